Background: an optimization exercise with open tools, aiming at small area. Do not read the settings as production practice.
At most, simulation tests tie the RTL to the original design; equivalence was not proved.
Order is by start time. A run may have started before the one above it ended, and the first run may already hold edits.
Not every run is shown, and edits may drop behaviour that the tests do not exercise.
The RTL of runs 2, 6, 7, 15, 17, 18 and 21 was laid out without a check of its function.
No activity file was given, so power comes from the tool's default toggle rates.

===== flow/design.v =====
`timescale 1ns / 1ps
module uart(
    input clk,  
    input rst,  
    input rx,  
    output tx,  
    input transmit,  
    input [7:0] tx_byte,  
    output received,  
    output [7:0] rx_byte,  
    output is_receiving,  
    output is_transmitting,  
    output recv_error  
    );
parameter CLOCK_DIVIDE = 2604;  
parameter RX_IDLE = 0;
parameter RX_CHECK_START = 1;
parameter RX_READ_BITS = 2;
parameter RX_CHECK_STOP = 3;
parameter RX_DELAY_RESTART = 4;
parameter RX_ERROR = 5;
parameter RX_RECEIVED = 6;
parameter TX_IDLE = 0;
parameter TX_SENDING = 1;
parameter TX_DELAY_RESTART = 2;
reg [12:0] rx_clk_divider;
reg [12:0] tx_clk_divider;
reg [2:0] recv_state;
reg [5:0] rx_countdown;
reg [3:0] rx_bits_remaining;
reg [7:0] rx_data;
reg tx_out;
reg [1:0] tx_state;
reg [5:0] tx_countdown;
reg [3:0] tx_bits_remaining;
reg [7:0] tx_data;
assign received = recv_state == RX_RECEIVED;
assign recv_error = recv_state == RX_ERROR;
assign is_receiving = recv_state != RX_IDLE;
assign rx_byte = rx_data;
assign tx = tx_out;
assign is_transmitting = tx_state != TX_IDLE;
reg [12:0] rx_clk_divider_n;
reg [12:0] tx_clk_divider_n;
reg [2:0] recv_state_n;
reg [5:0] rx_countdown_n;
reg [3:0] rx_bits_remaining_n;
reg [7:0] rx_data_n;
reg tx_out_n;
reg [1:0] tx_state_n;
reg [5:0] tx_countdown_n;
reg [3:0] tx_bits_remaining_n;
reg [7:0] tx_data_n;
always @(*) begin
	rx_clk_divider_n = rx_clk_divider;
	tx_clk_divider_n = tx_clk_divider;
	recv_state_n = recv_state;
	rx_countdown_n = rx_countdown;
	rx_bits_remaining_n = rx_bits_remaining;
	rx_data_n = rx_data;
	tx_out_n = tx_out;
	tx_state_n = tx_state;
	tx_countdown_n = tx_countdown;
	tx_bits_remaining_n = tx_bits_remaining;
	tx_data_n = tx_data;
	if (rst) begin
		recv_state_n = RX_IDLE;
		tx_state_n = TX_IDLE;
		tx_out_n = 1'b1;
		rx_clk_divider_n = CLOCK_DIVIDE;
		tx_clk_divider_n = CLOCK_DIVIDE;
	end else begin
	rx_clk_divider_n = rx_clk_divider_n - 1'b1;
	if (!rx_clk_divider_n) begin
		rx_clk_divider_n = CLOCK_DIVIDE;
		rx_countdown_n = rx_countdown_n - 1'b1;
	end
	tx_clk_divider_n = tx_clk_divider_n - 1'b1;
	if (!tx_clk_divider_n) begin
		tx_clk_divider_n = CLOCK_DIVIDE;
		tx_countdown_n = tx_countdown_n - 1'b1;
	end
	case (recv_state_n)
		RX_IDLE: begin
			if (!rx) begin
				rx_clk_divider_n = CLOCK_DIVIDE;
				rx_countdown_n = 2;
				recv_state_n = RX_CHECK_START;
			end
		end
		RX_CHECK_START: begin
			if (rx_countdown_n > 2) begin
				rx_countdown_n = 1;
			end
			if (!rx_countdown_n) begin
				if (!rx) begin
					rx_countdown_n = 4;
					rx_bits_remaining_n = 8;
					recv_state_n = RX_READ_BITS;
				end else begin
					recv_state_n = RX_ERROR;
				end
			end
		end
		RX_READ_BITS: begin
			if (!rx_countdown_n) begin
				rx_data_n = {rx, rx_data_n[7:1]};
				rx_countdown_n = 4;
				rx_bits_remaining_n = rx_bits_remaining_n - 1'b1;
				recv_state_n = rx_bits_remaining_n ? RX_READ_BITS : RX_CHECK_STOP;
			end
		end
		RX_CHECK_STOP: begin
			if (!rx_countdown_n) begin
				recv_state_n = rx ? RX_RECEIVED : RX_ERROR;
			end
		end
		RX_DELAY_RESTART: begin
			recv_state_n = rx_countdown_n ? RX_DELAY_RESTART : RX_IDLE;
		end
		RX_ERROR: begin
			rx_countdown_n = 8;
			recv_state_n = RX_DELAY_RESTART;
		end
		RX_RECEIVED: begin
			recv_state_n = RX_IDLE;
		end
		default: begin
			rx_countdown_n = 2;
			recv_state_n = RX_IDLE;
		end
	endcase
	case (tx_state_n)
		TX_IDLE: begin
			if (transmit) begin
				tx_data_n = tx_byte;
				tx_clk_divider_n = CLOCK_DIVIDE;
				tx_countdown_n = 4;
				tx_out_n = 0;
				tx_bits_remaining_n = 8;
				tx_state_n = TX_SENDING;
			end
		end
		TX_SENDING: begin
			if (!tx_countdown_n) begin
				if (tx_bits_remaining_n) begin
					tx_bits_remaining_n = tx_bits_remaining_n - 1;
					tx_out_n = tx_data_n[0];
					tx_data_n = {1'b0, tx_data_n[7:1]};
					tx_countdown_n = 4;
					tx_state_n = TX_SENDING;
				end else begin
					tx_out_n = 1;
					tx_countdown_n = 8;
					tx_state_n = TX_DELAY_RESTART;
				end
			end
		end
		TX_DELAY_RESTART: begin
			tx_state_n = tx_countdown_n ? TX_DELAY_RESTART : TX_IDLE;
		end
		default: begin
			tx_state_n = TX_IDLE;
		end
	endcase
	end
end
always @(posedge clk) begin
	rx_clk_divider <= rx_clk_divider_n;
	tx_clk_divider <= tx_clk_divider_n;
	recv_state <= recv_state_n;
	rx_countdown <= rx_countdown_n;
	rx_bits_remaining <= rx_bits_remaining_n;
	rx_data <= rx_data_n;
	tx_out <= tx_out_n;
	tx_state <= tx_state_n;
	tx_countdown <= tx_countdown_n;
	tx_bits_remaining <= tx_bits_remaining_n;
	tx_data <= tx_data_n;
end
endmodule
`timescale 1ns / 1ps
module packet_gen#(
	parameter DATAP = 8,
	parameter ADDRP = 16,
	parameter EXPIRE_AFTER = 31'h6000
)
(	
	input  Clk,
	input  Rst,
	input  [DATAP-1:0] RX_byte,
	input  REceived,
	input  IS_receiving,
	input  IS_transmitting,
	input  REcv_error,
	input  [DATAP-1:0] Ram_dout,
	input  [7:0] Status,
	output reg [DATAP-1:0] TX_byte,
	output wire Transmit,
	output wire [ADDRP-1:0] Ram_addr,
	output reg Ram_we,
	output reg [DATAP-1:0] Ram_din,
	output reg [DATAP-1:0] Command,
	output [31:0] Module_status
);
	parameter [7:0]
	IDLE 		    = 8'h01,
	CHK_HEAD 	 = 8'h02,
	WR_COMMAND 	 = 8'h03,
	SND_PKT  	 = 8'h04,
	SND_HEAD  	 = 8'h05,
	TRANS 	 	 = 8'h06,
	CALC_LnA 	 = 8'h07,
	WR_MEMORY 	 = 8'h08,
	RD_MEMORY	 = 8'h09,
	SNT_LnA		 = 8'h0a,
	DEFAULT 		 = 8'hf0;
	reg  [7:0] module_status1;
	reg  [7:0]  pg_state;
	reg  [7:0]  head;
	reg  [15:0] pkt_len;
	reg  [15:0] pkt_addr;
	reg  [7:0]  len1;
	reg  [7:0]  addr1;
	reg  [ADDRP-1:0]  addr2;
	reg  [1:0]  lna_count;
	reg  [ADDRP-1:0] data_count;
	reg  [31:0] waTCHDOG;
	reg  [ADDRP-1:0] Ram_addr_i;	
	reg  Transmit1;
	assign Transmit = Transmit1 & !IS_transmitting;
	assign Module_status = {pkt_len,head,module_status1};
	assign Ram_addr = Ram_we ? (Ram_addr_i - 1) : Ram_addr_i;	
	always@(posedge Clk)
	begin : PKT_FSM
		if(Rst)	begin 
			pg_state <= IDLE;
			Ram_we 		<= 1'b0;
			Ram_addr_i 	<= 16'h0000;
			Transmit1 	<= 1'b0;
			TX_byte 		<= 8'h00;
			head			<= 8'h00;
			lna_count	<= 2'b00;
			module_status1 <= 0;
			Ram_din		<= 8'h00;
			Command		<= 8'h00;
		end
		else	begin
			case (pg_state)
				IDLE: begin	
					module_status1 <= IDLE;					
					Ram_we <= 1'b0;
					Ram_addr_i <= 16'h0000;					
					if (!IS_transmitting) begin
						if (!Transmit1)
							TX_byte <= 8'h00;
					end
					else begin
						Transmit1 <= 1'b0;
					end
					head <= 8'h00;
					if(REceived && (RX_byte == 8'h70))	begin
						waTCHDOG <= EXPIRE_AFTER;
						pg_state <= CHK_HEAD;
					end
				end
				CHK_HEAD: begin	
					module_status1 <= CHK_HEAD;
					if(REceived) begin
						head <= RX_byte;
						case (RX_byte)
							8'h63:	begin
								pg_state <= WR_COMMAND;
								waTCHDOG <= EXPIRE_AFTER;
							end
							8'h73: begin
								pg_state <= SND_PKT;	
								waTCHDOG <= EXPIRE_AFTER;
							end
							8'h77: begin
								lna_count <= 2'b00;
								waTCHDOG <= EXPIRE_AFTER;
								pg_state <= CALC_LnA; 	
							end
							8'h72: begin
								lna_count <= 2'b00;
								waTCHDOG <= EXPIRE_AFTER;
								pg_state <= CALC_LnA; 	
							end
							default:	pg_state <= IDLE;
						endcase
					end
				end
				WR_COMMAND: begin
					module_status1 <= WR_COMMAND;
					if(REceived) begin
						Command <= RX_byte;
						waTCHDOG <= EXPIRE_AFTER;
						pg_state <= SND_PKT; 
					end
				end
				SND_PKT: begin
					module_status1 <= SND_PKT;
					if (!IS_transmitting)
					begin		
						if (Transmit1 == 1'b0) begin
							Transmit1 <= 1'b1;	
							TX_byte <= 8'h70;
							waTCHDOG <= EXPIRE_AFTER;
							pg_state <= SND_HEAD;
						end
					end
					else begin
						Transmit1 <= 1'b0;
					end
				end
				SND_HEAD: begin
					module_status1 <= SND_HEAD;
					if (!IS_transmitting)
					begin
						if (Transmit1 == 1'b0 ) begin
							Transmit1 <= 1'b1;	
							TX_byte <= head;
							waTCHDOG <= EXPIRE_AFTER;
							pg_state <= TRANS;
						end
					end
					else begin
						Transmit1 <= 1'b0;
					end
				end
				TRANS: begin		
					module_status1 <= TRANS;
					if (!IS_transmitting)
					begin		
						case (head)
							8'h73: begin
								if (Transmit1 == 1'b0) begin
									TX_byte <= Status;
									Transmit1 <= 1'b1;
									waTCHDOG <= EXPIRE_AFTER;
									pg_state <= IDLE;
								end
							end
							8'h63: begin		
								if (Transmit1 == 1'b0) begin						
									TX_byte <= Command;
									Transmit1 <= 1'b1;
									waTCHDOG <= EXPIRE_AFTER;
									pg_state <= IDLE;
								end
							end
							8'h72: begin								
								pg_state <= SNT_LnA;
								lna_count <= 2'b00;
								waTCHDOG <= EXPIRE_AFTER;
								Transmit1 <= 1'b0;
							end
							8'h77: begin								
								pg_state <= SNT_LnA;
								lna_count <= 2'b00;
								waTCHDOG <= EXPIRE_AFTER;
								Transmit1 <= 1'b0;
							end
							default: pg_state <= IDLE;
						endcase
					end
					else begin
						Transmit1 <= 1'b0;
					end
				end
				CALC_LnA: begin
					module_status1 <= CALC_LnA;
					if(REceived) begin					
						waTCHDOG <= EXPIRE_AFTER;
						case (lna_count)
							2'b00: begin
								len1 <= RX_byte;
								lna_count <= 2'b01;
							end
							2'b01: begin
								pkt_len <= {len1,RX_byte};
								lna_count <= 2'b10;
							end
							2'b10: begin
								addr1 <= RX_byte;
								data_count <= pkt_len + 1;
								lna_count <= 2'b11;
							end
							2'b11: begin
								Ram_addr_i <= {addr1,RX_byte};
								addr2 <= {addr1,RX_byte};
								case (head)
									8'h72: pg_state <= SND_PKT;
									8'h77: pg_state <= WR_MEMORY;
									default: pg_state <= IDLE;
								endcase
							end
						endcase
					end
				end
				SNT_LnA: begin
					module_status1 <= SNT_LnA;
					if (!IS_transmitting)
					begin				
						if (!Transmit1) begin
							waTCHDOG <= EXPIRE_AFTER;
							Transmit1 <= 1'b1;				
							case (lna_count)
								2'b00: begin
									TX_byte <= pkt_len[15:8];
									lna_count <= 2'b01;
								end
								2'b01: begin
									TX_byte <= pkt_len[7:0];
									lna_count <= 2'b10;
								end
								2'b10: begin
									TX_byte <= addr2[15:8];
									lna_count <= 2'b11;
								end
								2'b11: begin
									TX_byte <= addr2[7:0];
									if(head == 8'h72)			begin
										data_count <= pkt_len  + 1;			
										pg_state <= RD_MEMORY;	end
									else
										pg_state <= IDLE;
								end
							endcase
						end
					end
					else begin
						Transmit1 <= 1'b0;
					end
				end
				RD_MEMORY: begin
					module_status1 <= RD_MEMORY;
					if (!IS_transmitting)
					begin				
						if (!Transmit1) begin	
							waTCHDOG <= EXPIRE_AFTER;				
							if(data_count != 0) begin	
								Transmit1 <= 1'b1;				
								Ram_we <= 1'b0;	
								TX_byte <= Ram_dout;
								Ram_addr_i <= Ram_addr_i + 1'b1;
								data_count <= data_count - 1'b1;	
							end
							else if(data_count == 0) begin						
								Ram_we <= 1'b0;						
								Ram_addr_i <= 16'h0000;
								TX_byte <= 8'h00;
								Transmit1 <= 1'b0;
								pg_state <= IDLE;	
							end
						end
					end
					else begin
						Transmit1 <= 1'b0;
					end
				end
				WR_MEMORY: begin
					module_status1 <= WR_MEMORY;
					if(data_count != 0) begin
						if(REceived) begin
							waTCHDOG <= EXPIRE_AFTER;
							Ram_din <= RX_byte;
							Ram_we <= 1'b1;
							Ram_addr_i <= Ram_addr_i + 1'b1;
							data_count <= data_count - 1'b1;
						end
						else begin
							Ram_we <= 1'b0;
						end
					end
					else if(data_count == 0) begin
						Ram_we <= 1'b0;
						Ram_din <= 8'h00;
						pg_state <= SND_PKT;
					end
				end
				default: begin
					pg_state <= IDLE;
					module_status1 <= DEFAULT;
				end
			endcase	
		end
	end	
endmodule 
`timescale 1ns / 1ps
module top_UART (					
	input  clk,
	input  rst,
    input  [8-1:0] status, 
    input  [8-1:0] ram_dout,
    input  rx,
    output tx, 
    output ram_we,
    output [8-1:0] ram_din, 
    output [16-1:0] ram_addr,	
    output [8-1:0] command    				
);
wire transmit,received,is_receiving,is_transmitting,recv_error;
wire [8-1:0]  rx_byte;
wire [8-1:0]  tx_byte;
packet_gen #(
	 .DATAP			(8),
	 .ADDRP			(16),
	 .EXPIRE_AFTER	(31'h6000)
	 ) pkt_gen (
	 .Clk					(clk), 
	 .Rst					(rst), 
	 .RX_byte				(rx_byte), 
	 .REceived				(received), 
	 .IS_receiving			(is_receiving), 
	 .IS_transmitting		(is_transmitting), 
	 .REcv_error			(recv_error), 
	 .Ram_dout				(ram_dout), 
	 .Status				(status), 
	 .TX_byte				(tx_byte), 
	 .Transmit				(transmit), 
	 .Ram_addr				(ram_addr), 
	 .Ram_we				(ram_we), 
	 .Ram_din				(ram_din), 
	 .Command				(command), 
	 .Module_status		    ()
	 );		 
uart #(
	 .CLOCK_DIVIDE			(213)
	 ) uartUUT (
	 .clk					(clk), 
	 .rst					(rst), 
	 .rx					(rx), 
	 .tx					(tx), 
	 .transmit				(transmit), 
	 .tx_byte				(tx_byte), 
	 .received				(received), 
	 .rx_byte				(rx_byte), 
	 .is_receiving			(is_receiving), 
	 .is_transmitting		(is_transmitting), 
	 .recv_error			(recv_error)
	 );
endmodule

===== flow/run.sh =====
#!/bin/bash
# synth_recipe.tcl (not shown) runs the flow's synth.tcl, then flattens the netlist and writes it again
# the make line also repeats each setting of config.mk as NAME=value (left out here)
make -C /OpenROAD-flow-scripts/flow DESIGN_CONFIG=/design/flow/config.mk WORK_HOME=/design/flow/orfs CLKGATE_MAP_FILE= SYNTH_SCRIPT=/design/flow/synth_recipe.tcl finish

===== flow/config.mk =====
export PLATFORM = sky130hd
export DESIGN_NAME = top_UART
export DESIGN_NICKNAME = top_UART
export VERILOG_FILES = /design/flow/design.v
export SDC_FILE = /design/flow/constraint.sdc
export NUM_CORES = 4
export LEC_CHECK = 0
export CAP_MARGIN = 20
export CORE_MARGIN = 2
export CORE_UTILIZATION = 40
export SLEW_MARGIN = 20

===== flow/constraint.sdc =====
create_clock -name core_clock -period 5.0 [get_ports {clk}]
set_input_delay 1.0000 -clock core_clock [delete_from_list [all_inputs] [get_ports {clk}]]
set_output_delay 1.0000 -clock core_clock [all_outputs]
set_load 0.01 [all_outputs]

==> PnR_summary.wiki, run 1 <==
{| class="wikitable"
! Metric !! Value
|-
| Max transition margin || 0.381
|-
| Number of global-route vias before repair || approximately 7700
|-
| Avg Inst Size Synth || a little over 9 sq um
|-
| Antenna violations before repair || 0
|-
| WL final || ~25000 microns
|-
| Yosys warning count || 2
|-
| DRC viols || 0
|-
| Placed Area || 0.0109 sq mm
|-
| Post-detailed-route count of antenna-violating nets || 0
|-
| Synthesis-to-finish area growth || 14.0%
|-
| Global-route usage over all layers || 0.190
|-
| Sequential cell area fraction in the yosys report || 0.474
|-
| Number of flip-flops and latches in the synthesized netlist || 188
|-
| Number of distinct library cells after synthesis || 85
|-
| I/O pins || 53
|-
| Final Cycle Share || 0.826
|-
| Post-synthesis net count || 1112
|-
| Number of enable flip-flop cells after synthesis || 100
|-
| Type of the setup path with the least slack || reg2out
|-
| Kind of end point of the critical path || output port
|-
| Max Cap Violations || 0
|-
| Total number of vias || 7981
|-
| Setup tns final || 0 ns
|-
| Effective utilization at floorplan || 0.404
|-
| Post-CTS setup buffer count || 0
|-
| Cell breakdown of the critical path || nand2b_1 -> nor4_1 -> and3_1 -> nand2_1 -> or4_1 -> nor4_1 -> xnor2_1 -> clkdlybuf4s50_1
|-
| Drt pass-1 iters || 5
|-
| Worst path arrival time || between 3 and 4 ns
|-
| Worst VDD drop || 224 uV
|-
| Final Cell Area || 0.0115 sq mm
|-
| Hold-fix buffer count after cts || 0
|-
| Multi-input logic area || 0.00495 sq mm
|-
| Power density of the placed cells || approximately 310 mW/mm^2
|-
| Most used DFF post-synth || sky130_fd_sc_hd__edfxtp_1
|-
| Net total in the final layout || 1137
|-
| Status || timing/DRC/antenna clean
|-
| Area of the mapped netlist || just over 0.01 sq mm
|-
| Number of endpoints failing setup at the final stage || 0
|-
| Vias/cell || 5.53
|-
| X dimension of the die || 163 microns
|-
| Hold Violations, Final || 0
|-
| Number of cell rows || 58
|-
| Max Fclk || 0.242 GHz
|-
| HPWL Detailed || between 15000 and 20000 microns
|-
| Cell count after synthesis || 1076
|-
| Standby leakage power || ~3.8 nW
|-
| Placer congestion estimate || between 0.9 and 1
|-
| Storage cell area || ~0.0048 sq mm
|-
| Hold Crit Class || reg2reg
|-
| Worst-Skew Late Latency || 0.44 ns
|-
| Clock Skews || 0.0143 ns
|-
| Delay of the slowest cell on the worst path || about 0.55 ns
|-
| Routed length per placed instance || 17.0 microns
|-
| Worst hold slack || ~0.42 ns
|-
| Reg2Reg Setup Slack || approximately 1.4 ns
|-
| Chip height || ~160 microns
|-
| Antenna Cells || 0
|-
| Deepest clock path buffer count || 2
|-
| Type of element launching the critical path || register
|-
| Min Clock Period, post-route || between 4 and 5 ns
|-
| Pin count of the biggest net entering global routing || ~50
|-
| Dominant cells by area after synthesis || sky130_fd_sc_hd__edfxtp_1 30%, sky130_fd_sc_hd__dfxtp_1 18%, sky130_fd_sc_hd__xnor2_1 5.1%
|-
| CP max-delay cell || sky130_fd_sc_hd__clkdlybuf4s50_1
|-
| Number of sinks driven by the clock tree || 188
|-
| Data required time of the critical path || 4.00 ns
|-
| Die footprint || 0.0264 sq mm
|-
| Portion of synthesized cell area occupied by the leading cell type || 0.299
|-
| Buffers on Ports || 52
|-
| Worst-path maximum fanout || 8
|-
| Most common cell type on the critical path || sky130_fd_sc_hd__nor4_1
|-
| # resized after CTS || 0
|-
| Core area || 0.0249 sq mm
|-
| Wire length of the first global-routing pass || between 40000 and 50000 microns
|-
| Share of layout cells above drive strength 1 || 0.0610
|-
| Transition time at the pin with the least slew margin || 0.923 ns
|-
| Clock-pin transition on the worst setup and hold timing paths || 0.08 ns
|-
| Initial DRC count || between 600 and 700
|-
| Clock Root Buffer || sky130_fd_sc_hd__clkbuf_16
|-
| Fill cell count || about 2400
|-
| Synth area leader || sky130_fd_sc_hd__edfxtp_1
|-
| Clock tree from TritonCTS || built
|-
| Number of buffers created by CTS || 17
|-
| RSZ-0062 raised after global routing || false
|-
| Maximum level of the CTS H-tree || 4
|-
| Max Slew Vio Count || 0
|-
| Overflow left after global routing || 0
|-
| Fraction of registers with async set or reset after synthesis || 0
|}
==> routing by layer <==
| layer | vias up | track usage | part of all wire |
|---|---|---|---|
| li1 | 3986 | - | - |
| met1 | 3752 | 0.255 | 0.46 |
| met2 | 198 | 0.308 | 0.47 |
| met3 | 45 | 0.0367 | 0.043 |
| met4 | 0 | 0.0676 | 0.026 |
| met5 | - | 0 | 0 |
==> final timing paths <==
kind / start / to / cells after the start
max: pkt_gen.Ram_we / ram_addr[14] / 8
min: pkt_gen.len1[0] / pkt_gen.pkt_len[8] / 0
max reg2reg: pkt_gen.data_count[4] / pkt_gen.Ram_addr_i[4] / 6
min reg2reg: pkt_gen.len1[0] / pkt_gen.pkt_len[8] / 0
==> stage by stage <==
stage                     cells  power (mW)  setup WS [ns]  utilization
after floorplan            1076        2.13           1.07            -
after global placement     1412        2.26           1.36        0.436
after detailed placement   1412        2.27           1.32        0.437
after CTS                  1444        3.62          0.842        0.460
after global routing       1444        3.74          0.680        0.460
final                      1444        3.59          0.871        0.460
==> kinds of logic after synthesis <==
| logic type | share of synthesized area |
|---|---|
| flip-flops | 0.474 |
| AND/OR/NAND/NOR | 0.222 |
| AO/OA/AOI/OAI | 0.154 |
| XOR/XNOR | 0.0680 |
| buffers and inverters | 0.0363 |
| multiplexers | 0.0240 |
| adder cells (fa/ha/maj) | 0.0212 |
==> power breakdown <==
group,switching (mW),internal (mW)
Clock,0.677,0.673
Sequential,0.0725,1.68
Combinational,0.297,0.187
==> sequential cells by signal, indices dropped and copies added (netlist names), 8 cells and up <==
name and flops:
uartUUT.rx_data 8, uartUUT.tx_data 8, pkt_gen.addr2 16, pkt_gen.pkt_len 16, pkt_gen.Command 8, pkt_gen.len1 8, pkt_gen.head 8, pkt_gen.TX_byte 8
pkt_gen.Ram_din 8, pkt_gen.data_count 16, pkt_gen.Ram_addr_i 16, uartUUT.rx_clk_divider 13, pkt_gen.addr1 8, uartUUT.tx_clk_divider 13
==> synth_stat cells, types with 7 or more instances <==
cell type	instances
sky130_fd_sc_hd__nand2_1	112
sky130_fd_sc_hd__nor2_1	111
sky130_fd_sc_hd__edfxtp_1	100
sky130_fd_sc_hd__dfxtp_1	88
sky130_fd_sc_hd__a21oi_1	58
sky130_fd_sc_hd__xnor2_1	58
sky130_fd_sc_hd__o21ai_0	54
sky130_fd_sc_hd__clkbuf_1	50
sky130_fd_sc_hd__nor3_1	40
sky130_fd_sc_hd__inv_1	36
sky130_fd_sc_hd__nand3_1	32
sky130_fd_sc_hd__mux2i_1	23
sky130_fd_sc_hd__a22oi_1	20
sky130_fd_sc_hd__nor4_1	20
sky130_fd_sc_hd__xor2_1	20
sky130_fd_sc_hd__nand2b_1	18
sky130_fd_sc_hd__ha_1	17
sky130_fd_sc_hd__nand4_1	14
sky130_fd_sc_hd__and2_1	13
sky130_fd_sc_hd__nor2b_1	12
sky130_fd_sc_hd__and3_1	11
sky130_fd_sc_hd__a31oi_1	9
sky130_fd_sc_hd__o21ai_1	9
sky130_fd_sc_hd__a222oi_1	8
sky130_fd_sc_hd__o22ai_1	8
sky130_fd_sc_hd__or3_1	8
sky130_fd_sc_hd__or4_1	8
sky130_fd_sc_hd__o31ai_1	7
==> worst max-delay path, delay by kind of cell, from the launching register on <==
family        cells  cell delay (ns)
xor+xnor          1             0.16
flops             1             0.47
buf+inv           1             0.55
simple gates      6             1.52
==> layout make-up <==
type,count,area share
clock buffers,17,0.0371
clock inverters,15,0.0146
repair buffers,63,0.0522
multi-input cells,792,0.432
well taps,330,0.0360
inverters,39,0.0128
flip-flops and latches,188,0.416
==> cell usage in the layout (no fill, tap or decap), types with 23 or more instances in the layout <==
cell type / n
sky130_fd_sc_hd__inv_1: 36
sky130_fd_sc_hd__nand3_1: 32
sky130_fd_sc_hd__nor3_1: 39
sky130_fd_sc_hd__edfxtp_1: 100
sky130_fd_sc_hd__xnor2_1: 58
sky130_fd_sc_hd__mux2i_1: 23
sky130_fd_sc_hd__nand2_1: 112
sky130_fd_sc_hd__dfxtp_1: 88
sky130_fd_sc_hd__clkdlybuf4s50_1: 51
sky130_fd_sc_hd__nor2_1: 111
sky130_fd_sc_hd__a21oi_1: 58
sky130_fd_sc_hd__o21ai_0: 54
==> run 2: changes to the inputs <==
==> flow/design.v (replaced) <==
`timescale 1ns / 1ps
module top_UART (
	input  clk,
	input  rst,
	input  [8-1:0] status,
	input  [8-1:0] ram_dout,
	input  rx,
	output tx,
	output reg ram_we,
	output reg [8-1:0] ram_din,
	output reg [16-1:0] ram_addr,
	output reg [8-1:0] command
);
localparam [2:0] R_IDLE = 3'd0, R_START = 3'd1, R_READ = 3'd2, R_STOP = 3'd3,
                 R_RECV = 3'd4, R_ERR = 3'd5, R_DELAY = 3'd6;
reg [2:0]  rs;       
reg [10:0] rc;       
reg [8:0]  rsr;      
wire r_ev_half = rc == 11'b11100100101;    
wire r_ev_bit  = rc == 11'b00010101000;    
wire r_ev_rest = rc == 11'b10010111111;    
wire received = rs == R_RECV;
wire [7:0] rx_byte = rsr[8:1];
always @(posedge clk) begin
	if (rst)
		rs <= R_IDLE;
	else case (rs)
		R_IDLE:  if (!rx) rs <= R_START;
		R_START: if (r_ev_half) rs <= rx ? R_ERR : R_READ;
		R_READ:  if (r_ev_bit && rsr[1]) rs <= R_STOP;
		R_STOP:  if (r_ev_bit) rs <= rx ? R_RECV : R_ERR;
		R_RECV:  rs <= R_IDLE;
		R_ERR:   rs <= R_DELAY;
		R_DELAY: if (r_ev_rest) rs <= R_IDLE;
		default: rs <= R_IDLE;
	endcase
end
always @(posedge clk) begin
	if (rs == R_IDLE || rs == R_ERR ||
	    (rs == R_START && r_ev_half) || ((rs == R_READ || rs == R_STOP) && r_ev_bit))
		rc <= 11'd0;
	else
		rc <= {rc[9:0], ~(rc[10] ^ rc[8])};
	if (rs == R_START)
		rsr <= 9'h100;
	else if (rs == R_READ && r_ev_bit)
		rsr <= {rx, rsr[8:1]};
end
reg [3:0] tp;        
reg [9:0] tc;        
reg [7:0] tb;        
reg       t1;        
wire is_tx  = tp != 4'd0;
wire t_ev   = tc == 10'b1100011010;       
wire t_data = tp >= 4'd2 && tp <= 4'd9;
assign tx = (tp == 4'd1) ? 1'b0 : t_data ? tb[0] : 1'b1;
always @(posedge clk) begin
	if (rst)
		tp <= 4'd0;
	else if (!is_tx) begin
		if (t1) tp <= 4'd1;
	end else if (t_ev)
		tp <= (tp == 4'd11) ? 4'd0 : tp + 1'b1;
	if (!is_tx || t_ev)
		tc <= 10'd0;
	else
		tc <= {tc[8:0], ~(tc[9] ^ tc[6])};
end
localparam [3:0] IDLE = 4'd0, CHK_HEAD = 4'd1, WR_COMMAND = 4'd2, SND_PKT = 4'd3,
                 SND_HEAD = 4'd4, TRANS = 4'd5, WR_MEMORY = 4'd6, RD_MEMORY = 4'd7,
                 CALC_LNA = 4'd8,    
                 SNT_LNA = 4'd12;    
localparam [1:0] H_C = 2'd0, H_S = 2'd1, H_W = 2'd3, H_R = 2'd2;
reg [3:0]  st;
reg [1:0]  hd;       
reg [31:0] la;       
wire [15:0] len  = la[31:16];
wire [15:0] addr = la[15:0];
wire        wr = st == WR_MEMORY;
reg  [15:0] diff, addr_inc;
reg         cy, c8;
integer     i;
always @(*) begin
	cy = wr;
	for (i = 0; i < 8; i = i + 1) begin
		diff[i] = ram_addr[i] ^ ~addr[i] ^ cy;
		cy = (ram_addr[i] & ~addr[i]) | (cy & (ram_addr[i] ^ ~addr[i]));
	end
	c8 = cy;
	cy = c8_r;
	for (i = 8; i < 16; i = i + 1) begin
		diff[i] = ram_addr[i] ^ ~addr[i] ^ cy;
		cy = (ram_addr[i] & ~addr[i]) | (cy & (ram_addr[i] ^ ~addr[i]));
	end
	cy = 1'b1;
	for (i = 0; i < 16; i = i + 1) begin
		addr_inc[i] = ram_addr[i] ^ cy;
		cy = cy & ram_addr[i];
	end
end
reg c8_r;
always @(posedge clk) c8_r <= c8;
wire len_max = &len;
wire last = !wr ? (diff == len) : ram_we ? (diff == len) : len_max;
wire [7:0] head_byte = {3'b011, hd != H_C, 1'b0, hd == H_W, 1'b1, hd != H_R};
always @(posedge clk) begin
	if (rst) begin
		st <= IDLE;
		ram_we <= 1'b0;
		ram_addr <= 16'h0000;
		t1 <= 1'b0;
		ram_din <= 8'h00;
		command <= 8'h00;
	end else begin
		if (is_tx && t_ev && t_data)
			tb <= {tb[0], tb[7:1]};
		casez (st)
		IDLE: begin
			ram_we <= 1'b0;
			ram_addr <= 16'h0000;
			if (is_tx) t1 <= 1'b0;
			if (received && rx_byte == 8'h70) st <= CHK_HEAD;
		end
		CHK_HEAD: if (received) begin
			case (rx_byte)
			8'h63: begin hd <= H_C; st <= WR_COMMAND; end
			8'h73: begin hd <= H_S; st <= SND_PKT; end
			8'h77:  begin hd <= H_W; st <= CALC_LNA; end
			8'h72:  begin hd <= H_R; st <= CALC_LNA; end
			default:  st <= IDLE;
			endcase
		end
		WR_COMMAND: if (received) begin
			command <= rx_byte;
			st <= SND_PKT;
		end
		SND_PKT: begin
			if (is_tx) t1 <= 1'b0;
			else if (!t1) begin
				t1 <= 1'b1;
				tb <= 8'h70;
				st <= SND_HEAD;
			end
		end
		SND_HEAD: begin
			if (is_tx) t1 <= 1'b0;
			else if (!t1) begin
				t1 <= 1'b1;
				tb <= head_byte;
				st <= TRANS;
			end
		end
		TRANS: begin
			if (is_tx) t1 <= 1'b0;
			else if (hd[1]) begin
				st <= SNT_LNA;
				t1 <= 1'b0;
			end else if (!t1) begin
				tb <= hd[0] ? status : command;
				t1 <= 1'b1;
				st <= IDLE;
			end
		end
		4'b10??: if (received) begin     
			la <= {la[23:0], rx_byte};
			if (st[1:0] == 2'd3) begin
				ram_addr <= {la[7:0], rx_byte};
				st <= hd[0] ? WR_MEMORY : SND_PKT;
			end else
				st <= st + 1'b1;
		end
		4'b11??: begin                   
			if (is_tx) t1 <= 1'b0;
			else if (!t1) begin
				t1 <= 1'b1;
				tb <= la[31:24];
				la <= {la[23:0], la[31:24]};
				if (st[1:0] == 2'd3)
					st <= hd[0] ? IDLE : RD_MEMORY;
				else
					st <= st + 1'b1;
			end
		end
		RD_MEMORY: begin
			if (is_tx) t1 <= 1'b0;
			else if (!t1) begin
				if (!last) begin
					t1 <= 1'b1;
					tb <= ram_dout;
					ram_addr <= addr_inc;
				end else begin
					ram_addr <= 16'h0000;
					st <= IDLE;
				end
			end
		end
		WR_MEMORY: begin
			if (ram_we) ram_addr <= addr_inc;
			if (!last) begin
				if (received) begin
					ram_din <= rx_byte;
					ram_we <= 1'b1;
				end else
					ram_we <= 1'b0;
			end else begin
				ram_we <= 1'b0;
				ram_din <= 8'h00;
				st <= SND_PKT;
			end
		end
		endcase
	end
end
endmodule
==> PnR_summary.wiki, run 2 <==
{| class="wikitable"
! Metric !! Value
|-
| Number of buffers created by CTS || 17 (unchanged)
|-
| Synth area leader || sky130_fd_sc_hd__dfxtp_1
|-
| Critical register-to-register path startpoint || st[0]
|-
| Global-route usage over all layers || 0.205 (+0.0144)
|-
| Worst path arrival time || 5.37 ns (+2.24 ns)
|-
| Most used DFF post-synth || sky130_fd_sc_hd__dfxtp_1
|-
| Most frequent cell after synthesis || sky130_fd_sc_hd__dfxtp_1
|-
| Transition time at the pin with the least slew margin || 1.09 ns (+0.170 ns)
|-
| CP max-delay cell || sky130_fd_sc_hd__fa_1
|-
| Vias/cell || 5.62 (+1.7%)
|-
| Kind of end point of the critical path || register
|-
| Avg Inst Size Synth || 9.76 sq um (+4.5%)
|-
| Pin count of the biggest net entering global routing || 36 (-27%)
|-
| Post-route setup slack || -0.0593 ns (-0.930 ns)
|-
| Number of endpoints failing setup at the final stage || 22 (+22)
|-
| Layout violations || setup timing
|-
| Antenna Cells || 0 (unchanged)
|-
| RSZ-0062 raised after global routing || true
|-
| Relative contribution of the clock network to total power || 0.510 (+0.134)
|-
| Yosys warning count || 1 (-1)
|-
| Clock tree from TritonCTS || built
|-
| Worst VDD drop || 224 uV (-0.11%)
|-
| Max Cap Violations || 0 (unchanged)
|-
| Initial DRC count || 466 (-26%)
|-
| X dimension of the die || 131 microns (-19%)
|-
| Register name with the most flops || la
|-
| Critical Path Stages || 20 (+12)
|-
| Post-place setup slack || -0.225 ns (-1.55 ns)
|-
| Core area || 0.0158 sq mm (-36%)
|-
| Path depth of the worst reg2reg path || 20 (+14)
|-
| Final Cycle Share || 1.01 (+0.186)
|-
| Reg2Reg Setup Slack || -0.06 ns (-1.41 ns)
|-
| WL final || 17300 microns (-30%)
|-
| Delay of the slowest cell on the worst path || 0.41 ns (-0.14 ns)
|-
| Power density of the placed cells || 303 mW/mm^2 (-3.2%)
|-
| Data required time of the critical path || 5.31 ns (+1.31 ns)
|-
| Area of the mapped netlist || 0.00647 sq mm (-36%)
|-
| Synthesis-to-finish area growth || 26.0%
|-
| Number of cell rows || 46 (-21%)
|-
| Deepest clock path buffer count || 2 (unchanged)
|-
| I/O pins || 53 (unchanged)
|-
| Max transition margin || 0.269 (-0.112)
|-
| Largest family of logic cells by synthesized area || simple AND/OR/NAND/NOR gates
|-
| Hold-fix buffer count after cts || 0 (unchanged)
|-
| Timing startpoint of the critical path || st[0]
|-
| Chip height || 131 microns (-19%)
|-
| Commonest non-fill, non-tap cell in the layout || sky130_fd_sc_hd__dfxtp_1
|-
| Fraction of power spent switching nets || 0.241 (-0.0509)
|-
| Maximum level of the CTS H-tree || 4 (unchanged)
|-
| Type of the setup path with the least slack || reg2reg
|-
| Portion of synthesized cell area occupied by the leading cell type || 0.232 (-0.0668)
|-
| Synth Area in Simple Gates || 0.177 (-0.0448)
|-
| Leading cell types by count after synthesis || 75 x sky130_fd_sc_hd__dfxtp_1, 63 x sky130_fd_sc_hd__nand2_1, 56 x sky130_fd_sc_hd__inv_1, 42 x sky130_fd_sc_hd__edfxtp_1, 41 x sky130_fd_sc_hd__nor2_1
|-
| Number of buffers and inverters on the critical path || 5 (+4)
|-
| RR Endpoint || ram_addr[13]
|-
| Standby leakage power || 3.28 nW (-14%)
|-
| Capture point of the critical path || ram_addr[13]
|-
| Post-detailed-route count of antenna-violating nets || 0 (unchanged)
|-
| Total number of vias || 5352 (-33%)
|-
| Routed length per placed instance || 18.2 microns (+6.8%)
|-
| Worst-Skew Late Latency || 0.42 ns (-0.02 ns)
|-
| Min Clock Period, post-route || 5.06 ns (+0.930 ns)
|-
| DRC viols || 0 (unchanged)
|-
| Hold Crit Class || reg2reg
|-
| Largest registers ranked by flip-flop count || la x32, ram_addr x16, rc x11
|-
| Total net switching power || 0.595 mW (-43%)
|-
| Clock-pin transition on the worst setup and hold timing paths || 0.06 ns (-0.02 ns)
|-
| Flip-flop count of the largest register after layout || 32
|-
| Worst-path maximum fanout || 5 (-3)
|-
| Max Slew Vio Count || 0 (unchanged)
|-
| Drt pass-1 iters || 5 (unchanged)
|-
| Number of enable flip-flop cells after synthesis || 42 (-58%)
|-
| Status || finished with violations
|-
| Cell breakdown of the critical path || inv_2 -> ha_4 -> nand3b_4 -> fa_2 -> fa_2 -> fa_2 -> fa_2 -> fa_2 -> fa_2 -> fa_2 -> inv_2 -> fa_1 -> xnor2_1 -> nand4_1 -> buf_4 -> nor3_4 -> a31oi_4 -> buf_6 -> a222oi_1 -> inv_1
|-
| Dominant cells by area after synthesis || sky130_fd_sc_hd__dfxtp_1 23%, sky130_fd_sc_hd__edfxtp_1 19%, sky130_fd_sc_hd__fa_1 4.6%
|-
| Most common cell type on the critical path || sky130_fd_sc_hd__fa_2
|-
| Design internal power || 1.87 mW (-26%)
|-
| HPWL Detailed || 12300 microns (-28%)
|-
| Mux share of post-synthesis cell area || 0.0537 (+0.0297)
|-
| Synthesized-area fraction occupied by xor and xnor cells || 0.0298 (-0.0382)
|-
| Number of distinct library cells after synthesis || 81 (-4.7%)
|-
| Number of global-route vias before repair || 5260 (-32%)
|-
| Share of the synthesized area in compound gates (AO/OA/AOI/OAI) || 0.163 (+0.00830)
|-
| Cell count after synthesis || 663 (-38%)
|-
| Die footprint || 0.0172 sq mm (-35%)
|-
| Placed Area || 0.00729 sq mm (-33%)
|-
| Most frequent cells in the layout || 73 x sky130_fd_sc_hd__dfxtp_1, 63 x sky130_fd_sc_hd__nand2_1, 54 x sky130_fd_sc_hd__inv_1, 52 x sky130_fd_sc_hd__clkdlybuf4s50_1, 42 x sky130_fd_sc_hd__edfxtp_1
|-
| Effective utilization at floorplan || 0.409 (+0.00522)
|-
| Number of sinks driven by the clock tree || 117 (-38%)
|-
| Hold Violations, Final || 0 (unchanged)
|-
| Clock Root Buffer || sky130_fd_sc_hd__clkbuf_16
|-
| Share of synthesized cell area in full adder, half adder and majority cells || 0.0908 (+0.0697)
|-
| Wire length of the first global-routing pass || 28000 microns (-30%)
|-
| Antenna violations before repair || 0 (unchanged)
|-
| Net total in the final layout || 780 (-31%)
|-
| Part of the power in registers || 0.422 (-0.067)
|-
| Buffers on Ports || 52 (unchanged)
|-
| Final Cell Area || 0.00815 sq mm (-29%)
|-
| Clock Skews || 0.00998 ns (-0.00429 ns)
|-
| Number of flip-flops and latches in the synthesized netlist || 117 (-38%)
|-
| Max Fclk || 0.198 GHz (-18%)
|-
| Placer congestion estimate || 0.919 (+0.79%)
|-
| Fraction of registers with async set or reset after synthesis || 0 (unchanged)
|-
| Logic gate share of total power || 0.068 (-0.067)
|-
| Sequential cell area fraction in the yosys report || 0.427 (-0.0473)
|-
| Share of layout cells above drive strength 1 || 0.156 (+0.0952)
|-
| Overflow left after global routing || 0 (unchanged)
|-
| Post-synthesis net count || 720 (-35%)
|-
| CP delay by family, top || adder cells
|-
| Type of element launching the critical path || register
|}
==> run 2: timing repair <==
item,4_1_cts,5_1_grt
endpoints found under the hold margin,0,0
gates resized for setup,17,20
pin swaps,11,22
setup buffers,4,2
setup endpoints to repair,34,37
gates cloned,1,1
==> run 2: kinds of logic after synthesis <==
family	after synthesis
adders and majority gates	38
buffers and inverters	93
and+or+nand+nor	212
muxes	34
xor gates and xnor gates	22
AOI/OAI and AO/OA	147
DFF	117
==> run 2: how the worst min path moves through the flow <==
stage,cells past startpoint,slack (ns),to,startpoint
after floorplan,1,0.42,tc[2],tc[1]
after global routing,0,0.47,la[21],la[13]
final,1,0.45,tc[5],tc[4]
after detailed placement,1,0.44,tc[5],tc[4]
after CTS,1,0.45,tc[5],tc[4]
after global placement,1,0.43,tc[2],tc[1]
==> run 2: final cells by class <==
type                       instances  area (sq um)
inverter                          56           210
sequential                       117          2770
multi-input combinational        454          3540
fill                            1436          7670
clock inverter                    11           139
clock buffer                      21           482
timing repair buffer              77           744
tap                              216           270
==> run 2: power by group through the flow <==
stage	Sequential [mW]	Clock, mW	Combinational [mW]
6_report	1.04	1.26	0.169
3_3_place_gp	1.06	0	0.161
5_1_grt	1.05	1.32	0.189
3_5_place_dp	1.06	0	0.162
2_1_floorplan	1.04	0	0.138
4_1_cts	1.04	1.28	0.167
==> run 2: metal layers <==
metal	vias up	wire, microns	track usage
met3	30	787	0.0436
met5	-	0	0
met2	164	8270	0.326
li1	2537	-	-
met1	2621	7870	0.275
met4	0	400	0.0755
==> run 2: through the flow <==
| stage | hold WS (ns) | util | setup TNS [ns] | total power, mW | instances |
|---|---|---|---|---|---|
| 6_report | 0.447 | 0.515 | -0.392 | 2.47 | 952 |
| 5_1_grt | 0.468 | 0.515 | -7.06 | 2.56 | 952 |
| 4_1_cts | 0.449 | 0.507 | -0.608 | 2.48 | 949 |
| 3_5_place_dp | 0.436 | 0.460 | -4.93 | 1.22 | 912 |
| 3_3_place_gp | 0.432 | 0.460 | -0.591 | 1.22 | 912 |
| 2_1_floorplan | 0.421 | - | -0.136 | 1.17 | 663 |
==> run 3: changes to the inputs <==
--- a/flow/design.v
+++ b/flow/design.v
@@ -78,7 +78,7 @@
 wire [15:0] addr = la[15:0];
 wire        wr = st == WR_MEMORY;
 reg  [15:0] diff, addr_inc;
-reg         cy, c8;
+reg         cy, c8, c8_r, zero_r;
 integer     i;
 always @(*) begin
 	cy = wr;
@@ -98,10 +98,12 @@
 		cy = cy & ram_addr[i];
 	end
 end
-reg c8_r;
-always @(posedge clk) c8_r <= c8;
+always @(posedge clk) begin
+	c8_r <= c8;
+	zero_r <= diff == len;
+end
 wire len_max = &len;
-wire last = !wr ? (diff == len) : ram_we ? (diff == len) : len_max;
+wire last = (!wr || ram_we) ? zero_r : len_max;
 wire [7:0] head_byte = {3'b011, hd != H_C, 1'b0, hd == H_W, 1'b1, hd != H_R};
 always @(posedge clk) begin
 	if (rst) begin
==> PnR_summary.wiki, run 3 <==
{| class="wikitable"
! Metric !! Value
|-
| Area of the mapped netlist || 0.00644 sq mm (-0.44%)
|-
| Flip-flop count of the largest register after layout || 32 (unchanged)
|-
| Placer congestion estimate || 0.902 (-1.9%)
|-
| Fraction of registers with async set or reset after synthesis || 0 (unchanged)
|-
| Initial DRC count || 375 (-20%)
|-
| Antenna Cells || 0 (unchanged)
|-
| Vias/cell || 5.80 (+3.1%)
|-
| Most frequent cell after synthesis || sky130_fd_sc_hd__dfxtp_1
|-
| Standby leakage power || 2.87 nW (-12%)
|-
| Clock Skews || 0.0127 ns (+0.00271 ns)
|-
| Number of endpoints failing setup at the final stage || 0 (-100%)
|-
| Number of flip-flops and latches in the synthesized netlist || 118 (+0.85%)
|-
| Max Slew Vio Count || 0 (unchanged)
|-
| X dimension of the die || 131 microns (-0.21%)
|-
| Fill cell count || 1481 (+3.1%)
|-
| Pin count of the biggest net entering global routing || 33 (-8.3%)
|-
| Data required time of the critical path || 5.32 ns (about the same)
|-
| Share of layout cells above drive strength 1 || 0.0909 (-0.0653)
|-
| Max transition margin || 0.368 (+0.0996)
|-
| Clock-pin transition on the worst setup and hold timing paths || 0.05 ns (about the same)
|-
| Worst VDD drop || 250 uV (+12%)
|-
| Transition time at the pin with the least slew margin || 0.944 ns (-0.149 ns)
|-
| Final Cycle Share || 0.960 (-0.0514)
|-
| Core Util, Final || 0.489 (-0.0262)
|-
| Worst-path maximum fanout || 5 (unchanged)
|-
| Overflow left after global routing || 0 (unchanged)
|-
| Antenna violations before repair || 0 (unchanged)
|-
| Maximum level of the CTS H-tree || 4 (unchanged)
|-
| Die footprint || 0.0171 sq mm (-0.43%)
|-
| Kind of end point of the critical path || register
|-
| Type of element launching the critical path || register
|-
| Drt pass-1 iters || 7 (+2)
|-
| Global-route usage over all layers || 0.224 (+0.0198)
|-
| Clock tree from TritonCTS || built
|-
| I/O pins || 53 (unchanged)
|-
| Total number of vias || 5207 (-2.7%)
|-
| Wire length of the first global-routing pass || 29000 microns (+3.4%)
|-
| Min Clock Period, post-route || 4.80 ns (-0.257 ns)
|-
| Power density of the placed cells || 351 mW/mm^2 (+16%)
|-
| Type of the setup path with the least slack || reg2reg
|-
| Hold Violations, Final || 0 (unchanged)
|-
| Chip height || 131 microns (-0.21%)
|-
| Routed length per placed instance || 20.5 microns (+12%)
|-
| Sequential cell area fraction in the yosys report || 0.432 (+0.00501)
|-
| Number of sinks driven by the clock tree || 118 (+0.85%)
|-
| Effective utilization at floorplan || 0.407 (-0.00182)
|-
| Number of buffers created by CTS || 17 (unchanged)
|-
| Most used DFF post-synth || sky130_fd_sc_hd__dfxtp_1
|-
| Post-synthesis net count || 684 (-5.0%)
|-
| Dominant cells by area after synthesis || sky130_fd_sc_hd__dfxtp_1 24%, sky130_fd_sc_hd__edfxtp_1 20%, sky130_fd_sc_hd__fa_1 4.7%
|-
| DRC viols || 0 (unchanged)
|-
| Most common cell type on the critical path || sky130_fd_sc_hd__fa_1
|-
| Hold-fix buffer count after cts || 0 (unchanged)
|-
| Clock Root Buffer || sky130_fd_sc_hd__clkbuf_16
|-
| Avg Inst Size Synth || 10.3 sq um (+5.3%)
|-
| Max Fclk || 0.208 GHz (+5.3%)
|-
| Deepest clock path buffer count || 2 (unchanged)
|-
| Max Cap Violations || 0 (unchanged)
|-
| Yosys warning count || 1 (unchanged)
|-
| Number of enable flip-flop cells after synthesis || 42 (unchanged)
|-
| Leading cell types by count after synthesis || 76 x sky130_fd_sc_hd__dfxtp_1, 42 x sky130_fd_sc_hd__edfxtp_1, 36 x sky130_fd_sc_hd__nor2_1, 32 x sky130_fd_sc_hd__inv_1
|-
| Worst hold slack || 0.455 ns (+0.00793 ns)
|-
| Worst path arrival time || 5.12 ns (-0.25 ns)
|-
| Worst-Skew Late Latency || 0.42 ns (about the same)
|-
| Net total in the final layout || 728 (-6.7%)
|-
| Synth area leader || sky130_fd_sc_hd__dfxtp_1
|-
| Register name with the most flops || la
|-
| WL final || 18400 microns (+6.1%)
|-
| Final instance count without filler cells || 898 (-5.7%)
|-
| Status || timing/DRC/antenna clean
|-
| Most frequent cells in the layout || 76 x sky130_fd_sc_hd__dfxtp_1, 52 x sky130_fd_sc_hd__clkdlybuf4s50_1, 42 x sky130_fd_sc_hd__edfxtp_1, 35 x sky130_fd_sc_hd__nor2_1, 32 x sky130_fd_sc_hd__inv_1
|-
| Hold Crit Class || reg2reg
|-
| Post-detailed-route count of antenna-violating nets || 0 (unchanged)
|-
| Total instance count after detailed placement || 868 (-4.8%)
|-
| Buffers on Ports || 52 (unchanged)
|-
| Number of global-route vias before repair || 5141 (-2.3%)
|-
| Cell count after synthesis || 627 (-5.4%)
|-
| Delay of the slowest cell on the worst path || 0.43 ns (+0.02 ns)
|-
| Commonest non-fill, non-tap cell in the layout || sky130_fd_sc_hd__dfxtp_1
|-
| Number of cell rows || 46 (unchanged)
|-
| Portion of synthesized cell area occupied by the leading cell type || 0.236 (+0.00414)
|-
| HPWL Detailed || 12900 microns (+5.1%)
|-
| Largest registers ranked by flip-flop count || la x32, ram_addr x16, rc x11
|-
| Cell breakdown of the critical path || inv_1 -> ha_1 -> nand2_2 -> fa_1 -> fa_1 -> fa_1 -> fa_1 -> fa_1 -> fa_1 -> fa_1 -> inv_1 -> fa_1 -> xnor2_1 -> nand4_1 -> nor4_2
|-
| Setup tns final || 0 ns (+0.392 ns)
|-
| Synthesis-to-finish area growth || 20.1%
|-
| Core area || 0.0158 sq mm (unchanged)
|-
| CP max-delay cell || sky130_fd_sc_hd__fa_1
|-
| Number of distinct library cells after synthesis || 78 (-3.7%)
|}
-- run 3: logic make-up (layout without fill, tap and decap cells) --
kind of cell / count (synthesis) / in the layout / share of synthesized area
simple gates: 181 / 181 / 0.165
compound gates: 163 / 163 / 0.182
flops: 118 / 118 / 0.432
buf+inv: 68 / 123 / 0.0406
fa+ha+maj: 38 / 38 / 0.0912
mux: 36 / 36 / 0.0575
xor+xnor: 23 / 23 / 0.0313
-- run 3: worst max-delay path, delay by kind of cell, from the launching register on --
kind	cells	cell delay (ns)
adder cells (fa/ha/maj)	9	3.47
AND/OR/NAND/NOR	3	0.52
flip-flops	1	0.34
buffers and inverters	2	0.20
XOR/XNOR	1	0.16
-- run 3: timing repair --
item,in CTS,in global routing
endpoints found under the setup margin,0,1
resized for setup,0,2
buffers inserted,0,0
-- run 3: final timing paths --
check | start | end | slack (ns) | cells past startpoint
max | st[0] | zero_r | 0.20 | 15
min | la[12] | la[20] | 0.45 | 0
max reg2reg | st[0] | zero_r | 0.20 | 15
min reg2reg | la[12] | la[20] | 0.45 | 0
-- run 3: cell type report --
cell class	count	area (sq um)	area share
Inverter	32	120	0.0155
Tap cell	216	270	0.0349
Clock buffer	27	524	0.0677
Sequential cell	118	2780	0.360
Timing Repair Buffer	61	588	0.0760
Multi-Input combinational cell	441	3410	0.441
Clock inverter	3	42.5	0.00550
-- run 3: power breakdown --
group	leakage [nW]	total (mW)	internal (mW)	switching, mW
Sequential	0.983	1.08	1.04	0.0419
Clock	0.275	1.19	0.760	0.430
Combinational	1.61	0.451	0.177	0.274
-- run 3: per-stage QoR --
stage / setup slack, ns / total power [mW] / cell area, sq um
2_1_floorplan: 0.282 / 1.41 / 6440
3_3_place_gp: 0.373 / 1.53 / 7160
3_5_place_dp: 0.248 / 1.53 / 7160
4_1_cts: 0.222 / 2.72 / 7730
5_1_grt: -0.0411 / 2.83 / 7740
6_report: 0.198 / 2.72 / 7740
-- run 3: routing by layer --
layer,global-route usage,vias to the layer above,part of all wire
met5,0,-,0
met2,0.332,183,0.44
li1,-,2437,-
met1,0.329,2566,0.49
met3,0.0480,21,0.061
met4,0.0695,0,0.013
==> run 4: changes to the inputs <==
--- a/flow/config.mk
+++ b/flow/config.mk
@@ -7,5 +7,6 @@
 export LEC_CHECK = 0
 export CAP_MARGIN = 20
 export CORE_MARGIN = 2
-export CORE_UTILIZATION = 40
+export CORE_UTILIZATION = 55
+export CTS_BUF_LIST = sky130_fd_sc_hd__clkbuf_2 sky130_fd_sc_hd__clkbuf_4
 export SLEW_MARGIN = 20
==> PnR_summary.wiki, run 4 <==
{| class="wikitable"
! Metric !! Value
|-
| Status || timing/DRC/antenna clean
|-
| Total instance count after detailed placement || 796 (-8.3%)
|-
| Deepest clock path buffer count || 2 (unchanged)
|-
| Antenna Cells || 0 (unchanged)
|-
| Register name with the most flops || la
|-
| Total net switching power || 0.692 mW (-7.2%)
|-
| Standby leakage power || 2.75 nW (-4.2%)
|-
| Post-CTS setup buffer count || 0 (unchanged)
|-
| Power density of the placed cells || 299 mW/mm^2 (-15%)
|-
| Timing startpoint of the critical path || st[0]
|-
| Most frequent cell after synthesis || sky130_fd_sc_hd__dfxtp_1
|-
| RR Endpoint || zero_r
|-
| Part of the power in registers || 0.491 (+0.094)
|-
| Max Cap Violations || 0 (unchanged)
|-
| DRC viols || 0 (unchanged)
|-
| Initial DRC count || 470 (+25%)
|-
| Clock Root Buffer || sky130_fd_sc_hd__clkbuf_4
|-
| Net total in the final layout || 729 (+0.14%)
|-
| Relative contribution of the clock network to total power || 0.306 (-0.132)
|-
| Dominant cells by area after synthesis || sky130_fd_sc_hd__dfxtp_1 24%, sky130_fd_sc_hd__edfxtp_1 20%, sky130_fd_sc_hd__fa_1 4.7%
|-
| Die footprint || 0.0126 sq mm (-27%)
|-
| HPWL Detailed || 12200 microns (-5.6%)
|-
| Final instance count without filler cells || 828 (-7.8%)
|-
| Buffers on Ports || 52 (unchanged)
|-
| Worst-path maximum fanout || 5 (unchanged)
|-
| Fraction of power spent switching nets || 0.315 (+0.0413)
|-
| Data required time of the critical path || 5.45 ns (+0.13 ns)
|-
| Max transition margin || 0.407 (+0.0389)
|-
| Hold Violations, Final || 0 (unchanged)
|-
| Design internal power || 1.50 mW (-24%)
|-
| Final Cell Area || 0.00734 sq mm (-5.1%)
|-
| Post-detailed-route count of antenna-violating nets || 0 (unchanged)
|-
| Overflow left after global routing || 0 (unchanged)
|-
| I/O pins || 53 (unchanged)
|-
| Fraction of registers with async set or reset after synthesis || 0 (unchanged)
|-
| Final Cycle Share || 0.948 (-0.0126)
|-
| Avg Inst Size Synth || 10.3 sq um (unchanged)
|-
| Flip-flop count of the largest register after layout || 32 (unchanged)
|-
| Pin count of the biggest net entering global routing || 33 (unchanged)
|-
| Min Clock Period, post-route || 4.74 ns (-0.0631 ns)
|-
| Hold-fix buffer count after cts || 0 (unchanged)
|-
| Yosys warning count || 1 (unchanged)
|-
| Cell count after synthesis || 627 (unchanged)
|-
| Number of endpoints failing setup at the final stage || 0 (unchanged)
|-
| Met1 track utilization from global routing || 0.409 (+0.0802)
|-
| Routed length per placed instance || 20.5 microns (+0.32%)
|-
| Type of element launching the critical path || register
|-
| Largest registers ranked by flip-flop count || la x32, ram_addr x16, rc x11
|-
| Drt pass-1 iters || 5 (-2)
|-
| X dimension of the die || 112 microns (-14%)
|-
| Portion of synthesized cell area occupied by the leading cell type || 0.236 (unchanged)
|-
| Logic gate share of total power || 0.203 (+0.037)
|-
| Leading cell types by count after synthesis || 76 x sky130_fd_sc_hd__dfxtp_1, 42 x sky130_fd_sc_hd__edfxtp_1, 36 x sky130_fd_sc_hd__nor2_1, 32 x sky130_fd_sc_hd__inv_1
|-
| Maximum level of the CTS H-tree || 4 (unchanged)
|-
| Hold Crit Class || reg2reg
|-
| Met3 usage || 0.0745 (+0.0265)
|-
| Number of enable flip-flop cells after synthesis || 42 (unchanged)
|-
| Placer congestion estimate || 0.913 (+1.3%)
|-
| WL final || 17000 microns (-7.5%)
|-
| Effective utilization at floorplan || 0.564 (+0.157)
|-
| Synthesis-to-finish area growth || 13.9%
|-
| Capture point of the critical path || zero_r
|-
| Clock-pin transition on the worst setup and hold timing paths || 0.11 ns (+0.06 ns)
|-
| Max Slew Vio Count || 0 (unchanged)
|-
| Area of the mapped netlist || 0.00644 sq mm (unchanged)
|-
| Most frequent cells in the layout || 76 x sky130_fd_sc_hd__dfxtp_1, 52 x sky130_fd_sc_hd__clkdlybuf4s50_1, 42 x sky130_fd_sc_hd__edfxtp_1, 35 x sky130_fd_sc_hd__nor2_1, 32 x sky130_fd_sc_hd__inv_1
|-
| Number of flip-flops and latches in the synthesized netlist || 118 (unchanged)
|-
| Path depth of the worst reg2reg path || 15 (unchanged)
|-
| Wire length of the first global-routing pass || 27600 microns (-4.6%)
|-
| Share of layout cells above drive strength 1 || 0.0964 (+0.00544)
|-
| Worst path arrival time || 5.19 ns (+0.07 ns)
|-
| Chip height || 112 microns (-14%)
|-
| Clock Skews || 0.0165 ns (+0.00379 ns)
|-
| Number of buffers created by CTS || 17 (unchanged)
|-
| Number of sinks driven by the clock tree || 118 (unchanged)
|-
| Synth area leader || sky130_fd_sc_hd__dfxtp_1
|-
| Number of global-route vias before repair || 5094 (-0.91%)
|-
| Worst VDD drop || 284 uV (+14%)
|-
| RSZ-0062 raised after global routing || false
|-
| Met2 Resource Use GR || 0.407 (+0.0750)
|-
| Worst-Skew Late Latency || 0.55 ns (+0.13 ns)
|-
| Setup tns final || 0 ns (unchanged)
|-
| Number of distinct library cells after synthesis || 78 (unchanged)
|-
| Vias/cell || 6.33 (+9.2%)
|-
| Transition time at the pin with the least slew margin || 0.886 ns (-0.0581 ns)
|-
| # resized after CTS || 0 (unchanged)
|-
| Global-route usage over all layers || 0.282 (+0.0573)
|-
| Critical register-to-register path startpoint || st[0]
|-
| Routing layer with the top usage in global route || met1
|-
| Antenna violations before repair || 0 (unchanged)
|-
| Kind of end point of the critical path || register
|-
| Post-synthesis net count || 684 (unchanged)
|-
| Most used DFF post-synth || sky130_fd_sc_hd__dfxtp_1
|-
| Core area || 0.0114 sq mm (-28%)
|-
| Sequential cell area fraction in the yosys report || 0.432 (unchanged)
|-
| Type of the setup path with the least slack || reg2reg
|-
| Placed Area || 0.00708 sq mm (-1.2%)
|-
| Clock tree from TritonCTS || built
|-
| Number of cell rows || 39 (-15%)
|-
| Total number of vias || 5242 (+0.67%)
|-
| Max Fclk || 0.211 GHz (+1.3%)
|-
| Commonest non-fill, non-tap cell in the layout || sky130_fd_sc_hd__dfxtp_1
|-
| Reg2Reg Setup Slack || 0.26 ns (+0.06 ns)
|}
-- run 4: changes by cell type in the layout (fill, tap and decap cells not counted), sizes merged --
cell / previous run / this run
clkinv: 1 / 6
buf: 9 / 10
clkbuf: 27 / 17
inv: 32 / 38
bufinv: 1 / 2
-- run 4: layout make-up --
class,instances,area [sq um]
Clock inverter,15,134
Clock buffer,17,128
Multi-Input combinational cell,441,3400
Fill cell,965,4080
Timing Repair Buffer,62,596
Inverter,32,120
Sequential cell,118,2780
Tap cell,143,179
-- run 4: how the worst min path moves through the flow --
stage | start | end | slack (ns) | cells past startpoint
2_1_floorplan | rc[6] | rc[7] | 0.42 | 1
3_3_place_gp | la[13] | la[21] | 0.43 | 0
3_5_place_dp | la[13] | la[21] | 0.43 | 0
4_1_cts | la[13] | la[21] | 0.46 | 0
5_1_grt | la[13] | la[21] | 0.47 | 0
6_report | la[13] | la[21] | 0.46 | 0
-- run 4: cells by family after synthesis --
logic type	Yosys count	share of synthesized area
compound gates	163	0.182
xor+xnor	23	0.0313
fa+ha+maj	38	0.0912
buf+inv	68	0.0406
flops	118	0.432
mux	36	0.0575
simple gates	181	0.165
-- run 4: stage by stage --
stage               hold WS, ns  utilization  setup slack, ns  total power [mW]
floorplan                 0.420            -            0.282              1.41
global placement          0.432        0.620            0.433              1.52
detailed placement        0.435        0.620            0.348              1.53
CTS                       0.461        0.643            0.277              2.19
global route              0.470        0.643           0.0751              2.31
finish                    0.460        0.643            0.261              2.19
-- run 4: critical path: stages (launching register included) --
cell                      delay [ns]
sky130_fd_sc_hd__dfxtp_1        0.37
sky130_fd_sc_hd__inv_1          0.13
sky130_fd_sc_hd__ha_1           0.21
sky130_fd_sc_hd__nand2_1        0.11
sky130_fd_sc_hd__fa_1           0.40
sky130_fd_sc_hd__fa_1           0.41
sky130_fd_sc_hd__fa_1           0.41
sky130_fd_sc_hd__fa_1           0.40
sky130_fd_sc_hd__fa_1           0.41
sky130_fd_sc_hd__fa_1           0.39
sky130_fd_sc_hd__fa_1           0.36
sky130_fd_sc_hd__inv_1          0.08
sky130_fd_sc_hd__fa_1           0.42
sky130_fd_sc_hd__xnor2_1        0.15
sky130_fd_sc_hd__nand4_1        0.11
sky130_fd_sc_hd__nor4_1         0.29
-- run 4: layer usage --
layer  part of all wire  vias to the layer above
met5                  0                        -
met4              0.023                        0
met3              0.087                       33
met2               0.44                      234
met1               0.45                     2535
li1                   -                     2440
-- run 4: power groups by stage --
stage | clock [mW] | sequential [mW] | combinational [mW]
after floorplan | 0 | 1.07 | 0.341
after global placement | 0 | 1.09 | 0.427
after detailed placement | 0 | 1.10 | 0.433
after CTS | 0.683 | 1.07 | 0.436
after global routing | 0.732 | 1.08 | 0.493
final | 0.671 | 1.08 | 0.445
==> run 5: changes to the inputs <==
--- a/flow/config.mk
+++ b/flow/config.mk
@@ -7,6 +7,8 @@
 export LEC_CHECK = 0
 export CAP_MARGIN = 20
 export CORE_MARGIN = 2
-export CORE_UTILIZATION = 55
-export CTS_BUF_LIST = sky130_fd_sc_hd__clkbuf_2 sky130_fd_sc_hd__clkbuf_4
+export CORE_UTILIZATION = 40
+export CTS_BUF_LIST = sky130_fd_sc_hd__clkbuf_4
+export CTS_CLUSTER_DIAMETER = 60
+export CTS_CLUSTER_SIZE = 20
 export SLEW_MARGIN = 20
==> PnR_summary.wiki, run 5 <==
{| class="wikitable"
! Metric !! Value
|-
| Synth area leader || sky130_fd_sc_hd__dfxtp_1
|-
| Yosys warning count || 1 (unchanged)
|-
| CP delay by family, top || adder cells
|-
| Number of distinct library cells after synthesis || 78 (unchanged)
|-
| Cell breakdown of the critical path || inv_1 -> ha_1 -> nand2_2 -> fa_1 -> fa_1 -> fa_1 -> fa_1 -> fa_1 -> fa_1 -> fa_1 -> inv_1 -> fa_1 -> xnor2_1 -> nand4_1 -> nor4_2
|-
| Synthesis-to-finish area growth || 15.3%
|-
| Uppermost signal routing layer after detailed routing || met4
|-
| Total instance count after detailed placement || 868 (+9.0%)
|-
| Deepest clock path buffer count || 2 (unchanged)
|-
| Effective utilization at floorplan || 0.407 (-0.157)
|-
| Delay of the slowest cell on the worst path || 0.43 ns (about the same)
|-
| Antenna violations before repair || 1 (+1)
|-
| Synthesized-area fraction occupied by xor and xnor cells || 0.0313 (unchanged)
|-
| Wire length of the first global-routing pass || 28800 microns (+4.5%)
|-
| Min Clock Period, post-route || 4.82 ns (+0.0812 ns)
|-
| Worst-Skew Late Latency || 0.54 ns (about the same)
|-
| Post-route setup slack || 0.179 ns (-0.0812 ns)
|-
| Vias/cell || 5.79 (-8.5%)
|-
| Most frequent cells in the layout || 76 x sky130_fd_sc_hd__dfxtp_1, 52 x sky130_fd_sc_hd__clkdlybuf4s50_1, 42 x sky130_fd_sc_hd__edfxtp_1, 35 x sky130_fd_sc_hd__nor2_1, 32 x sky130_fd_sc_hd__inv_1
|-
| Post-layout total power || 2.19 mW (about the same)
|-
| Share of the synthesized area in compound gates (AO/OA/AOI/OAI) || 0.182 (unchanged)
|-
| Commonest non-fill, non-tap cell in the layout || sky130_fd_sc_hd__dfxtp_1
|-
| Number of flip-flops and latches in the synthesized netlist || 118 (unchanged)
|-
| Most frequent cell after synthesis || sky130_fd_sc_hd__dfxtp_1
|-
| Maximum level of the CTS H-tree || 4 (unchanged)
|-
| Most common cell type on the critical path || sky130_fd_sc_hd__fa_1
|-
| Worst hold slack || 0.463 ns (+0.00261 ns)
|-
| Most used DFF post-synth || sky130_fd_sc_hd__dfxtp_1
|-
| Flip-flop count of the largest register after layout || 32 (unchanged)
|-
| Avg Inst Size Synth || 10.3 sq um (unchanged)
|-
| Final Cycle Share || 0.964 (+0.0162)
|-
| Max Fclk || 0.207 GHz (-1.7%)
|-
| Cell count after synthesis || 627 (unchanged)
|-
| Max Cap Violations || 0 (unchanged)
|-
| Status || timing/DRC/antenna clean
|-
| HPWL Detailed || 12900 microns (+5.9%)
|-
| Standby leakage power || 2.74 nW (-0.56%)
|-
| Post-detailed-route count of antenna-violating nets || 0 (unchanged)
|-
| Post-CTS setup buffer count || 0 (unchanged)
|-
| Net total in the final layout || 728 (-0.14%)
|-
| Hold Violations, Final || 0 (unchanged)
|-
| Overflow left after global routing || 0 (unchanged)
|-
| Register name with the most flops || la
|-
| Die footprint || 0.0171 sq mm (+36%)
|-
| Share of layout cells above drive strength 1 || 0.0924 (-0.00397)
|-
| Initial DRC count || 364 (-23%)
|-
| Data required time of the critical path || 5.44 ns (about the same)
|-
| X dimension of the die || 131 microns (+17%)
|-
| Leading cell types by count after synthesis || 76 x sky130_fd_sc_hd__dfxtp_1, 42 x sky130_fd_sc_hd__edfxtp_1, 36 x sky130_fd_sc_hd__nor2_1, 32 x sky130_fd_sc_hd__inv_1
|-
| Number of cell rows || 46 (+18%)
|-
| Max Slew Vio Count || 0 (unchanged)
|-
| Number of global-route vias before repair || 5172 (+1.5%)
|-
| Transition time at the pin with the least slew margin || 0.895 ns (+0.00910 ns)
|-
| Type of element launching the critical path || register
|-
| Met2 Routed Length || 7910 microns (+6.7%)
|-
| Buffers on Ports || 52 (unchanged)
|-
| Area of the mapped netlist || 0.00644 sq mm (unchanged)
|-
| Routed length per placed instance || 20.2 microns (-1.6%)
|-
| Share of synthesized cell area in full adder, half adder and majority cells || 0.0912 (unchanged)
|-
| Clock Root Buffer || sky130_fd_sc_hd__clkbuf_4
|-
| Worst VDD drop || 123 uV (-57%)
|-
| Number of sinks driven by the clock tree || 118 (unchanged)
|-
| DRC viols || 0 (unchanged)
|-
| Post-synthesis net count || 684 (unchanged)
|-
| Max transition margin || 0.401 (-0.00609)
|-
| Synth Area in Simple Gates || 0.165 (unchanged)
|-
| Dominant cells by area after synthesis || sky130_fd_sc_hd__dfxtp_1 24%, sky130_fd_sc_hd__edfxtp_1 20%, sky130_fd_sc_hd__fa_1 4.7%
|-
| Largest registers ranked by flip-flop count || la x32, ram_addr x16, rc x11
|-
| Number of endpoints failing setup at the final stage || 0 (unchanged)
|-
| Global-route usage over all layers || 0.224 (-0.0582)
|-
| Clock Skews || 0.0233 ns (+0.00682 ns)
|-
| Final instance count without filler cells || 899 (+8.6%)
|-
| WL final || 18200 microns (+6.8%)
|-
| Placer congestion estimate || 0.902 (-1.3%)
|-
| Drt pass-1 iters || 5 (unchanged)
|-
| Number of buffers and inverters on the critical path || 2 (unchanged)
|-
| Hold Crit Class || reg2reg
|-
| Number of enable flip-flop cells after synthesis || 42 (unchanged)
|-
| Power density of the placed cells || 295 mW/mm^2 (-1.1%)
|-
| Portion of synthesized cell area occupied by the leading cell type || 0.236 (unchanged)
|-
| Fraction of registers with async set or reset after synthesis || 0 (unchanged)
|-
| Mux share of post-synthesis cell area || 0.0575 (unchanged)
|-
| Number of buffers created by CTS || 17 (unchanged)
|-
| Type of the setup path with the least slack || reg2reg
|-
| Clock-pin transition on the worst setup and hold timing paths || 0.10 ns (about the same)
|-
| Chip height || 131 microns (+17%)
|-
| Kind of end point of the critical path || register
|-
| CP max-delay cell || sky130_fd_sc_hd__fa_1
|-
| WL met3 || 1210 microns (-18%)
|-
| Clock tree from TritonCTS || built
|-
| Largest family of logic cells by synthesized area || compound AO/OA/AOI/OAI gates
|-
| Total number of vias || 5209 (-0.63%)
|-
| Pin count of the biggest net entering global routing || 33 (unchanged)
|-
| M1 wire length || 8760 microns (+14%)
|-
| Core area || 0.0158 sq mm (+39%)
|-
| Post-place setup slack || 0.248 ns (-0.0995 ns)
|-
| I/O pins || 53 (unchanged)
|-
| Sequential cell area fraction in the yosys report || 0.432 (unchanged)
|-
| Worst path arrival time || 5.26 ns (+0.07 ns)
|-
| Worst-path maximum fanout || 5 (unchanged)
|}
==> run 5: what timing repair did <==
action / CTS / global route
setup endpoints to repair: 0 / 1
hold buffers: 0 / 0
resized for setup: 0 / 2
==> run 5: final cells by class <==
cell class	count	area (sq um)
Tap cell	216	270
Clock buffer	22	165
Clock inverter	8	87.6
Timing Repair Buffer	61	588
Fill cell	1497	8400
Multi-Input combinational cell	441	3410
Antenna cell	1	2.50
Inverter	32	120
Sequential cell	118	2780
==> run 5: through the flow <==
step,utilization,area [sq um],setup TNS [ns]
2_1_floorplan,-,6440,0
3_3_place_gp,0.453,7160,0
3_5_place_dp,0.453,7160,0
4_1_cts,0.469,7420,0
5_1_grt,0.469,7430,-0.0478
6_report,0.469,7430,0
==> run 5: logic make-up after synthesis <==
family | after synthesis
adder cells (fa/ha/maj) | 38
AND/OR/NAND/NOR | 181
XOR/XNOR | 23
flip-flops | 118
multiplexers | 36
AO/OA/AOI/OAI | 163
buffers and inverters | 68
==> run 5: power by group <==
part	switching [mW]	internal (mW)	total, mW
combinational	0.271	0.177	0.448
sequential	0.0418	1.03	1.08
clock	0.357	0.312	0.669
==> run 5: per-layer routing <==
layer,track usage,vias to the layer above
li1,-,2443
met3,0.0505,23
met2,0.327,191
met5,0,-
met4,0.0726,0
met1,0.328,2552
==> run 5: path summary, 6_finish.rpt <==
path                            start  endpoint  slack (ns)  depth (start not counted)
worst min-delay path            rc[6]     rc[7]        0.46                          1
worst min register to register  rc[6]     rc[7]        0.46                          1
worst max-delay path            st[0]    zero_r        0.18                         15
worst max register to register  st[0]    zero_r        0.18                         15
==> run 6: changes to the inputs <==
--- a/flow/design.v
+++ b/flow/design.v
@@ -46,21 +46,21 @@
 	else if (rs == R_READ && r_ev_bit)
 		rsr <= {rx, rsr[8:1]};
 end
-reg [3:0] tp;        
+localparam [3:0] T_IDLE = 4'd2, T_START = 4'd7;
+reg [3:0] tp;
 reg [9:0] tc;        
 reg [7:0] tb;        
 reg       t1;        
-wire is_tx  = tp != 4'd0;
+wire is_tx  = tp != T_IDLE;
 wire t_ev   = tc == 10'b1100011010;       
-wire t_data = tp >= 4'd2 && tp <= 4'd9;
-assign tx = (tp == 4'd1) ? 1'b0 : t_data ? tb[0] : 1'b1;
+assign tx = tp[3] ? tb[tp[2:0]] : tp != T_START;
 always @(posedge clk) begin
 	if (rst)
-		tp <= 4'd0;
+		tp <= T_IDLE;
 	else if (!is_tx) begin
-		if (t1) tp <= 4'd1;
+		if (t1) tp <= T_START;
 	end else if (t_ev)
-		tp <= (tp == 4'd11) ? 4'd0 : tp + 1'b1;
+		tp <= tp + 1'b1;
 	if (!is_tx || t_ev)
 		tc <= 10'd0;
 	else
@@ -114,8 +114,6 @@
 		ram_din <= 8'h00;
 		command <= 8'h00;
 	end else begin
-		if (is_tx && t_ev && t_data)
-			tb <= {tb[0], tb[7:1]};
 		casez (st)
 		IDLE: begin
 			ram_we <= 1'b0;
--- a/flow/config.mk
+++ b/flow/config.mk
@@ -8,7 +8,4 @@
 export CAP_MARGIN = 20
 export CORE_MARGIN = 2
 export CORE_UTILIZATION = 40
-export CTS_BUF_LIST = sky130_fd_sc_hd__clkbuf_4
-export CTS_CLUSTER_DIAMETER = 60
-export CTS_CLUSTER_SIZE = 20
 export SLEW_MARGIN = 20
==> PnR_summary.wiki, run 6 <==
{| class="wikitable"
! Metric !! Value
|-
| Delay of the slowest cell on the worst path || 0.42 ns (about the same)
|-
| Min Clock Period, post-route || 4.75 ns (-0.0664 ns)
|-
| Clock Root Buffer || sky130_fd_sc_hd__clkbuf_16
|-
| HPWL Detailed || 10900 microns (-15%)
|-
| Storage cell area || 0.00278 sq mm (unchanged)
|-
| Number of endpoints failing setup at the final stage || 0 (unchanged)
|-
| WL final || 15700 microns (-13%)
|-
| Data required time of the critical path || 5.32 ns (-0.12 ns)
|-
| Max transition margin || 0.299 (-0.102)
|-
| Post-synthesis net count || 645 (-5.7%)
|-
| Type of element launching the critical path || register
|-
| Kind of end point of the critical path || register
|-
| Number of global-route vias before repair || 4805 (-7.1%)
|-
| Fraction of registers with async set or reset after synthesis || 0 (unchanged)
|-
| Hold Violations, Final || 0 (unchanged)
|-
| Register name with the most flops || la
|-
| I/O pins || 53 (unchanged)
|-
| Buffers on Ports || 52 (unchanged)
|-
| Setup tns final || 0 ns (unchanged)
|-
| Deepest clock path buffer count || 2 (unchanged)
|-
| Vias/cell || 5.64 (-2.7%)
|-
| RSZ-0062 raised after global routing || false
|-
| Max Cap Violations || 0 (unchanged)
|-
| X dimension of the die || 129 microns (-1.7%)
|-
| Post-place setup slack || 0.174 ns (-0.0740 ns)
|-
| Flip-flop count of the largest register after layout || 32 (unchanged)
|-
| Area of the mapped netlist || 0.00622 sq mm (-3.5%)
|-
| Number of buffers and inverters on the critical path || 3 (+1)
|-
| Max Slew Vio Count || 0 (unchanged)
|-
| Sequential cell area fraction in the yosys report || 0.448 (+0.0158)
|-
| CP delay by family, top || adder cells
|-
| Status || timing/DRC/antenna clean
|-
| Max Fclk || 0.210 GHz (+1.4%)
|-
| Synth area leader || sky130_fd_sc_hd__dfxtp_1
|-
| Worst-Skew Late Latency || 0.43 ns (-0.11 ns)
|-
| Total number of vias || 4730 (-9.2%)
|-
| Pin count of the biggest net entering global routing || 47 (+42%)
|-
| Post-layout total power || 2.64 mW (+20%)
|-
| Antenna violations before repair || 0 (-1)
|-
| Maximum level of the CTS H-tree || 4 (unchanged)
|-
| Worst hold slack || 0.441 ns (-0.0223 ns)
|-
| Wire length of the first global-routing pass || 25700 microns (-11%)
|-
| Multi-input logic area || 0.00318 sq mm (-6.9%)
|-
| Type of the setup path with the least slack || reg2reg
|-
| Final Cell Area || 0.00743 sq mm (about the same)
|-
| Yosys warning count || 1 (unchanged)
|-
| Drt pass-1 iters || 7 (+2)
|-
| Cell count after synthesis || 590 (-5.9%)
|-
| Most common cell type on the critical path || sky130_fd_sc_hd__fa_1
|-
| Most frequent cell after synthesis || sky130_fd_sc_hd__dfxtp_1
|-
| Core area || 0.0152 sq mm (-4.0%)
|-
| Overflow left after global routing || 0 (unchanged)
|-
| Synthesis-to-finish area growth || 19.5%
|-
| Placed Area || 0.00688 sq mm (-3.9%)
|-
| Core Util, Final || 0.489 (+0.0194)
|-
| Hold-fix buffer count after cts || 0 (unchanged)
|-
| Effective utilization at floorplan || 0.409 (+0.00178)
|-
| Most frequent cells in the layout || 76 x sky130_fd_sc_hd__dfxtp_1, 62 x sky130_fd_sc_hd__nor2_1, 51 x sky130_fd_sc_hd__clkdlybuf4s50_1, 46 x sky130_fd_sc_hd__nand2_1, 42 x sky130_fd_sc_hd__edfxtp_1
|-
| Final Cycle Share || 0.951 (-0.0133)
|-
| Global-route usage over all layers || 0.202 (-0.0213)
|-
| Placer congestion estimate || 0.883 (-2.2%)
|-
| Worst path arrival time || 5.08 ns (-0.18 ns)
|-
| Chip height || 129 microns (-1.7%)
|-
| Die footprint || 0.0166 sq mm (-3.4%)
|-
| CP max-delay cell || sky130_fd_sc_hd__fa_1
|-
| Clock Skews || 0.00789 ns (-0.0154 ns)
|-
| Number of cell rows || 45 (-2.2%)
|-
| Transition time at the pin with the least slew margin || 1.05 ns (+0.154 ns)
|-
| Number of enable flip-flop cells after synthesis || 42 (unchanged)
|-
| Routed length per placed instance || 18.7 microns (-7.3%)
|-
| Post-detailed-route count of antenna-violating nets || 0 (unchanged)
|-
| Number of sinks driven by the clock tree || 118 (unchanged)
|-
| Total instance count after detailed placement || 807 (-7.0%)
|-
| Number of distinct library cells after synthesis || 78 (unchanged)
|-
| Avg Inst Size Synth || 10.5 sq um (+2.5%)
|-
| Portion of synthesized cell area occupied by the leading cell type || 0.245 (+0.00865)
|-
| Clock tree from TritonCTS || built
|-
| Power density of the placed cells || 355 mW/mm^2 (+20%)
|-
| Most used DFF post-synth || sky130_fd_sc_hd__dfxtp_1
|-
| Commonest non-fill, non-tap cell in the layout || sky130_fd_sc_hd__dfxtp_1
|-
| DRC viols || 0 (unchanged)
|-
| Initial DRC count || 323 (-11%)
|-
| Number of flip-flops and latches in the synthesized netlist || 118 (unchanged)
|-
| Largest registers ranked by flip-flop count || la x32, ram_addr x16, rc x11
|-
| Cell breakdown of the critical path || inv_2 -> ha_1 -> and3b_2 -> inv_1 -> fa_1 -> fa_1 -> fa_1 -> fa_1 -> fa_1 -> fa_1 -> fa_1 -> inv_1 -> fa_1 -> xnor2_1 -> nand4_1 -> nor4_1
|-
| Standby leakage power || 2.74 nW (about the same)
|-
| Number of buffers created by CTS || 17 (unchanged)
|-
| Share of layout cells above drive strength 1 || 0.114 (+0.0213)
|-
| Worst VDD drop || 227 uV (+85%)
|-
| Antenna Cells || 0 (-1)
|-
| Final instance count without filler cells || 839 (-6.7%)
|-
| Leading cell types by count after synthesis || 76 x sky130_fd_sc_hd__dfxtp_1, 62 x sky130_fd_sc_hd__nor2_1, 46 x sky130_fd_sc_hd__nand2_1, 42 x sky130_fd_sc_hd__edfxtp_1, 32 x sky130_fd_sc_hd__inv_1
|-
| Hold Crit Class || reg2reg
|-
| Dominant cells by area after synthesis || sky130_fd_sc_hd__dfxtp_1 24%, sky130_fd_sc_hd__edfxtp_1 20%, sky130_fd_sc_hd__fa_1 4.8%
|-
| Post-route setup slack || 0.246 ns (+0.0664 ns)
|-
| Worst-path maximum fanout || 6 (+1)
|-
| Net total in the final layout || 693 (-4.8%)
|-
| Fill cell count || 1394 (-6.9%)
|-
| Clock-pin transition on the worst setup and hold timing paths || 0.06 ns (-0.04 ns)
|}
## run 6: changes by cell type after synthesis, moves of 9 or more
cell	change
sky130_fd_sc_hd__a22o_1	+16
sky130_fd_sc_hd__a22oi_2	+9
sky130_fd_sc_hd__and2_1	-13
sky130_fd_sc_hd__nand2_1	+19
sky130_fd_sc_hd__nor2_1	+26
sky130_fd_sc_hd__o21ai_0	-12
sky130_fd_sc_hd__o32ai_1	-9
## run 6: power breakdown
| group | switching [mW] | internal (mW) | leakage, nW | total, mW |
|---|---|---|---|---|
| Combinational | 0.290 | 0.178 | 1.48 | 0.468 |
| Clock | 0.447 | 0.675 | 0.266 | 1.12 |
| Sequential | 0.0359 | 1.02 | 0.989 | 1.05 |
| Total | 0.772 | 1.87 | 2.74 | 2.64 |
## run 6: logic make-up after synthesis
kind of cell / count (synthesis) / synth area share
DFF: 118 / 0.448
buffers and inverters: 62 / 0.0423
adders and majority gates: 36 / 0.0906
xor gates and xnor gates: 23 / 0.0324
AOI/OAI and AO/OA: 124 / 0.168
and+or+nand+nor: 205 / 0.179
muxes: 22 / 0.0407
## run 6: final timing paths
kind | startpoint | end | slack (ns) | cells after the start
max | st[0] | zero_r | 0.25 | 16
min | la[13] | la[21] | 0.44 | 0
max reg2reg | st[0] | zero_r | 0.25 | 16
min reg2reg | la[13] | la[21] | 0.44 | 0
## run 6: layout make-up
type | count | share of cell area
Multi-Input combinational cell | 410 | 0.428
Tap cell | 188 | 0.0317
Clock inverter | 10 | 0.00943
Clock buffer | 22 | 0.0640
Inverter | 32 | 0.0162
Timing Repair Buffer | 59 | 0.0765
Sequential cell | 118 | 0.375
## run 6: routing by layer
layer	share of wire	vias up	GRT usage
li1	-	2254	-
met1	0.48	2298	0.286
met5	0	-	0
met3	0.065	20	0.0607
met4	0.014	0	0.0588
met2	0.44	158	0.301
## run 6: repair_timing
item	in CTS	in global routing
setup buffers	0	0
setup endpoints to repair	0	1
resized for setup	0	2
==> run 7: changes to the inputs <==
==> flow/flow/run.sh (new file) <==
#!/bin/bash
# Layout flow: the standard ORFS flow (standard.sh) with two changes:
#  - each port gets a sky130_fd_sc_hd__buf_1 as its port buffer;
#  - the clock tree is built from small clock buffers, without dummy loads.
# Each tool's output goes to standard.log in the work folder.
set -euo pipefail
export BUFFER_PORTS_ARGS="-buffer_cell sky130_fd_sc_hd__buf_1"
export CTS_ARGS="-sink_clustering_enable -repair_clock_nets -buf_list sky130_fd_sc_hd__clkbuf_4 -root_buf sky130_fd_sc_hd__clkbuf_8 -dont_use_dummy_load"
bash standard.sh > standard.log 2>&1
==> flow/standard.sh (new file) <==
#!/bin/bash
# synth_recipe.tcl (not shown) runs the flow's synth.tcl, then flattens the netlist and writes it again
# the make line also repeats each setting of config.mk as NAME=value (left out here)
make -C /OpenROAD-flow-scripts/flow DESIGN_CONFIG=/design/flow/config.mk WORK_HOME=/design/flow/orfs CLKGATE_MAP_FILE= SYNTH_SCRIPT=/design/flow/synth_recipe.tcl "${@:-finish}"
removed: flow/run.sh
==> PnR_summary.wiki, run 7 <==
{| class="wikitable"
! Metric !! Value
|-
| Buffers on Ports || 52 (unchanged)
|-
| Most frequent cell after synthesis || sky130_fd_sc_hd__dfxtp_1
|-
| Antenna violations before repair || 0 (unchanged)
|-
| Type of element launching the critical path || register
|-
| Net total in the final layout || 693 (unchanged)
|-
| WL final || 15200 microns (-2.9%)
|-
| Clock Root Buffer || sky130_fd_sc_hd__clkbuf_8
|-
| Max Slew Vio Count || 0 (unchanged)
|-
| Worst Hold End || tc[4]
|-
| Clock Skews || 0.0371 ns (+0.0292 ns)
|-
| Post-CTS setup buffer count || 0 (unchanged)
|-
| Hold Violations, Final || 0 (unchanged)
|-
| Worst VDD drop || 191 uV (-16%)
|-
| Path depth of the worst reg2reg path || 16 (unchanged)
|-
| Die footprint || 0.0166 sq mm (unchanged)
|-
| Chip height || 129 microns (unchanged)
|-
| HPWL Detailed || 10900 microns (+0.12%)
|-
| Effective utilization at floorplan || 0.409 (unchanged)
|-
| Post-layout total power || 1.97 mW (-26%)
|-
| Synthesis-to-finish area growth || 7.75%
|-
| Antenna Cells || 0 (unchanged)
|-
| Number of sinks driven by the clock tree || 118 (unchanged)
|-
| Vias/cell || 5.69 (+0.98%)
|-
| Placed Area || 0.00656 sq mm (-4.6%)
|-
| Avg Inst Size Synth || 10.5 sq um (unchanged)
|-
| Flip-flop count of the largest register after layout || 32 (unchanged)
|-
| Reg2Reg Setup Slack || 0.26 ns (about the same)
|-
| Largest registers ranked by flip-flop count || la x32, ram_addr x16, rc x11
|-
| Worst path arrival time || 5.06 ns (-0.02 ns)
|-
| Initial DRC count || 382 (+18%)
|-
| Final instance count without filler cells || 824 (-1.8%)
|-
| Number of enable flip-flop cells after synthesis || 42 (unchanged)
|-
| Type of the setup path with the least slack || reg2reg
|-
| Sequential cell area fraction in the yosys report || 0.448 (unchanged)
|-
| Share of layout cells above drive strength 1 || 0.0959 (-0.0178)
|-
| Final Cycle Share || 0.949 (-0.00211)
|-
| Clock tree from TritonCTS || built
|-
| Post-detailed-route count of antenna-violating nets || 0 (unchanged)
|-
| Fraction of registers with async set or reset after synthesis || 0 (unchanged)
|-
| Number of distinct library cells after synthesis || 78 (unchanged)
|-
| Final Cell Area || 0.00670 sq mm (-9.8%)
|-
| Leading cell types by count after synthesis || 76 x sky130_fd_sc_hd__dfxtp_1, 62 x sky130_fd_sc_hd__nor2_1, 46 x sky130_fd_sc_hd__nand2_1, 42 x sky130_fd_sc_hd__edfxtp_1, 32 x sky130_fd_sc_hd__inv_1
|-
| RR Endpoint || zero_r
|-
| Core Util, Final || 0.441 (-0.0481)
|-
| Max transition margin || 0.333 (+0.0340)
|-
| Data required time of the critical path || 5.32 ns (about the same)
|-
| Worst-Skew Late Latency || 0.42 ns (about the same)
|-
| Worst-path maximum fanout || 6 (unchanged)
|-
| Multi-input logic area || 0.00318 sq mm (unchanged)
|-
| Fill cell count || 1439 (+3.2%)
|-
| Storage cell area || 0.00278 sq mm (unchanged)
|-
| Most frequent cells in the layout || 76 x sky130_fd_sc_hd__dfxtp_1, 62 x sky130_fd_sc_hd__nor2_1, 51 x sky130_fd_sc_hd__buf_1, 46 x sky130_fd_sc_hd__nand2_1, 42 x sky130_fd_sc_hd__edfxtp_1
|-
| Worst hold path depth || 1 (+1)
|-
| Kind of end point of the critical path || register
|-
| Status || timing/DRC/antenna clean
|-
| Routed length per placed instance || 18.5 microns (-1.2%)
|-
| Commonest non-fill, non-tap cell in the layout || sky130_fd_sc_hd__dfxtp_1
|-
| Max Cap Violations || 0 (unchanged)
|-
| Total number of vias || 4691 (-0.82%)
|-
| Number of buffers created by CTS || 17 (unchanged)
|-
| Overflow left after global routing || 0 (unchanged)
|-
| Max Fclk || 0.211 GHz (+0.22%)
|-
| Min Clock Period, post-route || 4.74 ns (-0.0106 ns)
|-
| DRC viols || 0 (unchanged)
|-
| Area of the mapped netlist || 0.00622 sq mm (unchanged)
|-
| Transition time at the pin with the least slew margin || 1.00 ns (-0.0477 ns)
|-
| I/O pins || 53 (unchanged)
|-
| Pin count of the biggest net entering global routing || 47 (unchanged)
|-
| Total instance count after detailed placement || 807 (unchanged)
|-
| Global-route usage over all layers || 0.192 (-0.00985)
|-
| Most used DFF post-synth || sky130_fd_sc_hd__dfxtp_1
|-
| Maximum level of the CTS H-tree || 4 (unchanged)
|-
| Cell count after synthesis || 590 (unchanged)
|-
| Standby leakage power || 2.43 nW (-11%)
|-
| Hold Crit Class || reg2reg
|-
| Synth area leader || sky130_fd_sc_hd__dfxtp_1
|-
| Wire length of the first global-routing pass || 24400 microns (-4.9%)
|-
| Number of cell rows || 45 (unchanged)
|-
| Setup tns final || 0 ns (unchanged)
|-
| X dimension of the die || 129 microns (unchanged)
|-
| RSZ-0062 raised after global routing || false
|-
| Number of endpoints failing setup at the final stage || 0 (unchanged)
|-
| Number of flip-flops and latches in the synthesized netlist || 118 (unchanged)
|-
| Number of global-route vias before repair || 4458 (-7.2%)
|-
| Drt pass-1 iters || 6 (-1)
|-
| Core area || 0.0152 sq mm (unchanged)
|-
| Power density of the placed cells || 293 mW/mm^2 (-17%)
|-
| Beginning of the worst hold path || tc[3]
|-
| Dominant cells by area after synthesis || sky130_fd_sc_hd__dfxtp_1 24%, sky130_fd_sc_hd__edfxtp_1 20%, sky130_fd_sc_hd__fa_1 4.8%
|-
| Portion of synthesized cell area occupied by the leading cell type || 0.245 (unchanged)
|-
| Register name with the most flops || la
|-
| Critical register-to-register path startpoint || st[0]
|-
| Placer congestion estimate || 0.845 (-4.2%)
|-
| Deepest clock path buffer count || 2 (unchanged)
|-
| Post-synthesis net count || 645 (unchanged)
|-
| Yosys warning count || 1 (unchanged)
|-
| Clock-pin transition on the worst setup and hold timing paths || 0.10 ns (+0.04 ns)
|}
[run 7: worst max-delay path by stage]
stage          start  endpoint  slack (ns)  depth (start not counted)
2_1_floorplan  st[0]    zero_r        0.37                         16
3_3_place_gp   st[0]    zero_r        0.31                         16
3_5_place_dp   st[0]    zero_r        0.23                         16
4_1_cts        st[0]    zero_r        0.25                         16
5_1_grt        st[0]    zero_r        0.01                         16
6_report       st[0]    zero_r        0.26                         16
[run 7: per-stage QoR]
step	setup WS, ns	hold WS (ns)
after floorplan	0.372	0.420
after global placement	0.312	0.431
after detailed placement	0.226	0.437
after CTS	0.247	0.427
after global routing	0.0128	0.430
final	0.256	0.417
[run 7: area by class of cell]
cell class	count	share of cell area
multi-input cells	410	0.474
flip-flops and latches	118	0.415
repair buffers	59	0.0372
well taps	188	0.0351
clock buffers	17	0.0200
inverters	32	0.0179
[run 7: per-layer routing]
| layer | global-route usage | part of all wire | wire length, microns | vias up |
|---|---|---|---|---|
| met4 | 0.0531 | 0.012 | 178 | 0 |
| met2 | 0.282 | 0.43 | 6610 | 155 |
| met1 | 0.280 | 0.49 | 7490 | 2277 |
| met3 | 0.0532 | 0.063 | 962 | 16 |
| li1 | - | - | - | 2243 |
| met5 | 0 | 0 | 0 | - |
[run 7: power by group]
part | total [mW] | internal [mW] | switching [mW]
Clock | 0.460 | 0.166 | 0.294
Combinational | 0.456 | 0.169 | 0.287
Sequential | 1.05 | 1.01 | 0.0351
[run 7: cells by family (layout without fill, tap and decap cells)]
| logic type | count (synthesis) | in the layout | share of synthesized area |
|---|---|---|---|
| AOI/OAI and AO/OA | 124 | 124 | 0.168 |
| xor gates and xnor gates | 23 | 23 | 0.0324 |
| adders and majority gates | 36 | 36 | 0.0906 |
| buffers and inverters | 62 | 108 | 0.0423 |
| DFF | 118 | 118 | 0.448 |
| muxes | 22 | 22 | 0.0407 |
| and+or+nand+nor | 205 | 205 | 0.179 |
[run 7: critical path, cell delays in order, from the launching register on]
cell and delay (ns):
sky130_fd_sc_hd__dfxtp_1 0.36, sky130_fd_sc_hd__inv_1 0.13, sky130_fd_sc_hd__ha_1 0.17, sky130_fd_sc_hd__and3b_2 0.22
sky130_fd_sc_hd__inv_1 0.07, sky130_fd_sc_hd__fa_1 0.38, sky130_fd_sc_hd__fa_1 0.39, sky130_fd_sc_hd__fa_1 0.39
sky130_fd_sc_hd__fa_1 0.40, sky130_fd_sc_hd__fa_1 0.41, sky130_fd_sc_hd__fa_1 0.39, sky130_fd_sc_hd__fa_1 0.36
sky130_fd_sc_hd__inv_1 0.07, sky130_fd_sc_hd__fa_1 0.42, sky130_fd_sc_hd__xnor2_1 0.14, sky130_fd_sc_hd__nand4_1 0.09
sky130_fd_sc_hd__nor4_1 0.26
[run 7: repair_timing]
| action | 4_1_cts | 5_1_grt |
|---|---|---|
| endpoints found under the setup margin | 0 | 1 |
| resized for setup | 0 | 1 |
| hold buffers | 0 | 0 |
==> run 8: changes to the inputs <==
--- a/flow/design.v
+++ b/flow/design.v
@@ -12,15 +12,15 @@
 	output reg [8-1:0] command
 );
 localparam [2:0] R_IDLE = 3'd0, R_START = 3'd1, R_READ = 3'd2, R_STOP = 3'd3,
-                 R_RECV = 3'd4, R_ERR = 3'd5, R_DELAY = 3'd6;
-reg [2:0]  rs;       
-reg [10:0] rc;       
-reg [8:0]  rsr;      
-wire r_ev_half = rc == 11'b11100100101;    
-wire r_ev_bit  = rc == 11'b00010101000;    
-wire r_ev_rest = rc == 11'b10010111111;    
+                 R_RECV = 3'd4, R_ERR = 3'd5, R_WAIT1 = 3'd6, R_WAIT2 = 3'd7;
+reg [2:0] rs;        
+reg [9:0] rc;        
+reg [8:1] rsr;       
+wire r_ev_half = rc == 10'b0110001110;    
+wire r_ev_bit  = rc == 10'b1100011010;    
+wire r_ev_bit1 = rc == 10'b1110001101;    
 wire received = rs == R_RECV;
-wire [7:0] rx_byte = rsr[8:1];
+wire [7:0] rx_byte = rsr;
 always @(posedge clk) begin
 	if (rst)
 		rs <= R_IDLE;
@@ -30,21 +30,21 @@
 		R_READ:  if (r_ev_bit && rsr[1]) rs <= R_STOP;
 		R_STOP:  if (r_ev_bit) rs <= rx ? R_RECV : R_ERR;
 		R_RECV:  rs <= R_IDLE;
-		R_ERR:   rs <= R_DELAY;
-		R_DELAY: if (r_ev_rest) rs <= R_IDLE;
-		default: rs <= R_IDLE;
+		R_ERR:   rs <= R_WAIT1;
+		R_WAIT1: if (r_ev_bit) rs <= R_WAIT2;
+		R_WAIT2: if (r_ev_bit1) rs <= R_IDLE;
 	endcase
 end
 always @(posedge clk) begin
-	if (rs == R_IDLE || rs == R_ERR ||
-	    (rs == R_START && r_ev_half) || ((rs == R_READ || rs == R_STOP) && r_ev_bit))
-		rc <= 11'd0;
+	if (rs == R_IDLE || rs == R_ERR || (rs == R_START && r_ev_half) ||
+	    ((rs == R_READ || rs == R_STOP || rs == R_WAIT1) && r_ev_bit))
+		rc <= 10'd0;
 	else
-		rc <= {rc[9:0], ~(rc[10] ^ rc[8])};
+		rc <= {rc[8:0], ~(rc[9] ^ rc[6])};
 	if (rs == R_START)
-		rsr <= 9'h100;
+		rsr <= 8'h80;
 	else if (rs == R_READ && r_ev_bit)
-		rsr <= {rx, rsr[8:1]};
+		rsr <= {rx, rsr[8:2]};
 end
 localparam [3:0] T_IDLE = 4'd2, T_START = 4'd7;
 reg [3:0] tp;
==> flow/flow/run.sh (replaced) <==
#!/bin/bash
# Layout flow: the standard ORFS flow (standard.sh) with three changes:
#  - synthesis maps the logic with an area-oriented ABC script (abc_area.script
#    beside this file, used through ABC_AREA=1 from config.mk); registers and
#    everything else in synthesis are as in the standard flow;
#  - each port gets a sky130_fd_sc_hd__buf_1 as its port buffer;
#  - the clock tree is built from small clock buffers, without dummy loads.
# The ORFS scripts are used from a copy in the work folder that differs only
# in abc_area.script. All tool output goes to standard.log in the work folder.
set -euo pipefail
here=$(pwd)
rm -rf "$here/orfs_scripts"
cp -r "$FLOW_HOME/scripts" "$here/orfs_scripts"
cp "$here/flow/abc_area.script" "$here/orfs_scripts/abc_area.script"
export SCRIPTS_DIR="$here/orfs_scripts"
export BUFFER_PORTS_ARGS="-buffer_cell sky130_fd_sc_hd__buf_1"
export CTS_ARGS="-sink_clustering_enable -repair_clock_nets -buf_list sky130_fd_sc_hd__clkbuf_4 -root_buf sky130_fd_sc_hd__clkbuf_8 -dont_use_dummy_load"
bash standard.sh > standard.log 2>&1
==> flow/flow/abc_area.script (new file) <==
strash
dch -f
map -a
strash
dch -f
map -a
amap
topo
--- a/flow/config.mk
+++ b/flow/config.mk
@@ -5,6 +5,7 @@
 export SDC_FILE = /design/flow/constraint.sdc
 export NUM_CORES = 4
 export LEC_CHECK = 0
+export ABC_AREA = 1
 export CAP_MARGIN = 20
 export CORE_MARGIN = 2
 export CORE_UTILIZATION = 40
==> PnR_summary.wiki, run 8 <==
{| class="wikitable"
! Metric !! Value
|-
| Fraction of registers with async set or reset after synthesis || 0 (unchanged)
|-
| Beginning of the worst hold path || rc[4]
|-
| Fraction of power spent switching nets || 0.337 (+0.0238)
|-
| Drt pass-1 iters || 7 (+1)
|-
| Hold-fix buffer count after cts || 0 (unchanged)
|-
| Synthesis-to-finish area growth || 13.0%
|-
| Sequential cell area fraction in the yosys report || 0.493 (+0.0457)
|-
| Timing startpoint of the critical path || st[0]
|-
| Cell count after synthesis || 591 (+0.17%)
|-
| Type of the setup path with the least slack || reg2reg
|-
| Clock-pin transition on the worst setup and hold timing paths || 0.09 ns (about the same)
|-
| Reg2Reg Setup Slack || 0.27 ns (about the same)
|-
| Relative contribution of the clock network to total power || 0.221 (-0.013)
|-
| RR Endpoint || zero_r
|-
| Logic gate share of total power || 0.257 (+0.025)
|-
| Core Util, Final || 0.460 (+0.0190)
|-
| Final Cycle Share || 0.946 (-0.00256)
|-
| Yosys warning count || 1 (unchanged)
|-
| Maximum level of the CTS H-tree || 4 (unchanged)
|-
| Most common cell type on the critical path || sky130_fd_sc_hd__fa_2
|-
| Delay of the slowest cell on the worst path || 0.44 ns (+0.02 ns)
|-
| Synth area leader || sky130_fd_sc_hd__dfxtp_1
|-
| Avg Inst Size Synth || 9.48 sq um (-10%)
|-
| Most used DFF post-synth || sky130_fd_sc_hd__dfxtp_1
|-
| Portion of synthesized cell area occupied by the leading cell type || 0.268 (+0.0234)
|-
| Critical register-to-register path startpoint || st[0]
|-
| Number of cell rows || 43 (-4.4%)
|-
| Vias/cell || 5.62 (-1.2%)
|-
| Total instance count after detailed placement || 840 (+4.1%)
|-
| Fill cell count || 1410 (-2.0%)
|-
| Max transition margin || 0.273 (-0.0602)
|-
| Worst-path maximum fanout || 2 (-4)
|-
| WL final || 15700 microns (+3.2%)
|-
| Global-route usage over all layers || 0.220 (+0.0277)
|-
| Kind of end point of the critical path || register
|-
| Die footprint || 0.0150 sq mm (-9.6%)
|-
| Area of the mapped netlist || 0.00560 sq mm (-9.9%)
|-
| Worst path arrival time || 5.07 ns (about the same)
|-
| Cell breakdown of the critical path || clkinv_1 -> ha_2 -> clkinv_2 -> nor2_4 -> clkinv_2 -> fa_2 -> fa_2 -> fa_2 -> fa_2 -> fa_2 -> fa_2 -> fa_1 -> clkinv_1 -> fa_1 -> nand2_1 -> o21ai_0 -> or4_1 -> nor4_2
|-
| Clock Skews || 0.0357 ns (-0.00144 ns)
|-
| HPWL Detailed || 11500 microns (+4.6%)
|-
| Placer congestion estimate || 0.947 (+12%)
|-
| DRC viols || 0 (unchanged)
|-
| Hold Crit Class || reg2reg
|-
| Design internal power || 1.40 mW (+3.7%)
|-
| Number of global-route vias before repair || 4470 (+0.27%)
|-
| Number of buffers created by CTS || 17 (unchanged)
|-
| Initial DRC count || 423 (+11%)
|-
| Total net switching power || 0.712 mW (+16%)
|-
| Part of the power in registers || 0.522 (-0.012)
|-
| Net total in the final layout || 734 (+5.9%)
|-
| Core area || 0.0138 sq mm (-9.4%)
|-
| CP max-delay cell || sky130_fd_sc_hd__or4_1
|-
| Post-synthesis net count || 646 (+0.16%)
|-
| Share of layout cells above drive strength 1 || 0.0709 (-0.0250)
|-
| Worst hold path depth || 2 (+1)
|-
| Wire length of the first global-routing pass || 24600 microns (+0.77%)
|-
| Power density of the placed cells || 333 mW/mm^2 (+14%)
|-
| Min Clock Period, post-route || 4.73 ns (-0.0128 ns)
|-
| I/O pins || 53 (unchanged)
|-
| Status || timing/DRC/antenna clean
|-
| Chip height || 122 microns (-4.9%)
|-
| Max Cap Violations || 0 (unchanged)
|-
| Routed length per placed instance || 18.4 microns (-0.79%)
|-
| Overflow left after global routing || 0 (unchanged)
|-
| Pin count of the biggest net entering global routing || 36 (-23%)
|-
| Most frequent cell after synthesis || sky130_fd_sc_hd__nor2_1
|-
| Type of element launching the critical path || register
|-
| Worst-Skew Late Latency || 0.43 ns (about the same)
|-
| Flip-flop count of the largest register after layout || 32 (unchanged)
|-
| Data required time of the critical path || 5.34 ns (+0.02 ns)
|-
| Hold Violations, Final || 0 (unchanged)
|-
| Total number of vias || 4819 (+2.7%)
|-
| Register name with the most flops || la
|-
| Path depth of the worst reg2reg path || 18 (+2)
|-
| Number of enable flip-flop cells after synthesis || 42 (unchanged)
|-
| Max Fclk || 0.211 GHz (+0.27%)
|-
| Antenna Cells || 0 (unchanged)
|-
| Commonest non-fill, non-tap cell in the layout || sky130_fd_sc_hd__nor2_1
|-
| Transition time at the pin with the least slew margin || 1.08 ns (+0.0789 ns)
|-
| Number of flip-flops and latches in the synthesized netlist || 117 (-0.85%)
|-
| Effective utilization at floorplan || 0.407 (-0.00236)
|-
| Worst Hold End || rc[5]
|-
| Antenna violations before repair || 0 (unchanged)
|-
| Buffers on Ports || 52 (unchanged)
|-
| Standby leakage power || 2.11 nW (-13%)
|-
| Clock tree from TritonCTS || built
|-
| Number of endpoints failing setup at the final stage || 0 (unchanged)
|-
| Worst VDD drop || 183 uV (-4.4%)
|-
| Dominant cells by area after synthesis || sky130_fd_sc_hd__dfxtp_1 27%, sky130_fd_sc_hd__edfxtp_1 23%, sky130_fd_sc_hd__nor2_1 6.4%
|-
| X dimension of the die || 122 microns (-4.9%)
|-
| Number of distinct library cells after synthesis || 40 (-49%)
|-
| Leading cell types by count after synthesis || 96 x sky130_fd_sc_hd__nor2_1, 95 x sky130_fd_sc_hd__clkinv_1, 75 x sky130_fd_sc_hd__dfxtp_1, 43 x sky130_fd_sc_hd__a21oi_1, 42 x sky130_fd_sc_hd__edfxtp_1
|-
| Max Slew Vio Count || 0 (unchanged)
|-
| Largest registers ranked by flip-flop count || la x32, ram_addr x16
|-
| Final instance count without filler cells || 857 (+4.0%)
|-
| Deepest clock path buffer count || 2 (unchanged)
|-
| Setup tns final || 0 ns (unchanged)
|-
| Most frequent cells in the layout || 95 x sky130_fd_sc_hd__nor2_1, 93 x sky130_fd_sc_hd__clkinv_1, 75 x sky130_fd_sc_hd__dfxtp_1, 52 x sky130_fd_sc_hd__buf_1, 43 x sky130_fd_sc_hd__a21oi_1
|-
| Number of sinks driven by the clock tree || 117 (-0.85%)
|-
| Clock Root Buffer || sky130_fd_sc_hd__clkbuf_8
|-
| Post-detailed-route count of antenna-violating nets || 0 (unchanged)
|}
==> run 8: area by class of cell <==
| cell class | count | area, sq um | area share |
|---|---|---|---|
| flip-flops and latches | 117 | 2760 | 0.436 |
| clock buffers | 17 | 134 | 0.0211 |
| well taps | 180 | 225 | 0.0356 |
| repair buffers | 69 | 323 | 0.0510 |
| multi-input cells | 379 | 2530 | 0.399 |
| inverters | 95 | 359 | 0.0567 |
==> run 8: cells by family (layout without fill, tap and decap cells) <==
family	after synthesis	in the layout	share of synthesized area
adders and majority gates	36	36	0.101
buffers and inverters	95	181	0.0637
xor gates and xnor gates	1	1	0.00156
and+or+nand+nor	162	162	0.128
DFF	117	117	0.493
AOI/OAI and AO/OA	180	180	0.213
==> run 8: repair_timing <==
action	4_1_cts	5_1_grt
hold endpoints to repair	0	0
pin swaps	1	2
resized for setup	3	6
buffers inserted	0	0
setup endpoints to repair	1	1
==> run 8: metal layers <==
layer | track usage | vias up | wire, microns
met3 | 0.0497 | 22 | 927
met4 | 0.0776 | 0 | 291
li1 | - | 2332 | -
met5 | 0 | - | 0
met2 | 0.319 | 166 | 6880
met1 | 0.322 | 2299 | 7630
==> run 8: through the flow <==
step           total power, mW  cell area, sq um  worst slack, ns  hold slack (ns)
2_1_floorplan             1.49              5610           0.0110            0.403
3_3_place_gp              1.65              6160          -0.0280            0.412
3_5_place_dp              1.66              6160           -0.129            0.418
4_1_cts                   2.12              6300          0.00363            0.425
5_1_grt                   2.24              6330         -0.00136            0.449
6_report                  2.11              6330            0.269            0.421
==> run 8: power groups by stage <==
stage          logic (mW)  registers, mW  clock network, mW
6_report            0.542           1.10              0.466
5_1_grt             0.606           1.11              0.522
4_1_cts             0.537           1.10              0.480
3_5_place_dp        0.533           1.12                  0
3_3_place_gp        0.528           1.12                  0
2_1_floorplan       0.375           1.11                  0
==> run 8: worst max-delay path: cells and delay by family, from the launching register on <==
kind | cells | cell delay (ns)
flip-flops | 1 | 0.32
adder cells (fa/ha/maj) | 9 | 3.11
buffers and inverters | 4 | 0.28
AND/OR/NAND/NOR | 4 | 0.89
AO/OA/AOI/OAI | 1 | 0.06
==> run 8: how the worst max path moves through the flow <==
stage | to | slack, ns | cells past startpoint
3_3_place_gp | zero_r | -0.03 | 18
6_report | zero_r | 0.27 | 18
4_1_cts | zero_r | 0.004 | 16
5_1_grt | zero_r | -0.001 | 18
2_1_floorplan | zero_r | 0.01 | 18
3_5_place_dp | zero_r | -0.13 | 18
==> run 9: changes to the inputs <==
--- a/flow/config.mk
+++ b/flow/config.mk
@@ -8,5 +8,7 @@
 export ABC_AREA = 1
 export CAP_MARGIN = 20
 export CORE_MARGIN = 2
-export CORE_UTILIZATION = 40
+export CORE_UTILIZATION = 50
+export GPL_ROUTABILITY_DRIVEN = 0
+export GPL_TIMING_DRIVEN = 0
 export SLEW_MARGIN = 20
==> PnR_summary.wiki, run 9 <==
{| class="wikitable"
! Metric !! Value
|-
| Status || finished with violations
|-
| Layout violations || setup timing
|-
| Vias/cell || 6.02 (+7.1%)
|-
| Post-layout total power || 2.14 mW (+1.6%)
|-
| Commonest non-fill, non-tap cell in the layout || sky130_fd_sc_hd__nor2_1
|-
| Pin count of the biggest net entering global routing || 37 (+2.8%)
|-
| Clock Root Buffer || sky130_fd_sc_hd__clkbuf_8
|-
| Total number of vias || 4910 (+1.9%)
|-
| Number of cell rows || 38 (-12%)
|-
| Worst-Skew Late Latency || 0.43 ns (about the same)
|-
| Placed Area || 0.00605 sq mm (-1.7%)
|-
| Most frequent cells in the layout || 94 x sky130_fd_sc_hd__nor2_1, 90 x sky130_fd_sc_hd__clkinv_1, 71 x sky130_fd_sc_hd__dfxtp_1, 51 x sky130_fd_sc_hd__buf_1, 43 x sky130_fd_sc_hd__a21oi_1
|-
| I/O pins || 53 (unchanged)
|-
| Number of enable flip-flop cells after synthesis || 42 (unchanged)
|-
| Worst hold slack || 0.430 ns (+0.00905 ns)
|-
| Wire length of the first global-routing pass || 23500 microns (-4.7%)
|-
| Delay of the slowest cell on the worst path || 0.43 ns (about the same)
|-
| Worst-path maximum fanout || 5 (+3)
|-
| Area of the mapped netlist || 0.00560 sq mm (unchanged)
|-
| Min Clock Period, post-route || 5.02 ns (+0.287 ns)
|-
| Buffers on Ports || 52 (unchanged)
|-
| Portion of synthesized cell area occupied by the leading cell type || 0.268 (unchanged)
|-
| Global-route usage over all layers || 0.262 (+0.0416)
|-
| Type of the setup path with the least slack || reg2reg
|-
| Post-place setup slack || -0.378 ns (-0.249 ns)
|-
| Core area || 0.0109 sq mm (-21%)
|-
| CP max-delay cell || sky130_fd_sc_hd__fa_1
|-
| Total instance count after detailed placement || 788 (-6.2%)
|-
| Maximum level of the CTS H-tree || 4 (unchanged)
|-
| Cell count after synthesis || 591 (unchanged)
|-
| Register name with the most flops || la
|-
| Drt pass-1 iters || 5 (-2)
|-
| Dominant cells by area after synthesis || sky130_fd_sc_hd__dfxtp_1 27%, sky130_fd_sc_hd__edfxtp_1 23%, sky130_fd_sc_hd__nor2_1 6.4%
|-
| Most frequent cell after synthesis || sky130_fd_sc_hd__nor2_1
|-
| Number of distinct library cells after synthesis || 40 (unchanged)
|-
| Multi-input logic area || 0.00258 sq mm (+1.9%)
|-
| Share of layout cells above drive strength 1 || 0.0919 (+0.0210)
|-
| Die footprint || 0.0121 sq mm (-19%)
|-
| Post-route setup slack || -0.0177 ns (-0.287 ns)
|-
| Number of buffers created by CTS || 17 (unchanged)
|-
| Hold Violations, Final || 0 (unchanged)
|-
| Leading cell types by count after synthesis || 96 x sky130_fd_sc_hd__nor2_1, 95 x sky130_fd_sc_hd__clkinv_1, 75 x sky130_fd_sc_hd__dfxtp_1, 43 x sky130_fd_sc_hd__a21oi_1, 42 x sky130_fd_sc_hd__edfxtp_1
|-
| Storage cell area || 0.00277 sq mm (+0.27%)
|-
| Effective utilization at floorplan || 0.514 (+0.108)
|-
| Net total in the final layout || 732 (-0.27%)
|-
| RSZ-0062 raised after global routing || true
|-
| X dimension of the die || 110 microns (-10%)
|-
| Final Cycle Share || 1.00 (+0.0574)
|-
| Number of flip-flops and latches in the synthesized netlist || 117 (unchanged)
|-
| Power density of the placed cells || 338 mW/mm^2 (+1.3%)
|-
| Setup tns final || -0.0177 ns (-0.0177 ns)
|-
| Synthesis-to-finish area growth || 13.3%
|-
| Cell breakdown of the critical path || inv_4 -> ha_4 -> clkinv_4 -> nor2_4 -> inv_4 -> fa_2 -> fa_2 -> fa_2 -> fa_2 -> fa_2 -> fa_2 -> fa_2 -> inv_2 -> fa_1 -> nand2_1 -> o21ai_1 -> or4_4 -> nor4_4
|-
| Most used DFF post-synth || sky130_fd_sc_hd__dfxtp_1
|-
| Standby leakage power || 2.13 nW (+0.98%)
|-
| HPWL Detailed || 10800 microns (-5.8%)
|-
| Clock-pin transition on the worst setup and hold timing paths || 0.11 ns (+0.02 ns)
|-
| Avg Inst Size Synth || 9.48 sq um (unchanged)
|-
| Clock Skews || 0.0349 ns (-0.000807 ns)
|-
| Flip-flop count of the largest register after layout || 32 (unchanged)
|-
| Antenna violations before repair || 0 (unchanged)
|-
| Max Cap Violations || 0 (unchanged)
|-
| Yosys warning count || 1 (unchanged)
|-
| Number of sinks driven by the clock tree || 117 (unchanged)
|-
| Post-synthesis net count || 646 (unchanged)
|-
| Largest registers ranked by flip-flop count || la x32, ram_addr x16
|-
| Fill cell count || 1001 (-29%)
|-
| Worst path arrival time || 5.36 ns (+0.29 ns)
|-
| Number of endpoints failing setup at the final stage || 1 (+1)
|-
| WL final || 15000 microns (-4.5%)
|-
| Max Slew Vio Count || 0 (unchanged)
|-
| Final Cell Area || 0.00635 sq mm (+0.24%)
|-
| Hold Crit Class || reg2reg
|-
| Transition time at the pin with the least slew margin || 1.04 ns (-0.0420 ns)
|-
| Kind of end point of the critical path || register
|-
| Initial DRC count || 347 (-18%)
|-
| Sequential cell area fraction in the yosys report || 0.493 (unchanged)
|-
| Most common cell type on the critical path || sky130_fd_sc_hd__fa_2
|-
| Number of global-route vias before repair || 4559 (+2.0%)
|-
| Synth area leader || sky130_fd_sc_hd__dfxtp_1
|-
| Overflow left after global routing || 0 (unchanged)
|-
| DRC viols || 0 (unchanged)
|-
| Chip height || 110 microns (-10%)
|-
| Type of element launching the critical path || register
|-
| Routed length per placed instance || 18.4 microns (+0.40%)
|-
| Max Fclk || 0.199 GHz (-5.7%)
|-
| Data required time of the critical path || 5.34 ns (about the same)
|-
| Final instance count without filler cells || 815 (-4.9%)
|-
| Post-detailed-route count of antenna-violating nets || 0 (unchanged)
|-
| Fraction of registers with async set or reset after synthesis || 0 (unchanged)
|-
| Worst VDD drop || 217 uV (+19%)
|-
| Antenna Cells || 0 (unchanged)
|-
| Clock tree from TritonCTS || built
|-
| Deepest clock path buffer count || 2 (unchanged)
|-
| Core Util, Final || 0.583 (+0.123)
|-
| Max transition margin || 0.306 (+0.0331)
|}
-- run 9: worst paths after layout --
| path | start | endpoint | slack, ns | depth (start not counted) |
|---|---|---|---|---|
| hold / removal | tc[8] | tc[9] | 0.43 | 2 |
| hold reg to reg | tc[8] | tc[9] | 0.43 | 2 |
| setup / recovery | st[0] | zero_r | -0.02 | 18 |
| setup reg to reg | st[0] | zero_r | -0.02 | 18 |
-- run 9: cells by family after synthesis --
logic type,after synthesis,share of synthesized area
compound gates,180,0.213
simple gates,162,0.128
xor+xnor,1,0.00156
fa+ha+maj,36,0.101
flops,117,0.493
buf+inv,95,0.0637
-- run 9: where the power goes --
part | leakage (nW) | total (mW) | internal, mW | switching [mW]
clock | 0.0808 | 0.474 | 0.166 | 0.307
sequential | 0.987 | 1.11 | 1.05 | 0.0573
combinational | 1.06 | 0.561 | 0.187 | 0.374
-- run 9: critical path: cells and delay by family (launching register included) --
kind | cells | cell delay, ns
AO/OA/AOI/OAI | 1 | 0.07
adder cells (fa/ha/maj) | 9 | 3.34
buffers and inverters | 4 | 0.25
flip-flops | 1 | 0.37
AND/OR/NAND/NOR | 4 | 0.90
-- run 9: what timing repair did --
item                       4_1_cts  5_1_grt
pin swaps                        3       14
resized for setup               12       15
setup endpoints to repair        1        1
buffers inserted                 2        8
hold buffers                     0        0
gates cloned                     0        0
-- run 9: layout make-up --
class | instances | area share
multi-input cells | 379 | 0.406
clock buffers | 17 | 0.0211
repair buffers | 67 | 0.0511
well taps | 140 | 0.0276
inverters | 95 | 0.0578
flip-flops and latches | 117 | 0.437
-- run 9: routing by layer --
layer,vias to the layer above,routed length (microns),global-route usage
met5,-,0,0
met4,0,393,0.113
met3,33,1150,0.0699
met2,201,6670,0.386
met1,2349,6820,0.362
li1,2327,-,-
==> run 10: changes to the inputs <==
--- a/flow/design.v
+++ b/flow/design.v
@@ -78,10 +78,10 @@
 wire [15:0] addr = la[15:0];
 wire        wr = st == WR_MEMORY;
 reg  [15:0] diff, addr_inc;
-reg         cy, c8, c8_r, zero_r;
+reg         cy, c8, c8_r, zero_r, wr_r;
 integer     i;
 always @(*) begin
-	cy = wr;
+	cy = wr_r;
 	for (i = 0; i < 8; i = i + 1) begin
 		diff[i] = ram_addr[i] ^ ~addr[i] ^ cy;
 		cy = (ram_addr[i] & ~addr[i]) | (cy & (ram_addr[i] ^ ~addr[i]));
@@ -99,6 +99,7 @@
 	end
 end
 always @(posedge clk) begin
+	wr_r <= wr;
 	c8_r <= c8;
 	zero_r <= diff == len;
 end
--- a/flow/config.mk
+++ b/flow/config.mk
@@ -8,7 +8,5 @@
 export ABC_AREA = 1
 export CAP_MARGIN = 20
 export CORE_MARGIN = 2
-export CORE_UTILIZATION = 50
-export GPL_ROUTABILITY_DRIVEN = 0
-export GPL_TIMING_DRIVEN = 0
+export CORE_UTILIZATION = 40
 export SLEW_MARGIN = 20
==> PnR_summary.wiki, run 10 <==
{| class="wikitable"
! Metric !! Value
|-
| Status || timing/DRC/antenna clean
|-
| Final Cell Area || 0.00633 sq mm (-0.32%)
|-
| Total net switching power || 0.582 mW (-21%)
|-
| Initial DRC count || 401 (+16%)
|-
| Power density of the placed cells || 299 mW/mm^2 (-12%)
|-
| Min Clock Period, post-route || 4.84 ns (-0.175 ns)
|-
| Most frequent cell after synthesis || sky130_fd_sc_hd__nor2_1
|-
| Final Cycle Share || 0.969 (-0.0349)
|-
| Share of layout cells above drive strength 1 || 0.0596 (-0.0323)
|-
| Fraction of registers with async set or reset after synthesis || 0 (unchanged)
|-
| Clock Skews || 0.0245 ns (-0.0103 ns)
|-
| WL final || 15100 microns (+0.43%)
|-
| Number of buffers and inverters on the critical path || 1 (-3)
|-
| Relative contribution of the clock network to total power || 0.244 (+0.023)
|-
| Area of the mapped netlist || 0.00565 sq mm (+0.92%)
|-
| Largest registers ranked by flip-flop count || la x32, ram_addr x16
|-
| Drt pass-1 iters || 8 (+3)
|-
| Flip-flop count of the largest register after layout || 32 (unchanged)
|-
| Number of endpoints failing setup at the final stage || 0 (-1)
|-
| I/O pins || 53 (unchanged)
|-
| Placer congestion estimate || 0.963
|-
| Avg Inst Size Synth || 9.30 sq um (-1.9%)
|-
| Post-place setup slack || -0.297 ns (+0.0812 ns)
|-
| Sequential cell area fraction in the yosys report || 0.492 (-0.000935)
|-
| Kind of end point of the critical path || register
|-
| Vias/cell || 5.62 (-6.8%)
|-
| Chip height || 123 microns (+12%)
|-
| Die footprint || 0.0151 sq mm (+25%)
|-
| Delay of the slowest cell on the worst path || 0.49 ns (+0.06 ns)
|-
| Post-route setup slack || 0.157 ns (+0.175 ns)
|-
| DRC viols || 0 (unchanged)
|-
| CP delay by family, top || adder cells
|-
| Pin count of the biggest net entering global routing || 34 (-8.1%)
|-
| Core Util, Final || 0.458 (-0.125)
|-
| Wire length of the first global-routing pass || 24100 microns (+2.8%)
|-
| Max Slew Vio Count || 0 (unchanged)
|-
| Most used DFF post-synth || sky130_fd_sc_hd__dfxtp_1
|-
| Maximum level of the CTS H-tree || 4 (unchanged)
|-
| Dominant cells by area after synthesis || sky130_fd_sc_hd__dfxtp_1 27%, sky130_fd_sc_hd__edfxtp_1 22%, sky130_fd_sc_hd__nor2_1 7.0%
|-
| Synthesized-area fraction occupied by xor and xnor cells || 0.00155 (-0.0000142)
|-
| Max transition margin || 0.394 (+0.0885)
|-
| Largest family of logic cells by synthesized area || compound AO/OA/AOI/OAI gates
|-
| Setup tns final || 0 ns (+0.0177 ns)
|-
| RSZ-0062 raised after global routing || true
|-
| Most frequent cells in the layout || 106 x sky130_fd_sc_hd__nor2_1, 88 x sky130_fd_sc_hd__clkinv_1, 75 x sky130_fd_sc_hd__dfxtp_1, 58 x sky130_fd_sc_hd__a21oi_1, 52 x sky130_fd_sc_hd__buf_1
|-
| Number of buffers created by CTS || 17 (unchanged)
|-
| Global-route usage over all layers || 0.212 (-0.0494)
|-
| Reg2Reg Setup Slack || 0.16 ns (+0.17 ns)
|-
| Worst-Skew Late Latency || 0.41 ns (-0.02 ns)
|-
| Number of cell rows || 43 (+13%)
|-
| Leading cell types by count after synthesis || 106 x sky130_fd_sc_hd__nor2_1, 89 x sky130_fd_sc_hd__clkinv_1, 76 x sky130_fd_sc_hd__dfxtp_1, 58 x sky130_fd_sc_hd__a21oi_1
|-
| Share of the synthesized area in compound gates (AO/OA/AOI/OAI) || 0.203 (-0.00990)
|-
| Type of the setup path with the least slack || reg2reg
|-
| Clock-pin transition on the worst setup and hold timing paths || 0.10 ns (about the same)
|-
| Part of the power in registers || 0.571 (+0.053)
|-
| Net total in the final layout || 745 (+1.8%)
|-
| Worst-path maximum fanout || 2 (-3)
|-
| X dimension of the die || 123 microns (+12%)
|-
| Type of element launching the critical path || register
|-
| Logic gate share of total power || 0.184 (-0.077)
|-
| Total instance count after detailed placement || 850 (+7.9%)
|-
| Post-layout total power || 1.89 mW (-12%)
|-
| Standby leakage power || 2.09 nW (-1.5%)
|-
| Yosys warning count || 1 (unchanged)
|-
| Cell breakdown of the critical path || fa_2 -> fa_2 -> fa_2 -> fa_2 -> fa_2 -> fa_2 -> fa_2 -> clkinv_1 -> fa_1 -> o22ai_1 -> or4_1 -> or4_1 -> or4_1 -> a2111oi_2
|-
| Design internal power || 1.31 mW (-7.0%)
|-
| Post-detailed-route count of antenna-violating nets || 0 (unchanged)
|-
| Buffers on Ports || 52 (unchanged)
|-
| Antenna violations before repair || 0 (unchanged)
|-
| Data required time of the critical path || 5.31 ns (-0.03 ns)
|-
| Worst hold slack || 0.432 ns (+0.00151 ns)
|-
| Register name with the most flops || la
|-
| Post-synthesis net count || 663 (+2.6%)
|-
| Placed Area || 0.00616 sq mm (+1.7%)
|-
| Routed length per placed instance || 17.4 microns (-5.7%)
|-
| Clock Root Buffer || sky130_fd_sc_hd__clkbuf_8
|-
| Portion of synthesized cell area occupied by the leading cell type || 0.269 (+0.00111)
|-
| Number of distinct library cells after synthesis || 40 (unchanged)
|-
| Overflow left after global routing || 0 (unchanged)
|-
| Mux share of post-synthesis cell area || 0 (unchanged)
|-
| Cell count after synthesis || 608 (+2.9%)
|-
| Number of flip-flops and latches in the synthesized netlist || 118 (+0.85%)
|-
| Core area || 0.0138 sq mm (+27%)
|-
| Final instance count without filler cells || 868 (+6.5%)
|-
| HPWL Detailed || 11200 microns (+3.5%)
|-
| Number of enable flip-flop cells after synthesis || 42 (unchanged)
|-
| Synthesis-to-finish area growth || 11.9%
|-
| Antenna Cells || 0 (unchanged)
|-
| Number of sinks driven by the clock tree || 118 (+0.85%)
|-
| Synth area leader || sky130_fd_sc_hd__dfxtp_1
|-
| Number of global-route vias before repair || 4679 (+2.6%)
|-
| Worst VDD drop || 216 uV (-0.45%)
|-
| CP max-delay cell || sky130_fd_sc_hd__or4_1
|-
| Worst path arrival time || 5.16 ns (-0.20 ns)
|-
| Deepest clock path buffer count || 2 (unchanged)
|-
| Synth Area in Simple Gates || 0.144 (+0.0163)
|-
| Hold-fix buffer count after cts || 0 (unchanged)
|-
| Clock tree from TritonCTS || built
|-
| Hold Violations, Final || 0 (unchanged)
|-
| Commonest non-fill, non-tap cell in the layout || sky130_fd_sc_hd__nor2_1
|-
| Hold Crit Class || reg2reg
|-
| Max Cap Violations || 0 (unchanged)
|-
| Share of synthesized cell area in full adder, half adder and majority cells || 0.0996 (-0.000913)
|-
| Total number of vias || 4874 (-0.73%)
|-
| Most common cell type on the critical path || sky130_fd_sc_hd__fa_2
|-
| Transition time at the pin with the least slew margin || 0.899 ns (-0.138 ns)
|-
| Max Fclk || 0.206 GHz (+3.6%)
|-
| Effective utilization at floorplan || 0.409 (-0.106)
|-
| Fraction of power spent switching nets || 0.308 (-0.0365)
|}
-- run 10: cell families (layout without fill, tap and decap cells) --
group	count (synthesis)	count (layout)
buffers and inverters	89	169
adder cells (fa/ha/maj)	36	36
AND/OR/NAND/NOR	183	183
flip-flops	118	118
XOR/XNOR	1	1
AO/OA/AOI/OAI	181	181
-- run 10: final timing paths --
path	start	to	cells after the start
hold / removal	tc[1]	tc[2]	2
setup reg to reg	la[0]	zero_r	14
hold reg to reg	tc[1]	tc[2]	2
setup / recovery	la[0]	zero_r	14
-- run 10: cell type report --
type | instances | area [sq um]
Tap cell | 180 | 225
Fill cell | 1359 | 7500
Multi-Input combinational cell | 401 | 2570
Clock buffer | 17 | 134
Timing Repair Buffer | 63 | 278
Sequential cell | 118 | 2780
Inverter | 89 | 335
-- run 10: tightest hold or removal path, stage by stage (launching register included) --
cell	delay, ns
sky130_fd_sc_hd__dfxtp_1	0.31
sky130_fd_sc_hd__clkinv_1	0.05
sky130_fd_sc_hd__nor2_1	0.04
-- run 10: repair_timing --
action / in CTS / in global routing
setup buffers: 1 / 0
endpoints found under the setup margin: 1 / 1
hold endpoints to repair: 0 / 0
cloned: 0 / 0
resized for setup: 6 / 5
-- run 10: layer usage --
metal / global-route usage / vias to the layer above / wire (microns)
li1: - / 2371 / -
met4: 0.0941 / 0 / 373
met3: 0.0576 / 30 / 1120
met5: 0 / - / 0
met2: 0.325 / 193 / 6920
met1: 0.281 / 2280 / 6680
-- run 10: power by group through the flow --
stage / clock network (mW) / registers [mW] / logic [mW]
after floorplan: 0 / 1.09 / 0.260
after detailed placement: 0 / 1.10 / 0.341
final: 0.461 / 1.08 / 0.348
after global placement: 0 / 1.10 / 0.328
after CTS: 0.478 / 1.08 / 0.341
after global routing: 0.514 / 1.09 / 0.392
==> run 11: changes to the inputs <==
--- a/flow/flow/run.sh
+++ b/flow/flow/run.sh
@@ -14,5 +14,5 @@
 cp "$here/flow/abc_area.script" "$here/orfs_scripts/abc_area.script"
 export SCRIPTS_DIR="$here/orfs_scripts"
 export BUFFER_PORTS_ARGS="-buffer_cell sky130_fd_sc_hd__buf_1"
-export CTS_ARGS="-sink_clustering_enable -repair_clock_nets -buf_list sky130_fd_sc_hd__clkbuf_4 -root_buf sky130_fd_sc_hd__clkbuf_8 -dont_use_dummy_load"
+export CTS_ARGS="-sink_clustering_enable -repair_clock_nets -buf_list sky130_fd_sc_hd__clkbuf_8 -root_buf sky130_fd_sc_hd__clkbuf_8 -sink_clustering_size 24 -dont_use_dummy_load"
 bash standard.sh > standard.log 2>&1
==> flow/flow/abc_area.script (replaced) <==
strash
dch -f
map -a
strash
dch -f
amap
topo
==> PnR_summary.wiki, run 11 <==
{| class="wikitable"
! Metric !! Value
|-
| Cell count after synthesis || 605 (-0.49%)
|-
| Buffers on Ports || 52 (unchanged)
|-
| Avg Inst Size Synth || 9.30 sq um (about the same)
|-
| Worst-Skew Late Latency || 0.44 ns (+0.03 ns)
|-
| RR Endpoint || zero_r
|-
| I/O pins || 53 (unchanged)
|-
| Clock-pin transition on the worst setup and hold timing paths || 0.07 ns (-0.03 ns)
|-
| Synthesis-to-finish area growth || 13.1%
|-
| Hold Crit Class || reg2reg
|-
| Area of the mapped netlist || 0.00563 sq mm (-0.44%)
|-
| Wire length of the first global-routing pass || 24400 microns (+1.2%)
|-
| Leading cell types by count after synthesis || 108 x sky130_fd_sc_hd__nor2_1, 90 x sky130_fd_sc_hd__clkinv_1, 76 x sky130_fd_sc_hd__dfxtp_1, 48 x sky130_fd_sc_hd__a21oi_1, 42 x sky130_fd_sc_hd__edfxtp_1
|-
| Routed length per placed instance || 17.8 microns (+2.4%)
|-
| Number of flip-flops and latches in the synthesized netlist || 118 (unchanged)
|-
| Commonest non-fill, non-tap cell in the layout || sky130_fd_sc_hd__nor2_1
|-
| Overflow left after global routing || 0 (unchanged)
|-
| Hold-fix buffer count after cts || 0 (unchanged)
|-
| Most frequent cells in the layout || 108 x sky130_fd_sc_hd__nor2_1, 90 x sky130_fd_sc_hd__clkinv_1, 76 x sky130_fd_sc_hd__dfxtp_1, 51 x sky130_fd_sc_hd__buf_1, 48 x sky130_fd_sc_hd__a21oi_1
|-
| Worst hold slack || 0.416 ns (-0.0155 ns)
|-
| Synth area leader || sky130_fd_sc_hd__dfxtp_1
|-
| Power density of the placed cells || 397 mW/mm^2 (+33%)
|-
| Share of synthesized cell area in full adder, half adder and majority cells || 0.100 (+0.000443)
|-
| Deepest clock path buffer count || 2 (unchanged)
|-
| Clock tree from TritonCTS || built
|-
| Status || timing/DRC/antenna clean
|-
| Number of enable flip-flop cells after synthesis || 42 (unchanged)
|-
| Core area || 0.0138 sq mm (unchanged)
|-
| Max transition margin || 0.427 (+0.0330)
|-
| Share of the synthesized area in compound gates (AO/OA/AOI/OAI) || 0.193 (-0.00999)
|-
| Chip height || 123 microns (-0.22%)
|-
| WL final || 15300 microns (+1.4%)
|-
| Share of layout cells above drive strength 1 || 0.0412 (-0.0184)
|-
| Worst-path maximum fanout || 4 (+2)
|-
| Standby leakage power || 2.14 nW (+2.3%)
|-
| Antenna violations before repair || 0 (unchanged)
|-
| Type of element launching the critical path || register
|-
| Worst hold path depth || 2 (unchanged)
|-
| Yosys warning count || 1 (unchanged)
|-
| Timing startpoint of the critical path || ram_addr[0]
|-
| Die footprint || 0.0150 sq mm (-0.43%)
|-
| Number of buffers created by CTS || 17 (unchanged)
|-
| RSZ-0062 raised after global routing || false
|-
| Routing layer with the top usage in global route || met2
|-
| Final Cell Area || 0.00636 sq mm (+0.59%)
|-
| Largest family of logic cells by synthesized area || compound AO/OA/AOI/OAI gates
|-
| Reg2Reg Setup Slack || 0.18 ns (+0.02 ns)
|-
| Net total in the final layout || 737 (-1.1%)
|-
| Post-CTS setup buffer count || 0 (-1)
|-
| Path depth of the worst reg2reg path || 14 (unchanged)
|-
| Effective utilization at floorplan || 0.407 (-0.00181)
|-
| Number of sinks driven by the clock tree || 118 (unchanged)
|-
| Number of global-route vias before repair || 4638 (-0.88%)
|-
| # resized after CTS || 0 (-6)
|-
| Fraction of registers with async set or reset after synthesis || 0 (unchanged)
|-
| Critical register-to-register path startpoint || ram_addr[0]
|-
| Max Slew Vio Count || 0 (unchanged)
|-
| Max Fclk || 0.207 GHz (+0.45%)
|-
| Min Clock Period, post-route || 4.82 ns (-0.0217 ns)
|-
| Flip-flop count of the largest register after layout || 32 (unchanged)
|-
| Sequential cell area fraction in the yosys report || 0.495 (+0.00219)
|-
| Worst VDD drop || 251 uV (+16%)
|-
| Vias/cell || 5.57 (-0.89%)
|-
| Setup tns final || 0 ns (unchanged)
|-
| Core Util, Final || 0.460 (+0.00271)
|-
| Clock Skews || 0.0214 ns (-0.00312 ns)
|-
| Final Cycle Share || 0.964 (-0.00433)
|-
| Most frequent cell after synthesis || sky130_fd_sc_hd__nor2_1
|-
| Met2 Resource Use GR || 0.348 (+0.0230)
|-
| Total instance count after detailed placement || 843 (-0.82%)
|-
| Placer congestion estimate || 0.937 (-2.7%)
|-
| Dominant cells by area after synthesis || sky130_fd_sc_hd__dfxtp_1 27%, sky130_fd_sc_hd__edfxtp_1 22%, sky130_fd_sc_hd__nor2_1 7.2%
|-
| Clock Root Buffer || sky130_fd_sc_hd__clkbuf_8
|-
| Final instance count without filler cells || 860 (-0.92%)
|-
| Total number of vias || 4786 (-1.8%)
|-
| HPWL Detailed || 11100 microns (-0.49%)
|-
| DRC viols || 0 (unchanged)
|-
| Initial DRC count || 353 (-12%)
|-
| Global-route usage over all layers || 0.216 (+0.00358)
|-
| Worst Hold End || tc[6]
|-
| Register name with the most flops || la
|-
| Number of endpoints failing setup at the final stage || 0 (unchanged)
|-
| Mux share of post-synthesis cell area || 0 (unchanged)
|-
| Portion of synthesized cell area occupied by the leading cell type || 0.270 (+0.00120)
|-
| Number of distinct library cells after synthesis || 39 (-2.5%)
|-
| Number of cell rows || 43 (unchanged)
|-
| Placed Area || 0.00611 sq mm (-0.75%)
|-
| Kind of end point of the critical path || register
|-
| X dimension of the die || 123 microns (-0.22%)
|-
| Type of the setup path with the least slack || reg2reg
|-
| Synthesized-area fraction occupied by xor and xnor cells || 0.00156 (+0.00000689)
|-
| Most used DFF post-synth || sky130_fd_sc_hd__dfxtp_1
|-
| Met1 track utilization from global routing || 0.279 (-0.00200)
|-
| Beginning of the worst hold path || tc[5]
|-
| Post-synthesis net count || 660 (-0.45%)
|-
| Maximum level of the CTS H-tree || 4 (unchanged)
|-
| Pin count of the biggest net entering global routing || 39 (+15%)
|-
| Synth Area in Simple Gates || 0.151 (+0.00642)
|-
| Worst path arrival time || 5.16 ns (about the same)
|-
| Post-detailed-route count of antenna-violating nets || 0 (unchanged)
|-
| Largest registers ranked by flip-flop count || la x32, ram_addr x16
|-
| Max Cap Violations || 0 (unchanged)
|-
| Antenna Cells || 0 (unchanged)
|-
| Data required time of the critical path || 5.34 ns (+0.03 ns)
|-
| Hold Violations, Final || 0 (unchanged)
|-
| Transition time at the pin with the least slew margin || 0.859 ns (-0.0401 ns)
|-
| Met3 usage || 0.0562 (-0.00139)
|-
| Drt pass-1 iters || 5 (-3)
|}
==> run 11: worst max-delay path by stage <==
stage               cells after the start  slack (ns)      to
finish                                 14        0.18  zero_r
global placement                       14        0.32  zero_r
global route                           14        0.02  zero_r
CTS                                    14        0.20  zero_r
detailed placement                     14        0.27  zero_r
floorplan                               1        0.28   la[0]
==> run 11: power breakdown <==
group          switching [mW]  total (mW)  internal (mW)
Clock                   0.329       0.627          0.298
Combinational           0.500       0.722          0.222
Sequential             0.0774        1.18           1.10
Total                   0.906        2.53           1.62
==> run 11: logic make-up (layout without fill, tap and decap cells) <==
family | count (synthesis) | count (layout)
fa+ha+maj | 36 | 36
buf+inv | 90 | 165
flops | 118 | 118
simple gates | 194 | 194
compound gates | 166 | 166
xor+xnor | 1 | 1
==> run 11: metal layers <==
layer / vias to the layer above / part of all wire
met5: - / 0
met3: 23 / 0.056
met2: 116 / 0.47
met1: 2302 / 0.45
li1: 2345 / -
met4: 0 / 0.024
==> run 11: area by class of cell <==
type | count | area [sq um]
clock buffers | 17 | 234
fillers | 1360 | 7460
inverters | 90 | 338
multi-input cells | 397 | 2540
flip-flops and latches | 118 | 2780
well taps | 180 | 225
repair buffers | 58 | 241
==> run 11: per-stage QoR <==
| stage | total power [mW] | setup slack, ns |
|---|---|---|
| after global placement | 1.89 | 0.320 |
| after detailed placement | 1.91 | 0.267 |
| after floorplan | 1.68 | 0.282 |
| after global routing | 2.68 | 0.0229 |
| final | 2.53 | 0.179 |
| after CTS | 2.53 | 0.202 |
==> run 11: worst max-delay path: stages (launching register included) <==
cell and delay (ns):
sky130_fd_sc_hd__dfxtp_1 0.39, sky130_fd_sc_hd__clkinv_1 0.14, sky130_fd_sc_hd__fa_1 0.44, sky130_fd_sc_hd__fa_1 0.40, sky130_fd_sc_hd__fa_1 0.40, sky130_fd_sc_hd__fa_1 0.41, sky130_fd_sc_hd__fa_1 0.39, sky130_fd_sc_hd__fa_1 0.39
sky130_fd_sc_hd__fa_1 0.38, sky130_fd_sc_hd__clkinv_1 0.07, sky130_fd_sc_hd__fa_1 0.42, sky130_fd_sc_hd__nand2_1 0.08, sky130_fd_sc_hd__o21ai_0 0.06, sky130_fd_sc_hd__or4_1 0.46, sky130_fd_sc_hd__nor4_1 0.28
==> run 12: changes to the inputs <==
--- a/flow/flow/run.sh
+++ b/flow/flow/run.sh
@@ -14,5 +14,5 @@
 cp "$here/flow/abc_area.script" "$here/orfs_scripts/abc_area.script"
 export SCRIPTS_DIR="$here/orfs_scripts"
 export BUFFER_PORTS_ARGS="-buffer_cell sky130_fd_sc_hd__buf_1"
-export CTS_ARGS="-sink_clustering_enable -repair_clock_nets -buf_list sky130_fd_sc_hd__clkbuf_8 -root_buf sky130_fd_sc_hd__clkbuf_8 -sink_clustering_size 24 -dont_use_dummy_load"
+export CTS_ARGS="-sink_clustering_enable -repair_clock_nets -buf_list sky130_fd_sc_hd__clkbuf_4 -root_buf sky130_fd_sc_hd__clkbuf_8 -dont_use_dummy_load"
 bash standard.sh > standard.log 2>&1
==> PnR_summary.wiki, run 12 <==
{| class="wikitable"
! Metric !! Value
|-
| Max Cap Violations || 0 (unchanged)
|-
| Number of flip-flops and latches in the synthesized netlist || 118 (unchanged)
|-
| Setup tns final || 0 ns (unchanged)
|-
| Number of enable flip-flop cells after synthesis || 42 (unchanged)
|-
| Worst VDD drop || 232 uV (-7.8%)
|-
| Clock Skews || 0.0330 ns (+0.0116 ns)
|-
| Number of global-route vias before repair || 4624 (-0.30%)
|-
| Number of sinks driven by the clock tree || 118 (unchanged)
|-
| Type of element launching the critical path || register
|-
| Drt pass-1 iters || 5 (unchanged)
|-
| Max Fclk || 0.207 GHz (about the same)
|-
| Portion of synthesized cell area occupied by the leading cell type || 0.270 (unchanged)
|-
| Leading cell types by count after synthesis || 108 x sky130_fd_sc_hd__nor2_1, 90 x sky130_fd_sc_hd__clkinv_1, 76 x sky130_fd_sc_hd__dfxtp_1, 48 x sky130_fd_sc_hd__a21oi_1, 42 x sky130_fd_sc_hd__edfxtp_1
|-
| Number of endpoints failing setup at the final stage || 0 (unchanged)
|-
| WL final || 15300 microns (+0.16%)
|-
| Transition time at the pin with the least slew margin || 0.854 ns (-0.00519 ns)
|-
| Synthesis-to-finish area growth || 11.3%
|-
| Number of distinct library cells after synthesis || 39 (unchanged)
|-
| Hold-fix buffer count after cts || 0 (unchanged)
|-
| Post-CTS setup buffer count || 0 (unchanged)
|-
| Commonest non-fill, non-tap cell in the layout || sky130_fd_sc_hd__nor2_1
|-
| Most used DFF post-synth || sky130_fd_sc_hd__dfxtp_1
|-
| Number of cell rows || 43 (unchanged)
|-
| Data required time of the critical path || 5.33 ns (about the same)
|-
| Buffers on Ports || 52 (unchanged)
|-
| Clock-pin transition on the worst setup and hold timing paths || 0.10 ns (+0.03 ns)
|-
| Total number of vias || 4770 (-0.33%)
|-
| Die footprint || 0.0150 sq mm (unchanged)
|-
| Worst path arrival time || 5.15 ns (about the same)
|-
| Dominant cells by area after synthesis || sky130_fd_sc_hd__dfxtp_1 27%, sky130_fd_sc_hd__edfxtp_1 22%, sky130_fd_sc_hd__nor2_1 7.2%
|-
| Share of layout cells above drive strength 1 || 0.0412 (unchanged)
|-
| Most common cell type on the critical path || sky130_fd_sc_hd__fa_1
|-
| Worst hold slack || 0.419 ns (+0.00257 ns)
|-
| # resized after CTS || 0 (unchanged)
|-
| Kind of end point of the critical path || register
|-
| Register name with the most flops || la
|-
| Post-detailed-route count of antenna-violating nets || 0 (unchanged)
|-
| Delay of the slowest cell on the worst path || 0.46 ns (about the same)
|-
| Effective utilization at floorplan || 0.407 (unchanged)
|-
| Status || timing/DRC/antenna clean
|-
| Cell breakdown of the critical path || clkinv_1 -> fa_1 -> fa_1 -> fa_1 -> fa_1 -> fa_1 -> fa_1 -> fa_1 -> clkinv_1 -> fa_1 -> nand2_1 -> o21ai_0 -> or4_1 -> nor4_1
|-
| DRC viols || 0 (unchanged)
|-
| Largest registers ranked by flip-flop count || la x32, ram_addr x16
|-
| Overflow left after global routing || 0 (unchanged)
|-
| Most frequent cells in the layout || 108 x sky130_fd_sc_hd__nor2_1, 90 x sky130_fd_sc_hd__clkinv_1, 76 x sky130_fd_sc_hd__dfxtp_1, 51 x sky130_fd_sc_hd__buf_1, 48 x sky130_fd_sc_hd__a21oi_1
|-
| Yosys warning count || 1 (unchanged)
|-
| Min Clock Period, post-route || 4.82 ns (-0.000159 ns)
|-
| Max Slew Vio Count || 0 (unchanged)
|-
| Net total in the final layout || 737 (unchanged)
|-
| Post-place setup slack || 0.267 ns (unchanged)
|-
| Flip-flop count of the largest register after layout || 32 (unchanged)
|-
| Synth area leader || sky130_fd_sc_hd__dfxtp_1
|-
| Standby leakage power || 2.10 nW (-1.9%)
|-
| Chip height || 123 microns (unchanged)
|-
| Type of the setup path with the least slack || reg2reg
|-
| Hold Crit Class || reg2reg
|-
| Max transition margin || 0.431 (+0.00346)
|-
| Post-synthesis net count || 660 (unchanged)
|-
| RSZ-0062 raised after global routing || false
|-
| Pin count of the biggest net entering global routing || 39 (unchanged)
|-
| Worst-Skew Late Latency || 0.43 ns (about the same)
|-
| Placer congestion estimate || 0.937 (unchanged)
|-
| Avg Inst Size Synth || 9.30 sq um (unchanged)
|-
| Routed length per placed instance || 17.8 microns (+0.16%)
|-
| I/O pins || 53 (unchanged)
|-
| Global-route usage over all layers || 0.216 (about the same)
|-
| HPWL Detailed || 11100 microns (unchanged)
|-
| CP max-delay cell || sky130_fd_sc_hd__or4_1
|-
| X dimension of the die || 123 microns (unchanged)
|-
| Clock tree from TritonCTS || built
|-
| Most frequent cell after synthesis || sky130_fd_sc_hd__nor2_1
|-
| Sequential cell area fraction in the yosys report || 0.495 (unchanged)
|-
| Vias/cell || 5.55 (-0.33%)
|-
| Antenna Cells || 0 (unchanged)
|-
| Wire length of the first global-routing pass || 24400 microns (about the same)
|-
| Initial DRC count || 405 (+15%)
|-
| Clock Root Buffer || sky130_fd_sc_hd__clkbuf_8
|-
| Maximum level of the CTS H-tree || 4 (unchanged)
|-
| Antenna violations before repair || 0 (unchanged)
|-
| Area of the mapped netlist || 0.00563 sq mm (unchanged)
|-
| Number of buffers created by CTS || 17 (unchanged)
|-
| Fraction of registers with async set or reset after synthesis || 0 (unchanged)
|-
| Final Cycle Share || 0.964 (about the same)
|-
| Cell count after synthesis || 605 (unchanged)
|-
| Deepest clock path buffer count || 2 (unchanged)
|-
| Post-route setup slack || 0.179 ns (+0.000159 ns)
|-
| Worst-path maximum fanout || 4 (unchanged)
|-
| Hold Violations, Final || 0 (unchanged)
|-
| Core area || 0.0138 sq mm (unchanged)
|-
| Power density of the placed cells || 380 mW/mm^2 (-4.4%)
|}
-- run 12: routing by layer --
layer	GRT usage	vias up	share of wire	routed length (microns)
met5	0	-	0	0
met4	0.0704	0	0.018	276
met3	0.0534	21	0.050	768
met2	0.352	112	0.47	7250
met1	0.281	2291	0.46	7030
li1	-	2346	-	-
-- run 12: through the flow --
stage	total power, mW	instances	instance area, sq um	utilization
CTS	2.38	860	6240	0.452
floorplan	1.68	605	5630	-
global placement	1.89	843	6110	0.442
detailed placement	1.91	843	6110	0.442
global route	2.53	860	6260	0.453
finish	2.38	860	6260	0.453
-- run 12: worst paths after layout --
kind               start      to  slack, ns  depth (start not counted)
max          ram_addr[0]  zero_r       0.18                         14
min                tc[5]   tc[6]       0.42                          2
max reg2reg  ram_addr[0]  zero_r       0.18                         14
min reg2reg        tc[5]   tc[6]       0.42                          2
-- run 12: layout make-up --
class | count | area [sq um]
flip-flops and latches | 118 | 2780
well taps | 180 | 225
repair buffers | 58 | 241
clock buffers | 17 | 134
inverters | 90 | 338
multi-input cells | 397 | 2540
fillers | 1368 | 7560
-- run 12: worst max-delay path: cells and delay by family, from the launching register on --
family	cells	cell delay, ns
adders and majority gates	8	3.23
and+or+nand+nor	3	0.82
buffers and inverters	2	0.21
AOI/OAI and AO/OA	1	0.06
DFF	1	0.40
-- run 12: cell families after synthesis --
family                     synth area share
and+or+nand+nor                       0.151
AOI/OAI and AO/OA                     0.193
DFF                                   0.495
buffers and inverters                0.0600
adders and majority gates             0.100
xor gates and xnor gates            0.00156
-- run 12: where the power goes --
group	switching, mW	total (mW)	internal (mW)
Clock	0.313	0.479	0.166
Combinational	0.500	0.722	0.222
Sequential	0.0778	1.18	1.10
==> run 13: changes to the inputs <==
--- a/flow/design.v
+++ b/flow/design.v
@@ -66,8 +66,8 @@
 	else
 		tc <= {tc[8:0], ~(tc[9] ^ tc[6])};
 end
-localparam [3:0] IDLE = 4'd0, CHK_HEAD = 4'd1, WR_COMMAND = 4'd2, SND_PKT = 4'd3,
-                 SND_HEAD = 4'd4, TRANS = 4'd5, WR_MEMORY = 4'd6, RD_MEMORY = 4'd7,
+localparam [3:0] IDLE = 4'd2, CHK_HEAD = 4'd5, WR_COMMAND = 4'd1, SND_PKT = 4'd7,
+                 SND_HEAD = 4'd0, TRANS = 4'd4, WR_MEMORY = 4'd3, RD_MEMORY = 4'd6,
                  CALC_LNA = 4'd8,    
                  SNT_LNA = 4'd12;    
 localparam [1:0] H_C = 2'd0, H_S = 2'd1, H_W = 2'd3, H_R = 2'd2;
==> PnR_summary.wiki, run 13 <==
{| class="wikitable"
! Metric !! Value
|-
| Final instance count without filler cells || 834 (-3.0%)
|-
| Area of the mapped netlist || 0.00551 sq mm (-2.0%)
|-
| Post-CTS setup buffer count || 0 (unchanged)
|-
| Min Clock Period, post-route || 4.90 ns (+0.0771 ns)
|-
| Setup tns final || 0 ns (unchanged)
|-
| Post-detailed-route count of antenna-violating nets || 0 (unchanged)
|-
| Share of synthesized cell area in full adder, half adder and majority cells || 0.0908 (-0.00928)
|-
| Standby leakage power || 2.03 nW (-3.2%)
|-
| Final Cycle Share || 0.980 (+0.0154)
|-
| Part of the power in registers || 0.483 (-0.012)
|-
| Synth area leader || sky130_fd_sc_hd__dfxtp_1
|-
| Portion of synthesized cell area occupied by the leading cell type || 0.276 (+0.00558)
|-
| Commonest non-fill, non-tap cell in the layout || sky130_fd_sc_hd__nor2_1
|-
| Beginning of the worst hold path || tc[8]
|-
| Antenna Cells || 0 (unchanged)
|-
| Relative contribution of the clock network to total power || 0.190 (-0.011)
|-
| Dominant cells by area after synthesis || sky130_fd_sc_hd__dfxtp_1 28%, sky130_fd_sc_hd__edfxtp_1 23%, sky130_fd_sc_hd__nor2_1 6.7%
|-
| Hold-fix buffer count after cts || 0 (unchanged)
|-
| Data required time of the critical path || 5.33 ns (about the same)
|-
| Cell breakdown of the critical path || fa_2 -> fa_2 -> fa_2 -> fa_2 -> fa_2 -> fa_2 -> fa_2 -> clkinv_1 -> fa_1 -> clkinv_1 -> o21ai_0 -> or4_1 -> or4_1 -> or4_4 -> nor3_2
|-
| RR Endpoint || zero_r
|-
| Clock tree from TritonCTS || built
|-
| Number of cell rows || 42 (-2.3%)
|-
| Sequential cell area fraction in the yosys report || 0.505 (+0.0102)
|-
| Most used DFF post-synth || sky130_fd_sc_hd__dfxtp_1
|-
| Synth Area in Simple Gates || 0.148 (-0.00279)
|-
| Transition time at the pin with the least slew margin || 0.924 ns (+0.0700 ns)
|-
| Die footprint || 0.0147 sq mm (-2.0%)
|-
| Number of sinks driven by the clock tree || 118 (unchanged)
|-
| Vias/cell || 5.60 (+0.96%)
|-
| Clock Root Buffer || sky130_fd_sc_hd__clkbuf_8
|-
| Type of the setup path with the least slack || reg2reg
|-
| Mux share of post-synthesis cell area || 0 (unchanged)
|-
| Chip height || 121 microns (-0.98%)
|-
| Post-synthesis net count || 631 (-4.4%)
|-
| Worst hold path depth || 2 (unchanged)
|-
| Most frequent cell after synthesis || sky130_fd_sc_hd__nor2_1
|-
| Critical register-to-register path startpoint || la[0]
|-
| Total net switching power || 0.915 mW (+2.8%)
|-
| Fraction of registers with async set or reset after synthesis || 0 (unchanged)
|-
| Worst path arrival time || 5.23 ns (+0.08 ns)
|-
| Effective utilization at floorplan || 0.413 (+0.00608)
|-
| I/O pins || 53 (unchanged)
|-
| Number of distinct library cells after synthesis || 36 (-7.7%)
|-
| Pin count of the biggest net entering global routing || 33 (-15%)
|-
| Path depth of the worst reg2reg path || 15 (+1)
|-
| RSZ-0062 raised after global routing || true
|-
| Clock-pin transition on the worst setup and hold timing paths || 0.10 ns (about the same)
|-
| Cell count after synthesis || 581 (-4.0%)
|-
| Synthesized-area fraction occupied by xor and xnor cells || 0 (-0.00156)
|-
| Overflow left after global routing || 0 (unchanged)
|-
| Core Util, Final || 0.463 (+0.0103)
|-
| Buffers on Ports || 52 (unchanged)
|-
| Max Slew Vio Count || 0 (unchanged)
|-
| Total number of vias || 4670 (-2.1%)
|-
| Clock Skews || 0.0392 ns (+0.00620 ns)
|-
| Max Fclk || 0.204 GHz (-1.6%)
|-
| Leading cell types by count after synthesis || 99 x sky130_fd_sc_hd__nor2_1, 79 x sky130_fd_sc_hd__clkinv_1, 76 x sky130_fd_sc_hd__dfxtp_1, 42 x sky130_fd_sc_hd__a21oi_1, 42 x sky130_fd_sc_hd__edfxtp_1
|-
| Post-route setup slack || 0.102 ns (-0.0771 ns)
|-
| Placer congestion estimate || 0.934 (-0.32%)
|-
| Fraction of power spent switching nets || 0.379 (+0.00419)
|-
| Flip-flop count of the largest register after layout || 32 (unchanged)
|-
| Register name with the most flops || la
|-
| Maximum level of the CTS H-tree || 4 (unchanged)
|-
| Logic gate share of total power || 0.327 (+0.024)
|-
| Status || timing/DRC/antenna clean
|-
| Number of enable flip-flop cells after synthesis || 42 (unchanged)
|-
| Routed length per placed instance || 17.1 microns (-4.2%)
|-
| Worst-path maximum fanout || 2 (-2)
|-
| Number of endpoints failing setup at the final stage || 0 (unchanged)
|-
| Type of element launching the critical path || register
|-
| Net total in the final layout || 710 (-3.7%)
|-
| Drt pass-1 iters || 5 (unchanged)
|-
| Power density of the placed cells || 391 mW/mm^2 (+2.9%)
|-
| Final Cell Area || 0.00618 sq mm (-1.3%)
|-
| CP max-delay cell || sky130_fd_sc_hd__edfxtp_1
|-
| Deepest clock path buffer count || 2 (unchanged)
|-
| Worst VDD drop || 184 uV (-20%)
|-
| DRC viols || 0 (unchanged)
|-
| Synthesis-to-finish area growth || 12.2%
|-
| Max transition margin || 0.378 (-0.0531)
|-
| Number of buffers and inverters on the critical path || 2 (unchanged)
|-
| Post-place setup slack || -0.158 ns (-0.425 ns)
|-
| Number of global-route vias before repair || 4405 (-4.7%)
|-
| Avg Inst Size Synth || 9.49 sq um (+2.0%)
|-
| Number of buffers created by CTS || 17 (unchanged)
|-
| Largest family of logic cells by synthesized area || compound AO/OA/AOI/OAI gates
|-
| Most common cell type on the critical path || sky130_fd_sc_hd__fa_2
|-
| Share of layout cells above drive strength 1 || 0.0608 (+0.0196)
|-
| Reg2Reg Setup Slack || 0.10 ns (-0.08 ns)
|-
| X dimension of the die || 121 microns (-0.98%)
|-
| Share of the synthesized area in compound gates (AO/OA/AOI/OAI) || 0.203 (+0.00966)
|-
| Placed Area || 0.00602 sq mm (-1.5%)
|-
| Core area || 0.0133 sq mm (-3.5%)
|-
| HPWL Detailed || 10700 microns (-4.0%)
|-
| Design internal power || 1.50 mW (+0.94%)
|-
| CP delay by family, top || adder cells
|-
| Total instance count after detailed placement || 817 (-3.1%)
|-
| Largest registers ranked by flip-flop count || la x32, ram_addr x16
|-
| Hold Crit Class || reg2reg
|-
| Initial DRC count || 438 (+8.1%)
|-
| Worst-Skew Late Latency || 0.42 ns (about the same)
|-
| Wire length of the first global-routing pass || 22800 microns (-6.4%)
|-
| Max Cap Violations || 0 (unchanged)
|-
| Hold Violations, Final || 0 (unchanged)
|-
| Yosys warning count || 1 (unchanged)
|-
| Most frequent cells in the layout || 99 x sky130_fd_sc_hd__nor2_1, 78 x sky130_fd_sc_hd__clkinv_1, 75 x sky130_fd_sc_hd__dfxtp_1, 52 x sky130_fd_sc_hd__buf_1, 42 x sky130_fd_sc_hd__edfxtp_1
|-
| Worst Hold End || tc[9]
|-
| Post-layout total power || 2.42 mW (+1.6%)
|-
| Kind of end point of the critical path || register
|-
| Number of flip-flops and latches in the synthesized netlist || 118 (unchanged)
|-
| WL final || 14200 microns (-7.1%)
|-
| Antenna violations before repair || 0 (unchanged)
|-
| Delay of the slowest cell on the worst path || 0.43 ns (-0.03 ns)
|-
| Global-route usage over all layers || 0.204 (-0.0118)
|-
| Worst hold slack || 0.429 ns (+0.00992 ns)
|}
==> run 13: cell count changes after synthesis, sizes merged, moves of 6 or more <==
cell / delta
nand3: -7
a21oi: -6
nor2b: +6
a22oi: +9
nor2: -9
clkinv: -11
==> run 13: layout make-up <==
type	count	area, sq um
fill	1353	7160
timing repair buffer	60	255
multi-input combinational	384	2490
tap	176	220
sequential	118	2790
clock buffer	17	134
inverter	79	298
==> run 13: logic make-up (layout without fill, tap and decap cells) <==
logic type	after synthesis	count (layout)
simple gates	184	184
compound gates	169	169
flops	118	118
buf+inv	79	156
fa+ha+maj	31	31
==> run 13: how the worst max path moves through the flow <==
stage                     start     end  slack, ns  cells past startpoint
floorplan           ram_addr[0]  zero_r       0.03                     16
global placement    ram_addr[0]  zero_r      -0.06                     16
detailed placement        la[0]  zero_r      -0.16                     15
CTS                       la[0]  zero_r       0.04                     15
global route              la[0]  zero_r      -0.02                     15
finish                    la[0]  zero_r       0.10                     15
==> run 13: metal layers <==
metal | track usage | wire length (microns) | up-vias
li1 | - | - | 2275
met1 | 0.300 | 6710 | 2208
met2 | 0.294 | 6220 | 164
met3 | 0.0418 | 1040 | 23
met4 | 0.0776 | 271 | 0
met5 | 0 | 0 | -
==> run 13: worst register-to-register path, delay by kind of cell (launching register included) <==
kind	cells	cell delay (ns)
adder cells (fa/ha/maj)	8	2.87
AND/OR/NAND/NOR	4	1.35
flip-flops	1	0.43
buffers and inverters	2	0.13
AO/OA/AOI/OAI	1	0.06
==> run 13: power by group through the flow <==
stage	combinational [mW]	clock, mW	sequential, mW
6_report	0.791	0.459	1.17
5_1_grt	0.891	0.515	1.18
4_1_cts	0.777	0.474	1.16
3_5_place_dp	0.774	0	1.19
3_3_place_gp	0.756	0	1.18
2_1_floorplan	0.548	0	1.17
==> run 13: what timing repair did <==
action | in CTS | in global routing
endpoints found under the setup margin | 1 | 1
pin swaps | 0 | 1
resized for setup | 7 | 1
==> run 14: changes to the inputs <==
--- a/flow/config.mk
+++ b/flow/config.mk
@@ -8,5 +8,5 @@
 export ABC_AREA = 1
 export CAP_MARGIN = 20
 export CORE_MARGIN = 2
-export CORE_UTILIZATION = 40
+export CORE_UTILIZATION = 45
 export SLEW_MARGIN = 20
==> PnR_summary.wiki, run 14 <==
{| class="wikitable"
! Metric !! Value
|-
| Status || timing/DRC/antenna clean
|-
| Vias/cell || 5.84 (+4.3%)
|-
| Cell count after synthesis || 581 (unchanged)
|-
| Clock-pin transition on the worst setup and hold timing paths || 0.09 ns (about the same)
|-
| Sequential cell area fraction in the yosys report || 0.505 (unchanged)
|-
| Number of endpoints failing setup at the final stage || 0 (unchanged)
|-
| Final Cycle Share || 0.982 (+0.00209)
|-
| Largest registers ranked by flip-flop count || la x32, ram_addr x16
|-
| Number of flip-flops and latches in the synthesized netlist || 118 (unchanged)
|-
| Worst-path maximum fanout || 2 (unchanged)
|-
| Avg Inst Size Synth || 9.49 sq um (unchanged)
|-
| Number of distinct library cells after synthesis || 36 (unchanged)
|-
| Max Cap Violations || 0 (unchanged)
|-
| Min Clock Period, post-route || 4.91 ns (+0.0104 ns)
|-
| Power density of the placed cells || 395 mW/mm^2 (+0.93%)
|-
| Most used DFF post-synth || sky130_fd_sc_hd__dfxtp_1
|-
| Beginning of the worst hold path || tc[8]
|-
| Number of global-route vias before repair || 4387 (-0.41%)
|-
| Placer congestion estimate || 0.920 (-1.6%)
|-
| Data required time of the critical path || 5.33 ns (about the same)
|-
| Fraction of registers with async set or reset after synthesis || 0 (unchanged)
|-
| Total number of vias || 4711 (+0.88%)
|-
| Type of element launching the critical path || register
|-
| Net total in the final layout || 712 (+0.28%)
|-
| Leading cell types by count after synthesis || 99 x sky130_fd_sc_hd__nor2_1, 79 x sky130_fd_sc_hd__clkinv_1, 76 x sky130_fd_sc_hd__dfxtp_1, 42 x sky130_fd_sc_hd__a21oi_1, 42 x sky130_fd_sc_hd__edfxtp_1
|-
| Effective utilization at floorplan || 0.461 (+0.0479)
|-
| Pin count of the biggest net entering global routing || 36 (+9.1%)
|-
| X dimension of the die || 115 microns (-5.5%)
|-
| Maximum level of the CTS H-tree || 4 (unchanged)
|-
| Clock tree from TritonCTS || built
|-
| Share of layout cells above drive strength 1 || 0.0621 (+0.00133)
|-
| Number of sinks driven by the clock tree || 118 (unchanged)
|-
| RSZ-0062 raised after global routing || true
|-
| Area of the mapped netlist || 0.00551 sq mm (unchanged)
|-
| RR Endpoint || zero_r
|-
| Transition time at the pin with the least slew margin || 0.958 ns (+0.0337 ns)
|-
| Drt pass-1 iters || 7 (+2)
|-
| Worst Hold End || tc[9]
|-
| Worst path arrival time || 5.23 ns (about the same)
|-
| Flip-flop count of the largest register after layout || 32 (unchanged)
|-
| Placed Area || 0.00598 sq mm (-0.62%)
|-
| Path depth of the worst reg2reg path || 16 (+1)
|-
| Portion of synthesized cell area occupied by the leading cell type || 0.276 (unchanged)
|-
| Dominant cells by area after synthesis || sky130_fd_sc_hd__dfxtp_1 28%, sky130_fd_sc_hd__edfxtp_1 23%, sky130_fd_sc_hd__nor2_1 6.7%
|-
| Post-synthesis net count || 631 (unchanged)
|-
| DRC viols || 0 (unchanged)
|-
| Worst VDD drop || 184 uV (about the same)
|-
| Most frequent cell after synthesis || sky130_fd_sc_hd__nor2_1
|-
| Fill cell count || 1147 (-15%)
|-
| Max Fclk || 0.204 GHz (-0.21%)
|-
| Clock Root Buffer || sky130_fd_sc_hd__clkbuf_8
|-
| Global-route usage over all layers || 0.233 (+0.0286)
|-
| Chip height || 115 microns (-5.5%)
|-
| Kind of end point of the critical path || register
|-
| Routed length per placed instance || 18.1 microns (+6.3%)
|-
| Wire length of the first global-routing pass || 22900 microns (+0.18%)
|-
| Deepest clock path buffer count || 2 (unchanged)
|-
| Buffers on Ports || 52 (unchanged)
|-
| Antenna Cells || 0 (unchanged)
|-
| HPWL Detailed || 10700 microns (+0.58%)
|-
| WL final || 14600 microns (+2.8%)
|-
| Core area || 0.0120 sq mm (-10%)
|-
| Synth area leader || sky130_fd_sc_hd__dfxtp_1
|-
| Yosys warning count || 1 (unchanged)
|-
| Die footprint || 0.0132 sq mm (-11%)
|-
| Hold Crit Class || reg2reg
|-
| Hold Violations, Final || 0 (unchanged)
|-
| Critical register-to-register path startpoint || ram_addr[0]
|-
| Number of cell rows || 40 (-4.8%)
|-
| Register name with the most flops || la
|-
| Core Util, Final || 0.515 (+0.0517)
|-
| Reg2Reg Setup Slack || 0.09 ns (about the same)
|-
| Final Cell Area || 0.00616 sq mm (-0.38%)
|-
| Post-detailed-route count of antenna-violating nets || 0 (unchanged)
|-
| Type of the setup path with the least slack || reg2reg
|-
| Worst hold path depth || 2 (unchanged)
|-
| Overflow left after global routing || 0 (unchanged)
|-
| Synthesis-to-finish area growth || 11.7%
|-
| Setup tns final || 0 ns (unchanged)
|-
| Max transition margin || 0.355 (-0.0227)
|-
| Standby leakage power || 2.04 nW (+0.45%)
|-
| Most frequent cells in the layout || 99 x sky130_fd_sc_hd__nor2_1, 78 x sky130_fd_sc_hd__clkinv_1, 75 x sky130_fd_sc_hd__dfxtp_1, 52 x sky130_fd_sc_hd__buf_1, 42 x sky130_fd_sc_hd__edfxtp_1
|-
| Number of enable flip-flop cells after synthesis || 42 (unchanged)
|-
| Initial DRC count || 336 (-23%)
|-
| Worst-Skew Late Latency || 0.42 ns (about the same)
|-
| Clock Skews || 0.0291 ns (-0.0101 ns)
|-
| Final instance count without filler cells || 807 (-3.2%)
|-
| Antenna violations before repair || 0 (unchanged)
|-
| Total instance count after detailed placement || 789 (-3.4%)
|-
| Number of buffers created by CTS || 17 (unchanged)
|-
| I/O pins || 53 (unchanged)
|-
| Max Slew Vio Count || 0 (unchanged)
|-
| Commonest non-fill, non-tap cell in the layout || sky130_fd_sc_hd__nor2_1
|}
## run 14: changes by cell type in the layout (fill, tap and decap cells not counted), sizes merged
cell | before | now
buf | 60 | 62
## run 14: cell families after synthesis
logic type | share of synthesized area
buffers and inverters | 0.0538
AND/OR/NAND/NOR | 0.148
AO/OA/AOI/OAI | 0.203
adder cells (fa/ha/maj) | 0.0908
flip-flops | 0.505
## run 14: worst max-delay path, stage by stage (launching register included)
cell,delay (ns)
sky130_fd_sc_hd__dfxtp_4,0.35
sky130_fd_sc_hd__clkinv_2,0.07
sky130_fd_sc_hd__fa_2,0.39
sky130_fd_sc_hd__fa_2,0.35
sky130_fd_sc_hd__fa_2,0.35
sky130_fd_sc_hd__fa_2,0.36
sky130_fd_sc_hd__fa_2,0.35
sky130_fd_sc_hd__fa_2,0.34
sky130_fd_sc_hd__fa_1,0.37
sky130_fd_sc_hd__clkinv_1,0.06
sky130_fd_sc_hd__fa_1,0.40
sky130_fd_sc_hd__clkinv_1,0.06
sky130_fd_sc_hd__o21ai_0,0.06
sky130_fd_sc_hd__or4_1,0.38
sky130_fd_sc_hd__or4_1,0.40
sky130_fd_sc_hd__or4_4,0.42
sky130_fd_sc_hd__nor3_2,0.11
## run 14: how the worst max path moves through the flow
stage / to / startpoint / slack, ns / depth (start not counted)
final: zero_r / ram_addr[0] / 0.09 / 16
after global routing: zero_r / ram_addr[0] / -0.06 / 16
after CTS: zero_r / la[0] / 0.006 / 15
after detailed placement: zero_r / ram_addr[0] / -0.14 / 16
after global placement: zero_r / ram_addr[0] / -0.04 / 16
after floorplan: zero_r / ram_addr[0] / 0.03 / 16
## run 14: layout make-up
| type | instances | area (sq um) | area share |
|---|---|---|---|
| flip-flops and latches | 118 | 2790 | 0.452 |
| inverters | 79 | 298 | 0.0483 |
| repair buffers | 62 | 270 | 0.0439 |
| clock buffers | 17 | 134 | 0.0217 |
| multi-input cells | 384 | 2490 | 0.404 |
| well taps | 147 | 184 | 0.0299 |
## run 14: what timing repair did
action | CTS | global route
setup buffers | 0 | 1
setup endpoints to repair | 1 | 1
hold buffers | 0 | 0
pin swaps | 0 | 1
resized for setup | 3 | 4
## run 14: routing by layer
metal | global-route usage | share of wire | vias to the layer above
met2 | 0.348 | 0.45 | 168
met3 | 0.0561 | 0.067 | 21
li1 | - | - | 2288
met4 | 0.0902 | 0.019 | 0
met5 | 0 | 0 | -
met1 | 0.326 | 0.47 | 2234
## run 14: where the power goes
group | internal [mW] | leakage (nW) | switching [mW]
sequential | 1.09 | 1.00 | 0.0765
combinational | 0.249 | 0.960 | 0.555
clock | 0.166 | 0.0808 | 0.295
## run 14: through the flow
stage | hold WS [ns] | setup WS [ns] | power [mW]
2_1_floorplan | 0.404 | 0.0346 | 1.71
3_3_place_gp | 0.412 | -0.0404 | 1.95
3_5_place_dp | 0.415 | -0.139 | 1.97
4_1_cts | 0.429 | 0.00563 | 2.43
5_1_grt | 0.452 | -0.0618 | 2.60
6_report | 0.432 | 0.0912 | 2.43
==> run 15: changes to the inputs <==
--- a/flow/design.v
+++ b/flow/design.v
@@ -77,6 +77,10 @@
 wire [15:0] len  = la[31:16];
 wire [15:0] addr = la[15:0];
 wire        wr = st == WR_MEMORY;
+wire        rd_go = st == RD_MEMORY && !is_tx && !t1;    
+wire        addr_step;                                   
+wire        addr_zero;                                   
+wire        addr_load = st == CALC_LNA + 4'd3 && received;
 reg  [15:0] diff, addr_inc;
 reg         cy, c8, c8_r, zero_r, wr_r;
 integer     i;
@@ -92,7 +96,7 @@
 		diff[i] = ram_addr[i] ^ ~addr[i] ^ cy;
 		cy = (ram_addr[i] & ~addr[i]) | (cy & (ram_addr[i] ^ ~addr[i]));
 	end
-	cy = 1'b1;
+	cy = addr_step;
 	for (i = 0; i < 16; i = i + 1) begin
 		addr_inc[i] = ram_addr[i] ^ cy;
 		cy = cy & ram_addr[i];
@@ -105,12 +109,21 @@
 end
 wire len_max = &len;
 wire last = (!wr || ram_we) ? zero_r : len_max;
+assign addr_step = (rd_go && !last) || (wr && ram_we);
+assign addr_zero = st == IDLE || (rd_go && last);
+always @(posedge clk) begin
+	if (rst || addr_zero)
+		ram_addr <= 16'h0000;
+	else if (addr_load)
+		ram_addr <= {la[7:0], rx_byte};
+	else
+		ram_addr <= addr_inc;
+end
 wire [7:0] head_byte = {3'b011, hd != H_C, 1'b0, hd == H_W, 1'b1, hd != H_R};
 always @(posedge clk) begin
 	if (rst) begin
 		st <= IDLE;
 		ram_we <= 1'b0;
-		ram_addr <= 16'h0000;
 		t1 <= 1'b0;
 		ram_din <= 8'h00;
 		command <= 8'h00;
@@ -118,7 +131,6 @@
 		casez (st)
 		IDLE: begin
 			ram_we <= 1'b0;
-			ram_addr <= 16'h0000;
 			if (is_tx) t1 <= 1'b0;
 			if (received && rx_byte == 8'h70) st <= CHK_HEAD;
 		end
@@ -165,7 +177,6 @@
 		4'b10??: if (received) begin     
 			la <= {la[23:0], rx_byte};
 			if (st[1:0] == 2'd3) begin
-				ram_addr <= {la[7:0], rx_byte};
 				st <= hd[0] ? WR_MEMORY : SND_PKT;
 			end else
 				st <= st + 1'b1;
@@ -188,15 +199,12 @@
 				if (!last) begin
 					t1 <= 1'b1;
 					tb <= ram_dout;
-					ram_addr <= addr_inc;
 				end else begin
-					ram_addr <= 16'h0000;
 					st <= IDLE;
 				end
 			end
 		end
 		WR_MEMORY: begin
-			if (ram_we) ram_addr <= addr_inc;
 			if (!last) begin
 				if (received) begin
 					ram_din <= rx_byte;
--- a/flow/config.mk
+++ b/flow/config.mk
@@ -8,5 +8,5 @@
 export ABC_AREA = 1
 export CAP_MARGIN = 20
 export CORE_MARGIN = 2
-export CORE_UTILIZATION = 45
+export CORE_UTILIZATION = 40
 export SLEW_MARGIN = 20
==> PnR_summary.wiki, run 15 <==
{| class="wikitable"
! Metric !! Value
|-
| Net total in the final layout || 699 (-1.8%)
|-
| Clock-pin transition on the worst setup and hold timing paths || 0.12 ns (+0.03 ns)
|-
| Total number of vias || 4556 (-3.3%)
|-
| Buffers on Ports || 52 (unchanged)
|-
| DRC viols || 0 (unchanged)
|-
| Global-route usage over all layers || 0.204 (-0.0283)
|-
| Met2 Routed Length || 6350 microns (-2.7%)
|-
| Number of flip-flops and latches in the synthesized netlist || 118 (unchanged)
|-
| Type of element launching the critical path || register
|-
| Area of the mapped netlist || 0.00538 sq mm (-2.4%)
|-
| Multi-input logic area || 0.00234 sq mm (-6.0%)
|-
| Post-synthesis net count || 599 (-5.1%)
|-
| Number of global-route vias before repair || 4345 (-0.96%)
|-
| Yosys warning count || 1 (unchanged)
|-
| Largest registers ranked by flip-flop count || la x32, ram_addr x16
|-
| Worst VDD drop || 241 uV (+31%)
|-
| Pin count of the biggest net entering global routing || 33 (-8.3%)
|-
| Max Fclk || 0.207 GHz (+1.7%)
|-
| Clock tree from TritonCTS || built
|-
| Portion of synthesized cell area occupied by the leading cell type || 0.283 (+0.00687)
|-
| Overflow left after global routing || 0 (unchanged)
|-
| Worst-path maximum fanout || 3 (+1)
|-
| Transition time at the pin with the least slew margin || 0.995 ns (+0.0378 ns)
|-
| RSZ-0062 raised after global routing || false
|-
| Min Clock Period, post-route || 4.83 ns (-0.0812 ns)
|-
| Synth area leader || sky130_fd_sc_hd__dfxtp_1
|-
| I/O pins || 53 (unchanged)
|-
| Standby leakage power || 2.11 nW (+3.5%)
|-
| Most frequent cells in the layout || 88 x sky130_fd_sc_hd__clkinv_1, 81 x sky130_fd_sc_hd__nor2_1, 75 x sky130_fd_sc_hd__dfxtp_1, 52 x sky130_fd_sc_hd__buf_1, 42 x sky130_fd_sc_hd__edfxtp_1
|-
| M1 wire length || 6350 microns (-7.4%)
|-
| WL final || 14000 microns (-4.6%)
|-
| Power density of the placed cells || 395 mW/mm^2 (+0.20%)
|-
| Post-detailed-route count of antenna-violating nets || 0 (unchanged)
|-
| WL met3 || 880 microns (-11%)
|-
| Status || timing/DRC/antenna clean
|-
| Core area || 0.0132 sq mm (+10%)
|-
| Initial DRC count || 335 (-0.30%)
|-
| Core Util, Final || 0.472 (-0.0434)
|-
| Total instance count after detailed placement || 804 (+1.9%)
|-
| Synthesis-to-finish area growth || 15.6%
|-
| Antenna violations before repair || 0 (unchanged)
|-
| Deepest clock path buffer count || 2 (unchanged)
|-
| X dimension of the die || 120 microns (+4.6%)
|-
| Vias/cell || 5.54 (-5.1%)
|-
| Fraction of registers with async set or reset after synthesis || 0 (unchanged)
|-
| Leading cell types by count after synthesis || 88 x sky130_fd_sc_hd__clkinv_1, 83 x sky130_fd_sc_hd__nor2_1, 76 x sky130_fd_sc_hd__dfxtp_1, 42 x sky130_fd_sc_hd__edfxtp_1
|-
| Register name with the most flops || la
|-
| Cell count after synthesis || 548 (-5.7%)
|-
| Final Cycle Share || 0.966 (-0.0162)
|-
| Placer congestion estimate || 0.952 (+3.5%)
|-
| Clock Skews || 0.0604 ns (+0.0313 ns)
|-
| Sequential cell area fraction in the yosys report || 0.517 (+0.0126)
|-
| Max Cap Violations || 0 (unchanged)
|-
| HPWL Detailed || 10700 microns (-0.29%)
|-
| Avg Inst Size Synth || 9.82 sq um (+3.4%)
|-
| Max Slew Vio Count || 0 (unchanged)
|-
| Number of enable flip-flop cells after synthesis || 42 (unchanged)
|-
| Number of endpoints failing setup at the final stage || 0 (unchanged)
|-
| Die footprint || 0.0144 sq mm (+9.4%)
|-
| Number of cell rows || 42 (+5.0%)
|-
| Type of the setup path with the least slack || reg2reg
|-
| Flip-flop count of the largest register after layout || 32 (unchanged)
|-
| Placed Area || 0.00603 sq mm (+0.79%)
|-
| Antenna Cells || 0 (unchanged)
|-
| Drt pass-1 iters || 5 (-2)
|-
| Max transition margin || 0.331 (-0.0236)
|-
| Effective utilization at floorplan || 0.408 (-0.0531)
|-
| Commonest non-fill, non-tap cell in the layout || sky130_fd_sc_hd__clkinv_1
|-
| Number of buffers created by CTS || 17 (unchanged)
|-
| Wire length of the first global-routing pass || 22400 microns (-1.9%)
|-
| Final Cell Area || 0.00622 sq mm (+0.98%)
|-
| Number of distinct library cells after synthesis || 35 (-2.8%)
|-
| Most frequent cell after synthesis || sky130_fd_sc_hd__clkinv_1
|-
| Uppermost signal routing layer after detailed routing || met4
|-
| Share of layout cells above drive strength 1 || 0.0913 (+0.0292)
|-
| Chip height || 120 microns (+4.6%)
|-
| Hold Violations, Final || 0 (unchanged)
|-
| Final instance count without filler cells || 822 (+1.9%)
|-
| Data required time of the critical path || 5.35 ns (+0.02 ns)
|-
| Kind of end point of the critical path || register
|-
| Clock Root Buffer || sky130_fd_sc_hd__clkbuf_8
|-
| Worst path arrival time || 5.18 ns (-0.05 ns)
|-
| Dominant cells by area after synthesis || sky130_fd_sc_hd__dfxtp_1 28%, sky130_fd_sc_hd__edfxtp_1 23%, sky130_fd_sc_hd__clkinv_1 6.1%
|-
| Hold Crit Class || reg2reg
|-
| Hold-fix buffer count after cts || 0 (unchanged)
|-
| Most used DFF post-synth || sky130_fd_sc_hd__dfxtp_1
|-
| Maximum level of the CTS H-tree || 4 (unchanged)
|-
| Post-layout total power || 2.46 mW (+1.2%)
|-
| Number of sinks driven by the clock tree || 118 (unchanged)
|-
| Storage cell area || 0.00278 sq mm (about the same)
|-
| Fill cell count || 1276 (+11%)
|-
| Worst-Skew Late Latency || 0.44 ns (+0.02 ns)
|-
| Routed length per placed instance || 17.0 microns (-6.4%)
|}
run 15: cell count changes after synthesis, sizes merged, moves of 4 or more:
| cell | before | now |
|---|---|---|
| a21oi | 42 | 23 |
| a22oi | 30 | 21 |
| clkinv | 79 | 88 |
| nand2 | 27 | 23 |
| nor2 | 99 | 83 |
| o21ai | 30 | 20 |
| o22ai | 15 | 23 |
run 15: logic make-up after synthesis:
group,share of synthesized area
and+or+nand+nor,0.134
AOI/OAI and AO/OA,0.191
DFF,0.517
buffers and inverters,0.0614
adders and majority gates,0.0954
xor gates and xnor gates,0.00163
run 15: routing by layer:
metal | vias to the layer above | track usage
li1 | 2195 | -
met1 | 2170 | 0.278
met2 | 164 | 0.308
met3 | 27 | 0.0513
met4 | 0 | 0.0890
met5 | - | 0
run 15: worst paths after layout:
path	end	slack, ns	from	depth (start not counted)
min	tc[2]	0.41	tc[1]	2
min reg2reg	tc[2]	0.41	tc[1]	2
max	zero_r	0.17	ram_addr[0]	14
max reg2reg	zero_r	0.17	ram_addr[0]	14
run 15: report_power, final:
group          total (mW)  switching [mW]  leakage [nW]  internal, mW
Clock               0.455           0.290        0.0808         0.166
Combinational       0.827           0.518          1.04         0.308
Sequential           1.18          0.0712         0.997          1.11
Total                2.46           0.879          2.11          1.58
run 15: through the flow:
stage | setup WS (ns) | hold slack, ns | setup TNS (ns)
4_1_cts | 0.0362 | 0.416 | 0
5_1_grt | 0.00421 | 0.430 | 0
2_1_floorplan | 0.250 | 0.403 | 0
3_3_place_gp | 0.136 | 0.409 | 0
6_report | 0.172 | 0.410 | 0
3_5_place_dp | -0.0182 | 0.420 | -0.0182
run 15: final cells by class:
cell class              count  area share
well taps                 176      0.0354
repair buffers             81      0.0664
inverters                  88      0.0531
clock buffers              17      0.0215
multi-input cells         342       0.376
flip-flops and latches    118       0.448
run 15: repair_timing:
| item | in CTS | in global routing |
|---|---|---|
| gates cloned | 0 | 0 |
| gates resized for setup | 2 | 12 |
| setup buffers | 0 | 1 |
| pin swaps | 0 | 0 |
| endpoints found under the setup margin | 1 | 3 |
run 15: worst max-delay path, cell delays in order, from the launching register on:
cell	delay, ns
sky130_fd_sc_hd__dfxtp_2	0.35
sky130_fd_sc_hd__clkinv_1	0.09
sky130_fd_sc_hd__fa_1	0.45
sky130_fd_sc_hd__fa_1	0.40
sky130_fd_sc_hd__fa_2	0.37
sky130_fd_sc_hd__fa_1	0.40
sky130_fd_sc_hd__fa_1	0.40
sky130_fd_sc_hd__fa_1	0.39
sky130_fd_sc_hd__fa_1	0.37
sky130_fd_sc_hd__clkinv_1	0.06
sky130_fd_sc_hd__fa_1	0.43
sky130_fd_sc_hd__nor2_1	0.13
sky130_fd_sc_hd__a21oi_1	0.05
sky130_fd_sc_hd__or4_1	0.57
sky130_fd_sc_hd__a2111oi_4	0.30
==> run 16: changes to the inputs <==
--- a/flow/design.v
+++ b/flow/design.v
@@ -77,10 +77,6 @@
 wire [15:0] len  = la[31:16];
 wire [15:0] addr = la[15:0];
 wire        wr = st == WR_MEMORY;
-wire        rd_go = st == RD_MEMORY && !is_tx && !t1;    
-wire        addr_step;                                   
-wire        addr_zero;                                   
-wire        addr_load = st == CALC_LNA + 4'd3 && received;
 reg  [15:0] diff, addr_inc;
 reg         cy, c8, c8_r, zero_r, wr_r;
 integer     i;
@@ -96,7 +92,7 @@
 		diff[i] = ram_addr[i] ^ ~addr[i] ^ cy;
 		cy = (ram_addr[i] & ~addr[i]) | (cy & (ram_addr[i] ^ ~addr[i]));
 	end
-	cy = addr_step;
+	cy = 1'b1;
 	for (i = 0; i < 16; i = i + 1) begin
 		addr_inc[i] = ram_addr[i] ^ cy;
 		cy = cy & ram_addr[i];
@@ -109,21 +105,12 @@
 end
 wire len_max = &len;
 wire last = (!wr || ram_we) ? zero_r : len_max;
-assign addr_step = (rd_go && !last) || (wr && ram_we);
-assign addr_zero = st == IDLE || (rd_go && last);
-always @(posedge clk) begin
-	if (rst || addr_zero)
-		ram_addr <= 16'h0000;
-	else if (addr_load)
-		ram_addr <= {la[7:0], rx_byte};
-	else
-		ram_addr <= addr_inc;
-end
 wire [7:0] head_byte = {3'b011, hd != H_C, 1'b0, hd == H_W, 1'b1, hd != H_R};
 always @(posedge clk) begin
 	if (rst) begin
 		st <= IDLE;
 		ram_we <= 1'b0;
+		ram_addr <= 16'h0000;
 		t1 <= 1'b0;
 		ram_din <= 8'h00;
 		command <= 8'h00;
@@ -131,6 +118,7 @@
 		casez (st)
 		IDLE: begin
 			ram_we <= 1'b0;
+			ram_addr <= 16'h0000;
 			if (is_tx) t1 <= 1'b0;
 			if (received && rx_byte == 8'h70) st <= CHK_HEAD;
 		end
@@ -177,6 +165,7 @@
 		4'b10??: if (received) begin     
 			la <= {la[23:0], rx_byte};
 			if (st[1:0] == 2'd3) begin
+				ram_addr <= {la[7:0], rx_byte};
 				st <= hd[0] ? WR_MEMORY : SND_PKT;
 			end else
 				st <= st + 1'b1;
@@ -199,12 +188,15 @@
 				if (!last) begin
 					t1 <= 1'b1;
 					tb <= ram_dout;
+					ram_addr <= addr_inc;
 				end else begin
+					ram_addr <= 16'h0000;
 					st <= IDLE;
 				end
 			end
 		end
 		WR_MEMORY: begin
+			if (ram_we) ram_addr <= addr_inc;
 			if (!last) begin
 				if (received) begin
 					ram_din <= rx_byte;
--- a/flow/config.mk
+++ b/flow/config.mk
@@ -9,4 +9,5 @@
 export CAP_MARGIN = 20
 export CORE_MARGIN = 2
 export CORE_UTILIZATION = 40
+export GPL_TIMING_DRIVEN = 0
 export SLEW_MARGIN = 20
==> PnR_summary.wiki, run 16 <==
{| class="wikitable"
! Metric !! Value
|-
| Type of the setup path with the least slack || reg2reg
|-
| Worst VDD drop || 194 uV (-19%)
|-
| Standby leakage power || 2.03 nW (-4.1%)
|-
| Number of global-route vias before repair || 4406 (+1.4%)
|-
| Total number of vias || 4707 (+3.3%)
|-
| Max Slew Vio Count || 0 (unchanged)
|-
| Clock Skews || 0.0241 ns (-0.0363 ns)
|-
| RR Endpoint || zero_r
|-
| Post-synthesis net count || 631 (+5.3%)
|-
| Effective utilization at floorplan || 0.413 (+0.00521)
|-
| Beginning of the worst hold path || tc[1]
|-
| M1 wire length || 6740 microns (+6.1%)
|-
| Synthesis-to-finish area growth || 12.2%
|-
| Cell count after synthesis || 581 (+6.0%)
|-
| RSZ-0062 raised after global routing || true
|-
| Clock Root Buffer || sky130_fd_sc_hd__clkbuf_8
|-
| Yosys warning count || 1 (unchanged)
|-
| Fraction of registers with async set or reset after synthesis || 0 (unchanged)
|-
| Routed length per placed instance || 17.1 microns (+0.97%)
|-
| Vias/cell || 5.67 (+2.3%)
|-
| Placer congestion estimate || 0.937 (-1.5%)
|-
| Antenna Cells || 0 (unchanged)
|-
| Post-detailed-route count of antenna-violating nets || 0 (unchanged)
|-
| Min Clock Period, post-route || 4.92 ns (+0.0926 ns)
|-
| Clock tree from TritonCTS || built
|-
| Final Cell Area || 0.00618 sq mm (-0.56%)
|-
| Number of sinks driven by the clock tree || 118 (unchanged)
|-
| Worst-Skew Late Latency || 0.41 ns (-0.03 ns)
|-
| WL final || 14200 microns (+1.9%)
|-
| Met2 Routed Length || 6370 microns (+0.25%)
|-
| DRC viols || 0 (unchanged)
|-
| Largest registers ranked by flip-flop count || la x32, ram_addr x16
|-
| Avg Inst Size Synth || 9.49 sq um (-3.3%)
|-
| Final Cycle Share || 0.984 (+0.0185)
|-
| Number of distinct library cells after synthesis || 36 (+2.9%)
|-
| I/O pins || 53 (unchanged)
|-
| Post-layout total power || 2.41 mW (-2.1%)
|-
| Transition time at the pin with the least slew margin || 1.02 ns (+0.0251 ns)
|-
| Leading cell types by count after synthesis || 99 x sky130_fd_sc_hd__nor2_1, 79 x sky130_fd_sc_hd__clkinv_1, 76 x sky130_fd_sc_hd__dfxtp_1, 42 x sky130_fd_sc_hd__a21oi_1, 42 x sky130_fd_sc_hd__edfxtp_1
|-
| Kind of end point of the critical path || register
|-
| Core Util, Final || 0.463 (-0.00819)
|-
| Max Fclk || 0.203 GHz (-1.9%)
|-
| Flip-flop count of the largest register after layout || 32 (unchanged)
|-
| Portion of synthesized cell area occupied by the leading cell type || 0.276 (-0.00687)
|-
| Buffers on Ports || 52 (unchanged)
|-
| Pin count of the biggest net entering global routing || 37 (+12%)
|-
| Uppermost signal routing layer after detailed routing || met4
|-
| Global-route usage over all layers || 0.204 (about the same)
|-
| Number of endpoints failing setup at the final stage || 0 (unchanged)
|-
| Type of element launching the critical path || register
|-
| WL met3 || 858 microns (-2.5%)
|-
| Synth area leader || sky130_fd_sc_hd__dfxtp_1
|-
| Most frequent cells in the layout || 98 x sky130_fd_sc_hd__nor2_1, 78 x sky130_fd_sc_hd__clkinv_1, 75 x sky130_fd_sc_hd__dfxtp_1, 51 x sky130_fd_sc_hd__buf_1, 42 x sky130_fd_sc_hd__edfxtp_1
|-
| Power density of the placed cells || 389 mW/mm^2 (-1.6%)
|-
| Number of cell rows || 42 (unchanged)
|-
| Worst path arrival time || 5.25 ns (+0.07 ns)
|-
| Worst Hold End || tc[2]
|-
| Dominant cells by area after synthesis || sky130_fd_sc_hd__dfxtp_1 28%, sky130_fd_sc_hd__edfxtp_1 23%, sky130_fd_sc_hd__nor2_1 6.7%
|-
| Fill cell count || 1332 (+4.4%)
|-
| Max Cap Violations || 0 (unchanged)
|-
| Net total in the final layout || 706 (+1.0%)
|-
| HPWL Detailed || 10600 microns (-1.4%)
|-
| Maximum level of the CTS H-tree || 4 (unchanged)
|-
| Most used DFF post-synth || sky130_fd_sc_hd__dfxtp_1
|-
| Critical register-to-register path startpoint || la[0]
|-
| Die footprint || 0.0147 sq mm (+2.4%)
|-
| Hold Violations, Final || 0 (unchanged)
|-
| Commonest non-fill, non-tap cell in the layout || sky130_fd_sc_hd__nor2_1
|-
| Antenna violations before repair || 0 (unchanged)
|-
| Register name with the most flops || la
|-
| Max transition margin || 0.312 (-0.0188)
|-
| Data required time of the critical path || 5.33 ns (-0.02 ns)
|-
| Drt pass-1 iters || 5 (unchanged)
|-
| Number of enable flip-flop cells after synthesis || 42 (unchanged)
|-
| X dimension of the die || 121 microns (+1.2%)
|-
| Wire length of the first global-routing pass || 22800 microns (+1.6%)
|-
| Worst-path maximum fanout || 2 (-1)
|-
| Hold Crit Class || reg2reg
|-
| Core area || 0.0133 sq mm (+1.2%)
|-
| Deepest clock path buffer count || 2 (unchanged)
|-
| Path depth of the worst reg2reg path || 15 (+1)
|-
| Placed Area || 0.00600 sq mm (-0.41%)
|-
| Status || timing/DRC/antenna clean
|-
| Share of layout cells above drive strength 1 || 0.0612 (-0.0302)
|-
| Setup tns final || 0 ns (unchanged)
|-
| Clock-pin transition on the worst setup and hold timing paths || 0.10 ns (-0.02 ns)
|-
| Initial DRC count || 399 (+19%)
|-
| Chip height || 121 microns (+1.2%)
|-
| Reg2Reg Setup Slack || 0.08 ns (-0.09 ns)
|-
| Worst hold path depth || 2 (unchanged)
|-
| Sequential cell area fraction in the yosys report || 0.505 (-0.0126)
|-
| Number of buffers created by CTS || 17 (unchanged)
|-
| Area of the mapped netlist || 0.00551 sq mm (+2.5%)
|-
| Most frequent cell after synthesis || sky130_fd_sc_hd__nor2_1
|-
| Overflow left after global routing || 0 (unchanged)
|-
| Hold-fix buffer count after cts || 0 (unchanged)
|-
| Number of flip-flops and latches in the synthesized netlist || 118 (unchanged)
|}
run 16: cell type report:
cell class | count | area, sq um | area share
Clock buffer | 17 | 134 | 0.0216
Multi-Input combinational cell | 384 | 2500 | 0.404
Timing Repair Buffer | 56 | 244 | 0.0394
Inverter | 79 | 299 | 0.0484
Sequential cell | 118 | 2790 | 0.451
Tap cell | 176 | 220 | 0.0356
run 16: worst max path at each step:
stage / startpoint / endpoint / slack, ns / depth (start not counted)
detailed placement: la[0] / zero_r / -0.28 / 15
global route: la[0] / zero_r / -0.10 / 15
floorplan: ram_addr[0] / zero_r / 0.03 / 16
global placement: st[1] / la[22] / -1.06 / 11
CTS: ram_addr[0] / zero_r / 0.008 / 16
finish: la[0] / zero_r / 0.08 / 15
run 16: logic make-up after synthesis:
| family | share of synthesized area |
|---|---|
| and+or+nand+nor | 0.148 |
| AOI/OAI and AO/OA | 0.203 |
| DFF | 0.505 |
| buffers and inverters | 0.0538 |
| adders and majority gates | 0.0908 |
run 16: through the flow:
| stage | hold WS, ns | setup slack [ns] | instances |
|---|---|---|---|
| floorplan | 0.404 | 0.0346 | 581 |
| global placement | 0.414 | -1.06 | 809 |
| detailed placement | 0.420 | -0.280 | 811 |
| CTS | 0.425 | 0.00810 | 829 |
| global route | 0.459 | -0.101 | 830 |
| finish | 0.423 | 0.0798 | 830 |
run 16: report_power, final:
part | internal [mW] | leakage (nW) | switching [mW]
sequential | 1.09 | 1.00 | 0.0783
combinational | 0.229 | 0.945 | 0.551
clock | 0.166 | 0.0808 | 0.294
total | 1.48 | 2.03 | 0.923
run 16: critical path, stage by stage, from the launching register on:
cell and delay, ns:
sky130_fd_sc_hd__edfxtp_1 0.43, sky130_fd_sc_hd__fa_2 0.38, sky130_fd_sc_hd__fa_2 0.35, sky130_fd_sc_hd__fa_2 0.36, sky130_fd_sc_hd__fa_2 0.36, sky130_fd_sc_hd__fa_2 0.35, sky130_fd_sc_hd__fa_2 0.35, sky130_fd_sc_hd__fa_2 0.33
sky130_fd_sc_hd__clkinv_1 0.06, sky130_fd_sc_hd__fa_1 0.40, sky130_fd_sc_hd__clkinv_1 0.06, sky130_fd_sc_hd__o21ai_0 0.06, sky130_fd_sc_hd__or4_1 0.40, sky130_fd_sc_hd__or4_1 0.41, sky130_fd_sc_hd__or4_4 0.43, sky130_fd_sc_hd__nor3_2 0.11
run 16: repair_timing:
item	CTS	global route
endpoints found under the setup margin	1	1
setup buffers	1	1
gates cloned	0	0
resized for setup	6	3
run 16: layer usage:
layer  global-route usage  up-vias
met2                0.304      169
met4               0.0733        0
met3               0.0526       23
met1                0.287     2242
met5                    0        -
li1                     -     2273
==> run 17: changes to the inputs <==
--- a/flow/design.v
+++ b/flow/design.v
@@ -77,8 +77,12 @@
 wire [15:0] len  = la[31:16];
 wire [15:0] addr = la[15:0];
 wire        wr = st == WR_MEMORY;
+wire        rd_go = st == RD_MEMORY && !is_tx && !t1;    
+wire        addr_step;                                   
+wire        addr_zero;                                   
+wire        addr_load = st == CALC_LNA + 4'd3 && received;
 reg  [15:0] diff, addr_inc;
-reg         cy, c8, c8_r, zero_r, wr_r;
+reg         cy, c8, c8_r, zero_lo_r, zero_hi_r, wr_r;
 integer     i;
 always @(*) begin
 	cy = wr_r;
@@ -92,7 +96,7 @@
 		diff[i] = ram_addr[i] ^ ~addr[i] ^ cy;
 		cy = (ram_addr[i] & ~addr[i]) | (cy & (ram_addr[i] ^ ~addr[i]));
 	end
-	cy = 1'b1;
+	cy = addr_step;
 	for (i = 0; i < 16; i = i + 1) begin
 		addr_inc[i] = ram_addr[i] ^ cy;
 		cy = cy & ram_addr[i];
@@ -101,16 +105,26 @@
 always @(posedge clk) begin
 	wr_r <= wr;
 	c8_r <= c8;
-	zero_r <= diff == len;
+	zero_lo_r <= diff[7:0] == len[7:0];
+	zero_hi_r <= diff[15:8] == len[15:8];
 end
 wire len_max = &len;
-wire last = (!wr || ram_we) ? zero_r : len_max;
+wire last = (!wr || ram_we) ? zero_lo_r && zero_hi_r : len_max;
+assign addr_step = (rd_go && !last) || (wr && ram_we);
+assign addr_zero = st == IDLE || (rd_go && last);
+always @(posedge clk) begin
+	if (rst || addr_zero)
+		ram_addr <= 16'h0000;
+	else if (addr_load)
+		ram_addr <= {la[7:0], rx_byte};
+	else
+		ram_addr <= addr_inc;
+end
 wire [7:0] head_byte = {3'b011, hd != H_C, 1'b0, hd == H_W, 1'b1, hd != H_R};
 always @(posedge clk) begin
 	if (rst) begin
 		st <= IDLE;
 		ram_we <= 1'b0;
-		ram_addr <= 16'h0000;
 		t1 <= 1'b0;
 		ram_din <= 8'h00;
 		command <= 8'h00;
@@ -118,7 +132,6 @@
 		casez (st)
 		IDLE: begin
 			ram_we <= 1'b0;
-			ram_addr <= 16'h0000;
 			if (is_tx) t1 <= 1'b0;
 			if (received && rx_byte == 8'h70) st <= CHK_HEAD;
 		end
@@ -165,7 +178,6 @@
 		4'b10??: if (received) begin     
 			la <= {la[23:0], rx_byte};
 			if (st[1:0] == 2'd3) begin
-				ram_addr <= {la[7:0], rx_byte};
 				st <= hd[0] ? WR_MEMORY : SND_PKT;
 			end else
 				st <= st + 1'b1;
@@ -188,15 +200,12 @@
 				if (!last) begin
 					t1 <= 1'b1;
 					tb <= ram_dout;
-					ram_addr <= addr_inc;
 				end else begin
-					ram_addr <= 16'h0000;
 					st <= IDLE;
 				end
 			end
 		end
 		WR_MEMORY: begin
-			if (ram_we) ram_addr <= addr_inc;
 			if (!last) begin
 				if (received) begin
 					ram_din <= rx_byte;
==> PnR_summary.wiki, run 17 <==
{| class="wikitable"
! Metric !! Value
|-
| Status || timing/DRC/antenna clean
|-
| Design internal power || 1.55 mW (+4.2%)
|-
| Worst path arrival time || 5.13 ns (-0.12 ns)
|-
| Transition time at the pin with the least slew margin || 1.11 ns (+0.0900 ns)
|-
| Max transition margin || 0.252 (-0.0606)
|-
| Avg Inst Size Synth || 9.56 sq um (+0.72%)
|-
| Hold Crit Class || reg2reg
|-
| Post-synthesis net count || 617 (-2.2%)
|-
| Min Clock Period, post-route || 4.84 ns (-0.0847 ns)
|-
| Initial DRC count || 351 (-12%)
|-
| Max Slew Vio Count || 0 (unchanged)
|-
| Net total in the final layout || 702 (-0.57%)
|-
| Flip-flop count of the largest register after layout || 32 (unchanged)
|-
| Number of cell rows || 42 (unchanged)
|-
| Standby leakage power || 2.06 nW (+1.7%)
|-
| Routed length per placed instance || 16.6 microns (-3.0%)
|-
| Type of the setup path with the least slack || reg2reg
|-
| Commonest non-fill, non-tap cell in the layout || sky130_fd_sc_hd__nor2_1
|-
| I/O pins || 53 (unchanged)
|-
| Number of sinks driven by the clock tree || 119 (+0.85%)
|-
| Clock Root Buffer || sky130_fd_sc_hd__clkbuf_8
|-
| Placer congestion estimate || 0.900 (-3.9%)
|-
| Post-detailed-route count of antenna-violating nets || 0 (unchanged)
|-
| Antenna violations before repair || 0 (unchanged)
|-
| Most used DFF post-synth || sky130_fd_sc_hd__dfxtp_1
|-
| Area of the mapped netlist || 0.00541 sq mm (-1.9%)
|-
| Worst VDD drop || 207 uV (+6.5%)
|-
| Register name with the most flops || la
|-
| Worst-Skew Late Latency || 0.41 ns (about the same)
|-
| Critical register-to-register path startpoint || la[28]
|-
| Worst-path maximum fanout || 3 (+1)
|-
| Number of flip-flops and latches in the synthesized netlist || 119 (+0.85%)
|-
| Worst Hold End || tc[9]
|-
| Overflow left after global routing || 0 (unchanged)
|-
| Storage cell area || 0.00280 sq mm (+0.63%)
|-
| Total instance count after detailed placement || 800 (-1.4%)
|-
| Maximum level of the CTS H-tree || 4 (unchanged)
|-
| Fraction of registers with async set or reset after synthesis || 0 (unchanged)
|-
| Power density of the placed cells || 391 mW/mm^2 (+0.60%)
|-
| Reg2Reg Setup Slack || 0.16 ns (+0.08 ns)
|-
| Placed Area || 0.00591 sq mm (-1.6%)
|-
| Fill cell count || 1286 (-3.5%)
|-
| Most frequent cells in the layout || 87 x sky130_fd_sc_hd__nor2_1, 77 x sky130_fd_sc_hd__clkinv_1, 76 x sky130_fd_sc_hd__dfxtp_1, 51 x sky130_fd_sc_hd__buf_1, 42 x sky130_fd_sc_hd__edfxtp_1
|-
| Portion of synthesized cell area occupied by the leading cell type || 0.285 (+0.00900)
|-
| Total net switching power || 0.882 mW (-4.4%)
|-
| Effective utilization at floorplan || 0.408 (-0.00456)
|-
| RR Endpoint || ram_addr[15]
|-
| Logic gate share of total power || 0.312 (-0.012)
|-
| Max Cap Violations || 0 (unchanged)
|-
| Cell count after synthesis || 566 (-2.6%)
|-
| Hold Violations, Final || 0 (unchanged)
|-
| Part of the power in registers || 0.500 (+0.015)
|-
| Total number of vias || 4549 (-3.4%)
|-
| Beginning of the worst hold path || tc[8]
|-
| Number of global-route vias before repair || 4308 (-2.2%)
|-
| Pin count of the biggest net entering global routing || 22 (-41%)
|-
| Final instance count without filler cells || 825 (-0.60%)
|-
| Number of buffers created by CTS || 17 (unchanged)
|-
| Antenna Cells || 0 (unchanged)
|-
| Core area || 0.0132 sq mm (-0.79%)
|-
| Synthesis-to-finish area growth || 14.7%
|-
| Number of enable flip-flop cells after synthesis || 42 (unchanged)
|-
| Yosys warning count || 1 (unchanged)
|-
| Final Cell Area || 0.00620 sq mm (+0.30%)
|-
| Type of element launching the critical path || register
|-
| Core Util, Final || 0.468 (+0.00510)
|-
| Die footprint || 0.0145 sq mm (-1.8%)
|-
| Synth area leader || sky130_fd_sc_hd__dfxtp_1
|-
| Kind of end point of the critical path || register
|-
| Clock Skews || 0.0333 ns (+0.00925 ns)
|-
| Multi-input logic area || 0.00240 sq mm (-4.0%)
|-
| Most frequent cell after synthesis || sky130_fd_sc_hd__nor2_1
|-
| HPWL Detailed || 10300 microns (-2.0%)
|-
| Vias/cell || 5.51 (-2.8%)
|-
| Wire length of the first global-routing pass || 22100 microns (-3.0%)
|-
| Data required time of the critical path || 5.30 ns (-0.03 ns)
|-
| Fraction of power spent switching nets || 0.363 (-0.0203)
|-
| Buffers on Ports || 52 (unchanged)
|-
| Share of layout cells above drive strength 1 || 0.0986 (+0.0375)
|-
| DRC viols || 0 (unchanged)
|-
| Max Fclk || 0.207 GHz (+1.8%)
|-
| Global-route usage over all layers || 0.199 (-0.00513)
|-
| Relative contribution of the clock network to total power || 0.188 (-0.003)
|-
| Chip height || 120 microns (-0.91%)
|-
| Number of distinct library cells after synthesis || 35 (-2.8%)
|-
| Timing startpoint of the critical path || la[28]
|-
| Drt pass-1 iters || 5 (unchanged)
|-
| Deepest clock path buffer count || 2 (unchanged)
|-
| Number of endpoints failing setup at the final stage || 0 (unchanged)
|-
| Leading cell types by count after synthesis || 90 x sky130_fd_sc_hd__nor2_1, 86 x sky130_fd_sc_hd__clkinv_1, 77 x sky130_fd_sc_hd__dfxtp_1, 42 x sky130_fd_sc_hd__edfxtp_1, 35 x sky130_fd_sc_hd__a21oi_1
|-
| Worst hold path depth || 2 (unchanged)
|-
| Clock tree from TritonCTS || built
|-
| Sequential cell area fraction in the yosys report || 0.518 (+0.0134)
|-
| Clock-pin transition on the worst setup and hold timing paths || 0.09 ns (about the same)
|-
| WL final || 13700 microns (-3.6%)
|-
| Final Cycle Share || 0.967 (-0.0169)
|-
| Path depth of the worst reg2reg path || 26 (+11)
|-
| Dominant cells by area after synthesis || sky130_fd_sc_hd__dfxtp_1 28%, sky130_fd_sc_hd__edfxtp_1 23%, sky130_fd_sc_hd__nor2_1 6.2%
|-
| X dimension of the die || 120 microns (-0.91%)
|-
| Largest registers ranked by flip-flop count || la x32, ram_addr x16
|}
[run 17: metal layers]
| metal | up-vias | part of all wire | wire length (microns) | global-route usage |
|---|---|---|---|---|
| met2 | 154 | 0.43 | 5960 | 0.294 |
| met3 | 17 | 0.077 | 1060 | 0.0533 |
| met5 | - | 0 | 0 | 0 |
| met1 | 2153 | 0.47 | 6480 | 0.281 |
| met4 | 0 | 0.016 | 215 | 0.0719 |
| li1 | 2225 | - | - | - |
[run 17: cell type report]
type	count	share of cell area
timing repair buffer	66	0.0494
inverter	86	0.0543
sequential	119	0.452
clock buffer	17	0.0216
tap	176	0.0355
multi-input combinational	361	0.387
[run 17: what timing repair did]
item,in CTS,in global routing
endpoints found under the setup margin,5,3
hold buffers,0,0
buffers inserted,5,3
gates resized for setup,17,16
pin swaps,4,8
[run 17: kinds of logic (layout without fill, tap and decap cells)]
family / count (synthesis) / count (layout) / share of synthesized area
AO/OA/AOI/OAI: 161 / 161 / 0.193
adder cells (fa/ha/maj): 32 / 32 / 0.0948
buffers and inverters: 86 / 169 / 0.0597
flip-flops: 119 / 119 / 0.518
AND/OR/NAND/NOR: 168 / 168 / 0.134
[run 17: stage by stage]
step                      worst slack [ns]  power (mW)  hold slack, ns  setup TNS [ns]
final                                0.165        2.43           0.425               0
after global routing               -0.0214        2.60           0.446         -0.0214
after CTS                          0.00346        2.43           0.428               0
after detailed placement            -0.644        1.97           0.416           -1.85
after global placement              -0.651        1.93           0.410           -1.93
after floorplan                     0.0770        1.75           0.403               0
[run 17: power by group through the flow]
stage                     Clock, mW  Combinational [mW]  Sequential [mW]
after global routing          0.515               0.854             1.23
after detailed placement          0               0.734             1.23
after global placement            0               0.693             1.23
after CTS                     0.473               0.744             1.21
after floorplan                   0               0.542             1.21
final                         0.457               0.756             1.21
[run 17: how the worst max path moves through the flow]
stage,depth (start not counted),end
3_5_place_dp,26,ram_addr[15]
4_1_cts,26,ram_addr[15]
5_1_grt,26,ram_addr[15]
3_3_place_gp,26,ram_addr[15]
6_report,26,ram_addr[15]
2_1_floorplan,26,ram_addr[15]
[run 17: critical path: stages (launching register included)]
cell and delay (ns):
sky130_fd_sc_hd__edfxtp_1 0.40, sky130_fd_sc_hd__clkinv_2 0.09, sky130_fd_sc_hd__nor3_2 0.15, sky130_fd_sc_hd__nand4_1 0.12
sky130_fd_sc_hd__or4_4 0.52, sky130_fd_sc_hd__o21ai_4 0.15, sky130_fd_sc_hd__nor2_2 0.06, sky130_fd_sc_hd__a22o_1 0.26
sky130_fd_sc_hd__ha_2 0.18, sky130_fd_sc_hd__ha_2 0.18, sky130_fd_sc_hd__ha_4 0.16, sky130_fd_sc_hd__ha_2 0.16
sky130_fd_sc_hd__ha_1 0.17, sky130_fd_sc_hd__ha_1 0.18, sky130_fd_sc_hd__ha_1 0.18, sky130_fd_sc_hd__ha_2 0.20
sky130_fd_sc_hd__ha_2 0.18, sky130_fd_sc_hd__ha_1 0.18, sky130_fd_sc_hd__ha_1 0.18, sky130_fd_sc_hd__ha_2 0.19
sky130_fd_sc_hd__ha_4 0.16, sky130_fd_sc_hd__ha_2 0.16, sky130_fd_sc_hd__ha_2 0.17, sky130_fd_sc_hd__nor2_1 0.10
sky130_fd_sc_hd__a21oi_1 0.05, sky130_fd_sc_hd__o22ai_1 0.11, sky130_fd_sc_hd__nor2_1 0.07
==> run 18: changes to the inputs <==
--- a/flow/config.mk
+++ b/flow/config.mk
@@ -9,5 +9,4 @@
 export CAP_MARGIN = 20
 export CORE_MARGIN = 2
 export CORE_UTILIZATION = 40
-export GPL_TIMING_DRIVEN = 0
 export SLEW_MARGIN = 20
==> PnR_summary.wiki, run 18 <==
{| class="wikitable"
! Metric !! Value
|-
| Register name with the most flops || la
|-
| Setup tns final || 0 ns (unchanged)
|-
| Standby leakage power || 2.12 nW (+2.9%)
|-
| WL final || 14200 microns (+3.5%)
|-
| Drt pass-1 iters || 5 (unchanged)
|-
| Final Cycle Share || 0.950 (-0.0168)
|-
| Antenna violations before repair || 0 (unchanged)
|-
| Wire length of the first global-routing pass || 22600 microns (+2.3%)
|-
| Worst-Skew Late Latency || 0.42 ns (about the same)
|-
| Total instance count after detailed placement || 819 (+2.4%)
|-
| Most frequent cell after synthesis || sky130_fd_sc_hd__nor2_1
|-
| Worst path arrival time || 5.04 ns (-0.09 ns)
|-
| Max transition margin || 0.273 (+0.0212)
|-
| Number of cell rows || 42 (unchanged)
|-
| Final instance count without filler cells || 837 (+1.5%)
|-
| Max Fclk || 0.210 GHz (+1.8%)
|-
| Global-route usage over all layers || 0.206 (+0.00711)
|-
| Die footprint || 0.0145 sq mm (unchanged)
|-
| Buffers on Ports || 52 (unchanged)
|-
| Routed length per placed instance || 17.0 microns (+2.0%)
|-
| Chip height || 120 microns (unchanged)
|-
| Core Util, Final || 0.471 (+0.00293)
|-
| Number of enable flip-flop cells after synthesis || 42 (unchanged)
|-
| Hold Violations, Final || 0 (unchanged)
|-
| Cell count after synthesis || 566 (unchanged)
|-
| Synth area leader || sky130_fd_sc_hd__dfxtp_1
|-
| RR Endpoint || ram_addr[15]
|-
| Placer congestion estimate || 0.942 (+4.6%)
|-
| Hold Crit Class || reg2reg
|-
| Maximum level of the CTS H-tree || 4 (unchanged)
|-
| Type of element launching the critical path || register
|-
| Deepest clock path buffer count || 2 (unchanged)
|-
| Worst Hold End || tc[4]
|-
| Worst hold path depth || 2 (unchanged)
|-
| Effective utilization at floorplan || 0.408 (unchanged)
|-
| Sequential cell area fraction in the yosys report || 0.518 (unchanged)
|-
| Synthesis-to-finish area growth || 15.4%
|-
| Reg2Reg Setup Slack || 0.25 ns (+0.08 ns)
|-
| Clock Skews || 0.0306 ns (-0.00274 ns)
|-
| Clock Root Buffer || sky130_fd_sc_hd__clkbuf_8
|-
| Clock-pin transition on the worst setup and hold timing paths || 0.09 ns (about the same)
|-
| Area of the mapped netlist || 0.00541 sq mm (unchanged)
|-
| Post-synthesis net count || 617 (unchanged)
|-
| Data required time of the critical path || 5.29 ns (about the same)
|-
| Fraction of registers with async set or reset after synthesis || 0 (unchanged)
|-
| X dimension of the die || 120 microns (unchanged)
|-
| Avg Inst Size Synth || 9.56 sq um (unchanged)
|-
| Most frequent cells in the layout || 87 x sky130_fd_sc_hd__nor2_1, 82 x sky130_fd_sc_hd__clkinv_1, 77 x sky130_fd_sc_hd__dfxtp_1, 52 x sky130_fd_sc_hd__buf_1, 42 x sky130_fd_sc_hd__edfxtp_1
|-
| Commonest non-fill, non-tap cell in the layout || sky130_fd_sc_hd__nor2_1
|-
| Number of distinct library cells after synthesis || 35 (unchanged)
|-
| Kind of end point of the critical path || register
|-
| Post-detailed-route count of antenna-violating nets || 0 (unchanged)
|-
| Largest registers ranked by flip-flop count || la x32, ram_addr x16
|-
| Most used DFF post-synth || sky130_fd_sc_hd__dfxtp_1
|-
| Flip-flop count of the largest register after layout || 32 (unchanged)
|-
| Antenna Cells || 0 (unchanged)
|-
| Yosys warning count || 1 (unchanged)
|-
| Number of sinks driven by the clock tree || 119 (unchanged)
|-
| Critical register-to-register path startpoint || la[26]
|-
| Type of the setup path with the least slack || reg2reg
|-
| Portion of synthesized cell area occupied by the leading cell type || 0.285 (unchanged)
|-
| Number of buffers created by CTS || 17 (unchanged)
|-
| Worst-path maximum fanout || 2 (-1)
|-
| Overflow left after global routing || 0 (unchanged)
|-
| Number of endpoints failing setup at the final stage || 0 (unchanged)
|-
| Vias/cell || 5.50 (-0.24%)
|-
| Pin count of the biggest net entering global routing || 33 (+50%)
|-
| Final Cell Area || 0.00624 sq mm (+0.63%)
|-
| Fill cell count || 1309 (+1.8%)
|-
| Dominant cells by area after synthesis || sky130_fd_sc_hd__dfxtp_1 28%, sky130_fd_sc_hd__edfxtp_1 23%, sky130_fd_sc_hd__nor2_1 6.2%
|-
| Min Clock Period, post-route || 4.75 ns (-0.0839 ns)
|-
| Max Cap Violations || 0 (unchanged)
|-
| Path depth of the worst reg2reg path || 26 (unchanged)
|-
| Power density of the placed cells || 398 mW/mm^2 (+1.7%)
|-
| Total number of vias || 4604 (+1.2%)
|-
| Number of flip-flops and latches in the synthesized netlist || 119 (unchanged)
|-
| Initial DRC count || 423 (+21%)
|-
| HPWL Detailed || 10900 microns (+4.9%)
|-
| Status || timing/DRC/antenna clean
|-
| Worst VDD drop || 161 uV (-22%)
|-
| Share of layout cells above drive strength 1 || 0.0983 (-0.000277)
|-
| Transition time at the pin with the least slew margin || 1.08 ns (-0.0315 ns)
|-
| Net total in the final layout || 714 (+1.7%)
|-
| Max Slew Vio Count || 0 (unchanged)
|-
| Clock tree from TritonCTS || built
|-
| DRC viols || 0 (unchanged)
|-
| Leading cell types by count after synthesis || 90 x sky130_fd_sc_hd__nor2_1, 86 x sky130_fd_sc_hd__clkinv_1, 77 x sky130_fd_sc_hd__dfxtp_1, 42 x sky130_fd_sc_hd__edfxtp_1, 35 x sky130_fd_sc_hd__a21oi_1
|-
| Number of global-route vias before repair || 4320 (+0.28%)
|-
| Placed Area || 0.00604 sq mm (+2.1%)
|-
| I/O pins || 53 (unchanged)
|-
| Hold-fix buffer count after cts || 0 (unchanged)
|-
| Beginning of the worst hold path || tc[3]
|-
| Core area || 0.0132 sq mm (unchanged)
|}
-- run 18: how the worst max path moves through the flow --
| stage | startpoint | end | depth (start not counted) |
|---|---|---|---|
| after floorplan | la[26] | ram_addr[15] | 26 |
| after global placement | la[26] | ram_addr[15] | 26 |
| after detailed placement | la[29] | ram_addr[15] | 26 |
| after CTS | la[29] | ram_addr[15] | 26 |
| after global routing | la[25] | ram_addr[15] | 26 |
| final | la[26] | ram_addr[15] | 26 |
-- run 18: critical path, stage by stage, from the launching register on --
cell                       delay, ns
sky130_fd_sc_hd__edfxtp_1       0.37
sky130_fd_sc_hd__inv_2          0.05
sky130_fd_sc_hd__nor3_2         0.16
sky130_fd_sc_hd__nand4_1        0.14
sky130_fd_sc_hd__or4_4          0.56
sky130_fd_sc_hd__o21ai_4        0.18
sky130_fd_sc_hd__nor2_2         0.06
sky130_fd_sc_hd__a22o_1         0.22
sky130_fd_sc_hd__ha_2           0.17
sky130_fd_sc_hd__ha_1           0.18
sky130_fd_sc_hd__ha_2           0.17
sky130_fd_sc_hd__ha_2           0.16
sky130_fd_sc_hd__ha_2           0.16
sky130_fd_sc_hd__ha_2           0.16
sky130_fd_sc_hd__ha_1           0.17
sky130_fd_sc_hd__ha_2           0.17
sky130_fd_sc_hd__ha_1           0.17
sky130_fd_sc_hd__ha_1           0.18
sky130_fd_sc_hd__ha_1           0.18
sky130_fd_sc_hd__ha_2           0.17
sky130_fd_sc_hd__ha_2           0.17
sky130_fd_sc_hd__ha_1           0.18
sky130_fd_sc_hd__ha_2           0.18
sky130_fd_sc_hd__nor2_2         0.09
sky130_fd_sc_hd__a21oi_1        0.05
sky130_fd_sc_hd__o22ai_1        0.11
sky130_fd_sc_hd__nor2_1         0.06
-- run 18: final cells by class --
cell class / instances / area [sq um] / area share
flip-flops and latches: 119 / 2800 / 0.449
inverters: 86 / 323 / 0.0517
multi-input cells: 361 / 2370 / 0.380
well taps: 176 / 220 / 0.0353
clock buffers: 17 / 134 / 0.0214
repair buffers: 78 / 390 / 0.0625
-- run 18: report_power, final --
| group | switching, mW | total, mW | internal (mW) | leakage [nW] |
|---|---|---|---|---|
| clock | 0.298 | 0.464 | 0.166 | 0.0808 |
| combinational | 0.528 | 0.813 | 0.286 | 1.04 |
| sequential | 0.0809 | 1.21 | 1.13 | 1.01 |
-- run 18: kinds of logic after synthesis --
| kind of cell | Yosys count | share of synthesized area |
|---|---|---|
| flops | 119 | 0.518 |
| buf+inv | 86 | 0.0597 |
| compound gates | 161 | 0.193 |
| simple gates | 168 | 0.134 |
| fa+ha+maj | 32 | 0.0948 |
-- run 18: per-stage QoR --
stage                     setup slack, ns  hold WS, ns  total power [mW]
final                               0.248        0.418              2.49
after global routing              -0.0172        0.451              2.65
after CTS                          0.0124        0.427              2.48
after detailed placement         -0.00776        0.415              2.02
after global placement             0.0572        0.411              2.00
after floorplan                    0.0770        0.403              1.75
-- run 18: what timing repair did --
item | CTS | global route
setup buffers | 0 | 1
pin swaps | 0 | 6
setup endpoints to repair | 2 | 3
gates resized for setup | 1 | 21
-- run 18: per-layer routing --
layer / vias up / global-route usage / part of all wire
li1: 2247 / - / -
met1: 2174 / 0.299 / 0.49
met2: 161 / 0.298 / 0.43
met3: 22 / 0.0514 / 0.060
met4: 0 / 0.0749 / 0.016
met5: - / 0 / 0
==> run 19: changes to the inputs <==
--- a/flow/design.v
+++ b/flow/design.v
@@ -96,9 +96,9 @@
 		diff[i] = ram_addr[i] ^ ~addr[i] ^ cy;
 		cy = (ram_addr[i] & ~addr[i]) | (cy & (ram_addr[i] ^ ~addr[i]));
 	end
-	cy = addr_step;
+	cy = 1'b1;       
 	for (i = 0; i < 16; i = i + 1) begin
-		addr_inc[i] = ram_addr[i] ^ cy;
+		addr_inc[i] = ram_addr[i] ^ (addr_step & cy);
 		cy = cy & ram_addr[i];
 	end
 end
--- a/flow/config.mk
+++ b/flow/config.mk
@@ -9,4 +9,5 @@
 export CAP_MARGIN = 20
 export CORE_MARGIN = 2
 export CORE_UTILIZATION = 40
+export GPL_TIMING_DRIVEN = 0
 export SLEW_MARGIN = 20
==> PnR_summary.wiki, run 19 <==
{| class="wikitable"
! Metric !! Value
|-
| Worst Hold End || tc[6]
|-
| Number of flip-flops and latches in the synthesized netlist || 119 (unchanged)
|-
| HPWL Detailed || 10700 microns (-1.2%)
|-
| Post-synthesis net count || 629 (+1.9%)
|-
| Number of cell rows || 42 (unchanged)
|-
| Data required time of the critical path || 5.34 ns (+0.05 ns)
|-
| Antenna Cells || 0 (unchanged)
|-
| Standby leakage power || 1.93 nW (-8.9%)
|-
| Transition time at the pin with the least slew margin || 1.06 ns (-0.0206 ns)
|-
| Reg2Reg Setup Slack || 0.48 ns (+0.23 ns)
|-
| Yosys warning count || 1 (unchanged)
|-
| Drt pass-1 iters || 5 (unchanged)
|-
| Worst-path maximum fanout || 7 (+5)
|-
| Relative contribution of the clock network to total power || 0.198 (+0.011)
|-
| Post-detailed-route count of antenna-violating nets || 0 (unchanged)
|-
| DRC viols || 0 (unchanged)
|-
| Synthesis-to-finish area growth || 11.3%
|-
| Part of the power in registers || 0.518 (+0.032)
|-
| # resized after CTS || 0 (-1)
|-
| Logic gate share of total power || 0.285 (-0.042)
|-
| Pin count of the biggest net entering global routing || 20 (-39%)
|-
| Number of buffers and inverters on the critical path || 5 (+4)
|-
| Worst path arrival time || 4.86 ns (-0.18 ns)
|-
| Number of global-route vias before repair || 4340 (+0.46%)
|-
| Hold Crit Class || reg2reg
|-
| Register name with the most flops || la
|-
| Die footprint || 0.0145 sq mm (+0.32%)
|-
| Avg Inst Size Synth || 9.17 sq um (-4.1%)
|-
| Clock tree from TritonCTS || built
|-
| Commonest non-fill, non-tap cell in the layout || sky130_fd_sc_hd__nor2_1
|-
| Overflow left after global routing || 0 (unchanged)
|-
| CP max-delay cell || sky130_fd_sc_hd__dfxtp_1
|-
| Number of sinks driven by the clock tree || 119 (unchanged)
|-
| Share of the synthesized area in compound gates (AO/OA/AOI/OAI) || 0.205 (+0.0118)
|-
| Most used DFF post-synth || sky130_fd_sc_hd__dfxtp_1
|-
| Fraction of power spent switching nets || 0.349 (-0.0156)
|-
| Core area || 0.0132 sq mm (unchanged)
|-
| Worst-Skew Late Latency || 0.41 ns (about the same)
|-
| Beginning of the worst hold path || tc[5]
|-
| Post-CTS setup buffer count || 0 (unchanged)
|-
| Type of element launching the critical path || register
|-
| RSZ-0062 raised after global routing || false
|-
| Fraction of registers with async set or reset after synthesis || 0 (unchanged)
|-
| Most frequent cell after synthesis || sky130_fd_sc_hd__nor2_1
|-
| Hold Violations, Final || 0 (unchanged)
|-
| Antenna violations before repair || 0 (unchanged)
|-
| Cell breakdown of the critical path || clkinv_1 -> nor2_1 -> clkinv_1 -> or3_1 -> a32oi_1 -> clkinv_1 -> o21ai_1 -> clkinv_1 -> nor3_1 -> clkinv_1 -> nor3_1 -> nand3_1 -> nor2_1 -> and2_0 -> nor2_1 -> a21oi_1 -> o221a_1
|-
| Power density of the placed cells || 376 mW/mm^2 (-5.6%)
|-
| Max Slew Vio Count || 0 (unchanged)
|-
| Most common cell type on the critical path || sky130_fd_sc_hd__clkinv_1
|-
| RR Endpoint || ram_addr[15]
|-
| Path depth of the worst reg2reg path || 17 (-35%)
|-
| Number of buffers created by CTS || 17 (unchanged)
|-
| Area of the mapped netlist || 0.00543 sq mm (+0.32%)
|-
| Routed length per placed instance || 16.6 microns (-2.1%)
|-
| Global-route usage over all layers || 0.202 (-0.00430)
|-
| Max Fclk || 0.221 GHz (+5.2%)
|-
| Worst VDD drop || 248 uV (+54%)
|-
| I/O pins || 53 (unchanged)
|-
| Buffers on Ports || 52 (unchanged)
|-
| X dimension of the die || 120 microns (+0.16%)
|-
| Cell count after synthesis || 592 (+4.6%)
|-
| Placer congestion estimate || 0.895 (-4.9%)
|-
| Design internal power || 1.48 mW (-6.4%)
|-
| Critical register-to-register path startpoint || st[0]
|-
| Worst hold path depth || 2 (unchanged)
|-
| Leading cell types by count after synthesis || 98 x sky130_fd_sc_hd__nor2_1, 88 x sky130_fd_sc_hd__clkinv_1, 77 x sky130_fd_sc_hd__dfxtp_1, 50 x sky130_fd_sc_hd__a21oi_1, 42 x sky130_fd_sc_hd__edfxtp_1
|-
| Maximum level of the CTS H-tree || 4 (unchanged)
|-
| WL final || 14000 microns (-1.5%)
|-
| Status || timing/DRC/antenna clean
|-
| Synthesized-area fraction occupied by xor and xnor cells || 0.00161 (+0.00161)
|-
| Sequential cell area fraction in the yosys report || 0.516 (-0.00167)
|-
| Number of distinct library cells after synthesis || 37 (+5.7%)
|-
| Vias/cell || 5.47 (-0.64%)
|-
| Delay of the slowest cell on the worst path || 0.47 ns (-0.09 ns)
|-
| Total number of vias || 4602 (-0.043%)
|-
| Worst hold slack || 0.401 ns (-0.0177 ns)
|-
| Largest family of logic cells by synthesized area || compound AO/OA/AOI/OAI gates
|-
| Portion of synthesized cell area occupied by the leading cell type || 0.284 (-0.000920)
|-
| Share of layout cells above drive strength 1 || 0.0420 (-0.0563)
|-
| Setup tns final || 0 ns (unchanged)
|-
| Number of endpoints failing setup at the final stage || 0 (unchanged)
|-
| Net total in the final layout || 705 (-1.3%)
|-
| Max Cap Violations || 0 (unchanged)
|-
| Most frequent cells in the layout || 97 x sky130_fd_sc_hd__nor2_1, 88 x sky130_fd_sc_hd__clkinv_1, 77 x sky130_fd_sc_hd__dfxtp_1, 52 x sky130_fd_sc_hd__buf_1, 50 x sky130_fd_sc_hd__a21oi_1
|-
| Clock Skews || 0.0287 ns (-0.00195 ns)
|-
| Final Cycle Share || 0.903 (-0.0468)
|-
| Clock-pin transition on the worst setup and hold timing paths || 0.09 ns (about the same)
|-
| Synth Area in Simple Gates || 0.154 (+0.0196)
|-
| Largest registers ranked by flip-flop count || la x32, ram_addr x16
|-
| Hold-fix buffer count after cts || 0 (unchanged)
|-
| Synth area leader || sky130_fd_sc_hd__dfxtp_1
|-
| Flip-flop count of the largest register after layout || 32 (unchanged)
|-
| Min Clock Period, post-route || 4.52 ns (-0.234 ns)
|-
| Type of the setup path with the least slack || reg2reg
|-
| Effective utilization at floorplan || 0.410 (+0.00132)
|-
| Total net switching power || 0.793 mW (-13%)
|-
| Clock Root Buffer || sky130_fd_sc_hd__clkbuf_8
|-
| Deepest clock path buffer count || 2 (unchanged)
|-
| Max transition margin || 0.276 (+0.00307)
|-
| Wire length of the first global-routing pass || 22500 microns (-0.70%)
|-
| Post-layout total power || 2.27 mW (-8.6%)
|-
| Fill cell count || 1336 (+2.1%)
|-
| Number of enable flip-flop cells after synthesis || 42 (unchanged)
|-
| Share of synthesized cell area in full adder, half adder and majority cells || 0.0623 (-0.0326)
|-
| Initial DRC count || 384 (-9.2%)
|-
| CP delay by family, top || simple AND/OR/NAND/NOR gates
|-
| Chip height || 120 microns (+0.16%)
|-
| Kind of end point of the critical path || register
|-
| Dominant cells by area after synthesis || sky130_fd_sc_hd__dfxtp_1 28%, sky130_fd_sc_hd__edfxtp_1 23%, sky130_fd_sc_hd__nor2_1 6.8%
|-
| Mux share of post-synthesis cell area || 0 (unchanged)
|}
[run 19: worst max path at each step]
| stage | start | endpoint | slack (ns) | cells after the start |
|---|---|---|---|---|
| global placement | rst | la[16] | -0.31 | 2 |
| finish | st[0] | ram_addr[15] | 0.48 | 17 |
| detailed placement | st[1] | ram_addr[14] | 0.47 | 16 |
| CTS | st[1] | ram_addr[15] | 0.43 | 17 |
| floorplan | ram_addr[0] | zero_lo_r | 0.92 | 13 |
| global route | st[0] | ram_addr[15] | 0.15 | 17 |
[run 19: metrics by stage]
stage	setup slack [ns]	area, sq um	util	instances
after global routing	0.154	6040	0.456	842
after floorplan	0.919	5430	-	592
after global placement	-0.310	5840	0.441	820
final	0.483	6040	0.456	842
after CTS	0.432	6030	0.456	842
after detailed placement	0.468	5900	0.446	825
[run 19: layer usage]
metal / part of all wire / GRT usage / wire [microns] / up-vias
met1: 0.46 / 0.269 / 6400 / 2141
li1: - / - / - / 2302
met3: 0.070 / 0.0618 / 981 / 16
met4: 0.011 / 0.0531 / 155 / 0
met5: 0 / 0 / 0 / -
met2: 0.46 / 0.320 / 6450 / 143
[run 19: kinds of logic after synthesis]
| family | after synthesis |
|---|---|
| adder cells (fa/ha/maj) | 18 |
| flip-flops | 119 |
| AO/OA/AOI/OAI | 173 |
| AND/OR/NAND/NOR | 193 |
| buffers and inverters | 88 |
| XOR/XNOR | 1 |
[run 19: layout make-up]
cell class / instances / area, sq um / share of cell area
sequential: 119 / 2800 / 0.464
timing repair buffer: 57 / 230 / 0.0381
inverter: 88 / 330 / 0.0547
clock buffer: 17 / 134 / 0.0222
tap: 176 / 220 / 0.0365
multi-input combinational: 385 / 2320 / 0.385
[run 19: power by group through the flow]
stage	combinational [mW]	sequential [mW]	clock, mW
global route	0.730	1.19	0.511
CTS	0.636	1.18	0.469
floorplan	0.479	1.18	0
global placement	0.616	1.20	0
finish	0.647	1.18	0.448
detailed placement	0.631	1.20	0
[run 19: worst min-delay path: stages (launching register included)]
cell and delay [ns]:
sky130_fd_sc_hd__dfxtp_1 0.30, sky130_fd_sc_hd__clkinv_1 0.05, sky130_fd_sc_hd__nor2_1 0.04
==> run 20: changes to the inputs <==
--- a/flow/config.mk
+++ b/flow/config.mk
@@ -9,5 +9,4 @@
 export CAP_MARGIN = 20
 export CORE_MARGIN = 2
 export CORE_UTILIZATION = 40
-export GPL_TIMING_DRIVEN = 0
 export SLEW_MARGIN = 20
==> PnR_summary.wiki, run 20 <==
{| class="wikitable"
! Metric !! Value
|-
| Most frequent cell after synthesis || sky130_fd_sc_hd__nor2_1
|-
| Yosys warning count || 1 (unchanged)
|-
| Deepest clock path buffer count || 2 (unchanged)
|-
| Standby leakage power || 1.95 nW (+0.69%)
|-
| Number of distinct library cells after synthesis || 37 (unchanged)
|-
| Number of flip-flops and latches in the synthesized netlist || 119 (unchanged)
|-
| Relative contribution of the clock network to total power || 0.202 (+0.004)
|-
| Synth area leader || sky130_fd_sc_hd__dfxtp_1
|-
| Clock-pin transition on the worst setup and hold timing paths || 0.10 ns (about the same)
|-
| Chip height || 120 microns (unchanged)
|-
| Fraction of power spent switching nets || 0.355 (+0.00605)
|-
| Avg Inst Size Synth || 9.17 sq um (unchanged)
|-
| Total net switching power || 0.814 mW (+2.7%)
|-
| Buffers on Ports || 52 (unchanged)
|-
| Overflow left after global routing || 0 (unchanged)
|-
| Wire length of the first global-routing pass || 23400 microns (+4.1%)
|-
| Register name with the most flops || la
|-
| Worst VDD drop || 247 uV (-0.28%)
|-
| Maximum level of the CTS H-tree || 4 (unchanged)
|-
| Sequential cell area fraction in the yosys report || 0.516 (unchanged)
|-
| Area of the mapped netlist || 0.00543 sq mm (unchanged)
|-
| Cell breakdown of the critical path || clkinv_1 -> nor2_1 -> clkinv_1 -> or3_1 -> a32oi_1 -> clkinv_1 -> o21ai_0 -> clkinv_1 -> nor3_1 -> clkinv_1 -> nor3_1 -> nand3_1 -> nor2_1 -> and2_0 -> nor2_1 -> a21oi_1 -> o221a_1
|-
| Number of sinks driven by the clock tree || 119 (unchanged)
|-
| RSZ-0062 raised after global routing || false
|-
| Hold Violations, Final || 0 (unchanged)
|-
| Pin count of the biggest net entering global routing || 33 (+65%)
|-
| Power density of the placed cells || 379 mW/mm^2 (+0.87%)
|-
| Total number of vias || 4656 (+1.2%)
|-
| Number of cell rows || 42 (unchanged)
|-
| Number of global-route vias before repair || 4351 (+0.25%)
|-
| Status || timing/DRC/antenna clean
|-
| Worst hold slack || 0.420 ns (+0.0190 ns)
|-
| X dimension of the die || 120 microns (unchanged)
|-
| Clock Root Buffer || sky130_fd_sc_hd__clkbuf_8
|-
| I/O pins || 53 (unchanged)
|-
| Max Slew Vio Count || 0 (unchanged)
|-
| Part of the power in registers || 0.513 (-0.005)
|-
| Storage cell area || 0.00280 sq mm (unchanged)
|-
| Net total in the final layout || 705 (unchanged)
|-
| Worst-Skew Late Latency || 0.43 ns (+0.02 ns)
|-
| Post-CTS setup buffer count || 0 (unchanged)
|-
| Largest registers ranked by flip-flop count || la x32, ram_addr x16
|-
| Die footprint || 0.0145 sq mm (unchanged)
|-
| Number of endpoints failing setup at the final stage || 0 (unchanged)
|-
| Clock Skews || 0.0437 ns (+0.0151 ns)
|-
| Kind of end point of the critical path || register
|-
| CP delay by family, top || simple AND/OR/NAND/NOR gates
|-
| Transition time at the pin with the least slew margin || 1.02 ns (-0.0395 ns)
|-
| Antenna violations before repair || 0 (unchanged)
|-
| Most common cell type on the critical path || sky130_fd_sc_hd__clkinv_1
|-
| Portion of synthesized cell area occupied by the leading cell type || 0.284 (unchanged)
|-
| Data required time of the critical path || 5.35 ns (about the same)
|-
| Max Cap Violations || 0 (unchanged)
|-
| Vias/cell || 5.53 (+1.2%)
|-
| # resized after CTS || 0 (unchanged)
|-
| Worst-path maximum fanout || 7 (unchanged)
|-
| HPWL Detailed || 10900 microns (+1.8%)
|-
| Min Clock Period, post-route || 4.33 ns (-0.189 ns)
|-
| Worst path arrival time || 4.68 ns (-0.18 ns)
|-
| WL final || 14500 microns (+3.9%)
|-
| Hold Crit Class || reg2reg
|-
| Number of buffers created by CTS || 17 (unchanged)
|-
| Commonest non-fill, non-tap cell in the layout || sky130_fd_sc_hd__nor2_1
|-
| Max Fclk || 0.231 GHz (+4.4%)
|-
| Initial DRC count || 485 (+26%)
|-
| Delay of the slowest cell on the worst path || 0.41 ns (-0.06 ns)
|-
| Antenna Cells || 0 (unchanged)
|-
| Most used DFF post-synth || sky130_fd_sc_hd__dfxtp_1
|-
| Final Cycle Share || 0.866 (-0.0379)
|-
| Flip-flop count of the largest register after layout || 32 (unchanged)
|-
| Placer congestion estimate || 0.889 (-0.76%)
|-
| Max transition margin || 0.303 (+0.0270)
|-
| Synthesis-to-finish area growth || 11.4% (about the same)
|-
| Cell count after synthesis || 592 (unchanged)
|-
| Logic gate share of total power || 0.285 (about the same)
|-
| DRC viols || 0 (unchanged)
|-
| Leading cell types by count after synthesis || 98 x sky130_fd_sc_hd__nor2_1, 88 x sky130_fd_sc_hd__clkinv_1, 77 x sky130_fd_sc_hd__dfxtp_1, 50 x sky130_fd_sc_hd__a21oi_1, 42 x sky130_fd_sc_hd__edfxtp_1
|-
| CP max-delay cell || sky130_fd_sc_hd__dfxtp_1
|-
| Post-synthesis net count || 629 (unchanged)
|-
| Clock tree from TritonCTS || built
|-
| Hold-fix buffer count after cts || 0 (unchanged)
|-
| Most frequent cells in the layout || 98 x sky130_fd_sc_hd__nor2_1, 88 x sky130_fd_sc_hd__clkinv_1, 77 x sky130_fd_sc_hd__dfxtp_1, 52 x sky130_fd_sc_hd__buf_1, 50 x sky130_fd_sc_hd__a21oi_1
|-
| Number of enable flip-flop cells after synthesis || 42 (unchanged)
|-
| Effective utilization at floorplan || 0.410 (unchanged)
|-
| Core area || 0.0132 sq mm (unchanged)
|-
| Drt pass-1 iters || 5 (unchanged)
|-
| Routed length per placed instance || 17.3 microns (+3.9%)
|-
| Fraction of registers with async set or reset after synthesis || 0 (unchanged)
|-
| Dominant cells by area after synthesis || sky130_fd_sc_hd__dfxtp_1 28%, sky130_fd_sc_hd__edfxtp_1 23%, sky130_fd_sc_hd__nor2_1 6.8%
|-
| Number of buffers and inverters on the critical path || 5 (unchanged)
|-
| Global-route usage over all layers || 0.212 (+0.0104)
|-
| Fill cell count || 1306 (-2.2%)
|-
| Share of layout cells above drive strength 1 || 0.0390 (-0.00300)
|-
| Type of the setup path with the least slack || reg2reg
|-
| Multi-input logic area || 0.00232 sq mm (about the same)
|-
| Setup tns final || 0 ns (unchanged)
|-
| Type of element launching the critical path || register
|-
| Design internal power || 1.48 mW (about the same)
|-
| Post-detailed-route count of antenna-violating nets || 0 (unchanged)
|}
-- run 20: worst paths after layout --
check / cells past startpoint / slack (ns) / to / start
max: 17 / 0.67 / ram_addr[15] / st[1]
min reg2reg: 2 / 0.42 / tc[6] / tc[5]
min: 2 / 0.42 / tc[6] / tc[5]
max reg2reg: 17 / 0.67 / ram_addr[15] / st[1]
-- run 20: tightest hold or removal path: stages, from the launching register on --
cell	delay, ns
sky130_fd_sc_hd__dfxtp_1	0.31
sky130_fd_sc_hd__clkinv_1	0.05
sky130_fd_sc_hd__nor2_1	0.04
-- run 20: power groups by stage --
stage               Sequential (mW)  Combinational [mW]  Clock [mW]
floorplan                      1.18               0.479           0
global placement               1.19               0.627           0
detailed placement             1.20               0.639           0
CTS                            1.17               0.644       0.485
global route                   1.19               0.730       0.520
finish                         1.18               0.653       0.463
-- run 20: per-stage QoR --
step / util / std cells / power [mW] / area, sq um / setup WS, ns
floorplan: - / 592 / 1.66 / 5430 / 0.919
detailed placement: 0.446 / 825 / 1.84 / 5900 / 0.785
global route: 0.456 / 842 / 2.44 / 6040 / 0.301
finish: 0.456 / 842 / 2.29 / 6040 / 0.672
CTS: 0.456 / 842 / 2.30 / 6030 / 0.773
global placement: 0.445 / 825 / 1.82 / 5900 / 0.905
-- run 20: logic make-up after synthesis --
logic type,count (synthesis),share of synthesized area
simple gates,193,0.154
compound gates,173,0.205
flops,119,0.516
buf+inv,88,0.0609
fa+ha+maj,18,0.0623
xor+xnor,1,0.00161
-- run 20: final cells by class --
| cell class | instances | share of cell area |
|---|---|---|
| Multi-Input combinational cell | 385 | 0.384 |
| Inverter | 88 | 0.0547 |
| Clock buffer | 17 | 0.0222 |
| Timing Repair Buffer | 57 | 0.0385 |
| Sequential cell | 119 | 0.464 |
| Tap cell | 176 | 0.0364 |
-- run 20: per-layer routing --
| layer | track usage | wire, microns | vias up |
|---|---|---|---|
| li1 | - | - | 2287 |
| met1 | 0.292 | 6720 | 2205 |
| met2 | 0.322 | 6730 | 147 |
| met3 | 0.0608 | 881 | 17 |
| met4 | 0.0705 | 201 | 0 |
| met5 | 0 | 0 | - |
==> run 21: changes to the inputs <==
--- a/flow/design.v
+++ b/flow/design.v
@@ -18,7 +18,7 @@
 reg [8:1] rsr;       
 wire r_ev_half = rc == 10'b0110001110;    
 wire r_ev_bit  = rc == 10'b1100011010;    
-wire r_ev_bit1 = rc == 10'b1110001101;    
+wire r_ev      = rs == R_START ? r_ev_half : r_ev_bit;
 wire received = rs == R_RECV;
 wire [7:0] rx_byte = rsr;
 always @(posedge clk) begin
@@ -32,12 +32,11 @@
 		R_RECV:  rs <= R_IDLE;
 		R_ERR:   rs <= R_WAIT1;
 		R_WAIT1: if (r_ev_bit) rs <= R_WAIT2;
-		R_WAIT2: if (r_ev_bit1) rs <= R_IDLE;
+		R_WAIT2: if (r_ev_bit) rs <= R_IDLE;
 	endcase
 end
 always @(posedge clk) begin
-	if (rs == R_IDLE || rs == R_ERR || (rs == R_START && r_ev_half) ||
-	    ((rs == R_READ || rs == R_STOP || rs == R_WAIT1) && r_ev_bit))
+	if (rs == R_IDLE || r_ev)
 		rc <= 10'd0;
 	else
 		rc <= {rc[8:0], ~(rc[9] ^ rc[6])};
==> PnR_summary.wiki, run 21 <==
{| class="wikitable"
! Metric !! Value
|-
| Status || timing/DRC/antenna clean
|-
| Post-detailed-route count of antenna-violating nets || 0 (unchanged)
|-
| Vias/cell || 5.59 (+1.0%)
|-
| Yosys warning count || 1 (unchanged)
|-
| Final Cycle Share || 0.927 (+0.0609)
|-
| Post-synthesis net count || 612 (-2.7%)
|-
| HPWL Detailed || 10600 microns (-2.6%)
|-
| Overflow left after global routing || 0 (unchanged)
|-
| Worst VDD drop || 245 uV (-1.2%)
|-
| Portion of synthesized cell area occupied by the leading cell type || 0.285 (+0.000986)
|-
| Min Clock Period, post-route || 4.63 ns (+0.305 ns)
|-
| Largest registers ranked by flip-flop count || la x32, ram_addr x16
|-
| Synthesis-to-finish area growth || 11.2%
|-
| Avg Inst Size Synth || 9.40 sq um (+2.6%)
|-
| Clock Root Buffer || sky130_fd_sc_hd__clkbuf_8
|-
| Hold Crit Class || reg2reg
|-
| Total number of vias || 4609 (-1.0%)
|-
| Number of cell rows || 42 (unchanged)
|-
| Fraction of power spent switching nets || 0.352 (-0.00362)
|-
| Worst-Skew Late Latency || 0.43 ns (about the same)
|-
| Maximum level of the CTS H-tree || 4 (unchanged)
|-
| Number of flip-flops and latches in the synthesized netlist || 119 (unchanged)
|-
| Dominant cells by area after synthesis || sky130_fd_sc_hd__dfxtp_1 29%, sky130_fd_sc_hd__edfxtp_1 23%, sky130_fd_sc_hd__nor2_1 6.3%
|-
| Number of endpoints failing setup at the final stage || 0 (unchanged)
|-
| Clock-pin transition on the worst setup and hold timing paths || 0.11 ns (about the same)
|-
| Path depth of the worst reg2reg path || 14 (-3)
|-
| Post-CTS setup buffer count || 0 (unchanged)
|-
| Clock tree from TritonCTS || built
|-
| Number of sinks driven by the clock tree || 119 (unchanged)
|-
| Core area || 0.0132 sq mm (unchanged)
|-
| Antenna violations before repair || 0 (unchanged)
|-
| Deepest clock path buffer count || 2 (unchanged)
|-
| Share of layout cells above drive strength 1 || 0.0401 (+0.00102)
|-
| Flip-flop count of the largest register after layout || 32 (unchanged)
|-
| Antenna Cells || 0 (unchanged)
|-
| Hold Violations, Final || 0 (unchanged)
|-
| Chip height || 120 microns (-0.17%)
|-
| Commonest non-fill, non-tap cell in the layout || sky130_fd_sc_hd__nor2_1
|-
| Pin count of the biggest net entering global routing || 33 (unchanged)
|-
| Hold-fix buffer count after cts || 0 (unchanged)
|-
| Placer congestion estimate || 0.871 (-2.0%)
|-
| Most frequent cells in the layout || 91 x sky130_fd_sc_hd__nor2_1, 89 x sky130_fd_sc_hd__clkinv_1, 77 x sky130_fd_sc_hd__dfxtp_1, 52 x sky130_fd_sc_hd__buf_1, 43 x sky130_fd_sc_hd__a21oi_1
|-
| Worst path arrival time || 4.95 ns (+0.27 ns)
|-
| Design internal power || 1.47 mW (-0.19%)
|-
| Logic gate share of total power || 0.275 (-0.010)
|-
| Leading cell types by count after synthesis || 91 x sky130_fd_sc_hd__nor2_1, 89 x sky130_fd_sc_hd__clkinv_1, 77 x sky130_fd_sc_hd__dfxtp_1, 43 x sky130_fd_sc_hd__a21oi_1, 42 x sky130_fd_sc_hd__edfxtp_1
|-
| Most frequent cell after synthesis || sky130_fd_sc_hd__nor2_1
|-
| Kind of end point of the critical path || register
|-
| Setup tns final || 0 ns (unchanged)
|-
| Type of the setup path with the least slack || reg2reg
|-
| Number of global-route vias before repair || 4385 (+0.78%)
|-
| Net total in the final layout || 688 (-2.4%)
|-
| Fraction of registers with async set or reset after synthesis || 0 (unchanged)
|-
| Final instance count without filler cells || 825 (-2.0%)
|-
| Transition time at the pin with the least slew margin || 0.987 ns (-0.0320 ns)
|-
| Number of distinct library cells after synthesis || 40 (+8.1%)
|-
| Total net switching power || 0.800 mW (-1.8%)
|-
| Worst-path maximum fanout || 4 (-3)
|-
| Drt pass-1 iters || 7 (+2)
|-
| # resized after CTS || 0 (unchanged)
|-
| X dimension of the die || 120 microns (-0.17%)
|-
| Part of the power in registers || 0.517 (+0.004)
|-
| Type of element launching the critical path || register
|-
| Total instance count after detailed placement || 808 (-2.1%)
|-
| Synth area leader || sky130_fd_sc_hd__dfxtp_1
|-
| Routed length per placed instance || 17.3 microns (+0.47%)
|-
| Cell count after synthesis || 575 (-2.9%)
|-
| Max Slew Vio Count || 0 (unchanged)
|-
| Register name with the most flops || la
|-
| Data required time of the critical path || 5.32 ns (-0.03 ns)
|-
| Max Cap Violations || 0 (unchanged)
|-
| Effective utilization at floorplan || 0.408 (-0.00142)
|-
| Number of enable flip-flop cells after synthesis || 42 (unchanged)
|-
| RSZ-0062 raised after global routing || false
|-
| Max Fclk || 0.216 GHz (-6.6%)
|-
| I/O pins || 53 (unchanged)
|-
| DRC viols || 0 (unchanged)
|-
| Wire length of the first global-routing pass || 23300 microns (-0.53%)
|-
| Number of buffers created by CTS || 17 (unchanged)
|-
| Power density of the placed cells || 378 mW/mm^2 (-0.27%)
|-
| Sequential cell area fraction in the yosys report || 0.518 (+0.00179)
|-
| Standby leakage power || 1.96 nW (+0.89%)
|-
| Clock Skews || 0.0412 ns (-0.00255 ns)
|-
| Most used DFF post-synth || sky130_fd_sc_hd__dfxtp_1
|-
| Global-route usage over all layers || 0.209 (-0.00267)
|-
| Area of the mapped netlist || 0.00541 sq mm (-0.35%)
|-
| WL final || 14300 microns (-1.6%)
|-
| Initial DRC count || 416 (-14%)
|-
| Die footprint || 0.0145 sq mm (-0.34%)
|-
| Worst hold path depth || 2 (unchanged)
|-
| Fill cell count || 1322 (+1.2%)
|-
| Buffers on Ports || 52 (unchanged)
|-
| Relative contribution of the clock network to total power || 0.208 (+0.006)
|-
| Max transition margin || 0.335 (+0.0319)
|}
run 21: logic make-up after synthesis:
logic type / synth area share
xor gates and xnor gates: 0.00486
buffers and inverters: 0.0618
and+or+nand+nor: 0.151
DFF: 0.518
AOI/OAI and AO/OA: 0.202
adders and majority gates: 0.0625
run 21: layer usage:
layer	global-route usage	wire length (microns)
met4	0.0705	215
met5	0	0
met3	0.0533	948
met2	0.311	6420
met1	0.299	6720
run 21: power groups by stage:
| stage | Combinational [mW] | Sequential, mW | Clock [mW] |
|---|---|---|---|
| 2_1_floorplan | 0.470 | 1.18 | 0 |
| 3_3_place_gp | 0.608 | 1.19 | 0 |
| 3_5_place_dp | 0.618 | 1.20 | 0 |
| 4_1_cts | 0.620 | 1.17 | 0.489 |
| 5_1_grt | 0.714 | 1.19 | 0.528 |
| 6_report | 0.626 | 1.18 | 0.473 |
run 21: worst paths after layout:
path,from,endpoint,slack (ns)
hold reg to reg,rc[4],rc[5],0.42
hold / removal,rc[4],rc[5],0.42
setup reg to reg,ram_addr[0],zero_lo_r,0.37
setup / recovery,ram_addr[0],zero_lo_r,0.37
run 21: area by class of cell:
| cell class | count | area [sq um] | share of cell area |
|---|---|---|---|
| sequential | 119 | 2800 | 0.466 |
| timing repair buffer | 57 | 233 | 0.0387 |
| inverter | 89 | 334 | 0.0555 |
| multi-input combinational | 367 | 2290 | 0.381 |
| clock buffer | 17 | 134 | 0.0223 |
| tap | 176 | 220 | 0.0366 |
run 21: critical path, cell delays in order (launching register included):
cell                       delay [ns]
sky130_fd_sc_hd__dfxtp_1         0.42
sky130_fd_sc_hd__clkinv_1        0.14
sky130_fd_sc_hd__fa_1            0.45
sky130_fd_sc_hd__fa_1            0.39
sky130_fd_sc_hd__fa_1            0.39
sky130_fd_sc_hd__fa_1            0.39
sky130_fd_sc_hd__fa_1            0.40
sky130_fd_sc_hd__fa_1            0.39
sky130_fd_sc_hd__fa_1            0.37
sky130_fd_sc_hd__clkinv_1        0.06
sky130_fd_sc_hd__fa_1            0.40
sky130_fd_sc_hd__clkinv_1        0.07
sky130_fd_sc_hd__o22ai_1         0.07
sky130_fd_sc_hd__or4_1           0.40
sky130_fd_sc_hd__nor4_1          0.18
run 21: through the flow:
step	setup slack (ns)	cell area, sq um	hold slack [ns]	power, mW	util
floorplan	0.585	5410	0.403	1.65	-
global placement	0.554	5870	0.413	1.80	0.443
detailed placement	0.448	5870	0.424	1.81	0.443
CTS	0.407	6000	0.431	2.28	0.453
global route	0.242	6010	0.447	2.43	0.454
finish	0.367	6010	0.425	2.27	0.454
==> run 22: changes to the inputs <==
--- a/flow/design.v
+++ b/flow/design.v
@@ -56,10 +56,10 @@
 always @(posedge clk) begin
 	if (rst)
 		tp <= T_IDLE;
-	else if (!is_tx) begin
-		if (t1) tp <= T_START;
-	end else if (t_ev)
-		tp <= tp + 1'b1;
+	else if (!is_tx && t1)
+		tp <= T_START;
+	else
+		tp <= tp + (is_tx && t_ev);
 	if (!is_tx || t_ev)
 		tc <= 10'd0;
 	else
--- a/flow/flow/run.sh
+++ b/flow/flow/run.sh
@@ -14,5 +14,5 @@
 cp "$here/flow/abc_area.script" "$here/orfs_scripts/abc_area.script"
 export SCRIPTS_DIR="$here/orfs_scripts"
 export BUFFER_PORTS_ARGS="-buffer_cell sky130_fd_sc_hd__buf_1"
-export CTS_ARGS="-sink_clustering_enable -repair_clock_nets -buf_list sky130_fd_sc_hd__clkbuf_4 -root_buf sky130_fd_sc_hd__clkbuf_8 -dont_use_dummy_load"
+export CTS_ARGS="-sink_clustering_enable -repair_clock_nets -buf_list sky130_fd_sc_hd__clkbuf_4 -root_buf sky130_fd_sc_hd__clkbuf_8 -dont_use_dummy_load -sink_clustering_size 12"
 bash standard.sh > standard.log 2>&1
==> PnR_summary.wiki, run 22 <==
{| class="wikitable"
! Metric !! Value
|-
| Status || timing/DRC/antenna clean
|-
| Flip-flop count of the largest register after layout || 32 (unchanged)
|-
| Number of flip-flops and latches in the synthesized netlist || 119 (unchanged)
|-
| Post-synthesis net count || 598 (-2.3%)
|-
| Type of element launching the critical path || register
|-
| I/O pins || 53 (unchanged)
|-
| Global-route usage over all layers || 0.206 (-0.00295)
|-
| Worst hold slack || 0.422 ns (-0.00320 ns)
|-
| Kind of end point of the critical path || register
|-
| Transition time at the pin with the least slew margin || 0.990 ns (+0.00251 ns)
|-
| Worst-Skew Late Latency || 0.42 ns (about the same)
|-
| Effective utilization at floorplan || 0.408 (-0.000638)
|-
| Clock Root Buffer || sky130_fd_sc_hd__clkbuf_8
|-
| Setup tns final || 0 ns (unchanged)
|-
| Number of endpoints failing setup at the final stage || 0 (unchanged)
|-
| Data required time of the critical path || 5.31 ns (about the same)
|-
| Die footprint || 0.0143 sq mm (-0.91%)
|-
| Pin count of the biggest net entering global routing || 33 (unchanged)
|-
| Commonest non-fill, non-tap cell in the layout || sky130_fd_sc_hd__nor2_1
|-
| Most used DFF post-synth || sky130_fd_sc_hd__dfxtp_1
|-
| Largest registers ranked by flip-flop count || la x32, ram_addr x16
|-
| DRC viols || 0 (unchanged)
|-
| Clock tree from TritonCTS || built
|-
| Core Util, Final || 0.454 (about the same)
|-
| Avg Inst Size Synth || 9.55 sq um (+1.5%)
|-
| Post-place setup slack || 0.717 ns (+0.269 ns)
|-
| CP max-delay cell || sky130_fd_sc_hd__nor2_1
|-
| Final instance count without filler cells || 813 (-1.5%)
|-
| Logic gate share of total power || 0.253 (-0.022)
|-
| Type of the setup path with the least slack || reg2reg
|-
| Post-route setup slack || 0.551 ns (+0.184 ns)
|-
| Max Fclk || 0.225 GHz (+4.1%)
|-
| Total instance count after detailed placement || 796 (-1.5%)
|-
| Hold Violations, Final || 0 (unchanged)
|-
| Deepest clock path buffer count || 2 (unchanged)
|-
| CP delay by family, top || simple AND/OR/NAND/NOR gates
|-
| Initial DRC count || 322 (-23%)
|-
| Routed length per placed instance || 17.1 microns (-1.6%)
|-
| Multi-input logic area || 0.00226 sq mm (-1.4%)
|-
| Yosys warning count || 1 (unchanged)
|-
| Area of the mapped netlist || 0.00536 sq mm (-0.95%)
|-
| Wire length of the first global-routing pass || 22700 microns (-2.4%)
|-
| Max Cap Violations || 0 (unchanged)
|-
| Clock Skews || 0.0320 ns (-0.00915 ns)
|-
| Number of buffers and inverters on the critical path || 5 (+2)
|-
| Clock-pin transition on the worst setup and hold timing paths || 0.09 ns (-0.02 ns)
|-
| X dimension of the die || 120 microns (-0.46%)
|-
| Portion of synthesized cell area occupied by the leading cell type || 0.288 (+0.00273)
|-
| Total net switching power || 0.714 mW (-11%)
|-
| Max Slew Vio Count || 0 (unchanged)
|-
| Register name with the most flops || la
|-
| Post-CTS setup buffer count || 0 (unchanged)
|-
| Number of global-route vias before repair || 4361 (-0.55%)
|-
| Number of cell rows || 42 (unchanged)
|-
| Total number of vias || 4533 (-1.6%)
|-
| Share of layout cells above drive strength 1 || 0.0408 (+0.000755)
|-
| Drt pass-1 iters || 5 (-2)
|-
| Delay of the slowest cell on the worst path || 0.45 ns (about the same)
|-
| Sequential cell area fraction in the yosys report || 0.523 (+0.00496)
|-
| Hold-fix buffer count after cts || 0 (unchanged)
|-
| Min Clock Period, post-route || 4.45 ns (-0.184 ns)
|-
| Storage cell area || 0.00280 sq mm (unchanged)
|-
| Chip height || 120 microns (-0.46%)
|-
| Power density of the placed cells || 360 mW/mm^2 (-4.7%)
|-
| Worst-path maximum fanout || 8 (+4)
|-
| Number of enable flip-flop cells after synthesis || 42 (unchanged)
|-
| Worst path arrival time || 4.76 ns (-0.19 ns)
|-
| Net total in the final layout || 676 (-1.7%)
|-
| Standby leakage power || 1.94 nW (-1.2%)
|-
| Most common cell type on the critical path || sky130_fd_sc_hd__nor2_1
|-
| Synth area leader || sky130_fd_sc_hd__dfxtp_1
|-
| Fraction of registers with async set or reset after synthesis || 0 (unchanged)
|-
| Final Cycle Share || 0.890 (-0.0367)
|-
| WL final || 13900 microns (-3.0%)
|-
| Max transition margin || 0.335 (about the same)
|-
| Placer congestion estimate || 0.952 (+9.3%)
|-
| Hold Crit Class || reg2reg
|-
| Worst VDD drop || 232 uV (-5.3%)
|-
| Maximum level of the CTS H-tree || 4 (unchanged)
|-
| Number of buffers created by CTS || 17 (unchanged)
|-
| Core area || 0.0131 sq mm (-0.79%)
|-
| Cell breakdown of the critical path || clkinv_1 -> nand2_1 -> nor2_1 -> clkinv_1 -> nor2_1 -> clkinv_1 -> nor2_1 -> a22oi_1 -> nor3b_1 -> nand2_1 -> nor2_1 -> clkinv_1 -> nor2_1 -> clkinv_1 -> nor2_1 -> and3_1 -> nand2_1 -> nand2_1 -> o21ai_0 -> o221a_1
|-
| Antenna violations before repair || 0 (unchanged)
|-
| Part of the power in registers || 0.528 (+0.011)
|-
| Dominant cells by area after synthesis || sky130_fd_sc_hd__dfxtp_1 29%, sky130_fd_sc_hd__edfxtp_1 24%, sky130_fd_sc_hd__nor2_1 6.4%
|-
| Vias/cell || 5.58 (-0.20%)
|-
| Fill cell count || 1315 (-0.53%)
|-
| RSZ-0062 raised after global routing || false
|-
| Post-detailed-route count of antenna-violating nets || 0 (unchanged)
|-
| Design internal power || 1.44 mW (-2.5%)
|-
| Relative contribution of the clock network to total power || 0.218 (+0.010)
|-
| Buffers on Ports || 52 (unchanged)
|-
| HPWL Detailed || 10600 microns (about the same)
|-
| Overflow left after global routing || 0 (unchanged)
|-
| Fraction of power spent switching nets || 0.332 (-0.0198)
|-
| Most frequent cells in the layout || 92 x sky130_fd_sc_hd__nor2_1, 81 x sky130_fd_sc_hd__clkinv_1, 77 x sky130_fd_sc_hd__dfxtp_1, 52 x sky130_fd_sc_hd__buf_1, 42 x sky130_fd_sc_hd__edfxtp_1
|-
| Most frequent cell after synthesis || sky130_fd_sc_hd__nor2_1
|-
| Synthesis-to-finish area growth || 11.4%
|-
| # resized after CTS || 0 (unchanged)
|-
| Cell count after synthesis || 561 (-2.4%)
|-
| Antenna Cells || 0 (unchanged)
|-
| Number of distinct library cells after synthesis || 40 (unchanged)
|-
| Number of sinks driven by the clock tree || 119 (unchanged)
|-
| Leading cell types by count after synthesis || 92 x sky130_fd_sc_hd__nor2_1, 81 x sky130_fd_sc_hd__clkinv_1, 77 x sky130_fd_sc_hd__dfxtp_1, 42 x sky130_fd_sc_hd__edfxtp_1, 36 x sky130_fd_sc_hd__a21oi_1
|}
[run 22: cell count changes after synthesis, moves of 4 or more]
cell	before	now
sky130_fd_sc_hd__a221oi_1	10	5
sky130_fd_sc_hd__nand3_1	13	3
sky130_fd_sc_hd__nor3_1	19	15
sky130_fd_sc_hd__nand2_1	27	33
sky130_fd_sc_hd__and3_1	0	6
sky130_fd_sc_hd__a21oi_1	43	36
sky130_fd_sc_hd__clkinv_1	89	81
[run 22: cells by family (layout without fill, tap and decap cells)]
group	Yosys count	in the layout	synth area share
and+or+nand+nor	181	181	0.150
AOI/OAI and AO/OA	162	162	0.206
DFF	119	119	0.523
adders and majority gates	18	18	0.0631
buffers and inverters	81	157	0.0568
[run 22: final cells by class]
| cell class | instances | share of cell area |
|---|---|---|
| Multi-Input combinational cell | 361 | 0.379 |
| Timing Repair Buffer | 59 | 0.0415 |
| Inverter | 81 | 0.0509 |
| Clock buffer | 17 | 0.0224 |
| Tap cell | 176 | 0.0369 |
| Sequential cell | 119 | 0.470 |
[run 22: final timing paths]
check / depth (start not counted) / slack [ns] / from / endpoint
worst max register to register: 20 / 0.55 / st[3] / ram_addr[15]
worst min register to register: 2 / 0.42 / tc[5] / tc[6]
worst max-delay path: 20 / 0.55 / st[3] / ram_addr[15]
worst min-delay path: 2 / 0.42 / tc[5] / tc[6]
[run 22: metrics by stage]
| stage | cell area [sq um] | total power, mW |
|---|---|---|
| after floorplan | 5360 | 1.55 |
| after global placement | 5830 | 1.69 |
| after detailed placement | 5830 | 1.69 |
| after CTS | 5970 | 2.16 |
| after global routing | 5970 | 2.29 |
| final | 5970 | 2.15 |
[run 22: power by group through the flow]
stage	logic, mW	registers, mW	clock network (mW)
global placement	0.534	1.16	0
detailed placement	0.536	1.16	0
CTS	0.537	1.14	0.485
finish	0.545	1.14	0.469
global route	0.618	1.15	0.523
floorplan	0.403	1.15	0
[run 22: worst reg2reg max path, cell delays in order, from the launching register on]
cell                       delay (ns)
sky130_fd_sc_hd__dfxtp_1         0.38
sky130_fd_sc_hd__clkinv_1        0.11
sky130_fd_sc_hd__nand2_1         0.10
sky130_fd_sc_hd__nor2_1          0.39
sky130_fd_sc_hd__clkinv_1        0.21
sky130_fd_sc_hd__nor2_1          0.45
sky130_fd_sc_hd__clkinv_1        0.26
sky130_fd_sc_hd__nor2_1          0.25
sky130_fd_sc_hd__a22oi_1         0.19
sky130_fd_sc_hd__nor3b_1         0.43
sky130_fd_sc_hd__nand2_1         0.16
sky130_fd_sc_hd__nor2_1          0.16
sky130_fd_sc_hd__clkinv_1        0.10
sky130_fd_sc_hd__nor2_1          0.18
sky130_fd_sc_hd__clkinv_1        0.11
sky130_fd_sc_hd__nor2_1          0.19
sky130_fd_sc_hd__and3_1          0.25
sky130_fd_sc_hd__nand2_1         0.11
sky130_fd_sc_hd__nand2_1         0.08
sky130_fd_sc_hd__o21ai_0         0.07
sky130_fd_sc_hd__o221a_1         0.20
[run 22: routing by layer]
| metal | GRT usage | part of all wire |
|---|---|---|
| met5 | 0 | 0 |
| met4 | 0.0676 | 0.013 |
| met3 | 0.0437 | 0.056 |
| met2 | 0.338 | 0.48 |
| met1 | 0.274 | 0.45 |
==> run 23: changes to the inputs <==
--- a/flow/flow/run.sh
+++ b/flow/flow/run.sh
@@ -14,5 +14,5 @@
 cp "$here/flow/abc_area.script" "$here/orfs_scripts/abc_area.script"
 export SCRIPTS_DIR="$here/orfs_scripts"
 export BUFFER_PORTS_ARGS="-buffer_cell sky130_fd_sc_hd__buf_1"
-export CTS_ARGS="-sink_clustering_enable -repair_clock_nets -buf_list sky130_fd_sc_hd__clkbuf_4 -root_buf sky130_fd_sc_hd__clkbuf_8 -dont_use_dummy_load -sink_clustering_size 12"
+export CTS_ARGS="-sink_clustering_enable -repair_clock_nets -buf_list sky130_fd_sc_hd__clkbuf_4 -root_buf sky130_fd_sc_hd__clkbuf_8 -dont_use_dummy_load"
 bash standard.sh > standard.log 2>&1
==> PnR_summary.wiki, run 23 <==
{| class="wikitable"
! Metric !! Value
|-
| Routed length per placed instance || 17.1 microns (unchanged)
|-
| Core area || 0.0131 sq mm (unchanged)
|-
| Vias/cell || 5.58 (unchanged)
|-
| CP delay by family, top || simple AND/OR/NAND/NOR gates
|-
| X dimension of the die || 120 microns (unchanged)
|-
| Most frequent cell after synthesis || sky130_fd_sc_hd__nor2_1
|-
| Total number of vias || 4533 (unchanged)
|-
| Hold Crit Class || reg2reg
|-
| Number of endpoints failing setup at the final stage || 0 (unchanged)
|-
| Synth Area in Simple Gates || 0.150 (unchanged)
|-
| Share of the synthesized area in compound gates (AO/OA/AOI/OAI) || 0.206 (unchanged)
|-
| Hold Violations, Final || 0 (unchanged)
|-
| Fill cell count || 1315 (unchanged)
|-
| Largest registers ranked by flip-flop count || la x32, ram_addr x16
|-
| Flip-flop count of the largest register after layout || 32 (unchanged)
|-
| Post-detailed-route count of antenna-violating nets || 0 (unchanged)
|-
| Fraction of registers with async set or reset after synthesis || 0 (unchanged)
|-
| Number of distinct library cells after synthesis || 40 (unchanged)
|-
| Chip height || 120 microns (unchanged)
|-
| Multi-input logic area || 0.00226 sq mm (unchanged)
|-
| Leading cell types by count after synthesis || 92 x sky130_fd_sc_hd__nor2_1, 81 x sky130_fd_sc_hd__clkinv_1, 77 x sky130_fd_sc_hd__dfxtp_1, 42 x sky130_fd_sc_hd__edfxtp_1, 36 x sky130_fd_sc_hd__a21oi_1
|-
| Number of global-route vias before repair || 4361 (unchanged)
|-
| Delay of the slowest cell on the worst path || 0.45 ns (about the same)
|-
| Sequential cell area fraction in the yosys report || 0.523 (unchanged)
|-
| Max transition margin || 0.335 (unchanged)
|-
| Data required time of the critical path || 5.31 ns (about the same)
|-
| WL final || 13900 microns (unchanged)
|-
| Status || timing/DRC/antenna clean
|-
| Buffers on Ports || 52 (unchanged)
|-
| Fraction of power spent switching nets || 0.332 (unchanged)
|-
| Most common cell type on the critical path || sky130_fd_sc_hd__nor2_1
|-
| Design internal power || 1.44 mW (unchanged)
|-
| Area of the mapped netlist || 0.00536 sq mm (unchanged)
|-
| Type of the setup path with the least slack || reg2reg
|-
| Avg Inst Size Synth || 9.55 sq um (unchanged)
|-
| Synthesis-to-finish area growth || 11.4% (unchanged)
|-
| Synthesized-area fraction occupied by xor and xnor cells || 0 (unchanged)
|-
| Transition time at the pin with the least slew margin || 0.990 ns (unchanged)
|-
| Most used DFF post-synth || sky130_fd_sc_hd__dfxtp_1
|-
| CP max-delay cell || sky130_fd_sc_hd__nor2_1
|-
| Worst-Skew Late Latency || 0.42 ns (about the same)
|-
| Portion of synthesized cell area occupied by the leading cell type || 0.288 (unchanged)
|-
| Synth area leader || sky130_fd_sc_hd__dfxtp_1
|-
| Post-CTS setup buffer count || 0 (unchanged)
|-
| I/O pins || 53 (unchanged)
|-
| Worst hold path depth || 2 (unchanged)
|-
| HPWL Detailed || 10600 microns (unchanged)
|-
| Cell breakdown of the critical path || clkinv_1 -> nand2_1 -> nor2_1 -> clkinv_1 -> nor2_1 -> clkinv_1 -> nor2_1 -> a22oi_1 -> nor3b_1 -> nand2_1 -> nor2_1 -> clkinv_1 -> nor2_1 -> clkinv_1 -> nor2_1 -> and3_1 -> nand2_1 -> nand2_1 -> o21ai_0 -> o221a_1
|-
| Yosys warning count || 1 (unchanged)
|-
| Max Fclk || 0.225 GHz (unchanged)
|-
| Wire length of the first global-routing pass || 22700 microns (unchanged)
|-
| Hold-fix buffer count after cts || 0 (unchanged)
|-
| DRC viols || 0 (unchanged)
|-
| Relative contribution of the clock network to total power || 0.218 (about the same)
|-
| Number of buffers and inverters on the critical path || 5 (unchanged)
|-
| Setup tns final || 0 ns (unchanged)
|-
| Net total in the final layout || 676 (unchanged)
|-
| Worst path arrival time || 4.76 ns (about the same)
|-
| Commonest non-fill, non-tap cell in the layout || sky130_fd_sc_hd__nor2_1
|-
| Number of sinks driven by the clock tree || 119 (unchanged)
|-
| Global-route usage over all layers || 0.206 (unchanged)
|-
| Maximum level of the CTS H-tree || 4 (unchanged)
|-
| Core Util, Final || 0.454 (unchanged)
|-
| Largest family of logic cells by synthesized area || compound AO/OA/AOI/OAI gates
|-
| Cell count after synthesis || 561 (unchanged)
|-
| Overflow left after global routing || 0 (unchanged)
|-
| Logic gate share of total power || 0.253 (about the same)
|-
| Max Cap Violations || 0 (unchanged)
|-
| Pin count of the biggest net entering global routing || 33 (unchanged)
|-
| Deepest clock path buffer count || 2 (unchanged)
|-
| Share of layout cells above drive strength 1 || 0.0408 (unchanged)
|-
| Post-layout total power || 2.15 mW (unchanged)
|-
| Initial DRC count || 322 (unchanged)
|-
| Dominant cells by area after synthesis || sky130_fd_sc_hd__dfxtp_1 29%, sky130_fd_sc_hd__edfxtp_1 24%, sky130_fd_sc_hd__nor2_1 6.4%
|-
| Antenna Cells || 0 (unchanged)
|-
| Mux share of post-synthesis cell area || 0 (unchanged)
|-
| Antenna violations before repair || 0 (unchanged)
|-
| Max Slew Vio Count || 0 (unchanged)
|-
| Total net switching power || 0.714 mW (unchanged)
|-
| Die footprint || 0.0143 sq mm (unchanged)
|-
| Effective utilization at floorplan || 0.408 (unchanged)
|-
| Number of cell rows || 42 (unchanged)
|-
| Path depth of the worst reg2reg path || 20 (unchanged)
|-
| RSZ-0062 raised after global routing || false
|-
| Number of flip-flops and latches in the synthesized netlist || 119 (unchanged)
|-
| Power density of the placed cells || 360 mW/mm^2 (unchanged)
|-
| # resized after CTS || 0 (unchanged)
|-
| Share of synthesized cell area in full adder, half adder and majority cells || 0.0631 (unchanged)
|-
| Most frequent cells in the layout || 92 x sky130_fd_sc_hd__nor2_1, 81 x sky130_fd_sc_hd__clkinv_1, 77 x sky130_fd_sc_hd__dfxtp_1, 52 x sky130_fd_sc_hd__buf_1, 42 x sky130_fd_sc_hd__edfxtp_1
|-
| Critical Path Stages || 20 (unchanged)
|-
| Clock Skews || 0.0320 ns (unchanged)
|-
| Drt pass-1 iters || 5 (unchanged)
|-
| Kind of end point of the critical path || register
|-
| Min Clock Period, post-route || 4.45 ns (unchanged)
|-
| Number of buffers created by CTS || 17 (unchanged)
|-
| Clock tree from TritonCTS || built
|-
| Final Cycle Share || 0.890 (unchanged)
|-
| Storage cell area || 0.00280 sq mm (unchanged)
|-
| Standby leakage power || 1.94 nW (unchanged)
|-
| Worst-path maximum fanout || 8 (unchanged)
|-
| Part of the power in registers || 0.528 (about the same)
|-
| Worst VDD drop || 232 uV (unchanged)
|-
| Clock Root Buffer || sky130_fd_sc_hd__clkbuf_8
|-
| Clock-pin transition on the worst setup and hold timing paths || 0.09 ns (about the same)
|-
| Number of enable flip-flop cells after synthesis || 42 (unchanged)
|-
| Post-synthesis net count || 598 (unchanged)
|-
| Register name with the most flops || la
|-
| Type of element launching the critical path || register
|-
| Placer congestion estimate || 0.952 (unchanged)
|}
==> run 23: cell counts in the layout (fill, tap and decap cells not counted) <==
Identical to the previous run, type by type.
==> run 23: path summary, 6_finish.rpt <==
kind         startpoint  slack (ns)            to
max               st[3]        0.55  ram_addr[15]
min reg2reg       tc[5]        0.42         tc[6]
max reg2reg       st[3]        0.55  ram_addr[15]
min               tc[5]        0.42         tc[6]
==> run 23: power by group through the flow <==
stage	clock (mW)	combinational, mW	sequential [mW]
after CTS	0.485	0.537	1.14
final	0.469	0.545	1.14
after global routing	0.523	0.618	1.15
after detailed placement	0	0.536	1.16
after floorplan	0	0.403	1.15
after global placement	0	0.534	1.16
==> run 23: layer usage <==
metal	track usage	part of all wire	vias up	routed length, microns
met2	0.338	0.48	142	6700
met3	0.0437	0.056	14	776
met5	0	0	-	0
met1	0.274	0.45	2180	6220
met4	0.0676	0.013	0	178
li1	-	-	2197	-
==> run 23: layout make-up <==
type | instances | share of cell area
Sequential cell | 119 | 0.470
Clock buffer | 17 | 0.0224
Inverter | 81 | 0.0509
Multi-Input combinational cell | 361 | 0.379
Timing Repair Buffer | 59 | 0.0415
Tap cell | 176 | 0.0369
==> run 23: worst min-delay path, stage by stage (launching register included) <==
cell,delay (ns)
sky130_fd_sc_hd__dfxtp_1,0.30
sky130_fd_sc_hd__clkinv_1,0.05
sky130_fd_sc_hd__nor2_1,0.03
==> run 23: logic make-up (layout without fill, tap and decap cells) <==
group / after synthesis / count (layout)
compound gates: 162 / 162
simple gates: 181 / 181
fa+ha+maj: 18 / 18
buf+inv: 81 / 157
flops: 119 / 119
==> run 23: through the flow <==
stage                     hold WS (ns)  std cells  area [sq um]  setup slack [ns]
after floorplan                  0.403        561          5360             0.898
after global placement           0.412        796          5830             0.847
after detailed placement         0.414        796          5830             0.717
after CTS                        0.425        813          5970             0.702
after global routing             0.442        813          5970             0.117
final                            0.422        813          5970             0.551
==> run 24: changes to the inputs <==
--- a/flow/design.v
+++ b/flow/design.v
@@ -119,18 +119,18 @@
 	else
 		ram_addr <= addr_inc;
 end
+always @(posedge clk)
+	ram_we <= !rst && wr && !last && received;
 wire [7:0] head_byte = {3'b011, hd != H_C, 1'b0, hd == H_W, 1'b1, hd != H_R};
 always @(posedge clk) begin
 	if (rst) begin
 		st <= IDLE;
-		ram_we <= 1'b0;
 		t1 <= 1'b0;
 		ram_din <= 8'h00;
 		command <= 8'h00;
 	end else begin
 		casez (st)
 		IDLE: begin
-			ram_we <= 1'b0;
 			if (is_tx) t1 <= 1'b0;
 			if (received && rx_byte == 8'h70) st <= CHK_HEAD;
 		end
@@ -206,13 +206,8 @@
 		end
 		WR_MEMORY: begin
 			if (!last) begin
-				if (received) begin
-					ram_din <= rx_byte;
-					ram_we <= 1'b1;
-				end else
-					ram_we <= 1'b0;
+				if (received) ram_din <= rx_byte;
 			end else begin
-				ram_we <= 1'b0;
 				ram_din <= 8'h00;
 				st <= SND_PKT;
 			end
==> PnR_summary.wiki, run 24 <==
{| class="wikitable"
! Metric !! Value
|-
| Commonest non-fill, non-tap cell in the layout || sky130_fd_sc_hd__clkinv_1
|-
| Number of flip-flops and latches in the synthesized netlist || 119 (unchanged)
|-
| Avg Inst Size Synth || 9.60 sq um (+0.56%)
|-
| Sequential cell area fraction in the yosys report || 0.526 (+0.00270)
|-
| Clock tree from TritonCTS || built
|-
| Leading cell types by count after synthesis || 87 x sky130_fd_sc_hd__clkinv_1, 77 x sky130_fd_sc_hd__dfxtp_1, 77 x sky130_fd_sc_hd__nor2_1, 42 x sky130_fd_sc_hd__a21oi_1, 42 x sky130_fd_sc_hd__edfxtp_1
|-
| Transition time at the pin with the least slew margin || 1.02 ns (+0.0284 ns)
|-
| Placer congestion estimate || 0.930 (-2.3%)
|-
| Most used DFF post-synth || sky130_fd_sc_hd__dfxtp_1
|-
| Number of endpoints failing setup at the final stage || 0 (unchanged)
|-
| Max Slew Vio Count || 0 (unchanged)
|-
| Maximum level of the CTS H-tree || 4 (unchanged)
|-
| Dominant cells by area after synthesis || sky130_fd_sc_hd__dfxtp_1 29%, sky130_fd_sc_hd__edfxtp_1 24%, sky130_fd_sc_hd__clkinv_1 6.1%
|-
| Wire length of the first global-routing pass || 22800 microns (+0.30%)
|-
| Standby leakage power || 1.91 nW (-1.6%)
|-
| Post-detailed-route count of antenna-violating nets || 0 (unchanged)
|-
| Path depth of the worst reg2reg path || 14 (-30%)
|-
| Hold Violations, Final || 0 (unchanged)
|-
| Relative contribution of the clock network to total power || 0.216 (-0.002)
|-
| Worst-path maximum fanout || 5 (-3)
|-
| Buffers on Ports || 52 (unchanged)
|-
| X dimension of the die || 119 microns (-0.25%)
|-
| Final instance count without filler cells || 806 (-0.86%)
|-
| Worst path arrival time || 4.98 ns (+0.22 ns)
|-
| I/O pins || 53 (unchanged)
|-
| Setup tns final || 0 ns (unchanged)
|-
| Number of enable flip-flop cells after synthesis || 42 (unchanged)
|-
| Deepest clock path buffer count || 2 (unchanged)
|-
| DRC viols || 0 (unchanged)
|-
| Drt pass-1 iters || 5 (unchanged)
|-
| Post-synthesis net count || 592 (-1.0%)
|-
| Part of the power in registers || 0.533 (+0.005)
|-
| Core area || 0.0131 sq mm (unchanged)
|-
| Type of the setup path with the least slack || reg2reg
|-
| Worst hold path depth || 2 (unchanged)
|-
| Synth area leader || sky130_fd_sc_hd__dfxtp_1
|-
| Beginning of the worst hold path || tc[4]
|-
| Number of global-route vias before repair || 4319 (-0.96%)
|-
| HPWL Detailed || 10600 microns (-0.39%)
|-
| Fraction of power spent switching nets || 0.337 (+0.00469)
|-
| Min Clock Period, post-route || 4.67 ns (+0.220 ns)
|-
| Logic gate share of total power || 0.252 (about the same)
|-
| Worst Hold End || tc[5]
|-
| Global-route usage over all layers || 0.209 (+0.00298)
|-
| Register name with the most flops || la
|-
| Routed length per placed instance || 17.7 microns (+3.4%)
|-
| Total net switching power || 0.725 mW (+1.6%)
|-
| # resized after CTS || 0 (unchanged)
|-
| RR Endpoint || zero_lo_r
|-
| Antenna violations before repair || 0 (unchanged)
|-
| Antenna Cells || 0 (unchanged)
|-
| WL final || 14200 microns (+2.5%)
|-
| Type of element launching the critical path || register
|-
| Effective utilization at floorplan || 0.406 (-0.00210)
|-
| Core Util, Final || 0.452 (-0.00181)
|-
| Reg2Reg Setup Slack || 0.33 ns (-0.22 ns)
|-
| Net total in the final layout || 669 (-1.0%)
|-
| Max Fclk || 0.214 GHz (-4.7%)
|-
| Share of layout cells above drive strength 1 || 0.0429 (+0.00204)
|-
| Vias/cell || 5.64 (+1.2%)
|-
| Area of the mapped netlist || 0.00533 sq mm (-0.51%)
|-
| Total instance count after detailed placement || 789 (-0.88%)
|-
| Number of cell rows || 42 (unchanged)
|-
| Flip-flop count of the largest register after layout || 32 (unchanged)
|-
| Number of sinks driven by the clock tree || 119 (unchanged)
|-
| Portion of synthesized cell area occupied by the leading cell type || 0.289 (+0.00149)
|-
| Initial DRC count || 381 (+18%)
|-
| Status || timing/DRC/antenna clean
|-
| Critical register-to-register path startpoint || ram_addr[0]
|-
| Post-layout total power || 2.15 mW (+0.14%)
|-
| Pin count of the biggest net entering global routing || 33 (unchanged)
|-
| Design internal power || 1.43 mW (-0.56%)
|-
| Synthesis-to-finish area growth || 11.6%
|-
| Clock-pin transition on the worst setup and hold timing paths || 0.10 ns (about the same)
|-
| Worst-Skew Late Latency || 0.42 ns (about the same)
|-
| Final Cycle Share || 0.934 (+0.0441)
|-
| Data required time of the critical path || 5.31 ns (about the same)
|-
| Yosys warning count || 1 (unchanged)
|-
| Overflow left after global routing || 0 (unchanged)
|-
| RSZ-0062 raised after global routing || false
|-
| Hold Crit Class || reg2reg
|-
| Power density of the placed cells || 362 mW/mm^2 (+0.54%)
|-
| Clock Root Buffer || sky130_fd_sc_hd__clkbuf_8
|-
| Die footprint || 0.0143 sq mm (-0.50%)
|-
| Most frequent cell after synthesis || sky130_fd_sc_hd__clkinv_1
|-
| Kind of end point of the critical path || register
|-
| Largest registers ranked by flip-flop count || la x32, ram_addr x16
|-
| Total number of vias || 4547 (+0.31%)
|-
| Chip height || 119 microns (-0.25%)
|-
| Cell count after synthesis || 555 (-1.1%)
|-
| Post-CTS setup buffer count || 0 (unchanged)
|-
| Worst VDD drop || 174 uV (-25%)
|-
| Hold-fix buffer count after cts || 0 (unchanged)
|-
| Clock Skews || 0.0282 ns (-0.00386 ns)
|-
| Number of distinct library cells after synthesis || 39 (-2.5%)
|-
| Max transition margin || 0.315 (-0.0201)
|-
| Most frequent cells in the layout || 87 x sky130_fd_sc_hd__clkinv_1, 77 x sky130_fd_sc_hd__nor2_1, 77 x sky130_fd_sc_hd__dfxtp_1, 52 x sky130_fd_sc_hd__buf_1
|-
| Number of buffers created by CTS || 17 (unchanged)
|-
| Fraction of registers with async set or reset after synthesis || 0 (unchanged)
|-
| Max Cap Violations || 0 (unchanged)
|}
run 24: changes by cell type after synthesis, moves of 3 or more:
cell and change:
sky130_fd_sc_hd__a221oi_1 +6, sky130_fd_sc_hd__clkinv_1 +6, sky130_fd_sc_hd__a21oi_1 +6, sky130_fd_sc_hd__nor2_1 -15
sky130_fd_sc_hd__nand3_1 +3, sky130_fd_sc_hd__o21ai_0 -3, sky130_fd_sc_hd__o221a_1 -3, sky130_fd_sc_hd__o32ai_1 +7
sky130_fd_sc_hd__nor2b_1 +3, sky130_fd_sc_hd__a22oi_1 -10, sky130_fd_sc_hd__nor4_1 +8
run 24: worst max-delay path: stages, from the launching register on:
cell	delay, ns
sky130_fd_sc_hd__dfxtp_1	0.44
sky130_fd_sc_hd__clkinv_1	0.13
sky130_fd_sc_hd__fa_1	0.44
sky130_fd_sc_hd__fa_1	0.39
sky130_fd_sc_hd__fa_1	0.39
sky130_fd_sc_hd__fa_1	0.39
sky130_fd_sc_hd__fa_1	0.38
sky130_fd_sc_hd__fa_1	0.40
sky130_fd_sc_hd__fa_1	0.38
sky130_fd_sc_hd__clkinv_1	0.06
sky130_fd_sc_hd__fa_1	0.42
sky130_fd_sc_hd__nor2_1	0.10
sky130_fd_sc_hd__a21oi_1	0.05
sky130_fd_sc_hd__or4_1	0.40
sky130_fd_sc_hd__nor4_1	0.21
run 24: worst max-delay path by stage:
| stage | from | slack (ns) | end |
|---|---|---|---|
| after floorplan | ram_addr[0] | 0.56 | zero_lo_r |
| after global placement | ram_addr[0] | 0.52 | zero_lo_r |
| after detailed placement | ram_addr[0] | 0.35 | zero_lo_r |
| after CTS | ram_addr[0] | 0.31 | zero_lo_r |
| after global routing | ram_addr[0] | 0.13 | zero_lo_r |
| final | ram_addr[0] | 0.33 | zero_lo_r |
run 24: final cells by class:
type / instances / area, sq um
multi-input combinational: 349 / 2220
tap: 176 / 220
sequential: 119 / 2800
inverter: 87 / 327
clock buffer: 17 / 134
timing repair buffer: 58 / 240
fill: 1324 / 7190
run 24: kinds of logic (layout without fill, tap and decap cells):
group,after synthesis,in the layout,synth area share
flip-flops,119,119,0.526
buffers and inverters,87,162,0.0613
adder cells (fa/ha/maj),18,18,0.0634
AO/OA/AOI/OAI,162,162,0.206
AND/OR/NAND/NOR,169,169,0.144
run 24: routing by layer:
| layer | vias up | part of all wire | GRT usage | wire (microns) |
|---|---|---|---|---|
| met5 | - | 0 | 0 | 0 |
| met4 | 0 | 0.020 | 0.0794 | 291 |
| met3 | 21 | 0.073 | 0.0580 | 1040 |
| met2 | 165 | 0.45 | 0.321 | 6420 |
| met1 | 2173 | 0.46 | 0.283 | 6480 |
| li1 | 2188 | - | - | - |
run 24: power groups by stage:
stage | Combinational [mW] | Sequential [mW] | Clock, mW
3_3_place_gp | 0.522 | 1.17 | 0
3_5_place_dp | 0.533 | 1.17 | 0
6_report | 0.543 | 1.15 | 0.464
2_1_floorplan | 0.398 | 1.15 | 0
4_1_cts | 0.535 | 1.15 | 0.480
5_1_grt | 0.613 | 1.16 | 0.518
run 24: metrics by stage:
stage	area [sq um]	hold WS (ns)	setup WS (ns)
2_1_floorplan	5330	0.404	0.562
6_report	5940	0.425	0.331
3_3_place_gp	5810	0.413	0.520
4_1_cts	5940	0.427	0.315
3_5_place_dp	5810	0.414	0.352
5_1_grt	5940	0.447	0.129
==> run 25: changes to the inputs <==
--- a/flow/config.mk
+++ b/flow/config.mk
@@ -8,5 +8,5 @@
 export ABC_AREA = 1
 export CAP_MARGIN = 20
 export CORE_MARGIN = 2
-export CORE_UTILIZATION = 40
+export CORE_UTILIZATION = 50
 export SLEW_MARGIN = 20
==> PnR_summary.wiki, run 25 <==
{| class="wikitable"
! Metric !! Value
|-
| Most frequent cells in the layout || 87 x sky130_fd_sc_hd__clkinv_1, 77 x sky130_fd_sc_hd__nor2_1, 77 x sky130_fd_sc_hd__dfxtp_1, 52 x sky130_fd_sc_hd__buf_1
|-
| Total number of vias || 4551 (+0.088%)
|-
| X dimension of the die || 107 microns (-10%)
|-
| Worst VDD drop || 250 uV (+44%)
|-
| Die footprint || 0.0115 sq mm (-19%)
|-
| Number of cell rows || 37 (-12%)
|-
| Standby leakage power || 1.91 nW (about the same)
|-
| Max Fclk || 0.217 GHz (+1.4%)
|-
| Chip height || 107 microns (-10%)
|-
| WL final || 13700 microns (-4.0%)
|-
| Final Cycle Share || 0.921 (-0.0133)
|-
| Buffers on Ports || 52 (unchanged)
|-
| Initial DRC count || 452 (+19%)
|-
| Maximum level of the CTS H-tree || 4 (unchanged)
|-
| I/O pins || 53 (unchanged)
|-
| Number of flip-flops and latches in the synthesized netlist || 119 (unchanged)
|-
| Antenna Cells || 0 (unchanged)
|-
| Min Clock Period, post-route || 4.60 ns (-0.0664 ns)
|-
| Dominant cells by area after synthesis || sky130_fd_sc_hd__dfxtp_1 29%, sky130_fd_sc_hd__edfxtp_1 24%, sky130_fd_sc_hd__clkinv_1 6.1%
|-
| Routed length per placed instance || 17.8 microns (+1.0%)
|-
| Number of sinks driven by the clock tree || 119 (unchanged)
|-
| Max Cap Violations || 0 (unchanged)
|-
| Max transition margin || 0.514 (+0.199)
|-
| Path depth of the worst reg2reg path || 14 (unchanged)
|-
| Cell count after synthesis || 555 (unchanged)
|-
| Number of endpoints failing setup at the final stage || 0 (unchanged)
|-
| Max Slew Vio Count || 0 (unchanged)
|-
| Fraction of registers with async set or reset after synthesis || 0 (unchanged)
|-
| Worst path arrival time || 4.90 ns (-0.08 ns)
|-
| Placer congestion estimate || 0.964 (+3.6%)
|-
| Post-layout total power || 2.16 mW (+0.45%)
|-
| Critical register-to-register path startpoint || ram_addr[0]
|-
| Post-synthesis net count || 592 (unchanged)
|-
| Data required time of the critical path || 5.30 ns (about the same)
|-
| Number of enable flip-flop cells after synthesis || 42 (unchanged)
|-
| # resized after CTS || 0 (unchanged)
|-
| Share of layout cells above drive strength 1 || 0.0429 (unchanged)
|-
| RR Endpoint || zero_lo_r
|-
| Worst hold path depth || 2 (unchanged)
|-
| Sequential cell area fraction in the yosys report || 0.526 (unchanged)
|-
| Type of element launching the critical path || register
|-
| Flip-flop count of the largest register after layout || 32 (unchanged)
|-
| Drt pass-1 iters || 8 (+3)
|-
| Transition time at the pin with the least slew margin || 0.725 ns (-0.292 ns)
|-
| Commonest non-fill, non-tap cell in the layout || sky130_fd_sc_hd__clkinv_1
|-
| Most frequent cell after synthesis || sky130_fd_sc_hd__clkinv_1
|-
| Worst-path maximum fanout || 5 (unchanged)
|-
| Synthesis-to-finish area growth || 10.8%
|-
| Most used DFF post-synth || sky130_fd_sc_hd__dfxtp_1
|-
| HPWL Detailed || 10100 microns (-4.4%)
|-
| Core area || 0.0103 sq mm (-21%)
|-
| Number of buffers created by CTS || 17 (unchanged)
|-
| Type of the setup path with the least slack || reg2reg
|-
| Beginning of the worst hold path || tc[4]
|-
| Leading cell types by count after synthesis || 87 x sky130_fd_sc_hd__clkinv_1, 77 x sky130_fd_sc_hd__dfxtp_1, 77 x sky130_fd_sc_hd__nor2_1, 42 x sky130_fd_sc_hd__a21oi_1, 42 x sky130_fd_sc_hd__edfxtp_1
|-
| Clock Root Buffer || sky130_fd_sc_hd__clkbuf_8
|-
| Avg Inst Size Synth || 9.60 sq um (unchanged)
|-
| Synth area leader || sky130_fd_sc_hd__dfxtp_1
|-
| Antenna violations before repair || 0 (unchanged)
|-
| Worst hold slack || 0.413 ns (-0.0123 ns)
|-
| Net total in the final layout || 669 (unchanged)
|-
| Largest registers ranked by flip-flop count || la x32, ram_addr x16
|-
| Global-route usage over all layers || 0.252 (+0.0422)
|-
| Worst-Skew Late Latency || 0.41 ns (about the same)
|-
| Clock Skews || 0.0284 ns (+0.000250 ns)
|-
| Post-detailed-route count of antenna-violating nets || 0 (unchanged)
|-
| Clock-pin transition on the worst setup and hold timing paths || 0.10 ns (about the same)
|-
| Power density of the placed cells || 367 mW/mm^2 (+1.2%)
|-
| Number of global-route vias before repair || 4248 (-1.6%)
|-
| Register name with the most flops || la
|-
| Reg2Reg Setup Slack || 0.40 ns (+0.07 ns)
|-
| Yosys warning count || 1 (unchanged)
|-
| Pin count of the biggest net entering global routing || 33 (unchanged)
|-
| RSZ-0062 raised after global routing || false
|-
| Overflow left after global routing || 0 (unchanged)
|-
| Area of the mapped netlist || 0.00533 sq mm (unchanged)
|-
| DRC viols || 0 (unchanged)
|-
| Wire length of the first global-routing pass || 21700 microns (-4.6%)
|-
| Hold-fix buffer count after cts || 0 (unchanged)
|-
| Number of distinct library cells after synthesis || 39 (unchanged)
|-
| Vias/cell || 5.94 (+5.3%)
|-
| Effective utilization at floorplan || 0.516 (+0.111)
|-
| Post-CTS setup buffer count || 0 (unchanged)
|-
| Setup tns final || 0 ns (unchanged)
|-
| Worst Hold End || tc[5]
|-
| Hold Crit Class || reg2reg
|-
| Deepest clock path buffer count || 2 (unchanged)
|-
| Clock tree from TritonCTS || built
|-
| Portion of synthesized cell area occupied by the leading cell type || 0.289 (unchanged)
|-
| Hold Violations, Final || 0 (unchanged)
|-
| Kind of end point of the critical path || register
|-
| Status || timing/DRC/antenna clean
|}
==> run 25: cell counts after synthesis <==
Identical to the previous run, type by type.
==> run 25: kinds of logic after synthesis <==
kind of cell | synth area share
buf+inv | 0.0613
simple gates | 0.144
flops | 0.526
compound gates | 0.206
fa+ha+maj | 0.0634
==> run 25: critical path, stage by stage (launching register included) <==
cell,delay [ns]
sky130_fd_sc_hd__dfxtp_1,0.42
sky130_fd_sc_hd__clkinv_1,0.12
sky130_fd_sc_hd__fa_1,0.45
sky130_fd_sc_hd__fa_1,0.39
sky130_fd_sc_hd__fa_1,0.39
sky130_fd_sc_hd__fa_1,0.39
sky130_fd_sc_hd__fa_1,0.39
sky130_fd_sc_hd__fa_1,0.39
sky130_fd_sc_hd__fa_1,0.38
sky130_fd_sc_hd__clkinv_1,0.06
sky130_fd_sc_hd__fa_1,0.42
sky130_fd_sc_hd__nor2_1,0.10
sky130_fd_sc_hd__a21oi_1,0.04
sky130_fd_sc_hd__or4_1,0.40
sky130_fd_sc_hd__nor4_1,0.16
==> run 25: worst max path at each step <==
stage	start	to	slack (ns)	cells past startpoint
after floorplan	ram_addr[0]	zero_lo_r	0.56	14
after global routing	ram_addr[0]	zero_lo_r	0.09	14
after global placement	ram_addr[0]	zero_lo_r	0.52	14
after CTS	ram_addr[0]	zero_lo_r	0.41	14
after detailed placement	ram_addr[0]	zero_lo_r	0.45	14
final	ram_addr[0]	zero_lo_r	0.40	14
==> run 25: final cells by class <==
type                    count  area [sq um]
flip-flops and latches    119          2800
well taps                 136           170
repair buffers             58           240
multi-input cells         349          2230
inverters                  87           327
clock buffers              17           134
fillers                   974          4420
==> run 25: through the flow <==
stage / setup slack, ns / utilization / cell area [sq um] / instances
after detailed placement: 0.454 / 0.558 / 5760 / 749
after CTS: 0.406 / 0.570 / 5890 / 766
after global routing: 0.0924 / 0.572 / 5900 / 766
final: 0.397 / 0.572 / 5900 / 766
after floorplan: 0.562 / - / 5330 / 555
after global placement: 0.518 / 0.558 / 5760 / 749
==> run 25: power by group <==
part / internal, mW / total [mW] / switching (mW)
Clock: 0.166 / 0.463 / 0.296
Combinational: 0.180 / 0.553 / 0.373
Sequential: 1.09 / 1.15 / 0.0597
==> run 25: routing by layer <==
layer | part of all wire | wire length [microns] | vias up | global-route usage
li1 | - | - | 2187 | -
met1 | 0.46 | 6340 | 2168 | 0.350
met2 | 0.45 | 6200 | 177 | 0.387
met3 | 0.071 | 966 | 19 | 0.0663
met4 | 0.012 | 163 | 0 | 0.0761
met5 | 0 | 0 | - | 0
==> run 26: changes to the inputs <==
--- a/flow/design.v
+++ b/flow/design.v
@@ -80,35 +80,22 @@
 wire        addr_step;                                   
 wire        addr_zero;                                   
 wire        addr_load = st == CALC_LNA + 4'd3 && received;
-reg  [15:0] diff, addr_inc;
-reg         cy, c8, c8_r, zero_lo_r, zero_hi_r, wr_r;
+reg  [15:0] ok, addr_inc;
+reg         kp;
 integer     i;
 always @(*) begin
-	cy = wr_r;
-	for (i = 0; i < 8; i = i + 1) begin
-		diff[i] = ram_addr[i] ^ ~addr[i] ^ cy;
-		cy = (ram_addr[i] & ~addr[i]) | (cy & (ram_addr[i] ^ ~addr[i]));
+	kp = ram_we;
+	for (i = 0; i < 16; i = i + 1) begin
+		ok[i] = (ram_addr[i] ^ ~addr[i] ^ len[i]) == kp;
+		kp = (ram_addr[i] & ~addr[i]) | ((ram_addr[i] | ~addr[i]) & ~len[i]);
 	end
-	c8 = cy;
-	cy = c8_r;
-	for (i = 8; i < 16; i = i + 1) begin
-		diff[i] = ram_addr[i] ^ ~addr[i] ^ cy;
-		cy = (ram_addr[i] & ~addr[i]) | (cy & (ram_addr[i] ^ ~addr[i]));
+	kp = 1'b1;       
+	for (i = 0; i < 16; i = i + 1) begin
+		addr_inc[i] = ram_addr[i] ^ (addr_step & kp);
+		kp = kp & ram_addr[i];
 	end
-	cy = 1'b1;       
-	for (i = 0; i < 16; i = i + 1) begin
-		addr_inc[i] = ram_addr[i] ^ (addr_step & cy);
-		cy = cy & ram_addr[i];
-	end
-end
-always @(posedge clk) begin
-	wr_r <= wr;
-	c8_r <= c8;
-	zero_lo_r <= diff[7:0] == len[7:0];
-	zero_hi_r <= diff[15:8] == len[15:8];
-end
-wire len_max = &len;
-wire last = (!wr || ram_we) ? zero_lo_r && zero_hi_r : len_max;
+end
+wire last = &ok;
 assign addr_step = (rd_go && !last) || (wr && ram_we);
 assign addr_zero = st == IDLE || (rd_go && last);
 always @(posedge clk) begin
--- a/flow/config.mk
+++ b/flow/config.mk
@@ -8,5 +8,5 @@
 export ABC_AREA = 1
 export CAP_MARGIN = 20
 export CORE_MARGIN = 2
-export CORE_UTILIZATION = 50
+export CORE_UTILIZATION = 40
 export SLEW_MARGIN = 20
==> PnR_summary.wiki, run 26 <==
{| class="wikitable"
! Metric !! Value
|-
| Total number of vias || 4323 (-5.0%)
|-
| Vias/cell || 5.49 (-7.7%)
|-
| Hold Crit Class || reg2reg
|-
| # resized after CTS || 0 (unchanged)
|-
| Max Cap Violations || 0 (unchanged)
|-
| Final Cycle Share || 0.816 (-0.105)
|-
| Fraction of registers with async set or reset after synthesis || 0 (unchanged)
|-
| Most used DFF post-synth || sky130_fd_sc_hd__dfxtp_1
|-
| Number of endpoints failing setup at the final stage || 0 (unchanged)
|-
| Leading cell types by count after synthesis || 89 x sky130_fd_sc_hd__nor2_1, 73 x sky130_fd_sc_hd__dfxtp_1, 71 x sky130_fd_sc_hd__clkinv_1, 42 x sky130_fd_sc_hd__edfxtp_1, 36 x sky130_fd_sc_hd__nand2_1
|-
| Clock Skews || 0.0427 ns (+0.0142 ns)
|-
| Clock tree from TritonCTS || built
|-
| Post-detailed-route count of antenna-violating nets || 0 (unchanged)
|-
| Relative contribution of the clock network to total power || 0.214 (about the same)
|-
| Initial DRC count || 367 (-19%)
|-
| Post-CTS setup buffer count || 0 (unchanged)
|-
| Number of sinks driven by the clock tree || 115 (-3.4%)
|-
| Data required time of the critical path || 5.26 ns (-0.04 ns)
|-
| Timing startpoint of the critical path || ram_addr[13]
|-
| Net total in the final layout || 655 (-2.1%)
|-
| Critical Path Stages || 10 (-4)
|-
| Number of flip-flops and latches in the synthesized netlist || 115 (-3.4%)
|-
| Number of global-route vias before repair || 4030 (-5.1%)
|-
| DRC viols || 0 (unchanged)
|-
| Synth area leader || sky130_fd_sc_hd__dfxtp_1
|-
| Dominant cells by area after synthesis || sky130_fd_sc_hd__dfxtp_1 28%, sky130_fd_sc_hd__edfxtp_1 24%, sky130_fd_sc_hd__nor2_1 6.5%
|-
| Hold-fix buffer count after cts || 0 (unchanged)
|-
| Fraction of power spent switching nets || 0.334 (-0.00292)
|-
| Placer congestion estimate || 0.896 (-7.0%)
|-
| Maximum level of the CTS H-tree || 4 (unchanged)
|-
| Type of element launching the critical path || register
|-
| Total instance count after detailed placement || 771 (+2.9%)
|-
| Number of enable flip-flop cells after synthesis || 42 (unchanged)
|-
| Max Fclk || 0.245 GHz (+13%)
|-
| Multi-input logic area || 0.00219 sq mm (-1.8%)
|-
| Synthesis-to-finish area growth || 11.9%
|-
| I/O pins || 53 (unchanged)
|-
| Worst VDD drop || 169 uV (-33%)
|-
| Fill cell count || 1272 (+31%)
|-
| Global-route usage over all layers || 0.197 (-0.0550)
|-
| Pin count of the biggest net entering global routing || 33 (unchanged)
|-
| Worst-Skew Late Latency || 0.42 ns (about the same)
|-
| Max Slew Vio Count || 0 (unchanged)
|-
| Capture point of the critical path || ram_din[7]
|-
| Transition time at the pin with the least slew margin || 1.12 ns (+0.399 ns)
|-
| CP delay by family, top || compound AO/OA/AOI/OAI gates
|-
| RSZ-0062 raised after global routing || false
|-
| Kind of end point of the critical path || register
|-
| Min Clock Period, post-route || 4.08 ns (-0.525 ns)
|-
| Routed length per placed instance || 16.6 microns (-6.7%)
|-
| Overflow left after global routing || 0 (unchanged)
|-
| Register name with the most flops || la
|-
| Critical register-to-register path startpoint || ram_addr[13]
|-
| Final instance count without filler cells || 788 (+2.9%)
|-
| Routing layer with the top usage in global route || met2
|-
| Drt pass-1 iters || 5 (-3)
|-
| Logic gate share of total power || 0.255 (about the same)
|-
| Antenna Cells || 0 (unchanged)
|-
| Portion of synthesized cell area occupied by the leading cell type || 0.283 (-0.00619)
|-
| Reg2Reg Setup Slack || 0.92 ns (+0.52 ns)
|-
| Worst path arrival time || 4.33 ns (-0.57 ns)
|-
| Yosys warning count || 1 (unchanged)
|-
| Max transition margin || 0.246 (-0.268)
|-
| Most common cell type on the critical path || sky130_fd_sc_hd__clkinv_1
|-
| RR Endpoint || ram_din[7]
|-
| Deepest clock path buffer count || 2 (unchanged)
|-
| Number of buffers and inverters on the critical path || 2 (unchanged)
|-
| Commonest non-fill, non-tap cell in the layout || sky130_fd_sc_hd__nor2_1
|-
| Number of cell rows || 41 (+11%)
|-
| Die footprint || 0.0138 sq mm (+20%)
|-
| Sequential cell area fraction in the yosys report || 0.527 (+0.00144)
|-
| Clock Root Buffer || sky130_fd_sc_hd__clkbuf_8
|-
| Number of distinct library cells after synthesis || 41 (+5.1%)
|-
| Type of the setup path with the least slack || reg2reg
|-
| Effective utilization at floorplan || 0.409 (-0.107)
|-
| Standby leakage power || 1.79 nW (-6.3%)
|-
| Status || timing/DRC/antenna clean
|-
| HPWL Detailed || 9610 microns (-5.1%)
|-
| Part of the power in registers || 0.530 (about the same)
|-
| Total net switching power || 0.703 mW (-3.6%)
|-
| Met3 usage || 0.0567 (-0.00958)
|-
| Met1 track utilization from global routing || 0.259 (-0.0902)
|-
| Power density of the placed cells || 364 mW/mm^2 (-0.58%)
|-
| Path depth of the worst reg2reg path || 10 (-4)
|-
| Hold Violations, Final || 0 (unchanged)
|-
| Antenna violations before repair || 0 (unchanged)
|-
| Flip-flop count of the largest register after layout || 32 (unchanged)
|-
| Design internal power || 1.40 mW (-2.3%)
|-
| Area of the mapped netlist || 0.00516 sq mm (-3.1%)
|-
| Chip height || 118 microns (+9.7%)
|-
| X dimension of the die || 118 microns (+9.7%)
|-
| Met2 Resource Use GR || 0.307 (-0.0803)
|-
| Share of layout cells above drive strength 1 || 0.0438 (+0.000974)
|-
| Buffers on Ports || 52 (unchanged)
|-
| Avg Inst Size Synth || 9.56 sq um (-0.43%)
|-
| Cell breakdown of the critical path || clkinv_1 -> fa_1 -> xnor2_1 -> a211o_1 -> or4_1 -> or4b_1 -> nor3_1 -> clkinv_1 -> a211oi_1 -> o32ai_1
|-
| Largest registers ranked by flip-flop count || la x32, ram_addr x16
|-
| Post-synthesis net count || 577 (-2.5%)
|-
| Post-layout total power || 2.11 mW (-2.7%)
|-
| Number of buffers created by CTS || 17 (unchanged)
|-
| Most frequent cell after synthesis || sky130_fd_sc_hd__nor2_1
|-
| Clock-pin transition on the worst setup and hold timing paths || 0.09 ns (about the same)
|-
| Wire length of the first global-routing pass || 21000 microns (-3.2%)
|-
| Most frequent cells in the layout || 89 x sky130_fd_sc_hd__nor2_1, 73 x sky130_fd_sc_hd__dfxtp_1, 71 x sky130_fd_sc_hd__clkinv_1, 52 x sky130_fd_sc_hd__buf_1, 42 x sky130_fd_sc_hd__edfxtp_1
|-
| Cell count after synthesis || 540 (-2.7%)
|-
| Core Util, Final || 0.458 (-0.114)
|-
| CP max-delay cell || sky130_fd_sc_hd__a211oi_1
|-
| Core area || 0.0126 sq mm (+22%)
|-
| Setup tns final || 0 ns (unchanged)
|-
| Delay of the slowest cell on the worst path || 0.93 ns (+0.48 ns)
|-
| Storage cell area || 0.00272 sq mm (-2.9%)
|-
| Worst-path maximum fanout || 8 (+3)
|-
| WL final || 13100 microns (-4.0%)
|}
==> run 26: cell types whose count changed after synthesis, sizes merged, moves of 8 or more <==
cell and change:
o221a -8, clkinv -16, a211oi +10, nor4 -9, nor3 +13, nor2 +12
==> run 26: worst min-delay path by stage <==
stage	endpoint	slack [ns]	cells past startpoint	from
2_1_floorplan	tc[4]	0.40	2	tc[3]
3_3_place_gp	tc[5]	0.42	2	tc[4]
3_5_place_dp	tc[4]	0.42	2	tc[3]
4_1_cts	rc[4]	0.42	2	rc[3]
5_1_grt	rc[4]	0.43	2	rc[3]
6_report	rc[4]	0.41	2	rc[3]
==> run 26: worst register-to-register path: cells and delay by family (launching register included) <==
kind,cells,cell delay [ns]
AO/OA/AOI/OAI,3,1.33
XOR/XNOR,1,0.15
adder cells (fa/ha/maj),1,0.49
buffers and inverters,2,0.31
flip-flops,1,0.38
AND/OR/NAND/NOR,3,1.26
==> run 26: cell families after synthesis <==
kind of cell             share of synthesized area
AND/OR/NAND/NOR                              0.157
AO/OA/AOI/OAI                                0.188
flip-flops                                   0.527
buffers and inverters                       0.0516
adder cells (fa/ha/maj)                     0.0654
XOR/XNOR                                    0.0102
==> run 26: power by group through the flow <==
stage	Combinational (mW)	Sequential, mW	Clock, mW
after floorplan	0.386	1.12	0
after global placement	0.520	1.13	0
after detailed placement	0.529	1.14	0
after CTS	0.532	1.11	0.471
after global routing	0.609	1.12	0.510
final	0.537	1.12	0.451
==> run 26: area by class of cell <==
| class | count | area share |
|---|---|---|
| flip-flops and latches | 115 | 0.471 |
| multi-input cells | 354 | 0.379 |
| inverters | 71 | 0.0461 |
| repair buffers | 59 | 0.0429 |
| well taps | 172 | 0.0373 |
| clock buffers | 17 | 0.0232 |
==> run 26: routing by layer <==
metal  up-vias  routed length, microns
met5         -                       0
met3        23                     764
met2       146                    5980
met1      2047                    6060
li1       2107                       -
met4         0                     301
==> run 26: through the flow <==
stage | hold WS (ns) | instance area, sq um | setup slack (ns)
3_5_place_dp | 0.420 | 5640 | 0.977
3_3_place_gp | 0.418 | 5640 | 1.12
6_report | 0.413 | 5780 | 0.922
5_1_grt | 0.434 | 5780 | 0.711
2_1_floorplan | 0.404 | 5160 | 0.852
4_1_cts | 0.416 | 5780 | 0.950
==> run 27: changes to the inputs <==
--- a/flow/config.mk
+++ b/flow/config.mk
@@ -9,4 +9,5 @@
 export CAP_MARGIN = 20
 export CORE_MARGIN = 2
 export CORE_UTILIZATION = 40
+export GPL_TIMING_DRIVEN = 0
 export SLEW_MARGIN = 20
==> PnR_summary.wiki, run 27 <==
{| class="wikitable"
! Metric !! Value
|-
| Status || timing/DRC/antenna clean
|-
| Leading cell types by count after synthesis || 89 x sky130_fd_sc_hd__nor2_1, 73 x sky130_fd_sc_hd__dfxtp_1, 71 x sky130_fd_sc_hd__clkinv_1, 42 x sky130_fd_sc_hd__edfxtp_1, 36 x sky130_fd_sc_hd__nand2_1
|-
| Part of the power in registers || 0.527 (-0.003)
|-
| Post-CTS setup buffer count || 0 (unchanged)
|-
| Path depth of the worst reg2reg path || 19 (+9)
|-
| Fraction of registers with async set or reset after synthesis || 0 (unchanged)
|-
| Number of cell rows || 41 (unchanged)
|-
| CP max-delay cell || sky130_fd_sc_hd__or4b_1
|-
| HPWL Detailed || 9910 microns (+3.1%)
|-
| Share of layout cells above drive strength 1 || 0.0550 (+0.0112)
|-
| Number of global-route vias before repair || 4120 (+2.2%)
|-
| Reg2Reg Setup Slack || 0.93 ns (about the same)
|-
| Placer congestion estimate || 0.872 (-2.7%)
|-
| Worst-path maximum fanout || 4 (-4)
|-
| Drt pass-1 iters || 5 (unchanged)
|-
| X dimension of the die || 118 microns (unchanged)
|-
| I/O pins || 53 (unchanged)
|-
| Post-synthesis net count || 577 (unchanged)
|-
| Beginning of the worst hold path || rc[7]
|-
| Max Slew Vio Count || 0 (unchanged)
|-
| Critical register-to-register path startpoint || ram_addr[13]
|-
| Routed length per placed instance || 16.6 microns (about the same)
|-
| Most frequent cells in the layout || 89 x sky130_fd_sc_hd__nor2_1, 73 x sky130_fd_sc_hd__dfxtp_1, 71 x sky130_fd_sc_hd__clkinv_1, 51 x sky130_fd_sc_hd__buf_1, 42 x sky130_fd_sc_hd__edfxtp_1
|-
| Final instance count without filler cells || 790 (+0.25%)
|-
| Net total in the final layout || 657 (+0.31%)
|-
| Hold Violations, Final || 0 (unchanged)
|-
| Total net switching power || 0.721 mW (+2.5%)
|-
| Pin count of the biggest net entering global routing || 23 (-30%)
|-
| Hold-fix buffer count after cts || 0 (unchanged)
|-
| Number of distinct library cells after synthesis || 41 (unchanged)
|-
| Clock Root Buffer || sky130_fd_sc_hd__clkbuf_8
|-
| Type of element launching the critical path || register
|-
| DRC viols || 0 (unchanged)
|-
| Register name with the most flops || la
|-
| Avg Inst Size Synth || 9.56 sq um (unchanged)
|-
| Global-route usage over all layers || 0.196 (-0.00112)
|-
| Synth area leader || sky130_fd_sc_hd__dfxtp_1
|-
| Clock Skews || 0.0330 ns (-0.00962 ns)
|-
| Data required time of the critical path || 5.33 ns (+0.07 ns)
|-
| Setup tns final || 0 ns (unchanged)
|-
| Most frequent cell after synthesis || sky130_fd_sc_hd__nor2_1
|-
| RR Endpoint || ram_addr[15]
|-
| Type of the setup path with the least slack || reg2reg
|-
| Effective utilization at floorplan || 0.409 (unchanged)
|-
| Post-detailed-route count of antenna-violating nets || 0 (unchanged)
|-
| Vias/cell || 5.40 (-1.5%)
|-
| Wire length of the first global-routing pass || 21000 microns (about the same)
|-
| Worst VDD drop || 230 uV (+36%)
|-
| Number of buffers created by CTS || 17 (unchanged)
|-
| Sequential cell area fraction in the yosys report || 0.527 (unchanged)
|-
| Worst Hold End || rc[8]
|-
| Area of the mapped netlist || 0.00516 sq mm (unchanged)
|-
| Chip height || 118 microns (unchanged)
|-
| Min Clock Period, post-route || 4.07 ns (-0.0114 ns)
|-
| Max Fclk || 0.246 GHz (+0.28%)
|-
| Deepest clock path buffer count || 2 (unchanged)
|-
| Synthesis-to-finish area growth || 12.7%
|-
| Commonest non-fill, non-tap cell in the layout || sky130_fd_sc_hd__nor2_1
|-
| Worst-Skew Late Latency || 0.41 ns (about the same)
|-
| Logic gate share of total power || 0.257 (+0.002)
|-
| Antenna violations before repair || 0 (unchanged)
|-
| Die footprint || 0.0138 sq mm (unchanged)
|-
| Delay of the slowest cell on the worst path || 0.57 ns (-0.36 ns)
|-
| Yosys warning count || 1 (unchanged)
|-
| WL final || 13100 microns (+0.27%)
|-
| Core area || 0.0126 sq mm (unchanged)
|-
| Portion of synthesized cell area occupied by the leading cell type || 0.283 (unchanged)
|-
| Fill cell count || 1234 (-3.0%)
|-
| Dominant cells by area after synthesis || sky130_fd_sc_hd__dfxtp_1 28%, sky130_fd_sc_hd__edfxtp_1 24%, sky130_fd_sc_hd__nor2_1 6.5%
|-
| Max Cap Violations || 0 (unchanged)
|-
| RSZ-0062 raised after global routing || false
|-
| Cell count after synthesis || 540 (unchanged)
|-
| Final Cycle Share || 0.813 (-0.00228)
|-
| Standby leakage power || 1.81 nW (+1.0%)
|-
| Antenna Cells || 0 (unchanged)
|-
| Design internal power || 1.40 mW (+0.21%)
|-
| Cell breakdown of the critical path || clkinv_1 -> fa_1 -> xnor2_1 -> a211o_1 -> or4_1 -> or4b_1 -> nor3_1 -> o21ai_0 -> clkinv_1 -> nor3_1 -> nand2_1 -> nor2_1 -> clkinv_1 -> nor3_1 -> nand2_1 -> nor2_1 -> a21oi_1 -> nor2_1 -> nor3_1
|-
| Flip-flop count of the largest register after layout || 32 (unchanged)
|-
| Number of endpoints failing setup at the final stage || 0 (unchanged)
|-
| Clock-pin transition on the worst setup and hold timing paths || 0.09 ns (about the same)
|-
| Number of flip-flops and latches in the synthesized netlist || 115 (unchanged)
|-
| Power density of the placed cells || 365 mW/mm^2 (+0.20%)
|-
| Clock tree from TritonCTS || built
|-
| Largest registers ranked by flip-flop count || la x32, ram_addr x16
|-
| Max transition margin || 0.413 (+0.167)
|-
| Kind of end point of the critical path || register
|-
| Maximum level of the CTS H-tree || 4 (unchanged)
|-
| Number of enable flip-flop cells after synthesis || 42 (unchanged)
|-
| Total number of vias || 4268 (-1.3%)
|-
| Buffers on Ports || 52 (unchanged)
|-
| Hold Crit Class || reg2reg
|-
| Worst hold slack || 0.431 ns (+0.0178 ns)
|-
| Worst hold path depth || 2 (unchanged)
|-
| Overflow left after global routing || 0 (unchanged)
|-
| Relative contribution of the clock network to total power || 0.216 (+0.002)
|-
| Most used DFF post-synth || sky130_fd_sc_hd__dfxtp_1
|-
| # resized after CTS || 0 (unchanged)
|-
| Fraction of power spent switching nets || 0.339 (+0.00498)
|-
| Worst path arrival time || 4.40 ns (+0.07 ns)
|-
| Initial DRC count || 293 (-20%)
|-
| Most common cell type on the critical path || sky130_fd_sc_hd__nor3_1
|-
| Transition time at the pin with the least slew margin || 0.876 ns (-0.249 ns)
|-
| Number of sinks driven by the clock tree || 115 (unchanged)
|-
| Total instance count after detailed placement || 773 (+0.26%)
|}
## run 27: cell types whose count changed in the layout (fill, tap and decap cells not counted), sizes merged
| cell | previous run | this run |
|---|---|---|
| buf | 59 | 60 |
| clkbuf | 17 | 18 |
## run 27: area by class of cell
type                       count  area, sq um  share of cell area
sequential                   115         2720               0.468
multi-input combinational    354         2210               0.380
timing repair buffer          61          269              0.0462
inverter                      71          267              0.0458
tap                          172          215              0.0370
clock buffer                  17          134              0.0230
## run 27: worst max-delay path by stage
stage / from / endpoint / cells past startpoint
detailed placement: ram_addr[13] / ram_din[1] / 10
finish: ram_addr[13] / ram_addr[15] / 19
global route: ram_addr[13] / ram_addr[15] / 20
CTS: ram_addr[13] / ram_din[1] / 10
global placement: tp[1] / la[19] / 5
floorplan: tp[1] / la[0] / 5
## run 27: kinds of logic (layout without fill, tap and decap cells)
| logic type | after synthesis | count (layout) | synth area share |
|---|---|---|---|
| compound gates | 145 | 145 | 0.188 |
| buf+inv | 71 | 149 | 0.0516 |
| simple gates | 185 | 185 | 0.157 |
| flops | 115 | 115 | 0.527 |
| fa+ha+maj | 18 | 18 | 0.0654 |
| xor+xnor | 6 | 6 | 0.0102 |
## run 27: power by group through the flow
stage	combinational [mW]	clock (mW)	sequential [mW]
after detailed placement	0.536	0	1.14
final	0.547	0.459	1.12
after CTS	0.539	0.477	1.12
after global routing	0.611	0.518	1.13
after global placement	0.497	0	1.14
after floorplan	0.386	0	1.12
## run 27: through the flow
step	area, sq um	power, mW	util	setup slack, ns
2_1_floorplan	5160	1.51	-	0.852
3_3_place_gp	5570	1.63	0.442	-0.850
3_5_place_dp	5670	1.67	0.450	0.824
4_1_cts	5810	2.13	0.460	0.766
5_1_grt	5820	2.26	0.461	0.488
6_report	5820	2.13	0.461	0.933
## run 27: critical path: cells and delay by family, from the launching register on
family | cells | cell delay [ns]
simple gates | 11 | 2.10
compound gates | 3 | 0.57
fa+ha+maj | 1 | 0.51
flops | 1 | 0.38
buf+inv | 3 | 0.27
xor+xnor | 1 | 0.15
## run 27: metal layers
metal,vias up,share of wire,track usage
met5,-,0,0
met4,0,0.0074,0.0520
met3,9,0.061,0.0514
met2,133,0.48,0.320
met1,2014,0.45,0.257
li1,2112,-,-

==> static timing again, ports no longer ideal <==
How much do the figures lean on ideal ports? The routed layouts below were timed once more, with nothing changed but the port constraints. Step 1: set_driving_cell puts a clkbuf_16 on clk and a buf_2 on each other input, an assumption about the parent block. Step 2, shift: input delay + t, output delay - t, t = (earliest + latest rising clock arrival at the registers) / 2. This alone moves slack from input paths to output paths. Three values: ideal ports, drivers, drivers and shift; two values: the first two.
| run | t (ns) | slack for setup (ns) | worst setup path after step 2 | worst slew at a driven data input, ns | pins driven straight from the clock port |
|---|---|---|---|---|---|
| run 1 | 0.479 | 0.871 / 0.820 / 1.299 | register to output | 0.04 | 1 |
| run 2 | 0.458 | -0.059 / -0.059 / -0.059 | register to register | 0.03 | 1 |
| run 3 | 0.454 | 0.198 / 0.198 / 0.198 | register to register | 0.03 | 1 |
| run 4 | 0.579 | 0.261 / 0.261 / 0.261 | register to register | 0.03 | 1 |
| run 5 | 0.565 | 0.179 / 0.179 / 0.179 | register to register | 0.03 | 1 |
| run 6 | 0.465 | 0.246 / 0.246 / 0.246 | register to register | 0.04 | 1 |
| run 7 | 0.438 | 0.256 / 0.256 / 0.256 | register to register | 0.04 | 1 |
| run 8 | 0.449 | 0.269 / 0.269 / 0.269 | register to register | 0.04 | 1 |
| run 9 | 0.447 | -0.018 / -0.018 / -0.018 | register to register | 0.04 | 1 |
| run 10 | 0.439 | 0.157 / 0.157 / 0.157 | register to register | 0.04 | 1 |
| run 11 | 0.464 | 0.179 / 0.179 / 0.179 | register to register | 0.05 | 1 |
| run 12 | 0.447 | 0.179 / 0.179 / 0.179 | register to register | 0.05 | 1 |
| run 13 | 0.433 | 0.102 / 0.102 / 0.102 | register to register | 0.04 | 1 |
| run 14 | 0.444 | 0.091 / 0.091 / 0.091 | register to register | 0.03 | 1 |
| run 15 | 0.444 | 0.172 / 0.172 / 0.172 | register to register | 0.04 | 1 |
| run 16 | 0.436 | 0.080 / 0.080 / 0.080 | register to register | 0.04 | 1 |
| run 17 | 0.429 | 0.165 / 0.165 / 0.165 | register to register | 0.04 | 1 |
| run 18 | 0.436 | 0.248 / 0.248 / 0.248 | register to register | 0.04 | 1 |
| run 19 | 0.439 | 0.483 / 0.483 / 0.483 | register to register | 0.04 | 1 |
| run 20 | 0.445 | 0.672 / 0.672 / 0.672 | register to register | 0.04 | 1 |
| run 21 | 0.440 | 0.367 / 0.367 / 0.367 | register to register | 0.04 | 1 |
| run 22 | 0.435 | 0.551 / 0.551 / 0.551 | register to register | 0.03 | 1 |
| run 23 | 0.435 | 0.551 / 0.551 / 0.551 | register to register | 0.03 | 1 |
| run 24 | 0.444 | 0.331 / 0.331 / 0.331 | register to register | 0.04 | 1 |
| run 25 | 0.425 | 0.397 / 0.397 / 0.397 | register to register | 0.04 | 1 |
| run 26 | 0.433 | 0.922 / 0.922 / 0.922 | register to register | 0.03 | 1 |
| run 27 | 0.429 | 0.933 / 0.933 / 0.933 | register to register | 0.04 | 1 |
